What follows belongs to an exercise in optimizing a design on an open flow for small area, a short achievable clock period and few clock cycles; a production flow would make more cautious choices. Only simulation tests tie the RTL to the original design; equivalence was not proved. Order is by start time. A run may have started before the one above it ended, and the first run may already hold edits. Some runs may be left out. An edit can pass the tests and still lose a function that they never use. No activity file was given, so power comes from the tool's default toggle rates.

**design/flow/config.mk**
```make
export PLATFORM = sky130hd
export DESIGN_NAME = steganography
export DESIGN_NICKNAME = steganography
export VERILOG_FILES = /design/flow/design.v
export SDC_FILE = /design/flow/constraint.sdc
export NUM_CORES = 4
export LEC_CHECK = 0
export CAP_MARGIN = 20
export CORE_MARGIN = 2
export CORE_UTILIZATION = 40
export SLEW_MARGIN = 20
```
**design/flow/constraint.sdc**
```tcl
create_clock -name core_clock -period 16.0 [get_ports {sys_clk}]
set_input_delay 3.2000 -clock core_clock [delete_from_list [all_inputs] [get_ports {sys_clk}]]
set_output_delay 3.2000 -clock core_clock [all_outputs]
set_load 0.01 [all_outputs]
```
**design/flow/design.v**
```verilog
`timescale 1ns / 1ps
module control_unit
#(		
		parameter REG_WIDTH = 32
	)
	(
		input [REG_WIDTH-1 : 0] control_signal,
		input [REG_WIDTH-1 : 0] message_size,
		output reg [REG_WIDTH-1 : 0] respond_signal,
		input out_finish,
		output reset,
		output start,
		output sgp_mode,
		output ps_enb,
		output reg out_sel,
		output reg [REG_WIDTH-1 : 0] pixel_size,
		output reg [REG_WIDTH-1 : 0] secret_size,
		output reg [REG_WIDTH-1 : 0] output_size
	);
	assign reset = ~control_signal[0];
	assign start = control_signal[1];
	assign sgp_mode = control_signal[2];
	assign ps_enb = control_signal[3];
	always @(*) begin
		respond_signal[REG_WIDTH-1 : 1] = {(REG_WIDTH-1){1'b0}};
		if (out_finish)
			respond_signal[0] <= 1;
		else
			respond_signal[0] <= 0;
	end
	always @(*) begin
	   case (sgp_mode)
	       1'b0: begin
	           pixel_size <= (message_size * 6);
	           secret_size <= message_size;
	           output_size <= (message_size * 6);
	           out_sel <= 1'b0;
	       end
	       1'b1: begin
	           pixel_size <= (message_size * 6);
	           secret_size <= 0;
	           output_size <= message_size;
	           out_sel <= 1'b1;
	       end
	   endcase
	end
endmodule
`timescale 1ns / 1ps
module fifo #
	(
		parameter FF_DEPTH = 16,
		parameter FF_WIDTH = 8
	)
	(
		input clk,
		input rst_n,
		input rden,
		output reg [FF_WIDTH-1 : 0] dout,
		output empty,
		input wren,
		input [FF_WIDTH-1 : 0] din,
		output full
	);
	localparam FF_ADDR_W = $clog2(FF_DEPTH);
	reg [FF_WIDTH-1 : 0] mem [FF_DEPTH-1 : 0];
	reg [FF_ADDR_W : 0] rdptr;
	reg [FF_ADDR_W : 0] wrptr;
	assign empty = (rdptr == wrptr);
	assign full = ({!rdptr[FF_ADDR_W],rdptr[FF_ADDR_W-1:0]} == wrptr);
	always @(posedge clk) begin
        if (!rst_n)
            wrptr <= {(FF_ADDR_W+1){1'b0}};
        else begin
            if (wren && !full) begin
                mem[wrptr[FF_ADDR_W-1 : 0]] <= din;
                wrptr <= wrptr + 1;
            end
        end
	end
    always @(posedge clk) begin
        if (!rst_n) begin
            rdptr <= {(FF_ADDR_W+1){1'b0}};
            dout <= {FF_WIDTH{1'b0}};
        end
        else begin
            if (rden && !empty) begin
                dout <= mem[rdptr[FF_ADDR_W-1 : 0]];
                rdptr <= rdptr + 1;
            end
        end
    end
endmodule
`timescale 1ns / 1ps
module ctrl_rd_bram #
    (
        parameter DATA_WIDTH = 32,
		parameter ADDR_WIDTH = 32,
		parameter NUM_BYTES = 4,
		parameter REG_WIDTH = 32,
		parameter FF_WIDTH = 8
    )  
    (
        input clk,
		input rst_n,
		output reg finish,
		input start,
		input [REG_WIDTH-1 : 0] data_size,
		output bram_clk,
		input [DATA_WIDTH-1 : 0] rddata,
		output reg [ADDR_WIDTH-1 : 0] addr,
		output [NUM_BYTES-1 : 0] we,
		input ff_full,
		output reg ff_wren,
		output reg [FF_WIDTH-1 : 0] ff_wr_data
    );
    reg [ADDR_WIDTH-1 : 0] addr_reg;
    reg [FF_WIDTH-1 : 0] data_reg [3 : 0];
    reg [1 : 0] wr_sel;
    reg [REG_WIDTH-1 : 0] data_cnt;
    wire start_rd;
    assign we = {NUM_BYTES{1'b0}};
    assign start_rd = (start && (data_size > 0));
    assign bram_clk = clk; 
    localparam INIT = 3'd0;
    localparam LD_ADDR = 3'd1;
    localparam RD_BRAM = 3'd2;
    localparam WAIT_BRAM = 3'd3;
    localparam WR_FF = 3'd4;
    localparam LD_FF = 3'd5;
    localparam FINISH = 3'd6;
    reg [2:0] next_state;
    wire [2:0] curr_state;
    assign curr_state = next_state;
    integer i;
    always @(posedge clk) begin
        if (!rst_n) begin
            addr <= {ADDR_WIDTH{1'b0}};
            ff_wren <= 1'b0;
            next_state <= INIT;
        end
        else begin
            case (curr_state)
            INIT: begin
                finish <= 1'b0;
                addr <= {ADDR_WIDTH{1'b0}};
                ff_wren <= 1'b0;
                ff_wr_data <= {FF_WIDTH{1'b0}};
                addr_reg <= {ADDR_WIDTH{1'b0}};
                for (i=0; i<4; i=i+1)
                    data_reg[i] <= {FF_WIDTH{1'b0}};
                wr_sel <= 2'd0;
                data_cnt <= {REG_WIDTH{1'b0}};
                if (start_rd)
                    next_state <= LD_ADDR;
                else
                    next_state <= INIT;
            end
            LD_ADDR: begin
                ff_wren <= 1'b0;
                finish <= 1'b0;
                if (data_cnt >= data_size) begin
                    next_state <= FINISH;
                end
                else begin
                    addr <= addr_reg << 2;
                    next_state <= WAIT_BRAM;
                end
            end
            WAIT_BRAM: begin
                next_state <= RD_BRAM;
            end
            RD_BRAM: begin
                addr_reg <= addr_reg + 1;
                data_reg[0] <= rddata[7:0];
                data_reg[1] <= rddata[15:8];
                data_reg[2] <= rddata[23:16];
                data_reg[3] <= rddata[31:24];
                next_state <= WR_FF;
            end
            WR_FF: begin
                if (data_cnt >= data_size) begin
                    ff_wren <= 1'b0;
                    next_state <= FINISH;
                end
                else if (ff_full) begin
                    ff_wren <= 1'b0;
                    ff_wr_data <= {FF_WIDTH{1'b0}};
                    next_state <= WR_FF;
                end
                else if (wr_sel != 2'd3) begin
                    data_cnt <= data_cnt + 1;
                    wr_sel <= wr_sel + 1;
                    ff_wren <= 1'b1;
                    ff_wr_data <= data_reg[wr_sel];
                    next_state <= LD_FF;
                end
                else begin
                    data_cnt <= data_cnt + 1;
                    wr_sel <= wr_sel + 1;
                    ff_wren <= 1'b1;
                    ff_wr_data <= data_reg[wr_sel];
                    next_state <= LD_ADDR;
                end
            end
            LD_FF: begin
                ff_wren <= 1'b0;
                next_state <= WR_FF;
            end
            FINISH: begin
                finish <= 1'b1;
                next_state <= FINISH;  
            end
            default:
                next_state <= INIT;
            endcase
        end
    end
endmodule
`timescale 1ns / 1ps
module ctrl_wr_bram #
    (
        parameter DATA_WIDTH = 32,
		parameter ADDR_WIDTH = 32,
		parameter NUM_BYTES = 4,
		parameter REG_WIDTH = 32,
		parameter FF_WIDTH = 8
    )  
    (
        input clk,
		input rst_n,
		output reg finish,
		input sel,
		input start,
		input [REG_WIDTH-1 : 0] data_size,
		output image_clk,
		output [DATA_WIDTH-1 : 0] image_wrdata,
		output [ADDR_WIDTH-1 : 0] image_addr,
		output [NUM_BYTES-1 : 0] image_we,
		output secret_clk,
		output [DATA_WIDTH-1 : 0] secret_wrdata,
		output [ADDR_WIDTH-1 : 0] secret_addr,
		output [NUM_BYTES-1 : 0] secret_we,
		input ff_empty,
		input [FF_WIDTH-1 : 0] ff_rd_data,
		output reg ff_rden
    );
    wire bram_clk;
    reg [DATA_WIDTH-1 : 0] wrdata;
    reg [ADDR_WIDTH-1 : 0] addr;
    reg [NUM_BYTES-1 : 0] we;
    reg [ADDR_WIDTH-1 : 0] addr_reg;
    reg [FF_WIDTH-1 : 0] data_reg [3 : 0];
    reg we_reg [3 : 0];
    reg [1 : 0] wr_sel;
    reg [REG_WIDTH-1 : 0] data_cnt;
    wire start_wr;
    assign start_wr = (start && (data_size > 0));
    assign image_clk = clk;
    assign secret_clk = clk;
    assign image_wrdata = wrdata;
    assign secret_wrdata = wrdata;
    assign image_addr = addr;
    assign secret_addr = addr;
    assign image_we = (sel) ? {NUM_BYTES{1'b0}} : we;
    assign secret_we = (sel) ? we : {NUM_BYTES{1'b0}};
    localparam INIT = 3'd0;
    localparam RD_FF = 3'd1;
    localparam LD_FF = 3'd2;
    localparam LD_ADDR = 3'd3;
    localparam WR_BRAM = 3'd4;
    localparam FINISH = 3'd5;
    reg [2:0] next_state;
    wire [2:0] curr_state;
    assign curr_state = next_state;
    integer i;
    always @(posedge clk) begin
        if (!rst_n) begin
            addr <= {ADDR_WIDTH{1'b0}};
            we <= {NUM_BYTES{1'b0}};
            finish <= 1'b0;
            ff_rden <= 1'b0;
            next_state <= INIT;
        end
        else begin
            case (curr_state)
                INIT: begin
                    finish <= 1'b0;
                    wrdata <= {DATA_WIDTH{1'b0}};
                    addr <= {ADDR_WIDTH{1'b0}};
                    we <= {NUM_BYTES{1'b0}};
                    ff_rden <= 1'b0;
                    addr_reg <= {ADDR_WIDTH{1'b0}};
                    wr_sel <= 2'd0;
                    data_cnt <= {REG_WIDTH{1'b0}};
                    for (i=0; i<4; i=i+1) begin
                        data_reg[i] <= {FF_WIDTH{1'b0}};
                        we_reg[i] <= 1'b0;
                    end
                    if (start_wr)
                        next_state <= RD_FF;
                    else
                        next_state <= INIT;
                end
                RD_FF: begin
                    finish <= 1'b0;
                    we <= {NUM_BYTES{1'b0}};                   
                    if (data_cnt >= data_size)
                        next_state <= FINISH;
                    else if (ff_empty)
                        next_state <= RD_FF;
                    else begin      
                        ff_rden <= 1'b1;                  
                        next_state <= LD_FF;
                    end
                end
                LD_FF: begin
                    ff_rden <= 1'b0;
                    next_state <= LD_ADDR;
                end
                LD_ADDR: begin
                    ff_rden <= 1'b0;
                    addr <= addr_reg << 2;
                    data_reg[wr_sel] <= ff_rd_data;
                    wr_sel <= wr_sel + 1;
                    next_state <= WR_BRAM;
                end
                WR_BRAM: begin
                    wrdata <= {data_reg[3],data_reg[2],data_reg[1],data_reg[0]};
                    we <= {NUM_BYTES{1'b1}};
                    data_cnt <= data_cnt + 1;
                    if (wr_sel == 2'd0) begin
                        addr_reg <= addr_reg + 1;
                        for (i=0; i<4; i=i+1)
                            data_reg[i] <= {FF_WIDTH{1'b0}};
                    end
                    next_state <= RD_FF;
                end
                FINISH: begin
                    finish <= 1'b1;
                    ff_rden <= 1'b0;
                    next_state <= FINISH; 
                end
                default:
                    next_state <= INIT;
            endcase
        end
    end
endmodule
`timescale 1ns / 1ps
module sgpp #
    (
        parameter REG_WIDTH = 32,
        parameter FF_WIDTH = 8
    )
    (
        input clk,
        input rst_n,
        input start,
        input sgp_mode,
        output [REG_WIDTH-1 : 0] debug_data,
        input ff_image_empty,
        input [FF_WIDTH-1 : 0] ff_rdimage,
        output reg ff_image_rden,
        input ff_secret_empty,
        input [FF_WIDTH-1 : 0] ff_rdsecret,
        output reg ff_secret_rden,
        input ff_out_full,
        output reg [FF_WIDTH-1 : 0] ff_out_wrdata,
        output reg ff_out_wren
    );
    integer i;
    reg [FF_WIDTH*2-1 : 0] image_data [2 : 0];
    reg [FF_WIDTH*2-1 : 0] secret_data;
    reg [FF_WIDTH*2-1 : 0] pixel [2 : 0];
    reg [FF_WIDTH*2-1 : 0] message;
    reg [FF_WIDTH-1 : 0] wrpixel [2 : 0];
    reg [FF_WIDTH-1 : 0] wrmessage;
    reg imagevld;
    reg secretvld;
    reg rdimage;
    reg rdsecret;
    reg sgpvalid;
    reg rdsgp;
    localparam INIT = 3'd0;
    localparam RD_FF = 3'd1;
    localparam LD_FF = 3'd2;
    localparam WR_DATA = 3'd3;
    localparam VALID = 3'd4;
    reg [1:0] image_sel;
    reg [2:0] image_next;
    wire [2:0] image_state;
    assign image_state = image_next;
    always @(posedge clk) begin
        if (!rst_n) begin
            ff_image_rden <= 1'b0;
            image_next <= INIT;
        end
        else begin
            case (image_state)
            INIT: begin
                ff_image_rden <= 1'b0;
                image_sel <= 2'd0;
                for (i=0; i<3; i=i+1)
                    image_data[i] <= {(FF_WIDTH*2){1'b0}};
                imagevld <= 1'b0;
                if (start)
                    image_next <= RD_FF;
                else
                    image_next <= INIT;
            end
            RD_FF: begin
                imagevld <= 1'b0;
                if (ff_image_empty)
                    image_next <= RD_FF;
                else begin
                    ff_image_rden <= 1'b1;
                    image_next <= LD_FF;
                end
            end
            LD_FF: begin
                ff_image_rden <= 1'b0;
                image_next <= WR_DATA;
            end
            WR_DATA: begin
                image_data[image_sel][FF_WIDTH-1 : 0] <= ff_rdimage;
                image_sel <= image_sel + 1;
                if (image_sel == 2'd2)
                    image_next <= VALID;
                else
                    image_next <= RD_FF;
            end
            VALID: begin
                image_sel <= 2'd0;
                imagevld <= 1'b1;
                if (rdimage)
                    image_next <= RD_FF;
                else
                    image_next <= VALID;
            end
            default:
                image_next <= INIT;
            endcase
        end
    end
    reg [2:0] secret_next;
    wire [2:0] secret_state;
    assign secret_state = secret_next;
    always @(posedge clk) begin
        if (!rst_n) begin
            ff_secret_rden <= 1'b0;
            secret_next <= INIT;
        end
        else begin
            case (secret_state)
            INIT: begin
                ff_secret_rden <= 1'b0;
                secret_data <= {(FF_WIDTH*2){1'b0}};
                secretvld <= 1'b0;
                if (start & !sgp_mode)
                    secret_next <= RD_FF;
                else
                    secret_next <= INIT;
            end
            RD_FF: begin
                secretvld <= 1'b0;
                if (ff_secret_empty)
                    secret_next <= RD_FF;
                else begin
                    ff_secret_rden <= 1'b1;
                    secret_next <= LD_FF;
                end
            end
            LD_FF: begin
                ff_secret_rden <= 1'b0;
                secret_next <= WR_DATA;
            end
            WR_DATA: begin
                secret_data[FF_WIDTH-1 : 0] <= ff_rdsecret;
                secret_next <= VALID;
            end
            VALID: begin
                secretvld <= 1'b1;
                if (rdsecret)
                    secret_next <= RD_FF;
                else
                    secret_next <= VALID;
            end
            default:
                secret_next <= INIT;
            endcase
        end
    end
    localparam INITIAL = 4'd0;
    localparam WAIT = 4'd1;
    localparam LOAD = 4'd2;
    localparam PRE_PROCESS = 4'd3;
    localparam EXTRACT_FUNCTION = 4'd4;
    localparam DECISION = 4'd5;
    localparam F4_1 = 4'd6;
    localparam F4_2 = 4'd7;
    localparam EMBED = 4'd8;
    localparam DATA_OUT = 4'd9;
    localparam READY = 4'd10;
    reg [FF_WIDTH*2-1 : 0] secret;
    reg [FF_WIDTH*2-1 : 0] image [2 : 0];
    reg [FF_WIDTH*2-1 : 0] res_f;
    reg [FF_WIDTH*2-1 : 0] res_s;
    reg [FF_WIDTH*2-1 : 0] res_secret;
    reg [FF_WIDTH*2-1 : 0] res_f4 [2 : 0];
    reg sgp_run;
    reg [3:0] sgp_next;
    wire [3:0] sgp_state;
    assign sgp_state = sgp_next;
    assign debug_data[3:0] = sgp_state;
    assign debug_data[4] = imagevld;
    assign debug_data[5] = secretvld;
    assign debug_data[6] = sgp_mode & imagevld;
    assign debug_data[7] = sgp_mode && imagevld;
    assign debug_data[8] = sgp_mode;
    always @(posedge clk) begin
        if (!rst_n)
            sgp_next <= INITIAL;
        else begin
            case (sgp_state)
            INITIAL: begin
                rdimage <= 1'b0;
                rdsecret <= 1'b0;
                sgpvalid <= 1'b0;
                sgp_run <= 1'b0;
                for (i=0; i<3; i=i+1) begin
                   image[i] <= {(FF_WIDTH*2){1'b0}};
                   pixel[i] <= {(FF_WIDTH*2){1'b0}};
                end
                secret <= {(FF_WIDTH*2){1'b0}};
                res_secret <= {(FF_WIDTH*2){1'b0}};
                res_f <= {(FF_WIDTH*2){1'b0}};
                message <= {(FF_WIDTH*2){1'b0}};
                if (start)
                    sgp_next <= WAIT;
                else
                    sgp_next <= INITIAL;
            end
            WAIT: begin
                sgpvalid <= 1'b0;
                if (!sgp_mode && imagevld && secretvld && !sgp_run)
                    sgp_next <= LOAD;
                else if (!sgp_mode && imagevld && sgp_run)
                    sgp_next <= LOAD;
                else if (sgp_mode && imagevld)
                    sgp_next <= LOAD;
                else
                    sgp_next <= WAIT;
            end
            LOAD: begin
                rdimage <= 1'b1;
                if (!sgp_mode && !sgp_run) begin
                    secret <= secret_data;
                    rdsecret <= 1'b1;
                end
                else
                    rdsecret <= 1'b0;
                for (i=0; i<3; i=i+1)
                   image[i] <= image_data[i];
                if (sgp_mode)
                    sgp_next <= EXTRACT_FUNCTION;
                else
                    sgp_next <= PRE_PROCESS;
            end
            PRE_PROCESS: begin
                rdimage <= 1'b0;
                rdsecret <= 1'b0;
                if (sgp_run)
                    res_secret[3:0] <= secret[3:0];
                else
                    res_secret[3:0] <= secret[7:4];
                for (i=0; i<3; i=i+1) begin
                    if (image[i] == 255)
                        image[i] <= 254;
                    else if (image[i] == 0)
                        image[i] <= 1;
                    else
                        image[i] <= image[i];
                end
                sgp_next <= EXTRACT_FUNCTION;
            end
            EXTRACT_FUNCTION: begin
                rdimage <= 1'b0;
                rdsecret <= 1'b0;
                res_f <= (image[0] + image[1] * 3 + image[2] * 9) % 27;
                if (sgp_mode) 
                    sgp_next <= DATA_OUT;
                else
                    sgp_next <= DECISION;
            end
            DECISION: begin
                if (res_f == res_secret)
                    sgp_next <= DATA_OUT;
                else begin
                    res_s <= ((res_secret - res_f) + 27) % 27;
                    sgp_next <= F4_1;
                end
            end
            F4_1: begin
                res_f4[0] <= (res_s - 1);
                res_f4[1] <= (res_s - 2) / 3;
                res_f4[2] <= (res_s - 5) / 9;
                sgp_next <= F4_2;
            end
            F4_2: begin
                for (i=0; i<3; i=i+1)
                    res_f4[i] <= res_f4[i] % 3;
                sgp_next <= EMBED;
            end
            EMBED: begin
                for (i=0; i<3; i=i+1) begin
                    if (res_f4[i] == 0 && res_s > (3**i - 1) / 2)
                        image[i] <= image[i] + 1;
                    else if (res_f4[i] == 1 && res_s > (3**i - 1) / 2)
                        image[i] <= image[i] - 1;
                    else
                        image[i] <= image[i];
                end
                sgp_next <= DATA_OUT;
            end
            DATA_OUT: begin
                if (sgp_mode && !sgp_run) begin
                    message[7:4] <= res_f[3:0];
                    sgp_run <= 1'b1;
                    sgp_next <= WAIT;
                end
                else if (sgp_mode && sgp_run) begin
                    message[3:0] <= res_f[3:0];
                    sgp_run <= 1'b0;
                    sgp_next <= READY;
                end    
                else if (!sgp_run) begin
                    sgp_run <= 1'b1;
                    for (i=0; i<3; i=i+1)
                        pixel[i] <= image[i];
                    sgp_next <= READY;
               end
               else begin
                    sgp_run <= 1'b0;
                    for (i=0; i<3; i=i+1)
                        pixel[i] <= image[i];
                    sgp_next <= READY;
               end
            end
            READY: begin
                sgpvalid <= 1'b1;
                if (rdsgp)
                    sgp_next <= WAIT;
                else
                    sgp_next <= READY; 
            end
            default:
                sgp_next <= INITIAL;
            endcase
        end
    end
    localparam RD_DATA = 3'd1;
    localparam LD_DATA = 3'd2;
    localparam WR_FF = 3'd3;
    localparam CK_FF = 3'd4;
    reg [1:0] out_sel;
    reg [2:0] out_next;
    wire [2:0] out_state;
    assign out_state = out_next;
    always @(posedge clk) begin
        if (!rst_n) begin
            ff_out_wren <= 1'b0;
            out_next <= INIT;
        end
        else begin
            case (out_state)
            INIT: begin
                ff_out_wren <= 1'b0;
                rdsgp <= 1'b0;
                out_sel <= 2'd0;
                ff_out_wrdata <= {(FF_WIDTH){1'b0}};
                wrmessage <= {(FF_WIDTH){1'b0}};
                for (i=0; i<3; i=i+1)
                    wrpixel[i] <= {(FF_WIDTH){1'b0}};
                if (start)
                    out_next <= RD_DATA;
                else
                    out_next <= INIT;
            end
            RD_DATA: begin
                out_sel <= 2'd0;
                if (sgpvalid)
                    out_next <= LD_DATA;
                else
                    out_next <= RD_DATA;
            end
            LD_DATA: begin
                rdsgp <= 1'b1;
                if (sgp_mode)
                    wrmessage <= message[FF_WIDTH-1 : 0];
                else
                    for (i=0; i<3; i=i+1)
                        wrpixel[i] <= pixel[i][FF_WIDTH-1 : 0];
                out_next <= WR_FF;
            end
            WR_FF: begin
                rdsgp <= 1'b0;
                if (ff_out_full)
                    out_next <= WR_FF;
                else if (sgp_mode) begin
                    ff_out_wren <= 1'b1;
                    ff_out_wrdata <= wrmessage;
                    out_sel <= 2'd3;
                    out_next <= CK_FF;
                end
                else begin
                    ff_out_wren <= 1'b1;
                    ff_out_wrdata <= wrpixel[out_sel];
                    out_sel <= out_sel + 1;
                    out_next <= CK_FF;
                end
            end
            CK_FF: begin
                ff_out_wren <= 1'b0;
                if (out_sel == 2'd3)
                    out_next <= RD_DATA;
                else
                    out_next <= WR_FF;
            end
            endcase
        end    
    end
endmodule
`timescale 1ns / 1ps
module steganography #
    (
        parameter DATA_WIDTH = 32,
        parameter ADDR_WIDTH = 32,
        parameter NUM_BYTES = 4,
        parameter REG_WIDTH = 32,
        parameter FF_WIDTH = 8
    )
    (        
        input sys_clk,
        input reset,
        input start,
        input mode,
        input [REG_WIDTH-1 : 0] message_size,
        output done,
        output [ADDR_WIDTH-1 : 0] image_addra,
        input [DATA_WIDTH-1 : 0] image_rddataa,
        output [ADDR_WIDTH-1 : 0] secret_addra,
        input [DATA_WIDTH-1 : 0] secret_rddataa,
        output [DATA_WIDTH-1 : 0] image_wrdatab,
        output [NUM_BYTES-1 : 0] image_web,
        output [ADDR_WIDTH-1 : 0] image_addrb,
        output [DATA_WIDTH-1 : 0] secret_wrdatab,
        output [NUM_BYTES-1 : 0] secret_web,
        output [ADDR_WIDTH-1 : 0] secret_addrb
    );
    wire out_finish;
    wire rst_n;
    wire out_sel;
    wire [REG_WIDTH-1 : 0] image_size;
    wire [REG_WIDTH-1 : 0] secret_size;
    wire [REG_WIDTH-1 : 0] output_size;
    wire ff_image_full;
    wire ff_image_empty;
    wire ff_image_wren;
    wire ff_image_rden;
    wire [FF_WIDTH-1 : 0] ff_image_wrdata;
    wire [FF_WIDTH-1 : 0] ff_image_rddata;
    wire ff_secret_full;
    wire ff_secret_empty;
    wire ff_secret_wren;
    wire ff_secret_rden;
    wire [FF_WIDTH-1 : 0] ff_secret_wrdata;
    wire [FF_WIDTH-1 : 0] ff_secret_rddata;
    wire ff_out_full;
    wire ff_out_empty;
    wire ff_out_wren;
    wire ff_out_rden;
    wire [FF_WIDTH-1 : 0] ff_out_wrdata;
    wire [FF_WIDTH-1 : 0] ff_out_rddata;
    wire [REG_WIDTH-1 : 0] control_signal;
    wire [REG_WIDTH-1 : 0] respond_signal;
    assign control_signal = {{(REG_WIDTH-3){1'b0}}, mode, start, reset};
    assign done = respond_signal[0];
    control_unit control_unit  
        (.control_signal(control_signal),
        .message_size(message_size),
        .respond_signal(respond_signal),
        .out_finish(out_finish),
        .reset(rst_n),
        .start(),
        .sgp_mode(),
        .ps_enb(),
        .out_sel(out_sel),
        .pixel_size(image_size),
        .secret_size(secret_size),
        .output_size(output_size)
        );
    ctrl_rd_bram rd_bram_image
        (.clk(sys_clk),
		.rst_n(rst_n),
		.finish(),
		.start(start),
		.data_size(image_size),
		.bram_clk(),
		.rddata(image_rddataa),
		.addr(image_addra),
		.we(),
		.ff_full(ff_image_full),
		.ff_wren(ff_image_wren),
		.ff_wr_data(ff_image_wrdata)
        );
    ctrl_rd_bram rd_bram_secret
        (.clk(sys_clk),
		.rst_n(rst_n),
		.finish(),
		.start(start),
		.data_size(secret_size),
		.bram_clk(),
		.rddata(secret_rddataa),
		.addr(secret_addra),
		.we(),
		.ff_full(ff_secret_full),
		.ff_wren(ff_secret_wren),
		.ff_wr_data(ff_secret_wrdata)
        );
    fifo ff_image
        (.clk(sys_clk),
		.rst_n(rst_n),
		.rden(ff_image_rden),
		.dout(ff_image_rddata),
		.empty(ff_image_empty),
		.wren(ff_image_wren),
		.din(ff_image_wrdata),
		.full(ff_image_full)
        );
    fifo ff_secret
        (.clk(sys_clk),
		.rst_n(rst_n),
		.rden(ff_secret_rden),
		.dout(ff_secret_rddata),
		.empty(ff_secret_empty),
		.wren(ff_secret_wren),
		.din(ff_secret_wrdata),
		.full(ff_secret_full)
        );
    sgpp sgpp_1
        (.clk(sys_clk),
        .rst_n(rst_n),
        .start(start),
        .sgp_mode(mode),
        .debug_data(),
        .ff_image_empty(ff_image_empty),
        .ff_rdimage(ff_image_rddata),
        .ff_image_rden(ff_image_rden),
        .ff_secret_empty(ff_secret_empty),
        .ff_rdsecret(ff_secret_rddata),
        .ff_secret_rden(ff_secret_rden),
        .ff_out_full(ff_out_full),
        .ff_out_wrdata(ff_out_wrdata),
        .ff_out_wren(ff_out_wren)
        );
    fifo ff_out
        (.clk(sys_clk),
		.rst_n(rst_n),
		.rden(ff_out_rden),
		.dout(ff_out_rddata),
		.empty(ff_out_empty),
		.wren(ff_out_wren),
		.din(ff_out_wrdata),
		.full(ff_out_full)
        );
    ctrl_wr_bram wr_bram_1
        (.clk(sys_clk),
		.rst_n(rst_n),
		.finish(out_finish),
		.sel(out_sel),
		.start(start),
		.data_size(output_size),
		.image_clk(),
		.image_wrdata(image_wrdatab),
		.image_addr(image_addrb),
		.image_we(image_web),
		.secret_clk(),
		.secret_wrdata(secret_wrdatab),
		.secret_addr(secret_addrb),
		.secret_we(secret_web),
		.ff_empty(ff_out_empty),
		.ff_rd_data(ff_out_rddata),
		.ff_rden(ff_out_rden)
        );
endmodule
```
**design/flow/run.sh**
```bash
#!/bin/bash
# synth_recipe.tcl (not shown) runs the flow's synth.tcl, then flattens the netlist and writes it again
# the make line also repeats each setting of config.mk as NAME=value (left out here)
make -C /OpenROAD-flow-scripts/flow DESIGN_CONFIG=/design/flow/config.mk WORK_HOME=/design/flow/orfs CLKGATE_MAP_FILE= SYNTH_SCRIPT=/design/flow/synth_recipe.tcl finish
```
==> results.toml, run 1 <==
[run_status]
status = "timing/DRC/antenna clean"

[clocking]
cts_sinks = 1149
tritoncts = "done"
path_clk_slew_ps = 60
h-tree-depth = 3
clock_path_buffers = 3
ctsRootBufferMaster = "clkbuf_16"
insertion_delay_ps = 780
numCtsBuffers = 121

[die]
rows = 160
dieHeight_microns = 442
die_w_microns = 442
die_area_sq_um = 195000
core_sq_um = 190000
num_io_pins = 301
initial_core_util_pct = 40.3

[placed_design]
place_hpwl_microns = 140000
post-place-ws_ps = -79.8
gp_congestion = 0.867
io_buffers = 292

[grt]
grt.total_usage_pct = 18.9
grt_util_met1_pct = 27.1
grt_max_degree = 86
grt_pass1_wl_microns = 309000
grt_pass1_vias = 56600
met3_usage_pct = 2.23
antenna_found_initial = 1
met2_usage_pct = 30.6
grt_overflow = 0
top_usage_layer = "met2"

[sta]
clock_skew_ps = 73.4
tightest_slew_ps = 1050
setup_viol = 0
period_minus_slack_ps = 15260
finalMaxSlewViolations = 0
worst_slack_ps = 739
timing.final.crit_share_pct = 95.4
final-hold-violation-count = 0
fmax_mhz = 65.5
slew_headroom_pct = 28.4

[synth]
syn_avg_cell_area_sq_um = 9.76
ys_seq_area_share_pct = 42.7
yosys_warnings = 11
yosysTopAreaCellShare_pct = 38.1
synth_flop_cell = "edfxtp_1"
synth-edff-count = 975
synthTopCellsByArea = "edfxtp_1 (38%), ha_1 (5.2%), dfxtp_1 (4.5%)"
yosysMostFrequentCell = "edfxtp_1"
synthArstFlopShare_pct = 0
synth_cell_types = 139
synthCells = 7870
syn_area_sq_um = 76800
yosys.area.top_type = "edfxtp_1"
synth-seq-cells = 1149
synth_commonest_cells = "edfxtp_1 (975), nor2_1 (880), nand2_1 (663)"

[critical_path]
crit_type = "register to register"
cpMaxStageDelayCell = "fa_2"
start_kind = "register"
crit_path_max_fanout = 9
rr_worst_depth = 64
critPathBufInv = 4
end_kind = "register"
required_ps = 16450
cp_num_cells = 64
path_delay_family = "compound AO/OA/AOI/OAI gates"
slowest_delay_ps = 650
arrival_ps = 15710

[drt]
drc = 0
post_drt_wl_per_cell_microns = 18.1
final_antenna_net_count = 0
routed_wl_microns = 193000
viasPerCell = 5.65
vias = 60100
drtIter0Drc = 4683
dr.pass1.iters = 5

[cells_and_area]
syn2layout_area_growth_pct = 13.2
nNetsFinal = 8477
post_route_cells_drive_above_1_share_pct = 9.35
antennaDiodeCount = 0

[flow_run]
max_cap_viol_count = 0

[min_path]
whs_path_depth = 2
hold_path_class = "register to register"
[worst reg2reg max path: cells and delay by family (launching register included)]
family	cells	cell delay (ps)
AOI/OAI and AO/OA	33	7870
xor gates and xnor gates	5	1060
adders and majority gates	5	1660
buffers and inverters	4	570
DFF	1	500
muxes	1	160
and+or+nand+nor	16	3110
[per-stage QoR]
| step | cell area, sq um | std cells | util (%) | hold WS [ps] | TNS, ps |
|---|---|---|---|---|---|
| 2_1_floorplan | 76800 | 7880 | - | 432 | 0 |
| 3_3_place_gp | 82300 | 10400 | 43.2 | 441 | 0 |
| 3_5_place_dp | 82300 | 10400 | 43.2 | 446 | -91.0 |
| 4_1_cts | 86300 | 10600 | 45.3 | 457 | 0 |
| 5_1_grt | 86900 | 10600 | 45.7 | 471 | -98.3 |
| 6_report | 86900 | 10600 | 45.7 | 451 | 0 |
[layer usage]
layer | part of all wire (%) | wire (microns) | vias to the layer above
met5 | 0 | 0 | -
met3 | 4.5 | 8600 | 226
met2 | 46 | 88900 | 1420
li1 | - | - | 29500
met4 | 2.1 | 4120 | 0
met1 | 47 | 91400 | 29000
[cells in the final DEF, fill, tap and decap left out, types with 162 or more instances in the layout]
cell type        netlist  routed
clkdlybuf4s50_1        0     290
xnor2_1              348     346
nand3_1              252     251
o21ai_0              295     293
nand2_1              663     659
nor2_1               880     872
inv_1                235     235
xor2_1               285     285
a21oi_1              596     580
buf_4                 82     173
and3_1               218     217
ha_1                 316     314
edfxtp_1             975     975
dfxtp_1              174     171
nor3_1               175     162
[area by class of cell]
cell class                      instances  area (sq um)
Clock buffer                          146          3130
Clock inverter                         77           921
Fill cell                           17700        103000
Multi-Input combinational cell       6061         41800
Tap cell                             2511          3140
Timing Repair Buffer                  465          4220
Inverter                              240           901
Sequential cell                      1149         32800
[what timing repair did]
item / 4_1_cts / 5_1_grt
hold buffers: 0 / 0
cloned: 0 / 1
buffers inserted: 0 / 15
pin swaps: 0 / 18
endpoints found under the setup margin: 8 / 15
gates resized for setup: 4 / 84
[worst paths after layout]
path / slack, ps / from / endpoint
max reg2reg: 740 / sgpp_1.image[1][1] / sgpp_1.res_f[0]
min: 450 / ff_secret.dout[5] / ff_secret.dout[5]
min reg2reg: 450 / ff_secret.dout[5] / ff_secret.dout[5]
max: 740 / sgpp_1.image[1][1] / sgpp_1.res_f[0]
[cells by family (layout without fill, tap and decap cells)]
logic type	after synthesis	in the layout	share of synthesized area, %
AO/OA/AOI/OAI	1839	1840	16.1
multiplexers	228	228	5.01
buffers and inverters	671	928	3.72
AND/OR/NAND/NOR	2990	2990	19.1
XOR/XNOR	642	642	7.44
other	2	12	0.00978
adder cells (fa/ha/maj)	349	349	5.88
flip-flops	1149	1149	42.7
Testbench counts, summed over its fixed seeds: cycles 155,633.
Power of run 1 is left out: the tool's default activity adds up to more than one toggle a clock period on the data nets, which glitch-free logic cannot reach.
==> run 2: changes to the inputs <==
==> design/flow/design.v (replaced) <==
`timescale 1ns / 1ps
module steganography (
    input         sys_clk,
    input         reset,
    input         start,
    input         mode,
    input  [31:0] message_size,
    output        done,
    output [31:0] image_addra,
    input  [31:0] image_rddataa,
    output [31:0] secret_addra,
    input  [31:0] secret_rddataa,
    output [31:0] image_wrdatab,
    output [3:0]  image_web,
    output [31:0] image_addrb,
    output [31:0] secret_wrdatab,
    output [3:0]  secret_web,
    output [31:0] secret_addrb
);
    function [4:0] r27;
        input [7:0] b;
        input       cl;
        reg   [7:0] c;
        begin
            c = b;
            if (cl && b == 8'd0)   c = 8'd1;
            if (cl && b == 8'd255) c = 8'd254;
            r27 = c % 27;
        end
    endfunction
    function [4:0] wsum;
        input [4:0] x;
        input [4:0] y;
        input [4:0] z;
        reg   [3:0] y9;
        reg   [1:0] z3;
        reg   [6:0] t;
        begin
            y9 = y % 9;
            z3 = z % 3;
            t = x + 3 * y9 + 9 * z3;
            if (t >= 7'd54)      wsum = t - 7'd54;
            else if (t >= 7'd27) wsum = t - 7'd27;
            else                 wsum = t[4:0];
        end
    endfunction
    function [5:0] trits;
        input [3:0] n;
        input [4:0] f;
        reg   [5:0] d;
        reg   [4:0] s;
        begin
            d = {2'b00, n} - {1'b0, f};
            s = d[5] ? d[4:0] + 5'd27 : d[4:0];
            case (s)
                5'd0:  trits = 6'b00_00_00;
                5'd1:  trits = 6'b00_00_01;
                5'd2:  trits = 6'b00_01_10;
                5'd3:  trits = 6'b00_01_00;
                5'd4:  trits = 6'b00_01_01;
                5'd5:  trits = 6'b01_10_10;
                5'd6:  trits = 6'b01_10_00;
                5'd7:  trits = 6'b01_10_01;
                5'd8:  trits = 6'b01_00_10;
                5'd9:  trits = 6'b01_00_00;
                5'd10: trits = 6'b01_00_01;
                5'd11: trits = 6'b01_01_10;
                5'd12: trits = 6'b01_01_00;
                5'd13: trits = 6'b01_01_01;
                5'd14: trits = 6'b10_10_10;
                5'd15: trits = 6'b10_10_00;
                5'd16: trits = 6'b10_10_01;
                5'd17: trits = 6'b10_00_10;
                5'd18: trits = 6'b10_00_00;
                5'd19: trits = 6'b10_00_01;
                5'd20: trits = 6'b10_01_10;
                5'd21: trits = 6'b10_01_00;
                5'd22: trits = 6'b10_01_01;
                5'd23: trits = 6'b00_10_10;
                5'd24: trits = 6'b00_10_00;
                5'd25: trits = 6'b00_10_01;
                default: trits = 6'b00_00_10;
            endcase
        end
    endfunction
    function [7:0] adj;
        input [7:0] b;
        input [1:0] t;
        reg   [7:0] c;
        begin
            c = b;
            if (b == 8'd0)   c = 8'd1;
            if (b == 8'd255) c = 8'd254;
            if (t[0])      adj = c + 8'd1;
            else if (t[1]) adj = c - 8'd1;
            else           adj = c;
        end
    endfunction
    reg        started;
    reg        v1, v2, pv;         
    reg        wvi, wvs;           
    reg        done_r;
    reg [16:0] ra;                 
    reg [15:0] K;                  
    reg [16:0] wa;                 
    reg [2:0]  p1;                 
    reg [2:0]  p2;                 
    wire hit = (K == message_size[15:0]);    
    always @(posedge sys_clk) begin
        if (reset) begin
            started <= 1'b0;
            v1      <= 1'b0;
            v2      <= 1'b0;
            pv      <= 1'b0;
            wvi     <= 1'b0;
            wvs     <= 1'b0;
            done_r  <= 1'b0;
            ra      <= 17'd0;
            K       <= 16'd0;
            wa      <= 17'd0;
            p1      <= 3'd5;
        end else begin
            if (!started) begin
                if (start) begin
                    started <= 1'b1;
                    v1      <= 1'b1;
                    ra      <= 17'd1;
                    p1      <= 3'd0;
                end
            end else begin
                ra <= ra + 17'd1;
                if (p1 != 3'd2 && p1 != 3'd5)
                    K <= K + 16'd1;
                p1 <= (p1 == 3'd5) ? 3'd0 : p1 + 3'd1;
                if (hit)
                    v1 <= 1'b0;
            end
            v2  <= v1;
            pv  <= v2;
            wvi <= ~mode & pv;
            wvs <= mode & v2 & ((p2 == 3'd5) | ~v1);
            if (wvi | wvs)
                wa <= wa + 17'd1;
            if ((wvi & ~pv) | (wvs & ~v2))
                done_r <= 1'b1;
        end
    end
    always @(posedge sys_clk)
        p2 <= p1;
    reg [31:0] d1;
    reg [4:0]  r0, r1, r2, r3;
    reg [3:0]  nA, nB;
    always @(posedge sys_clk) begin
        d1 <= image_rddataa;
        r0 <= r27(image_rddataa[7:0],   ~mode);
        r1 <= r27(image_rddataa[15:8],  ~mode);
        r2 <= r27(image_rddataa[23:16], ~mode);
        r3 <= r27(image_rddataa[31:24], ~mode);
        case (p1)
            3'd0:    nA <= secret_rddataa[7:4];
            3'd1:    nA <= secret_rddataa[3:0];
            3'd2:    nA <= secret_rddataa[15:12];
            3'd3:    nA <= secret_rddataa[23:20];
            3'd4:    nA <= secret_rddataa[19:16];
            default: nA <= secret_rddataa[31:28];
        endcase
        nB <= (p1 == 3'd2) ? secret_rddataa[11:8] : secret_rddataa[27:24];
    end
    wire ph0 = (p2 == 3'd0) | (p2 == 3'd3);
    wire ph1 = (p2 == 3'd1) | (p2 == 3'd4);
    wire ph2 = (p2 == 3'd2) | (p2 == 3'd5);
    reg  [4:0] carry;              
    wire [4:0] fA = ph0 ? wsum(r0, r1, r2) :
                    ph1 ? wsum(carry, r0, r1) :
                          wsum(carry, 5'd0, r0);
    wire [4:0] fB = wsum(r1, r2, r3);
    wire [5:0] tA = trits(nA, fA);
    wire [5:0] tB = trits(nB, fB);
    reg [31:0] pw;                 
    reg [7:0]  pt;                 
    wire [1:0] q0 = pt[1:0];
    wire [1:0] q1 = pt[3:2];
    wire [1:0] q2 = ph2 ? tA[1:0] : pt[5:4];
    wire [1:0] q3 = ph1 ? tA[1:0] : ph2 ? tA[3:2] : pt[7:6];
    wire       zhi = ~v2 & ph2;    
    wire [31:0] emb = {zhi ? 8'd0 : adj(pw[31:24], q3),
                       zhi ? 8'd0 : adj(pw[23:16], q2),
                       adj(pw[15:8], q1),
                       adj(pw[7:0],  q0)};
    reg [31:0] wrdata;
    always @(posedge sys_clk) begin
        carry <= ph0 ? r3 : wsum(r2, r3, 5'd0);
        pw <= d1;
        pt[1:0] <= ph0 ? tA[1:0] : ph1 ? tA[3:2] : tA[5:4];
        pt[3:2] <= ph0 ? tA[3:2] : ph1 ? tA[5:4] : tB[1:0];
        pt[5:4] <= ph0 ? tA[5:4] : tB[3:2];
        pt[7:6] <= tB[5:4];
        if (!mode)
            wrdata <= emb;
        else if (v2) begin
            case (p2)
                3'd0: wrdata <= {24'd0, fA[3:0], 4'd0};
                3'd1: wrdata[3:0] <= fA[3:0];
                3'd2: begin
                    wrdata[15:12] <= fA[3:0];
                    wrdata[11:8]  <= fB[3:0];
                end
                3'd3: wrdata[23:20] <= fA[3:0];
                3'd4: wrdata[19:16] <= fA[3:0];
                default: begin
                    wrdata[31:28] <= fA[3:0];
                    wrdata[27:24] <= fB[3:0];
                end
            endcase
        end
    end
    assign done           = done_r;
    assign image_addra    = {13'd0, ra, 2'b00};
    assign secret_addra   = {14'd0, K[15:2], 2'b00};
    assign image_addrb    = {13'd0, wa, 2'b00};
    assign secret_addrb   = {13'd0, wa, 2'b00};
    assign image_wrdatab  = wrdata;
    assign secret_wrdatab = wrdata;
    assign image_web      = {4{wvi}};
    assign secret_web     = {4{wvs}};
endmodule
==> run 2 against run 1 <==
Against the previous run:
- via count shrank 73%
- critical path depth shrank 20
- fmax grew 22%
- register-to-register slack gained 2800 ps
- non-clock buffer count shrank 235
- first-iteration DRC count shrank 82%
- setup slack gained 2800 ps
- design area shrank 76%
- area after synthesis shrank 76%
- largest cell class unchanged
- highest routed layer unchanged
==> results.toml, run 2 <==
[clocking]
cts_hold_buf = 0
h-tree-depth = 4
tritoncts = "done"
cts_sinks = 200
insertion_delay_ps = 450
cts_resized = 0
numCtsBuffers = 17
path_clk_slew_ps = 80
postCtsSetupRepairBufs = 0
ctsRootBufferMaster = "clkbuf_16"
clock_path_buffers = 2

[sta]
finalMaxSlewViolations = 0
final-hold-violation-count = 0
setup_viol = 0
period_minus_slack_ps = 12470
slew_headroom_pct = 30.6
clock_skew_ps = 8.56
rsz0062_at_grt = "false"
tightest_slew_ps = 1040
setup_tns_ps = 0
worst_slack_ps = 3530
fmax_mhz = 80.2
timing.final.crit_share_pct = 78.0

[die]
core_sq_um = 46400
dieHeight_microns = 220
rows = 79
die_w_microns = 220
initial_core_util_pct = 40.4
num_io_pins = 301
die_area_sq_um = 48600

[placed_design]
io_buffers = 221
gp_congestion = 0.872
post-place-ws_ps = 3670
place_hpwl_microns = 37800

[critical_path]
slowest_delay_ps = 610
start_kind = "register"
regToRegSetupSlack_ps = 3530
rr_worst_depth = 44
worstSetupEndpoint = "wrdata[25]"
r2r-start = "r1[1]"
cpMaxStageDelayCell = "o311ai_0"
crit_top_cell = "inv_1"
required_ps = 16170
end_kind = "register"
r2r-end = "wrdata[25]"
crit_path_max_fanout = 10
crit_type = "register to register"
startpoint = "r1[1]"
arrival_ps = 12640

[grt]
antenna_found_initial = 0
grt_overflow = 0
grt_pass1_wl_microns = 75800
grt.total_usage_pct = 19.1
grt_pass1_vias = 15100
grt_max_degree = 60

[synth]
synth-edff-count = 32
yosys.area.top_type = "dfxtp_1"
synth_commonest_cells = "nor2_1 (185), nand2_1 (182), dfxtp_1 (168)"
yosysTopAreaCellShare_pct = 18.0
syn_area_sq_um = 18700
synthArstFlopShare_pct = 0
ys_seq_area_share_pct = 23.1
synth_cell_types = 124
synthCells = 2316
synthTopCellsByArea = "dfxtp_1 (18%), ha_1 (11%), buf_4 (5.5%)"
syn_avg_cell_area_sq_um = 8.09
yosys_warnings = 1
synth-seq-cells = 200
synth_flop_cell = "dfxtp_1"
yosysMostFrequentCell = "nor2_1"

[cells_and_area]
post_route_cells_drive_above_1_share_pct = 5.77
mostFrequentLayoutCells = "clkdlybuf4s50_1 (219), nor2_1 (185), nand2_1 (182)"
final_common_cell = "clkdlybuf4s50_1"
multi_input_area_sq_um = 12700
antennaDiodeCount = 0
nFillCells = 4526
syn2layout_area_growth_pct = 12.9
seqCellArea_sq_um = 4320
nNetsFinal = 2687

[drt]
drc = 0
post_drt_wl_per_cell_microns = 15.8
routed_wl_microns = 47700
drtIter0Drc = 841
vias = 16400
viasPerCell = 5.43
final_antenna_net_count = 0
dr.pass1.iters = 7

[run_status]
status = "timing/DRC/antenna clean"

[min_path]
hold_path_class = "register to register"

[flow_run]
max_cap_viol_count = 0
-- run 2: cell types whose count changed after synthesis, moves of 215 or more --
cell / change
a21oi_1: -452
nand2_1: -481
xor2_1: -237
xnor2_1: -234
edfxtp_1: -943
clkbuf_1: -215
nor2_1: -695
-- run 2: stage by stage --
stage / area [sq um] / std cells / hold WS [ps] / utilization [%]
5_1_grt: 21100 / 3014 / 332 / 45.6
4_1_cts: 21100 / 3014 / 326 / 45.6
3_5_place_dp: 20600 / 2982 / 312 / 44.3
3_3_place_gp: 20600 / 2982 / 312 / 44.3
2_1_floorplan: 19000 / 2378 / 310 / -
6_report: 21100 / 3014 / 326 / 45.6
-- run 2: critical path, delay by kind of cell, from the launching register on --
family	cells	cell delay, ps
adders and majority gates	9	3280
and+or+nand+nor	5	1360
muxes	3	1020
AOI/OAI and AO/OA	18	4780
buffers and inverters	8	1020
xor gates and xnor gates	1	160
DFF	1	540
-- run 2: logic make-up (layout without fill, tap and decap cells) --
family / Yosys count / after routing / synth area share [%]
buffers and inverters: 374 / 403 / 10.6
AOI/OAI and AO/OA: 583 / 583 / 21.0
and+or+nand+nor: 734 / 734 / 19.7
DFF: 200 / 200 / 23.1
xor gates and xnor gates: 165 / 165 / 7.83
adders and majority gates: 194 / 194 / 14.0
muxes: 65 / 65 / 3.78
other: 1 / 63 / 0.0200
-- run 2: worst min-delay path by stage --
stage	from	end	slack, ps	cells after the start
floorplan	d1[0]	pw[0]	310	0
global placement	d1[14]	pw[14]	310	0
detailed placement	d1[25]	pw[25]	310	0
CTS	d1[22]	pw[22]	330	0
global route	d1[30]	pw[30]	330	0
finish	d1[22]	pw[22]	330	0
-- run 2: layer usage --
metal  up-vias  part of all wire (%)  global-route usage (%)
met5         -                     0                       0
li1       8214                     -                       -
met2       333                    48                    33.1
met3        32                   4.7                    3.26
met4         0                   1.4                    4.65
met1      7777                    46                    24.6
-- run 2: final cells by class --
type | count | area share, %
clock buffers | 23 | 2.36
inverters | 141 | 2.50
flip-flops and latches | 200 | 20.5
clock inverters | 9 | 0.373
well taps | 607 | 3.59
multi-input cells | 1804 | 60.0
repair buffers | 230 | 10.7
Testbench counts for the RTL of run 2, summed over its fixed seeds: cycles 9,243.
Power of run 2 is left out for the same reason.
==> run 3: changes to the inputs <==
==> design/flow/design.v (replaced) <==
`timescale 1ns / 1ps
module steganography (
    input         sys_clk,
    input         reset,
    input         start,
    input         mode,
    input  [31:0] message_size,
    output        done,
    output [31:0] image_addra,
    input  [31:0] image_rddataa,
    output [31:0] secret_addra,
    input  [31:0] secret_rddataa,
    output [31:0] image_wrdatab,
    output [3:0]  image_web,
    output [31:0] image_addrb,
    output [31:0] secret_wrdatab,
    output [3:0]  secret_web,
    output [31:0] secret_addrb
);
    function [5:0] tlo;
        input [3:0] l;
        begin
            case (l)
                4'd0: tlo = 6'b000000;
                4'd1: tlo = 6'b000001;
                4'd2: tlo = 6'b000010;
                4'd3: tlo = 6'b000100;
                4'd4: tlo = 6'b000101;
                4'd5: tlo = 6'b000110;
                4'd6: tlo = 6'b001000;
                4'd7: tlo = 6'b001001;
                4'd8: tlo = 6'b001010;
                4'd9: tlo = 6'b010000;
                4'd10: tlo = 6'b010001;
                4'd11: tlo = 6'b010010;
                4'd12: tlo = 6'b010100;
                4'd13: tlo = 6'b010101;
                4'd14: tlo = 6'b010110;
                4'd15: tlo = 6'b011000;
                default: tlo = 6'b0;
            endcase
        end
    endfunction
    function [5:0] thi;
        input [3:0] h;
        begin
            case (h)
                4'd0: thi = 6'b000000;
                4'd1: thi = 6'b011001;
                4'd2: thi = 6'b000110;
                4'd3: thi = 6'b100100;
                4'd4: thi = 6'b010001;
                4'd5: thi = 6'b101010;
                4'd6: thi = 6'b011000;
                4'd7: thi = 6'b000101;
                4'd8: thi = 6'b100010;
                4'd9: thi = 6'b010000;
                4'd10: thi = 6'b101001;
                4'd11: thi = 6'b010110;
                4'd12: thi = 6'b000100;
                4'd13: thi = 6'b100001;
                4'd14: thi = 6'b001010;
                4'd15: thi = 6'b101000;
                default: thi = 6'b0;
            endcase
        end
    endfunction
    function [2:0] dadd;
        input [1:0] a;
        input [1:0] b;
        input       c;
        begin
            case ({a, b, c})
                5'd0: dadd = 3'b000;
                5'd1: dadd = 3'b001;
                5'd2: dadd = 3'b001;
                5'd3: dadd = 3'b010;
                5'd4: dadd = 3'b010;
                5'd5: dadd = 3'b100;
                5'd8: dadd = 3'b001;
                5'd9: dadd = 3'b010;
                5'd10: dadd = 3'b010;
                5'd11: dadd = 3'b100;
                5'd12: dadd = 3'b100;
                5'd13: dadd = 3'b101;
                5'd16: dadd = 3'b010;
                5'd17: dadd = 3'b100;
                5'd18: dadd = 3'b100;
                5'd19: dadd = 3'b101;
                5'd20: dadd = 3'b101;
                5'd21: dadd = 3'b110;
                default: dadd = 3'b000;
            endcase
        end
    endfunction
    function [3:0] bst0;
        input [1:0] n;
        input [1:0] f;
        begin
            case ({n, f})
                4'd0: bst0 = 4'b0000;
                4'd1: bst0 = 4'b0010;
                4'd2: bst0 = 4'b1001;
                4'd4: bst0 = 4'b0001;
                4'd5: bst0 = 4'b0000;
                4'd6: bst0 = 4'b0010;
                4'd8: bst0 = 4'b0110;
                4'd9: bst0 = 4'b0001;
                4'd10: bst0 = 4'b0000;
                default: bst0 = 4'b0000;
            endcase
        end
    endfunction
    function [3:0] bst1;
        input [1:0] n;
        input [1:0] f;
        input [1:0] c;
        begin
            case ({n, f, c})
                6'd0: bst1 = 4'b0000;
                6'd1: bst1 = 4'b0001;
                6'd2: bst1 = 4'b0010;
                6'd4: bst1 = 4'b0010;
                6'd5: bst1 = 4'b0000;
                6'd6: bst1 = 4'b1001;
                6'd8: bst1 = 4'b1001;
                6'd9: bst1 = 4'b0010;
                6'd10: bst1 = 4'b1000;
                6'd16: bst1 = 4'b0001;
                6'd17: bst1 = 4'b0110;
                6'd18: bst1 = 4'b0000;
                6'd20: bst1 = 4'b0000;
                6'd21: bst1 = 4'b0001;
                6'd22: bst1 = 4'b0010;
                6'd24: bst1 = 4'b0010;
                6'd25: bst1 = 4'b0000;
                6'd26: bst1 = 4'b1001;
                6'd32: bst1 = 4'b0110;
                6'd33: bst1 = 4'b0100;
                6'd34: bst1 = 4'b0001;
                6'd36: bst1 = 4'b0001;
                6'd37: bst1 = 4'b0110;
                6'd38: bst1 = 4'b0000;
                6'd40: bst1 = 4'b0000;
                6'd41: bst1 = 4'b0001;
                6'd42: bst1 = 4'b0010;
                default: bst1 = 4'b0000;
            endcase
        end
    endfunction
    function [1:0] bst2;
        input       n;
        input [1:0] f;
        input [1:0] c;
        begin
            case ({n, f, c})
                5'd0: bst2 = 2'b00;
                5'd1: bst2 = 2'b01;
                5'd2: bst2 = 2'b10;
                5'd4: bst2 = 2'b10;
                5'd5: bst2 = 2'b00;
                5'd6: bst2 = 2'b01;
                5'd8: bst2 = 2'b01;
                5'd9: bst2 = 2'b10;
                5'd10: bst2 = 2'b00;
                5'd16: bst2 = 2'b01;
                5'd17: bst2 = 2'b10;
                5'd18: bst2 = 2'b00;
                5'd20: bst2 = 2'b00;
                5'd21: bst2 = 2'b01;
                5'd22: bst2 = 2'b10;
                5'd24: bst2 = 2'b10;
                5'd25: bst2 = 2'b00;
                5'd26: bst2 = 2'b01;
                default: bst2 = 2'b00;
            endcase
        end
    endfunction
    function [3:0] tbin;
        input [5:0] f;
        begin
            case ({f})
                6'd0: tbin = 4'b0000;
                6'd1: tbin = 4'b0001;
                6'd2: tbin = 4'b0010;
                6'd4: tbin = 4'b0011;
                6'd5: tbin = 4'b0100;
                6'd6: tbin = 4'b0101;
                6'd8: tbin = 4'b0110;
                6'd9: tbin = 4'b0111;
                6'd10: tbin = 4'b1000;
                6'd16: tbin = 4'b1001;
                6'd17: tbin = 4'b1010;
                6'd18: tbin = 4'b1011;
                6'd20: tbin = 4'b1100;
                6'd21: tbin = 4'b1101;
                6'd22: tbin = 4'b1110;
                6'd24: tbin = 4'b1111;
                6'd25: tbin = 4'b0000;
                6'd26: tbin = 4'b0001;
                6'd32: tbin = 4'b0010;
                6'd33: tbin = 4'b0011;
                6'd34: tbin = 4'b0100;
                6'd36: tbin = 4'b0101;
                6'd37: tbin = 4'b0110;
                6'd38: tbin = 4'b0111;
                6'd40: tbin = 4'b1000;
                6'd41: tbin = 4'b1001;
                6'd42: tbin = 4'b1010;
                default: tbin = 4'b0000;
            endcase
        end
    endfunction
    function [5:0] tr27;
        input [7:0] b;
        input       cl;
        reg   [7:0] c;
        reg   [5:0] x, y;
        reg   [2:0] s0, s1, s2;
        begin
            c = {b[7:1], b[0] ^ (cl & ((b == 8'd0) | (b == 8'd255)))};
            x = tlo(c[3:0]);
            y = thi(c[7:4]);
            s0 = dadd(x[1:0], y[1:0], 1'b0);
            s1 = dadd(x[3:2], y[3:2], s0[2]);
            s2 = dadd(x[5:4], y[5:4], s1[2]);
            tr27 = {s2[1:0], s1[1:0], s0[1:0]};
        end
    endfunction
    function [5:0] tsum;
        input [5:0] x;
        input [3:0] y;
        input [1:0] z;
        reg   [2:0] s1, s2, s3;
        begin
            s1 = dadd(x[3:2], y[1:0], 1'b0);
            s2 = dadd(x[5:4], y[3:2], s1[2]);
            s3 = dadd(s2[1:0], z, 1'b0);
            tsum = {s3[1:0], s1[1:0], x[1:0]};
        end
    endfunction
    function [5:0] trits;
        input [4:0] n;                 
        input [5:0] f;
        reg   [3:0] b0, b1;
        begin
            b0 = bst0(n[1:0], f[1:0]);
            b1 = bst1(n[3:2], f[3:2], b0[3:2]);
            trits = {bst2(n[4], f[5:4], b1[3:2]), b1[1:0], b0[1:0]};
        end
    endfunction
    function [7:0] adj;
        input [7:0] b;
        input [1:0] t;
        reg   [7:0] c;
        reg         up, dn;
        integer     i;
        begin
            c = {b[7:1], b[0] ^ ((b == 8'd0) | (b == 8'd255))};
            adj[0] = c[0] ^ (t[0] | t[1]);
            up = t[0] & c[0];
            dn = t[1] & ~c[0];
            for (i = 1; i < 8; i = i + 1) begin
                adj[i] = c[i] ^ (up | dn);
                up = up & c[i];
                dn = dn & ~c[i];
            end
        end
    endfunction
    reg        started;
    reg        mode_r;
    reg        v1, v2, v3, pv;     
    reg        wvi, wvs;           
    reg        done_r;
    reg [16:0] ra;                 
    reg [15:0] K;                  
    reg [16:0] wa;                 
    reg [2:0]  p1, p2, p3;         
    wire hit = (K == message_size[15:0]);    
    always @(posedge sys_clk) begin
        if (reset) begin
            started <= 1'b0;
            v1      <= 1'b0;
            v2      <= 1'b0;
            v3      <= 1'b0;
            pv      <= 1'b0;
            wvi     <= 1'b0;
            wvs     <= 1'b0;
            done_r  <= 1'b0;
            ra      <= 17'd0;
            K       <= 16'd0;
            wa      <= 17'd0;
            p1      <= 3'd5;
        end else begin
            if (!started) begin
                if (start) begin
                    started <= 1'b1;
                    v1      <= 1'b1;
                    ra      <= 17'd1;
                    p1      <= 3'd0;
                end
            end else begin
                ra <= ra + 17'd1;
                if (p1 != 3'd2 && p1 != 3'd5)
                    K <= K + 16'd1;
                p1 <= (p1 == 3'd5) ? 3'd0 : p1 + 3'd1;
                if (hit)
                    v1 <= 1'b0;
            end
            v2  <= v1;
            v3  <= v2;
            pv  <= v3;
            wvi <= ~mode_r & pv;
            wvs <= mode_r & v3 & ((p3 == 3'd5) | ~v2);
            if (wvi | wvs)
                wa <= wa + 17'd1;
            if ((wvi & ~pv) | (wvs & ~v3))
                done_r <= 1'b1;
        end
    end
    always @(posedge sys_clk) begin
        mode_r <= mode;
        p2 <= p1;
        p3 <= p2;
    end
    reg [31:0] d1;
    reg [3:0]  sA1, sB1;           
    always @(posedge sys_clk) begin
        d1 <= image_rddataa;
        case (p1)
            3'd0:    sA1 <= secret_rddataa[7:4];
            3'd1:    sA1 <= secret_rddataa[3:0];
            3'd2:    sA1 <= secret_rddataa[15:12];
            3'd3:    sA1 <= secret_rddataa[23:20];
            3'd4:    sA1 <= secret_rddataa[19:16];
            default: sA1 <= secret_rddataa[31:28];
        endcase
        sB1 <= (p1 == 3'd2) ? secret_rddataa[11:8] : secret_rddataa[27:24];
    end
    wire s2ph0 = (p2 == 3'd0) | (p2 == 3'd3);
    wire s2ph1 = (p2 == 3'd1) | (p2 == 3'd4);
    wire [5:0] r0 = tr27(d1[7:0],   ~mode_r);
    wire [5:0] r1 = tr27(d1[15:8],  ~mode_r);
    wire [5:0] r2 = tr27(d1[23:16], ~mode_r);
    wire [5:0] r3 = tr27(d1[31:24], ~mode_r);
    reg  [5:0] carry;              
    wire [5:0] xA = s2ph0 ? r0 : carry;
    wire [3:0] yA = s2ph0 ? r1[3:0] : s2ph1 ? r0[3:0] : 4'd0;
    wire [1:0] zA = s2ph0 ? r2[1:0] : s2ph1 ? r1[1:0] : r0[1:0];
    wire [5:0] cx = s2ph0 ? r3 : r2;
    wire [3:0] cy = s2ph0 ? 4'd0 : r3[3:0];
    reg  [5:0] fA, fB;             
    reg  [31:0] d2;
    reg  [4:0] nA, nB;             
    wire [5:0] tnA = tlo(sA1);
    wire [5:0] tnB = tlo(sB1);
    always @(posedge sys_clk) begin
        fA <= tsum(xA, yA, zA);
        fB <= tsum(r1, r2[3:0], r3[1:0]);
        carry <= tsum(cx, cy, 2'd0);
        d2 <= d1;
        nA <= {tnA[4], tnA[3:0]};
        nB <= {tnB[4], tnB[3:0]};
    end
    wire ph1 = (p3 == 3'd1) | (p3 == 3'd4);
    wire ph2 = (p3 == 3'd2) | (p3 == 3'd5);
    wire ph0 = ~ph1 & ~ph2;
    wire [5:0] tA = trits(nA, fA);
    wire [5:0] tB = trits(nB, fB);
    wire [3:0] xA3 = tbin(fA);
    wire [3:0] xB3 = tbin(fB);
    reg [31:0] pw;                 
    reg [7:0]  pt;                 
    wire [1:0] q0 = pt[1:0];
    wire [1:0] q1 = pt[3:2];
    wire [1:0] q2 = ph2 ? tA[1:0] : pt[5:4];
    wire [1:0] q3 = ph1 ? tA[1:0] : ph2 ? tA[3:2] : pt[7:6];
    wire       zhi = ~v3 & ph2;    
    wire [31:0] emb = {zhi ? 8'd0 : adj(pw[31:24], q3),
                       zhi ? 8'd0 : adj(pw[23:16], q2),
                       adj(pw[15:8], q1),
                       adj(pw[7:0],  q0)};
    reg [31:0] wrdata;
    always @(posedge sys_clk) begin
        pw <= d2;
        pt[1:0] <= ph0 ? tA[1:0] : ph1 ? tA[3:2] : tA[5:4];
        pt[3:2] <= ph0 ? tA[3:2] : ph1 ? tA[5:4] : tB[1:0];
        pt[5:4] <= ph0 ? tA[5:4] : tB[3:2];
        pt[7:6] <= tB[5:4];
        if (!mode_r)
            wrdata <= emb;
        else if (v3) begin
            case (p3)
                3'd0: wrdata <= {24'd0, xA3, 4'd0};
                3'd1: wrdata[3:0] <= xA3;
                3'd2: begin
                    wrdata[15:12] <= xA3;
                    wrdata[11:8]  <= xB3;
                end
                3'd3: wrdata[23:20] <= xA3;
                3'd4: wrdata[19:16] <= xA3;
                default: begin
                    wrdata[31:28] <= xA3;
                    wrdata[27:24] <= xB3;
                end
            endcase
        end
    end
    assign done           = done_r;
    assign image_addra    = {13'd0, ra, 2'b00};
    assign secret_addra   = {14'd0, K[15:2], 2'b00};
    assign image_addrb    = {13'd0, wa, 2'b00};
    assign secret_addrb   = {13'd0, wa, 2'b00};
    assign image_wrdatab  = wrdata;
    assign secret_wrdatab = wrdata;
    assign image_web      = {4{wvi}};
    assign secret_web     = {4{wvs}};
endmodule
==> run 3 against run 2 <==
Against the previous run:
- critical endpoint is now fA[5]
- still clean on timing, DRC and antenna
- sequential share of layout area increased by 8.7 points
- final cell count decreased by 14%
- worst hold slack got worse by 1.3 ps
- sequential cell count increased by 64
- via count decreased by 18%
- wire length decreased by 18%
- register-to-register slack improved by 6400 ps
==> results.toml, run 3 <==
[run_status]
status = "timing/DRC/antenna clean"

[cells_and_area]
final_common_cell = "dfxtp_1"
fin_util_pct = 47.2
mostFrequentLayoutCells = "dfxtp_1 (232), clkdlybuf4s50_1 (220), nor2_1 (160)"
stdcell_area_sq_um = 19300
antennaDiodeCount = 0
nNetsFinal = 2248
syn2layout_area_growth_pct = 16.3
post_route_cells_drive_above_1_share_pct = 6.09

[drt]
dr.pass1.iters = 6
viasPerCell = 5.21
routed_wl_microns = 39300
vias = 13500
drtIter0Drc = 680
final_antenna_net_count = 0
drc = 0
post_drt_wl_per_cell_microns = 15.2

[synth]
synthArstFlopShare_pct = 0
synth_flop_cell = "dfxtp_1"
synthCells = 1936
synthTopCellsByArea = "dfxtp_1 (28%), ha_1 (8.8%), buf_4 (6.3%)"
yosysMostFrequentCell = "dfxtp_1"
synth-seq-cells = 264
synth_commonest_cells = "dfxtp_1 (232), nor2_1 (160), nand2_1 (143)"
synth-edff-count = 32
yosys.area.top_type = "dfxtp_1"
synth_cell_types = 90
syn_avg_cell_area_sq_um = 8.55
syn_area_sq_um = 16600
yosysTopAreaCellShare_pct = 28.1
yosys_warnings = 1
ys_seq_area_share_pct = 33.9

[die]
die_area_sq_um = 43000
die_w_microns = 207
initial_core_util_pct = 40.5
dieHeight_microns = 207
core_sq_um = 40800
rows = 74
num_io_pins = 301

[power_and_ir_drop]
ir_drop_mv = 0.0832
power.density_nw_per_um2 = 114
power_mw = 2.20
p_leak_nw = 7.74

[clocking]
postCtsSetupRepairBufs = 0
path_clk_slew_ps = 60
cts_resized = 0
tritoncts = "done"
h-tree-depth = 1
cts_hold_buf = 0
ctsRootBufferMaster = "clkbuf_16"
clock_path_buffers = 3
numCtsBuffers = 29
cts_sinks = 264
insertion_delay_ps = 550

[min_path]
hold_path_class = "register to register"

[sta]
finalMaxSlewViolations = 0
setup_tns_ps = 0
timing.final.crit_share_pct = 38.2
setup_viol = 0
fmax_mhz = 164
period_minus_slack_ps = 6120
rsz0062_at_grt = "false"
hold_slack_ps = 324
clock_skew_ps = 11.3
tightest_slew_ps = 1050
slew_headroom_pct = 29.4
final-hold-violation-count = 0

[critical_path]
crit_type = "register to register"
crit_path_max_fanout = 40
required_ps = 16470
end_kind = "register"
start_kind = "register"
arrival_ps = 6580

[grt]
grt_pass1_vias = 12400
grt.total_usage_pct = 17.4
grt_max_degree = 61
grt_overflow = 0
antenna_found_initial = 0
grt_pass1_wl_microns = 63000

[placed_design]
placed_cell_area_sq_um = 18300
io_buffers = 221
place_hpwl_microns = 30100
gp_congestion = 0.875

[flow_run]
max_cap_viol_count = 0
-- run 3: layout make-up --
| class | count | area, sq um |
|---|---|---|
| Fill cell | 3868 | 21600 |
| Multi-Input combinational cell | 1405 | 9410 |
| Sequential cell | 264 | 5610 |
| Timing Repair Buffer | 225 | 2240 |
| Clock buffer | 39 | 845 |
| Tap cell | 532 | 666 |
| Inverter | 107 | 402 |
| Clock inverter | 13 | 83.8 |
-- run 3: power by group --
| part | internal, mW | leakage [nW] | switching (mW) |
|---|---|---|---|
| clock network | 0.370 | 0.449 | 0.269 |
| registers | 0.749 | 2.25 | 0.107 |
| logic | 0.312 | 5.04 | 0.394 |
-- run 3: worst max-delay path: stages (launching register included) --
cell and delay, ps:
dfxtp_1 290, buf_4 270, nor4_1 310, a21oi_1 100
nor2_1 260, ha_1 230, nor2b_1 140, a211oi_1 60
a31oi_1 350, mux2_2 380, a22o_1 290, mux2i_1 180
nor2_1 60, a31oi_1 160, nor2_1 70, a31oi_1 240
ha_1 290, nand3b_1 90, o211ai_1 90, and2_1 210
o2bb2ai_1 140, and2_1 150, ha_1 290, or3_1 380
mux2i_1 210, a211oi_2 120, or4b_1 530, o211ai_1 120
-- run 3: path summary, 6_finish.rpt --
check	startpoint	end	slack [ps]	depth (start not counted)
setup / recovery	mode_r	fA[5]	9880	27
hold / removal	d2[8]	pw[8]	320	0
setup reg to reg	mode_r	fA[5]	9880	27
hold reg to reg	d2[8]	pw[8]	320	0
-- run 3: kinds of logic after synthesis --
group / synth area share [%]
simple gates: 17.6
buf+inv: 10.7
xor+xnor: 3.81
fa+ha+maj: 8.77
flops: 33.9
mux: 7.25
compound gates: 18.0
other cells: 0.0227
-- run 3: per-stage QoR --
stage                     cells  worst slack, ps
after global placement     2533            10080
final                      2585             9880
after CTS                  2585             9920
after global routing       2585             9370
after detailed placement   2533             9930
after floorplan            1998            10630
-- run 3: per-layer routing --
metal  track usage, %  routed length [microns]
met1             22.2                    17500
met2             30.6                    19400
met3             1.82                     1320
met4             5.89                     1100
met5                0                        0
Testbench counts for the RTL of run 3, summed over its fixed seeds: cycles 9,323.
==> run 4: changes to the inputs <==
==> design/flow/flow/run.sh (new file) <==
#!/bin/bash
# Standard layout, with plain buf_1 cells as the port buffers.
set -euo pipefail
export BUFFER_PORTS_ARGS="-buffer_cell sky130_fd_sc_hd__buf_1"
bash standard.sh > standard.log 2>&1
==> design/flow/standard.sh (new file) <==
#!/bin/bash
# synth_recipe.tcl (not shown) runs the flow's synth.tcl, then flattens the netlist and writes it again
# the make line also repeats each setting of config.mk as NAME=value (left out here)
make -C /OpenROAD-flow-scripts/flow DESIGN_CONFIG=/design/flow/config.mk WORK_HOME=/design/flow/orfs CLKGATE_MAP_FILE= SYNTH_SCRIPT=/design/flow/synth_recipe.tcl "${@:-finish}"
removed: design/flow/run.sh
==> run 4 against run 3 <==
Against the previous run:
- critical path depth is the same
- sequential cell count is the same
- setup slack gained 2.4 ps
- register-to-register slack is essentially flat
- via count shrank 0.39%
- global-route usage shrank 0.60 points
- area after synthesis is the same
- clock skew is essentially flat
- sequential share of layout area grew 2.1 points
- final cell count is essentially flat
- synthesized cell count is the same
- still clean on timing, DRC and antenna
- clock-buffer cell count grew 3
==> results.toml, run 4 <==
[run_status]
status = "timing/DRC/antenna clean"

[sta]
finalMaxSlewViolations = 0
timing.final.crit_share_pct = 38.2
tightest_slew_ps = 1030
final-hold-violation-count = 0
fmax_mhz = 164
rsz0062_at_grt = "false"
hold_slack_ps = 323
period_minus_slack_ps = 6110
slew_headroom_pct = 30.4
worst_slack_ps = 9890
setup_viol = 0
setup_tns_ps = 0
clock_skew_ps = 11.6

[critical_path]
r2r-start = "mode_r"
start_kind = "register"
end_kind = "register"
r2r-end = "fA[5]"
crit_path_max_fanout = 40
worstSetupEndpoint = "fA[5]"
arrival_ps = 6580
startpoint = "mode_r"
rr_worst_depth = 27
crit_type = "register to register"
regToRegSetupSlack_ps = 9890
required_ps = 16470

[power_and_ir_drop]
power_mw = 2.18
power.density_nw_per_um2 = 122
ir_drop_mv = 0.0717
p_leak_nw = 7.23

[drt]
drtIter0Drc = 729
drc = 0
viasPerCell = 5.19
routed_wl_microns = 37800
post_drt_wl_per_cell_microns = 14.6
dr.pass1.iters = 5
final_antenna_net_count = 0
vias = 13400

[synth]
synth_flop_cell = "dfxtp_1"
yosys_warnings = 1
synth-edff-count = 32
ys_seq_area_share_pct = 33.9
synth_commonest_cells = "dfxtp_1 (232), nor2_1 (160), nand2_1 (143)"
yosysTopAreaCellShare_pct = 28.1
synth-seq-cells = 264
synthTopCellsByArea = "dfxtp_1 (28%), ha_1 (8.8%), buf_4 (6.3%)"
yosys.area.top_type = "dfxtp_1"
synthCells = 1936
syn_area_sq_um = 16600
synthArstFlopShare_pct = 0
yosysMostFrequentCell = "dfxtp_1"
synth_cell_types = 90
syn_avg_cell_area_sq_um = 8.55

[die]
core_sq_um = 40800
initial_core_util_pct = 40.5
dieHeight_microns = 207
num_io_pins = 301
die_w_microns = 207
die_area_sq_um = 43000
rows = 74

[clocking]
insertion_delay_ps = 550
cts_hold_buf = 0
h-tree-depth = 1
postCtsSetupRepairBufs = 0
tritoncts = "done"
numCtsBuffers = 28
path_clk_slew_ps = 60
clock_path_buffers = 3
cts_sinks = 264
ctsRootBufferMaster = "clkbuf_16"
cts_resized = 0

[grt]
antenna_found_initial = 0
grt.total_usage_pct = 16.8
grt_overflow = 0
grt_pass1_vias = 12300
grt_max_degree = 61
grt_pass1_wl_microns = 61400

[cells_and_area]
final_common_cell = "dfxtp_1"
final_cells = 2586
post_route_cells_drive_above_1_share_pct = 6.13
syn2layout_area_growth_pct = 8.34
antennaDiodeCount = 0
nNetsFinal = 2248
mostFrequentLayoutCells = "dfxtp_1 (232), buf_1 (220), nor2_1 (160)"

[flow_run]
max_cap_viol_count = 0

[placed_design]
post-place-ws_ps = 9970
gp_congestion = 0.859
dp.cells = 2534
io_buffers = 221
place_hpwl_microns = 29000

[min_path]
min_from = "d2[17]"
hold_path_class = "register to register"
run 4: cell counts after synthesis:
Identical to the previous run, type by type.
run 4: worst min path at each step:
stage	endpoint	slack (ps)	cells past startpoint
finish	pw[17]	320	0
global route	pw[21]	330	0
CTS	pw[22]	320	0
detailed placement	pw[0]	310	0
global placement	pw[19]	310	0
floorplan	pw[0]	310	0
run 4: worst max-delay path: stages (launching register included):
cell and delay, ps:
dfxtp_1 290, buf_4 270, nor4_1 300, a21oi_1 100, nor2_1 290, ha_1 230, nor2b_1 140, a211oi_1 60
a31oi_1 330, mux2_2 380, a22o_1 310, mux2i_1 180, nor2_1 50, a31oi_1 150, nor2_1 80, a31oi_1 240
ha_1 290, nand3b_1 90, o211ai_1 100, and2_1 220, o2bb2ai_1 140, and2_1 150, ha_1 290, or3_1 360
mux2i_1 200, a211oi_2 120, or4b_1 530, o211ai_1 110
run 4: cell families (layout without fill, tap and decap cells):
| group | count (synthesis) | count (layout) | share of synthesized area, % |
|---|---|---|---|
| xor gates and xnor gates | 72 | 72 | 3.81 |
| buffers and inverters | 329 | 385 | 10.7 |
| DFF | 264 | 264 | 33.9 |
| muxes | 113 | 113 | 7.25 |
| and+or+nand+nor | 589 | 589 | 17.6 |
| AOI/OAI and AO/OA | 452 | 452 | 18.0 |
| adders and majority gates | 116 | 116 | 8.77 |
| other | 1 | 63 | 0.0227 |
run 4: layout make-up:
class | instances | area (sq um)
fill | 3980 | 22900
multi-input combinational | 1405 | 9410
sequential | 264 | 5610
clock buffer | 42 | 877
timing repair buffer | 226 | 868
tap | 532 | 666
inverter | 107 | 402
clock inverter | 10 | 104
run 4: report_power, final:
group	switching [mW]	internal, mW	total, mW
Clock	0.261	0.410	0.671
Combinational	0.389	0.266	0.655
Sequential	0.107	0.749	0.856
Total	0.757	1.42	2.18
run 4: per-layer routing:
layer	vias up	global-route usage [%]	routed length [microns]
met5	-	0	0
met1	6260	21.6	17100
met4	0	5.34	1010
met3	68	1.88	1360
met2	274	29.3	18300
li1	6815	-	-
run 4: per-stage QoR:
step / cell area (sq um) / utilization [%]
after floorplan: 16800 / -
after global placement: 17000 / 41.5
after detailed placement: 17000 / 41.5
after CTS: 17900 / 43.9
after global routing: 17900 / 43.9
final: 17900 / 43.9
==> run 5: changes to the inputs <==
--- a/design/flow/design.v
+++ b/design/flow/design.v
@@ -213,14 +213,11 @@
     endfunction
     function [5:0] tr27;
         input [7:0] b;
-        input       cl;
-        reg   [7:0] c;
         reg   [5:0] x, y;
         reg   [2:0] s0, s1, s2;
         begin
-            c = {b[7:1], b[0] ^ (cl & ((b == 8'd0) | (b == 8'd255)))};
-            x = tlo(c[3:0]);
-            y = thi(c[7:4]);
+            x = tlo(b[3:0]);
+            y = thi(b[7:4]);
             s0 = dadd(x[1:0], y[1:0], 1'b0);
             s1 = dadd(x[3:2], y[3:2], s0[2]);
             s2 = dadd(x[5:4], y[5:4], s1[2]);
@@ -249,14 +246,18 @@
             trits = {bst2(n[4], f[5:4], b1[3:2]), b1[1:0], b0[1:0]};
         end
     endfunction
-    function [7:0] adj;
+    function [7:0] clamp;
         input [7:0] b;
+        begin
+            clamp = {b[7:1], b[0] ^ ((b == 8'd0) | (b == 8'd255))};
+        end
+    endfunction
+    function [7:0] adj;
+        input [7:0] c;
         input [1:0] t;
-        reg   [7:0] c;
         reg         up, dn;
         integer     i;
         begin
-            c = {b[7:1], b[0] ^ ((b == 8'd0) | (b == 8'd255))};
             adj[0] = c[0] ^ (t[0] | t[1]);
             up = t[0] & c[0];
             dn = t[1] & ~c[0];
@@ -326,7 +327,11 @@
     reg [31:0] d1;
     reg [3:0]  sA1, sB1;           
     always @(posedge sys_clk) begin
-        d1 <= image_rddataa;
+        if (mode_r)
+            d1 <= image_rddataa;
+        else
+            d1 <= {clamp(image_rddataa[31:24]), clamp(image_rddataa[23:16]),
+                   clamp(image_rddataa[15:8]),  clamp(image_rddataa[7:0])};
         case (p1)
             3'd0:    sA1 <= secret_rddataa[7:4];
             3'd1:    sA1 <= secret_rddataa[3:0];
@@ -339,10 +344,10 @@
     end
     wire s2ph0 = (p2 == 3'd0) | (p2 == 3'd3);
     wire s2ph1 = (p2 == 3'd1) | (p2 == 3'd4);
-    wire [5:0] r0 = tr27(d1[7:0],   ~mode_r);
-    wire [5:0] r1 = tr27(d1[15:8],  ~mode_r);
-    wire [5:0] r2 = tr27(d1[23:16], ~mode_r);
-    wire [5:0] r3 = tr27(d1[31:24], ~mode_r);
+    wire [5:0] r0 = tr27(d1[7:0]);
+    wire [5:0] r1 = tr27(d1[15:8]);
+    wire [5:0] r2 = tr27(d1[23:16]);
+    wire [5:0] r3 = tr27(d1[31:24]);
     reg  [5:0] carry;              
     wire [5:0] xA = s2ph0 ? r0 : carry;
     wire [3:0] yA = s2ph0 ? r1[3:0] : s2ph1 ? r0[3:0] : 4'd0;
==> design/flow/flow/run.sh (replaced) <==
#!/bin/bash
# Own flow: the standard synthesis; then the synthesized logic (not the
# registers, which keep their names and cells) is mapped again with ABC for
# area; then the standard layout, with buf_1 cells as the port buffers.
# Each tool's output goes to a log file here.
set -euo pipefail
W=$(pwd)
F=$W/flow
R=$W/orfs/results/$FLOW_PLATFORM/steganography/base
LIB=$FLOW_HOME/platforms/sky130hd/lib/sky130_fd_sc_hd__tt_025C_1v80.lib
export BUFFER_PORTS_ARGS="-buffer_cell sky130_fd_sc_hd__buf_1"

# 1. standard synthesis
bash standard.sh synth > synth.log 2>&1
cp $R/1_2_yosys.v synth_standard.v

# 2. logic re-mapping
yosys -q -l cells.log -p "read_liberty -ignore_miss_func -ignore_miss_dir $LIB; write_verilog -noattr cells_all.v"
python3 $F/mkmap.py cells_all.v comb_map.v
DU=""
for c in $(cat $F/dont_use.txt); do DU="$DU -dont_use $c"; done
printf 'strash\n&get -n\n&deepsyn -T %s\n&put\ndch -f\nmap -a\ntopo\nstime -c\n' "${DEEPSYN_T:-120}" > remap.abc
yosys -l remap.log -p "
read_liberty -lib $LIB
read_verilog synth_standard.v
hierarchy -top $FLOW_TOP
techmap -map comb_map.v
techmap
opt -fast
abc -script $W/remap.abc -liberty $LIB $DU
opt_clean -purge
hilomap -singleton -hicell sky130_fd_sc_hd__conb_1 HI -locell sky130_fd_sc_hd__conb_1 LO
insbuf -buf sky130_fd_sc_hd__buf_4 A X
write_verilog -noattr -noexpr -nohex -nodec $W/remapped.v
stat -liberty $LIB
" > /dev/null
cp remapped.v $R/1_2_yosys.v

# 3. standard layout from the re-mapped netlist
bash standard.sh > layout.log 2>&1
==> design/flow/flow/dont_use.txt (new file) <==
sky130_fd_sc_hd__lpflow_bleeder_1
sky130_fd_sc_hd__lpflow_clkbufkapwr_1
sky130_fd_sc_hd__lpflow_clkbufkapwr_16
sky130_fd_sc_hd__lpflow_clkbufkapwr_2
sky130_fd_sc_hd__lpflow_clkbufkapwr_4
sky130_fd_sc_hd__lpflow_clkbufkapwr_8
sky130_fd_sc_hd__lpflow_clkinvkapwr_1
sky130_fd_sc_hd__lpflow_clkinvkapwr_16
sky130_fd_sc_hd__lpflow_clkinvkapwr_2
sky130_fd_sc_hd__lpflow_clkinvkapwr_4
sky130_fd_sc_hd__lpflow_clkinvkapwr_8
sky130_fd_sc_hd__lpflow_decapkapwr_12
sky130_fd_sc_hd__lpflow_decapkapwr_3
sky130_fd_sc_hd__lpflow_decapkapwr_4
sky130_fd_sc_hd__lpflow_decapkapwr_6
sky130_fd_sc_hd__lpflow_decapkapwr_8
sky130_fd_sc_hd__lpflow_inputiso0n_1
sky130_fd_sc_hd__lpflow_inputiso0p_1
sky130_fd_sc_hd__lpflow_inputiso1n_1
sky130_fd_sc_hd__lpflow_inputiso1p_1
sky130_fd_sc_hd__lpflow_inputisolatch_1
sky130_fd_sc_hd__lpflow_isobufsrc_1
sky130_fd_sc_hd__lpflow_isobufsrc_16
sky130_fd_sc_hd__lpflow_isobufsrc_2
sky130_fd_sc_hd__lpflow_isobufsrc_4
sky130_fd_sc_hd__lpflow_isobufsrc_8
sky130_fd_sc_hd__lpflow_isobufsrckapwr_16
sky130_fd_sc_hd__lpflow_lsbuf_lh_hl_isowell_tap_1
sky130_fd_sc_hd__lpflow_lsbuf_lh_hl_isowell_tap_2
sky130_fd_sc_hd__lpflow_lsbuf_lh_hl_isowell_tap_4
sky130_fd_sc_hd__lpflow_lsbuf_lh_isowell_4
sky130_fd_sc_hd__lpflow_lsbuf_lh_isowell_tap_1
sky130_fd_sc_hd__lpflow_lsbuf_lh_isowell_tap_2
sky130_fd_sc_hd__lpflow_lsbuf_lh_isowell_tap_4
sky130_fd_sc_hd__probe_p_8
sky130_fd_sc_hd__probec_p_8
==> design/flow/flow/mkmap.py (new file) <==
#!/usr/bin/env python3
# Keep the combinational cell models of a yosys-written liberty model file
# (no flip-flops, latches or tie cells): a techmap file that turns the
# synthesized netlist's logic cells back into gates.
import re, sys
s = open(sys.argv[1]).read()
out = []
for body, name in re.findall(r'(module (\S+)\(.*?endmodule\n)', s, re.S):
    if 'always' in body or ' reg ' in body or 'conb' in name or 'output' not in body:
        continue
    out.append(body)
open(sys.argv[2], 'w').write("\n".join(out))
==> run 5 against run 4 <==
Against the previous run:
- largest cell class is now registers
- sequential share of layout area up 9.2 points
- clock-buffer cell count unchanged
- sequential power up 2%
- critical path depth down 23
- via count down 14%
- combinational power down 16%
- synthesized cell count down 10%
==> results.toml, run 5 <==
[drt]
viasPerCell = 4.82
drc = 0
final_antenna_net_count = 0
post_drt_wl_per_cell_microns = 13.0
dr.pass1.iters = 5
vias = 11500
routed_wl_microns = 31200
drtIter0Drc = 724

[grt]
grt.total_usage_pct = 17.6
met2_usage_pct = 30.4
grt_overflow = 0
met3_usage_pct = 2.33
top_usage_layer = "met2"
grt_pass1_wl_microns = 49000
grt_max_degree = 36
antenna_found_initial = 3
grt_util_met1_pct = 23.0
grt_pass1_vias = 10200

[sta]
finalMaxSlewViolations = 0
final-hold-violation-count = 0
tightest_slew_ps = 778
rsz0062_at_grt = "false"
clock_skew_ps = 21.4
period_minus_slack_ps = 4990
timing.final.crit_share_pct = 31.2
slew_headroom_pct = 47.8
setup_tns_ps = 0
fmax_mhz = 200
setup_viol = 0

[min_path]
whs_path_depth = 0
hold_path_class = "register to register"

[critical_path]
start_kind = "primary input"
required_ps = 16400
crit_path_max_fanout = 35
end_kind = "register"
crit_type = "primary input to register"
arrival_ps = 5390
rr_worst_depth = 22

[die]
rows = 66
dieHeight_microns = 186
die_w_microns = 186
core_sq_um = 32500
initial_core_util_pct = 40.6
die_area_sq_um = 34400
num_io_pins = 301

[placed_design]
placed_cell_area_sq_um = 13800
place_hpwl_microns = 24600
gp_congestion = 0.870
io_buffers = 221

[clocking]
ctsRootBufferMaster = "clkbuf_16"
cts_hold_buf = 0
cts_sinks = 284
h-tree-depth = 1
insertion_delay_ps = 550
postCtsSetupRepairBufs = 0
cts_resized = 0
clock_path_buffers = 3
path_clk_slew_ps = 60
numCtsBuffers = 30
tritoncts = "done"

[power_and_ir_drop]
p_seq_share_pct = 41.3
comb_power_share_pct = 26.1
p_clk_share_pct = 32.6
internal_power_mw = 1.40
switchingPower_uw = 719
p_leak_nw = 5.62
ir_drop_mv = 0.0897
power_mw = 2.12
power.density_nw_per_um2 = 143
switching_share_pct = 34.0

[cells_and_area]
fin_util_pct = 45.7
stdcell_area_sq_um = 14800
nNetsFinal = 2027
syn2layout_area_growth_pct = 12.5
final_common_cell = "clkinv_1"
antennaDiodeCount = 0
post_route_cells_drive_above_1_share_pct = 3.69
mostFrequentLayoutCells = "clkinv_1 (289), dfxtp_1 (252), nor2_1 (243)"

[synth]
yosys_warnings = 1
syn_area_sq_um = 13200
synthCells = 1742
syn_avg_cell_area_sq_um = 7.57

[run_status]
status = "timing/DRC/antenna clean"

[flow_run]
max_cap_viol_count = 0
[run 5: path summary, 6_finish.rpt]
path	startpoint	endpoint	slack (ps)
worst max-delay path	reset	ra[14]	11010
worst min-delay path	d1[12]	d2[12]	330
worst max register to register	fA[2]	wrdata[31]	11820
worst min register to register	d1[12]	d2[12]	330
[run 5: power groups by stage]
stage | Sequential (mW) | Combinational, mW | Clock, mW
after CTS | 0.873 | 0.547 | 0.708
final | 0.873 | 0.552 | 0.690
after floorplan | 0.873 | 0.417 | 0
after global routing | 0.883 | 0.625 | 0.740
after detailed placement | 0.888 | 0.545 | 0
after global placement | 0.886 | 0.532 | 0
[run 5: final cells by class]
cell class	instances	area, sq um
fillers	3280	17600
flip-flops and latches	284	6010
multi-input cells	1096	5310
well taps	442	553
clock inverters	14	114
inverters	289	1080
repair buffers	226	867
clock buffers	42	898
[run 5: through the flow]
| stage | setup WS, ps | hold WS, ps | instances |
|---|---|---|---|
| global placement | 10460 | 311 | 2337 |
| finish | 11010 | 326 | 2393 |
| detailed placement | 10410 | 312 | 2337 |
| global route | 10750 | 331 | 2393 |
| CTS | 11000 | 326 | 2393 |
| floorplan | 11460 | 310 | 1804 |
[run 5: critical path, cell delays in order]
cell	delay (ps)
buf_1	450
clkinv_1	810
nand2_1	780
nor3_1	130
[run 5: layer usage]
layer | share of wire (%) | vias up
li1 | - | 5979
met1 | 45 | 5182
met2 | 47 | 334
met3 | 5.7 | 45
met4 | 2.1 | 0
met5 | 0 | -
Testbench counts for the RTL of run 5, summed over its fixed seeds: cycles 9,323.
==> run 6: changes to the inputs <==
==> design/flow/run.sh (new file) <==
#!/bin/bash
# synth_recipe.tcl (not shown) runs the flow's synth.tcl, then flattens the netlist and writes it again
# the make line also repeats each setting of config.mk as NAME=value (left out here)
make -C /OpenROAD-flow-scripts/flow DESIGN_CONFIG=/design/flow/config.mk WORK_HOME=/design/flow/orfs CLKGATE_MAP_FILE= SYNTH_SCRIPT=/design/flow/synth_recipe.tcl finish
--- a/design/flow/config.mk
+++ b/design/flow/config.mk
@@ -5,6 +5,7 @@
 export SDC_FILE = /design/flow/constraint.sdc
 export NUM_CORES = 4
 export LEC_CHECK = 0
+export ABC_AREA = 1
 export CAP_MARGIN = 20
 export CORE_MARGIN = 2
 export CORE_UTILIZATION = 40
removed: design/flow/flow/run.sh
removed: design/flow/flow/dont_use.txt
removed: design/flow/flow/mkmap.py
removed: design/flow/standard.sh
==> run 6 against run 5 <==
Against the previous run:
- highest routed layer unchanged
- synthesized cell count up 21%
- area after synthesis rose by 21%
- die area rose by 20%
- clock power increased by 12%
- first-iteration DRC count rose by 1.9%
- still clean on timing, DRC and antenna
- sequential power is essentially flat
- setup slack better by 160 ps
- sequential cell count unchanged
- non-clock buffer count unchanged
==> results.toml, run 6 <==
[die]
die_w_microns = 203
dieHeight_microns = 203
initial_core_util_pct = 40.3
rows = 73
num_io_pins = 301
core_sq_um = 39500
die_area_sq_um = 41400

[critical_path]
r2r-end = "carry[5]"
crit_path_max_fanout = 5
arrival_ps = 1630
path_delay_family = "buffers and inverters"
regToRegSetupSlack_ps = 12310
critPathBufInv = 1
start_kind = "register"
slowest_delay_ps = 610
rr_worst_depth = 18
crit_type = "register to primary output"
required_ps = 12800
end_kind = "primary output"
cpMaxStageDelayCell = "clkdlybuf4s50_1"
crit_path_cell_trace = "clkdlybuf4s50_1"

[sta]
hold_slack_ps = 321
timing.final.crit_share_pct = 30.2
tightest_slew_ps = 970
fmax_mhz = 207
setup_viol = 0
slew_headroom_pct = 35.1
final-hold-violation-count = 0
period_minus_slack_ps = 4830
clock_skew_ps = 16.2
rsz0062_at_grt = "false"
finalMaxSlewViolations = 0
setup_tns_ps = 0

[power_and_ir_drop]
p_seq_share_pct = 38.5
switchingPower_uw = 769
internal_power_mw = 1.50
comb_power_share_pct = 27.4
ir_drop_mv = 0.0616
switching_share_pct = 33.9
p_leak_nw = 8.52
power.density_nw_per_um2 = 119
p_clk_share_pct = 34.1

[drt]
final_antenna_net_count = 0
vias = 13700
routed_wl_microns = 38700
drc = 0
post_drt_wl_per_cell_microns = 13.7
drtIter0Drc = 738
viasPerCell = 4.86
dr.pass1.iters = 8

[placed_design]
io_buffers = 221
place_hpwl_microns = 30200
gp_congestion = 0.888
placed_cell_area_sq_um = 17900

[clocking]
cts_hold_buf = 0
h-tree-depth = 2
cts_sinks = 284
path_clk_slew_ps = 60
ctsRootBufferMaster = "clkbuf_16"
numCtsBuffers = 34
clock_path_buffers = 3
postCtsSetupRepairBufs = 0
tritoncts = "done"
cts_resized = 0
insertion_delay_ps = 520

[min_path]
min_from = "d2[25]"
worstHoldEndpoint = "pw[25]"
whs_path_depth = 0
hold_path_class = "register to register"

[synth]
synthCells = 2110
yosys.area.top_type = "dfxtp_1"
yosysMostFrequentCell = "nand2_1"
yosysTopAreaCellShare_pct = 31.7
synth_cell_types = 67
synth-seq-cells = 284
syn_area_sq_um = 15900
synth_flop_cell = "dfxtp_1"
synthArstFlopShare_pct = 0
synthTopCellsByArea = "dfxtp_1 (32%), ha_1 (9.4%), nand2_1 (9.0%)"
syn_avg_cell_area_sq_um = 7.54
synth-edff-count = 32
synth_commonest_cells = "nand2_1 (383), inv_1 (321), dfxtp_1 (252)"
yosys_warnings = 1
ys_seq_area_share_pct = 37.8

[grt]
grt_max_degree = 34
grt_pass1_vias = 12900
grt_pass1_wl_microns = 62700
antenna_found_initial = 0
grt_overflow = 0
grt.total_usage_pct = 18.4

[cells_and_area]
mostFrequentLayoutCells = "nand2_1 (383), inv_1 (321), dfxtp_1 (252)"
stdcell_area_sq_um = 19000
nNetsFinal = 2489
antennaDiodeCount = 0
final_common_cell = "nand2_1"
syn2layout_area_growth_pct = 19.7
post_route_cells_drive_above_1_share_pct = 4.84

[run_status]
status = "timing/DRC/antenna clean"

[flow_run]
max_cap_viol_count = 0
-- run 6: through the flow --
stage	instances	utilization, %	worst slack [ps]	power [mW]
4_1_cts	2820	48.3	11150	2.29
2_1_floorplan	2172	-	11430	1.31
6_report	2820	48.3	11170	2.27
3_3_place_gp	2758	45.4	10700	1.49
3_5_place_dp	2758	45.4	10640	1.51
5_1_grt	2820	48.3	10950	2.42
-- run 6: cell type report --
type                       instances  area [sq um]
sequential                       284          6010
inverter                         336          1270
clock inverter                    19           211
tap                              525           657
fill                            3733         20400
timing repair buffer             226          2250
clock buffer                      43           925
multi-input combinational       1387          7730
-- run 6: cell families after synthesis --
family	Yosys count	share of synthesized area [%]
AND/OR/NAND/NOR	740	20.1
other	1	0.0236
buffers and inverters	501	15.1
multiplexers	3	0.189
adder cells (fa/ha/maj)	120	9.44
XOR/XNOR	16	0.881
flip-flops	284	37.8
AO/OA/AOI/OAI	445	16.5
-- run 6: power groups by stage --
stage                     Sequential [mW]  Clock [mW]  Combinational [mW]
after floorplan                     0.859           0               0.456
after global placement              0.888           0               0.604
after detailed placement            0.888           0               0.618
after CTS                           0.874       0.797               0.621
after global routing                0.885       0.825               0.708
final                               0.875       0.775               0.623
-- run 6: routing by layer --
layer / vias to the layer above / share of wire (%) / GRT usage (%)
li1: 7057 / - / -
met1: 6257 / 45 / 23.4
met2: 355 / 48 / 32.7
met3: 48 / 4.8 / 2.43
met4: 0 / 2.0 / 5.08
met5: - / 0 / 0
-- run 6: worst max-delay path by stage --
stage / startpoint / to / depth (start not counted)
6_report: K[4] / secret_addra[4] / 1
5_1_grt: image_rddataa[21] / register / 12
4_1_cts: K[4] / secret_addra[4] / 1
3_5_place_dp: image_rddataa[21] / register / 10
3_3_place_gp: image_rddataa[21] / register / 10
2_1_floorplan: image_rddataa[20] / register / 9
-- run 6: worst reg2reg max path, delay by kind of cell (launching register included) --
family | cells | cell delay, ps
and+or+nand+nor | 4 | 570
adders and majority gates | 3 | 750
DFF | 1 | 330
buffers and inverters | 3 | 160
AOI/OAI and AO/OA | 8 | 1790
==> run 7: changes to the inputs <==
==> design/flow/design.v (replaced) <==
module g_tr27(b, r);
  input [7:0] b;
  wire [7:0] b;
  output [5:0] r;
  wire [5:0] r;
  wire _0_;
  wire _10_;
  wire _11_;
  wire _12_;
  wire _13_;
  wire _14_;
  wire _15_;
  wire _16_;
  wire _17_;
  wire _18_;
  wire _19_;
  wire _1_;
  wire _20_;
  wire _21_;
  wire _22_;
  wire _23_;
  wire _24_;
  wire _25_;
  wire _26_;
  wire _27_;
  wire _28_;
  wire _29_;
  wire _2_;
  wire _30_;
  wire _31_;
  wire _32_;
  wire _33_;
  wire _34_;
  wire _35_;
  wire _36_;
  wire _37_;
  wire _38_;
  wire _39_;
  wire _3_;
  wire _40_;
  wire _41_;
  wire _42_;
  wire _43_;
  wire _44_;
  wire _45_;
  wire _46_;
  wire _47_;
  wire _48_;
  wire _49_;
  wire _4_;
  wire _50_;
  wire _51_;
  wire _52_;
  wire _53_;
  wire _54_;
  wire _55_;
  wire _56_;
  wire _57_;
  wire _58_;
  wire _59_;
  wire _5_;
  wire _60_;
  wire _61_;
  wire _62_;
  wire _63_;
  wire _64_;
  wire _65_;
  wire _66_;
  wire _67_;
  wire _68_;
  wire _69_;
  wire _6_;
  wire _70_;
  wire _71_;
  wire _72_;
  wire _73_;
  wire _74_;
  wire _75_;
  wire _76_;
  wire _77_;
  wire _78_;
  wire _79_;
  wire _7_;
  wire _80_;
  wire _81_;
  wire _8_;
  wire _9_;
  assign _49_ = _55_ & ~(_54_);
  assign _48_ = ~(_49_ | _57_);
  assign _47_ = _50_ & ~(_48_);
  assign _46_ = _47_ & _65_;
  assign _45_ = _46_ | _52_;
  assign _44_ = _47_ | _66_;
  assign _43_ = _44_ & ~(_45_);
  assign _42_ = _43_ | _51_;
  assign _41_ = b[6] | ~(b[7]);
  assign _40_ = b[7] | ~(b[6]);
  assign _39_ = _40_ & _41_;
  assign _38_ = ~(_39_ | _42_);
  assign _37_ = ~_66_;
  assign _36_ = _52_ ? _37_ : _46_;
  assign _35_ = _64_ | ~(_36_);
  assign _34_ = _65_ & ~(_44_);
  assign _33_ = _34_ | ~(_35_);
  assign _32_ = _33_ & _40_;
  assign _31_ = _38_ & ~(_32_);
  assign _30_ = _31_ | _67_;
  assign _29_ = ~(_57_ | _61_);
  assign _28_ = _36_ ? _61_ : _29_;
  assign _27_ = _28_ & _30_;
  assign _26_ = _50_ & _59_;
  assign _25_ = _26_ | _28_;
  assign _24_ = _60_ & ~(_45_);
  assign _23_ = _24_ | ~(_25_);
  assign _22_ = ~(_28_ | _30_);
  assign _21_ = _22_ & ~(_23_);
  assign r[2] = _21_ | _27_;
  assign _20_ = _41_ & ~(_33_);
  assign r[0] = ~(_20_ ^ _38_);
  assign _19_ = ~(_25_ | _42_);
  assign _18_ = b[4] | ~(b[3]);
  assign _17_ = b[5] & b[2];
  assign _16_ = b[3] | ~(b[4]);
  assign _15_ = ~(_16_ | _17_);
  assign _14_ = _18_ & ~(_15_);
  assign _13_ = _14_ ^ _19_;
  assign _12_ = _17_ | ~(b[3]);
  assign _11_ = ~(_12_ | _13_);
  assign _10_ = ~b[1];
  assign _9_ = _10_ & ~(_66_);
  assign _8_ = _9_ | _16_;
  assign _7_ = b[4] & b[1];
  assign _6_ = _7_ | ~(b[3]);
  assign _5_ = ~(_6_ & _17_);
  assign _4_ = _8_ & ~(_5_);
  assign _3_ = ~(_66_ & b[1]);
  assign _2_ = _61_ & ~(_3_);
  assign _1_ = _2_ | _4_;
  assign _0_ = _1_ | _11_;
  assign _81_ = _39_ & ~(_23_);
  assign _80_ = _39_ & _42_;
  assign _79_ = _31_ & ~(_20_);
  assign r[1] = _79_ | _80_;
  assign _78_ = ~(_23_ & b[7]);
  assign _77_ = r[1] & ~(_78_);
  assign _76_ = _77_ | _81_;
  assign _75_ = _14_ ^ b[6];
  assign _74_ = ~(_75_ | _76_);
  assign r[4] = _0_ ? _76_ : _74_;
  assign r[3] = _30_ ? _23_ : _28_;
  assign _73_ = ~(_74_ | _0_);
  assign _72_ = _19_ ^ b[6];
  assign _71_ = _76_ ? _13_ : _72_;
  assign _70_ = _73_ & ~(_71_);
  assign _69_ = _76_ | ~(_72_);
  assign _68_ = _0_ & ~(_69_);
  assign r[5] = _68_ | _70_;
  assign _67_ = ~(b[7] | b[6]);
  assign _66_ = b[0] & ~(b[3]);
  assign _65_ = b[0] | ~(b[3]);
  assign _64_ = _65_ & ~(_66_);
  assign _63_ = b[4] & ~(b[1]);
  assign _62_ = b[5] | ~(b[2]);
  assign _61_ = b[5] & ~(b[2]);
  assign _60_ = _62_ & ~(_61_);
  assign _59_ = _60_ | _63_;
  assign _58_ = b[1] & ~(b[4]);
  assign _57_ = _62_ & ~(_58_);
  assign _56_ = _57_ | ~(_59_);
  assign _55_ = b[2] | ~(b[5]);
  assign _54_ = ~(b[4] ^ b[1]);
  assign _53_ = _54_ & ~(_55_);
  assign _52_ = _53_ | ~(_56_);
  assign _51_ = _52_ & _64_;
  assign _50_ = ~(_60_ & _63_);
endmodule
module g_s2mix(r0, r1, r2, r3, carry, p, fA, fB, cn);
  input [5:0] r0;
  wire [5:0] r0;
  input [5:0] r1;
  wire [5:0] r1;
  input [5:0] r2;
  wire [5:0] r2;
  input [5:0] r3;
  wire [5:0] r3;
  input [5:0] carry;
  wire [5:0] carry;
  input [2:0] p;
  wire [2:0] p;
  output [5:0] fA;
  wire [5:0] fA;
  output [5:0] fB;
  wire [5:0] fB;
  output [5:0] cn;
  wire [5:0] cn;
  wire _0_;
  wire _100_;
  wire _101_;
  wire _102_;
  wire _103_;
  wire _104_;
  wire _105_;
  wire _106_;
  wire _107_;
  wire _108_;
  wire _109_;
  wire _10_;
  wire _110_;
  wire _111_;
  wire _112_;
  wire _113_;
  wire _114_;
  wire _115_;
  wire _116_;
  wire _117_;
  wire _118_;
  wire _119_;
  wire _11_;
  wire _120_;
  wire _121_;
  wire _122_;
  wire _123_;
  wire _124_;
  wire _125_;
  wire _126_;
  wire _127_;
  wire _128_;
  wire _129_;
  wire _12_;
  wire _130_;
  wire _131_;
  wire _132_;
  wire _133_;
  wire _134_;
  wire _135_;
  wire _136_;
  wire _137_;
  wire _138_;
  wire _139_;
  wire _13_;
  wire _140_;
  wire _141_;
  wire _142_;
  wire _143_;
  wire _144_;
  wire _145_;
  wire _146_;
  wire _147_;
  wire _148_;
  wire _149_;
  wire _14_;
  wire _150_;
  wire _151_;
  wire _152_;
  wire _153_;
  wire _154_;
  wire _155_;
  wire _156_;
  wire _157_;
  wire _158_;
  wire _159_;
  wire _15_;
  wire _160_;
  wire _161_;
  wire _16_;
  wire _17_;
  wire _18_;
  wire _19_;
  wire _1_;
  wire _20_;
  wire _21_;
  wire _22_;
  wire _23_;
  wire _24_;
  wire _25_;
  wire _26_;
  wire _27_;
  wire _28_;
  wire _29_;
  wire _2_;
  wire _30_;
  wire _31_;
  wire _32_;
  wire _33_;
  wire _34_;
  wire _35_;
  wire _36_;
  wire _37_;
  wire _38_;
  wire _39_;
  wire _3_;
  wire _40_;
  wire _41_;
  wire _42_;
  wire _43_;
  wire _44_;
  wire _45_;
  wire _46_;
  wire _47_;
  wire _48_;
  wire _49_;
  wire _4_;
  wire _50_;
  wire _51_;
  wire _52_;
  wire _53_;
  wire _54_;
  wire _55_;
  wire _56_;
  wire _57_;
  wire _58_;
  wire _59_;
  wire _5_;
  wire _60_;
  wire _61_;
  wire _62_;
  wire _63_;
  wire _64_;
  wire _65_;
  wire _66_;
  wire _67_;
  wire _68_;
  wire _69_;
  wire _6_;
  wire _70_;
  wire _71_;
  wire _72_;
  wire _73_;
  wire _74_;
  wire _75_;
  wire _76_;
  wire _77_;
  wire _78_;
  wire _79_;
  wire _7_;
  wire _80_;
  wire _81_;
  wire _82_;
  wire _83_;
  wire _84_;
  wire _85_;
  wire _86_;
  wire _87_;
  wire _88_;
  wire _89_;
  wire _8_;
  wire _90_;
  wire _91_;
  wire _92_;
  wire _93_;
  wire _94_;
  wire _95_;
  wire _96_;
  wire _97_;
  wire _98_;
  wire _99_;
  wire _9_;
  wire [5:0] cx;
  wire [1:0] n0_ ;
  wire [1:0] n1_ ;
  wire [1:0] n2_ ;
  wire [1:0] n3_ ;
  wire [1:0] n4_ ;
  wire [1:0] n5_ ;
  wire [1:0] n6_ ;
  wire [1:0] n7_ ;
  wire n8_ ;
  wire [1:0] n9_ ;
  wire [1:0] n10_ ;
  wire n11_ ;
  wire [1:0] n12_ ;
  wire [1:0] n13_ ;
  wire n14_ ;
  wire [1:0] n15_ ;
  wire [1:0] n16_ ;
  wire [1:0] n17_ ;
  wire [1:0] n18_ ;
  wire [1:0] n19_ ;
  wire [2:0] n20_ ;
  wire [2:0] n21_ ;
  wire [2:0] n22_ ;
  wire [5:0] n23_ ;
  wire [3:0] n24_ ;
  wire [1:0] n25_ ;
  wire [2:0] n26_ ;
  wire [2:0] n27_ ;
  wire [2:0] n28_ ;
  wire [5:0] n29_ ;
  wire [3:0] n30_ ;
  wire [1:0] n31_ ;
  wire [2:0] n32_ ;
  wire [2:0] n33_ ;
  wire [2:0] n34_ ;
  wire [5:0] n35_ ;
  wire [3:0] n36_ ;
  wire [5:0] xA;
  assign _112_ = ~r0[1];
  assign _111_ = p[0] ? p[2] : p[1];
  assign _110_ = p[0] & ~(p[1]);
  assign _109_ = _110_ | p[2];
  assign _108_ = _111_ | ~(_109_);
  assign _107_ = _108_ | _112_;
  assign _106_ = p[0] | ~(p[1]);
  assign _105_ = _109_ | ~(_106_);
  assign _104_ = r1[1] & ~(_105_);
  assign _103_ = _107_ & ~(_104_);
  assign _102_ = ~carry[3];
  assign _101_ = ~r0[3];
  assign _100_ = _105_ ? _102_ : _101_;
  assign _99_ = _100_ & _103_;
  assign _98_ = ~r0[0];
  assign _97_ = _108_ | _98_;
  assign _96_ = r1[0] & ~(_105_);
  assign _95_ = _97_ & ~(_96_);
  assign _94_ = _106_ & ~(_109_);
  assign _93_ = _94_ ? r0[2] : carry[2];
  assign _92_ = _93_ & ~(_95_);
  assign _91_ = _93_ | ~(_95_);
  assign _90_ = ~(_95_ ^ _103_);
  assign _89_ = _93_ & ~(_100_);
  assign _88_ = _100_ & ~(_93_);
  assign _87_ = _88_ | _99_;
  assign _86_ = _87_ | _89_;
  assign _85_ = _86_ | _90_;
  assign _84_ = _85_ & ~(_91_);
  assign fA[3] = _99_ ? _92_ : _84_;
  assign _83_ = _99_ & ~(_92_);
  assign _82_ = ~_85_;
  assign fA[2] = _91_ ? _83_ : _82_;
  assign cn[1] = _105_ ? r2[1] : r3[1];
  assign cn[0] = _105_ ? r2[0] : r3[0];
  assign fA[1] = _94_ ? r0[1] : carry[1];
  assign fA[0] = _94_ ? r0[0] : carry[0];
  assign _81_ = r3[3] & ~(r3[2]);
  assign _80_ = ~(r3[0] | r3[1]);
  assign _79_ = r2[3] & ~(r2[2]);
  assign _78_ = _79_ & _80_;
  assign _77_ = r2[2] & ~(r2[3]);
  assign _76_ = r3[0] & ~(r3[1]);
  assign _75_ = _76_ & _77_;
  assign _74_ = r3[1] & ~(r3[0]);
  assign _73_ = ~(r2[3] | r2[2]);
  assign _72_ = _73_ & _74_;
  assign _71_ = _72_ | _75_;
  assign _70_ = _71_ | _78_;
  assign cn[3] = _94_ ? _81_ : _70_;
  assign _69_ = r3[2] & ~(r3[3]);
  assign _68_ = _77_ & _80_;
  assign _67_ = _73_ & _76_;
  assign _66_ = _74_ & _79_;
  assign _65_ = _66_ | _67_;
  assign _64_ = _65_ | _68_;
  assign cn[2] = _94_ ? _69_ : _64_;
  assign _63_ = _105_ ? carry[5] : r0[5];
  assign _62_ = _63_ & ~(_85_);
  assign _61_ = _85_ & ~(_63_);
  assign _60_ = _105_ ? carry[4] : r0[4];
  assign _59_ = _61_ & ~(_60_);
  assign _58_ = _59_ | _62_;
  assign _57_ = r0[2] & ~(_108_);
  assign _56_ = r1[2] & ~(_105_);
  assign _55_ = ~(_56_ | _57_);
  assign _54_ = ~_55_;
  assign _53_ = _54_ & ~(_58_);
  assign _52_ = ~_63_;
  assign _51_ = ~_60_;
  assign _50_ = _85_ ? _52_ : _51_;
  assign _49_ = r0[3] & ~(_108_);
  assign _48_ = r1[3] & ~(_105_);
  assign _47_ = ~(_48_ | _49_);
  assign _46_ = _47_ & ~(_50_);
  assign _45_ = _58_ & ~(_54_);
  assign _44_ = _45_ | _46_;
  assign _43_ = _44_ | _53_;
  assign _42_ = r1[0] & ~(_108_);
  assign _41_ = r2[0] & ~(_105_);
  assign _40_ = _111_ & ~(_98_);
  assign _39_ = _40_ | _41_;
  assign _38_ = _39_ | _42_;
  assign _37_ = ~(_38_ | _43_);
  assign _36_ = _60_ & _63_;
  assign _35_ = _55_ & ~(_36_);
  assign _34_ = ~_35_;
  assign _33_ = _58_ & ~(_34_);
  assign _32_ = _47_ | ~(_50_);
  assign _31_ = ~_32_;
  assign _30_ = ~_47_;
  assign _29_ = _50_ ? _30_ : _34_;
  assign _28_ = ~_29_;
  assign _27_ = _33_ ? _31_ : _28_;
  assign _26_ = _27_ & ~(_37_);
  assign _25_ = ~(_94_ & r2[1]);
  assign _24_ = r1[1] & ~(_108_);
  assign _23_ = _111_ & ~(_112_);
  assign _22_ = _23_ | _24_;
  assign _21_ = _25_ & ~(_22_);
  assign _20_ = _26_ | ~(_21_);
  assign _113_ = _27_ | _38_;
  assign _114_ = _38_ & _43_;
  assign _115_ = _21_ & ~(_114_);
  assign _116_ = _113_ & ~(_115_);
  assign fA[5] = _20_ & ~(_116_);
  assign _117_ = _21_ | _38_;
  assign _118_ = _43_ & ~(_117_);
  assign _119_ = _20_ & ~(_118_);
  assign fA[4] = _113_ & ~(_119_);
  assign _120_ = ~(_77_ | _79_);
  assign _121_ = _76_ & ~(r2[2]);
  assign _122_ = ~(_121_ | _74_);
  assign _123_ = _122_ | _120_;
  assign _124_ = r2[5] | ~(r2[4]);
  assign _125_ = _69_ & ~(_124_);
  assign _126_ = ~(r2[5] & r3[3]);
  assign _127_ = r2[4] | r3[2];
  assign _128_ = ~(r2[5] | r3[3]);
  assign _129_ = _128_ | _127_;
  assign _130_ = _126_ & ~(_129_);
  assign _131_ = ~(_130_ | _125_);
  assign _132_ = _128_ ^ _127_;
  assign _133_ = _131_ & ~(_132_);
  assign _134_ = _133_ | _123_;
  assign _135_ = _131_ & _123_;
  assign _136_ = _135_ | _94_;
  assign _137_ = _134_ & ~(_136_);
  assign _138_ = r3[4] | ~(r3[5]);
  assign _139_ = _94_ & ~(_138_);
  assign cn[5] = _139_ | _137_;
  assign _140_ = ~(r1[2] | r2[0]);
  assign _141_ = r1[2] & r2[0];
  assign _142_ = ~(r1[3] | r2[1]);
  assign _143_ = _142_ & ~(_141_);
  assign _144_ = ~(r1[2] & r2[1]);
  assign _145_ = r1[3] ? r1[2] : _144_;
  assign _146_ = r2[0] ^ r2[1];
  assign _147_ = _146_ & ~(_145_);
  assign fB[2] = _140_ ? _147_ : _143_;
  assign _148_ = r2[4] | r3[3];
  assign _149_ = _132_ & ~(_148_);
  assign _150_ = _81_ & ~(_124_);
  assign _151_ = _150_ | _123_;
  assign _152_ = _151_ | _149_;
  assign _153_ = _123_ & ~(_133_);
  assign _154_ = _153_ | _94_;
  assign _155_ = _152_ & ~(_154_);
  assign _156_ = r3[5] | ~(r3[4]);
  assign _157_ = _94_ & ~(_156_);
  assign cn[4] = _157_ | _155_;
  assign _158_ = r1[5] | ~(r1[4]);
  assign _159_ = _73_ & ~(_158_);
  assign _160_ = r1[4] | ~(r1[5]);
  assign _161_ = _79_ & ~(_160_);
  assign _0_ = r1[5] | r1[4];
  assign _1_ = _77_ & ~(_0_);
  assign _2_ = _1_ | _161_;
  assign _3_ = ~(_2_ | _159_);
  assign _4_ = ~_3_;
  assign _5_ = _73_ & ~(_0_);
  assign _6_ = _77_ & ~(_160_);
  assign _7_ = _79_ & ~(_158_);
  assign _8_ = _7_ | _6_;
  assign _9_ = _8_ | _5_;
  assign _10_ = _147_ ? _9_ : _4_;
  assign _11_ = _73_ & ~(_160_);
  assign _12_ = _77_ & ~(_158_);
  assign _13_ = _79_ & ~(_0_);
  assign _14_ = _13_ | _12_;
  assign _15_ = ~(_14_ | _11_);
  assign _16_ = _147_ ? _3_ : _15_;
  assign _17_ = _16_ ? _76_ : _74_;
  assign fB[4] = _10_ ? _80_ : _17_;
  assign _18_ = _140_ & ~(_147_);
  assign fB[3] = _142_ ? _141_ : _18_;
  assign _19_ = _10_ ? _76_ : _74_;
  assign fB[5] = _16_ ? _19_ : _80_;
  assign n19_  = 2'hx;
  assign n11_  = 1'hx;
  assign n10_  = 2'hx;
  assign n9_  = 2'hx;
  assign n3_  = 2'hx;
  assign n2_  = 2'hx;
  assign n34_  = 3'hx;
  assign n33_  = 3'hx;
  assign n32_  = 3'hx;
  assign n36_  = 4'hx;
  assign n35_  = 6'hxx;
  assign n18_  = 2'hx;
  assign n17_  = 2'hx;
  assign n8_  = 1'hx;
  assign n7_  = 2'hx;
  assign n6_  = 2'hx;
  assign n1_  = 2'hx;
  assign n0_  = 2'hx;
  assign n28_  = 3'hx;
  assign n27_  = 3'hx;
  assign n26_  = 3'hx;
  assign n31_  = 2'hx;
  assign n30_  = 4'hx;
  assign n29_  = 6'hxx;
  assign n16_  = 2'hx;
  assign n15_  = 2'hx;
  assign n14_  = 1'hx;
  assign n13_  = 2'hx;
  assign n12_  = 2'hx;
  assign n5_  = 2'hx;
  assign n4_  = 2'hx;
  assign n22_  = 3'hx;
  assign n21_  = 3'hx;
  assign n20_  = 3'hx;
  assign n25_  = 2'hx;
  assign n24_  = 4'hx;
  assign n23_  = 6'hxx;
  assign cx[1:0] = cn[1:0];
  assign xA[1:0] = fA[1:0];
  assign fB[1:0] = r1[1:0];
endmodule
module g_s3(nA, nB, fA, fB, p, pw, pt, v3, emb, ptn, xA, xB);
  input [4:0] nA;
  wire [4:0] nA;
  input [4:0] nB;
  wire [4:0] nB;
  input [5:0] fA;
  wire [5:0] fA;
  input [5:0] fB;
  wire [5:0] fB;
  input [2:0] p;
  wire [2:0] p;
  input [31:0] pw;
  wire [31:0] pw;
  input [7:0] pt;
  wire [7:0] pt;
  input v3;
  wire v3;
  output [31:0] emb;
  wire [31:0] emb;
  output [7:0] ptn;
  wire [7:0] ptn;
  output [3:0] xA;
  wire [3:0] xA;
  output [3:0] xB;
  wire [3:0] xB;
  wire _0_;
  wire _100_;
  wire _101_;
  wire _102_;
  wire _103_;
  wire _104_;
  wire _105_;
  wire _106_;
  wire _107_;
  wire _108_;
  wire _109_;
  wire _10_;
  wire _110_;
  wire _111_;
  wire _112_;
  wire _113_;
  wire _114_;
  wire _115_;
  wire _116_;
  wire _117_;
  wire _118_;
  wire _119_;
  wire _11_;
  wire _120_;
  wire _121_;
  wire _122_;
  wire _123_;
  wire _124_;
  wire _125_;
  wire _126_;
  wire _127_;
  wire _128_;
  wire _129_;
  wire _12_;
  wire _130_;
  wire _131_;
  wire _132_;
  wire _133_;
  wire _134_;
  wire _135_;
  wire _136_;
  wire _137_;
  wire _138_;
  wire _139_;
  wire _13_;
  wire _140_;
  wire _141_;
  wire _142_;
  wire _143_;
  wire _144_;
  wire _145_;
  wire _146_;
  wire _147_;
  wire _148_;
  wire _149_;
  wire _14_;
  wire _150_;
  wire _151_;
  wire _152_;
  wire _153_;
  wire _154_;
  wire _155_;
  wire _156_;
  wire _157_;
  wire _158_;
  wire _159_;
  wire _15_;
  wire _160_;
  wire _161_;
  wire _162_;
  wire _163_;
  wire _164_;
  wire _165_;
  wire _166_;
  wire _167_;
  wire _168_;
  wire _169_;
  wire _16_;
  wire _170_;
  wire _171_;
  wire _172_;
  wire _173_;
  wire _174_;
  wire _175_;
  wire _176_;
  wire _177_;
  wire _178_;
  wire _179_;
  wire _17_;
  wire _180_;
  wire _181_;
  wire _182_;
  wire _183_;
  wire _184_;
  wire _185_;
  wire _186_;
  wire _187_;
  wire _188_;
  wire _189_;
  wire _18_;
  wire _190_;
  wire _191_;
  wire _192_;
  wire _193_;
  wire _194_;
  wire _195_;
  wire _196_;
  wire _197_;
  wire _198_;
  wire _199_;
  wire _19_;
  wire _1_;
  wire _200_;
  wire _201_;
  wire _202_;
  wire _203_;
  wire _204_;
  wire _205_;
  wire _206_;
  wire _207_;
  wire _208_;
  wire _209_;
  wire _20_;
  wire _210_;
  wire _211_;
  wire _212_;
  wire _213_;
  wire _214_;
  wire _215_;
  wire _216_;
  wire _217_;
  wire _218_;
  wire _219_;
  wire _21_;
  wire _220_;
  wire _221_;
  wire _222_;
  wire _223_;
  wire _224_;
  wire _225_;
  wire _226_;
  wire _227_;
  wire _228_;
  wire _229_;
  wire _22_;
  wire _230_;
  wire _231_;
  wire _232_;
  wire _233_;
  wire _234_;
  wire _235_;
  wire _236_;
  wire _237_;
  wire _238_;
  wire _239_;
  wire _23_;
  wire _240_;
  wire _241_;
  wire _242_;
  wire _243_;
  wire _244_;
  wire _245_;
  wire _246_;
  wire _247_;
  wire _248_;
  wire _249_;
  wire _24_;
  wire _250_;
  wire _251_;
  wire _252_;
  wire _253_;
  wire _254_;
  wire _255_;
  wire _256_;
  wire _257_;
  wire _258_;
  wire _259_;
  wire _25_;
  wire _260_;
  wire _261_;
  wire _262_;
  wire _263_;
  wire _264_;
  wire _265_;
  wire _266_;
  wire _267_;
  wire _268_;
  wire _269_;
  wire _26_;
  wire _270_;
  wire _271_;
  wire _272_;
  wire _273_;
  wire _274_;
  wire _275_;
  wire _276_;
  wire _277_;
  wire _278_;
  wire _279_;
  wire _27_;
  wire _280_;
  wire _281_;
  wire _282_;
  wire _283_;
  wire _284_;
  wire _285_;
  wire _286_;
  wire _287_;
  wire _288_;
  wire _289_;
  wire _28_;
  wire _290_;
  wire _291_;
  wire _292_;
  wire _293_;
  wire _294_;
  wire _295_;
  wire _296_;
  wire _297_;
  wire _298_;
  wire _299_;
  wire _29_;
  wire _2_;
  wire _300_;
  wire _301_;
  wire _302_;
  wire _303_;
  wire _304_;
  wire _305_;
  wire _306_;
  wire _307_;
  wire _308_;
  wire _309_;
  wire _30_;
  wire _310_;
  wire _311_;
  wire _312_;
  wire _313_;
  wire _314_;
  wire _315_;
  wire _316_;
  wire _317_;
  wire _318_;
  wire _319_;
  wire _31_;
  wire _320_;
  wire _321_;
  wire _322_;
  wire _323_;
  wire _324_;
  wire _325_;
  wire _326_;
  wire _327_;
  wire _328_;
  wire _329_;
  wire _32_;
  wire _330_;
  wire _331_;
  wire _332_;
  wire _333_;
  wire _334_;
  wire _335_;
  wire _336_;
  wire _337_;
  wire _338_;
  wire _339_;
  wire _33_;
  wire _340_;
  wire _341_;
  wire _342_;
  wire _343_;
  wire _344_;
  wire _345_;
  wire _346_;
  wire _347_;
  wire _348_;
  wire _349_;
  wire _34_;
  wire _350_;
  wire _351_;
  wire _352_;
  wire _353_;
  wire _354_;
  wire _355_;
  wire _356_;
  wire _357_;
  wire _358_;
  wire _359_;
  wire _35_;
  wire _360_;
  wire _361_;
  wire _362_;
  wire _363_;
  wire _364_;
  wire _365_;
  wire _366_;
  wire _367_;
  wire _368_;
  wire _369_;
  wire _36_;
  wire _370_;
  wire _371_;
  wire _372_;
  wire _373_;
  wire _374_;
  wire _375_;
  wire _376_;
  wire _377_;
  wire _378_;
  wire _379_;
  wire _37_;
  wire _380_;
  wire _381_;
  wire _382_;
  wire _383_;
  wire _384_;
  wire _385_;
  wire _386_;
  wire _387_;
  wire _388_;
  wire _389_;
  wire _38_;
  wire _390_;
  wire _391_;
  wire _392_;
  wire _393_;
  wire _394_;
  wire _395_;
  wire _396_;
  wire _397_;
  wire _398_;
  wire _399_;
  wire _39_;
  wire _3_;
  wire _400_;
  wire _401_;
  wire _402_;
  wire _403_;
  wire _404_;
  wire _405_;
  wire _406_;
  wire _407_;
  wire _408_;
  wire _409_;
  wire _40_;
  wire _410_;
  wire _41_;
  wire _42_;
  wire _43_;
  wire _44_;
  wire _45_;
  wire _46_;
  wire _47_;
  wire _48_;
  wire _49_;
  wire _4_;
  wire _50_;
  wire _51_;
  wire _52_;
  wire _53_;
  wire _54_;
  wire _55_;
  wire _56_;
  wire _57_;
  wire _58_;
  wire _59_;
  wire _5_;
  wire _60_;
  wire _61_;
  wire _62_;
  wire _63_;
  wire _64_;
  wire _65_;
  wire _66_;
  wire _67_;
  wire _68_;
  wire _69_;
  wire _6_;
  wire _70_;
  wire _71_;
  wire _72_;
  wire _73_;
  wire _74_;
  wire _75_;
  wire _76_;
  wire _77_;
  wire _78_;
  wire _79_;
  wire _7_;
  wire _80_;
  wire _81_;
  wire _82_;
  wire _83_;
  wire _84_;
  wire _85_;
  wire _86_;
  wire _87_;
  wire _88_;
  wire _89_;
  wire _8_;
  wire _90_;
  wire _91_;
  wire _92_;
  wire _93_;
  wire _94_;
  wire _95_;
  wire _96_;
  wire _97_;
  wire _98_;
  wire _99_;
  wire _9_;
  wire [7:0] n37_ ;
  wire n38_ ;
  wire [31:0] n39_ ;
  wire [1:0] n40_ ;
  wire n41_ ;
  wire [7:0] n42_ ;
  wire n43_ ;
  wire [31:0] n44_ ;
  wire [1:0] n45_ ;
  wire n46_ ;
  wire [7:0] n47_ ;
  wire n48_ ;
  wire [31:0] n49_ ;
  wire [1:0] n50_ ;
  wire n51_ ;
  wire [7:0] n52_ ;
  wire n53_ ;
  wire [31:0] n54_ ;
  wire [1:0] n55_ ;
  wire n56_ ;
  wire [1:0] n57_ ;
  wire [1:0] n58_ ;
  wire [1:0] n59_ ;
  wire [1:0] n60_ ;
  wire [1:0] n61_ ;
  wire [1:0] n62_ ;
  wire [1:0] n63_ ;
  wire [1:0] n64_ ;
  wire [1:0] n65_ ;
  wire [1:0] n66_ ;
  wire [1:0] n67_ ;
  wire [1:0] n68_ ;
  wire n69_ ;
  wire [1:0] n70_ ;
  wire [1:0] n71_ ;
  wire n72_ ;
  wire [1:0] q0;
  wire [1:0] q1;
  wire [5:0] tB;
  wire [5:0] n73_ ;
  wire [5:0] n74_ ;
  wire [3:0] n75_ ;
  wire [3:0] n76_ ;
  wire [5:0] n77_ ;
  wire [4:0] n78_ ;
  wire [3:0] n79_ ;
  wire [3:0] n80_ ;
  wire [5:0] n81_ ;
  wire [4:0] n82_ ;
  assign _296_ = ~nB[4];
  assign _295_ = ~(nB[2] | fB[2]);
  assign _294_ = fB[3] & ~(nB[3]);
  assign _293_ = _294_ & _295_;
  assign _292_ = fB[1] & ~(fB[0]);
  assign _291_ = nB[0] | nB[1];
  assign _290_ = _292_ & ~(_291_);
  assign _289_ = nB[3] | fB[3];
  assign _288_ = fB[2] & ~(nB[2]);
  assign _287_ = _289_ | ~(_288_);
  assign _286_ = fB[3] | ~(nB[3]);
  assign _285_ = _295_ & ~(_286_);
  assign _284_ = nB[2] & ~(fB[2]);
  assign _283_ = _284_ & _294_;
  assign _282_ = _283_ | _285_;
  assign _281_ = _287_ & ~(_282_);
  assign _280_ = _290_ & ~(_281_);
  assign _279_ = ~(_280_ | _293_);
  assign _278_ = _279_ & ~(_296_);
  assign _277_ = ~(fB[1] | fB[0]);
  assign _276_ = nB[0] | ~(nB[1]);
  assign _275_ = _277_ & ~(_276_);
  assign _274_ = _289_ | ~(_284_);
  assign _273_ = _288_ & ~(_286_);
  assign _272_ = _273_ | _293_;
  assign _271_ = _274_ & ~(_272_);
  assign _270_ = _275_ & ~(_271_);
  assign _269_ = ~(_270_ | _285_);
  assign _268_ = ~_269_;
  assign _267_ = _269_ & ~(fB[5]);
  assign _266_ = fB[4] & ~(fB[5]);
  assign _265_ = _266_ ? _268_ : _267_;
  assign _264_ = _265_ & _278_;
  assign _263_ = _296_ & ~(_279_);
  assign _262_ = ~(_263_ | _278_);
  assign _261_ = fB[5] & ~(fB[4]);
  assign _260_ = _261_ & ~(_269_);
  assign _259_ = _260_ | fB[4];
  assign _258_ = _259_ | _267_;
  assign _257_ = _262_ & ~(_258_);
  assign _256_ = ~_266_;
  assign _255_ = ~_261_;
  assign _254_ = _269_ ? _256_ : _255_;
  assign _253_ = _263_ & ~(_254_);
  assign _252_ = _253_ | _257_;
  assign ptn[6] = _252_ | _264_;
  assign _251_ = ~fB[3];
  assign _250_ = ~fB[2];
  assign _249_ = ~(fB[5] | fB[1]);
  assign _248_ = ~(fB[4] | fB[0]);
  assign _247_ = _249_ & ~(_248_);
  assign _246_ = fB[1] | ~(fB[0]);
  assign _245_ = _266_ & ~(_246_);
  assign _244_ = ~(fB[5] & fB[1]);
  assign _243_ = ~(_261_ | _292_);
  assign _242_ = _244_ & ~(_243_);
  assign _241_ = ~(_242_ | _245_);
  assign _240_ = _241_ & ~(_247_);
  assign _239_ = _240_ | _250_;
  assign _238_ = ~fB[1];
  assign _237_ = _248_ & ~(_238_);
  assign _236_ = _237_ & fB[5];
  assign _235_ = _239_ & ~(_236_);
  assign _234_ = _251_ & ~(_235_);
  assign _233_ = fB[3] & ~(fB[2]);
  assign _232_ = ~(_233_ & _249_);
  assign _231_ = ~(_232_ | _245_);
  assign xB[2] = _231_ | _234_;
  assign _230_ = ~(_233_ | _266_);
  assign _229_ = fB[3] & ~(_261_);
  assign _228_ = _229_ | _230_;
  assign _227_ = _292_ & ~(_228_);
  assign _226_ = ~(_227_ | _231_);
  assign _225_ = ~(_245_ | _248_);
  assign _224_ = _225_ | _250_;
  assign _223_ = _224_ | _241_;
  assign _222_ = _224_ & _241_;
  assign _221_ = _222_ | fB[3];
  assign _220_ = _221_ | ~(_223_);
  assign xB[1] = ~(_220_ & _226_);
  assign _219_ = _251_ & ~(_224_);
  assign _218_ = _225_ & ~(fB[2]);
  assign _217_ = _218_ & ~(_240_);
  assign xB[0] = _217_ | _219_;
  assign _216_ = ~(p[2] | p[0]);
  assign _215_ = _216_ ^ p[1];
  assign _214_ = ~nA[4];
  assign _213_ = fA[3] & ~(fA[2]);
  assign _212_ = nA[2] | nA[3];
  assign _211_ = _213_ & ~(_212_);
  assign _210_ = ~(nA[1] | nA[0]);
  assign _209_ = fA[1] & ~(fA[0]);
  assign _208_ = _209_ & _210_;
  assign _207_ = fA[3] | ~(fA[2]);
  assign _206_ = _207_ | _212_;
  assign _205_ = nA[3] | ~(nA[2]);
  assign _204_ = _213_ & ~(_205_);
  assign _203_ = fA[3] | fA[2];
  assign _202_ = nA[2] | ~(nA[3]);
  assign _201_ = ~(_202_ | _203_);
  assign _200_ = _201_ | _204_;
  assign _199_ = _206_ & ~(_200_);
  assign _198_ = _208_ & ~(_199_);
  assign _197_ = ~(_198_ | _211_);
  assign _196_ = _197_ & ~(_214_);
  assign _195_ = _214_ & ~(_197_);
  assign _194_ = ~(_195_ | _196_);
  assign _193_ = nA[1] & ~(nA[0]);
  assign _192_ = fA[1] | fA[0];
  assign _191_ = _193_ & ~(_192_);
  assign _190_ = _203_ | _205_;
  assign _189_ = fA[2] & ~(fA[3]);
  assign _188_ = _189_ & ~(_202_);
  assign _187_ = _188_ | _211_;
  assign _186_ = _187_ | ~(_190_);
  assign _185_ = _186_ & _191_;
  assign _184_ = ~(_185_ | _201_);
  assign _183_ = ~_184_;
  assign _182_ = ~(_184_ | fA[4]);
  assign _181_ = ~_182_;
  assign _180_ = fA[5] & ~(fA[4]);
  assign _179_ = _180_ ? _183_ : _181_;
  assign _178_ = _194_ & ~(_179_);
  assign _177_ = fA[4] & ~(fA[5]);
  assign _176_ = ~_177_;
  assign _175_ = _184_ & ~(_176_);
  assign _174_ = _175_ | fA[5];
  assign _173_ = _174_ | _182_;
  assign _172_ = _196_ & ~(_173_);
  assign _171_ = ~_180_;
  assign _170_ = _184_ ? _176_ : _171_;
  assign _169_ = _195_ & ~(_170_);
  assign _168_ = _169_ | _172_;
  assign _167_ = _168_ | _178_;
  assign _166_ = _167_ | ~(_215_);
  assign _165_ = ~(_215_ | _280_);
  assign _164_ = nB[3] & ~(_233_);
  assign _163_ = _284_ | _294_;
  assign _162_ = _163_ | _288_;
  assign _161_ = _162_ | _164_;
  assign _160_ = _275_ & ~(_161_);
  assign _159_ = _275_ | _290_;
  assign _158_ = ~(_159_ | _271_);
  assign _157_ = _158_ | _160_;
  assign _156_ = _165_ & ~(_157_);
  assign ptn[4] = _166_ & ~(_156_);
  assign _155_ = _216_ | p[1];
  assign _154_ = p[2] & p[0];
  assign _153_ = ~(_154_ | _155_);
  assign _152_ = _167_ | ~(_153_);
  assign _151_ = fA[2] | ~(fA[3]);
  assign _150_ = _202_ | _151_;
  assign _149_ = ~(_203_ | _212_);
  assign _148_ = _189_ & ~(_205_);
  assign _147_ = _148_ | _149_;
  assign _146_ = _150_ & ~(_147_);
  assign _145_ = _191_ & ~(_146_);
  assign _144_ = _191_ | _208_;
  assign _143_ = _186_ & ~(_144_);
  assign _142_ = _143_ | _198_;
  assign _141_ = _142_ | _145_;
  assign _140_ = _215_ & ~(_141_);
  assign _139_ = _153_ | _215_;
  assign _138_ = ~(_246_ | _276_);
  assign _137_ = nB[1] | ~(nB[0]);
  assign _136_ = _277_ & ~(_137_);
  assign _135_ = _136_ | _290_;
  assign _134_ = _135_ | _138_;
  assign _133_ = ~(_134_ | _139_);
  assign _132_ = _133_ | _140_;
  assign ptn[2] = _152_ & ~(_132_);
  assign _131_ = _139_ | _167_;
  assign _130_ = _153_ & ~(_141_);
  assign _129_ = nA[1] | ~(nA[0]);
  assign _128_ = ~(_129_ | _192_);
  assign _127_ = fA[1] | ~(fA[0]);
  assign _126_ = _193_ & ~(_127_);
  assign _125_ = _126_ | _208_;
  assign _124_ = ~(_125_ | _128_);
  assign _123_ = _124_ & _215_;
  assign _122_ = _123_ | _130_;
  assign ptn[0] = _131_ & ~(_122_);
  assign _121_ = ~(_139_ | _141_);
  assign _120_ = _124_ & _153_;
  assign _119_ = _215_ & ~(pt[6]);
  assign _118_ = _119_ | _120_;
  assign _117_ = _118_ | _121_;
  assign _116_ = _117_ | ~(pw[24]);
  assign _115_ = _116_ | ~(pw[25]);
  assign _114_ = _115_ | ~(pw[26]);
  assign _113_ = _114_ | ~(pw[27]);
  assign _112_ = _113_ | ~(pw[28]);
  assign _111_ = pw[29] & ~(_112_);
  assign _110_ = ~pw[29];
  assign _109_ = _144_ | _199_;
  assign _108_ = _208_ & ~(_146_);
  assign _107_ = _108_ | _185_;
  assign _106_ = _109_ & ~(_107_);
  assign _105_ = _106_ | _139_;
  assign _104_ = _129_ | ~(_209_);
  assign _103_ = _210_ & ~(_127_);
  assign _102_ = _103_ | _191_;
  assign _101_ = _104_ & ~(_102_);
  assign _100_ = _153_ & ~(_101_);
  assign _99_ = _215_ & pt[7];
  assign _98_ = _99_ | _100_;
  assign _97_ = _105_ & ~(_98_);
  assign _96_ = _97_ | pw[24];
  assign _95_ = _96_ | pw[25];
  assign _94_ = _95_ | pw[26];
  assign _93_ = _94_ | pw[27];
  assign _92_ = _93_ | pw[28];
  assign _91_ = _110_ & ~(_92_);
  assign _90_ = _91_ | pw[30];
  assign _89_ = _90_ | _111_;
  assign _88_ = pw[29] ? _112_ : _92_;
  assign _87_ = pw[30] & ~(_88_);
  assign _86_ = ~(_139_ | v3);
  assign _85_ = _86_ | _87_;
  assign emb[30] = _89_ & ~(_85_);
  assign _84_ = pw[28] ? _113_ : _93_;
  assign _83_ = ~(_84_ & _110_);
  assign _82_ = pw[29] & ~(_84_);
  assign _81_ = _82_ | _86_;
  assign emb[29] = _83_ & ~(_81_);
  assign _80_ = pw[27] ? _114_ : _94_;
  assign _79_ = pw[28] | ~(_80_);
  assign _78_ = pw[28] & ~(_80_);
  assign _77_ = _78_ | _86_;
  assign emb[28] = _79_ & ~(_77_);
  assign _76_ = pw[26] ? _115_ : _95_;
  assign _75_ = pw[27] | ~(_76_);
  assign _74_ = pw[27] & ~(_76_);
  assign _73_ = _74_ | _86_;
  assign emb[27] = _75_ & ~(_73_);
  assign _72_ = pw[25] ? _116_ : _96_;
  assign _71_ = pw[26] | ~(_72_);
  assign _70_ = pw[26] & ~(_72_);
  assign _297_ = _70_ | _86_;
  assign emb[26] = _71_ & ~(_297_);
  assign _298_ = pw[24] ? _117_ : _97_;
  assign _299_ = pw[25] | ~(_298_);
  assign _300_ = pw[25] & ~(_298_);
  assign _301_ = _300_ | _86_;
  assign emb[25] = _299_ & ~(_301_);
  assign _302_ = _97_ & _117_;
  assign _303_ = pw[24] | ~(_302_);
  assign _304_ = pw[24] & ~(_302_);
  assign _305_ = _304_ | _86_;
  assign emb[24] = _303_ & ~(_305_);
  assign _306_ = ~pw[16];
  assign _307_ = ~pt[4];
  assign _308_ = _139_ ? _307_ : _124_;
  assign _309_ = _308_ | _306_;
  assign _310_ = _309_ | ~(pw[17]);
  assign _311_ = _310_ | ~(pw[18]);
  assign _312_ = _311_ | ~(pw[19]);
  assign _313_ = pw[20] & ~(_312_);
  assign _314_ = ~pt[5];
  assign _315_ = _139_ ? _314_ : _101_;
  assign _316_ = _315_ | pw[16];
  assign _317_ = _316_ | pw[17];
  assign _318_ = _317_ | pw[18];
  assign _319_ = _318_ | pw[19];
  assign _320_ = ~(_319_ | pw[20]);
  assign _321_ = pw[21] ? _313_ : _320_;
  assign _322_ = ~(_321_ & pw[22]);
  assign _323_ = ~(_321_ | pw[22]);
  assign _324_ = _323_ | _86_;
  assign emb[22] = _322_ & ~(_324_);
  assign _325_ = pw[20] ? _312_ : _319_;
  assign _326_ = pw[21] | ~(_325_);
  assign _327_ = pw[21] & ~(_325_);
  assign _328_ = _327_ | _86_;
  assign emb[21] = _326_ & ~(_328_);
  assign _329_ = pw[19] ? _311_ : _318_;
  assign _330_ = pw[20] | ~(_329_);
  assign _331_ = pw[20] & ~(_329_);
  assign _332_ = _331_ | _86_;
  assign emb[20] = _330_ & ~(_332_);
  assign _333_ = pw[18] ? _310_ : _317_;
  assign _334_ = pw[19] | ~(_333_);
  assign _335_ = pw[19] & ~(_333_);
  assign _336_ = _335_ | _86_;
  assign emb[19] = _334_ & ~(_336_);
  assign _337_ = pw[17] ? _309_ : _316_;
  assign _338_ = pw[18] | ~(_337_);
  assign _339_ = pw[18] & ~(_337_);
  assign _340_ = _339_ | _86_;
  assign emb[18] = _338_ & ~(_340_);
  assign _341_ = pw[16] ? _308_ : _315_;
  assign _342_ = _341_ ^ pw[17];
  assign emb[17] = ~(_342_ | _86_);
  assign _343_ = _315_ & ~(_306_);
  assign _344_ = ~(_316_ & _308_);
  assign _345_ = _344_ | _343_;
  assign _346_ = _86_ | ~(_309_);
  assign emb[16] = _345_ & ~(_346_);
  assign _347_ = _151_ & ~(_177_);
  assign _348_ = fA[3] & ~(_180_);
  assign _349_ = _348_ | _347_;
  assign _350_ = _209_ & ~(_349_);
  assign _351_ = ~(fA[1] | fA[4]);
  assign _352_ = _351_ | ~(_192_);
  assign _353_ = _151_ | fA[5];
  assign _354_ = _352_ & ~(_353_);
  assign _355_ = ~(_354_ | _350_);
  assign _356_ = fA[4] & ~(_355_);
  assign _357_ = ~(_349_ | fA[1]);
  assign _358_ = _151_ | fA[4];
  assign _359_ = _209_ & ~(_358_);
  assign _360_ = _359_ | _357_;
  assign xA[3] = _360_ | _356_;
  assign _361_ = ~_351_;
  assign _362_ = fA[0] ? fA[1] : _351_;
  assign _363_ = fA[5] ? _361_ : _362_;
  assign _364_ = _189_ & ~(_363_);
  assign _365_ = fA[3] | ~(_180_);
  assign _366_ = _209_ & ~(_365_);
  assign _367_ = _366_ | _354_;
  assign xA[2] = _367_ | _364_;
  assign _368_ = fB[4] & ~(_226_);
  assign _369_ = _233_ & _237_;
  assign _370_ = _238_ & ~(_228_);
  assign _371_ = _370_ | _369_;
  assign xB[3] = _371_ | _368_;
  assign _372_ = _127_ & ~(_189_);
  assign _373_ = fA[2] & fA[0];
  assign _374_ = _373_ | fA[4];
  assign _375_ = _374_ | _372_;
  assign _376_ = ~(_207_ & fA[0]);
  assign _377_ = _127_ & fA[2];
  assign _378_ = _377_ | _176_;
  assign _379_ = _376_ & ~(_378_);
  assign _380_ = _375_ & ~(_379_);
  assign _381_ = _363_ | _203_;
  assign _382_ = _380_ & ~(_381_);
  assign _383_ = _363_ & ~(_375_);
  assign _384_ = _365_ | _127_;
  assign _385_ = ~(_384_ & _355_);
  assign _386_ = _385_ | _383_;
  assign xA[1] = _386_ | _382_;
  assign xA[0] = ~_380_;
  assign _387_ = _263_ & _265_;
  assign _388_ = _278_ & ~(_258_);
  assign _389_ = _262_ & ~(_254_);
  assign _390_ = _389_ | _388_;
  assign ptn[7] = _390_ | _387_;
  assign _391_ = ~pw[12];
  assign _392_ = ~pw[11];
  assign _393_ = ~pw[10];
  assign _394_ = ~(pw[8] & pt[2]);
  assign _395_ = _394_ | ~(pw[9]);
  assign _396_ = _395_ | _393_;
  assign _397_ = _396_ | _392_;
  assign _398_ = _397_ | _391_;
  assign _399_ = pw[13] & ~(_398_);
  assign _400_ = ~pw[13];
  assign _401_ = pt[3] & ~(pw[8]);
  assign _402_ = pw[9] | ~(_401_);
  assign _403_ = _402_ | pw[10];
  assign _404_ = _403_ | pw[11];
  assign _405_ = _404_ | pw[12];
  assign _406_ = _400_ & ~(_405_);
  assign _407_ = pw[14] ? _399_ : _406_;
  assign emb[15] = _407_ ^ pw[15];
  assign _408_ = pw[13] ? _398_ : _405_;
  assign emb[14] = ~(_408_ ^ pw[14]);
  assign _409_ = pw[12] ? _397_ : _404_;
  assign emb[13] = _409_ ^ _400_;
  assign _410_ = pw[11] ? _396_ : _403_;
  assign emb[12] = _410_ ^ _391_;
  assign _0_ = pw[10] ? _395_ : _402_;
  assign emb[11] = _0_ ^ _392_;
  assign _1_ = _402_ & _395_;
  assign emb[10] = _1_ ^ _393_;
  assign _2_ = pw[8] ? pt[2] : pt[3];
  assign emb[9] = _2_ ^ pw[9];
  assign _3_ = pt[3] | ~(pw[8]);
  assign _4_ = _401_ | pt[2];
  assign _5_ = _3_ & ~(_4_);
  assign emb[8] = _394_ & ~(_5_);
  assign _6_ = ~pw[6];
  assign _7_ = ~pw[1];
  assign _8_ = pt[1] & ~(pw[0]);
  assign _9_ = ~(_8_ & _7_);
  assign _10_ = _9_ | pw[2];
  assign _11_ = _10_ | pw[3];
  assign _12_ = _11_ | pw[4];
  assign _13_ = ~(_12_ | pw[5]);
  assign _14_ = ~pw[4];
  assign _15_ = ~pw[3];
  assign _16_ = ~pw[2];
  assign _17_ = ~(pw[0] & pt[0]);
  assign _18_ = _17_ | _7_;
  assign _19_ = _18_ | _16_;
  assign _20_ = _19_ | _15_;
  assign _21_ = _20_ | _14_;
  assign _22_ = pw[5] & ~(_21_);
  assign _23_ = _6_ ? _13_ : _22_;
  assign emb[7] = _23_ ^ pw[7];
  assign _24_ = pw[5] ? _21_ : _12_;
  assign _25_ = _6_ & ~(_24_);
  assign _26_ = pw[6] & ~(_22_);
  assign _27_ = _26_ & ~(_13_);
  assign emb[6] = _27_ | _25_;
  assign _28_ = ~(_12_ & pw[5]);
  assign _29_ = _13_ | ~(_21_);
  assign _30_ = _28_ & ~(_29_);
  assign emb[5] = ~(_30_ | _22_);
  assign _31_ = _15_ ? _10_ : _19_;
  assign emb[4] = _31_ ^ _14_;
  assign _32_ = _16_ ? _9_ : _18_;
  assign emb[3] = _32_ ^ _15_;
  assign _33_ = _18_ & _9_;
  assign emb[2] = _33_ ^ _16_;
  assign _34_ = pw[0] ? pt[0] : pt[1];
  assign emb[1] = _34_ ^ pw[1];
  assign _35_ = pt[1] | ~(pw[0]);
  assign _36_ = _8_ | pt[0];
  assign _37_ = _35_ & ~(_36_);
  assign emb[0] = _17_ & ~(_37_);
  assign _38_ = _195_ & ~(_173_);
  assign _39_ = _196_ & ~(_179_);
  assign _40_ = _194_ & ~(_170_);
  assign _41_ = _40_ | _39_;
  assign _42_ = _41_ | _38_;
  assign _43_ = _42_ | ~(_215_);
  assign _44_ = ~(_215_ | _270_);
  assign _45_ = ~(_159_ | _281_);
  assign _46_ = _290_ & ~(_161_);
  assign _47_ = _46_ | _45_;
  assign _48_ = _44_ & ~(_47_);
  assign ptn[5] = _43_ & ~(_48_);
  assign _49_ = _42_ | ~(_153_);
  assign _50_ = _106_ & _215_;
  assign _51_ = ~(_246_ | _291_);
  assign _52_ = _292_ & ~(_137_);
  assign _53_ = _52_ | _275_;
  assign _54_ = _53_ | _51_;
  assign _55_ = ~(_54_ | _139_);
  assign _56_ = _55_ | _50_;
  assign ptn[3] = _49_ & ~(_56_);
  assign _57_ = _42_ | _139_;
  assign _58_ = _106_ & _153_;
  assign _59_ = _101_ & _215_;
  assign _60_ = _59_ | _58_;
  assign ptn[1] = _57_ & ~(_60_);
  assign _61_ = pw[30] ? _111_ : _91_;
  assign _62_ = ~(_61_ & pw[31]);
  assign _63_ = ~(_61_ | pw[31]);
  assign _64_ = _63_ | _86_;
  assign emb[31] = _62_ & ~(_64_);
  assign _65_ = pw[22] ^ pw[19];
  assign _66_ = _321_ & ~(_65_);
  assign _67_ = ~(_66_ & pw[23]);
  assign _68_ = ~(_66_ | pw[23]);
  assign _69_ = _68_ | _86_;
  assign emb[23] = _67_ & ~(_69_);
  assign n54_  = 32'hxxxxxxxx;
  assign n53_  = 1'hx;
  assign n56_  = 1'hx;
  assign n55_  = 2'hx;
  assign n52_  = 8'hxx;
  assign n49_  = 32'hxxxxxxxx;
  assign n48_  = 1'hx;
  assign n51_  = 1'hx;
  assign n50_  = 2'hx;
  assign n47_  = 8'hxx;
  assign n44_  = 32'hxxxxxxxx;
  assign n43_  = 1'hx;
  assign n46_  = 1'hx;
  assign n45_  = 2'hx;
  assign n42_  = 8'hxx;
  assign n39_  = 32'hxxxxxxxx;
  assign n38_  = 1'hx;
  assign n41_  = 1'hx;
  assign n40_  = 2'hx;
  assign n37_  = 8'hxx;
  assign n74_  = 6'hxx;
  assign n73_  = 6'hxx;
  assign n70_  = 2'hx;
  assign n71_  = 2'hx;
  assign n72_  = 1'hx;
  assign n64_  = 2'hx;
  assign n65_  = 2'hx;
  assign n66_  = 2'hx;
  assign n59_  = 2'hx;
  assign n60_  = 2'hx;
  assign n80_  = 4'hx;
  assign n79_  = 4'hx;
  assign n81_  = 6'hxx;
  assign n82_  = 5'hxx;
  assign n67_  = 2'hx;
  assign n68_  = 2'hx;
  assign n69_  = 1'hx;
  assign n61_  = 2'hx;
  assign n62_  = 2'hx;
  assign n63_  = 2'hx;
  assign n57_  = 2'hx;
  assign n58_  = 2'hx;
  assign n76_  = 4'hx;
  assign n75_  = 4'hx;
  assign n77_  = 6'hxx;
  assign n78_  = 5'hxx;
  assign q1 = pt[3:2];
  assign q0 = pt[1:0];
  assign tB[5:4] = ptn[7:6];
endmodule
`timescale 1ns / 1ps
module steganography (
    input         sys_clk,
    input         reset,
    input         start,
    input         mode,
    input  [31:0] message_size,
    output        done,
    output [31:0] image_addra,
    input  [31:0] image_rddataa,
    output [31:0] secret_addra,
    input  [31:0] secret_rddataa,
    output [31:0] image_wrdatab,
    output [3:0]  image_web,
    output [31:0] image_addrb,
    output [31:0] secret_wrdatab,
    output [3:0]  secret_web,
    output [31:0] secret_addrb
);
    function [5:0] tlo;
        input [3:0] l;
        begin
            case (l)
                4'd0: tlo = 6'b000000;
                4'd1: tlo = 6'b000001;
                4'd2: tlo = 6'b000010;
                4'd3: tlo = 6'b000100;
                4'd4: tlo = 6'b000101;
                4'd5: tlo = 6'b000110;
                4'd6: tlo = 6'b001000;
                4'd7: tlo = 6'b001001;
                4'd8: tlo = 6'b001010;
                4'd9: tlo = 6'b010000;
                4'd10: tlo = 6'b010001;
                4'd11: tlo = 6'b010010;
                4'd12: tlo = 6'b010100;
                4'd13: tlo = 6'b010101;
                4'd14: tlo = 6'b010110;
                4'd15: tlo = 6'b011000;
                default: tlo = 6'b0;
            endcase
        end
    endfunction
    function [7:0] clamp;
        input [7:0] b;
        begin
            clamp = {b[7:1], b[0] ^ ((b == 8'd0) | (b == 8'd255))};
        end
    endfunction
    reg        started;
    reg        mode_r;
    reg        v1, v2, v3, pv;     
    reg        wvi, wvs;           
    reg        done_r;
    reg [16:0] ra;                 
    reg [15:0] K;                  
    reg [16:0] wa;                 
    reg [2:0]  p1, p2, p3;         
    wire hit = (K == message_size[15:0]);    
    always @(posedge sys_clk) begin
        if (reset) begin
            started <= 1'b0;
            v1      <= 1'b0;
            v2      <= 1'b0;
            v3      <= 1'b0;
            pv      <= 1'b0;
            wvi     <= 1'b0;
            wvs     <= 1'b0;
            done_r  <= 1'b0;
            ra      <= 17'd0;
            K       <= 16'd0;
            wa      <= 17'd0;
            p1      <= 3'd5;
        end else begin
            if (!started) begin
                if (start) begin
                    started <= 1'b1;
                    v1      <= 1'b1;
                    ra      <= 17'd1;
                    p1      <= 3'd0;
                end
            end else begin
                ra <= ra + 17'd1;
                if (p1 != 3'd2 && p1 != 3'd5)
                    K <= K + 16'd1;
                p1 <= (p1 == 3'd5) ? 3'd0 : p1 + 3'd1;
                if (hit)
                    v1 <= 1'b0;
            end
            v2  <= v1;
            v3  <= v2;
            pv  <= v3;
            wvi <= ~mode_r & pv;
            wvs <= mode_r & v3 & ((p3 == 3'd5) | ~v2);
            if (wvi | wvs)
                wa <= wa + 17'd1;
            if ((wvi & ~pv) | (wvs & ~v3))
                done_r <= 1'b1;
        end
    end
    always @(posedge sys_clk) begin
        mode_r <= mode;
        p2 <= p1;
        p3 <= p2;
    end
    reg [31:0] d1;
    reg [3:0]  sA1, sB1;           
    always @(posedge sys_clk) begin
        if (mode_r)
            d1 <= image_rddataa;
        else
            d1 <= {clamp(image_rddataa[31:24]), clamp(image_rddataa[23:16]),
                   clamp(image_rddataa[15:8]),  clamp(image_rddataa[7:0])};
        case (p1)
            3'd0:    sA1 <= secret_rddataa[7:4];
            3'd1:    sA1 <= secret_rddataa[3:0];
            3'd2:    sA1 <= secret_rddataa[15:12];
            3'd3:    sA1 <= secret_rddataa[23:20];
            3'd4:    sA1 <= secret_rddataa[19:16];
            default: sA1 <= secret_rddataa[31:28];
        endcase
        sB1 <= (p1 == 3'd2) ? secret_rddataa[11:8] : secret_rddataa[27:24];
    end
    wire [5:0] r0, r1, r2, r3;     
    g_tr27 u_r0 (.b(d1[7:0]),   .r(r0));
    g_tr27 u_r1 (.b(d1[15:8]),  .r(r1));
    g_tr27 u_r2 (.b(d1[23:16]), .r(r2));
    g_tr27 u_r3 (.b(d1[31:24]), .r(r3));
    reg  [5:0] carry;              
    wire [5:0] fA2, fB2, cn2;
    g_s2mix u_s2 (.r0(r0), .r1(r1), .r2(r2), .r3(r3), .carry(carry), .p(p2),
                  .fA(fA2), .fB(fB2), .cn(cn2));
    reg  [5:0] fA, fB;             
    reg  [31:0] d2;
    reg  [4:0] nA, nB;             
    wire [5:0] tnA = tlo(sA1);
    wire [5:0] tnB = tlo(sB1);
    always @(posedge sys_clk) begin
        fA <= fA2;
        fB <= fB2;
        carry <= cn2;
        d2 <= d1;
        nA <= {tnA[4], tnA[3:0]};
        nB <= {tnB[4], tnB[3:0]};
    end
    reg [31:0] pw;                 
    reg [7:0]  pt;                 
    wire [31:0] emb;               
    wire [7:0]  ptn;               
    wire [3:0]  xA3, xB3;          
    g_s3 u_s3 (.nA(nA), .nB(nB), .fA(fA), .fB(fB), .p(p3), .pw(pw), .pt(pt),
               .v3(v3), .emb(emb), .ptn(ptn), .xA(xA3), .xB(xB3));
    reg [31:0] wrdata;
    always @(posedge sys_clk) begin
        pw <= d2;
        pt <= ptn;
        if (!mode_r)
            wrdata <= emb;
        else if (v3) begin
            case (p3)
                3'd0: wrdata <= {24'd0, xA3, 4'd0};
                3'd1: wrdata[3:0] <= xA3;
                3'd2: begin
                    wrdata[15:12] <= xA3;
                    wrdata[11:8]  <= xB3;
                end
                3'd3: wrdata[23:20] <= xA3;
                3'd4: wrdata[19:16] <= xA3;
                default: begin
                    wrdata[31:28] <= xA3;
                    wrdata[27:24] <= xB3;
                end
            endcase
        end
    end
    assign done           = done_r;
    assign image_addra    = {13'd0, ra, 2'b00};
    assign secret_addra   = {14'd0, K[15:2], 2'b00};
    assign image_addrb    = {13'd0, wa, 2'b00};
    assign secret_addrb   = {13'd0, wa, 2'b00};
    assign image_wrdatab  = wrdata;
    assign secret_wrdatab = wrdata;
    assign image_web      = {4{wvi}};
    assign secret_web     = {4{wvs}};
endmodule
==> run 7 against run 6 <==
Against the previous run:
- still clean on timing, DRC and antenna
- worst hold slack better by 1.6 ps
- wire length down 9.4%
- clock skew down 8.4 ps
- sequential power decreased by 15%
- sequential cell count decreased by 44
- final cell count is 9.7% lower
- setup slack gained 19 ps
- first-iteration DRC count shrank 19%
- power down 11%
- clock-buffer cell count down 4
- design area shrank 12%
- largest cell class unchanged
- largest power group unchanged
- highest routed layer unchanged
==> results.toml, run 7 <==
[synth]
ys_seq_area_share_pct = 36.7
synthTopCellsByArea = "dfxtp_1 (30%), nand2_1 (9.5%), inv_1 (8.6%)"
yosysMostFrequentCell = "nand2_1"
yosys.area.top_type = "dfxtp_1"
yosysTopAreaCellShare_pct = 29.9
syn_area_sq_um = 13900
synth_cell_types = 60
synthCells = 1905
yosys_warnings = 1
synthArstFlopShare_pct = 0
syn_avg_cell_area_sq_um = 7.32
synth-edff-count = 32
synth-seq-cells = 240
synth_commonest_cells = "nand2_1 (354), inv_1 (318), dfxtp_1 (208)"
synth_flop_cell = "dfxtp_1"

[clocking]
path_clk_slew_ps = 60
cts_hold_buf = 0
clock_path_buffers = 3
h-tree-depth = 1
cts_sinks = 240
cts_resized = 0
ctsRootBufferMaster = "clkbuf_16"
numCtsBuffers = 27
postCtsSetupRepairBufs = 0
tritoncts = "done"
insertion_delay_ps = 540

[sta]
hold_slack_ps = 323
setup_viol = 0
period_minus_slack_ps = 4810
finalMaxSlewViolations = 0
fmax_mhz = 208
setup_tns_ps = 0
slew_headroom_pct = 45.1
tightest_slew_ps = 824
clock_skew_ps = 7.78
timing.final.crit_share_pct = 30.1
final-hold-violation-count = 0
rsz0062_at_grt = "false"
worst_slack_ps = 11190

[critical_path]
crit_path_cell_trace = "clkdlybuf4s50_1"
cpMaxStageDelayCell = "clkdlybuf4s50_1"
critPathBufInv = 1
required_ps = 12800
path_delay_family = "buffers and inverters"
arrival_ps = 1610
regToRegSetupSlack_ps = 12520
crit_type = "register to primary output"
slowest_delay_ps = 590
crit_path_max_fanout = 6
start_kind = "register"
end_kind = "primary output"

[cells_and_area]
nNetsFinal = 2247
syn2layout_area_growth_pct = 20.4
mostFrequentLayoutCells = "nand2_1 (354), inv_1 (318), clkdlybuf4s50_1 (221)"
fin_util_pct = 48.7
final_common_cell = "nand2_1"
antennaDiodeCount = 0
post_route_cells_drive_above_1_share_pct = 4.88
final_cells = 2546

[placed_design]
dp.cells = 2497
place_hpwl_microns = 28000
post-place-ws_ps = 11050
io_buffers = 221
gp_congestion = 0.894

[drt]
post_drt_wl_per_cell_microns = 13.8
routed_wl_microns = 35000
final_antenna_net_count = 0
viasPerCell = 4.80
drtIter0Drc = 601
vias = 12200
drc = 0
dr.pass1.iters = 5

[die]
die_area_sq_um = 36400
core_sq_um = 34500
die_w_microns = 191
initial_core_util_pct = 40.5
dieHeight_microns = 191
num_io_pins = 301
rows = 68

[grt]
grt.total_usage_pct = 18.8
grt_pass1_vias = 11400
grt_pass1_wl_microns = 55600
grt_max_degree = 40
grt_overflow = 0
antenna_found_initial = 0

[run_status]
status = "timing/DRC/antenna clean"

[min_path]
hold_path_class = "register to register"

[flow_run]
max_cap_viol_count = 0

[power_and_ir_drop]
ir_drop_mv = 0.109
power.density_nw_per_um2 = 121
p_leak_nw = 7.56
## run 7: routing by layer
layer	routed length (microns)	share of wire, %	up-vias	global-route usage, %
met5	0	0	-	0
met4	1150	3.3	0	6.29
met3	2020	5.8	69	3.07
met2	16200	46	343	32.1
met1	15600	45	5487	24.1
li1	-	-	6323	-
## run 7: stage by stage
| step | cell area [sq um] | power [mW] |
|---|---|---|
| 3_5_place_dp | 15900 | 1.42 |
| 2_1_floorplan | 14200 | 1.21 |
| 4_1_cts | 16800 | 2.04 |
| 5_1_grt | 16800 | 2.16 |
| 3_3_place_gp | 15900 | 1.40 |
| 6_report | 16800 | 2.03 |
## run 7: final timing paths
| path | end | cells past startpoint | startpoint |
|---|---|---|---|
| setup / recovery | secret_addra[4] | 1 | K[4] |
| hold / removal | pw[5] | 0 | d2[5] |
| setup reg to reg | carry[4] | 29 | d1[18] |
| hold reg to reg | pw[5] | 0 | d2[5] |
## run 7: area by class of cell
cell class	instances	area, sq um
inverter	324	1220
timing repair buffer	224	2230
clock inverter	10	106
fill	3366	17700
sequential	240	5120
multi-input combinational	1254	6770
clock buffer	39	772
tap	455	569
## run 7: cell families (layout without fill, tap and decap cells)
logic type | count (synthesis) | in the layout | share of synthesized area, %
compound gates | 297 | 297 | 13.0
xor+xnor | 31 | 31 | 1.95
fa+ha+maj | 76 | 76 | 6.82
buf+inv | 473 | 597 | 16.4
flops | 240 | 240 | 36.7
mux | 2 | 2 | 0.144
other cells | 1 | 63 | 0.0269
simple gates | 785 | 785 | 25.0
## run 7: power by group
part | switching [mW] | internal (mW) | leakage, nW
logic | 0.429 | 0.246 | 5.08
clock network | 0.244 | 0.366 | 0.432
registers | 0.0553 | 0.687 | 2.05
total | 0.728 | 1.30 | 7.56
Testbench counts for the RTL of run 7, summed over its fixed seeds: cycles 9,323.
==> run 8: changes to the inputs <==
==> design/flow/flow/run.sh (new file) <==
#!/bin/bash
# Own flow: the standard synthesis; then the synthesized logic (not the
# registers, which keep their names and cells) is mapped again with ABC for
# area; then the standard layout, with buf_1 cells as the port buffers.
# Each tool's output goes to a log file here.
set -euo pipefail
W=$(pwd)
F=$W/flow
R=$W/orfs/results/$FLOW_PLATFORM/steganography/base
LIB=$FLOW_HOME/platforms/sky130hd/lib/sky130_fd_sc_hd__tt_025C_1v80.lib
export BUFFER_PORTS_ARGS="-buffer_cell sky130_fd_sc_hd__buf_1"

# 1. standard synthesis
bash standard.sh synth > synth.log 2>&1
cp $R/1_2_yosys.v synth_standard.v

# 2. logic re-mapping
yosys -q -l cells.log -p "read_liberty -ignore_miss_func -ignore_miss_dir $LIB; write_verilog -noattr cells_all.v"
python3 $F/mkmap.py cells_all.v comb_map.v
DU=""
for c in $(cat $F/dont_use.txt); do DU="$DU -dont_use $c"; done
printf 'strash\n&get -n\n&deepsyn -T %s\n&put\ndch -f\nmap -a\ntopo\nstime -c\n' "${DEEPSYN_T:-120}" > remap.abc
yosys -l remap.log -p "
read_liberty -lib $LIB
read_verilog synth_standard.v
hierarchy -top $FLOW_TOP
techmap -map comb_map.v
techmap
opt -fast
abc -script $W/remap.abc -liberty $LIB $DU
opt_clean -purge
hilomap -singleton -hicell sky130_fd_sc_hd__conb_1 HI -locell sky130_fd_sc_hd__conb_1 LO
insbuf -buf sky130_fd_sc_hd__buf_4 A X
write_verilog -noattr -noexpr -nohex -nodec $W/remapped.v
stat -liberty $LIB
" > /dev/null
cp remapped.v $R/1_2_yosys.v

# 3. standard layout from the re-mapped netlist
bash standard.sh > layout.log 2>&1
==> design/flow/flow/dont_use.txt (new file) <==
sky130_fd_sc_hd__lpflow_bleeder_1
sky130_fd_sc_hd__lpflow_clkbufkapwr_1
sky130_fd_sc_hd__lpflow_clkbufkapwr_16
sky130_fd_sc_hd__lpflow_clkbufkapwr_2
sky130_fd_sc_hd__lpflow_clkbufkapwr_4
sky130_fd_sc_hd__lpflow_clkbufkapwr_8
sky130_fd_sc_hd__lpflow_clkinvkapwr_1
sky130_fd_sc_hd__lpflow_clkinvkapwr_16
sky130_fd_sc_hd__lpflow_clkinvkapwr_2
sky130_fd_sc_hd__lpflow_clkinvkapwr_4
sky130_fd_sc_hd__lpflow_clkinvkapwr_8
sky130_fd_sc_hd__lpflow_decapkapwr_12
sky130_fd_sc_hd__lpflow_decapkapwr_3
sky130_fd_sc_hd__lpflow_decapkapwr_4
sky130_fd_sc_hd__lpflow_decapkapwr_6
sky130_fd_sc_hd__lpflow_decapkapwr_8
sky130_fd_sc_hd__lpflow_inputiso0n_1
sky130_fd_sc_hd__lpflow_inputiso0p_1
sky130_fd_sc_hd__lpflow_inputiso1n_1
sky130_fd_sc_hd__lpflow_inputiso1p_1
sky130_fd_sc_hd__lpflow_inputisolatch_1
sky130_fd_sc_hd__lpflow_isobufsrc_1
sky130_fd_sc_hd__lpflow_isobufsrc_16
sky130_fd_sc_hd__lpflow_isobufsrc_2
sky130_fd_sc_hd__lpflow_isobufsrc_4
sky130_fd_sc_hd__lpflow_isobufsrc_8
sky130_fd_sc_hd__lpflow_isobufsrckapwr_16
sky130_fd_sc_hd__lpflow_lsbuf_lh_hl_isowell_tap_1
sky130_fd_sc_hd__lpflow_lsbuf_lh_hl_isowell_tap_2
sky130_fd_sc_hd__lpflow_lsbuf_lh_hl_isowell_tap_4
sky130_fd_sc_hd__lpflow_lsbuf_lh_isowell_4
sky130_fd_sc_hd__lpflow_lsbuf_lh_isowell_tap_1
sky130_fd_sc_hd__lpflow_lsbuf_lh_isowell_tap_2
sky130_fd_sc_hd__lpflow_lsbuf_lh_isowell_tap_4
sky130_fd_sc_hd__probe_p_8
sky130_fd_sc_hd__probec_p_8
==> design/flow/flow/mkmap.py (new file) <==
#!/usr/bin/env python3
# Keep the combinational cell models of a yosys-written liberty model file
# (no flip-flops, latches or tie cells): a techmap file that turns the
# synthesized netlist's logic cells back into gates.
import re, sys
s = open(sys.argv[1]).read()
out = []
for body, name in re.findall(r'(module (\S+)\(.*?endmodule\n)', s, re.S):
    if 'always' in body or ' reg ' in body or 'conb' in name or 'output' not in body:
        continue
    out.append(body)
open(sys.argv[2], 'w').write("\n".join(out))
==> design/flow/standard.sh (new file) <==
#!/bin/bash
# synth_recipe.tcl (not shown) runs the flow's synth.tcl, then flattens the netlist and writes it again
# the make line also repeats each setting of config.mk as NAME=value (left out here)
make -C /OpenROAD-flow-scripts/flow DESIGN_CONFIG=/design/flow/config.mk WORK_HOME=/design/flow/orfs CLKGATE_MAP_FILE= SYNTH_SCRIPT=/design/flow/synth_recipe.tcl "${@:-finish}"
removed: design/flow/run.sh
==> run 8 against run 7 <==
Against the previous run:
- power down 4.9%
- clock power down 3.9%
- register-to-register slack worse by 1500 ps
- wire length down 17%
- critical path depth up 3
- synthesized cell count down 15%
- clock skew up 2.7 ps
- final cell count down 14%
- worst hold slack better by 3.0 ps
- critical path type is now primary input to register
- largest cell class unchanged
==> results.toml, run 8 <==
[sta]
hold_slack_ps = 326
setup_tns_ps = 0
tightest_slew_ps = 1100
rsz0062_at_grt = "false"
period_minus_slack_ps = 5200
fmax_mhz = 192
finalMaxSlewViolations = 0
slew_headroom_pct = 26.6
timing.final.crit_share_pct = 32.5
setup_viol = 0
clock_skew_ps = 10.5
final-hold-violation-count = 0

[grt]
grt_overflow = 0
grt_pass1_wl_microns = 45600
antenna_found_initial = 2
grt.total_usage_pct = 17.8
grt_pass1_vias = 9426
grt_max_degree = 36

[min_path]
min_from = "d2[27]"
whs_path_depth = 0
worstHoldEndpoint = "pw[27]"
hold_path_class = "register to register"

[cells_and_area]
final_common_cell = "nor2_1"
fin_util_pct = 45.1
nNetsFinal = 1875
final_cells = 2185
antennaDiodeCount = 0
syn2layout_area_growth_pct = 10.5
mostFrequentLayoutCells = "nor2_1 (237), clkinv_1 (234), buf_1 (221)"
nFillCells = 2985
multi_input_area_sq_um = 5200
seqCellArea_sq_um = 5120
post_route_cells_drive_above_1_share_pct = 3.73

[die]
rows = 63
num_io_pins = 301
core_sq_um = 29700
dieHeight_microns = 178
die_area_sq_um = 31700
die_w_microns = 178
initial_core_util_pct = 40.8

[power_and_ir_drop]
ir_drop_mv = 0.0709
power.density_nw_per_um2 = 144
power_mw = 1.93
p_leak_nw = 5.12

[critical_path]
crit_type = "primary input to register"
rr_worst_depth = 27
crit_path_max_fanout = 35
regToRegSetupSlack_ps = 10980
end_kind = "register"
arrival_ps = 5600
required_ps = 16400
r2r-start = "d1[5]"
r2r-end = "fA[5]"
start_kind = "primary input"

[drt]
final_antenna_net_count = 0
routed_wl_microns = 29000
vias = 10800
drtIter0Drc = 679
dr.pass1.iters = 6
viasPerCell = 4.93
post_drt_wl_per_cell_microns = 13.3
drc = 0

[placed_design]
dp.cells = 2137
place_hpwl_microns = 22800
io_buffers = 221
gp_congestion = 0.894

[clocking]
postCtsSetupRepairBufs = 0
insertion_delay_ps = 530
numCtsBuffers = 26
cts_resized = 0
ctsRootBufferMaster = "clkbuf_16"
tritoncts = "done"
h-tree-depth = 1
path_clk_slew_ps = 60
clock_path_buffers = 3
cts_sinks = 240
cts_hold_buf = 0

[flow_run]
max_cap_viol_count = 0

[synth]
synthCells = 1615
syn_area_sq_um = 12100
syn_avg_cell_area_sq_um = 7.50
yosys_warnings = 1

[run_status]
status = "timing/DRC/antenna clean"
[run 8: per-stage QoR]
| step | area [sq um] | setup slack (ps) |
|---|---|---|
| after global routing | 13400 | 10380 |
| final | 13400 | 10800 |
| after floorplan | 12300 | 11890 |
| after detailed placement | 12500 | 10190 |
| after global placement | 12500 | 10230 |
| after CTS | 13400 | 10750 |
[run 8: final cells by class]
| cell class | count | share of cell area [%] |
|---|---|---|
| multi-input cells | 1054 | 38.9 |
| repair buffers | 224 | 6.36 |
| well taps | 390 | 3.64 |
| flip-flops and latches | 240 | 38.3 |
| inverters | 229 | 6.42 |
| clock buffers | 29 | 5.25 |
| clock inverters | 19 | 1.16 |
[run 8: worst max-delay path, stage by stage]
cell      delay, ps
buf_1           690
clkinv_1       1000
nand2_1         580
nor3_1          110
[run 8: power breakdown]
group          switching, mW  total, mW  internal (mW)
Sequential            0.0677      0.759          0.692
Clock                  0.250      0.586          0.336
Combinational          0.390      0.581          0.191
[run 8: worst max path at each step]
stage	startpoint	to	slack (ps)	depth (start not counted)
floorplan	reset	ra[15]	11890	3
global placement	reset	ra[4]	10230	4
detailed placement	reset	ra[4]	10190	4
CTS	reset	ra[4]	10750	4
global route	d1[5]	fA[5]	10380	27
finish	reset	ra[4]	10800	4
[run 8: per-layer routing]
layer  up-vias  global-route usage [%]  share of wire (%)
li1       5525                       -                  -
met1      4879                    22.8                 44
met2       306                    30.2                 47
met3        68                    2.47                5.0
met4         2                    6.80                3.3
met5         -                       0              0.034
==> run 9: changes to the inputs <==
--- a/design/flow/flow/run.sh
+++ b/design/flow/flow/run.sh
@@ -9,6 +9,7 @@
 R=$W/orfs/results/$FLOW_PLATFORM/steganography/base
 LIB=$FLOW_HOME/platforms/sky130hd/lib/sky130_fd_sc_hd__tt_025C_1v80.lib
 export BUFFER_PORTS_ARGS="-buffer_cell sky130_fd_sc_hd__buf_1"
+export SETUP_SLACK_MARGIN=11.0
 
 # 1. standard synthesis
 bash standard.sh synth > synth.log 2>&1
==> run 9 against run 8 <==
Against the previous run:
- global-route usage unchanged
- non-clock buffer count increased by 1
- setup slack improved by 480 ps
- core utilization increased by 0.093 points
- critical endpoint unchanged
- fmax increased by 10%
- design area increased by 0.21%
- still clean
- power increased by 0.18%
- wire length about the same
- largest power group unchanged
- clock skew decreased by 0.58 ps
- final cell count about the same
==> results.toml, run 9 <==
[placed_design]
gp_congestion = 0.894
io_buffers = 221
place_hpwl_microns = 22800
placed_cell_area_sq_um = 12500

[sta]
period_minus_slack_ps = 4720
final-hold-violation-count = 0
fmax_mhz = 212
tightest_slew_ps = 1090
setup_tns_ps = 0
setup_viol = 0
timing.final.crit_share_pct = 29.5
clock_skew_ps = 9.88
slew_headroom_pct = 27.1
finalMaxSlewViolations = 0
hold_slack_ps = 326
rsz0062_at_grt = "false"

[run_status]
status = "timing/DRC/antenna clean"

[critical_path]
r2r-end = "fA[5]"
crit_type = "primary input to register"
crit_path_max_fanout = 35
arrival_ps = 5120
start_kind = "primary input"
end_kind = "register"
regToRegSetupSlack_ps = 11470
required_ps = 16410
rr_worst_depth = 27
r2r-start = "d1[5]"

[drt]
drtIter0Drc = 774
final_antenna_net_count = 0
viasPerCell = 4.94
post_drt_wl_per_cell_microns = 13.3
routed_wl_microns = 29100
drc = 0
vias = 10800
dr.pass1.iters = 7

[grt]
grt_max_degree = 36
antenna_found_initial = 2
grt_pass1_wl_microns = 45600
grt_pass1_vias = 9422
grt_overflow = 0
grt.total_usage_pct = 17.8

[cells_and_area]
nNetsFinal = 1876
stdcell_area_sq_um = 13400
final_common_cell = "nor2_1"
post_route_cells_drive_above_1_share_pct = 4.18
syn2layout_area_growth_pct = 10.8
antennaDiodeCount = 0
mostFrequentLayoutCells = "nor2_1 (234), clkinv_1 (233), buf_1 (221)"

[power_and_ir_drop]
switchingPower_uw = 710
comb_power_share_pct = 30.3
power.density_nw_per_um2 = 144
p_clk_share_pct = 30.3
power_mw = 1.93
switching_share_pct = 36.8
ir_drop_mv = 0.0710
internal_power_mw = 1.22
p_seq_share_pct = 39.3
p_leak_nw = 5.13

[die]
dieHeight_microns = 178
rows = 63
num_io_pins = 301
die_area_sq_um = 31700
die_w_microns = 178
initial_core_util_pct = 40.8
core_sq_um = 29700

[clocking]
tritoncts = "done"
h-tree-depth = 1
clock_path_buffers = 3
numCtsBuffers = 26
cts_hold_buf = 0
ctsRootBufferMaster = "clkbuf_16"
cts_sinks = 240
path_clk_slew_ps = 60
insertion_delay_ps = 530

[flow_run]
max_cap_viol_count = 0

[min_path]
hold_path_class = "register to register"
whs_path_depth = 0
worstHoldEndpoint = "pw[27]"
min_from = "d2[27]"

[synth]
synthCells = 1615
yosys_warnings = 1
syn_avg_cell_area_sq_um = 7.50
syn_area_sq_um = 12100
## run 9: stage by stage
stage,utilization (%),std cells,setup slack [ps]
2_1_floorplan,-,1677,11890
6_report,45.1,2186,11280
5_1_grt,45.1,2186,10990
3_3_place_gp,42.2,2137,10230
4_1_cts,45.1,2185,11050
3_5_place_dp,42.2,2137,10190
## run 9: power by group through the flow
stage          clock, mW  sequential (mW)  combinational, mW
2_1_floorplan          0            0.755              0.440
3_3_place_gp           0            0.770              0.562
3_5_place_dp           0            0.772              0.572
4_1_cts            0.601            0.759              0.575
5_1_grt            0.628            0.770              0.657
6_report           0.585            0.759              0.586
## run 9: layout make-up
type,count,area [sq um]
fillers,2984,16300
multi-input cells,1054,5220
flip-flops and latches,240,5120
inverters,229,861
repair buffers,225,860
clock buffers,29,703
well taps,390,488
clock inverters,19,155
## run 9: critical path, stage by stage
cell	delay [ps]
buf_1	710
clkinv_2	650
nand2_1	450
nor3_1	100
## run 9: per-layer routing
metal / vias up / share of wire [%] / track usage [%]
li1: 5532 / - / -
met1: 4884 / 44 / 22.8
met2: 320 / 47 / 30.2
met3: 71 / 5.4 / 2.47
met4: 2 / 3.5 / 6.80
met5: - / 0.034 / 0
## run 9: repair_timing
action,in CTS,in global routing
pin swaps,0,1
buffers inserted,0,1
gates resized for setup,1,12
endpoints found under the setup margin,8,2
## run 9: worst max-delay path by stage
stage / slack, ps / to / depth (start not counted) / startpoint
2_1_floorplan: 11890 / ra[15] / 3 / reset
3_3_place_gp: 10230 / ra[4] / 4 / reset
3_5_place_dp: 10190 / ra[4] / 4 / reset
4_1_cts: 11050 / fA[5] / 27 / d1[5]
5_1_grt: 10990 / fA[5] / 30 / d1[5]
6_report: 11280 / ra[4] / 4 / reset
==> run 10: changes to the inputs <==
--- a/design/flow/flow/run.sh
+++ b/design/flow/flow/run.sh
@@ -9,7 +9,7 @@
 R=$W/orfs/results/$FLOW_PLATFORM/steganography/base
 LIB=$FLOW_HOME/platforms/sky130hd/lib/sky130_fd_sc_hd__tt_025C_1v80.lib
 export BUFFER_PORTS_ARGS="-buffer_cell sky130_fd_sc_hd__buf_1"
-export SETUP_SLACK_MARGIN=11.0
+export SETUP_SLACK_MARGIN=11.6
 
 # 1. standard synthesis
 bash standard.sh synth > synth.log 2>&1
==> run 10 against run 9 <==
Against the previous run:
- still clean
- power rose by 1.1%
- sequential power barely moved
- synthesized cell count did not move
- final cell count rose by 0.23%
- combinational power rose by 3%
- sequential share of layout area fell by 0.36 points
- critical path depth fell by 3
- via count rose by 0.23%
- core utilization rose by 0.52 points
- worst hold slack barely moved
- first-iteration DRC count fell by 6.3%
- largest cell class unchanged
==> results.toml, run 10 <==
[drt]
drtIter0Drc = 725
drc = 0
routed_wl_microns = 29400
dr.pass1.iters = 5
post_drt_wl_per_cell_microns = 13.4
final_antenna_net_count = 0
viasPerCell = 4.94
vias = 10800

[critical_path]
required_ps = 12800
rr_worst_depth = 29
r2r-start = "d1[2]"
cpMaxStageDelayCell = "edfxtp_1"
path_delay_family = "flip-flops"
crit_path_max_fanout = 2
crit_type = "register to primary output"
regToRegSetupSlack_ps = 11850
r2r-end = "fA[4]"
arrival_ps = 1130
slowest_delay_ps = 350
crit_path_cell_trace = "buf_1"
critPathBufInv = 1
start_kind = "register"
end_kind = "primary output"

[grt]
grt_pass1_vias = 9469
grt_pass1_wl_microns = 45700
grt_overflow = 0
grt.total_usage_pct = 17.8
antenna_found_initial = 2
grt_max_degree = 36

[placed_design]
gp_congestion = 0.894
dp.cells = 2137
io_buffers = 221
place_hpwl_microns = 22800
placed_cell_area_sq_um = 12500

[die]
num_io_pins = 301
die_w_microns = 178
initial_core_util_pct = 40.8
dieHeight_microns = 178
core_sq_um = 29700
rows = 63
die_area_sq_um = 31700

[cells_and_area]
final_cells = 2191
final_common_cell = "nor2_1"
stdcell_area_sq_um = 13600
syn2layout_area_growth_pct = 12.0
antennaDiodeCount = 0
post_route_cells_drive_above_1_share_pct = 6.39
mostFrequentLayoutCells = "nor2_1 (229), clkinv_1 (224), buf_1 (218)"
nNetsFinal = 1881

[sta]
rsz0062_at_grt = "true"
fmax_mhz = 231
clock_skew_ps = 10.7
final-hold-violation-count = 0
setup_tns_ps = 0
timing.final.crit_share_pct = 27.1
period_minus_slack_ps = 4330
setup_viol = 0
finalMaxSlewViolations = 0
tightest_slew_ps = 1100
slew_headroom_pct = 26.6

[synth]
yosys_warnings = 1
syn_avg_cell_area_sq_um = 7.50
syn_area_sq_um = 12100
synthCells = 1615

[run_status]
status = "timing/DRC/antenna clean"

[clocking]
h-tree-depth = 1
path_clk_slew_ps = 60
clock_path_buffers = 3
insertion_delay_ps = 530
ctsRootBufferMaster = "clkbuf_16"
tritoncts = "done"
numCtsBuffers = 26
cts_sinks = 240
cts_hold_buf = 0

[flow_run]
max_cap_viol_count = 0

[min_path]
hold_path_class = "register to register"
min_from = "d2[27]"
whs_path_depth = 0
worstHoldEndpoint = "pw[27]"

[power_and_ir_drop]
power.density_nw_per_um2 = 144
p_leak_nw = 5.21
ir_drop_mv = 0.0715
run 10: changes by cell type in the layout (fill, tap and decap cells not counted), moves of 5 or more:
cell / delta
dfxtp_1: -6
dfxtp_2: +5
buf_4: +5
nor2_1: -5
inv_2: +9
clkinv_1: -9
o21ai_1: +7
o21ai_0: -10
run 10: repair_timing:
item | CTS | global route
pin swaps | 3 | 5
endpoints found under the setup margin | 48 | 13
gates resized for setup | 20 | 46
buffers inserted | 3 | 3
run 10: stage by stage:
step / util, % / setup WS [ps] / power [mW] / hold slack [ps]
2_1_floorplan: - / 11890 / 1.20 / 310
3_3_place_gp: 42.2 / 10230 / 1.33 / 310
3_5_place_dp: 42.2 / 10190 / 1.34 / 312
4_1_cts: 45.3 / 11600 / 1.94 / 326
5_1_grt: 45.7 / 11500 / 2.08 / 333
6_report: 45.7 / 11670 / 1.95 / 326
run 10: how the worst max path moves through the flow:
stage,start,endpoint,slack (ps),depth (start not counted)
6_report,wrdata[15],secret_wrdatab[15],11670,1
3_3_place_gp,reset,ra[4],10230,4
2_1_floorplan,reset,ra[15],11890,3
5_1_grt,d1[5],fA[4],11500,32
4_1_cts,d1[5],fA[4],11600,30
3_5_place_dp,reset,ra[4],10190,4
run 10: area by class of cell:
cell class	count	area, sq um
inverter	229	865
multi-input combinational	1054	5320
tap	390	488
fill	2964	16100
sequential	240	5130
timing repair buffer	230	907
clock buffer	29	703
clock inverter	19	155
run 10: power by group:
part / switching [mW] / internal (mW)
Combinational: 0.401 / 0.204
Sequential: 0.0695 / 0.692
Clock: 0.249 / 0.336
Total: 0.720 / 1.23
run 10: metal layers:
layer / part of all wire (%) / vias up / track usage [%]
met2: 47 / 321 / 30.5
met3: 5.0 / 61 / 2.47
met5: 0.034 / - / 0
li1: - / 5538 / -
met4: 3.1 / 2 / 6.80
met1: 44 / 4912 / 22.8
==> run 11: changes to the inputs <==
--- a/design/flow/design.v
+++ b/design/flow/design.v
@@ -1664,7 +1664,8 @@
     reg [16:0] ra;                 
     reg [15:0] K;                  
     reg [16:0] wa;                 
-    reg [2:0]  p1, p2, p3;         
+    reg [2:0]  p1;                 
+    reg [2:0]  p2, p3;             
     wire hit = (K == message_size[15:0]);    
     always @(posedge sys_clk) begin
         if (reset) begin
@@ -1678,8 +1679,6 @@
             done_r  <= 1'b0;
             ra      <= 17'd0;
             K       <= 16'd0;
-            wa      <= 17'd0;
-            p1      <= 3'd5;
         end else begin
             if (!started) begin
                 if (start) begin
@@ -1701,16 +1700,25 @@
             pv  <= v3;
             wvi <= ~mode_r & pv;
             wvs <= mode_r & v3 & ((p3 == 3'd5) | ~v2);
-            if (wvi | wvs)
+            if (!started)
+                wa <= 17'd0;
+            else if (wvi | wvs)
                 wa <= wa + 17'd1;
             if ((wvi & ~pv) | (wvs & ~v3))
                 done_r <= 1'b1;
         end
     end
-    always @(posedge sys_clk) begin
+    always @(posedge sys_clk)
         mode_r <= mode;
-        p2 <= p1;
-        p3 <= p2;
+    always @(*) begin
+        case (p1)
+            3'd0:    begin p2 = 3'd5; p3 = 3'd4; end
+            3'd1:    begin p2 = 3'd0; p3 = 3'd5; end
+            3'd2:    begin p2 = 3'd1; p3 = 3'd0; end
+            3'd3:    begin p2 = 3'd2; p3 = 3'd1; end
+            3'd4:    begin p2 = 3'd3; p3 = 3'd2; end
+            default: begin p2 = 3'd4; p3 = 3'd3; end
+        endcase
     end
     reg [31:0] d1;
     reg [3:0]  sA1, sB1;           
--- a/design/flow/flow/run.sh
+++ b/design/flow/flow/run.sh
@@ -20,7 +20,7 @@
 python3 $F/mkmap.py cells_all.v comb_map.v
 DU=""
 for c in $(cat $F/dont_use.txt); do DU="$DU -dont_use $c"; done
-printf 'strash\n&get -n\n&deepsyn -T %s\n&put\ndch -f\nmap -a\ntopo\nstime -c\n' "${DEEPSYN_T:-120}" > remap.abc
+printf 'strash\n&get -n\n&deepsyn -T %s\n&put\ndch -f\n&get -n\n&nf -R 1000\n&put\ntopo\nstime -c\n' "${DEEPSYN_T:-120}" > remap.abc
 yosys -l remap.log -p "
 read_liberty -lib $LIB
 read_verilog synth_standard.v
==> run 11 against run 10 <==
Against the previous run:
- power shrank 1.5%
- area after synthesis shrank 0.94%
- sequential power shrank 0.9%
- design area grew 0.27%
- non-clock buffer count grew 11
- worst hold slack lost 0.71 ps
- die area shrank 0.92%
- sequential cell count shrank 6
- combinational power shrank 5.3%
- clock skew shrank 3.2 ps
- largest power group unchanged
==> results.toml, run 11 <==
[sta]
setup_tns_ps = 0
rsz0062_at_grt = "true"
slew_headroom_pct = 33.0
timing.final.crit_share_pct = 27.2
worst_slack_ps = 11650
hold_slack_ps = 325
setup_viol = 0
final-hold-violation-count = 0
tightest_slew_ps = 1000
clock_skew_ps = 7.58
finalMaxSlewViolations = 0
fmax_mhz = 230
period_minus_slack_ps = 4350

[die]
core_sq_um = 29600
initial_core_util_pct = 40.6
dieHeight_microns = 177
rows = 63
die_w_microns = 177
num_io_pins = 301
die_area_sq_um = 31400

[clocking]
insertion_delay_ps = 520
numCtsBuffers = 26
ctsRootBufferMaster = "clkbuf_16"
cts_sinks = 234
tritoncts = "done"
h-tree-depth = 1
cts_hold_buf = 0
path_clk_slew_ps = 60
clock_path_buffers = 3

[grt]
grt.total_usage_pct = 17.4
grt_max_degree = 35
grt_pass1_vias = 8973
grt_pass1_wl_microns = 44300
grt_overflow = 0
antenna_found_initial = 0

[min_path]
hold_path_class = "register to register"
min_from = "d2[24]"

[power_and_ir_drop]
p_leak_nw = 5.09
comb_power_share_pct = 29.8
internal_power_mw = 1.26
p_seq_share_pct = 39.2
ir_drop_mv = 0.0821
p_clk_share_pct = 31.0
switchingPower_uw = 660
power.density_nw_per_um2 = 141
power_mw = 1.92
switching_share_pct = 34.3

[drt]
final_antenna_net_count = 0
vias = 10200
routed_wl_microns = 28800
dr.pass1.iters = 5
viasPerCell = 5.11
drtIter0Drc = 611
post_drt_wl_per_cell_microns = 14.5
drc = 0

[critical_path]
path_delay_family = "flip-flops"
slowest_delay_ps = 460
startpoint = "wa[14]"
critPathBufInv = 1
cpMaxStageDelayCell = "edfxtp_1"
start_kind = "register"
crit_path_cell_trace = "buf_1"
arrival_ps = 1150
crit_type = "register to primary output"
required_ps = 12800
regToRegSetupSlack_ps = 11940
end_kind = "primary output"
crit_path_max_fanout = 5
r2r-start = "d1[2]"

[cells_and_area]
mostFrequentLayoutCells = "buf_1 (217), dfxtp_1 (177), nor2_1 (143)"
syn2layout_area_growth_pct = 13.4
final_common_cell = "buf_1"
nNetsFinal = 1676
antennaDiodeCount = 0
post_route_cells_drive_above_1_share_pct = 6.14
stdcell_area_sq_um = 13600

[placed_design]
placed_cell_area_sq_um = 12500
place_hpwl_microns = 21900
gp_congestion = 0.838
post-place-ws_ps = 11350
io_buffers = 221

[run_status]
status = "timing/DRC/antenna clean"

[flow_run]
max_cap_viol_count = 0

[synth]
syn_area_sq_um = 12000
syn_avg_cell_area_sq_um = 8.60
synthCells = 1395
yosys_warnings = 1
[run 11: worst register-to-register path: cells and delay by family (launching register included)]
family	cells	cell delay [ps]
flip-flops	1	380
AND/OR/NAND/NOR	8	890
AO/OA/AOI/OAI	12	1750
multiplexers	1	280
XOR/XNOR	3	610
buffers and inverters	1	60
[run 11: worst paths after layout]
kind                           to  cells past startpoint
setup / recovery  image_addrb[16]                      1
hold / removal             pw[24]                      0
setup reg to reg            fA[4]                     25
hold reg to reg            pw[24]                      0
[run 11: final cells by class]
cell class                 instances  area (sq um)
fill                            2866         16000
multi-input combinational       1035          5900
sequential                       234          5210
timing repair buffer             241           985
clock buffer                      41           810
tap                              390           488
inverter                          38           143
clock inverter                     7          70.1
[run 11: repair_timing]
| action | CTS | global route |
|---|---|---|
| cloned | 0 | 0 |
| hold endpoints to repair | 0 | 0 |
| pin swaps | 0 | 4 |
| buffers inserted | 2 | 11 |
| resized for setup | 5 | 41 |
| setup endpoints to repair | 8 | 25 |
[run 11: power by group through the flow]
stage               Combinational [mW]  Sequential [mW]  Clock, mW
floorplan                        0.427            0.751          0
global placement                 0.536            0.764          0
detailed placement               0.548            0.765          0
CTS                              0.553            0.753      0.609
global route                     0.640            0.765      0.635
finish                           0.573            0.754      0.596
[run 11: per-layer routing]
layer / GRT usage [%] / vias up / share of wire [%]
li1: - / 5122 / -
met1: 21.9 / 4702 / 43
met2: 30.9 / 281 / 49
met3: 2.56 / 47 / 5.3
met4: 5.06 / 0 / 2.3
met5: 0 / - / 0
[run 11: stage by stage]
step / std cells / util [%]
2_1_floorplan: 1457 / -
3_3_place_gp: 1925 / 42.2
3_5_place_dp: 1925 / 42.2
4_1_cts: 1975 / 45.3
5_1_grt: 1986 / 46.0
6_report: 1986 / 46.0
Testbench counts for the RTL of run 11, summed over its fixed seeds: cycles 9,323.
==> run 12: changes to the inputs <==
--- a/design/flow/flow/run.sh
+++ b/design/flow/flow/run.sh
@@ -10,6 +10,7 @@
 LIB=$FLOW_HOME/platforms/sky130hd/lib/sky130_fd_sc_hd__tt_025C_1v80.lib
 export BUFFER_PORTS_ARGS="-buffer_cell sky130_fd_sc_hd__buf_1"
 export SETUP_SLACK_MARGIN=11.6
+export CTS_ARGS="-sink_clustering_enable -repair_clock_nets -buf_list {sky130_fd_sc_hd__clkbuf_8 sky130_fd_sc_hd__clkbuf_16} -root_buf sky130_fd_sc_hd__clkbuf_16 -sink_clustering_size 24 -sink_clustering_max_diameter 120 -dont_use_dummy_load"
 
 # 1. standard synthesis
 bash standard.sh synth > synth.log 2>&1
==> run 12 against run 11 <==
Against the previous run:
- still clean on timing, DRC and antenna
- clock-buffer cell count down 28
- setup slack better by 20 ps
- sequential cell count unchanged
- fmax up 0.45%
- final cell count down 2.1%
- wire length down 1.4%
- non-clock buffer count down 7
- combinational power about the same
- clock skew up 19 ps
- core utilization down 2.0 points
- critical path depth unchanged
- highest routed layer unchanged
==> results.toml, run 12 <==
[run_status]
status = "timing/DRC/antenna clean"

[critical_path]
critPathBufInv = 1
arrival_ps = 1130
path_delay_family = "flip-flops"
crit_path_max_fanout = 6
required_ps = 12800
cp_num_cells = 1
crit_path_cell_trace = "buf_1"
start_kind = "register"
crit_type = "register to primary output"
end_kind = "primary output"
cpMaxStageDelayCell = "edfxtp_1"
rr_worst_depth = 25
slowest_delay_ps = 480

[grt]
grt_pass1_vias = 8790
grt.total_usage_pct = 17.3
grt_max_degree = 35
antenna_found_initial = 0
grt_overflow = 0
grt_pass1_wl_microns = 43900

[clocking]
path_clk_slew_ps = 100
tritoncts = "done"
cts_sinks = 234
h-tree-depth = 1
insertion_delay_ps = 470
ctsRootBufferMaster = "clkbuf_16"
clock_path_buffers = 3
numCtsBuffers = 13

[placed_design]
place_hpwl_microns = 21900
placed_cell_area_sq_um = 12500
gp_congestion = 0.838
io_buffers = 221

[cells_and_area]
nNetsFinal = 1656
syn2layout_area_growth_pct = 8.37
final_common_cell = "buf_1"
stdcell_area_sq_um = 13000
nFillCells = 2915
antennaDiodeCount = 0
post_route_cells_drive_above_1_share_pct = 3.80
mostFrequentLayoutCells = "buf_1 (221), dfxtp_1 (179), nor2_1 (143)"

[die]
num_io_pins = 301
die_w_microns = 177
rows = 63
dieHeight_microns = 177
initial_core_util_pct = 40.6
core_sq_um = 29600
die_area_sq_um = 31400

[drt]
drc = 0
final_antenna_net_count = 0
drtIter0Drc = 695
viasPerCell = 5.16
routed_wl_microns = 28400
vias = 10000
post_drt_wl_per_cell_microns = 14.6
dr.pass1.iters = 5

[sta]
clock_skew_ps = 26.7
timing.final.crit_share_pct = 27.1
setup_viol = 0
finalMaxSlewViolations = 0
period_minus_slack_ps = 4330
slew_headroom_pct = 33.0
tightest_slew_ps = 1000
fmax_mhz = 231
hold_slack_ps = 317
rsz0062_at_grt = "false"
setup_tns_ps = 0
final-hold-violation-count = 0

[min_path]
hold_path_class = "register to register"
whs_path_depth = 0

[synth]
synthCells = 1395
syn_avg_cell_area_sq_um = 8.60
yosys_warnings = 1
syn_area_sq_um = 12000

[power_and_ir_drop]
ir_drop_mv = 0.0575
power.density_nw_per_um2 = 127
power_mw = 1.65
p_leak_nw = 4.78

[flow_run]
max_cap_viol_count = 0
[run 12: cell types whose count changed in the layout (fill, tap and decap cells not counted), sizes merged]
cell      previous run  this run
clkbuf              45        13
inv                  2         0
buf                237       234
clkinv              41        38
clkinvlp             1         0
bufinv               1         0
[run 12: worst paths after layout]
path	start	to	slack [ps]
min	d2[9]	pw[9]	320
max	wa[9]	secret_addrb[11]	11670
max reg2reg	d1[2]	fA[4]	11950
min reg2reg	d2[9]	pw[9]	320
[run 12: what timing repair did]
| action | 4_1_cts | 5_1_grt |
|---|---|---|
| gates resized for setup | 5 | 39 |
| hold buffers | 0 | 0 |
| setup endpoints to repair | 2 | 12 |
| pin swaps | 0 | 5 |
| buffers inserted | 1 | 5 |
[run 12: report_power, final]
part	leakage, nW	switching [mW]	internal (mW)	total, mW
logic	2.59	0.355	0.217	0.572
clock network	0.160	0.181	0.146	0.327
registers	2.03	0.0717	0.681	0.752
total	4.78	0.607	1.04	1.65
[run 12: layout make-up]
cell class,instances,area (sq um),share of cell area [%]
multi-input combinational,1035,5910,45.5
clock buffer,13,325,2.50
tap,390,488,3.75
inverter,38,143,1.10
timing repair buffer,234,927,7.13
sequential,234,5210,40.1
[run 12: per-layer routing]
layer	vias up	track usage [%]	wire length, microns
met5	-	0	0
met1	4659	22.1	12500
met4	0	4.24	572
li1	5066	-	-
met2	280	31.0	14000
met3	32	2.02	1370
[run 12: per-stage QoR]
step           instances  setup WS, ps  utilization, %
2_1_floorplan       1457         11890               -
3_3_place_gp        1925         11330            42.2
3_5_place_dp        1925         11350            42.2
4_1_cts             1939         11620            43.4
5_1_grt             1944         11590            44.0
6_report            1944         11670            44.0
==> run 13: changes to the inputs <==
--- a/design/flow/design.v
+++ b/design/flow/design.v
@@ -1658,15 +1658,18 @@
     endfunction
     reg        started;
     reg        mode_r;
-    reg        v1, v2, v3, pv;     
+    reg        v1;                 
+    reg        v2, v3, pv;         
     reg        wvi, wvs;           
     reg        done_r;
     reg [16:0] ra;                 
-    reg [15:0] K;                  
+    reg [15:0] K;
     reg [16:0] wa;                 
-    reg [2:0]  p1;                 
-    reg [2:0]  p2, p3;             
+    reg [2:0]  p2;                 
+    reg [2:0]  p3;                 
     wire hit = (K == message_size[15:0]);    
+    wire kinc = v2 & (p2 != 3'd2) & (p2 != 3'd5);
+    wire wr   = wvi | wvs;
     always @(posedge sys_clk) begin
         if (reset) begin
             started <= 1'b0;
@@ -1680,63 +1683,41 @@
             ra      <= 17'd0;
             K       <= 16'd0;
         end else begin
-            if (!started) begin
-                if (start) begin
-                    started <= 1'b1;
-                    v1      <= 1'b1;
-                    ra      <= 17'd1;
-                    p1      <= 3'd0;
-                end
-            end else begin
-                ra <= ra + 17'd1;
-                if (p1 != 3'd2 && p1 != 3'd5)
-                    K <= K + 16'd1;
-                p1 <= (p1 == 3'd5) ? 3'd0 : p1 + 3'd1;
-                if (hit)
-                    v1 <= 1'b0;
-            end
-            v2  <= v1;
-            v3  <= v2;
-            pv  <= v3;
-            wvi <= ~mode_r & pv;
-            wvs <= mode_r & v3 & ((p3 == 3'd5) | ~v2);
-            if (!started)
-                wa <= 17'd0;
-            else if (wvi | wvs)
-                wa <= wa + 17'd1;
-            if ((wvi & ~pv) | (wvs & ~v3))
-                done_r <= 1'b1;
+            started <= started | start;
+            v1      <= ~started & start;
+            ra      <= started ? ra + 17'd1 : {16'd0, start};
+            K       <= K + {15'd0, kinc};
+            v2      <= v1 | (v2 & ~hit);
+            v3      <= v2;
+            pv      <= v3;
+            wvi     <= ~mode_r & pv;
+            wvs     <= mode_r & v3 & ((p3 == 3'd5) | ~v2);
+            done_r  <= done_r | (wvi & ~pv) | (wvs & ~v3);
         end
     end
     always @(posedge sys_clk)
+        wa <= {17{started}} & (wa + {16'd0, wr});
+    always @(posedge sys_clk)
+        p2 <= ~started ? 3'd5 : (p2 == 3'd5) ? 3'd0 : p2 + 3'd1;
+    always @(posedge sys_clk)
         mode_r <= mode;
     always @(*) begin
-        case (p1)
-            3'd0:    begin p2 = 3'd5; p3 = 3'd4; end
-            3'd1:    begin p2 = 3'd0; p3 = 3'd5; end
-            3'd2:    begin p2 = 3'd1; p3 = 3'd0; end
-            3'd3:    begin p2 = 3'd2; p3 = 3'd1; end
-            3'd4:    begin p2 = 3'd3; p3 = 3'd2; end
-            default: begin p2 = 3'd4; p3 = 3'd3; end
+        case (p2)
+            3'd0:    p3 = 3'd5;
+            3'd1:    p3 = 3'd0;
+            3'd2:    p3 = 3'd1;
+            3'd3:    p3 = 3'd2;
+            3'd4:    p3 = 3'd3;
+            default: p3 = 3'd4;
         endcase
     end
     reg [31:0] d1;
-    reg [3:0]  sA1, sB1;           
     always @(posedge sys_clk) begin
         if (mode_r)
             d1 <= image_rddataa;
         else
             d1 <= {clamp(image_rddataa[31:24]), clamp(image_rddataa[23:16]),
                    clamp(image_rddataa[15:8]),  clamp(image_rddataa[7:0])};
-        case (p1)
-            3'd0:    sA1 <= secret_rddataa[7:4];
-            3'd1:    sA1 <= secret_rddataa[3:0];
-            3'd2:    sA1 <= secret_rddataa[15:12];
-            3'd3:    sA1 <= secret_rddataa[23:20];
-            3'd4:    sA1 <= secret_rddataa[19:16];
-            default: sA1 <= secret_rddataa[31:28];
-        endcase
-        sB1 <= (p1 == 3'd2) ? secret_rddataa[11:8] : secret_rddataa[27:24];
     end
     wire [5:0] r0, r1, r2, r3;     
     g_tr27 u_r0 (.b(d1[7:0]),   .r(r0));
@@ -1750,8 +1731,20 @@
     reg  [5:0] fA, fB;             
     reg  [31:0] d2;
     reg  [4:0] nA, nB;             
-    wire [5:0] tnA = tlo(sA1);
-    wire [5:0] tnB = tlo(sB1);
+    reg  [3:0] sA;                 
+    always @(*) begin
+        case (p2)
+            3'd0:    sA = secret_rddataa[7:4];
+            3'd1:    sA = secret_rddataa[3:0];
+            3'd2:    sA = secret_rddataa[15:12];
+            3'd3:    sA = secret_rddataa[23:20];
+            3'd4:    sA = secret_rddataa[19:16];
+            default: sA = secret_rddataa[31:28];
+        endcase
+    end
+    wire [3:0] sB = (p2 == 3'd2) ? secret_rddataa[11:8] : secret_rddataa[27:24];
+    wire [5:0] tnA = tlo(sA);
+    wire [5:0] tnB = tlo(sB);
     always @(posedge sys_clk) begin
         fA <= fA2;
         fB <= fB2;
==> run 13 against run 12 <==
Against the previous run:
- still clean on timing, DRC and antenna
- final cell count decreased by 1.4%
- clock-buffer cell count unchanged
- register-to-register slack lost 50 ps
- design area shrank 3.5%
- sequential cell count fell by 8
- critical path depth unchanged
- synthesized cell count decreased by 1.7%
- setup slack better by 9.8 ps
- combinational power rose by 2%
- clock power decreased by 2%
- critical endpoint is now secret_wrdatab[14]
- highest routed layer unchanged
==> results.toml, run 13 <==
[sta]
tightest_slew_ps = 1050
final-hold-violation-count = 0
clock_skew_ps = 32.5
fmax_mhz = 231
timing.final.crit_share_pct = 27.0
setup_tns_ps = 0
slew_headroom_pct = 29.7
period_minus_slack_ps = 4320
setup_viol = 0
finalMaxSlewViolations = 0
rsz0062_at_grt = "true"

[min_path]
worstHoldEndpoint = "pw[29]"
whs_path_depth = 0
hold_path_class = "register to register"
min_from = "d2[29]"

[cells_and_area]
antennaDiodeCount = 0
mostFrequentLayoutCells = "buf_1 (221), dfxtp_1 (188), nor2_1 (145)"
final_cells = 1916
final_common_cell = "buf_1"
post_route_cells_drive_above_1_share_pct = 3.33
nNetsFinal = 1634
stdcell_area_sq_um = 12500
syn2layout_area_growth_pct = 8.28

[die]
dieHeight_microns = 174
core_sq_um = 28600
die_w_microns = 174
num_io_pins = 301
die_area_sq_um = 30300
initial_core_util_pct = 40.5
rows = 62

[placed_design]
dp.cells = 1897
place_hpwl_microns = 21900
placed_cell_area_sq_um = 12100
io_buffers = 221
gp_congestion = 0.899

[critical_path]
arrival_ps = 1120
crit_path_max_fanout = 2
end_kind = "primary output"
critPathBufInv = 1
cpMaxStageDelayCell = "edfxtp_1"
start_kind = "register"
r2r-start = "d1[13]"
path_delay_family = "flip-flops"
slowest_delay_ps = 480
crit_path_cell_trace = "buf_1"
regToRegSetupSlack_ps = 11900
required_ps = 12800
crit_type = "register to primary output"
rr_worst_depth = 24
r2r-end = "fB[4]"

[grt]
antenna_found_initial = 0
grt_pass1_vias = 8578
grt_max_degree = 38
grt_pass1_wl_microns = 42700
grt.total_usage_pct = 17.2
grt_overflow = 0

[drt]
final_antenna_net_count = 0
wl_met3_microns = 1300
vias = 9792
viasPerCell = 5.11
routed_wl_microns = 27800
post_drt_wl_per_cell_microns = 14.5
drc = 0
wl_met2_microns = 13100
wl_met1_microns = 12600
drtIter0Drc = 609
dr.pass1.iters = 6
top_layer = "met4"

[run_status]
status = "timing/DRC/antenna clean"

[synth]
syn_avg_cell_area_sq_um = 8.45
synthCells = 1371
syn_area_sq_um = 11600
yosys_warnings = 1

[clocking]
cts_sinks = 226
insertion_delay_ps = 470
ctsRootBufferMaster = "clkbuf_16"
clock_path_buffers = 3
path_clk_slew_ps = 100
h-tree-depth = 1
numCtsBuffers = 13
tritoncts = "done"

[power_and_ir_drop]
ir_drop_mv = 0.0565
power.density_nw_per_um2 = 130
p_leak_nw = 4.72
power_mw = 1.63

[flow_run]
max_cap_viol_count = 0
[run 13: worst register-to-register path, delay by kind of cell (launching register included)]
kind                   cells  cell delay [ps]
AO/OA/AOI/OAI             12             1940
AND/OR/NAND/NOR            7              890
flip-flops                 1              390
multiplexers               2              310
buffers and inverters      2              270
XOR/XNOR                   1              170
[run 13: how the worst max path moves through the flow]
stage,startpoint,end,slack (ps),cells past startpoint
finish,wrdata[14],secret_wrdatab[14],11680,1
global route,d1[13],fB[4],11530,24
CTS,d1[2],fA[4],11560,25
detailed placement,message_size[13],v2,11360,8
global placement,message_size[13],v2,11330,8
floorplan,message_size[13],v2,11620,7
[run 13: cell type report]
class	instances	area, sq um
Fill cell	2833	16100
Inverter	40	150
Multi-Input combinational cell	1021	5820
Clock buffer	13	325
Tap cell	384	480
Timing Repair Buffer	232	912
Sequential cell	226	4850
[run 13: where the power goes]
group | switching, mW | leakage (nW) | internal [mW]
Combinational | 0.356 | 2.63 | 0.228
Clock | 0.174 | 0.160 | 0.146
Sequential | 0.0725 | 1.93 | 0.653
Total | 0.603 | 4.72 | 1.03
[run 13: stage by stage]
step           utilization (%)  worst slack (ps)  hold slack, ps
6_report                  43.8             11680             328
5_1_grt                   43.8             11530             336
4_1_cts                   43.4             11560             324
3_5_place_dp              42.2             11360             312
3_3_place_gp              42.2             11330             310
2_1_floorplan                -             11620             310
[run 13: repair_timing]
action / 4_1_cts / 5_1_grt
hold buffers: 0 / 0
pin swaps: 0 / 5
gates cloned: 0 / 0
setup buffers: 0 / 6
setup endpoints to repair: 6 / 10
resized for setup: 8 / 29
[run 13: metal layers]
layer / up-vias / track usage, %
met2: 273 / 30.3
met1: 4503 / 21.9
li1: 4980 / -
met4: 0 / 4.94
met5: - / 0
met3: 36 / 2.19
Testbench counts for the RTL of run 13, summed over its fixed seeds: cycles 9,323.
==> run 14: changes to the inputs <==
--- a/design/flow/design.v
+++ b/design/flow/design.v
@@ -1663,12 +1663,22 @@
     reg        wvi, wvs;           
     reg        done_r;
     reg [16:0] ra;                 
-    reg [15:0] K;
+    reg [13:0] G;                  
+    reg [1:0]  Kl;                 
     reg [16:0] wa;                 
     reg [2:0]  p2;                 
     reg [2:0]  p3;                 
-    wire hit = (K == message_size[15:0]);    
-    wire kinc = v2 & (p2 != 3'd2) & (p2 != 3'd5);
+    always @(*) begin
+        case (p2)
+            3'd1:    Kl = 2'd1;
+            3'd2:    Kl = 2'd2;
+            3'd3:    Kl = 2'd2;
+            3'd4:    Kl = 2'd3;
+            default: Kl = 2'd0;
+        endcase
+    end
+    wire hit = ({G, Kl} == message_size[15:0]);    
+    wire ginc = v2 & (p2 == 3'd4);
     wire wr   = wvi | wvs;
     always @(posedge sys_clk) begin
         if (reset) begin
@@ -1681,12 +1691,12 @@
             wvs     <= 1'b0;
             done_r  <= 1'b0;
             ra      <= 17'd0;
-            K       <= 16'd0;
+            G       <= 14'd0;
         end else begin
             started <= started | start;
             v1      <= ~started & start;
             ra      <= started ? ra + 17'd1 : {16'd0, start};
-            K       <= K + {15'd0, kinc};
+            G       <= G + {13'd0, ginc};
             v2      <= v1 | (v2 & ~hit);
             v3      <= v2;
             pv      <= v3;
@@ -1785,7 +1795,7 @@
     end
     assign done           = done_r;
     assign image_addra    = {13'd0, ra, 2'b00};
-    assign secret_addra   = {14'd0, K[15:2], 2'b00};
+    assign secret_addra   = {16'd0, G, 2'b00};
     assign image_addrb    = {13'd0, wa, 2'b00};
     assign secret_addrb   = {13'd0, wa, 2'b00};
     assign image_wrdatab  = wrdata;
==> run 14 against run 13 <==
Against the previous run:
- highest routed layer unchanged
- clock-buffer cell count unchanged
- global-route usage up 0.55 points
- synthesized cell count down 2.7%
- critical path depth unchanged
- largest cell class unchanged
==> results.toml, run 14 <==
[die]
dieHeight_microns = 173
core_sq_um = 27900
die_w_microns = 173
num_io_pins = 301
rows = 61
die_area_sq_um = 30000
initial_core_util_pct = 41.0

[power_and_ir_drop]
p_leak_nw = 4.68
power_mw = 1.63
ir_drop_mv = 0.0650
power.density_nw_per_um2 = 130

[clocking]
tritoncts = "done"
insertion_delay_ps = 470
path_clk_slew_ps = 100
clock_path_buffers = 3
cts_sinks = 224
numCtsBuffers = 13
ctsRootBufferMaster = "clkbuf_16"
cts_hold_buf = 0
h-tree-depth = 1

[placed_design]
gp_congestion = 0.879
io_buffers = 221
post-place-ws_ps = 11080
place_hpwl_microns = 21900

[synth]
yosys_warnings = 1
syn_avg_cell_area_sq_um = 8.58
synthCells = 1334
syn_area_sq_um = 11400

[critical_path]
critPathBufInv = 1
cpMaxStageDelayCell = "edfxtp_1"
slowest_delay_ps = 400
required_ps = 12800
start_kind = "register"
crit_path_max_fanout = 2
arrival_ps = 1140
path_delay_family = "flip-flops"
crit_type = "register to primary output"
crit_path_cell_trace = "buf_1"
end_kind = "primary output"

[grt]
antenna_found_initial = 0
grt.total_usage_pct = 17.7
grt_pass1_wl_microns = 44000
grt_overflow = 0
grt_max_degree = 38
grt_pass1_vias = 8611

[sta]
tightest_slew_ps = 893
fmax_mhz = 230
final-hold-violation-count = 0
setup_tns_ps = 0
finalMaxSlewViolations = 0
worst_slack_ps = 11660
rsz0062_at_grt = "true"
period_minus_slack_ps = 4340
timing.final.crit_share_pct = 27.1
clock_skew_ps = 30.0
slew_headroom_pct = 39.9
setup_viol = 0
hold_slack_ps = 317

[drt]
routed_wl_microns = 28000
dr.pass1.iters = 6
post_drt_wl_per_cell_microns = 14.9
viasPerCell = 5.16
vias = 9687
drc = 0
final_antenna_net_count = 0
drtIter0Drc = 601

[min_path]
hold_path_class = "register to register"

[cells_and_area]
nNetsFinal = 1603
multi_input_area_sq_um = 5810
post_route_cells_drive_above_1_share_pct = 4.33
seqCellArea_sq_um = 4820
antennaDiodeCount = 0
mostFrequentLayoutCells = "buf_1 (220), dfxtp_1 (186), nor2_1 (122)"
fin_util_pct = 44.8
final_common_cell = "buf_1"
syn2layout_area_growth_pct = 9.31
nFillCells = 2755

[flow_run]
max_cap_viol_count = 0

[run_status]
status = "timing/DRC/antenna clean"
-- run 14: path summary, 6_finish.rpt --
check             startpoint           endpoint  slack, ps  depth (start not counted)
setup reg to reg       d1[2]              fA[4]      11840                         24
hold reg to reg       d2[19]             pw[19]        320                          0
hold / removal        d2[19]             pw[19]        320                          0
setup / recovery  wrdata[25]  image_wrdatab[25]      11660                          1
-- run 14: per-stage QoR --
| step | cell area, sq um | instances |
|---|---|---|
| floorplan | 11700 | 1396 |
| global placement | 12000 | 1859 |
| detailed placement | 12000 | 1859 |
| CTS | 12300 | 1876 |
| global route | 12500 | 1879 |
| finish | 12500 | 1879 |
-- run 14: repair_timing --
item,in CTS,in global routing
buffers inserted,4,3
gates resized for setup,8,47
setup endpoints to repair,4,12
pin swaps,4,9
-- run 14: power by group --
part	leakage, nW	switching [mW]	total, mW	internal, mW
registers	1.92	0.0708	0.717	0.646
clock network	0.160	0.172	0.318	0.146
logic	2.60	0.359	0.592	0.233
-- run 14: cell type report --
| cell class | count | area share (%) |
|---|---|---|
| clock buffer | 13 | 2.60 |
| inverter | 43 | 1.29 |
| timing repair buffer | 233 | 7.36 |
| tap | 378 | 3.78 |
| multi-input combinational | 988 | 46.4 |
| sequential | 224 | 38.5 |
-- run 14: layer usage --
metal,share of wire [%],GRT usage [%]
met5,0,0
met4,3.6,6.60
met3,4.5,2.24
met2,47,30.1
met1,45,23.0
Testbench counts for the RTL of run 14, summed over its fixed seeds: cycles 9,323.
==> run 15: changes to the inputs <==
--- a/design/flow/flow/run.sh
+++ b/design/flow/flow/run.sh
@@ -9,7 +9,7 @@
 R=$W/orfs/results/$FLOW_PLATFORM/steganography/base
 LIB=$FLOW_HOME/platforms/sky130hd/lib/sky130_fd_sc_hd__tt_025C_1v80.lib
 export BUFFER_PORTS_ARGS="-buffer_cell sky130_fd_sc_hd__buf_1"
-export SETUP_SLACK_MARGIN=11.6
+export SETUP_SLACK_MARGIN=12.0
 export CTS_ARGS="-sink_clustering_enable -repair_clock_nets -buf_list {sky130_fd_sc_hd__clkbuf_8 sky130_fd_sc_hd__clkbuf_16} -root_buf sky130_fd_sc_hd__clkbuf_16 -sink_clustering_size 24 -sink_clustering_max_diameter 120 -dont_use_dummy_load"
 
 # 1. standard synthesis
==> run 15 against run 14 <==
Against the previous run:
- worst hold slack worse by 15 ps
- via count increased by 4.8%
- die area did not move
- sequential share of layout area is 3.8 points lower
- area after synthesis is the same
- sequential cell count unchanged
- design area is 14% higher
- sequential power is essentially flat
- synthesized cell count is the same
- wire length increased by 9.2%
- power increased by 4.3%
- largest cell class unchanged
- largest power group unchanged
==> results.toml, run 15 <==
[cells_and_area]
nFillCells = 2550
nNetsFinal = 1672
multi_input_area_sq_um = 6220
final_common_cell = "dfxtp_1"
seqCellArea_sq_um = 4940
post_route_cells_drive_above_1_share_pct = 25.4
syn2layout_area_growth_pct = 24.5
antennaDiodeCount = 0
mostFrequentLayoutCells = "dfxtp_1 (132), nor2_1 (110), nand2_1 (92)"

[die]
die_w_microns = 173
rows = 61
die_area_sq_um = 30000
initial_core_util_pct = 41.0
num_io_pins = 301
core_sq_um = 27900
dieHeight_microns = 173

[grt]
grt_pass1_vias = 9259
grt_pass1_wl_microns = 46900
grt_overflow = 0
grt.total_usage_pct = 18.8
grt_max_degree = 32
antenna_found_initial = 0

[min_path]
hold_path_class = "register to register"
min_from = "d2[10]"
worstHoldEndpoint = "pw[10]"
whs_path_depth = 0

[clocking]
insertion_delay_ps = 480
tritoncts = "done"
ctsRootBufferMaster = "clkbuf_16"
clock_path_buffers = 3
numCtsBuffers = 13
h-tree-depth = 1
path_clk_slew_ps = 90
cts_sinks = 224

[power_and_ir_drop]
power_mw = 1.70
power.density_nw_per_um2 = 119
ir_drop_mv = 0.0590
p_leak_nw = 5.78

[sta]
clock_skew_ps = 39.6
timing.final.crit_share_pct = 27.2
final-hold-violation-count = 0
slew_headroom_pct = 34.3
tightest_slew_ps = 983
setup_viol = 0
period_minus_slack_ps = 4350
hold_slack_ps = 302
setup_tns_ps = 0
rsz0062_at_grt = "true"
fmax_mhz = 230
finalMaxSlewViolations = 0

[critical_path]
crit_type = "register to primary output"
regToRegSetupSlack_ps = 11850
slowest_delay_ps = 500
rr_worst_depth = 19
r2r-end = "fA[4]"
critPathBufInv = 1
cpMaxStageDelayCell = "edfxtp_1"
crit_path_max_fanout = 2
start_kind = "register"
required_ps = 12800
crit_path_cell_trace = "buf_1"
path_delay_family = "flip-flops"
r2r-start = "d1[5]"
arrival_ps = 1150
end_kind = "primary output"

[placed_design]
gp_congestion = 0.904
io_buffers = 221
place_hpwl_microns = 22000

[drt]
drtIter0Drc = 599
viasPerCell = 5.21
dr.pass1.iters = 6
final_antenna_net_count = 0
vias = 10100
post_drt_wl_per_cell_microns = 15.7
routed_wl_microns = 30600
drc = 0

[synth]
synthCells = 1334
yosys_warnings = 1
syn_area_sq_um = 11400
syn_avg_cell_area_sq_um = 8.58

[flow_run]
max_cap_viol_count = 0

[run_status]
status = "timing/DRC/antenna clean"
==> run 15: report_power, final <==
part / internal [mW] / switching, mW / leakage, nW
clock: 0.146 / 0.175 / 0.160
combinational: 0.273 / 0.385 / 3.67
sequential: 0.643 / 0.0744 / 1.95
total: 1.06 / 0.635 / 5.78
==> run 15: cell type report <==
type | count | area share (%)
clock buffers | 13 | 2.28
inverters | 43 | 1.24
multi-input cells | 988 | 43.7
flip-flops and latches | 224 | 34.7
well taps | 378 | 3.32
repair buffers | 302 | 14.8
==> run 15: per-stage QoR <==
step                      instance area, sq um  std cells  utilization [%]  setup slack, ps
after floorplan                          11800       1396                -            11560
after global placement                   12100       1860             43.3            10980
after detailed placement                 12100       1860             43.3            10960
after CTS                                13600       1929             48.8            11630
after global routing                     14200       1948             51.0            11580
final                                    14200       1948             51.0            11650
==> run 15: worst max-delay path by stage <==
stage	start	depth (start not counted)	endpoint
3_3_place_gp	message_size[9]	8	v2
4_1_cts	wrdata[24]	1	secret_wrdatab[24]
6_report	wrdata[24]	1	secret_wrdatab[24]
5_1_grt	d1[5]	23	fA[4]
3_5_place_dp	message_size[9]	8	v2
2_1_floorplan	message_size[9]	7	v2
==> run 15: metal layers <==
layer | GRT usage (%) | share of wire (%)
met1 | 23.8 | 43
met2 | 33.4 | 50
met3 | 2.22 | 4.6
met4 | 5.72 | 2.9
met5 | 0 | 0
==> run 15: worst reg2reg max path, delay by kind of cell (launching register included) <==
kind	cells	cell delay (ps)
buf+inv	1	120
compound gates	6	950
flops	1	380
xor+xnor	2	420
simple gates	6	1030
mux	4	1200
==> run 15: timing repair <==
action,CTS,global route
pin swaps,12,21
endpoints found under the setup margin,145,161
gates resized for setup,267,164
setup buffers,56,19
hold buffers,0,0
==> run 16: changes to the inputs <==
--- a/design/flow/design.v
+++ b/design/flow/design.v
@@ -1660,7 +1660,8 @@
     reg        mode_r;
     reg        v1;                 
     reg        v2, v3, pv;         
-    reg        wvi, wvs;           
+    reg        wvi;                
+    reg [3:0]  wvs;                
     reg        done_r;
     reg [16:0] ra;                 
     reg [13:0] G;                  
@@ -1679,7 +1680,7 @@
     end
     wire hit = ({G, Kl} == message_size[15:0]);    
     wire ginc = v2 & (p2 == 3'd4);
-    wire wr   = wvi | wvs;
+    wire wr   = wvi | (wvs == 4'b1000);    
     always @(posedge sys_clk) begin
         if (reset) begin
             started <= 1'b0;
@@ -1688,24 +1689,30 @@
             v3      <= 1'b0;
             pv      <= 1'b0;
             wvi     <= 1'b0;
-            wvs     <= 1'b0;
+            wvs     <= 4'd0;
             done_r  <= 1'b0;
             ra      <= 17'd0;
-            G       <= 14'd0;
         end else begin
             started <= started | start;
             v1      <= ~started & start;
             ra      <= started ? ra + 17'd1 : {16'd0, start};
-            G       <= G + {13'd0, ginc};
             v2      <= v1 | (v2 & ~hit);
             v3      <= v2;
             pv      <= v3;
             wvi     <= ~mode_r & pv;
-            wvs     <= mode_r & v3 & ((p3 == 3'd5) | ~v2);
-            done_r  <= done_r | (wvi & ~pv) | (wvs & ~v3);
+            case (p3)
+                3'd1:    wvs <= {4{mode_r & v3}};
+                3'd2:    wvs <= {2'b00, mode_r & v3, 1'b0};
+                3'd4:    wvs <= {1'b0, mode_r & v3, 2'b00};
+                3'd5:    wvs <= {mode_r & v3, 3'b000};
+                default: wvs <= 4'd0;
+            endcase
+            done_r  <= done_r | (wvi & ~pv) | ((|wvs) & ~v3);
         end
     end
     always @(posedge sys_clk)
+        G <= {14{started}} & (G + {13'd0, ginc});
+    always @(posedge sys_clk)
         wa <= {17{started}} & (wa + {16'd0, wr});
     always @(posedge sys_clk)
         p2 <= ~started ? 3'd5 : (p2 == 3'd5) ? 3'd0 : p2 + 3'd1;
@@ -1770,28 +1777,14 @@
     wire [3:0]  xA3, xB3;          
     g_s3 u_s3 (.nA(nA), .nB(nB), .fA(fA), .fB(fB), .p(p3), .pw(pw), .pt(pt),
                .v3(v3), .emb(emb), .ptn(ptn), .xA(xA3), .xB(xB3));
+    wire        xph14 = (p3 == 3'd1) | (p3 == 3'd4);
+    wire [7:0]  xb    = xph14 ? {wrdata[7:4], xA3} : {xA3, xB3};
+    wire [31:0] ext   = (p3 == 3'd1) ? {24'd0, xb} : {4{xb}};
     reg [31:0] wrdata;
     always @(posedge sys_clk) begin
         pw <= d2;
         pt <= ptn;
-        if (!mode_r)
-            wrdata <= emb;
-        else if (v3) begin
-            case (p3)
-                3'd0: wrdata <= {24'd0, xA3, 4'd0};
-                3'd1: wrdata[3:0] <= xA3;
-                3'd2: begin
-                    wrdata[15:12] <= xA3;
-                    wrdata[11:8]  <= xB3;
-                end
-                3'd3: wrdata[23:20] <= xA3;
-                3'd4: wrdata[19:16] <= xA3;
-                default: begin
-                    wrdata[31:28] <= xA3;
-                    wrdata[27:24] <= xB3;
-                end
-            endcase
-        end
+        wrdata <= mode_r ? ext : emb;
     end
     assign done           = done_r;
     assign image_addra    = {13'd0, ra, 2'b00};
@@ -1801,5 +1794,5 @@
     assign image_wrdatab  = wrdata;
     assign secret_wrdatab = wrdata;
     assign image_web      = {4{wvi}};
-    assign secret_web     = {4{wvs}};
+    assign secret_web     = wvs;
 endmodule
--- a/design/flow/flow/run.sh
+++ b/design/flow/flow/run.sh
@@ -9,7 +9,7 @@
 R=$W/orfs/results/$FLOW_PLATFORM/steganography/base
 LIB=$FLOW_HOME/platforms/sky130hd/lib/sky130_fd_sc_hd__tt_025C_1v80.lib
 export BUFFER_PORTS_ARGS="-buffer_cell sky130_fd_sc_hd__buf_1"
-export SETUP_SLACK_MARGIN=12.0
+export SETUP_SLACK_MARGIN=11.6
 export CTS_ARGS="-sink_clustering_enable -repair_clock_nets -buf_list {sky130_fd_sc_hd__clkbuf_8 sky130_fd_sc_hd__clkbuf_16} -root_buf sky130_fd_sc_hd__clkbuf_16 -sink_clustering_size 24 -sink_clustering_max_diameter 120 -dont_use_dummy_load"
 
 # 1. standard synthesis
==> run 16 against run 15 <==
Against the previous run:
- sequential cell count increased by 3
- global-route usage decreased by 1.6 points
- area after synthesis decreased by 1.7%
- sequential share of layout area increased by 2.5 points
- critical path depth unchanged
- die area decreased by 1.6%
- register-to-register slack improved by 120 ps
- wire length decreased by 14%
- still clean
==> results.toml, run 16 <==
[die]
rows = 61
die_w_microns = 172
initial_core_util_pct = 40.6
dieHeight_microns = 172
core_sq_um = 27700
die_area_sq_um = 29500
num_io_pins = 301

[critical_path]
critPathBufInv = 1
crit_path_cell_trace = "buf_1"
crit_type = "register to primary output"
arrival_ps = 1110
end_kind = "primary output"
cpMaxStageDelayCell = "dfxtp_1"
crit_path_max_fanout = 6
start_kind = "register"
path_delay_family = "flip-flops"
required_ps = 12800
slowest_delay_ps = 440

[sta]
fmax_mhz = 232
setup_viol = 0
hold_slack_ps = 319
clock_skew_ps = 25.7
timing.final.crit_share_pct = 26.9
finalMaxSlewViolations = 0
setup_tns_ps = 0
period_minus_slack_ps = 4310
tightest_slew_ps = 951
final-hold-violation-count = 0
slew_headroom_pct = 36.3
rsz0062_at_grt = "true"

[placed_design]
gp_congestion = 0.883
placed_cell_area_sq_um = 11800
dp.cells = 1906
io_buffers = 221
place_hpwl_microns = 20100

[grt]
grt_pass1_vias = 8518
grt_pass1_wl_microns = 40900
antenna_found_initial = 1
grt_overflow = 0
grt.total_usage_pct = 17.2
grt_max_degree = 38

[power_and_ir_drop]
power.density_nw_per_um2 = 140
p_clk_share_pct = 18.8
p_leak_nw = 4.58
switchingPower_uw = 666
comb_power_share_pct = 38.7
ir_drop_mv = 0.0589
internal_power_mw = 1.04
switching_share_pct = 39.0
p_seq_share_pct = 42.6

[synth]
syn_avg_cell_area_sq_um = 8.17
syn_area_sq_um = 11200
yosys_warnings = 1
synthCells = 1376

[run_status]
status = "timing/DRC/antenna clean"

[clocking]
path_clk_slew_ps = 90
h-tree-depth = 1
ctsRootBufferMaster = "clkbuf_16"
insertion_delay_ps = 480
clock_path_buffers = 3
numCtsBuffers = 13
cts_sinks = 227
tritoncts = "done"

[cells_and_area]
antennaDiodeCount = 0
syn2layout_area_growth_pct = 8.73
mostFrequentLayoutCells = "dfxtp_1 (225), buf_1 (221), nor2_1 (131)"
post_route_cells_drive_above_1_share_pct = 3.05
final_common_cell = "dfxtp_1"
final_cells = 1921
nNetsFinal = 1645
stdcell_area_sq_um = 12200

[drt]
dr.pass1.iters = 5
drtIter0Drc = 532
viasPerCell = 5.04
drc = 0
vias = 9690
routed_wl_microns = 26500
post_drt_wl_per_cell_microns = 13.8
final_antenna_net_count = 0

[min_path]
hold_path_class = "register to register"

[flow_run]
max_cap_viol_count = 0
[run 16: cell types whose count changed in the layout (fill, tap and decap cells not counted), moves of 34 or more]
cell | before | now
buf_1 | 86 | 221
dfxtp_1 | 132 | 225
buf_6 | 80 | 0
buf_4 | 80 | 10
clkbuf_2 | 56 | 0
dfxtp_2 | 36 | 2
[run 16: power by group through the flow]
stage          Combinational (mW)  Clock [mW]  Sequential, mW
3_3_place_gp                0.622           0           0.737
4_1_cts                     0.635       0.337           0.727
2_1_floorplan               0.488           0           0.734
5_1_grt                     0.739       0.353           0.741
3_5_place_dp                0.630           0           0.740
6_report                    0.661       0.320           0.727
[run 16: cell type report]
cell class | instances | area [sq um]
inverters | 41 | 154
repair buffers | 231 | 905
multi-input cells | 1031 | 5830
well taps | 378 | 473
flip-flops and latches | 227 | 4550
clock buffers | 13 | 325
fillers | 2805 | 15500
[run 16: path summary, 6_finish.rpt]
check              start      endpoint  slack, ps  cells after the start
hold / removal    d2[28]        pw[28]        320                      0
setup / recovery     wvi  image_web[1]      11690                      1
hold reg to reg   d2[28]        pw[28]        320                      0
setup reg to reg   d1[5]         fA[5]      11970                     23
[run 16: stage by stage]
| step | total power, mW | utilization [%] | worst slack, ps |
|---|---|---|---|
| 4_1_cts | 1.70 | 43.8 | 11650 |
| 3_3_place_gp | 1.36 | 42.6 | 11400 |
| 2_1_floorplan | 1.22 | - | 11650 |
| 3_5_place_dp | 1.37 | 42.6 | 11360 |
| 5_1_grt | 1.83 | 44.1 | 11550 |
| 6_report | 1.71 | 44.1 | 11690 |
[run 16: metal layers]
| metal | vias to the layer above | global-route usage, % | wire [microns] |
|---|---|---|---|
| met2 | 237 | 30.3 | 12300 |
| met3 | 39 | 2.49 | 1350 |
| met5 | - | 0 | 13 |
| li1 | 4966 | - | - |
| met4 | 2 | 4.53 | 640 |
| met1 | 4446 | 21.8 | 12100 |
[run 16: repair_timing]
item / in CTS / in global routing
resized for setup: 3 / 29
hold buffers: 0 / 0
pin swaps: 0 / 2
endpoints found under the setup margin: 2 / 8
buffers inserted: 0 / 2
Testbench counts for the RTL of run 16, summed over its fixed seeds: cycles 9,323.
==> run 17: changes to the inputs <==
--- a/design/flow/config.mk
+++ b/design/flow/config.mk
@@ -8,5 +8,5 @@
 export ABC_AREA = 1
 export CAP_MARGIN = 20
 export CORE_MARGIN = 2
-export CORE_UTILIZATION = 40
+export CORE_UTILIZATION = 60
 export SLEW_MARGIN = 20
==> run 17 against run 16 <==
Against the previous run:
- still clean on timing, DRC and antenna
- combinational power fell by 4.2%
- core utilization rose by 21 points
- largest cell class unchanged
- largest power group unchanged
- sequential power barely moved
- area after synthesis did not move
- critical path type unchanged
- worst hold slack gained 11 ps
- register-to-register slack hardly changed
- setup slack got worse by 14 ps
==> results.toml, run 17 <==
[run_status]
status = "timing/DRC/antenna clean"

[cells_and_area]
fin_util_pct = 64.9
final_cells = 1774
nFillCells = 1643
nNetsFinal = 1642
final_common_cell = "dfxtp_1"
mostFrequentLayoutCells = "dfxtp_1 (225), buf_1 (221), nor2_1 (132)"
syn2layout_area_growth_pct = 6.91
antennaDiodeCount = 0
post_route_cells_drive_above_1_share_pct = 2.79

[critical_path]
crit_path_max_fanout = 7
required_ps = 12800
end_kind = "primary output"
path_delay_family = "flip-flops"
start_kind = "register"
cpMaxStageDelayCell = "dfxtp_1"
slowest_delay_ps = 460
crit_path_cell_trace = "buf_1"
crit_type = "register to primary output"
arrival_ps = 1120
critPathBufInv = 1

[grt]
met3_usage_pct = 2.31
grt_max_degree = 38
top_usage_layer = "met2"
grt_util_met1_pct = 31.4
met2_usage_pct = 41.1
grt_overflow = 0
grt_pass1_vias = 8198
grt_pass1_wl_microns = 38700
grt.total_usage_pct = 23.5
antenna_found_initial = 0

[die]
core_sq_um = 18500
initial_core_util_pct = 60.7
dieHeight_microns = 141
die_w_microns = 141
die_area_sq_um = 19900
num_io_pins = 301
rows = 50

[placed_design]
gp_congestion = 0.900
dp.cells = 1760
place_hpwl_microns = 19400
io_buffers = 221

[clocking]
tritoncts = "done"
clock_path_buffers = 3
cts_hold_buf = 0
cts_sinks = 227
path_clk_slew_ps = 90
insertion_delay_ps = 480
ctsRootBufferMaster = "clkbuf_16"
numCtsBuffers = 13
h-tree-depth = 1

[flow_run]
max_cap_viol_count = 0

[power_and_ir_drop]
ir_drop_mv = 0.0887
internal_power_mw = 1.04
p_clk_share_pct = 18.8
power.density_nw_per_um2 = 139
switchingPower_uw = 638
p_leak_nw = 4.57
p_seq_share_pct = 43.4
comb_power_share_pct = 37.8
switching_share_pct = 38.1

[sta]
setup_viol = 0
hold_slack_ps = 330
tightest_slew_ps = 953
clock_skew_ps = 35.9
finalMaxSlewViolations = 0
fmax_mhz = 231
period_minus_slack_ps = 4320
setup_tns_ps = 0
timing.final.crit_share_pct = 27.0
rsz0062_at_grt = "false"
final-hold-violation-count = 0
slew_headroom_pct = 36.4

[drt]
post_drt_wl_per_cell_microns = 14.1
vias = 9744
drtIter0Drc = 609
drc = 0
viasPerCell = 5.49
routed_wl_microns = 25000
final_antenna_net_count = 0
dr.pass1.iters = 5

[synth]
syn_area_sq_um = 11200
syn_avg_cell_area_sq_um = 8.17
yosys_warnings = 1
synthCells = 1376

[min_path]
hold_path_class = "register to register"
-- run 17: cell count changes in the layout (fill, tap and decap cells not counted), sizes merged --
cell    change
buf         -3
inv         +1
clkinv      -1
-- run 17: repair_timing --
action	in CTS	in global routing
setup endpoints to repair	0	7
gates resized for setup	0	31
buffers inserted	0	1
-- run 17: per-layer routing --
metal | routed length [microns] | part of all wire, % | vias to the layer above
met2 | 11800 | 47 | 324
met4 | 532 | 2.1 | 0
met1 | 11300 | 45 | 4409
met3 | 1390 | 5.6 | 39
met5 | 0 | 0 | -
li1 | - | - | 4972
-- run 17: area by class of cell --
cell class,count,area (sq um),share of cell area (%)
inverters,41,154,1.28
multi-input cells,1031,5820,48.4
clock buffers,13,325,2.71
flip-flops and latches,227,4550,37.8
repair buffers,228,882,7.34
well taps,234,293,2.43
-- run 17: final timing paths --
kind	startpoint	slack, ps	end	cells past startpoint
min	d2[6]	330	pw[6]	0
min reg2reg	d2[6]	330	pw[6]	0
max reg2reg	d1[21]	11980	carry[5]	19
max	G[7]	11680	secret_addra[9]	1
-- run 17: power by group through the flow --
stage | registers, mW | clock network, mW | logic [mW]
floorplan | 0.734 | 0 | 0.488
global placement | 0.737 | 0 | 0.605
detailed placement | 0.739 | 0 | 0.616
CTS | 0.726 | 0.324 | 0.619
global route | 0.739 | 0.346 | 0.705
finish | 0.727 | 0.315 | 0.633
-- run 17: stage by stage --
stage	cell area, sq um	setup slack, ps	power (mW)
2_1_floorplan	11500	11650	1.22
3_3_place_gp	11600	11320	1.34
3_5_place_dp	11600	11310	1.35
4_1_cts	11900	11600	1.67
5_1_grt	12000	11590	1.79
6_report	12000	11680	1.68
==> run 18: changes to the inputs <==
--- a/design/flow/design.v
+++ b/design/flow/design.v
@@ -254,14 +254,7 @@
   wire _152_;
   wire _153_;
   wire _154_;
-  wire _155_;
-  wire _156_;
-  wire _157_;
-  wire _158_;
-  wire _159_;
   wire _15_;
-  wire _160_;
-  wire _161_;
   wire _16_;
   wire _17_;
   wire _18_;
@@ -355,263 +348,253 @@
   wire _98_;
   wire _99_;
   wire _9_;
-  wire [5:0] cx;
+  wire [5:0] c2;
   wire [1:0] n0_ ;
   wire [1:0] n1_ ;
   wire [1:0] n2_ ;
   wire [1:0] n3_ ;
   wire [1:0] n4_ ;
   wire [1:0] n5_ ;
-  wire [1:0] n6_ ;
+  wire n6_ ;
   wire [1:0] n7_ ;
-  wire n8_ ;
-  wire [1:0] n9_ ;
+  wire [1:0] n8_ ;
+  wire n9_ ;
   wire [1:0] n10_ ;
-  wire n11_ ;
-  wire [1:0] n12_ ;
+  wire [1:0] n11_ ;
+  wire n12_ ;
   wire [1:0] n13_ ;
-  wire n14_ ;
+  wire [1:0] n14_ ;
   wire [1:0] n15_ ;
   wire [1:0] n16_ ;
   wire [1:0] n17_ ;
-  wire [1:0] n18_ ;
-  wire [1:0] n19_ ;
+  wire [2:0] n18_ ;
+  wire [2:0] n19_ ;
   wire [2:0] n20_ ;
-  wire [2:0] n21_ ;
-  wire [2:0] n22_ ;
-  wire [5:0] n23_ ;
-  wire [3:0] n24_ ;
-  wire [1:0] n25_ ;
+  wire [5:0] n21_ ;
+  wire [3:0] n22_ ;
+  wire [1:0] n23_ ;
+  wire [2:0] n24_ ;
+  wire [2:0] n25_ ;
   wire [2:0] n26_ ;
-  wire [2:0] n27_ ;
-  wire [2:0] n28_ ;
-  wire [5:0] n29_ ;
-  wire [3:0] n30_ ;
-  wire [1:0] n31_ ;
-  wire [2:0] n32_ ;
-  wire [2:0] n33_ ;
-  wire [2:0] n34_ ;
-  wire [5:0] n35_ ;
-  wire [3:0] n36_ ;
-  wire [5:0] xA;
-  assign _112_ = ~r0[1];
-  assign _111_ = p[0] ? p[2] : p[1];
-  assign _110_ = p[0] & ~(p[1]);
-  assign _109_ = _110_ | p[2];
-  assign _108_ = _111_ | ~(_109_);
-  assign _107_ = _108_ | _112_;
-  assign _106_ = p[0] | ~(p[1]);
-  assign _105_ = _109_ | ~(_106_);
-  assign _104_ = r1[1] & ~(_105_);
-  assign _103_ = _107_ & ~(_104_);
-  assign _102_ = ~carry[3];
-  assign _101_ = ~r0[3];
-  assign _100_ = _105_ ? _102_ : _101_;
-  assign _99_ = _100_ & _103_;
-  assign _98_ = ~r0[0];
-  assign _97_ = _108_ | _98_;
-  assign _96_ = r1[0] & ~(_105_);
-  assign _95_ = _97_ & ~(_96_);
-  assign _94_ = _106_ & ~(_109_);
-  assign _93_ = _94_ ? r0[2] : carry[2];
-  assign _92_ = _93_ & ~(_95_);
-  assign _91_ = _93_ | ~(_95_);
-  assign _90_ = ~(_95_ ^ _103_);
-  assign _89_ = _93_ & ~(_100_);
-  assign _88_ = _100_ & ~(_93_);
-  assign _87_ = _88_ | _99_;
-  assign _86_ = _87_ | _89_;
-  assign _85_ = _86_ | _90_;
-  assign _84_ = _85_ & ~(_91_);
-  assign fA[3] = _99_ ? _92_ : _84_;
-  assign _83_ = _99_ & ~(_92_);
-  assign _82_ = ~_85_;
-  assign fA[2] = _91_ ? _83_ : _82_;
-  assign cn[1] = _105_ ? r2[1] : r3[1];
-  assign cn[0] = _105_ ? r2[0] : r3[0];
-  assign fA[1] = _94_ ? r0[1] : carry[1];
-  assign fA[0] = _94_ ? r0[0] : carry[0];
-  assign _81_ = r3[3] & ~(r3[2]);
-  assign _80_ = ~(r3[0] | r3[1]);
-  assign _79_ = r2[3] & ~(r2[2]);
-  assign _78_ = _79_ & _80_;
-  assign _77_ = r2[2] & ~(r2[3]);
-  assign _76_ = r3[0] & ~(r3[1]);
-  assign _75_ = _76_ & _77_;
-  assign _74_ = r3[1] & ~(r3[0]);
-  assign _73_ = ~(r2[3] | r2[2]);
-  assign _72_ = _73_ & _74_;
-  assign _71_ = _72_ | _75_;
-  assign _70_ = _71_ | _78_;
-  assign cn[3] = _94_ ? _81_ : _70_;
-  assign _69_ = r3[2] & ~(r3[3]);
-  assign _68_ = _77_ & _80_;
-  assign _67_ = _73_ & _76_;
-  assign _66_ = _74_ & _79_;
-  assign _65_ = _66_ | _67_;
-  assign _64_ = _65_ | _68_;
-  assign cn[2] = _94_ ? _69_ : _64_;
-  assign _63_ = _105_ ? carry[5] : r0[5];
-  assign _62_ = _63_ & ~(_85_);
-  assign _61_ = _85_ & ~(_63_);
-  assign _60_ = _105_ ? carry[4] : r0[4];
-  assign _59_ = _61_ & ~(_60_);
-  assign _58_ = _59_ | _62_;
-  assign _57_ = r0[2] & ~(_108_);
-  assign _56_ = r1[2] & ~(_105_);
-  assign _55_ = ~(_56_ | _57_);
-  assign _54_ = ~_55_;
-  assign _53_ = _54_ & ~(_58_);
-  assign _52_ = ~_63_;
-  assign _51_ = ~_60_;
-  assign _50_ = _85_ ? _52_ : _51_;
-  assign _49_ = r0[3] & ~(_108_);
-  assign _48_ = r1[3] & ~(_105_);
-  assign _47_ = ~(_48_ | _49_);
-  assign _46_ = _47_ & ~(_50_);
-  assign _45_ = _58_ & ~(_54_);
-  assign _44_ = _45_ | _46_;
-  assign _43_ = _44_ | _53_;
-  assign _42_ = r1[0] & ~(_108_);
-  assign _41_ = r2[0] & ~(_105_);
-  assign _40_ = _111_ & ~(_98_);
-  assign _39_ = _40_ | _41_;
-  assign _38_ = _39_ | _42_;
-  assign _37_ = ~(_38_ | _43_);
-  assign _36_ = _60_ & _63_;
-  assign _35_ = _55_ & ~(_36_);
-  assign _34_ = ~_35_;
-  assign _33_ = _58_ & ~(_34_);
-  assign _32_ = _47_ | ~(_50_);
-  assign _31_ = ~_32_;
-  assign _30_ = ~_47_;
-  assign _29_ = _50_ ? _30_ : _34_;
-  assign _28_ = ~_29_;
-  assign _27_ = _33_ ? _31_ : _28_;
-  assign _26_ = _27_ & ~(_37_);
-  assign _25_ = ~(_94_ & r2[1]);
-  assign _24_ = r1[1] & ~(_108_);
-  assign _23_ = _111_ & ~(_112_);
-  assign _22_ = _23_ | _24_;
-  assign _21_ = _25_ & ~(_22_);
-  assign _20_ = _26_ | ~(_21_);
-  assign _113_ = _27_ | _38_;
-  assign _114_ = _38_ & _43_;
-  assign _115_ = _21_ & ~(_114_);
-  assign _116_ = _113_ & ~(_115_);
-  assign fA[5] = _20_ & ~(_116_);
-  assign _117_ = _21_ | _38_;
-  assign _118_ = _43_ & ~(_117_);
-  assign _119_ = _20_ & ~(_118_);
-  assign fA[4] = _113_ & ~(_119_);
-  assign _120_ = ~(_77_ | _79_);
-  assign _121_ = _76_ & ~(r2[2]);
-  assign _122_ = ~(_121_ | _74_);
-  assign _123_ = _122_ | _120_;
-  assign _124_ = r2[5] | ~(r2[4]);
-  assign _125_ = _69_ & ~(_124_);
-  assign _126_ = ~(r2[5] & r3[3]);
-  assign _127_ = r2[4] | r3[2];
-  assign _128_ = ~(r2[5] | r3[3]);
-  assign _129_ = _128_ | _127_;
-  assign _130_ = _126_ & ~(_129_);
-  assign _131_ = ~(_130_ | _125_);
-  assign _132_ = _128_ ^ _127_;
-  assign _133_ = _131_ & ~(_132_);
-  assign _134_ = _133_ | _123_;
-  assign _135_ = _131_ & _123_;
-  assign _136_ = _135_ | _94_;
-  assign _137_ = _134_ & ~(_136_);
-  assign _138_ = r3[4] | ~(r3[5]);
-  assign _139_ = _94_ & ~(_138_);
-  assign cn[5] = _139_ | _137_;
-  assign _140_ = ~(r1[2] | r2[0]);
-  assign _141_ = r1[2] & r2[0];
-  assign _142_ = ~(r1[3] | r2[1]);
-  assign _143_ = _142_ & ~(_141_);
-  assign _144_ = ~(r1[2] & r2[1]);
-  assign _145_ = r1[3] ? r1[2] : _144_;
-  assign _146_ = r2[0] ^ r2[1];
-  assign _147_ = _146_ & ~(_145_);
-  assign fB[2] = _140_ ? _147_ : _143_;
-  assign _148_ = r2[4] | r3[3];
-  assign _149_ = _132_ & ~(_148_);
-  assign _150_ = _81_ & ~(_124_);
-  assign _151_ = _150_ | _123_;
-  assign _152_ = _151_ | _149_;
-  assign _153_ = _123_ & ~(_133_);
-  assign _154_ = _153_ | _94_;
-  assign _155_ = _152_ & ~(_154_);
-  assign _156_ = r3[5] | ~(r3[4]);
-  assign _157_ = _94_ & ~(_156_);
-  assign cn[4] = _157_ | _155_;
-  assign _158_ = r1[5] | ~(r1[4]);
-  assign _159_ = _73_ & ~(_158_);
-  assign _160_ = r1[4] | ~(r1[5]);
-  assign _161_ = _79_ & ~(_160_);
-  assign _0_ = r1[5] | r1[4];
-  assign _1_ = _77_ & ~(_0_);
-  assign _2_ = _1_ | _161_;
-  assign _3_ = ~(_2_ | _159_);
-  assign _4_ = ~_3_;
-  assign _5_ = _73_ & ~(_0_);
-  assign _6_ = _77_ & ~(_160_);
-  assign _7_ = _79_ & ~(_158_);
-  assign _8_ = _7_ | _6_;
-  assign _9_ = _8_ | _5_;
-  assign _10_ = _147_ ? _9_ : _4_;
-  assign _11_ = _73_ & ~(_160_);
-  assign _12_ = _77_ & ~(_158_);
-  assign _13_ = _79_ & ~(_0_);
-  assign _14_ = _13_ | _12_;
-  assign _15_ = ~(_14_ | _11_);
-  assign _16_ = _147_ ? _3_ : _15_;
-  assign _17_ = _16_ ? _76_ : _74_;
-  assign fB[4] = _10_ ? _80_ : _17_;
-  assign _18_ = _140_ & ~(_147_);
-  assign fB[3] = _142_ ? _141_ : _18_;
-  assign _19_ = _10_ ? _76_ : _74_;
-  assign fB[5] = _16_ ? _19_ : _80_;
-  assign n19_  = 2'hx;
-  assign n11_  = 1'hx;
-  assign n10_  = 2'hx;
-  assign n9_  = 2'hx;
-  assign n3_  = 2'hx;
-  assign n2_  = 2'hx;
-  assign n34_  = 3'hx;
-  assign n33_  = 3'hx;
-  assign n32_  = 3'hx;
-  assign n36_  = 4'hx;
-  assign n35_  = 6'hxx;
-  assign n18_  = 2'hx;
+  wire [5:0] n27_ ;
+  wire [1:0] n28_ ;
+  wire [2:0] n29_ ;
+  wire [2:0] n30_ ;
+  wire [2:0] n31_ ;
+  wire [5:0] n32_ ;
+  wire [3:0] n33_ ;
+  wire [5:0] u;
+  wire [5:0] x;
+  assign _103_ = p[0] ^ p[1];
+  assign _102_ = _103_ | p[2];
+  assign _101_ = r0[3] & ~(_102_);
+  assign _100_ = ~(p[0] ^ p[2]);
+  assign _99_ = _100_ | p[1];
+  assign _98_ = carry[3] & ~(_99_);
+  assign _97_ = p[0] ? p[2] : p[1];
+  assign _96_ = _97_ & r1[3];
+  assign _95_ = _96_ | _98_;
+  assign _94_ = _95_ | _101_;
+  assign _93_ = _102_ | r1[1];
+  assign _92_ = ~r0[1];
+  assign _91_ = _92_ & ~(_99_);
+  assign _90_ = _97_ & ~(r2[1]);
+  assign _89_ = _90_ | _91_;
+  assign _88_ = _93_ & ~(_89_);
+  assign _87_ = ~(_88_ | _94_);
+  assign _86_ = _102_ | ~(r1[0]);
+  assign _85_ = r0[0] & ~(_99_);
+  assign _84_ = _97_ & r2[0];
+  assign _83_ = _84_ | _85_;
+  assign _82_ = _86_ & ~(_83_);
+  assign _81_ = _102_ | ~(r0[2]);
+  assign _80_ = carry[2] & ~(_99_);
+  assign _79_ = _97_ & r1[2];
+  assign _78_ = _79_ | _80_;
+  assign _77_ = _78_ | ~(_81_);
+  assign _76_ = _77_ & ~(_82_);
+  assign _75_ = _82_ & ~(_77_);
+  assign _74_ = _88_ & _94_;
+  assign _73_ = _75_ & ~(_74_);
+  assign fB[3] = _87_ ? _76_ : _73_;
+  assign _72_ = _87_ & ~(_76_);
+  assign fB[2] = _75_ ? _74_ : _72_;
+  assign _71_ = r2[3] & ~(r2[2]);
+  assign _70_ = ~(r3[0] ^ r3[1]);
+  assign _69_ = _71_ & ~(_70_);
+  assign _68_ = ~r2[3];
+  assign _67_ = _68_ & ~(_70_);
+  assign _66_ = r3[0] | ~(r2[2]);
+  assign _65_ = _67_ & ~(_66_);
+  assign _64_ = _65_ | _69_;
+  assign _63_ = r2[5] | r3[2];
+  assign _62_ = ~(r2[4] | r3[3]);
+  assign _61_ = _63_ & ~(_62_);
+  assign _60_ = ~(r2[4] | r3[2]);
+  assign _59_ = ~_60_;
+  assign _58_ = ~(r2[5] | r3[3]);
+  assign _57_ = _60_ | ~(_58_);
+  assign _56_ = _61_ ? _59_ : _57_;
+  assign _55_ = _64_ & ~(_56_);
+  assign _54_ = _102_ & ~(_55_);
+  assign _53_ = _60_ & ~(_58_);
+  assign _52_ = _53_ | _61_;
+  assign _51_ = _64_ & ~(_52_);
+  assign _50_ = _56_ & ~(_51_);
+  assign _49_ = _54_ & ~(_50_);
+  assign _48_ = r3[4] & ~(_102_);
+  assign cn[4] = _48_ | _49_;
+  assign _47_ = ~(r2[2] ^ r3[0]);
+  assign _46_ = _47_ & _67_;
+  assign _45_ = r3[0] | r3[1];
+  assign _44_ = _71_ & ~(_45_);
+  assign _43_ = _44_ | ~(_102_);
+  assign _42_ = _43_ | _46_;
+  assign _41_ = ~(_102_ | r3[3]);
+  assign cn[3] = _42_ & ~(_41_);
+  assign _40_ = r3[2] & ~(_102_);
+  assign _39_ = ~r3[1];
+  assign _38_ = _69_ | _39_;
+  assign _37_ = _68_ & ~(_47_);
+  assign _36_ = _39_ & ~(_37_);
+  assign _35_ = _36_ | ~(_102_);
+  assign _34_ = _38_ & ~(_35_);
+  assign cn[2] = _34_ | _40_;
+  assign cn[1] = _102_ ? r2[1] : r3[1];
+  assign cn[0] = _102_ ? r2[0] : r3[0];
+  assign _104_ = _102_ | ~(r0[5]);
+  assign _105_ = carry[5] & ~(_99_);
+  assign _106_ = _97_ & r1[5];
+  assign _107_ = _106_ | _105_;
+  assign _108_ = _104_ & ~(_107_);
+  assign _109_ = _73_ | _87_;
+  assign _110_ = _88_ & ~(_82_);
+  assign _111_ = _77_ & _94_;
+  assign _112_ = _111_ | _110_;
+  assign _113_ = _112_ | _109_;
+  assign _114_ = r0[3] & ~(_99_);
+  assign _115_ = _97_ & ~(_68_);
+  assign _116_ = r1[3] & ~(_102_);
+  assign _117_ = _116_ | _115_;
+  assign _118_ = _117_ | _114_;
+  assign _119_ = r0[2] & ~(_99_);
+  assign _120_ = _97_ & r2[2];
+  assign _121_ = r1[2] & ~(_102_);
+  assign _122_ = _121_ | _120_;
+  assign _123_ = ~(_122_ | _119_);
+  assign _124_ = ~_123_;
+  assign _125_ = _113_ ? _118_ : _124_;
+  assign _126_ = _125_ & ~(_108_);
+  assign _127_ = _108_ & ~(_125_);
+  assign _128_ = ~carry[4];
+  assign _129_ = _128_ & ~(_99_);
+  assign _130_ = ~(_102_ | r0[4]);
+  assign _131_ = _97_ & ~(r1[4]);
+  assign _132_ = _131_ | _130_;
+  assign _133_ = ~(_132_ | _129_);
+  assign _134_ = ~_133_;
+  assign _135_ = ~(_118_ | _113_);
+  assign _136_ = _135_ ^ _124_;
+  assign _137_ = _136_ & ~(_134_);
+  assign _138_ = _127_ & ~(_137_);
+  assign _139_ = _138_ | _126_;
+  assign _140_ = ~(_99_ | r1[1]);
+  assign _141_ = ~(_102_ | r2[1]);
+  assign _142_ = _97_ & ~(r3[1]);
+  assign _143_ = _142_ | _141_;
+  assign _144_ = ~(_143_ | _140_);
+  assign _145_ = ~_144_;
+  assign _146_ = _145_ & ~(_139_);
+  assign _147_ = _134_ & ~(_136_);
+  assign _148_ = ~(_147_ ^ _127_);
+  assign _149_ = _148_ | _146_;
+  assign _150_ = r2[0] & ~(_102_);
+  assign _151_ = r1[0] & ~(_99_);
+  assign _152_ = _97_ & r3[0];
+  assign _153_ = _152_ | _151_;
+  assign _154_ = ~(_153_ | _150_);
+  assign _0_ = ~_154_;
+  assign _1_ = _139_ & ~(_145_);
+  assign _2_ = _1_ | _0_;
+  assign _3_ = ~(_2_ | _149_);
+  assign _4_ = ~(_154_ | _144_);
+  assign _5_ = _4_ & _148_;
+  assign fB[4] = _5_ | _3_;
+  assign _6_ = carry[5] | ~(r0[0]);
+  assign _7_ = carry[5] & ~(r0[0]);
+  assign _8_ = ~_7_;
+  assign _9_ = _92_ ? _6_ : _8_;
+  assign _10_ = carry[4] & ~(_9_);
+  assign _11_ = _92_ & ~(_7_);
+  assign _12_ = carry[4] | r0[0];
+  assign _13_ = _12_ | _11_;
+  assign _14_ = _9_ & ~(_13_);
+  assign _15_ = _14_ | ~(_97_);
+  assign _16_ = ~(_15_ | _10_);
+  assign _17_ = _11_ & ~(_128_);
+  assign _18_ = _9_ & ~(_17_);
+  assign _19_ = _16_ & ~(_18_);
+  assign _20_ = fB[4] & ~(_97_);
+  assign fA[4] = _20_ | _19_;
+  assign _21_ = carry[3] & ~(carry[2]);
+  assign fA[3] = _97_ ? _21_ : fB[3];
+  assign _22_ = carry[2] & ~(carry[3]);
+  assign fA[2] = _97_ ? _22_ : fB[2];
+  assign fA[1] = _102_ ? carry[1] : r0[1];
+  assign fB[1] = _97_ ? r1[1] : fA[1];
+  assign fA[0] = _102_ ? carry[0] : r0[0];
+  assign fB[0] = _97_ ? r1[0] : fA[0];
+  assign _23_ = _4_ | _149_;
+  assign _24_ = _148_ & ~(_144_);
+  assign _25_ = _139_ & ~(_148_);
+  assign _26_ = _0_ & ~(_25_);
+  assign _27_ = _26_ | _24_;
+  assign fB[5] = _23_ & ~(_27_);
+  assign _28_ = _102_ | r3[5];
+  assign _29_ = ~_53_;
+  assign _30_ = _61_ ? _57_ : _29_;
+  assign _31_ = ~(_30_ | _64_);
+  assign _32_ = _54_ & ~(_31_);
+  assign cn[5] = _28_ & ~(_32_);
+  assign _33_ = fB[5] | _97_;
+  assign fA[5] = _33_ & ~(_16_);
   assign n17_  = 2'hx;
-  assign n8_  = 1'hx;
+  assign n9_  = 1'hx;
+  assign n8_  = 2'hx;
   assign n7_  = 2'hx;
-  assign n6_  = 2'hx;
+  assign n2_  = 2'hx;
   assign n1_  = 2'hx;
-  assign n0_  = 2'hx;
-  assign n28_  = 3'hx;
-  assign n27_  = 3'hx;
-  assign n26_  = 3'hx;
-  assign n31_  = 2'hx;
-  assign n30_  = 4'hx;
-  assign n29_  = 6'hxx;
+  assign n31_  = 3'hx;
+  assign n30_  = 3'hx;
+  assign n29_  = 3'hx;
+  assign n33_  = 4'hx;
+  assign n32_  = 6'hxx;
   assign n16_  = 2'hx;
   assign n15_  = 2'hx;
-  assign n14_  = 1'hx;
-  assign n13_  = 2'hx;
-  assign n12_  = 2'hx;
+  assign n6_  = 1'hx;
   assign n5_  = 2'hx;
+  assign n0_  = 2'hx;
+  assign n26_  = 3'hx;
+  assign n25_  = 3'hx;
+  assign n24_  = 3'hx;
+  assign n28_  = 2'hx;
+  assign n27_  = 6'hxx;
+  assign n14_  = 2'hx;
+  assign n13_  = 2'hx;
+  assign n12_  = 1'hx;
+  assign n11_  = 2'hx;
+  assign n10_  = 2'hx;
   assign n4_  = 2'hx;
-  assign n22_  = 3'hx;
-  assign n21_  = 3'hx;
+  assign n3_  = 2'hx;
   assign n20_  = 3'hx;
-  assign n25_  = 2'hx;
-  assign n24_  = 4'hx;
-  assign n23_  = 6'hxx;
-  assign cx[1:0] = cn[1:0];
-  assign xA[1:0] = fA[1:0];
-  assign fB[1:0] = r1[1:0];
+  assign n19_  = 3'hx;
+  assign n18_  = 3'hx;
+  assign n23_  = 2'hx;
+  assign n22_  = 4'hx;
+  assign n21_  = 6'hxx;
+  assign c2[1:0] = carry[1:0];
+  assign u = fB;
+  assign x[1:0] = fB[1:0];
 endmodule
 module g_s3(nA, nB, fA, fB, p, pw, pt, v3, emb, ptn, xA, xB);
   input [4:0] nA;
--- a/design/flow/flow/run.sh
+++ b/design/flow/flow/run.sh
@@ -21,7 +21,7 @@
 python3 $F/mkmap.py cells_all.v comb_map.v
 DU=""
 for c in $(cat $F/dont_use.txt); do DU="$DU -dont_use $c"; done
-printf 'strash\n&get -n\n&deepsyn -T %s\n&put\ndch -f\n&get -n\n&nf -R 1000\n&put\ntopo\nstime -c\n' "${DEEPSYN_T:-120}" > remap.abc
+printf 'strash\n&get -n\n&deepsyn -T %s\n&put\ndch -f\n&get -n\n&nf -R 1000\n&put\ntopo\nstime -c\n' "${DEEPSYN_T:-300}" > remap.abc
 yosys -l remap.log -p "
 read_liberty -lib $LIB
 read_verilog synth_standard.v
--- a/design/flow/config.mk
+++ b/design/flow/config.mk
@@ -8,5 +8,5 @@
 export ABC_AREA = 1
 export CAP_MARGIN = 20
 export CORE_MARGIN = 2
-export CORE_UTILIZATION = 60
+export CORE_UTILIZATION = 40
 export SLEW_MARGIN = 20
==> run 18 against run 17 <==
Against the previous run:
- largest cell class unchanged
- first-iteration DRC count up 7.6%
- critical path depth up 8
- wire length up 12%
- design area up 3.7%
- core utilization down 20 points
- synthesized cell count down 1.4%
==> results.toml, run 18 <==
[run_status]
status = "timing/DRC/antenna clean"

[clocking]
cts_sinks = 227
tritoncts = "done"
numCtsBuffers = 13
path_clk_slew_ps = 100
h-tree-depth = 1
insertion_delay_ps = 470
clock_path_buffers = 3
cts_hold_buf = 0
ctsRootBufferMaster = "clkbuf_16"

[power_and_ir_drop]
p_seq_share_pct = 41.9
internal_power_mw = 1.07
switching_share_pct = 39.1
power_mw = 1.75
switchingPower_uw = 684
power.density_nw_per_um2 = 140
ir_drop_mv = 0.0674
p_leak_nw = 4.69
comb_power_share_pct = 39.6
p_clk_share_pct = 18.5

[critical_path]
crit_path_max_fanout = 7
slowest_delay_ps = 330
startpoint = "secret_rddataa[9]"
crit_path_cell_trace = "buf_1 -> mux2i_4 -> nor2b_4 -> xnor2_1 -> o21bai_1 -> o21a_1 -> a21oi_1 -> or3_1 -> o311a_1"
r2r-end = "fA[5]"
worstSetupEndpoint = "nB[2]"
required_ps = 16360
r2r-start = "d1[5]"
rr_worst_depth = 26
regToRegSetupSlack_ps = 11760
cpMaxStageDelayCell = "or3_1"
start_kind = "primary input"
end_kind = "register"
crit_type = "primary input to register"
arrival_ps = 4700

[synth]
syn_area_sq_um = 11200
synthCells = 1357
yosys_warnings = 1
syn_avg_cell_area_sq_um = 8.28

[die]
die_w_microns = 172
num_io_pins = 301
rows = 61
initial_core_util_pct = 40.6
dieHeight_microns = 172
core_sq_um = 27700
die_area_sq_um = 29400

[drt]
routed_wl_microns = 27800
viasPerCell = 5.06
final_antenna_net_count = 0
dr.pass1.iters = 5
drc = 0
vias = 9652
drtIter0Drc = 655
post_drt_wl_per_cell_microns = 14.6

[placed_design]
place_hpwl_microns = 21400
io_buffers = 221
gp_congestion = 0.935

[grt]
grt_pass1_wl_microns = 42200
antenna_found_initial = 0
grt_max_degree = 37
grt_pass1_vias = 8465
grt.total_usage_pct = 17.8
grt_overflow = 0

[sta]
rsz0062_at_grt = "true"
clock_skew_ps = 32.5
setup_viol = 0
finalMaxSlewViolations = 0
tightest_slew_ps = 972
final-hold-violation-count = 0
timing.final.crit_share_pct = 27.1
setup_tns_ps = 0
slew_headroom_pct = 35.2
period_minus_slack_ps = 4340
fmax_mhz = 231

[cells_and_area]
final_common_cell = "dfxtp_1"
nNetsFinal = 1633
post_route_cells_drive_above_1_share_pct = 5.81
antennaDiodeCount = 0
syn2layout_area_growth_pct = 11.0
mostFrequentLayoutCells = "dfxtp_1 (222), buf_1 (221), nor2_1 (143)"

[flow_run]
max_cap_viol_count = 0

[min_path]
hold_path_class = "register to register"
-- run 18: changes by cell type in the layout (fill, tap and decap cells not counted), sizes merged, moves of 7 or more --
cell	delta
and2	+9
o31ai	+15
nand2	-17
a22oi	-12
a21oi	-9
o22ai	-7
buf	+10
nand3	-8
nor2	+16
o21ai	-17
-- run 18: how the worst min path moves through the flow --
stage | from | slack [ps] | to | cells after the start
2_1_floorplan | d2[0] | 310 | pw[0] | 0
3_3_place_gp | d2[8] | 310 | pw[8] | 0
3_5_place_dp | d2[16] | 310 | pw[16] | 0
4_1_cts | d2[18] | 300 | pw[18] | 0
5_1_grt | d2[18] | 300 | pw[18] | 0
6_report | d2[18] | 300 | pw[18] | 0
-- run 18: layout make-up --
class | instances | area, sq um
timing repair buffer | 238 | 957
fill | 2785 | 15200
inverter | 36 | 136
clock buffer | 13 | 325
tap | 378 | 473
multi-input combinational | 1017 | 6030
sequential | 227 | 4560
-- run 18: routing by layer --
| metal | vias to the layer above | track usage [%] | share of wire [%] |
|---|---|---|---|
| met4 | 0 | 4.38 | 2.0 |
| met1 | 4416 | 22.5 | 45 |
| met3 | 27 | 2.07 | 5.3 |
| met2 | 294 | 32.2 | 48 |
| li1 | 4915 | - | - |
| met5 | - | 0 | 0 |
-- run 18: power groups by stage --
stage / registers (mW) / logic (mW) / clock network, mW
2_1_floorplan: 0.738 / 0.491 / 0
3_3_place_gp: 0.745 / 0.631 / 0
3_5_place_dp: 0.747 / 0.637 / 0
4_1_cts: 0.733 / 0.648 / 0.336
5_1_grt: 0.748 / 0.770 / 0.356
6_report: 0.734 / 0.693 / 0.323
-- run 18: through the flow --
stage                     hold WS, ps  util [%]  std cells  cell area, sq um  setup slack (ps)
after floorplan                   310         -       1419             11500             11440
after detailed placement          312      42.7       1887             11800             11160
final                             299      45.0       1909             12500             11660
after CTS                         299      44.1       1902             12200             11610
after global routing              300      45.0       1909             12500             11520
after global placement            311      42.7       1887             11800             11230
-- run 18: worst max-delay path: cells and delay by family --
family          cells  cell delay (ps)
simple gates        2              540
compound gates      4              510
xor+xnor            1              150
mux                 1              220
buf+inv             1               90
-- run 18: repair_timing --
action | in CTS | in global routing
resized for setup | 10 | 59
setup endpoints to repair | 2 | 6
buffers inserted | 2 | 7
pin swaps | 3 | 11
Testbench counts for the RTL of run 18, summed over its fixed seeds: cycles 9,323.
==> run 19: changes to the inputs <==
--- a/design/flow/flow/run.sh
+++ b/design/flow/flow/run.sh
@@ -10,7 +10,7 @@
 LIB=$FLOW_HOME/platforms/sky130hd/lib/sky130_fd_sc_hd__tt_025C_1v80.lib
 export BUFFER_PORTS_ARGS="-buffer_cell sky130_fd_sc_hd__buf_1"
 export SETUP_SLACK_MARGIN=11.6
-export CTS_ARGS="-sink_clustering_enable -repair_clock_nets -buf_list {sky130_fd_sc_hd__clkbuf_8 sky130_fd_sc_hd__clkbuf_16} -root_buf sky130_fd_sc_hd__clkbuf_16 -sink_clustering_size 24 -sink_clustering_max_diameter 120 -dont_use_dummy_load"
+export CTS_ARGS="-sink_clustering_enable -repair_clock_nets -buf_list {sky130_fd_sc_hd__clkbuf_16} -root_buf sky130_fd_sc_hd__clkbuf_16 -sink_clustering_size 32 -sink_clustering_max_diameter 150 -dont_use_dummy_load"
 
 # 1. standard synthesis
 bash standard.sh synth > synth.log 2>&1
==> run 19 against run 18 <==
Against the previous run:
- first-iteration DRC count increased by 5.3%
- non-clock buffer count unchanged
- core utilization decreased by 0.28 points
- combinational power decreased by 0.9%
- sequential share of layout area increased by 0.26 points
- fmax increased by 0.24%
- still clean
- wire length decreased by 0.18%
- critical path depth decreased by 8
- worst hold slack improved by 15 ps
- highest routed layer unchanged
- register-to-register slack got worse by 20 ps
==> results.toml, run 19 <==
[run_status]
status = "timing/DRC/antenna clean"

[sta]
timing.final.crit_share_pct = 27.0
clock_skew_ps = 82.0
fmax_mhz = 231
tightest_slew_ps = 953
final-hold-violation-count = 0
rsz0062_at_grt = "true"
setup_viol = 0
slew_headroom_pct = 36.5
worst_slack_ps = 11670
setup_tns_ps = 0
period_minus_slack_ps = 4330
finalMaxSlewViolations = 0
hold_slack_ps = 314

[critical_path]
start_kind = "register"
slowest_delay_ps = 430
path_delay_family = "flip-flops"
r2r-end = "fA[5]"
regToRegSetupSlack_ps = 11740
end_kind = "primary output"
crit_path_cell_trace = "buf_1"
crit_path_max_fanout = 3
cpMaxStageDelayCell = "dfxtp_1"
rr_worst_depth = 25
critPathBufInv = 1
r2r-start = "d1[5]"
arrival_ps = 1130
required_ps = 12800
crit_type = "register to primary output"

[clocking]
h-tree-depth = 1
ctsRootBufferMaster = "clkbuf_16"
tritoncts = "done"
clock_path_buffers = 3
cts_sinks = 227
cts_hold_buf = 0
path_clk_slew_ps = 120
insertion_delay_ps = 490
numCtsBuffers = 11

[cells_and_area]
nFillCells = 2805
antennaDiodeCount = 0
stdcell_area_sq_um = 12400
nNetsFinal = 1631
post_route_cells_drive_above_1_share_pct = 5.49
final_cells = 1907
fin_util_pct = 44.7
mostFrequentLayoutCells = "dfxtp_1 (221), buf_1 (221), nor2_1 (144)"
syn2layout_area_growth_pct = 10.3

[synth]
syn_area_sq_um = 11200
synthCells = 1357
syn_avg_cell_area_sq_um = 8.28
yosys_warnings = 1

[grt]
grt_pass1_vias = 8443
met3_usage_pct = 1.91
grt_max_degree = 37
grt_pass1_wl_microns = 42000
met2_usage_pct = 32.2
grt_util_met1_pct = 22.3
grt_overflow = 0
top_usage_layer = "met2"
antenna_found_initial = 0
grt.total_usage_pct = 17.7

[die]
die_w_microns = 172
initial_core_util_pct = 40.6
die_area_sq_um = 29400
rows = 61
num_io_pins = 301
dieHeight_microns = 172
core_sq_um = 27700

[placed_design]
gp_congestion = 0.935
post-place-ws_ps = 11160
io_buffers = 221
place_hpwl_microns = 21400
dp.cells = 1887
placed_cell_area_sq_um = 11800

[min_path]
min_from = "d1[18]"
hold_path_class = "register to register"
worstHoldEndpoint = "d2[18]"
whs_path_depth = 0

[drt]
routed_wl_microns = 27800
dr.pass1.iters = 6
final_antenna_net_count = 0
viasPerCell = 5.07
vias = 9662
drtIter0Drc = 690
drc = 0
post_drt_wl_per_cell_microns = 14.6

[flow_run]
max_cap_viol_count = 0

[power_and_ir_drop]
power_mw = 1.72
power.density_nw_per_um2 = 139
p_leak_nw = 4.66
ir_drop_mv = 0.0679
==> run 19: layout make-up <==
class,instances,area (sq um),area share [%]
inverters,36,136,1.10
multi-input cells,1017,6000,48.4
repair buffers,238,957,7.72
well taps,378,473,3.82
flip-flops and latches,227,4560,36.8
clock buffers,11,275,2.22
==> run 19: what timing repair did <==
item / 4_1_cts / 5_1_grt
hold endpoints to repair: 0 / 0
resized for setup: 10 / 53
endpoints found under the setup margin: 2 / 6
setup buffers: 1 / 8
pin swaps: 3 / 13
==> run 19: worst max-delay path by stage <==
| stage | endpoint | slack, ps | startpoint | cells past startpoint |
|---|---|---|---|---|
| after global placement | nB[2] | 11230 | secret_rddataa[9] | 9 |
| after global routing | fA[4] | 11430 | d1[10] | 26 |
| final | image_wrdatab[7] | 11670 | wrdata[7] | 1 |
| after floorplan | nB[2] | 11440 | secret_rddataa[9] | 8 |
| after CTS | image_wrdatab[7] | 11630 | wrdata[7] | 1 |
| after detailed placement | nB[2] | 11160 | secret_rddataa[9] | 9 |
==> run 19: where the power goes <==
group          switching [mW]  internal [mW]
Sequential             0.0814          0.652
Combinational           0.423          0.265
Clock                   0.172          0.125
Total                   0.676           1.04
==> run 19: per-layer routing <==
layer | up-vias | wire, microns
met5 | - | 0
met4 | 0 | 607
met3 | 29 | 1310
met2 | 292 | 13400
met1 | 4437 | 12500
li1 | 4904 | -
==> run 20: changes to the inputs <==
==> design/flow/design.v: back to that of run 16 <==
--- a/design/flow/flow/run.sh
+++ b/design/flow/flow/run.sh
@@ -9,8 +9,8 @@
 R=$W/orfs/results/$FLOW_PLATFORM/steganography/base
 LIB=$FLOW_HOME/platforms/sky130hd/lib/sky130_fd_sc_hd__tt_025C_1v80.lib
 export BUFFER_PORTS_ARGS="-buffer_cell sky130_fd_sc_hd__buf_1"
-export SETUP_SLACK_MARGIN=11.6
-export CTS_ARGS="-sink_clustering_enable -repair_clock_nets -buf_list {sky130_fd_sc_hd__clkbuf_16} -root_buf sky130_fd_sc_hd__clkbuf_16 -sink_clustering_size 32 -sink_clustering_max_diameter 150 -dont_use_dummy_load"
+export SETUP_SLACK_MARGIN=11.7
+export CTS_ARGS="-sink_clustering_enable -repair_clock_nets -buf_list {sky130_fd_sc_hd__clkbuf_8 sky130_fd_sc_hd__clkbuf_16} -root_buf sky130_fd_sc_hd__clkbuf_16 -sink_clustering_size 24 -sink_clustering_max_diameter 120 -dont_use_dummy_load"
 
 # 1. standard synthesis
 bash standard.sh synth > synth.log 2>&1
@@ -21,7 +21,7 @@
 python3 $F/mkmap.py cells_all.v comb_map.v
 DU=""
 for c in $(cat $F/dont_use.txt); do DU="$DU -dont_use $c"; done
-printf 'strash\n&get -n\n&deepsyn -T %s\n&put\ndch -f\n&get -n\n&nf -R 1000\n&put\ntopo\nstime -c\n' "${DEEPSYN_T:-300}" > remap.abc
+printf 'strash\n&get -n\n&deepsyn -T %s\n&put\ndch -f\n&get -n\n&nf -R 1000\n&put\ntopo\nstime -c\n' "${DEEPSYN_T:-120}" > remap.abc
 yosys -l remap.log -p "
 read_liberty -lib $LIB
 read_verilog synth_standard.v
==> run 20 against run 19 <==
Against the previous run:
- setup slack better by 65 ps
- synthesized cell count is 1.4% higher
- still clean
- final cell count is 0.79% higher
- clock skew is 38 ps lower
- largest power group unchanged
- global-route usage hardly changed
==> results.toml, run 20 <==
[drt]
drtIter0Drc = 638
post_drt_wl_per_cell_microns = 14.3
vias = 9775
viasPerCell = 5.09
dr.pass1.iters = 5
drc = 0
routed_wl_microns = 27600
final_antenna_net_count = 0

[cells_and_area]
post_route_cells_drive_above_1_share_pct = 6.22
antennaDiodeCount = 0
nFillCells = 2788
nNetsFinal = 1646
final_common_cell = "buf_1"
stdcell_area_sq_um = 12300
mostFrequentLayoutCells = "buf_1 (205), dfxtp_1 (202), nor2_1 (129)"
syn2layout_area_growth_pct = 9.64

[power_and_ir_drop]
switchingPower_uw = 661
ir_drop_mv = 0.0995
p_clk_share_pct = 19.0
comb_power_share_pct = 38.3
p_seq_share_pct = 42.7
internal_power_mw = 1.05
p_leak_nw = 4.68
power.density_nw_per_um2 = 138
switching_share_pct = 38.7

[clocking]
cts_sinks = 227
numCtsBuffers = 13
ctsRootBufferMaster = "clkbuf_16"
h-tree-depth = 1
tritoncts = "done"
clock_path_buffers = 3
path_clk_slew_ps = 100
insertion_delay_ps = 490

[die]
num_io_pins = 301
rows = 61
die_area_sq_um = 29500
initial_core_util_pct = 40.6
dieHeight_microns = 172
core_sq_um = 27700
die_w_microns = 172

[placed_design]
placed_cell_area_sq_um = 11800
io_buffers = 221
place_hpwl_microns = 21600
gp_congestion = 0.856

[sta]
finalMaxSlewViolations = 0
timing.final.crit_share_pct = 26.6
slew_headroom_pct = 45.1
final-hold-violation-count = 0
hold_slack_ps = 314
rsz0062_at_grt = "false"
period_minus_slack_ps = 4260
fmax_mhz = 235
tightest_slew_ps = 823
setup_viol = 0
setup_tns_ps = 0
clock_skew_ps = 43.9

[critical_path]
required_ps = 12800
critPathBufInv = 1
cpMaxStageDelayCell = "dfxtp_1"
crit_path_max_fanout = 4
slowest_delay_ps = 400
start_kind = "register"
arrival_ps = 1060
crit_type = "register to primary output"
end_kind = "primary output"
path_delay_family = "flip-flops"
crit_path_cell_trace = "buf_2"

[synth]
syn_area_sq_um = 11200
synthCells = 1376
yosys_warnings = 1
syn_avg_cell_area_sq_um = 8.17

[grt]
grt.total_usage_pct = 17.7
grt_pass1_wl_microns = 41800
grt_max_degree = 39
grt_overflow = 0
met3_usage_pct = 2.42
antenna_found_initial = 0
met2_usage_pct = 31.0
grt_util_met1_pct = 22.2
grt_pass1_vias = 8440
top_usage_layer = "met2"

[flow_run]
max_cap_viol_count = 0

[min_path]
hold_path_class = "register to register"

[run_status]
status = "timing/DRC/antenna clean"
[run 20: final cells by class]
class	count	area [sq um]	share of cell area (%)
flip-flops and latches	227	4580	37.1
clock buffers	13	325	2.64
inverters	41	154	1.25
well taps	378	473	3.84
repair buffers	232	932	7.56
multi-input cells	1031	5870	47.6
[run 20: stage by stage]
step,std cells,worst slack (ps),power (mW),util (%)
floorplan,1438,11700,1.22,-
global placement,1904,11390,1.35,42.6
detailed placement,1904,11420,1.37,42.6
CTS,1917,11700,1.70,43.9
global route,1922,11570,1.83,44.5
finish,1922,11740,1.71,44.5
[run 20: timing repair]
action / CTS / global route
setup buffers: 0 / 5
resized for setup: 18 / 60
setup endpoints to repair: 22 / 34
hold buffers: 0 / 0
pin swaps: 0 / 3
[run 20: metal layers]
metal  vias up  wire length (microns)
met3        53                   1660
li1       4973                      -
met4         0                    824
met5         -                      0
met2       295                  12900
met1      4454                  12100
[run 20: worst paths after layout]
path	from	to	slack [ps]	cells after the start
setup / recovery	G[3]	secret_addra[5]	11740	1
hold / removal	d2[19]	pw[19]	310	0
setup reg to reg	d1[10]	fB[4]	11990	22
hold reg to reg	d2[19]	pw[19]	310	0
[run 20: power groups by stage]
stage	combinational, mW	clock, mW	sequential [mW]
6_report	0.653	0.324	0.729
5_1_grt	0.730	0.357	0.745
4_1_cts	0.628	0.339	0.729
3_5_place_dp	0.624	0	0.741
3_3_place_gp	0.615	0	0.740
2_1_floorplan	0.488	0	0.734
Testbench counts for the RTL of run 20, summed over its fixed seeds: cycles 9,323.
==> run 21: changes to the inputs <==
--- a/design/flow/flow/run.sh
+++ b/design/flow/flow/run.sh
@@ -9,7 +9,7 @@
 R=$W/orfs/results/$FLOW_PLATFORM/steganography/base
 LIB=$FLOW_HOME/platforms/sky130hd/lib/sky130_fd_sc_hd__tt_025C_1v80.lib
 export BUFFER_PORTS_ARGS="-buffer_cell sky130_fd_sc_hd__buf_1"
-export SETUP_SLACK_MARGIN=11.7
+export SETUP_SLACK_MARGIN=11.5
 export CTS_ARGS="-sink_clustering_enable -repair_clock_nets -buf_list {sky130_fd_sc_hd__clkbuf_8 sky130_fd_sc_hd__clkbuf_16} -root_buf sky130_fd_sc_hd__clkbuf_16 -sink_clustering_size 24 -sink_clustering_max_diameter 120 -dont_use_dummy_load"
 
 # 1. standard synthesis
==> run 21 against run 20 <==
Against the previous run:
- global-route usage fell by 0.52 points
- sequential cell count unchanged
- die area unchanged
- core utilization fell by 0.51 points
- worst hold slack better by 7.0 ps
- setup slack got worse by 49 ps
- combinational power barely moved
- critical endpoint is now image_web[1]
==> results.toml, run 21 <==
[grt]
grt_pass1_vias = 8518
antenna_found_initial = 1
grt.total_usage_pct = 17.2
grt_overflow = 0
grt_pass1_wl_microns = 40900
grt_max_degree = 38

[die]
num_io_pins = 301
core_sq_um = 27700
dieHeight_microns = 172
die_w_microns = 172
rows = 61
die_area_sq_um = 29500
initial_core_util_pct = 40.6

[drt]
drtIter0Drc = 507
viasPerCell = 5.03
post_drt_wl_per_cell_microns = 13.8
dr.pass1.iters = 5
routed_wl_microns = 26500
vias = 9656
final_antenna_net_count = 0
drc = 0

[critical_path]
crit_path_max_fanout = 6
rr_worst_depth = 23
path_delay_family = "flip-flops"
cpMaxStageDelayCell = "dfxtp_1"
r2r-end = "fA[4]"
slowest_delay_ps = 440
crit_type = "register to primary output"
required_ps = 12800
end_kind = "primary output"
startpoint = "wvi"
r2r-start = "d1[5]"
arrival_ps = 1110
regToRegSetupSlack_ps = 11900
critPathBufInv = 1
start_kind = "register"
crit_path_cell_trace = "buf_1"

[power_and_ir_drop]
power_mw = 1.70
switchingPower_uw = 661
p_seq_share_pct = 42.8
p_clk_share_pct = 18.9
switching_share_pct = 38.9
comb_power_share_pct = 38.3
internal_power_mw = 1.04
p_leak_nw = 4.57
power.density_nw_per_um2 = 139
ir_drop_mv = 0.0579

[sta]
final-hold-violation-count = 0
rsz0062_at_grt = "true"
finalMaxSlewViolations = 0
period_minus_slack_ps = 4310
fmax_mhz = 232
slew_headroom_pct = 37.7
setup_tns_ps = 0
timing.final.crit_share_pct = 26.9
setup_viol = 0
tightest_slew_ps = 911
clock_skew_ps = 25.8

[clocking]
insertion_delay_ps = 480
h-tree-depth = 1
numCtsBuffers = 13
path_clk_slew_ps = 90
clock_path_buffers = 3
cts_hold_buf = 0
ctsRootBufferMaster = "clkbuf_16"
tritoncts = "done"
cts_sinks = 227

[placed_design]
io_buffers = 221
gp_congestion = 0.883
place_hpwl_microns = 20100
dp.cells = 1906

[cells_and_area]
final_common_cell = "dfxtp_1"
post_route_cells_drive_above_1_share_pct = 2.40
antennaDiodeCount = 0
fin_util_pct = 44.0
nFillCells = 2808
syn2layout_area_growth_pct = 8.39
final_cells = 1920
nNetsFinal = 1644
mostFrequentLayoutCells = "dfxtp_1 (225), buf_1 (221), nor2_1 (135)"

[min_path]
whs_path_depth = 0
min_from = "d2[28]"
hold_path_class = "register to register"
worstHoldEndpoint = "pw[28]"

[run_status]
status = "timing/DRC/antenna clean"

[synth]
yosys_warnings = 1
syn_area_sq_um = 11200
synthCells = 1376
syn_avg_cell_area_sq_um = 8.17

[flow_run]
max_cap_viol_count = 0
[run 21: cell type report]
| cell class | instances | area, sq um | share of cell area [%] |
|---|---|---|---|
| Multi-Input combinational cell | 1031 | 5790 | 47.5 |
| Sequential cell | 227 | 4550 | 37.3 |
| Timing Repair Buffer | 230 | 897 | 7.36 |
| Tap cell | 378 | 473 | 3.88 |
| Clock buffer | 13 | 325 | 2.67 |
| Inverter | 41 | 154 | 1.26 |
[run 21: worst max-delay path by stage]
stage / end / slack, ps / cells after the start
after floorplan: nA[3] / 11650 / 7
after global placement: nA[3] / 11400 / 7
after detailed placement: nA[3] / 11360 / 7
after CTS: fA[4] / 11530 / 23
after global routing: fA[4] / 11460 / 23
final: image_web[1] / 11690 / 1
[run 21: per-stage QoR]
| step | setup slack [ps] | cell area (sq um) | hold slack (ps) |
|---|---|---|---|
| CTS | 11530 | 12100 | 324 |
| detailed placement | 11360 | 11800 | 312 |
| global placement | 11400 | 11800 | 310 |
| finish | 11690 | 12200 | 321 |
| global route | 11460 | 12200 | 333 |
| floorplan | 11650 | 11500 | 310 |
[run 21: per-layer routing]
layer	share of wire (%)	vias to the layer above	global-route usage (%)
met3	4.8	41	2.49
met4	2.4	2	4.53
li1	-	4960	-
met5	0.049	-	0
met1	46	4419	21.8
met2	47	234	30.3
[run 21: power groups by stage]
stage | clock network (mW) | registers [mW] | logic [mW]
after floorplan | 0 | 0.734 | 0.488
after global placement | 0 | 0.737 | 0.622
after detailed placement | 0 | 0.740 | 0.630
after CTS | 0.337 | 0.727 | 0.635
after global routing | 0.353 | 0.740 | 0.729
final | 0.321 | 0.727 | 0.650
[run 21: what timing repair did]
| item | CTS | global route |
|---|---|---|
| gates cloned | 0 | 0 |
| buffers inserted | 0 | 1 |
| endpoints found under the setup margin | 2 | 7 |
| gates resized for setup | 2 | 19 |
| pin swaps | 0 | 2 |
==> run 22: changes to the inputs <==
==> design/flow/design.v: back to that of run 18 <==
--- a/design/flow/flow/run.sh
+++ b/design/flow/flow/run.sh
@@ -9,7 +9,7 @@
 R=$W/orfs/results/$FLOW_PLATFORM/steganography/base
 LIB=$FLOW_HOME/platforms/sky130hd/lib/sky130_fd_sc_hd__tt_025C_1v80.lib
 export BUFFER_PORTS_ARGS="-buffer_cell sky130_fd_sc_hd__buf_1"
-export SETUP_SLACK_MARGIN=11.5
+export SETUP_SLACK_MARGIN=11.6
 export CTS_ARGS="-sink_clustering_enable -repair_clock_nets -buf_list {sky130_fd_sc_hd__clkbuf_8 sky130_fd_sc_hd__clkbuf_16} -root_buf sky130_fd_sc_hd__clkbuf_16 -sink_clustering_size 24 -sink_clustering_max_diameter 120 -dont_use_dummy_load"
 
 # 1. standard synthesis
==> run 22 against run 21 <==
Against the previous run:
- synthesized cell count fell by 1.4%
- clock power hardly changed
- sequential power up 1%
- register-to-register slack worse by 140 ps
- area after synthesis shrank 0.10%
- clock skew grew 6.7 ps
- critical path depth up 8
- final cell count is 0.57% lower
- fmax is 0.62% lower
- non-clock buffer count up 8
- first-iteration DRC count rose by 29%
==> results.toml, run 22 <==
[run_status]
status = "timing/DRC/antenna clean"

[die]
die_area_sq_um = 29400
die_w_microns = 172
num_io_pins = 301
initial_core_util_pct = 40.6
rows = 61
core_sq_um = 27700
dieHeight_microns = 172

[grt]
grt_overflow = 0
grt_pass1_vias = 8465
grt.total_usage_pct = 17.8
antenna_found_initial = 0
grt_max_degree = 37
grt_pass1_wl_microns = 42200

[critical_path]
start_kind = "primary input"
crit_path_max_fanout = 7
end_kind = "register"
slowest_delay_ps = 330
crit_path_cell_trace = "buf_1 -> mux2i_4 -> nor2b_4 -> xnor2_1 -> o21bai_1 -> o21a_1 -> a21oi_1 -> or3_1 -> o311a_1"
startpoint = "secret_rddataa[9]"
regToRegSetupSlack_ps = 11760
required_ps = 16360
cpMaxStageDelayCell = "or3_1"
crit_type = "primary input to register"
r2r-start = "d1[5]"
arrival_ps = 4700

[cells_and_area]
post_route_cells_drive_above_1_share_pct = 5.81
antennaDiodeCount = 0
syn2layout_area_growth_pct = 11.0
final_cells = 1909
final_common_cell = "dfxtp_1"
nFillCells = 2785
mostFrequentLayoutCells = "dfxtp_1 (222), buf_1 (221), nor2_1 (143)"
nNetsFinal = 1633

[clocking]
numCtsBuffers = 13
insertion_delay_ps = 470
clock_path_buffers = 3
cts_sinks = 227
h-tree-depth = 1
path_clk_slew_ps = 100
ctsRootBufferMaster = "clkbuf_16"
tritoncts = "done"
cts_hold_buf = 0

[sta]
rsz0062_at_grt = "true"
tightest_slew_ps = 972
final-hold-violation-count = 0
fmax_mhz = 231
setup_viol = 0
period_minus_slack_ps = 4340
finalMaxSlewViolations = 0
clock_skew_ps = 32.5
slew_headroom_pct = 35.2
setup_tns_ps = 0
timing.final.crit_share_pct = 27.1

[placed_design]
dp.cells = 1887
io_buffers = 221
place_hpwl_microns = 21400
gp_congestion = 0.935

[drt]
viasPerCell = 5.06
final_antenna_net_count = 0
vias = 9652
drtIter0Drc = 655
drc = 0
routed_wl_microns = 27800
dr.pass1.iters = 5
post_drt_wl_per_cell_microns = 14.6

[min_path]
hold_path_class = "register to register"
min_from = "d2[18]"

[flow_run]
max_cap_viol_count = 0

[synth]
syn_area_sq_um = 11200
yosys_warnings = 1
synthCells = 1357
syn_avg_cell_area_sq_um = 8.28

[power_and_ir_drop]
p_leak_nw = 4.69
ir_drop_mv = 0.0674
power.density_nw_per_um2 = 140
[run 22: area by class of cell]
type | count | area [sq um] | share of cell area (%)
Clock buffer | 13 | 325 | 2.61
Inverter | 36 | 136 | 1.09
Timing Repair Buffer | 238 | 957 | 7.67
Multi-Input combinational cell | 1017 | 6030 | 48.3
Tap cell | 378 | 473 | 3.79
Sequential cell | 227 | 4560 | 36.5
[run 22: repair_timing]
action,in CTS,in global routing
endpoints found under the hold margin,0,0
resized for setup,10,59
setup buffers,2,7
pin swaps,3,11
setup endpoints to repair,2,6
[run 22: where the power goes]
part / leakage [nW] / switching [mW] / total, mW / internal [mW]
combinational: 2.64 / 0.425 / 0.693 / 0.268
sequential: 1.89 / 0.0815 / 0.734 / 0.652
clock: 0.160 / 0.177 / 0.323 / 0.146
total: 4.69 / 0.684 / 1.75 / 1.07
[run 22: final timing paths]
kind / endpoint / cells past startpoint
worst max-delay path: nB[2] / 9
worst min-delay path: pw[18] / 0
worst max register to register: fA[5] / 26
worst min register to register: pw[18] / 0
[run 22: routing by layer]
metal	up-vias	wire, microns	track usage, %
met5	-	0	0
met4	0	548	4.38
met3	27	1470	2.07
met2	294	13400	32.2
met1	4416	12500	22.5
li1	4915	-	-
[run 22: metrics by stage]
step	power [mW]	hold slack [ps]	setup WS, ps	util, %	cell area, sq um
after floorplan	1.23	310	11440	-	11500
after global placement	1.38	311	11230	42.7	11800
after detailed placement	1.38	312	11160	42.7	11800
after CTS	1.72	299	11610	44.1	12200
after global routing	1.87	300	11520	45.0	12500
final	1.75	299	11660	45.0	12500
[run 22: worst max-delay path: cells and delay by family]
kind                      cells  cell delay (ps)
AOI/OAI and AO/OA             4              510
xor gates and xnor gates      1              150
buffers and inverters         1               90
muxes                         1              220
and+or+nand+nor               2              540
Testbench counts for the RTL of run 22, summed over its fixed seeds: cycles 9,323.
==> run 23: changes to the inputs <==
--- a/design/flow/design.v
+++ b/design/flow/design.v
@@ -254,7 +254,14 @@
   wire _152_;
   wire _153_;
   wire _154_;
+  wire _155_;
+  wire _156_;
+  wire _157_;
+  wire _158_;
+  wire _159_;
   wire _15_;
+  wire _160_;
+  wire _161_;
   wire _16_;
   wire _17_;
   wire _18_;
@@ -348,253 +355,263 @@
   wire _98_;
   wire _99_;
   wire _9_;
-  wire [5:0] c2;
+  wire [5:0] cx;
   wire [1:0] n0_ ;
   wire [1:0] n1_ ;
   wire [1:0] n2_ ;
   wire [1:0] n3_ ;
   wire [1:0] n4_ ;
   wire [1:0] n5_ ;
-  wire n6_ ;
+  wire [1:0] n6_ ;
   wire [1:0] n7_ ;
-  wire [1:0] n8_ ;
-  wire n9_ ;
+  wire n8_ ;
+  wire [1:0] n9_ ;
   wire [1:0] n10_ ;
-  wire [1:0] n11_ ;
-  wire n12_ ;
+  wire n11_ ;
+  wire [1:0] n12_ ;
   wire [1:0] n13_ ;
-  wire [1:0] n14_ ;
+  wire n14_ ;
   wire [1:0] n15_ ;
   wire [1:0] n16_ ;
   wire [1:0] n17_ ;
-  wire [2:0] n18_ ;
-  wire [2:0] n19_ ;
+  wire [1:0] n18_ ;
+  wire [1:0] n19_ ;
   wire [2:0] n20_ ;
-  wire [5:0] n21_ ;
-  wire [3:0] n22_ ;
-  wire [1:0] n23_ ;
-  wire [2:0] n24_ ;
-  wire [2:0] n25_ ;
+  wire [2:0] n21_ ;
+  wire [2:0] n22_ ;
+  wire [5:0] n23_ ;
+  wire [3:0] n24_ ;
+  wire [1:0] n25_ ;
   wire [2:0] n26_ ;
-  wire [5:0] n27_ ;
-  wire [1:0] n28_ ;
-  wire [2:0] n29_ ;
-  wire [2:0] n30_ ;
-  wire [2:0] n31_ ;
-  wire [5:0] n32_ ;
-  wire [3:0] n33_ ;
-  wire [5:0] u;
-  wire [5:0] x;
-  assign _103_ = p[0] ^ p[1];
-  assign _102_ = _103_ | p[2];
-  assign _101_ = r0[3] & ~(_102_);
-  assign _100_ = ~(p[0] ^ p[2]);
-  assign _99_ = _100_ | p[1];
-  assign _98_ = carry[3] & ~(_99_);
-  assign _97_ = p[0] ? p[2] : p[1];
-  assign _96_ = _97_ & r1[3];
-  assign _95_ = _96_ | _98_;
-  assign _94_ = _95_ | _101_;
-  assign _93_ = _102_ | r1[1];
-  assign _92_ = ~r0[1];
-  assign _91_ = _92_ & ~(_99_);
-  assign _90_ = _97_ & ~(r2[1]);
-  assign _89_ = _90_ | _91_;
-  assign _88_ = _93_ & ~(_89_);
-  assign _87_ = ~(_88_ | _94_);
-  assign _86_ = _102_ | ~(r1[0]);
-  assign _85_ = r0[0] & ~(_99_);
-  assign _84_ = _97_ & r2[0];
-  assign _83_ = _84_ | _85_;
-  assign _82_ = _86_ & ~(_83_);
-  assign _81_ = _102_ | ~(r0[2]);
-  assign _80_ = carry[2] & ~(_99_);
-  assign _79_ = _97_ & r1[2];
-  assign _78_ = _79_ | _80_;
-  assign _77_ = _78_ | ~(_81_);
-  assign _76_ = _77_ & ~(_82_);
-  assign _75_ = _82_ & ~(_77_);
-  assign _74_ = _88_ & _94_;
-  assign _73_ = _75_ & ~(_74_);
-  assign fB[3] = _87_ ? _76_ : _73_;
-  assign _72_ = _87_ & ~(_76_);
-  assign fB[2] = _75_ ? _74_ : _72_;
-  assign _71_ = r2[3] & ~(r2[2]);
-  assign _70_ = ~(r3[0] ^ r3[1]);
-  assign _69_ = _71_ & ~(_70_);
-  assign _68_ = ~r2[3];
-  assign _67_ = _68_ & ~(_70_);
-  assign _66_ = r3[0] | ~(r2[2]);
-  assign _65_ = _67_ & ~(_66_);
-  assign _64_ = _65_ | _69_;
-  assign _63_ = r2[5] | r3[2];
-  assign _62_ = ~(r2[4] | r3[3]);
-  assign _61_ = _63_ & ~(_62_);
-  assign _60_ = ~(r2[4] | r3[2]);
-  assign _59_ = ~_60_;
-  assign _58_ = ~(r2[5] | r3[3]);
-  assign _57_ = _60_ | ~(_58_);
-  assign _56_ = _61_ ? _59_ : _57_;
-  assign _55_ = _64_ & ~(_56_);
-  assign _54_ = _102_ & ~(_55_);
-  assign _53_ = _60_ & ~(_58_);
-  assign _52_ = _53_ | _61_;
-  assign _51_ = _64_ & ~(_52_);
-  assign _50_ = _56_ & ~(_51_);
-  assign _49_ = _54_ & ~(_50_);
-  assign _48_ = r3[4] & ~(_102_);
-  assign cn[4] = _48_ | _49_;
-  assign _47_ = ~(r2[2] ^ r3[0]);
-  assign _46_ = _47_ & _67_;
-  assign _45_ = r3[0] | r3[1];
-  assign _44_ = _71_ & ~(_45_);
-  assign _43_ = _44_ | ~(_102_);
-  assign _42_ = _43_ | _46_;
-  assign _41_ = ~(_102_ | r3[3]);
-  assign cn[3] = _42_ & ~(_41_);
-  assign _40_ = r3[2] & ~(_102_);
-  assign _39_ = ~r3[1];
-  assign _38_ = _69_ | _39_;
-  assign _37_ = _68_ & ~(_47_);
-  assign _36_ = _39_ & ~(_37_);
-  assign _35_ = _36_ | ~(_102_);
-  assign _34_ = _38_ & ~(_35_);
-  assign cn[2] = _34_ | _40_;
-  assign cn[1] = _102_ ? r2[1] : r3[1];
-  assign cn[0] = _102_ ? r2[0] : r3[0];
-  assign _104_ = _102_ | ~(r0[5]);
-  assign _105_ = carry[5] & ~(_99_);
-  assign _106_ = _97_ & r1[5];
-  assign _107_ = _106_ | _105_;
-  assign _108_ = _104_ & ~(_107_);
-  assign _109_ = _73_ | _87_;
-  assign _110_ = _88_ & ~(_82_);
-  assign _111_ = _77_ & _94_;
-  assign _112_ = _111_ | _110_;
-  assign _113_ = _112_ | _109_;
-  assign _114_ = r0[3] & ~(_99_);
-  assign _115_ = _97_ & ~(_68_);
-  assign _116_ = r1[3] & ~(_102_);
-  assign _117_ = _116_ | _115_;
-  assign _118_ = _117_ | _114_;
-  assign _119_ = r0[2] & ~(_99_);
-  assign _120_ = _97_ & r2[2];
-  assign _121_ = r1[2] & ~(_102_);
-  assign _122_ = _121_ | _120_;
-  assign _123_ = ~(_122_ | _119_);
-  assign _124_ = ~_123_;
-  assign _125_ = _113_ ? _118_ : _124_;
-  assign _126_ = _125_ & ~(_108_);
-  assign _127_ = _108_ & ~(_125_);
-  assign _128_ = ~carry[4];
-  assign _129_ = _128_ & ~(_99_);
-  assign _130_ = ~(_102_ | r0[4]);
-  assign _131_ = _97_ & ~(r1[4]);
-  assign _132_ = _131_ | _130_;
-  assign _133_ = ~(_132_ | _129_);
-  assign _134_ = ~_133_;
-  assign _135_ = ~(_118_ | _113_);
-  assign _136_ = _135_ ^ _124_;
-  assign _137_ = _136_ & ~(_134_);
-  assign _138_ = _127_ & ~(_137_);
-  assign _139_ = _138_ | _126_;
-  assign _140_ = ~(_99_ | r1[1]);
-  assign _141_ = ~(_102_ | r2[1]);
-  assign _142_ = _97_ & ~(r3[1]);
-  assign _143_ = _142_ | _141_;
-  assign _144_ = ~(_143_ | _140_);
-  assign _145_ = ~_144_;
-  assign _146_ = _145_ & ~(_139_);
-  assign _147_ = _134_ & ~(_136_);
-  assign _148_ = ~(_147_ ^ _127_);
-  assign _149_ = _148_ | _146_;
-  assign _150_ = r2[0] & ~(_102_);
-  assign _151_ = r1[0] & ~(_99_);
-  assign _152_ = _97_ & r3[0];
-  assign _153_ = _152_ | _151_;
-  assign _154_ = ~(_153_ | _150_);
-  assign _0_ = ~_154_;
-  assign _1_ = _139_ & ~(_145_);
-  assign _2_ = _1_ | _0_;
-  assign _3_ = ~(_2_ | _149_);
-  assign _4_ = ~(_154_ | _144_);
-  assign _5_ = _4_ & _148_;
-  assign fB[4] = _5_ | _3_;
-  assign _6_ = carry[5] | ~(r0[0]);
-  assign _7_ = carry[5] & ~(r0[0]);
-  assign _8_ = ~_7_;
-  assign _9_ = _92_ ? _6_ : _8_;
-  assign _10_ = carry[4] & ~(_9_);
-  assign _11_ = _92_ & ~(_7_);
-  assign _12_ = carry[4] | r0[0];
-  assign _13_ = _12_ | _11_;
-  assign _14_ = _9_ & ~(_13_);
-  assign _15_ = _14_ | ~(_97_);
-  assign _16_ = ~(_15_ | _10_);
-  assign _17_ = _11_ & ~(_128_);
-  assign _18_ = _9_ & ~(_17_);
-  assign _19_ = _16_ & ~(_18_);
-  assign _20_ = fB[4] & ~(_97_);
-  assign fA[4] = _20_ | _19_;
-  assign _21_ = carry[3] & ~(carry[2]);
-  assign fA[3] = _97_ ? _21_ : fB[3];
-  assign _22_ = carry[2] & ~(carry[3]);
-  assign fA[2] = _97_ ? _22_ : fB[2];
-  assign fA[1] = _102_ ? carry[1] : r0[1];
-  assign fB[1] = _97_ ? r1[1] : fA[1];
-  assign fA[0] = _102_ ? carry[0] : r0[0];
-  assign fB[0] = _97_ ? r1[0] : fA[0];
-  assign _23_ = _4_ | _149_;
-  assign _24_ = _148_ & ~(_144_);
-  assign _25_ = _139_ & ~(_148_);
-  assign _26_ = _0_ & ~(_25_);
-  assign _27_ = _26_ | _24_;
-  assign fB[5] = _23_ & ~(_27_);
-  assign _28_ = _102_ | r3[5];
-  assign _29_ = ~_53_;
-  assign _30_ = _61_ ? _57_ : _29_;
-  assign _31_ = ~(_30_ | _64_);
-  assign _32_ = _54_ & ~(_31_);
-  assign cn[5] = _28_ & ~(_32_);
-  assign _33_ = fB[5] | _97_;
-  assign fA[5] = _33_ & ~(_16_);
+  wire [2:0] n27_ ;
+  wire [2:0] n28_ ;
+  wire [5:0] n29_ ;
+  wire [3:0] n30_ ;
+  wire [1:0] n31_ ;
+  wire [2:0] n32_ ;
+  wire [2:0] n33_ ;
+  wire [2:0] n34_ ;
+  wire [5:0] n35_ ;
+  wire [3:0] n36_ ;
+  wire [5:0] xA;
+  assign _112_ = ~r0[1];
+  assign _111_ = p[0] ? p[2] : p[1];
+  assign _110_ = p[0] & ~(p[1]);
+  assign _109_ = _110_ | p[2];
+  assign _108_ = _111_ | ~(_109_);
+  assign _107_ = _108_ | _112_;
+  assign _106_ = p[0] | ~(p[1]);
+  assign _105_ = _109_ | ~(_106_);
+  assign _104_ = r1[1] & ~(_105_);
+  assign _103_ = _107_ & ~(_104_);
+  assign _102_ = ~carry[3];
+  assign _101_ = ~r0[3];
+  assign _100_ = _105_ ? _102_ : _101_;
+  assign _99_ = _100_ & _103_;
+  assign _98_ = ~r0[0];
+  assign _97_ = _108_ | _98_;
+  assign _96_ = r1[0] & ~(_105_);
+  assign _95_ = _97_ & ~(_96_);
+  assign _94_ = _106_ & ~(_109_);
+  assign _93_ = _94_ ? r0[2] : carry[2];
+  assign _92_ = _93_ & ~(_95_);
+  assign _91_ = _93_ | ~(_95_);
+  assign _90_ = ~(_95_ ^ _103_);
+  assign _89_ = _93_ & ~(_100_);
+  assign _88_ = _100_ & ~(_93_);
+  assign _87_ = _88_ | _99_;
+  assign _86_ = _87_ | _89_;
+  assign _85_ = _86_ | _90_;
+  assign _84_ = _85_ & ~(_91_);
+  assign fA[3] = _99_ ? _92_ : _84_;
+  assign _83_ = _99_ & ~(_92_);
+  assign _82_ = ~_85_;
+  assign fA[2] = _91_ ? _83_ : _82_;
+  assign cn[1] = _105_ ? r2[1] : r3[1];
+  assign cn[0] = _105_ ? r2[0] : r3[0];
+  assign fA[1] = _94_ ? r0[1] : carry[1];
+  assign fA[0] = _94_ ? r0[0] : carry[0];
+  assign _81_ = r3[3] & ~(r3[2]);
+  assign _80_ = ~(r3[0] | r3[1]);
+  assign _79_ = r2[3] & ~(r2[2]);
+  assign _78_ = _79_ & _80_;
+  assign _77_ = r2[2] & ~(r2[3]);
+  assign _76_ = r3[0] & ~(r3[1]);
+  assign _75_ = _76_ & _77_;
+  assign _74_ = r3[1] & ~(r3[0]);
+  assign _73_ = ~(r2[3] | r2[2]);
+  assign _72_ = _73_ & _74_;
+  assign _71_ = _72_ | _75_;
+  assign _70_ = _71_ | _78_;
+  assign cn[3] = _94_ ? _81_ : _70_;
+  assign _69_ = r3[2] & ~(r3[3]);
+  assign _68_ = _77_ & _80_;
+  assign _67_ = _73_ & _76_;
+  assign _66_ = _74_ & _79_;
+  assign _65_ = _66_ | _67_;
+  assign _64_ = _65_ | _68_;
+  assign cn[2] = _94_ ? _69_ : _64_;
+  assign _63_ = _105_ ? carry[5] : r0[5];
+  assign _62_ = _63_ & ~(_85_);
+  assign _61_ = _85_ & ~(_63_);
+  assign _60_ = _105_ ? carry[4] : r0[4];
+  assign _59_ = _61_ & ~(_60_);
+  assign _58_ = _59_ | _62_;
+  assign _57_ = r0[2] & ~(_108_);
+  assign _56_ = r1[2] & ~(_105_);
+  assign _55_ = ~(_56_ | _57_);
+  assign _54_ = ~_55_;
+  assign _53_ = _54_ & ~(_58_);
+  assign _52_ = ~_63_;
+  assign _51_ = ~_60_;
+  assign _50_ = _85_ ? _52_ : _51_;
+  assign _49_ = r0[3] & ~(_108_);
+  assign _48_ = r1[3] & ~(_105_);
+  assign _47_ = ~(_48_ | _49_);
+  assign _46_ = _47_ & ~(_50_);
+  assign _45_ = _58_ & ~(_54_);
+  assign _44_ = _45_ | _46_;
+  assign _43_ = _44_ | _53_;
+  assign _42_ = r1[0] & ~(_108_);
+  assign _41_ = r2[0] & ~(_105_);
+  assign _40_ = _111_ & ~(_98_);
+  assign _39_ = _40_ | _41_;
+  assign _38_ = _39_ | _42_;
+  assign _37_ = ~(_38_ | _43_);
+  assign _36_ = _60_ & _63_;
+  assign _35_ = _55_ & ~(_36_);
+  assign _34_ = ~_35_;
+  assign _33_ = _58_ & ~(_34_);
+  assign _32_ = _47_ | ~(_50_);
+  assign _31_ = ~_32_;
+  assign _30_ = ~_47_;
+  assign _29_ = _50_ ? _30_ : _34_;
+  assign _28_ = ~_29_;
+  assign _27_ = _33_ ? _31_ : _28_;
+  assign _26_ = _27_ & ~(_37_);
+  assign _25_ = ~(_94_ & r2[1]);
+  assign _24_ = r1[1] & ~(_108_);
+  assign _23_ = _111_ & ~(_112_);
+  assign _22_ = _23_ | _24_;
+  assign _21_ = _25_ & ~(_22_);
+  assign _20_ = _26_ | ~(_21_);
+  assign _113_ = _27_ | _38_;
+  assign _114_ = _38_ & _43_;
+  assign _115_ = _21_ & ~(_114_);
+  assign _116_ = _113_ & ~(_115_);
+  assign fA[5] = _20_ & ~(_116_);
+  assign _117_ = _21_ | _38_;
+  assign _118_ = _43_ & ~(_117_);
+  assign _119_ = _20_ & ~(_118_);
+  assign fA[4] = _113_ & ~(_119_);
+  assign _120_ = ~(_77_ | _79_);
+  assign _121_ = _76_ & ~(r2[2]);
+  assign _122_ = ~(_121_ | _74_);
+  assign _123_ = _122_ | _120_;
+  assign _124_ = r2[5] | ~(r2[4]);
+  assign _125_ = _69_ & ~(_124_);
+  assign _126_ = ~(r2[5] & r3[3]);
+  assign _127_ = r2[4] | r3[2];
+  assign _128_ = ~(r2[5] | r3[3]);
+  assign _129_ = _128_ | _127_;
+  assign _130_ = _126_ & ~(_129_);
+  assign _131_ = ~(_130_ | _125_);
+  assign _132_ = _128_ ^ _127_;
+  assign _133_ = _131_ & ~(_132_);
+  assign _134_ = _133_ | _123_;
+  assign _135_ = _131_ & _123_;
+  assign _136_ = _135_ | _94_;
+  assign _137_ = _134_ & ~(_136_);
+  assign _138_ = r3[4] | ~(r3[5]);
+  assign _139_ = _94_ & ~(_138_);
+  assign cn[5] = _139_ | _137_;
+  assign _140_ = ~(r1[2] | r2[0]);
+  assign _141_ = r1[2] & r2[0];
+  assign _142_ = ~(r1[3] | r2[1]);
+  assign _143_ = _142_ & ~(_141_);
+  assign _144_ = ~(r1[2] & r2[1]);
+  assign _145_ = r1[3] ? r1[2] : _144_;
+  assign _146_ = r2[0] ^ r2[1];
+  assign _147_ = _146_ & ~(_145_);
+  assign fB[2] = _140_ ? _147_ : _143_;
+  assign _148_ = r2[4] | r3[3];
+  assign _149_ = _132_ & ~(_148_);
+  assign _150_ = _81_ & ~(_124_);
+  assign _151_ = _150_ | _123_;
+  assign _152_ = _151_ | _149_;
+  assign _153_ = _123_ & ~(_133_);
+  assign _154_ = _153_ | _94_;
+  assign _155_ = _152_ & ~(_154_);
+  assign _156_ = r3[5] | ~(r3[4]);
+  assign _157_ = _94_ & ~(_156_);
+  assign cn[4] = _157_ | _155_;
+  assign _158_ = r1[5] | ~(r1[4]);
+  assign _159_ = _73_ & ~(_158_);
+  assign _160_ = r1[4] | ~(r1[5]);
+  assign _161_ = _79_ & ~(_160_);
+  assign _0_ = r1[5] | r1[4];
+  assign _1_ = _77_ & ~(_0_);
+  assign _2_ = _1_ | _161_;
+  assign _3_ = ~(_2_ | _159_);
+  assign _4_ = ~_3_;
+  assign _5_ = _73_ & ~(_0_);
+  assign _6_ = _77_ & ~(_160_);
+  assign _7_ = _79_ & ~(_158_);
+  assign _8_ = _7_ | _6_;
+  assign _9_ = _8_ | _5_;
+  assign _10_ = _147_ ? _9_ : _4_;
+  assign _11_ = _73_ & ~(_160_);
+  assign _12_ = _77_ & ~(_158_);
+  assign _13_ = _79_ & ~(_0_);
+  assign _14_ = _13_ | _12_;
+  assign _15_ = ~(_14_ | _11_);
+  assign _16_ = _147_ ? _3_ : _15_;
+  assign _17_ = _16_ ? _76_ : _74_;
+  assign fB[4] = _10_ ? _80_ : _17_;
+  assign _18_ = _140_ & ~(_147_);
+  assign fB[3] = _142_ ? _141_ : _18_;
+  assign _19_ = _10_ ? _76_ : _74_;
+  assign fB[5] = _16_ ? _19_ : _80_;
+  assign n19_  = 2'hx;
+  assign n11_  = 1'hx;
+  assign n10_  = 2'hx;
+  assign n9_  = 2'hx;
+  assign n3_  = 2'hx;
+  assign n2_  = 2'hx;
+  assign n34_  = 3'hx;
+  assign n33_  = 3'hx;
+  assign n32_  = 3'hx;
+  assign n36_  = 4'hx;
+  assign n35_  = 6'hxx;
+  assign n18_  = 2'hx;
   assign n17_  = 2'hx;
-  assign n9_  = 1'hx;
-  assign n8_  = 2'hx;
+  assign n8_  = 1'hx;
   assign n7_  = 2'hx;
-  assign n2_  = 2'hx;
+  assign n6_  = 2'hx;
   assign n1_  = 2'hx;
-  assign n31_  = 3'hx;
-  assign n30_  = 3'hx;
-  assign n29_  = 3'hx;
-  assign n33_  = 4'hx;
-  assign n32_  = 6'hxx;
-  assign n16_  = 2'hx;
-  assign n15_  = 2'hx;
-  assign n6_  = 1'hx;
-  assign n5_  = 2'hx;
   assign n0_  = 2'hx;
+  assign n28_  = 3'hx;
+  assign n27_  = 3'hx;
   assign n26_  = 3'hx;
-  assign n25_  = 3'hx;
-  assign n24_  = 3'hx;
-  assign n28_  = 2'hx;
-  assign n27_  = 6'hxx;
-  assign n14_  = 2'hx;
+  assign n31_  = 2'hx;
+  assign n30_  = 4'hx;
+  assign n29_  = 6'hxx;
+  assign n16_  = 2'hx;
+  assign n15_  = 2'hx;
+  assign n14_  = 1'hx;
   assign n13_  = 2'hx;
-  assign n12_  = 1'hx;
-  assign n11_  = 2'hx;
-  assign n10_  = 2'hx;
+  assign n12_  = 2'hx;
+  assign n5_  = 2'hx;
   assign n4_  = 2'hx;
-  assign n3_  = 2'hx;
+  assign n22_  = 3'hx;
+  assign n21_  = 3'hx;
   assign n20_  = 3'hx;
-  assign n19_  = 3'hx;
-  assign n18_  = 3'hx;
-  assign n23_  = 2'hx;
-  assign n22_  = 4'hx;
-  assign n21_  = 6'hxx;
-  assign c2[1:0] = carry[1:0];
-  assign u = fB;
-  assign x[1:0] = fB[1:0];
+  assign n25_  = 2'hx;
+  assign n24_  = 4'hx;
+  assign n23_  = 6'hxx;
+  assign cx[1:0] = cn[1:0];
+  assign xA[1:0] = fA[1:0];
+  assign fB[1:0] = r1[1:0];
 endmodule
 module g_s3(nA, nB, fA, fB, p, pw, pt, v3, emb, ptn, xA, xB);
   input [4:0] nA;
@@ -1760,10 +1777,10 @@
     wire [3:0]  xA3, xB3;          
     g_s3 u_s3 (.nA(nA), .nB(nB), .fA(fA), .fB(fB), .p(p3), .pw(pw), .pt(pt),
                .v3(v3), .emb(emb), .ptn(ptn), .xA(xA3), .xB(xB3));
+    reg  [31:0] wrdata;
     wire        xph14 = (p3 == 3'd1) | (p3 == 3'd4);
     wire [7:0]  xb    = xph14 ? {wrdata[7:4], xA3} : {xA3, xB3};
     wire [31:0] ext   = (p3 == 3'd1) ? {24'd0, xb} : {4{xb}};
-    reg [31:0] wrdata;
     always @(posedge sys_clk) begin
         pw <= d2;
         pt <= ptn;
==> run 23 against run 22 <==
Against the previous run:
- first-iteration DRC count is 19% lower
- sequential share of layout area up 0.66 points
- core utilization shrank 0.88 points
- highest routed layer is now met5
- fmax rose by 0.66%
- clock skew down 6.8 ps
- sequential power down 1%
- synthesized cell count rose by 1.4%
- setup slack better by 28 ps
- area after synthesis rose by 0.10%
- global-route usage decreased by 0.64 points
- power down 2.4%
==> results.toml, run 23 <==
[sta]
setup_viol = 0
setup_tns_ps = 0
timing.final.crit_share_pct = 26.9
rsz0062_at_grt = "true"
finalMaxSlewViolations = 0
worst_slack_ps = 11690
tightest_slew_ps = 951
clock_skew_ps = 25.7
fmax_mhz = 232
slew_headroom_pct = 36.3
final-hold-violation-count = 0
period_minus_slack_ps = 4310

[die]
initial_core_util_pct = 40.6
die_area_sq_um = 29500
rows = 61
core_sq_um = 27700
num_io_pins = 301
die_w_microns = 172
dieHeight_microns = 172

[grt]
grt_overflow = 0
grt.total_usage_pct = 17.2
grt_pass1_vias = 8518
antenna_found_initial = 1
grt_pass1_wl_microns = 40900
grt_max_degree = 38

[clocking]
numCtsBuffers = 13
ctsRootBufferMaster = "clkbuf_16"
tritoncts = "done"
insertion_delay_ps = 480
cts_sinks = 227
clock_path_buffers = 3
cts_hold_buf = 0
path_clk_slew_ps = 90
h-tree-depth = 1

[critical_path]
startpoint = "wvi"
required_ps = 12800
cpMaxStageDelayCell = "dfxtp_1"
crit_path_cell_trace = "buf_1"
rr_worst_depth = 23
arrival_ps = 1110
start_kind = "register"
critPathBufInv = 1
path_delay_family = "flip-flops"
r2r-start = "d1[5]"
cp_num_cells = 1
crit_path_max_fanout = 6
end_kind = "primary output"
crit_type = "register to primary output"
slowest_delay_ps = 440

[drt]
drc = 0
final_antenna_net_count = 0
post_drt_wl_per_cell_microns = 13.8
vias = 9690
routed_wl_microns = 26500
drtIter0Drc = 532
viasPerCell = 5.04
dr.pass1.iters = 5

[cells_and_area]
nNetsFinal = 1645
post_route_cells_drive_above_1_share_pct = 3.05
syn2layout_area_growth_pct = 8.73
final_common_cell = "dfxtp_1"
mostFrequentLayoutCells = "dfxtp_1 (225), buf_1 (221), nor2_1 (131)"
final_cells = 1921
antennaDiodeCount = 0

[min_path]
whs_path_depth = 0
min_from = "d2[28]"
hold_path_class = "register to register"

[flow_run]
max_cap_viol_count = 0

[placed_design]
post-place-ws_ps = 11360
place_hpwl_microns = 20100
io_buffers = 221
gp_congestion = 0.883
dp.cells = 1906

[synth]
synthCells = 1376
syn_area_sq_um = 11200
yosys_warnings = 1
syn_avg_cell_area_sq_um = 8.17

[power_and_ir_drop]
ir_drop_mv = 0.0589
power.density_nw_per_um2 = 140
p_leak_nw = 4.58

[run_status]
status = "timing/DRC/antenna clean"
==> run 23: routing by layer <==
| metal | GRT usage (%) | part of all wire [%] |
|---|---|---|
| met1 | 21.8 | 46 |
| met2 | 30.3 | 47 |
| met3 | 2.49 | 5.1 |
| met4 | 4.53 | 2.4 |
| met5 | 0 | 0.049 |
==> run 23: stage by stage <==
stage | power [mW] | util [%] | hold WS [ps] | instance area [sq um]
floorplan | 1.22 | - | 310 | 11500
global placement | 1.36 | 42.6 | 310 | 11800
detailed placement | 1.37 | 42.6 | 312 | 11800
CTS | 1.70 | 43.8 | 324 | 12100
global route | 1.83 | 44.1 | 333 | 12200
finish | 1.71 | 44.1 | 319 | 12200
==> run 23: area by class of cell <==
type | count | area [sq um]
Sequential cell | 227 | 4550
Fill cell | 2805 | 15500
Inverter | 41 | 154
Multi-Input combinational cell | 1031 | 5830
Tap cell | 378 | 473
Timing Repair Buffer | 231 | 905
Clock buffer | 13 | 325
==> run 23: repair_timing <==
| action | 4_1_cts | 5_1_grt |
|---|---|---|
| pin swaps | 0 | 2 |
| setup buffers | 0 | 2 |
| setup endpoints to repair | 2 | 8 |
| resized for setup | 3 | 29 |
==> run 23: worst paths after layout <==
kind	to	slack, ps
min reg2reg	pw[28]	320
max	image_web[1]	11690
max reg2reg	fA[5]	11970
min	pw[28]	320
==> run 23: power breakdown <==
| part | switching [mW] | leakage [nW] | internal (mW) |
|---|---|---|---|
| Combinational | 0.415 | 2.53 | 0.246 |
| Clock | 0.174 | 0.160 | 0.146 |
| Sequential | 0.0761 | 1.89 | 0.651 |
| Total | 0.666 | 4.58 | 1.04 |
==> run 23: worst reg2reg max path, delay by kind of cell, from the launching register on <==
kind,cells,cell delay (ps)
compound gates,10,1480
xor+xnor,2,450
flops,1,380
simple gates,11,1650
Testbench counts for the RTL of run 23, summed over its fixed seeds: cycles 9,323.

==> afterwards: timing with drivers on the ports <==
The results above use ideal ports. As a check the final layouts listed here were re-extracted and re-timed, cells and wires unchanged. Step 1, drivers: a clkbuf_16 drives sys_clk and a buf_2 each remaining input, both assumed. Step 2, shift: input delay + t, output delay - t, t = (earliest + latest rising clock arrival at the registers) / 2. This alone moves slack from input paths to output paths. Slacks: ideal ports / drivers / drivers and shift; pairs: ideal ports / drivers.
| run | t, ns | setup WS [ns] | latest minus earliest clock arrival (ns) | worst data-port slew with drivers (ns) |
|---|---|---|---|---|
| run 1 | 0.828 | 0.739 / 0.739 / 0.739 | 0.076 / 0.076 | 0.07 |
| run 2 | 0.498 | 3.527 / 3.527 / 3.527 | 0.011 / 0.011 | 0.05 |
| run 3 | 0.596 | 9.885 / 9.885 / 9.885 | 0.011 / 0.012 | 0.06 |
| run 4 | 0.597 | 9.887 / 9.887 / 9.887 | 0.012 / 0.012 | 0.06 |
| run 5 | 0.592 | 11.008 / 11.019 / 10.427 | 0.022 / 0.022 | 0.05 |
| run 6 | 0.568 | 11.172 / 11.119 / 10.636 | 0.022 / 0.022 | 0.06 |
| run 7 | 0.587 | 11.191 / 11.139 / 11.078 | 0.008 / 0.009 | 0.06 |
| run 8 | 0.573 | 10.803 / 10.824 / 10.251 | 0.011 / 0.011 | 0.04 |
| run 9 | 0.573 | 11.281 / 11.301 / 10.728 | 0.010 / 0.010 | 0.04 |
| run 10 | 0.575 | 11.666 / 11.617 / 11.394 | 0.011 / 0.011 | 0.04 |
| run 11 | 0.568 | 11.648 / 11.600 / 11.362 | 0.008 / 0.008 | 0.04 |
| run 12 | 0.510 | 11.667 / 11.617 / 11.382 | 0.026 / 0.027 | 0.04 |
| run 13 | 0.505 | 11.677 / 11.629 / 11.371 | 0.033 / 0.034 | 0.06 |
| run 14 | 0.512 | 11.657 / 11.604 / 11.248 | 0.032 / 0.033 | 0.05 |
| run 15 | 0.510 | 11.648 / 11.599 / 11.350 | 0.045 / 0.046 | 0.06 |
| run 16 | 0.514 | 11.690 / 11.639 / 11.275 | 0.027 / 0.027 | 0.04 |
| run 17 | 0.507 | 11.676 / 11.633 / 11.236 | 0.036 / 0.036 | 0.04 |
| run 18 | 0.506 | 11.662 / 11.636 / 11.182 | 0.033 / 0.033 | 0.05 |
| run 19 | 0.497 | 11.672 / 11.621 / 11.222 | 0.085 / 0.085 | 0.04 |
| run 20 | 0.514 | 11.737 / 11.688 / 11.425 | 0.044 / 0.044 | 0.05 |
| run 21 | 0.515 | 11.689 / 11.638 / 11.285 | 0.027 / 0.028 | 0.04 |
| run 22 | 0.506 | 11.662 / 11.636 / 11.182 | 0.033 / 0.033 | 0.05 |
| run 23 | 0.514 | 11.690 / 11.639 / 11.275 | 0.027 / 0.027 | 0.04 |
After both steps setup and hold are still met in every run listed. The setup slack of run 5, which loses most, moves by +0.011 ns with the drivers and by -0.581 ns with both steps.
